This is an optimization exercise on Yosys and OpenROAD, whose aim is small area and a short achievable clock period, not a production implementation. At most, simulation tests tie the RTL to the original design; equivalence was not proved. Order is by start time. A run may have started before the one above it ended, and the first run may already hold edits. Some runs may be left out. An edit can pass the tests and still lose a function that they never use. No functional check of the RTL was part of runs 4 to 15. Power and IR drop assume default switching activity.

File: flow/constraint.sdc
create_clock -name core_clock -period 8.0 [get_ports {CLOCK_50}]
set_input_delay 1.6000 -clock core_clock [delete_from_list [all_inputs] [get_ports {CLOCK_50}]]
set_output_delay 1.6000 -clock core_clock [all_outputs]
set_load 0.01 [all_outputs]
File: flow/run.sh
#!/bin/bash
# synth_recipe.tcl (not shown) runs the flow's synth.tcl, then flattens the netlist and writes it again
# the make line also repeats each setting of config.mk as NAME=value (left out here)
make -C /OpenROAD-flow-scripts/flow DESIGN_CONFIG=/design/flow/config.mk WORK_HOME=/design/flow/orfs CLKGATE_MAP_FILE= SYNTH_SCRIPT=/design/flow/synth_recipe.tcl finish
File: flow/config.mk
export PLATFORM = sky130hd
export DESIGN_NAME = project3_frame
export DESIGN_NICKNAME = project3_frame
export VERILOG_FILES = /design/flow/design.v
export SDC_FILE = /design/flow/constraint.sdc
export NUM_CORES = 4
export LEC_CHECK = 0
export CAP_MARGIN = 20
export CORE_MARGIN = 2
export CORE_UTILIZATION = 40
export SLEW_MARGIN = 20
File: flow/design.v
module FE_STAGE(
  input clk,
  input reset,
  input [1-1:0] from_DE_to_FE,
  input [(1 + 1 + 1 + 32 + 32 )-1:0] from_AGEX_to_FE,   
  input [4-1:0] from_MEM_to_FE,   
  input [4-1:0] from_WB_to_FE, 
  output [16-2-1:0] imem_addr,
  input  [32-1:0] imem_data,
  output[(32+32+32+4)-1:0] FE_latch_out
);
  reg [(32+32+32+4)-1:0] FE_latch;   
  reg [32-1:0] PC_FE_latch;  
  wire [32-1:0] inst_FE;   
  wire [32-1:0] pcplus_FE;   
  wire stall_pipe;  
  wire [(32+32+32+4)-1:0] FE_latch_contents; 
  wire from_AGEX_is_br;
  wire from_AGEX_is_jmp;
  wire from_AGEX_br_cond;
  wire [32-1:0] from_AGEX_br_target;
  wire [32-1:0] from_AGEX_jmp_target;
  reg after_branch;  
  wire busy_stall;
  assign imem_addr = PC_FE_latch[16-1:2];
  assign inst_FE = imem_data;
  assign FE_latch_out = FE_latch;
  assign pcplus_FE = PC_FE_latch + 32'd4;
  assign FE_latch_contents = { 
                                inst_FE,
                                PC_FE_latch, 
                                pcplus_FE,
                                4'b1111  
                                };
   assign  {
                              from_AGEX_is_br,
                              from_AGEX_is_jmp,
                              from_AGEX_br_cond,
                              from_AGEX_br_target,
                              from_AGEX_jmp_target
                              } = from_AGEX_to_FE; 
   assign {
            busy_stall
            } = from_DE_to_FE;
  assign stall_pipe = after_branch;
  always @ (posedge clk or posedge reset) begin
    if(reset) begin
      PC_FE_latch <= 32'h100;
      after_branch <= 0;
      end
    else if(!stall_pipe) begin
            if (((inst_FE[31:28] == 4'b0010) || (inst_FE[31:28] == 4'b0011)) && !busy_stall)  
                after_branch <= 1;
            if (!busy_stall)
                PC_FE_latch <= pcplus_FE;  
            else
                PC_FE_latch <= PC_FE_latch;  
         end
    else if ((from_AGEX_is_br || from_AGEX_is_jmp)) begin
        if (from_AGEX_is_jmp) begin
            PC_FE_latch <= from_AGEX_jmp_target;
            after_branch <= 0; 
        end   
        else if (from_AGEX_br_cond) begin
            PC_FE_latch <= from_AGEX_br_target;
            after_branch <= 0;  
            end
        else
            PC_FE_latch <= PC_FE_latch;
            if (inst_FE[31:28] == 4'b0010)
                after_branch <= 1;
            else
                after_branch <= 0;  
        end
      else
        PC_FE_latch <= PC_FE_latch;
  end
  always @ (posedge clk or posedge reset) begin
    if(reset) 
        begin 
        FE_latch <= {(32+32+32+4){1'b0}}; 
        end 
     else    
        begin
            if (stall_pipe && !busy_stall && !(inst_FE[31:28] == 4'b0010))
                FE_latch <= {(32+32+32+4){1'b0}};  
            else if (!busy_stall)
                FE_latch <= FE_latch_contents; 
        end  
  end
endmodule
module DE_STAGE(
  input clk,
  input reset,
  input [(32+32+32+4)-1:0] from_FE_latch,
  input [(1 + 1 + 1 + 32 + 32 )-1:0] from_AGEX_to_DE,  
  input [4-1:0] from_MEM_to_DE,     
  input [(1 + 1 + 4 + 32 + 32)-1:0] from_WB_to_DE,  
  output [1-1:0] from_DE_to_FE,   
  output[(32+32+32+6+8+32+32+32 + 1 + 1 + 1 + 1 + 1+ 4 + 8 + 4)-1:0] DE_latch_out
);
  reg [(32+32+32+6+8+32+32+32 + 1 + 1 + 1 + 1 + 1+ 4 + 8 + 4)-1:0] DE_latch;
  reg [32-1:0] regs [(1 << 4)-1:0];
  reg [32-1:0] bb_table;  
  wire [32-1:0] inst_DE; 
  wire [32-1:0] inst_logic;
  wire clear_bubble_reg;
  wire [32-1:0] PC_DE;
  wire [32-1:0] pcplus_DE; 
  wire [6-1:0] op1_DE;
  wire [8-1:0] op2_DE;
  wire [16-1:0] imm_DE;
  wire [4-1:0] rd_DE;
  wire [4-1:0] rs_DE;
  wire [4-1:0] rt_DE;
  wire signed [32-1:0] regval1_DE;
  wire signed [32-1:0] regval2_DE;
  wire signed [32-1:0] sxt_imm_DE;
  wire is_br_DE;
  wire is_jmp_DE;
  wire writes_rt;
  wire rd_mem_DE;
  wire wr_mem_DE;
  wire wr_reg_DE;
  wire [4-1:0] wregno_DE;
  reg [32-1:0] prev_inst;
  reg should_bubble;
  wire busy_stall;
  reg [4-1:0] prev_write;
  reg prev_wr_reg_DE;
  wire[(32+32+32+6+8+32+32+32 + 1 + 1 + 1 + 1 + 1+ 4 + 8 + 4)-1:0] DE_latch_contents; 
  wire[4-1:0] bus_canary_DE; 
  wire from_WB_write;
  wire from_WB_readmem;
  wire [4-1:0] from_WB_regno;
  wire [32-1:0] from_WB_memval;
  wire [32-1:0] from_WB_aluval;
  wire from_AGEX_is_br;
  wire from_AGEX_is_jmp;
  wire from_AGEX_br_cond;
  wire [32-1:0] from_AGEX_br_target;
  wire [32-1:0] from_AGEX_jmp_target;
  assign op1_DE = inst_DE[31:26];   
  assign op2_DE = inst_DE[25:18];
  assign imm_DE = inst_DE[23:8];
  assign rd_DE = inst_DE[11:8];
  assign rs_DE = inst_DE[7:4];
  assign rt_DE = inst_DE[3:0];
  assign regval1_DE = regs[rs_DE];
  assign regval2_DE = regs[rt_DE];
  assign writes_rt = ((op1_DE == 6'b010010) || (inst_DE[31] == 1'b1) || (is_jmp_DE));
  assign is_br_DE = (inst_DE[31:28] == 4'b0010);
  assign is_jmp_DE = (inst_DE[31:28] == 4'b0011);
  assign rd_mem_DE = (op1_DE == 6'b010010);  
  assign wr_reg_DE = (writes_rt || (op1_DE == 6'b000000));
  assign wr_mem_DE = (op1_DE == 6'b011010);  
  assign wregno_DE = (writes_rt) ? rt_DE : rd_DE;
  assign DE_latch_out = DE_latch; 
  SXT mysxt (.IN(imm_DE), .OUT(sxt_imm_DE));
  assign {
            inst_DE,
            PC_DE, 
            pcplus_DE,
            bus_canary_DE 
            }  = from_FE_latch;   
  assign {
    from_WB_write,  
    from_WB_readmem,  
    from_WB_regno,  
    from_WB_memval,  
    from_WB_aluval   
  } = from_WB_to_DE;
  assign {
    from_AGEX_is_br,
    from_AGEX_is_jmp,
    from_AGEX_br_cond,
    from_AGEX_br_target,
    from_AGEX_jmp_target
  } = from_AGEX_to_DE;
  assign from_DE_to_FE = {busy_stall};
  wire busy_rs;
  wire busy_rt;
  assign busy_rs = bb_table[rs_DE];
  assign busy_rt = bb_table[rt_DE];
  assign busy_stall = 0;  
    assign DE_latch_contents = {
                                  inst_DE,                         
                                  PC_DE,
                                  pcplus_DE,
                                  op1_DE,
                                  op2_DE,
                                  regval1_DE,
                                  regval2_DE,
                                  sxt_imm_DE,
                                  is_br_DE,
                                  is_jmp_DE,
                                  rd_mem_DE,
                                  wr_mem_DE,
                                  wr_reg_DE,
                                  wregno_DE,
                                  rs_DE,
                                  rt_DE,
                                   bus_canary_DE 
                                  }; 
  always @ (negedge clk or posedge reset) begin
    if(reset) begin
	  	regs[0] <= {32{1'b0}};
	  	regs[1] <= {32{1'b0}};
	   	regs[2] <= {32{1'b0}};
		  regs[3] <= {32{1'b0}};
	  	regs[4] <= {32{1'b0}};
		  regs[5] <= {32{1'b0}};
		  regs[6] <= {32{1'b0}};
		  regs[7] <= {32{1'b0}};
		  regs[8] <= {32{1'b0}};
		  regs[9] <= {32{1'b0}};
		  regs[10] <= {32{1'b0}};
		  regs[11] <= {32{1'b0}};
		  regs[12] <= {32{1'b0}};
		  regs[13] <= {32{1'b0}};
		  regs[14] <= {32{1'b0}};
		  regs[15] <= {32{1'b0}}; 
		  bb_table <= 0;
     end else begin
        if (from_WB_write) begin
            regs[from_WB_regno] <= (from_WB_readmem) ? from_WB_memval : from_WB_aluval;
            bb_table[from_WB_regno] <= 0;  
        end
        if (prev_wr_reg_DE)
            bb_table[prev_write] <= 1;   
     end
  end
  always @ (posedge clk or posedge reset) begin
    if(reset) begin
      DE_latch <= {(32+32+32+6+8+32+32+32 + 1 + 1 + 1 + 1 + 1+ 4 + 8 + 4){1'b0}};
      should_bubble <= 0;
      prev_write <= 0;
      prev_wr_reg_DE <= 0;
      end
     else begin
     if (busy_stall || should_bubble)
        DE_latch <= {(32+32+32+6+8+32+32+32 + 1 + 1 + 1 + 1 + 1+ 4 + 8 + 4){1'b0}};
     else
        DE_latch <= DE_latch_contents;
      if (!busy_stall) begin
        prev_wr_reg_DE <= wr_reg_DE;
        if (wr_reg_DE)                                        
            prev_write <= wregno_DE;
        end
      else begin
        prev_wr_reg_DE <= 0;
        prev_write <= 0;
        end
      if ((!should_bubble) && (!busy_stall))       
        should_bubble <= (is_br_DE || is_jmp_DE);
      else if ((from_AGEX_is_br || from_AGEX_is_jmp))
        should_bubble <= 0;
     end
  end
endmodule
module SXT(IN, OUT);
  parameter IBITS = 16;
  parameter OBITS = 32;
  input  [IBITS-1:0] IN;
  output [OBITS-1:0] OUT;
  assign OUT = {{(OBITS-IBITS){IN[IBITS-1]}}, IN};
endmodule
module AGEX_STAGE(
  input clk,
  input reset,
  input [4 + 1 + 32-1:0] from_MEM_to_AGEX,    
  input [4 + 1 + 32-1:0] from_WB_to_AGEX,   
  input [(32+32+32+6+8+32+32+32 + 1 + 1 + 1 + 1 + 1+ 4 + 8 + 4)-1:0] from_DE_latch,
  output[(32+32+32 + 32 + 1 + 1 + 1 + 4 + 4)-1:0] AGEX_latch_out,
  output[(1 + 1 + 1 + 32 + 32 )-1:0] from_AGEX_to_FE,
  output[(1 + 1 + 1 + 32 + 32 )-1:0] from_AGEX_to_DE
);
  reg [(32+32+32 + 32 + 1 + 1 + 1 + 4 + 4)-1:0] AGEX_latch; 
  assign AGEX_latch_out = AGEX_latch;
  wire[(32+32+32 + 32 + 1 + 1 + 1 + 4 + 4)-1:0] AGEX_latch_contents; 
  wire [32-1:0]inst_AGEX; 
  wire [32-1:0]PC_AGEX;
  wire [32-1:0]pcplus_AGEX; 
  wire [6-1:0] op1_AGEX;
  wire [8-1:0] op2_AGEX;
  wire [16-1:0] imm_AGEX;
  wire signed [32-1:0] regval1_AGEX;
  wire signed [32-1:0] regval2_AGEX;
  wire signed [32-1:0] sxt_imm_AGEX;
  wire signed [32-1:0] raw1;
  wire signed [32-1:0] raw2;
  wire forward_check1EX;
  wire forward_check2EX;
  wire forward_check1MEM;
  wire forward_check2MEM;
  wire [3:0] ex_dest;
  wire ex_write;
  wire [32-1:0] alu_forward; 
  wire [3:0] memwb_dest;
  wire memwb_write;
  wire [32-1:0] wb_forward;
  wire is_br_AGEX;
  wire is_jmp_AGEX;
  wire rd_mem_AGEX;
  wire wr_mem_AGEX;
  wire wr_reg_AGEX;
  wire [4-1:0] wregno_AGEX;
  reg br_cond_AGEX;
  reg [32-1:0] aluout_AGEX; 
  wire[32-1:0] pctarget_AGEX;
  wire[32-1:0] pctarget_AGEX_JMP; 
  wire[3:0] incoming_reg1;
  wire[3:0] incoming_reg2;
  wire[4-1:0] bus_canary_AGEX; 
  always @ (op1_AGEX or regval1_AGEX or regval2_AGEX) begin
    case (op1_AGEX)
      6'b001000 : br_cond_AGEX = (regval1_AGEX == regval2_AGEX);
      6'b001001 : br_cond_AGEX = (regval1_AGEX < regval2_AGEX);
      6'b001010 : br_cond_AGEX = (regval1_AGEX <= regval2_AGEX);
      6'b001011 : br_cond_AGEX = (regval1_AGEX != regval2_AGEX);
      default : br_cond_AGEX = 1'b0;
    endcase
  end
  always @ (op1_AGEX or op2_AGEX or regval1_AGEX or regval2_AGEX or sxt_imm_AGEX) begin
    if(op1_AGEX == 6'b000000)
      case (op2_AGEX)
			8'b00001000	 : aluout_AGEX = {31'b0, regval1_AGEX == regval2_AGEX};
			8'b00001001	 : aluout_AGEX = {31'b0, regval1_AGEX < regval2_AGEX};
		    8'b00001010  : aluout_AGEX = {31'b0, regval1_AGEX <= regval2_AGEX};
		    8'b00001011  : aluout_AGEX = {31'b0, regval1_AGEX != regval2_AGEX};
		    8'b00100000  : aluout_AGEX = (regval1_AGEX + regval2_AGEX);
		    8'b00100100  : aluout_AGEX = (regval1_AGEX & regval2_AGEX);
		    8'b00100101  : aluout_AGEX = (regval1_AGEX | regval2_AGEX);
		    8'b00100110  : aluout_AGEX = (regval1_AGEX ^ regval2_AGEX);
		    8'b00101000  : aluout_AGEX = (regval1_AGEX - regval2_AGEX);
		    8'b00101100  : aluout_AGEX = (~(regval1_AGEX & regval2_AGEX));
		    8'b00101101  : aluout_AGEX = (~(regval1_AGEX | regval2_AGEX));
		    8'b00101110  : aluout_AGEX = (~(regval1_AGEX ^ regval2_AGEX));
		    8'b00110000  : aluout_AGEX = (regval1_AGEX >> regval2_AGEX);
		    8'b00110001  : aluout_AGEX = (regval1_AGEX << regval2_AGEX);
			default	 : aluout_AGEX = {32{1'b0}};
		endcase
	 else if(op1_AGEX == 6'b010010 || op1_AGEX == 6'b011010 || op1_AGEX == 6'b100000)
		aluout_AGEX = regval1_AGEX + sxt_imm_AGEX;
	 else if(op1_AGEX == 6'b100100)
		aluout_AGEX = regval1_AGEX & sxt_imm_AGEX;
	 else if(op1_AGEX == 6'b100101)
		aluout_AGEX = regval1_AGEX | sxt_imm_AGEX;
	 else if(op1_AGEX == 6'b100110)
		aluout_AGEX = regval1_AGEX ^ sxt_imm_AGEX;
     else if(op1_AGEX == 6'b001100)
        aluout_AGEX = PC_AGEX + 4;  
	 else
		aluout_AGEX = {32{1'b0}};
	 end
    assign pctarget_AGEX = PC_AGEX + 4 + 4 * sxt_imm_AGEX;
    assign pctarget_AGEX_JMP = regval1_AGEX + 4 * sxt_imm_AGEX;
    assign {
      ex_dest,
      ex_write,
      alu_forward
    } = from_MEM_to_AGEX;
    assign {
      memwb_dest,
      memwb_write,
      wb_forward
    } = from_WB_to_AGEX;
    wire[4-1:0] in_destex;
    wire[4-1:0] raw_destex;
    assign in_destex = raw_destex;
    wire forward_checkDESTEX;
    assign forward_check1EX = ((incoming_reg1 == ex_dest) & ex_write);
    assign forward_check2EX = ((incoming_reg2 == ex_dest) & ex_write);
    assign forward_checkDESTEX = (((in_destex == ex_dest) & ex_write) & (op1_AGEX == 6'b010010 || op1_AGEX == 6'b011010 || op1_AGEX == 6'b100000));
    assign forward_check1MEM = (memwb_write & (memwb_dest == incoming_reg1) & (~(ex_dest == incoming_reg1) || (ex_write == 0)));
    assign forward_check2MEM = (memwb_write & (memwb_dest == incoming_reg2) & (~(ex_dest == incoming_reg2) || (ex_write == 0)));
    assign forward_checkDESTMEM = ((memwb_write & (memwb_dest == in_destex) & (~(ex_dest == in_destex) || (ex_write == 0))) & (op1_AGEX == 6'b010010 || op1_AGEX == 6'b011010 || op1_AGEX == 6'b100000));
    assign regval1_AGEX = forward_check1EX ? alu_forward : (forward_check1MEM ? wb_forward : raw1);
    assign regval2_AGEX = forward_check2EX ? alu_forward : (forward_check2MEM ? wb_forward : raw2);
    assign wregno_AGEX = in_destex;
    assign  {
                                  inst_AGEX,
                                  PC_AGEX,
                                  pcplus_AGEX,
                                  op1_AGEX,
                                  op2_AGEX,
                                  raw1,
                                  raw2,
                                  sxt_imm_AGEX,                                
                                  is_br_AGEX,
                                  is_jmp_AGEX,
                                  rd_mem_AGEX,
                                  wr_mem_AGEX,
                                  wr_reg_AGEX,
                                  raw_destex,
                                  incoming_reg1,
                                  incoming_reg2,
                                  bus_canary_AGEX
                                  } = from_DE_latch; 
  assign AGEX_latch_contents = {
                                inst_AGEX,
                                PC_AGEX,
                                aluout_AGEX,
                                regval2_AGEX,
                                rd_mem_AGEX,
                                wr_mem_AGEX,
                                wr_reg_AGEX,
                                wregno_AGEX,
                                bus_canary_AGEX     
                                 }; 
  assign from_AGEX_to_FE = {
                                is_br_AGEX,  
                                is_jmp_AGEX,  
                                br_cond_AGEX,  
                                pctarget_AGEX,  
                                pctarget_AGEX_JMP  
                                 }; 
  assign from_AGEX_to_DE = {
                                is_br_AGEX,  
                                is_jmp_AGEX,  
                                br_cond_AGEX,  
                                pctarget_AGEX,  
                                pctarget_AGEX_JMP  
                                 };
  always @ (posedge clk or posedge reset) begin
    if(reset) begin
      AGEX_latch <= {(32+32+32 + 32 + 1 + 1 + 1 + 4 + 4){1'b0}};
        end 
    else 
        begin
            AGEX_latch <= AGEX_latch_contents ;
        end 
  end
endmodule
module MEM_STAGE(
  input clk,
  input reset,
  input  [3:0] KEY,
  output [16-2-1:0] dmem_addr,
  output [32-1:0] dmem_wdata,
  output dmem_we,
  output dmem_re,
  input  [32-1:0] dmem_rdata,
  input [4-1:0] from_WB_to_MEM,  
  input [(32+32+32 + 32 + 1 + 1 + 1 + 4 + 4)-1:0] from_AGEX_latch, 
  output[(32+32+32 +32 + 32 + 1 + 1 + 4 + 1 + 32 + 32 + 4)-1:0] MEM_latch_out,
  output[4-1:0] from_MEM_to_FE,
  output[4-1:0] from_MEM_to_DE,
  output[4 + 1 + 32-1:0] from_MEM_to_AGEX
);
  reg [(32+32+32 +32 + 32 + 1 + 1 + 4 + 1 + 32 + 32 + 4)-1:0] MEM_latch; 
  wire[(32+32+32 +32 + 32 + 1 + 1 + 4 + 1 + 32 + 32 + 4)-1:0] MEM_latch_contents; 
  wire [32-1:0] rd_val_MEM; 
  wire [32-1:0] memaddr_MEM; 
  wire [32-1:0] inst_MEM; 
  wire [32-1:0] PC_MEM;
  wire [32-1:0] aluout_MEM; 
  wire [32-1:0] regval2_MEM;
  wire rd_mem_MEM;
  wire wr_mem_MEM;
  wire wr_reg_MEM;
  wire [4-1:0] wregno_MEM;
  wire [32-1:0 ] regval_MEM;  
   wire [4-1:0] bus_canary_MEM;
  assign rd_val_MEM = (memaddr_MEM == 32'hFFFFF080) ? {{(32-4){1'b0}}, ~KEY} :
  								dmem_rdata;
  assign dmem_addr = memaddr_MEM[16-1:2];
  assign dmem_wdata = regval2_MEM;
  assign dmem_we = wr_mem_MEM;
  assign dmem_re = rd_mem_MEM;
   assign MEM_latch_out = MEM_latch; 
   assign memaddr_MEM = aluout_MEM;
   assign regval_MEM = 0;
   assign {
                                inst_MEM,
                                PC_MEM,
                                aluout_MEM,
                                regval2_MEM,
                                rd_mem_MEM,
                                wr_mem_MEM,
                                wr_reg_MEM,
                                wregno_MEM,
                                 bus_canary_MEM
                                 } = from_AGEX_latch;  
   assign MEM_latch_contents = {
                                inst_MEM,
                                PC_MEM,
                                memaddr_MEM,
                                regval_MEM,
                                regval2_MEM, 
                                wr_mem_MEM,
                                wr_reg_MEM,
                                wregno_MEM,
                                rd_mem_MEM,  
                                rd_val_MEM,  
                                aluout_MEM,  
                              bus_canary_MEM                   
   };
   assign from_MEM_to_AGEX = {
                                wregno_MEM,
                                wr_reg_MEM,
                                aluout_MEM
   };
  always @ (posedge clk or posedge reset) begin
    if(reset) begin
        MEM_latch <= {(32+32+32 +32 + 32 + 1 + 1 + 4 + 1 + 32 + 32 + 4){1'b0}}; 
    end
    else 
     begin 
        MEM_latch <= MEM_latch_contents;
     end 
  end
endmodule
module WB_STAGE(
  input clk,
  input reset,  
  input [(32+32+32 +32 + 32 + 1 + 1 + 4 + 1 + 32 + 32 + 4)-1:0] from_MEM_latch,
  output[4-1:0] from_WB_to_FE,
  output[(1 + 1 + 4 + 32 + 32)-1:0] from_WB_to_DE,  
  output[4 + 1 + 32-1:0] from_WB_to_AGEX,
  output[4-1:0] from_WB_to_MEM,
  output [6:0] HEX0,
  output [6:0] HEX1, 
  output [9:0] LEDR 
);
  wire [32-1:0]inst_WB; 
  wire [32-1:0]PC_WB;
  wire [32-1:0] memaddr_WB; 
  wire [32-1:0] regval_WB; 
  wire [32-1:0] regval2_WB;
  wire wr_mem_WB;
  wire wr_reg_WB;
  wire [4-1:0] wregno_WB;
  wire [4-1:0] bus_canary_WB;
  reg [23:0] HEX_out; 
  reg [9:0] LEDR_out; 
  wire rd_mem_WB;
  wire [32-1:0] rd_val_WB;
  wire [32-1:0] aluout_WB;
 always @ (posedge clk or posedge reset) begin
    if(reset)
	   HEX_out <= 24'hFEDEAD;
	 else if(wr_mem_WB && (memaddr_WB == 32'hFFFFF000))
      HEX_out <= regval2_WB[24-1:0];
  end
  assign HEX0 = HEX_out[3:0];  
  assign HEX1 = HEX_out[7:4];
   assign {
                                inst_WB,                        
                                PC_WB,
                                memaddr_WB,
                                regval_WB,
                                regval2_WB,
                                wr_mem_WB,
                                wr_reg_WB,
                                wregno_WB,
                                rd_mem_WB,
                                rd_val_WB, 
                                aluout_WB, 
                                 bus_canary_WB 
                                 } = from_MEM_latch; 
   assign from_WB_to_DE = {
                                wr_reg_WB,  
                                rd_mem_WB,  
                                wregno_WB,  
                                rd_val_WB,  
                                aluout_WB   
   };
   assign from_WB_to_AGEX = {
                                wregno_WB,
                                wr_reg_WB,
                                aluout_WB
   };
   always @ (posedge clk or posedge reset) begin
    if(reset)
	   LEDR_out <= 0;
	 else if(wr_mem_WB && (memaddr_WB == 32'hFFFFF020))
      LEDR_out <= regval2_WB[10-1:0];
  end
  assign LEDR = LEDR_out;
endmodule 
module project3_frame(
  input        CLOCK_50,
  input        RESET_N,
  input  [3:0] KEY,
  output [6:0] HEX0,
  output [6:0] HEX1,
  output [9:0] LEDR,
  output [16-2-1:0] imem_addr,
  input  [32-1:0] imem_data,
  output [16-2-1:0] dmem_addr,
  output [32-1:0] dmem_wdata,
  output dmem_we,
  output dmem_re,
  input  [32-1:0] dmem_rdata
);
 wire clk;
 wire reset; 
  assign clk = CLOCK_50;
  assign reset = !RESET_N;
  wire [(32+32+32+4)-1:0] FE_latch_out; 
  wire [(32+32+32+6+8+32+32+32 + 1 + 1 + 1 + 1 + 1+ 4 + 8 + 4)-1:0] DE_latch_out; 
  wire [(32+32+32 + 32 + 1 + 1 + 1 + 4 + 4)-1:0] AGEX_latch_out; 
  wire [(32+32+32 +32 + 32 + 1 + 1 + 4 + 1 + 32 + 32 + 4)-1:0] MEM_latch_out;
  wire [1-1:0] from_DE_to_FE;
  wire [(1 + 1 + 1 + 32 + 32 )-1:0] from_AGEX_to_FE;
  wire [4-1:0] from_MEM_to_FE;
  wire [4-1:0] from_WB_to_FE;
  wire [(1 + 1 + 1 + 32 + 32 )-1:0] from_AGEX_to_DE;
  wire [4-1:0] from_MEM_to_DE;
  wire [(1 + 1 + 4 + 32 + 32)-1:0] from_WB_to_DE;
  wire [4 + 1 + 32-1:0] from_MEM_to_AGEX;
  wire [4 + 1 + 32-1:0] from_WB_to_AGEX;
  wire [4-1:0] from_WB_to_MEM;
FE_STAGE my_FE_stage(
    .clk(clk), 
    .reset(reset), 
    .from_DE_to_FE(from_DE_to_FE),
    .from_AGEX_to_FE(from_AGEX_to_FE),
    .from_MEM_to_FE(from_MEM_to_FE),
    .from_WB_to_FE(from_WB_to_FE),
    .imem_addr(imem_addr),
    .imem_data(imem_data),
    .FE_latch_out(FE_latch_out)); 
DE_STAGE my_DE_stage(
  .clk(clk),
  .reset(reset),
  .from_FE_latch(FE_latch_out),
  .from_AGEX_to_DE(from_AGEX_to_DE),  
  .from_MEM_to_DE(from_MEM_to_DE),     
  .from_WB_to_DE(from_WB_to_DE), 
  .from_DE_to_FE(from_DE_to_FE),   
  .DE_latch_out(DE_latch_out)
);
AGEX_STAGE my_AGEX_stage(
  .clk(clk),
  .reset(reset),
  .from_MEM_to_AGEX(from_MEM_to_AGEX),    
  .from_WB_to_AGEX(from_WB_to_AGEX),   
  .from_DE_latch(DE_latch_out),
  .AGEX_latch_out(AGEX_latch_out),
  .from_AGEX_to_FE(from_AGEX_to_FE),
  .from_AGEX_to_DE(from_AGEX_to_DE)
);
MEM_STAGE my_MEM_stage(
  .clk(clk),
  .reset(reset),
  .KEY(KEY),
  .dmem_addr(dmem_addr),
  .dmem_wdata(dmem_wdata),
  .dmem_we(dmem_we),
  .dmem_re(dmem_re),
  .dmem_rdata(dmem_rdata),
  .from_WB_to_MEM(from_WB_to_MEM),  
  .from_AGEX_latch(AGEX_latch_out), 
  .MEM_latch_out(MEM_latch_out),
  .from_MEM_to_FE(from_MEM_to_FE),
  .from_MEM_to_DE(from_MEM_to_DE),
  .from_MEM_to_AGEX(from_MEM_to_AGEX)
);     
WB_STAGE my_WB_stage(
  .clk(clk),
  .reset(reset),  
  .from_MEM_latch(MEM_latch_out),
  .from_WB_to_FE(from_WB_to_FE),
  .from_WB_to_DE(from_WB_to_DE),  
  .from_WB_to_AGEX(from_WB_to_AGEX),
  .from_WB_to_MEM(from_WB_to_MEM),
  .HEX0(HEX0),
  .HEX1(HEX1), 
  .LEDR(LEDR) 
);
endmodule
==> results of run 1 <==
[per-layer routing]
metal | track usage, % | part of all wire (%) | vias to the layer above
li1 | - | - | 22452
met1 | 45.97 | 39 | 25512
met2 | 48.49 | 41 | 3835
met3 | 11.93 | 14 | 943
met4 | 18.34 | 6.5 | 24
met5 | 0.5832 | 0.10 | -
[worst reg2reg max path, delay by kind of cell, from the launching register on]
kind | cells | cell delay (ns)
DFF | 1 | 0.50
AOI/OAI and AO/OA | 1 | 0.08
and+or+nand+nor | 3 | 1.50
buffers and inverters | 2 | 0.59
[cell usage after synthesis, types with 27 or more instances]
| master | count |
|---|---|
| sky130_fd_sc_hd__nor2_1 | 718 |
| sky130_fd_sc_hd__a21oi_1 | 621 |
| sky130_fd_sc_hd__dfrtn_1 | 512 |
| sky130_fd_sc_hd__nand2_1 | 449 |
| sky130_fd_sc_hd__dfrtp_1 | 399 |
| sky130_fd_sc_hd__clkbuf_1 | 396 |
| sky130_fd_sc_hd__o21ai_0 | 388 |
| sky130_fd_sc_hd__a22oi_1 | 365 |
| sky130_fd_sc_hd__mux2i_1 | 242 |
| sky130_fd_sc_hd__ha_1 | 206 |
| sky130_fd_sc_hd__nor3_1 | 167 |
| sky130_fd_sc_hd__nand4_1 | 159 |
| sky130_fd_sc_hd__xnor2_1 | 149 |
| sky130_fd_sc_hd__inv_1 | 142 |
| sky130_fd_sc_hd__nand3_1 | 118 |
| sky130_fd_sc_hd__and2_1 | 107 |
| sky130_fd_sc_hd__nor2b_1 | 79 |
| sky130_fd_sc_hd__a221oi_1 | 76 |
| sky130_fd_sc_hd__xor2_1 | 74 |
| sky130_fd_sc_hd__buf_4 | 66 |
| sky130_fd_sc_hd__a31oi_1 | 57 |
| sky130_fd_sc_hd__a22o_1 | 56 |
| sky130_fd_sc_hd__a211oi_1 | 53 |
| sky130_fd_sc_hd__o31ai_1 | 49 |
| sky130_fd_sc_hd__a21o_1 | 47 |
| sky130_fd_sc_hd__o21a_1 | 45 |
| sky130_fd_sc_hd__buf_1 | 43 |
| sky130_fd_sc_hd__nand2b_1 | 43 |
| sky130_fd_sc_hd__and3_1 | 35 |
| sky130_fd_sc_hd__buf_2 | 34 |
| sky130_fd_sc_hd__o22ai_1 | 33 |
| sky130_fd_sc_hd__o211ai_1 | 32 |
| sky130_fd_sc_hd__nor4_1 | 28 |
| sky130_fd_sc_hd__o21bai_1 | 27 |
[registers in the layout, indices dropped and copies added (netlist names)]
| name | cells |
|---|---|
| my_WB_stage.LEDR_out | 10 |
| my_FE_stage.PC_FE_latch | 32 |
| my_FE_stage.after_branch | 1 |
| my_DE_stage.should_bubble | 1 |
| my_DE_stage.regs | 512 |
| my_FE_stage.FE_latch | 64 |
| my_DE_stage.DE_latch | 137 |
| my_WB_stage.HEX_out | 8 |
| my_MEM_stage.MEM_latch | 81 |
| my_AGEX_stage.AGEX_latch | 71 |
[area by class of cell]
cell class,instances,share of cell area (%)
inverter,145,0.8751
sequential,917,36.85
clock inverter,53,1.170
clock buffer,141,4.787
antenna,4,0.01606
multi-input combinational,4678,47.76
timing repair buffer,344,4.942
tap,1794,3.601
[layout by cell type, fill, tap and decap left out, types with 21 or more instances in the layout]
master and count:
sky130_fd_sc_hd__clkdlybuf4s50_1 148, sky130_fd_sc_hd__dfrtp_1 393, sky130_fd_sc_hd__dfrtn_1 512, sky130_fd_sc_hd__a211oi_1 53, sky130_fd_sc_hd__nand2b_1 43, sky130_fd_sc_hd__nor3_1 155, sky130_fd_sc_hd__inv_1 141, sky130_fd_sc_hd__nor4_1 24
sky130_fd_sc_hd__xor2_1 73, sky130_fd_sc_hd__a21o_1 47, sky130_fd_sc_hd__a22o_1 56, sky130_fd_sc_hd__o21bai_1 27, sky130_fd_sc_hd__o211ai_1 32, sky130_fd_sc_hd__xnor2_1 148, sky130_fd_sc_hd__nor2_1 689, sky130_fd_sc_hd__ha_1 206
sky130_fd_sc_hd__mux2i_2 24, sky130_fd_sc_hd__o31ai_1 48, sky130_fd_sc_hd__nand4_1 159, sky130_fd_sc_hd__nand2_1 448, sky130_fd_sc_hd__nor2b_1 79, sky130_fd_sc_hd__o22ai_1 33, sky130_fd_sc_hd__clkbuf_16 106, sky130_fd_sc_hd__o21ai_0 388
sky130_fd_sc_hd__a21oi_1 620, sky130_fd_sc_hd__a22oi_1 365, sky130_fd_sc_hd__buf_4 185, sky130_fd_sc_hd__mux2_2 25, sky130_fd_sc_hd__mux2i_1 219, sky130_fd_sc_hd__nor2_4 28, sky130_fd_sc_hd__a31oi_1 54, sky130_fd_sc_hd__a221oi_1 76
sky130_fd_sc_hd__and2_1 107, sky130_fd_sc_hd__nand3_1 116, sky130_fd_sc_hd__o21a_1 45, sky130_fd_sc_hd__and3_1 35, sky130_fd_sc_hd__clkinv_2 21
[per-stage QoR]
stage / hold WS (ns) / utilization [%] / std cells / cell area, sq um / setup WS (ns)
3_5_place_dp: 0.3356 / 42.77 / 7878 / 58590 / 1.189
3_3_place_gp: 0.3339 / 42.70 / 7876 / 58490 / 1.234
5_1_grt: 0.3521 / 45.50 / 8073 / 62330 / 0.9091
2_1_floorplan: 0.3312 / - / 6282 / 55080 / 1.981
6_report: 0.3414 / 45.51 / 8076 / 62330 / 1.069
4_1_cts: 0.3489 / 45.48 / 8072 / 62300 / 1.096
[where the power goes]
part | internal [mW] | switching [mW] | leakage, nW
logic | 5.05 | 10.8 | 13.0
clock network | 3.05 | 2.15 | 1.82
registers | 5.94 | 1.45 | 12.3
total | 14.0 | 14.3 | 27.2
[worst min path at each step]
stage	to	startpoint	cells past startpoint	slack [ns]
after CTS	my_AGEX_stage.AGEX_latch[4]	my_DE_stage.DE_latch[12]	0	0.35
after global routing	my_AGEX_stage.AGEX_latch[8]	my_DE_stage.DE_latch[16]	0	0.35
after detailed placement	my_AGEX_stage.AGEX_latch[4]	my_DE_stage.DE_latch[12]	0	0.34
after global placement	my_AGEX_stage.AGEX_latch[9]	my_DE_stage.DE_latch[17]	0	0.33
final	my_AGEX_stage.AGEX_latch[8]	my_DE_stage.DE_latch[16]	0	0.34
after floorplan	my_AGEX_stage.AGEX_latch[10]	my_DE_stage.DE_latch[18]	0	0.33
[kinds of logic after synthesis]
| kind of cell | Yosys count | synth area share, % |
|---|---|---|
| compound gates | 1996 | 23.04 |
| simple gates | 1972 | 16.59 |
| flops | 917 | 41.69 |
| buf+inv | 687 | 5.254 |
| mux | 270 | 5.017 |
| xor+xnor | 223 | 3.547 |
| fa+ha+maj | 211 | 4.863 |
| other cells | 1 | 0.006811 |
==> results.txt, run 1 <==
CLOCK TREE
---------------------------------------------------------------------------
Clock Tree Root                                                sky130_fd_sc_hd__clkbuf_16
Clock tree from TritonCTS                                               yes
Worst-skew pair later-pin latency                                   0.77 ns
Hold buffers post-CTS                                                     0
Number of levels in the clock H-tree                                      3
Post-CTS Setup Repair Bufs                                                0
Number of buffers created by CTS                                        102
Worst-path clk slew                                                 0.06 ns
Number of gates given a new drive strength after cts                      0
Maximum clock path buffer count                                           3
# clock sinks                                                           917

WORST SETUP PATH
---------------------------------------------------------------------------
CP endpoint kind                                                       flop
Crit-path leading delay family                                 simple AND/OR/NAND/NOR gates
Register-to-register setup slack                                    1.07 ns
Peak fanout along the critical path                                      34
Slowest stage delay, CP                                             0.81 ns
Buf/Inv on CP                                                             2
Worst R2R End                                                  my_DE_stage.regs[8][13]
CP Data Arrival Time                                                3.43 ns
Cell count along the critical path                                        6
Crit path capture                                              my_DE_stage.regs[8][13]
Worst setup path start                                         my_MEM_stage.MEM_latch[72]
Master of the slowest instance on the critical path            sky130_fd_sc_hd__or3_2
CP Cell Sequence                                               inv_1 > or3_1 > or3_2 > buf_4 > nand2_1 > o21ai_0
Required time of the critical path                                  4.50 ns
Critical Path Start Type                                               flop
Cell count of the worst reg-to-reg path                                   6
Launch instance of the worst register-to-register path         my_MEM_stage.MEM_latch[72]
Critical path class                                            flop to flop

LOGIC SYNTHESIS
---------------------------------------------------------------------------
Total of warnings raised by yosys                                         7
Leading cell types by total area after synthesis               sky130_fd_sc_hd__dfrtn_1, sky130_fd_sc_hd__dfrtp_1, sky130_fd_sc_hd__a21oi_1, sky130_fd_sc_hd__a22oi_1, sky130_fd_sc_hd__nor2_1
Dominant synthesized flop cell                                 sky130_fd_sc_hd__dfrtn_1
Post-synthesis area per instance                                8.772 sq um
Share of Yosys cell area claimed by the top area cell type           23.27%
Seq/Total Area, Yosys                                                41.69%
Async SR Flop Fraction                                               100.0%
Post-synth top area cell                                       sky130_fd_sc_hd__dfrtn_1
Unique cell type count in the Yosys netlist                              88
Count of state elements after synthesis                                 917
EDFF count, synth                                                         0
Number of instances in the synthesized netlist                         6277
Post-Syn Area                                                   55060 sq um

FLOORPLANNING
---------------------------------------------------------------------------
Standard-cell rows                                                      136
I/O pins                                                                156
Die W                                                          375.0 microns
Starting density of the core                                         40.20%
Area of the placeable core                                     137000 sq um
Total die area                                                 140600 sq um
Chip Height                                                    375.0 microns

CELLS AND AREA
---------------------------------------------------------------------------
Net count, final                                                       6469
Multi-input gate area in the final layout                       29770 sq um
Register Area                                                   22970 sq um
Synthesis-to-finish area growth                                      13.21%
Fraction of final layout cells sized beyond drive strength 1         8.410%
Fill cell count                                                      13.11k

JOB
---------------------------------------------------------------------------
Number of max-capacitance violations reported                             0

GLOBAL ROUTE
---------------------------------------------------------------------------
Total global-route track usage                                       34.37%
First-pass GRT wire length                                     355800 microns
Antenna violations before repair                                         16
Congestion Overflow GR                                                    0
Via count of the first global-routing pass                           49.72k
Pin count of the biggest net entering global routing                     91

STATUS
---------------------------------------------------------------------------
Status                                                         complete, no violations

TIMING
---------------------------------------------------------------------------
Count of final max-slew check failures                                    0
Hold Violations, Final                                                    0
Unrepaired setup endpoints after global routing                          no
Endpoints failing setup                                                   0
Worst relative slew slack                                            12.30%
Slew at the pin closest to its max-slew limit                      1.309 ns
Setup Total Neg Slack                                                  0 ns
Largest clock skew in the final design                           0.08915 ns

PWR
---------------------------------------------------------------------------
Pwr/cell area                                                  455.5 nW/um^2
Total power of the final layout                                    28.39 mW
Worst IR Drop VDD                                                  301.2 uV
Leakage power total                                                27.21 nW

DETAILED ROUTING
---------------------------------------------------------------------------
Iteration-0 DRC count of the detailed router                           7779
1st-pass router iterations                                                7
Average wire per cell in the routed design                     30.63 microns
Count of unresolved DRC violations after routing                          0
Avg Vias per Cell                                                     6.534
Routed wire length                                             247400 microns
Total vias in the final route                                        52.77k
Post-DRT Antenna Nets                                                     0

PLACEMENT
---------------------------------------------------------------------------
Quantity of I/O buffers inserted on ports                               149
Placed wire-length estimate after detailed placement           169000 microns
Routability Congestion                                                1.077

MIN PATH
---------------------------------------------------------------------------
Classification of the worst-slack hold path                    flop to flop

==> inputs of run 2 (changes only) <==
==> flow/design.v (replaced) <==
module project3_frame(
  input        CLOCK_50,
  input        RESET_N,
  input  [3:0] KEY,
  output [6:0] HEX0,
  output [6:0] HEX1,
  output [9:0] LEDR,
  output [13:0] imem_addr,
  input  [31:0] imem_data,
  output [13:0] dmem_addr,
  output [31:0] dmem_wdata,
  output dmem_we,
  output dmem_re,
  input  [31:0] dmem_rdata
);
  wire clk = CLOCK_50;
  wire reset = !RESET_N;
  reg [31:0] pc;
  reg        ab;           
  reg        fl_v;         
  reg [31:0] fl_inst;
  reg [31:0] fl_pcp;       
  reg        sb;           
  reg        d_isbr, d_isjmp, d_rd, d_wr, d_wreg;
  reg [3:0]  d_wregno;
  reg [31:0] d_r1, d_r2, d_pcp;
  reg [15:0] d_imm;
  reg        d_fwd1, d_fwd2;
  reg        d_useimm, d_sub, d_jal;
  reg [1:0]  d_ct;         
  reg [3:0]  d_cls;
  reg        m_rd, m_wr, m_wreg;
  reg [3:0]  m_wregno;
  reg [31:0] m_alu, m_r2;
  reg        w_hexwe, w_ledwe;
  reg [9:0]  w_data;
  reg [7:0]  hex;
  reg [9:0]  ledr;
  reg [31:0] regs [0:15];
  reg [15:0] rvalid;
  localparam C_ZERO = 4'd0, C_ADD = 4'd1, C_CMP = 4'd2, C_AND = 4'd3,
             C_OR = 4'd4, C_XOR = 4'd5, C_NAND = 4'd6, C_NOR = 4'd7,
             C_NXOR = 4'd8, C_SHR = 4'd9, C_SHL = 4'd10, C_JAL = 4'd11;
  wire [31:0] inst_f = imem_data;
  wire f_isbj = (inst_f[31:29] == 3'b001);
  wire f_isbr = (inst_f[31:28] == 4'b0010);
  wire [31:0] pcplus = pc + 32'd4;
  assign imem_addr = pc[15:2];
  wire        br_cond;
  wire [31:0] jt, bt;
  always @(posedge clk or posedge reset) begin
    if (reset) begin
      pc <= 32'h100;
      ab <= 1'b0;
      fl_v <= 1'b0;
    end else begin
      if (!ab) begin
        pc <= pcplus;
        if (f_isbj) ab <= 1'b1;
      end else if (d_isbr || d_isjmp) begin
        if (d_isjmp) pc <= jt;
        else if (br_cond) pc <= bt;
        ab <= f_isbr;
      end
      fl_v <= !(ab && !f_isbr);
    end
  end
  always @(posedge clk) begin
    fl_inst <= inst_f;
    fl_pcp <= pcplus;
  end
  wire [31:0] inst = fl_inst;
  wire v = fl_v;
  wire [5:0] op1 = inst[31:26];
  wire [7:0] op2 = inst[25:18];
  wire [3:0] rd_f = inst[11:8];
  wire [3:0] rs = inst[7:4];
  wire [3:0] rt = inst[3:0];
  wire is_br_d  = v && (inst[31:28] == 4'b0010);
  wire is_jmp_d = v && (inst[31:28] == 4'b0011);
  wire is_lw_d  = v && (op1 == 6'b010010);
  wire is_sw_d  = v && (op1 == 6'b011010);
  wire alur_d   = !v || (op1 == 6'b000000);
  wire writes_rt = is_lw_d || (v && inst[31]) || is_jmp_d;
  wire wr_reg_d = writes_rt || alur_d;
  wire [3:0] wregno_d = writes_rt ? rt : (v ? rd_f : 4'd0);
  reg [3:0] cls_d;
  reg useimm_d, sub_d;
  always @* begin
    cls_d = C_ZERO;
    useimm_d = 1'b0;
    sub_d = 1'b0;
    if (!v) begin
      cls_d = C_ZERO;
    end else if (op1 == 6'b000000) begin
      case (op2)
        8'b00001000, 8'b00001001, 8'b00001010, 8'b00001011: begin cls_d = C_CMP; sub_d = 1'b1; end
        8'b00100000:  cls_d = C_ADD;
        8'b00101000:  begin cls_d = C_ADD; sub_d = 1'b1; end
        8'b00100100:  cls_d = C_AND;
        8'b00100101:   cls_d = C_OR;
        8'b00100110:  cls_d = C_XOR;
        8'b00101100: cls_d = C_NAND;
        8'b00101101:  cls_d = C_NOR;
        8'b00101110: cls_d = C_NXOR;
        8'b00110000: cls_d = C_SHR;
        8'b00110001: cls_d = C_SHL;
        default:   cls_d = C_ZERO;
      endcase
    end else begin
      case (op1)
        6'b010010, 6'b011010, 6'b100000: begin cls_d = C_ADD; useimm_d = 1'b1; end
        6'b100100: begin cls_d = C_AND; useimm_d = 1'b1; end
        6'b100101:  begin cls_d = C_OR;  useimm_d = 1'b1; end
        6'b100110: begin cls_d = C_XOR; useimm_d = 1'b1; end
        6'b001100:  cls_d = C_JAL;
        default:   cls_d = C_ZERO;
      endcase
      if (inst[31:28] == 4'b0010) sub_d = 1'b1;
    end
  end
  wire [31:0] rf1 = rvalid[rs] ? regs[rs] : 32'd0;
  wire [31:0] rf2 = rvalid[rt] ? regs[rt] : 32'd0;
  wire [31:0] rv1 = (m_wreg && m_wregno == rs) ? m_alu : rf1;
  wire [31:0] rv2 = (m_wreg && m_wregno == rt) ? m_alu : rf2;
  always @(posedge clk or posedge reset) begin
    if (reset) begin
      sb <= 1'b0;
      d_isbr <= 1'b0;
      d_isjmp <= 1'b0;
      d_rd <= 1'b0;
      d_wr <= 1'b0;
      d_wreg <= 1'b0;
    end else begin
      d_isbr <= !sb && is_br_d;
      d_isjmp <= !sb && is_jmp_d;
      d_rd <= !sb && is_lw_d;
      d_wr <= !sb && is_sw_d;
      d_wreg <= !sb && wr_reg_d;
      if (!sb) sb <= is_br_d || is_jmp_d;
      else if (d_isbr || d_isjmp) sb <= 1'b0;
    end
  end
  always @(posedge clk) begin
    d_wregno <= wregno_d;
    d_r1 <= rv1;
    d_r2 <= rv2;
    d_pcp <= fl_pcp;
    d_imm <= inst[23:8];
    d_fwd1 <= d_wreg && (d_wregno == rs);
    d_fwd2 <= d_wreg && (d_wregno == rt);
    d_cls <= cls_d;
    d_useimm <= useimm_d;
    d_sub <= sub_d;
    d_ct <= (inst[31:28] == 4'b0010) ? op1[1:0] : op2[1:0];
  end
  wire [31:0] r1 = d_fwd1 ? m_alu : d_r1;
  wire [31:0] r2 = d_fwd2 ? m_alu : d_r2;
  wire [31:0] simm = {{16{d_imm[15]}}, d_imm};
  wire [31:0] bl = d_useimm ? simm : r2;
  wire [31:0] bx = d_isjmp ? {simm[29:0], 2'b00} : bl;
  wire [31:0] sum = r1 + (d_sub ? ~bx : bx) + {31'd0, d_sub};
  wire [31:0] xr = r1 ^ bl;
  wire eq = (xr == 32'd0);
  wire lt = (r1[31] ^ r2[31]) ? r1[31] : sum[31];
  reg cmp;
  always @* begin
    case (d_ct)
      2'd0: cmp = eq;
      2'd1: cmp = lt;
      2'd2: cmp = lt | eq;
      default: cmp = !eq;
    endcase
  end
  wire big = |r2[31:5];
  wire [31:0] shr = big ? 32'd0 : (r1 >> r2[4:0]);
  wire [31:0] shl = big ? 32'd0 : (r1 << r2[4:0]);
  reg [31:0] aluout;
  always @* begin
    case (d_cls)
      C_ADD:  aluout = sum;
      C_CMP:  aluout = {31'd0, cmp};
      C_AND:  aluout = r1 & bl;
      C_OR:   aluout = r1 | bl;
      C_XOR:  aluout = xr;
      C_NAND: aluout = ~(r1 & bl);
      C_NOR:  aluout = ~(r1 | bl);
      C_NXOR: aluout = ~xr;
      C_SHR:  aluout = shr;
      C_SHL:  aluout = shl;
      C_JAL:  aluout = d_pcp;
      default: aluout = 32'd0;
    endcase
  end
  assign br_cond = cmp;
  assign jt = sum;
  assign bt = d_pcp + {simm[29:0], 2'b00};
  always @(posedge clk or posedge reset) begin
    if (reset) begin
      m_rd <= 1'b0;
      m_wr <= 1'b0;
      m_wreg <= 1'b0;
    end else begin
      m_rd <= d_rd;
      m_wr <= d_wr;
      m_wreg <= d_wreg;
    end
  end
  always @(posedge clk) begin
    m_wregno <= d_wregno;
    m_alu <= aluout;
    m_r2 <= r2;
  end
  assign dmem_addr = m_alu[15:2];
  assign dmem_wdata = m_r2;
  assign dmem_we = m_wr;
  assign dmem_re = m_rd;
  wire io_hi = (m_alu[31:8] == 24'hFFFFF0);
  wire [31:0] rdval = (io_hi && m_alu[7:0] == 8'h80) ? {28'd0, ~KEY} : dmem_rdata;
  wire [31:0] wbval = m_rd ? rdval : m_alu;
  integer k;
  always @(posedge clk) begin
    for (k = 0; k < 16; k = k + 1)
      if (m_wreg && m_wregno == k) regs[k] <= wbval;
  end
  always @(posedge clk or posedge reset) begin
    if (reset) begin
      rvalid <= 16'd0;
      w_hexwe <= 1'b0;
      w_ledwe <= 1'b0;
    end else begin
      if (m_wreg) rvalid[m_wregno] <= 1'b1;
      w_hexwe <= m_wr && io_hi && m_alu[7:0] == 8'h00;
      w_ledwe <= m_wr && io_hi && m_alu[7:0] == 8'h20;
    end
  end
  always @(posedge clk) begin
    w_data <= m_r2[9:0];
  end
  always @(posedge clk or posedge reset) begin
    if (reset) begin
      hex <= 8'hAD;
      ledr <= 10'd0;
    end else begin
      if (w_hexwe) hex <= w_data[7:0];
      if (w_ledwe) ledr <= w_data;
    end
  end
  assign HEX0 = {3'b000, hex[3:0]};
  assign HEX1 = {3'b000, hex[7:4]};
  assign LEDR = ledr;
endmodule
==> results.txt, run 2 <==
PWR
----------------------------------------------------------------------------------------
Worst IR Drop VDD                                                               187.2 uV
Internal power consumption                                                      9.939 mW
Pwr/cell area                                                               320.5 nW/um^2
Sw power                                                                        6.203 mW
Switching power as a share of total power                                         38.43%
Leakage power total                                                             18.48 nW
Comb power frac                                                                    34.0%
Part of the power in the clock network                                             28.5%
Sequential Power Share                                                             37.5%

CELLS AND AREA
----------------------------------------------------------------------------------------
Flip-flop count of the largest register after layout                                 512
Net count, final                                                                    4391
Register ranked first by flip-flop count                                            regs
Top library cells by usage in the layout, fill and taps aside               sky130_fd_sc_hd__edfxtp_1, sky130_fd_sc_hd__nand2_1, sky130_fd_sc_hd__a22oi_1, sky130_fd_sc_hd__dfxtp_1, sky130_fd_sc_hd__o21ai_0
Post-route cell area                                                         50370 sq um
Synthesis-to-finish area growth                                                   14.70%
Fraction of final layout cells sized beyond drive strength 1                      10.03%
Share of the core filled with cells                                               46.27%
Number of inserted diodes                                                              0
Most frequent standard cell in the layout excluding fill and tap cells      sky130_fd_sc_hd__edfxtp_1

CLOCK TREE
----------------------------------------------------------------------------------------
Number of buffers created by CTS                                                      94
Maximum clock path buffer count                                                        3
Clock tree from TritonCTS                                                            yes
Clock Tree Root                                                             sky130_fd_sc_hd__clkbuf_16
Hold buffers post-CTS                                                                  0
# clock sinks                                                                        864
Post-CTS Setup Repair Bufs                                                             0
Number of gates given a new drive strength after cts                                   0
Worst-path clk slew                                                              0.06 ns
Worst-skew pair later-pin latency                                                0.75 ns
Number of levels in the clock H-tree                                                   3

LOGIC SYNTHESIS
----------------------------------------------------------------------------------------
Area share of xor/xnor cells in the synthesized design                            2.553%
Synth cell count leaders                                                    sky130_fd_sc_hd__edfxtp_1, sky130_fd_sc_hd__nand2_1, sky130_fd_sc_hd__a22oi_1, sky130_fd_sc_hd__dfxtp_1, sky130_fd_sc_hd__clkbuf_1
Fraction of the mapped netlist area in simple logic gates                         9.935%
EDFF count, synth                                                                    512
Dominant synthesized flop cell                                              sky130_fd_sc_hd__edfxtp_1
Unique cell type count in the Yosys netlist                                           82
Share of Yosys cell area claimed by the top area cell type                        35.01%
Count of state elements after synthesis                                              864
Post-synthesis adder-cell area fraction                                           3.938%
Post-synth top area cell                                                    sky130_fd_sc_hd__edfxtp_1
Seq/Total Area, Yosys                                                             51.97%
Post-Syn Area                                                                43910 sq um
Leading cell types by total area after synthesis                            sky130_fd_sc_hd__edfxtp_1, sky130_fd_sc_hd__dfxtp_1, sky130_fd_sc_hd__a22oi_1, sky130_fd_sc_hd__dfrtp_1, sky130_fd_sc_hd__mux2i_1
Number of instances in the synthesized netlist                                      4146
Cell with the most instances after synthesis                                sky130_fd_sc_hd__edfxtp_1
Async SR Flop Fraction                                                            9.144%
Total of warnings raised by yosys                                                      2
Post-synthesis compound-gate area fraction                                        21.56%
Largest family of logic cells by synthesized area                           compound AO/OA/AOI/OAI gates
Multiplexer share of the synthesized area                                         5.824%
Post-synthesis area per instance                                             10.59 sq um

FLOORPLANNING
----------------------------------------------------------------------------------------
Standard-cell rows                                                                   121
Area of the placeable core                                                  108900 sq um
Starting density of the core                                                      40.34%
Total die area                                                              112500 sq um
Die W                                                                       335.3 microns
I/O pins                                                                             156
Chip Height                                                                 335.3 microns

WORST SETUP PATH
----------------------------------------------------------------------------------------
Cell count of the worst reg-to-reg path                                               17
Required time of the critical path                                               8.60 ns
Worst R2R End                                                                     pc[12]
CP endpoint kind                                                                    flop
Peak fanout along the critical path                                                   42
Crit path capture                                                                 pc[12]
Critical Path Start Type                                                            flop
Critical path class                                                         flop to flop
CP Data Arrival Time                                                             6.56 ns
Worst setup path start                                                          d_useimm
Register-to-register setup slack                                                 2.03 ns
Launch instance of the worst register-to-register path                          d_useimm

DETAILED ROUTING
----------------------------------------------------------------------------------------
1st-pass router iterations                                                             8
Total vias in the final route                                                     37.92k
Iteration-0 DRC count of the detailed router                                        6422
Routed wire length                                                          194300 microns
Average wire per cell in the routed design                                  34.25 microns
Post-DRT Antenna Nets                                                                  0
Count of unresolved DRC violations after routing                                       0
Avg Vias per Cell                                                                  6.686

GLOBAL ROUTE
----------------------------------------------------------------------------------------
Via count of the first global-routing pass                                        35.88k
Total global-route track usage                                                    33.58%
Congestion Overflow GR                                                                 0
Antenna violations before repair                                                       5
Pin count of the biggest net entering global routing                                  65
First-pass GRT wire length                                                  269200 microns

PLACEMENT
----------------------------------------------------------------------------------------
Placed wire-length estimate after detailed placement                        123400 microns
Post-place instance area                                                     47000 sq um
Quantity of I/O buffers inserted on ports                                            149
Routability Congestion                                                             1.019

TIMING
----------------------------------------------------------------------------------------
Count of final max-slew check failures                                                 0
Post-route minimum period                                                       5.967 ns
Slew at the pin closest to its max-slew limit                                   1.247 ns
Worst relative slew slack                                                         16.86%
Setup Total Neg Slack                                                               0 ns
Portion of the clock cycle consumed by the worst path in the final layout         74.58%
Hold Violations, Final                                                                 0
Endpoints failing setup                                                                0
Unrepaired setup endpoints after global routing                                       no
Largest clock skew in the final design                                         0.1022 ns
Fmax                                                                          0.1676 GHz

JOB
----------------------------------------------------------------------------------------
Number of max-capacitance violations reported                                          0

MIN PATH
----------------------------------------------------------------------------------------
WHS Path Cells                                                                         0
Classification of the worst-slack hold path                                 flop to flop

STATUS
----------------------------------------------------------------------------------------
Status                                                                      complete, no violations

-- run 2: final cells by class --
cell class | instances | area (sq um)
Inverter | 137 | 516.7
Clock inverter | 55 | 749.5
Multi-Input combinational cell | 2835 | 19720
Tap cell | 1414 | 1769
Clock buffer | 114 | 2517
Fill cell | 9989 | 58480
Timing Repair Buffer | 252 | 2262
Sequential cell | 864 | 22830
-- run 2: power by group through the flow --
| stage | Combinational (mW) | Clock, mW | Sequential [mW] |
|---|---|---|---|
| after floorplan | 3.53 | 0 | 5.77 |
| after global placement | 5.32 | 0 | 6.13 |
| after detailed placement | 5.29 | 0 | 6.13 |
| after CTS | 5.32 | 4.64 | 6.04 |
| after global routing | 5.84 | 4.81 | 6.09 |
| final | 5.48 | 4.60 | 6.06 |
-- run 2: worst min-delay path by stage --
| stage | start | end | slack [ns] |
|---|---|---|---|
| finish | fl_inst[8] | d_imm[0] | 0.29 |
| global placement | fl_pcp[1] | d_pcp[1] | 0.31 |
| global route | fl_inst[10] | d_imm[2] | 0.30 |
| CTS | fl_inst[9] | d_imm[1] | 0.30 |
| floorplan | fl_inst[20] | d_imm[12] | 0.31 |
| detailed placement | fl_pcp[28] | d_pcp[28] | 0.31 |
-- run 2: critical path: stages (launching register included) --
cell and delay [ns]:
sky130_fd_sc_hd__dfxtp_1 0.30, sky130_fd_sc_hd__buf_4 0.21, sky130_fd_sc_hd__inv_1 0.71, sky130_fd_sc_hd__mux2i_1 0.48
sky130_fd_sc_hd__o21ai_0 0.16, sky130_fd_sc_hd__xor2_1 0.20, sky130_fd_sc_hd__ha_1 0.42, sky130_fd_sc_hd__o211ai_1 0.12
sky130_fd_sc_hd__a21oi_1 0.33, sky130_fd_sc_hd__o211ai_1 0.16, sky130_fd_sc_hd__a221oi_1 0.61, sky130_fd_sc_hd__a211oi_1 0.18
sky130_fd_sc_hd__nor3_2 0.40, sky130_fd_sc_hd__o31a_1 0.67, sky130_fd_sc_hd__and2_1 0.22, sky130_fd_sc_hd__buf_4 0.36
sky130_fd_sc_hd__nor2_1 0.09, sky130_fd_sc_hd__a22o_1 0.21
-- run 2: layer usage --
metal	vias up	wire, microns	GRT usage [%]	part of all wire (%)
met4	0	15880	23.00	8.2
li1	16008	-	-	-
met3	732	22650	7.808	12
met1	18198	71760	42.46	37
met2	2978	83970	50.99	43
met5	-	0	0	0
-- run 2: kinds of logic after synthesis --
logic type	count (synthesis)
AO/OA/AOI/OAI	1385
AND/OR/NAND/NOR	942
flip-flops	864
buffers and inverters	452
multiplexers	237
adder cells (fa/ha/maj)	137
XOR/XNOR	128
other	1
-- run 2: metrics by stage --
stage	hold WS [ns]	std cells	power, mW	setup slack (ns)
after global routing	0.2951	5671	16.74	1.817
after detailed placement	0.3121	5501	11.42	2.170
after floorplan	0.3096	4151	9.295	3.129
after CTS	0.2959	5670	16.00	2.156
final	0.2932	5671	16.14	2.033
after global placement	0.3108	5501	11.45	2.246
==> inputs of run 3 (changes only) <==
--- a/flow/config.mk
+++ b/flow/config.mk
@@ -8,4 +8,5 @@
 export CAP_MARGIN = 20
 export CORE_MARGIN = 2
 export CORE_UTILIZATION = 40
+export SETUP_SLACK_MARGIN = 4.5
 export SLEW_MARGIN = 20
==> results.txt, run 3 <==
LOGIC SYNTHESIS
----------------------------------------------------------------------------------------
Post-synthesis area per instance                                             10.59 sq um
Count of state elements after synthesis                                              864
Dominant synthesized flop cell                                              sky130_fd_sc_hd__edfxtp_1
Post-Syn Area                                                                43910 sq um
Post-synth top area cell                                                    sky130_fd_sc_hd__edfxtp_1
Async SR Flop Fraction                                                            9.144%
Number of instances in the synthesized netlist                                      4146
Seq/Total Area, Yosys                                                             51.97%
Total of warnings raised by yosys                                                      2
Share of Yosys cell area claimed by the top area cell type                        35.01%
EDFF count, synth                                                                    512
Cell with the most instances after synthesis                                sky130_fd_sc_hd__edfxtp_1
Leading cell types by total area after synthesis                            sky130_fd_sc_hd__edfxtp_1, sky130_fd_sc_hd__dfxtp_1, sky130_fd_sc_hd__a22oi_1, sky130_fd_sc_hd__dfrtp_1, sky130_fd_sc_hd__mux2i_1
Unique cell type count in the Yosys netlist                                           82
Synth cell count leaders                                                    sky130_fd_sc_hd__edfxtp_1, sky130_fd_sc_hd__nand2_1, sky130_fd_sc_hd__a22oi_1, sky130_fd_sc_hd__dfxtp_1, sky130_fd_sc_hd__clkbuf_1

TIMING
----------------------------------------------------------------------------------------
Setup ws final                                                                  3.770 ns
Minimum hold slack                                                             0.3251 ns
Post-route minimum period                                                       4.230 ns
Largest clock skew in the final design                                        0.05163 ns
Hold Violations, Final                                                                 0
Fmax                                                                          0.2364 GHz
Worst relative slew slack                                                         20.58%
Portion of the clock cycle consumed by the worst path in the final layout         52.88%
Unrepaired setup endpoints after global routing                                      yes
Endpoints failing setup                                                                0
Slew at the pin closest to its max-slew limit                                   1.191 ns
Count of final max-slew check failures                                                 0
Setup Total Neg Slack                                                               0 ns

FLOORPLANNING
----------------------------------------------------------------------------------------
Chip Height                                                                 335.3 microns
Area of the placeable core                                                  108900 sq um
I/O pins                                                                             156
Total die area                                                              112500 sq um
Standard-cell rows                                                                   121
Die W                                                                       335.3 microns
Starting density of the core                                                      40.34%

GLOBAL ROUTE
----------------------------------------------------------------------------------------
Antenna violations before repair                                                       3
Global-route layer with the greatest usage                                          met2
Pin count of the biggest net entering global routing                                  65
Congestion Overflow GR                                                                 0
Total global-route track usage                                                    34.17%
Global Route met2 Usage                                                           52.24%
M3 GR Usage                                                                       8.593%
First-pass GRT wire length                                                  274100 microns
Met1 usage                                                                        42.42%
Via count of the first global-routing pass                                        36.94k

DETAILED ROUTING
----------------------------------------------------------------------------------------
Post-DRT Antenna Nets                                                                  0
Total vias in the final route                                                     38.83k
1st-pass router iterations                                                             8
Count of unresolved DRC violations after routing                                       0
Iteration-0 DRC count of the detailed router                                        5864
Avg Vias per Cell                                                                  6.664
Routed wire length                                                          198400 microns
Average wire per cell in the routed design                                  34.05 microns

WORST SETUP PATH
----------------------------------------------------------------------------------------
Register-to-register setup slack                                                 3.77 ns
CP endpoint kind                                                                    flop
CP Data Arrival Time                                                             4.81 ns
Critical path class                                                         flop to flop
Cell count of the worst reg-to-reg path                                               17
Crit path capture                                                                 pc[30]
Critical Path Start Type                                                            flop
Worst setup path start                                                            d_fwd2
Peak fanout along the critical path                                                   11
Required time of the critical path                                               8.58 ns
Worst R2R End                                                                     pc[30]
Launch instance of the worst register-to-register path                            d_fwd2

MIN PATH
----------------------------------------------------------------------------------------
Classification of the worst-slack hold path                                 flop to flop

CLOCK TREE
----------------------------------------------------------------------------------------
Maximum clock path buffer count                                                        3
# clock sinks                                                                        864
Number of buffers created by CTS                                                      93
Number of levels in the clock H-tree                                                   3
Clock tree from TritonCTS                                                            yes
Worst-path clk slew                                                              0.06 ns
Worst-skew pair later-pin latency                                                0.72 ns
Clock Tree Root                                                             sky130_fd_sc_hd__clkbuf_16

CELLS AND AREA
----------------------------------------------------------------------------------------
Share of the core filled with cells                                               48.85%
Net count, final                                                                    4537
Number of non-filler instances in the completed layout                              5827
Most frequent standard cell in the layout excluding fill and tap cells      sky130_fd_sc_hd__edfxtp_1
Register ranked first by flip-flop count                                            regs
Register Area                                                                22880 sq um
Fill cell count                                                                     9749
Synthesis-to-finish area growth                                                   21.09%
Top library cells by usage in the layout, fill and taps aside               sky130_fd_sc_hd__edfxtp_1, sky130_fd_sc_hd__nand2_1, sky130_fd_sc_hd__a22oi_1, sky130_fd_sc_hd__dfxtp_1, sky130_fd_sc_hd__buf_4
Fraction of final layout cells sized beyond drive strength 1                      17.62%
Post-route cell area                                                         53170 sq um
Flip-flop count of the largest register after layout                                 512
Multi-input gate area in the final layout                                    21150 sq um

PLACEMENT
----------------------------------------------------------------------------------------
Pre-CTS setup slack                                                             2.344 ns
Post-place instance area                                                     47170 sq um
Quantity of I/O buffers inserted on ports                                            149
Routability Congestion                                                             1.030
Cell Count Post-Placement                                                           5512
Placed wire-length estimate after detailed placement                        125100 microns

PWR
----------------------------------------------------------------------------------------
Worst IR Drop VDD                                                               165.2 uV
Pwr/cell area                                                               321.5 nW/um^2
Leakage power total                                                             19.58 nW
Total power of the final layout                                                 17.09 mW

JOB
----------------------------------------------------------------------------------------
Number of max-capacitance violations reported                                          0

STATUS
----------------------------------------------------------------------------------------
Status                                                                      complete, no violations

==> run 3: cell counts after synthesis <==
Identical to the previous run, type by type.
==> run 3: worst min-delay path by stage <==
| stage | start | endpoint | cells past startpoint |
|---|---|---|---|
| floorplan | fl_inst[23] | d_imm[15] | 0 |
| global placement | fl_pcp[26] | d_pcp[26] | 0 |
| detailed placement | fl_inst[13] | d_imm[5] | 0 |
| CTS | fl_pcp[30] | d_pcp[30] | 0 |
| global route | fl_pcp[5] | d_pcp[5] | 0 |
| finish | fl_pcp[8] | d_pcp[8] | 0 |
==> run 3: critical path, cell delays in order (launching register included) <==
cell and delay, ns:
sky130_fd_sc_hd__dfxtp_4 0.39, sky130_fd_sc_hd__buf_12 0.15, sky130_fd_sc_hd__mux2_4 0.36, sky130_fd_sc_hd__mux2i_2 0.20, sky130_fd_sc_hd__o21ai_1 0.10, sky130_fd_sc_hd__xor2_1 0.15, sky130_fd_sc_hd__ha_1 0.36, sky130_fd_sc_hd__buf_4 0.16
sky130_fd_sc_hd__a21oi_2 0.48, sky130_fd_sc_hd__and3_1 0.30, sky130_fd_sc_hd__a221oi_4 0.09, sky130_fd_sc_hd__a211oi_2 0.26, sky130_fd_sc_hd__nor3_2 0.08, sky130_fd_sc_hd__o31a_1 0.27, sky130_fd_sc_hd__buf_8 0.16, sky130_fd_sc_hd__a2111oi_2 0.32
sky130_fd_sc_hd__nand3_1 0.12, sky130_fd_sc_hd__nor3b_1 0.15
==> run 3: routing by layer <==
metal / wire length (microns) / up-vias
li1: - / 16352
met1: 72710 / 18771
met2: 86270 / 2937
met3: 22830 / 768
met4: 16610 / 2
met5: 15 / -
==> run 3: report_power, final <==
part	switching [mW]	leakage, nW	internal (mW)	total [mW]
clock	1.92	1.55	2.55	4.46
combinational	4.04	10.1	2.53	6.57
sequential	0.659	7.92	5.40	6.06
==> run 3: layout make-up <==
type	count	share of cell area, %
antenna	2	0.009412
multi-input combinational	2838	39.78
clock buffer	123	4.758
timing repair inverter	2	0.03059
timing repair buffer	394	6.857
clock inverter	53	1.202
sequential	864	43.02
inverter	137	1.019
tap	1414	3.327
==> run 3: kinds of logic after synthesis <==
| logic type | count (synthesis) | synth area share [%] |
|---|---|---|
| AND/OR/NAND/NOR | 942 | 9.935 |
| buffers and inverters | 452 | 4.205 |
| multiplexers | 237 | 5.824 |
| adder cells (fa/ha/maj) | 137 | 3.938 |
| flip-flops | 864 | 51.97 |
| XOR/XNOR | 128 | 2.553 |
| AO/OA/AOI/OAI | 1385 | 21.56 |
| other | 1 | 0.008539 |
==> run 3: timing repair <==
item	in CTS	in global routing
setup buffers	96	31
hold buffers	0	0
setup endpoints to repair	594	142
resized for setup	267	116
gates cloned	7	0
pin swaps	42	48
==> inputs of run 4 (changes only) <==
--- a/flow/design.v
+++ b/flow/design.v
@@ -119,8 +119,18 @@
       if (inst[31:28] == 4'b0010) sub_d = 1'b1;
     end
   end
-  wire [31:0] rf1 = rvalid[rs] ? regs[rs] : 32'd0;
-  wire [31:0] rf2 = rvalid[rt] ? regs[rt] : 32'd0;
+  wire [15:0] sel1 = rvalid & (16'd1 << rs);
+  wire [15:0] sel2 = rvalid & (16'd1 << rt);
+  reg [31:0] rf1, rf2;
+  integer j;
+  always @* begin
+    rf1 = 32'd0;
+    rf2 = 32'd0;
+    for (j = 0; j < 16; j = j + 1) begin
+      rf1 = rf1 | ({32{sel1[j]}} & regs[j]);
+      rf2 = rf2 | ({32{sel2[j]}} & regs[j]);
+    end
+  end
   wire [31:0] rv1 = (m_wreg && m_wregno == rs) ? m_alu : rf1;
   wire [31:0] rv2 = (m_wreg && m_wregno == rt) ? m_alu : rf2;
   always @(posedge clk or posedge reset) begin
==> results.txt, run 4 <==
STATUS
----------------------------------------------------------------------------------------
Status                                                                      complete, no violations

CLOCK TREE
----------------------------------------------------------------------------------------
Clock Tree Root                                                             sky130_fd_sc_hd__clkbuf_16
Worst-path clk slew                                                              0.06 ns
Number of levels in the clock H-tree                                                   3
Clock tree from TritonCTS                                                            yes
# clock sinks                                                                        864
Worst-skew pair later-pin latency                                                0.73 ns
Maximum clock path buffer count                                                        3
Number of buffers created by CTS                                                      94

TIMING
----------------------------------------------------------------------------------------
Portion of the clock cycle consumed by the worst path in the final layout         51.02%
Setup Total Neg Slack                                                               0 ns
Post-route minimum period                                                       4.081 ns
Setup ws final                                                                  3.919 ns
Worst relative slew slack                                                         22.83%
Endpoints failing setup                                                                0
Count of final max-slew check failures                                                 0
Unrepaired setup endpoints after global routing                                      yes
Slew at the pin closest to its max-slew limit                                   1.158 ns
Hold Violations, Final                                                                 0
Largest clock skew in the final design                                        0.08863 ns
Fmax                                                                          0.2450 GHz

LOGIC SYNTHESIS
----------------------------------------------------------------------------------------
Post-synth top area cell                                                    sky130_fd_sc_hd__edfxtp_1
Post-synthesis area per instance                                             10.50 sq um
Number of instances in the synthesized netlist                                      4185
Synth cell count leaders                                                    sky130_fd_sc_hd__edfxtp_1, sky130_fd_sc_hd__nand2_1, sky130_fd_sc_hd__nor2_1, sky130_fd_sc_hd__dfxtp_1, sky130_fd_sc_hd__a22oi_1
Post-Syn Area                                                                43950 sq um
Leading cell types by total area after synthesis                            sky130_fd_sc_hd__edfxtp_1, sky130_fd_sc_hd__dfxtp_1, sky130_fd_sc_hd__a22oi_1, sky130_fd_sc_hd__dfrtp_1, sky130_fd_sc_hd__ha_1
Seq/Total Area, Yosys                                                             51.93%
Cell with the most instances after synthesis                                sky130_fd_sc_hd__edfxtp_1
Share of Yosys cell area claimed by the top area cell type                        34.98%
Dominant synthesized flop cell                                              sky130_fd_sc_hd__edfxtp_1
EDFF count, synth                                                                    512
Total of warnings raised by yosys                                                      2
Unique cell type count in the Yosys netlist                                           82
Async SR Flop Fraction                                                            9.144%
Count of state elements after synthesis                                              864

DETAILED ROUTING
----------------------------------------------------------------------------------------
Count of unresolved DRC violations after routing                                       0
Post-DRT Antenna Nets                                                                  0
Total vias in the final route                                                     38.14k
Avg Vias per Cell                                                                  6.568
1st-pass router iterations                                                             6
Iteration-0 DRC count of the detailed router                                        5488
Routed wire length                                                          195700 microns
Average wire per cell in the routed design                                  33.70 microns

FLOORPLANNING
----------------------------------------------------------------------------------------
Area of the placeable core                                                  108900 sq um
Die W                                                                       335.5 microns
Standard-cell rows                                                                   121
Total die area                                                              112600 sq um
Starting density of the core                                                      40.38%
Chip Height                                                                 335.5 microns
I/O pins                                                                             156

CELLS AND AREA
----------------------------------------------------------------------------------------
Fill cell count                                                                     9827
Top library cells by usage in the layout, fill and taps aside               sky130_fd_sc_hd__edfxtp_1, sky130_fd_sc_hd__nand2_1, sky130_fd_sc_hd__a22oi_1, sky130_fd_sc_hd__nor2_1, sky130_fd_sc_hd__dfxtp_1
Register Area                                                                22870 sq um
Synthesis-to-finish area growth                                                   19.76%
Net count, final                                                                    4517
Most frequent standard cell in the layout excluding fill and tap cells      sky130_fd_sc_hd__edfxtp_1
Multi-input gate area in the final layout                                    20660 sq um
Register ranked first by flip-flop count                                            regs
Fraction of final layout cells sized beyond drive strength 1                      16.51%
Flip-flop count of the largest register after layout                                 512

GLOBAL ROUTE
----------------------------------------------------------------------------------------
Total global-route track usage                                                    33.78%
M3 GR Usage                                                                       8.639%
Global-route layer with the greatest usage                                          met2
First-pass GRT wire length                                                  271500 microns
Met1 usage                                                                        41.44%
Global Route met2 Usage                                                           52.66%
Via count of the first global-routing pass                                        36.90k
Antenna violations before repair                                                       5
Pin count of the biggest net entering global routing                                  65
Congestion Overflow GR                                                                 0

PLACEMENT
----------------------------------------------------------------------------------------
Placed wire-length estimate after detailed placement                        122000 microns
Routability Congestion                                                             1.035
Pre-CTS setup slack                                                             2.756 ns
Quantity of I/O buffers inserted on ports                                            149

WORST SETUP PATH
----------------------------------------------------------------------------------------
Crit path capture                                                                  pc[6]
Critical path class                                                         flop to flop
Cell count of the worst reg-to-reg path                                               17
Peak fanout along the critical path                                                    9
Worst R2R End                                                                      pc[6]
Crit-path leading delay family                                              compound AO/OA/AOI/OAI gates
Slowest stage delay, CP                                                          0.45 ns
Cell count along the critical path                                                    17
Launch instance of the worst register-to-register path                            d_fwd2
CP Cell Sequence                                                            buf_12 > mux2_4 > mux2i_4 > o21ai_0 > xnor2_1 > ha_1 > or2_2 > o31ai_2 > a31oi_4 > o21ai_4 > nor3_2 > o21a_1 > o2111ai_2 > and3_4 > buf_12 > a21oi_1 > o22a_1
Critical path's most frequent cell                                          sky130_fd_sc_hd__buf_12
Master of the slowest instance on the critical path                         sky130_fd_sc_hd__dfxtp_4
CP endpoint kind                                                                    flop
Register-to-register setup slack                                                 3.92 ns
Buf/Inv on CP                                                                          2
Worst setup path start                                                            d_fwd2
Critical Path Start Type                                                            flop
Required time of the critical path                                               8.58 ns
CP Data Arrival Time                                                             4.66 ns

PWR
----------------------------------------------------------------------------------------
Worst IR Drop VDD                                                               195.5 uV
Pwr/cell area                                                               346.3 nW/um^2
Leakage power total                                                             19.88 nW

MIN PATH
----------------------------------------------------------------------------------------
Worst hold start                                                                    d_wr
Classification of the worst-slack hold path                                 flop to flop

JOB
----------------------------------------------------------------------------------------
Number of max-capacitance violations reported                                          0

run 4: cell types whose count changed after synthesis, moves of 19 or more:
cell | before | now
sky130_fd_sc_hd__mux2i_1 | 170 | 149
sky130_fd_sc_hd__nand2_1 | 386 | 324
sky130_fd_sc_hd__a221oi_1 | 88 | 146
sky130_fd_sc_hd__nand3_1 | 106 | 172
sky130_fd_sc_hd__clkbuf_1 | 233 | 252
sky130_fd_sc_hd__and3_1 | 40 | 68
sky130_fd_sc_hd__nor2_1 | 172 | 275
sky130_fd_sc_hd__a22o_1 | 66 | 146
sky130_fd_sc_hd__xor2_1 | 77 | 46
sky130_fd_sc_hd__nand4_1 | 87 | 18
sky130_fd_sc_hd__o31ai_1 | 71 | 12
sky130_fd_sc_hd__xnor2_1 | 51 | 83
sky130_fd_sc_hd__a22oi_1 | 349 | 270
sky130_fd_sc_hd__o22ai_1 | 146 | 61
run 4: repair_timing:
action | 4_1_cts | 5_1_grt
setup buffers | 80 | 4
pin swaps | 75 | 22
hold buffers | 0 | 0
endpoints found under the setup margin | 479 | 194
gates resized for setup | 275 | 58
gates cloned | 17 | 0
run 4: cell families after synthesis:
kind of cell / after synthesis / synth area share [%]
AO/OA/AOI/OAI: 1335 / 21.16
AND/OR/NAND/NOR: 1021 / 10.64
flip-flops: 864 / 51.93
buffers and inverters: 472 / 4.367
multiplexers: 225 / 5.366
adder cells (fa/ha/maj): 138 / 3.957
XOR/XNOR: 129 / 2.571
other: 1 / 0.008532
run 4: through the flow:
step	util [%]	std cells	total power, mW	cell area, sq um	hold WS, ns
2_1_floorplan	-	4190	10.03	44250	0.3095
3_3_place_gp	43.04	5523	12.47	46850	0.3097
3_5_place_dp	43.06	5524	12.45	46870	0.3121
4_1_cts	48.00	5797	17.84	52250	0.3083
5_1_grt	48.35	5804	18.84	52630	0.3146
6_report	48.36	5807	18.23	52640	0.3070
run 4: layout make-up:
cell class,instances,area share [%]
tap,1414,3.361
clock buffer,130,5.015
timing repair inverter,1,0.01426
sequential,864,43.45
timing repair buffer,355,6.834
clock inverter,46,1.036
inverter,139,1.015
multi-input combinational,2855,39.26
antenna,3,0.01426
run 4: worst min-delay path by stage:
| stage | end | slack (ns) | cells after the start |
|---|---|---|---|
| final | m_wr | 0.31 | 0 |
| after global routing | m_wr | 0.31 | 0 |
| after CTS | m_wr | 0.31 | 0 |
| after detailed placement | d_pcp[1] | 0.31 | 0 |
| after global placement | d_imm[14] | 0.31 | 0 |
| after floorplan | d_imm[15] | 0.31 | 0 |
run 4: power breakdown:
| part | internal [mW] | total [mW] | switching, mW |
|---|---|---|---|
| Combinational | 2.99 | 7.70 | 4.71 |
| Clock | 2.55 | 4.46 | 1.91 |
| Sequential | 5.43 | 6.07 | 0.635 |
run 4: routing by layer:
| metal | part of all wire, % | vias to the layer above |
|---|---|---|
| met2 | 44 | 2800 |
| met4 | 7.7 | 4 |
| met1 | 36 | 18476 |
| met3 | 12 | 737 |
| li1 | - | 16124 |
| met5 | 0.014 | - |
==> inputs of run 5 (changes only) <==
--- a/flow/design.v
+++ b/flow/design.v
@@ -23,10 +23,9 @@
   reg        sb;           
   reg        d_isbr, d_isjmp, d_rd, d_wr, d_wreg;
   reg [3:0]  d_wregno;
-  reg [31:0] d_r1, d_r2, d_pcp;
-  reg [15:0] d_imm;
-  reg        d_fwd1, d_fwd2;
-  reg        d_useimm, d_sub, d_jal;
+  reg [31:0] d_r1, d_r2, d_b, d_y;
+  reg        d_fwd1, d_fwd2, d_fwdb;
+  reg        d_sub;
   reg [1:0]  d_ct;         
   reg [3:0]  d_cls;
   reg        m_rd, m_wr, m_wreg;
@@ -151,28 +150,33 @@
       else if (d_isbr || d_isjmp) sb <= 1'b0;
     end
   end
+  wire [31:0] simm_d = {{16{inst[23]}}, inst[23:8]};
+  wire useb_imm = useimm_d || is_jmp_d;
+  wire [31:0] immx_d = is_jmp_d ? {simm_d[29:0], 2'b00} : simm_d;
+  wire [31:0] b_d = useb_imm ? immx_d : (sub_d ? ~rv2 : rv2);
+  wire [31:0] y_d = fl_pcp + ((inst[31:28] == 4'b0010) ? {simm_d[29:0], 2'b00} : 32'd0);
+  wire hit2 = d_wreg && (d_wregno == rt);
   always @(posedge clk) begin
     d_wregno <= wregno_d;
     d_r1 <= rv1;
     d_r2 <= rv2;
-    d_pcp <= fl_pcp;
-    d_imm <= inst[23:8];
+    d_b <= b_d;
+    d_y <= y_d;
     d_fwd1 <= d_wreg && (d_wregno == rs);
-    d_fwd2 <= d_wreg && (d_wregno == rt);
+    d_fwd2 <= hit2;
+    d_fwdb <= hit2 && !useb_imm;
     d_cls <= cls_d;
-    d_useimm <= useimm_d;
     d_sub <= sub_d;
     d_ct <= (inst[31:28] == 4'b0010) ? op1[1:0] : op2[1:0];
   end
   wire [31:0] r1 = d_fwd1 ? m_alu : d_r1;
-  wire [31:0] r2 = d_fwd2 ? m_alu : d_r2;
-  wire [31:0] simm = {{16{d_imm[15]}}, d_imm};
-  wire [31:0] bl = d_useimm ? simm : r2;
-  wire [31:0] bx = d_isjmp ? {simm[29:0], 2'b00} : bl;
-  wire [31:0] sum = r1 + (d_sub ? ~bx : bx) + {31'd0, d_sub};
-  wire [31:0] xr = r1 ^ bl;
-  wire eq = (xr == 32'd0);
-  wire lt = (r1[31] ^ r2[31]) ? r1[31] : sum[31];
+  wire [31:0] r2 = d_fwd2 ? m_alu : d_r2;               
+  wire [31:0] b  = d_fwdb ? (m_alu ^ {32{d_sub}}) : d_b;  
+  wire [32:0] sum_c = {r1, 1'b1} + {b, d_sub};
+  wire [31:0] sum = sum_c[32:1];
+  wire [31:0] xr = r1 ^ b;
+  wire eq = &xr;                                        
+  wire lt = (r1[31] ^ ~b[31]) ? r1[31] : sum[31];
   reg cmp;
   always @* begin
     case (d_ct)
@@ -182,29 +186,29 @@
       default: cmp = !eq;
     endcase
   end
-  wire big = |r2[31:5];
-  wire [31:0] shr = big ? 32'd0 : (r1 >> r2[4:0]);
-  wire [31:0] shl = big ? 32'd0 : (r1 << r2[4:0]);
+  wire big = |b[31:5];
+  wire [31:0] shr = big ? 32'd0 : (r1 >> b[4:0]);
+  wire [31:0] shl = big ? 32'd0 : (r1 << b[4:0]);
   reg [31:0] aluout;
   always @* begin
     case (d_cls)
       C_ADD:  aluout = sum;
       C_CMP:  aluout = {31'd0, cmp};
-      C_AND:  aluout = r1 & bl;
-      C_OR:   aluout = r1 | bl;
+      C_AND:  aluout = r1 & b;
+      C_OR:   aluout = r1 | b;
       C_XOR:  aluout = xr;
-      C_NAND: aluout = ~(r1 & bl);
-      C_NOR:  aluout = ~(r1 | bl);
+      C_NAND: aluout = ~(r1 & b);
+      C_NOR:  aluout = ~(r1 | b);
       C_NXOR: aluout = ~xr;
       C_SHR:  aluout = shr;
       C_SHL:  aluout = shl;
-      C_JAL:  aluout = d_pcp;
+      C_JAL:  aluout = d_y;
       default: aluout = 32'd0;
     endcase
   end
   assign br_cond = cmp;
   assign jt = sum;
-  assign bt = d_pcp + {simm[29:0], 2'b00};
+  assign bt = d_y;
   always @(posedge clk or posedge reset) begin
     if (reset) begin
       m_rd <= 1'b0;
==> results.txt, run 5 <==
STATUS
----------------------------------------------------------------------------------------
Status                                                                      complete, no violations

CLOCK TREE
----------------------------------------------------------------------------------------
Hold buffers post-CTS                                                                  0
Worst-path clk slew                                                              0.06 ns
Maximum clock path buffer count                                                        3
Worst-skew pair later-pin latency                                                0.72 ns
Clock tree from TritonCTS                                                            yes
Number of buffers created by CTS                                                      93
Number of levels in the clock H-tree                                                   3
# clock sinks                                                                        880
Clock Tree Root                                                             sky130_fd_sc_hd__clkbuf_16

WORST SETUP PATH
----------------------------------------------------------------------------------------
Register-to-register setup slack                                                 2.71 ns
CP endpoint kind                                                                    flop
Peak fanout along the critical path                                                    7
Buf/Inv on CP                                                                          3
Crit-path leading delay family                                              compound AO/OA/AOI/OAI gates
Cell count of the worst reg-to-reg path                                               22
Cell count along the critical path                                                    22
Required time of the critical path                                               8.56 ns
Critical Path Start Type                                                            flop
Critical path class                                                         flop to flop
CP Data Arrival Time                                                             5.86 ns
Master of the slowest instance on the critical path                         sky130_fd_sc_hd__fa_2
Launch instance of the worst register-to-register path                            d_fwd1
Worst R2R End                                                                     pc[28]
CP Cell Sequence                                                            mux2_4 > fa_2 > a211oi_4 > nor2_2 > o31ai_4 > a211oi_4 > o41a_1 > a221o_1 > a21o_1 > a221o_1 > a21o_1 > fa_2 > inv_2 > o21ai_2 > a31o_2 > o311ai_4 > nand2_4 > buf_6 > buf_6 > mux2_4 > o22ai_2 > a31oi_1
Slowest stage delay, CP                                                          0.44 ns

PWR
----------------------------------------------------------------------------------------
Pwr/cell area                                                               327.2 nW/um^2
Part of the power in the clock network                                             25.2%
Sequential Power Share                                                             34.2%
Internal power consumption                                                      10.81 mW
Sw power                                                                        7.056 mW
Comb power frac                                                                    40.5%
Worst IR Drop VDD                                                               191.6 uV
Leakage power total                                                             19.91 nW
Switching power as a share of total power                                         39.49%

PLACEMENT
----------------------------------------------------------------------------------------
Routability Congestion                                                             1.100
Quantity of I/O buffers inserted on ports                                            149
Placed wire-length estimate after detailed placement                        124700 microns
Post-place instance area                                                     48290 sq um

CELLS AND AREA
----------------------------------------------------------------------------------------
Top library cells by usage in the layout, fill and taps aside               sky130_fd_sc_hd__edfxtp_1, sky130_fd_sc_hd__nor2_1, sky130_fd_sc_hd__a22oi_1, sky130_fd_sc_hd__dfxtp_1, sky130_fd_sc_hd__nand2_1
Most frequent standard cell in the layout excluding fill and tap cells      sky130_fd_sc_hd__edfxtp_1
Fraction of final layout cells sized beyond drive strength 1                      18.14%
Register ranked first by flip-flop count                                            regs
Share of the core filled with cells                                               48.53%
Net count, final                                                                    4648
Synthesis-to-finish area growth                                                   20.38%
Flip-flop count of the largest register after layout                                 512
Post-route cell area                                                         54600 sq um

MIN PATH
----------------------------------------------------------------------------------------
Hold path endpoint                                                                d_y[0]
Worst hold start                                                               fl_pcp[0]
WHS Path Cells                                                                         0
Classification of the worst-slack hold path                                 flop to flop

GLOBAL ROUTE
----------------------------------------------------------------------------------------
Via count of the first global-routing pass                                        37.47k
Congestion Overflow GR                                                                 0
Total global-route track usage                                                    32.74%
Pin count of the biggest net entering global routing                                  66
Antenna violations before repair                                                      11
First-pass GRT wire length                                                  275500 microns

TIMING
----------------------------------------------------------------------------------------
Fmax                                                                          0.1889 GHz
Slew at the pin closest to its max-slew limit                                   1.253 ns
Portion of the clock cycle consumed by the worst path in the final layout         66.18%
Setup Total Neg Slack                                                               0 ns
Unrepaired setup endpoints after global routing                                      yes
Count of final max-slew check failures                                                 0
Post-route minimum period                                                       5.295 ns
Endpoints failing setup                                                                0
Largest clock skew in the final design                                        0.05499 ns
Worst relative slew slack                                                         16.30%
Hold Violations, Final                                                                 0

DETAILED ROUTING
----------------------------------------------------------------------------------------
Avg Vias per Cell                                                                  6.617
Post-DRT Antenna Nets                                                                  0
Total vias in the final route                                                     40.05k
Average wire per cell in the routed design                                  32.76 microns
1st-pass router iterations                                                             7
Count of unresolved DRC violations after routing                                       0
Iteration-0 DRC count of the detailed router                                        6674
Routed wire length                                                          198300 microns

LOGIC SYNTHESIS
----------------------------------------------------------------------------------------
Total of warnings raised by yosys                                                      2
Cell with the most instances after synthesis                                sky130_fd_sc_hd__edfxtp_1
Count of state elements after synthesis                                              880
Dominant synthesized flop cell                                              sky130_fd_sc_hd__edfxtp_1
Post-synth top area cell                                                    sky130_fd_sc_hd__edfxtp_1
Post-synthesis area per instance                                             10.41 sq um
Leading cell types by total area after synthesis                            sky130_fd_sc_hd__edfxtp_1, sky130_fd_sc_hd__dfxtp_1, sky130_fd_sc_hd__a22oi_1, sky130_fd_sc_hd__dfrtp_1, sky130_fd_sc_hd__mux2i_1
Unique cell type count in the Yosys netlist                                           88
Share of Yosys cell area claimed by the top area cell type                        33.90%
EDFF count, synth                                                                    512
Seq/Total Area, Yosys                                                             51.03%
Synth cell count leaders                                                    sky130_fd_sc_hd__edfxtp_1, sky130_fd_sc_hd__nor2_1, sky130_fd_sc_hd__a22oi_1, sky130_fd_sc_hd__dfxtp_1, sky130_fd_sc_hd__nand2_1
Post-Syn Area                                                                45360 sq um
Number of instances in the synthesized netlist                                      4358
Async SR Flop Fraction                                                            8.977%

FLOORPLANNING
----------------------------------------------------------------------------------------
Total die area                                                              116100 sq um
I/O pins                                                                             156
Starting density of the core                                                      40.32%
Chip Height                                                                 340.7 microns
Standard-cell rows                                                                   123
Area of the placeable core                                                  112500 sq um
Die W                                                                       340.7 microns

JOB
----------------------------------------------------------------------------------------
Number of max-capacitance violations reported                                          0

==> run 5: cell types whose count changed after synthesis, sizes merged, moves of 19 or more <==
cell,delta
nor2,+99
buf,+64
nand2,-56
o21ai,-50
a22oi,+36
a31oi,+31
o22ai,-30
ha,-29
nor3,+22
a221oi,-19
==> run 5: cell families (layout without fill, tap and decap cells) <==
logic type / count (synthesis) / count (layout) / share of synthesized area, %
flops: 880 / 880 / 51.03
buf+inv: 520 / 704 / 4.880
other cells: 1 / 9 / 0.008268
xor+xnor: 161 / 161 / 3.109
mux: 239 / 239 / 5.779
compound gates: 1351 / 1351 / 20.99
fa+ha+maj: 109 / 109 / 3.056
simple gates: 1097 / 1099 / 11.15
==> run 5: per-stage QoR <==
stage	worst slack, ns	std cells	total power [mW]	hold WS, ns
finish	2.705	6052	17.87	0.3207
global placement	1.822	5744	11.97	0.3116
global route	2.652	6050	18.35	0.3292
floorplan	2.705	4363	9.707	0.3096
detailed placement	1.661	5744	11.95	0.3182
CTS	2.805	6002	17.12	0.3202
==> run 5: area by class of cell <==
cell class              count  area [sq um]
clock buffers             125          2603
clock inverters            50         561.8
multi-input cells        2965         22060
well taps                1500          1877
fillers                 10087         57900
flip-flops and latches    880         23190
repair buffers            395          3762
diodes                      3         7.507
inverters                 134         533.0
==> run 5: worst max path at each step <==
| stage | start | endpoint |
|---|---|---|
| finish | d_fwd1 | pc[28] |
| global placement | d_fwd1 | pc[16] |
| global route | d_sub | pc[16] |
| floorplan | d_sub | pc[30] |
| CTS | d_fwd1 | pc[28] |
| detailed placement | d_fwd1 | pc[7] |
==> run 5: per-layer routing <==
metal  up-vias  global-route usage [%]  part of all wire [%]
li1      16682                       -                     -
met5         -                       0                0.0091
met4         4                   19.67                   7.3
met2      3170                   50.79                    44
met1     19413                   40.65                    36
met3       779                   9.152                    13
==> run 5: timing repair <==
action,in CTS,in global routing
buffers inserted,76,42
gates cloned,7,4
endpoints found under the setup margin,609,100
resized for setup,295,168
endpoints found under the hold margin,0,0
pin swaps,45,57
==> run 5: power by group through the flow <==
stage | clock network, mW | logic [mW] | registers (mW)
floorplan | 0 | 3.81 | 5.89
global placement | 0 | 5.81 | 6.16
detailed placement | 0 | 5.79 | 6.16
CTS | 4.55 | 6.49 | 6.08
global route | 4.74 | 7.45 | 6.16
finish | 4.51 | 7.24 | 6.11
==> inputs of run 6 (changes only) <==
==> flow/design.v: back to that of run 4 <==
--- a/flow/config.mk
+++ b/flow/config.mk
@@ -5,6 +5,7 @@
 export SDC_FILE = /design/flow/constraint.sdc
 export NUM_CORES = 4
 export LEC_CHECK = 0
+export ABC_AREA = 1
 export CAP_MARGIN = 20
 export CORE_MARGIN = 2
 export CORE_UTILIZATION = 40
==> results.txt, run 6 <==
CLOCK TREE
----------------------------------------------------------------------------------------
Hold buffers post-CTS                                                                  0
# clock sinks                                                                        864
Maximum clock path buffer count                                                        3
Worst-path clk slew                                                              0.07 ns
Worst-skew pair later-pin latency                                                0.74 ns
Number of buffers created by CTS                                                      94
Clock Tree Root                                                             sky130_fd_sc_hd__clkbuf_16
Clock tree from TritonCTS                                                            yes
Number of levels in the clock H-tree                                                   3

CELLS AND AREA
----------------------------------------------------------------------------------------
Most frequent standard cell in the layout excluding fill and tap cells      sky130_fd_sc_hd__nand2_1
Post-route cell area                                                         55130 sq um
Register ranked first by flip-flop count                                            regs
Flip-flop count of the largest register after layout                                 512
Fraction of final layout cells sized beyond drive strength 1                      17.26%
Top library cells by usage in the layout, fill and taps aside               sky130_fd_sc_hd__nand2_1, sky130_fd_sc_hd__inv_1, sky130_fd_sc_hd__edfxtp_1, sky130_fd_sc_hd__o21ai_0, sky130_fd_sc_hd__buf_4
Net count, final                                                                    5519
Synthesis-to-finish area growth                                                   23.62%
Share of the core filled with cells                                               49.82%

TIMING
----------------------------------------------------------------------------------------
Endpoints failing setup                                                                0
Fmax                                                                          0.2685 GHz
Hold Violations, Final                                                                 0
Unrepaired setup endpoints after global routing                                      yes
Count of final max-slew check failures                                                 0
Largest clock skew in the final design                                        0.07711 ns
Portion of the clock cycle consumed by the worst path in the final layout         46.55%
Setup Total Neg Slack                                                               0 ns
Post-route minimum period                                                       3.724 ns
Worst relative slew slack                                                         22.48%
Minimum hold slack                                                             0.3253 ns
Slew at the pin closest to its max-slew limit                                   1.159 ns

DETAILED ROUTING
----------------------------------------------------------------------------------------
Average wire per cell in the routed design                                  30.88 microns
Iteration-0 DRC count of the detailed router                                        6683
Avg Vias per Cell                                                                  6.262
1st-pass router iterations                                                             7
Routed wire length                                                          212700 microns
Count of unresolved DRC violations after routing                                       0
Post-DRT Antenna Nets                                                                  0
Total vias in the final route                                                     43.14k

GLOBAL ROUTE
----------------------------------------------------------------------------------------
First-pass GRT wire length                                                  293600 microns
Pin count of the biggest net entering global routing                                  64
Total global-route track usage                                                    36.28%
Via count of the first global-routing pass                                        40.11k
Antenna violations before repair                                                       9
Congestion Overflow GR                                                                 0

PWR
----------------------------------------------------------------------------------------
Worst IR Drop VDD                                                               232.1 uV
Leakage power total                                                             22.30 nW
Pwr/cell area                                                               345.0 nW/um^2
Total power of the final layout                                                 19.02 mW

FLOORPLANNING
----------------------------------------------------------------------------------------
Standard-cell rows                                                                   122
Die W                                                                       337.9 microns
Chip Height                                                                 337.9 microns
I/O pins                                                                             156
Area of the placeable core                                                  110700 sq um
Starting density of the core                                                      40.30%
Total die area                                                              114200 sq um

WORST SETUP PATH
----------------------------------------------------------------------------------------
Worst R2R End                                                                   d_r2[17]
Cell count of the worst reg-to-reg path                                                8
Launch instance of the worst register-to-register path                        fl_inst[0]
CP endpoint kind                                                                    flop
Critical path class                                                         flop to flop
CP Data Arrival Time                                                             4.22 ns
Required time of the critical path                                               8.50 ns
Peak fanout along the critical path                                                   27
Critical Path Start Type                                                            flop
Register-to-register setup slack                                                 4.28 ns

LOGIC SYNTHESIS
----------------------------------------------------------------------------------------
Post-synth top area cell                                                    sky130_fd_sc_hd__edfxtp_1
EDFF count, synth                                                                    512
Cell with the most instances after synthesis                                sky130_fd_sc_hd__nand2_1
Total of warnings raised by yosys                                                      2
Unique cell type count in the Yosys netlist                                           68
Async SR Flop Fraction                                                            9.144%
Dominant synthesized flop cell                                              sky130_fd_sc_hd__edfxtp_1
Leading cell types by total area after synthesis                            sky130_fd_sc_hd__edfxtp_1, sky130_fd_sc_hd__dfxtp_1, sky130_fd_sc_hd__nand2_1, sky130_fd_sc_hd__inv_1, sky130_fd_sc_hd__o21ai_0
Post-Syn Area                                                                44600 sq um
Synth cell count leaders                                                    sky130_fd_sc_hd__nand2_1, sky130_fd_sc_hd__inv_1, sky130_fd_sc_hd__edfxtp_1, sky130_fd_sc_hd__o21ai_0, sky130_fd_sc_hd__dfxtp_1
Share of Yosys cell area claimed by the top area cell type                        34.47%
Count of state elements after synthesis                                              864
Seq/Total Area, Yosys                                                             51.18%
Number of instances in the synthesized netlist                                      4988
Post-synthesis area per instance                                             8.941 sq um

PLACEMENT
----------------------------------------------------------------------------------------
Placed wire-length estimate after detailed placement                        138400 microns
Routability Congestion                                                             1.034
Quantity of I/O buffers inserted on ports                                            149
Post-place instance area                                                     48120 sq um

JOB
----------------------------------------------------------------------------------------
Number of max-capacitance violations reported                                          0

MIN PATH
----------------------------------------------------------------------------------------
Hold path endpoint                                                              d_pcp[9]
WHS Path Cells                                                                         0
Worst hold start                                                               fl_pcp[9]
Classification of the worst-slack hold path                                 flop to flop

STATUS
----------------------------------------------------------------------------------------
Status                                                                      complete, no violations

-- run 6: where the power goes --
part           total, mW  internal, mW  switching, mW  leakage, nW
Clock               4.55          2.63           1.92         1.55
Combinational       8.45          2.99           5.46         12.7
Sequential          6.02          5.44          0.580         8.01
Total               19.0          11.1           7.97         22.3
-- run 6: per-stage QoR --
stage / setup slack (ns) / std cells
3_5_place_dp: 2.860 / 6513
2_1_floorplan: 4.507 / 4993
4_1_cts: 4.472 / 6815
3_3_place_gp: 2.947 / 6513
6_report: 4.276 / 6889
5_1_grt: 4.204 / 6882
-- run 6: worst max-delay path: stages, from the launching register on --
cell                       delay, ns
sky130_fd_sc_hd__dfxtp_1        0.45
sky130_fd_sc_hd__inv_1          0.19
sky130_fd_sc_hd__nor3_1         0.38
sky130_fd_sc_hd__nand3_1        0.76
sky130_fd_sc_hd__inv_6          0.69
sky130_fd_sc_hd__a221oi_1       0.16
sky130_fd_sc_hd__nand3_1        0.14
sky130_fd_sc_hd__nor4_1         0.06
sky130_fd_sc_hd__a21oi_1        0.70
-- run 6: how the worst max path moves through the flow --
stage / startpoint / to / slack [ns]
floorplan: d_fwd2 / pc[10] / 4.51
global placement: d_fwd2 / m_alu[30] / 2.95
detailed placement: d_fwd2 / pc[25] / 2.86
CTS: fl_inst[3] / d_r2[11] / 4.47
global route: d_useimm / pc[30] / 4.20
finish: fl_inst[0] / d_r2[17] / 4.28
-- run 6: logic make-up after synthesis --
group / share of synthesized area, %
buffers and inverters: 7.852
adders and majority gates: 3.877
DFF: 51.18
and+or+nand+nor: 16.47
xor gates and xnor gates: 1.807
other: 0.008408
AOI/OAI and AO/OA: 18.03
muxes: 0.7715
-- run 6: what timing repair did --
| item | CTS | global route |
|---|---|---|
| setup endpoints to repair | 125 | 117 |
| pin swaps | 76 | 67 |
| gates cloned | 18 | 2 |
| setup buffers | 107 | 64 |
| gates resized for setup | 338 | 192 |
-- run 6: cell type report --
| cell class | count | area (sq um) |
|---|---|---|
| well taps | 1488 | 1862 |
| fillers | 10363 | 55540 |
| clock buffers | 127 | 2599 |
| inverters | 615 | 2429 |
| flip-flops and latches | 864 | 22860 |
| clock inverters | 50 | 614.3 |
| multi-input cells | 3262 | 20220 |
| diodes | 8 | 20.02 |
| repair buffers | 475 | 4526 |
-- run 6: routing by layer --
layer	vias up	part of all wire [%]	global-route usage [%]
met1	20561	36	45.88
met2	3362	42	54.65
met5	-	0.011	0
met3	904	13	9.896
met4	4	8.3	23.50
li1	18311	-	-
==> inputs of run 7 (changes only) <==
==> flow/design.v: back to that of run 5 <==
==> results.txt, run 7 <==
CLOCK TREE
----------------------------------------------------------------------------------------
Hold buffers post-CTS                                                                  0
Worst-skew pair later-pin latency                                                0.74 ns
# clock sinks                                                                        880
Number of levels in the clock H-tree                                                   3
Worst-path clk slew                                                              0.06 ns
Clock Tree Root                                                             sky130_fd_sc_hd__clkbuf_16
Clock tree from TritonCTS                                                            yes
Maximum clock path buffer count                                                        3
Number of buffers created by CTS                                                      97

WORST SETUP PATH
----------------------------------------------------------------------------------------
CP endpoint kind                                                                    flop
Critical Path Start Type                                                            flop
Critical path class                                                         flop to flop
Required time of the critical path                                               8.59 ns
CP Data Arrival Time                                                             4.35 ns
Peak fanout along the critical path                                                    8

LOGIC SYNTHESIS
----------------------------------------------------------------------------------------
Async SR Flop Fraction                                                            8.977%
Post-synth top area cell                                                    sky130_fd_sc_hd__edfxtp_1
Synth cell count leaders                                                    sky130_fd_sc_hd__nand2_1, sky130_fd_sc_hd__inv_1, sky130_fd_sc_hd__nand3_1, sky130_fd_sc_hd__edfxtp_1, sky130_fd_sc_hd__nor2_1
Total of warnings raised by yosys                                                      2
Post-Syn Area                                                                46720 sq um
Share of Yosys cell area claimed by the top area cell type                        32.91%
Fraction of the mapped netlist area in simple logic gates                         21.33%
Leading cell types by total area after synthesis                            sky130_fd_sc_hd__edfxtp_1, sky130_fd_sc_hd__dfxtp_1, sky130_fd_sc_hd__nand2_1, sky130_fd_sc_hd__nand3_1, sky130_fd_sc_hd__inv_1
Dominant synthesized flop cell                                              sky130_fd_sc_hd__edfxtp_1
Unique cell type count in the Yosys netlist                                           77
Post-synthesis compound-gate area fraction                                        14.57%
Count of state elements after synthesis                                              880
Area share of xor/xnor cells in the synthesized design                            1.875%
Post-synthesis area per instance                                             8.435 sq um
Post-synthesis adder-cell area fraction                                           2.967%
EDFF count, synth                                                                    512
Seq/Total Area, Yosys                                                             49.54%
Cell with the most instances after synthesis                                sky130_fd_sc_hd__nand2_1
Number of instances in the synthesized netlist                                      5539
Largest family of logic cells by synthesized area                           simple AND/OR/NAND/NOR gates
Multiplexer share of the synthesized area                                        0.4338%

PWR
----------------------------------------------------------------------------------------
Sequential Power Share                                                             34.9%
Internal power consumption                                                      10.21 mW
Leakage power total                                                             23.68 nW
Comb power frac                                                                    39.7%
Part of the power in the clock network                                             25.4%
Sw power                                                                        7.102 mW
Switching power as a share of total power                                         41.03%
Pwr/cell area                                                               304.8 nW/um^2
Worst IR Drop VDD                                                               189.1 uV

TIMING
----------------------------------------------------------------------------------------
Count of final max-slew check failures                                                 0
Portion of the clock cycle consumed by the worst path in the final layout         47.05%
Slew at the pin closest to its max-slew limit                                   1.222 ns
Minimum hold slack                                                             0.3311 ns
Largest clock skew in the final design                                        0.06958 ns
Unrepaired setup endpoints after global routing                                      yes
Endpoints failing setup                                                                0
Setup Total Neg Slack                                                               0 ns
Hold Violations, Final                                                                 0
Worst relative slew slack                                                         18.00%
Fmax                                                                          0.2657 GHz
Post-route minimum period                                                       3.764 ns

PLACEMENT
----------------------------------------------------------------------------------------
Quantity of I/O buffers inserted on ports                                            149
Routability Congestion                                                             1.014
Placed wire-length estimate after detailed placement                        151000 microns

DETAILED ROUTING
----------------------------------------------------------------------------------------
Total vias in the final route                                                     45.89k
Count of unresolved DRC violations after routing                                       0
1st-pass router iterations                                                             7
Avg Vias per Cell                                                                  6.178
Average wire per cell in the routed design                                  30.87 microns
Routed wire length                                                          229300 microns
Post-DRT Antenna Nets                                                                  0
Iteration-0 DRC count of the detailed router                                        7683

STATUS
----------------------------------------------------------------------------------------
Status                                                                      complete, no violations

FLOORPLANNING
----------------------------------------------------------------------------------------
Total die area                                                              119600 sq um
I/O pins                                                                             156
Die W                                                                       345.8 microns
Standard-cell rows                                                                   125
Starting density of the core                                                      40.26%
Area of the placeable core                                                  116000 sq um
Chip Height                                                                 345.8 microns

MIN PATH
----------------------------------------------------------------------------------------
Classification of the worst-slack hold path                                 flop to flop

GLOBAL ROUTE
----------------------------------------------------------------------------------------
Congestion Overflow GR                                                                 0
Pin count of the biggest net entering global routing                                  69
First-pass GRT wire length                                                  315200 microns
Total global-route track usage                                                    36.82%
Via count of the first global-routing pass                                        42.18k
Antenna violations before repair                                                      12

CELLS AND AREA
----------------------------------------------------------------------------------------
Register ranked first by flip-flop count                                            regs
Flip-flop count of the largest register after layout                                 512
Top library cells by usage in the layout, fill and taps aside               sky130_fd_sc_hd__nand2_1, sky130_fd_sc_hd__inv_1, sky130_fd_sc_hd__nand3_1, sky130_fd_sc_hd__edfxtp_1, sky130_fd_sc_hd__nor2_1
Synthesis-to-finish area growth                                                   21.56%
Most frequent standard cell in the layout excluding fill and tap cells      sky130_fd_sc_hd__nand2_1
Fraction of final layout cells sized beyond drive strength 1                      14.77%
Net count, final                                                                    5997

JOB
----------------------------------------------------------------------------------------
Number of max-capacitance violations reported                                          0

run 7: path summary, 6_finish.rpt:
check / start / end / slack, ns / cells past startpoint
worst max-delay path: d_sub / pc[7] / 4.24 / 21
worst min-delay path: fl_pcp[1] / d_y[1] / 0.33 / 0
worst max register to register: d_sub / pc[7] / 4.24 / 21
worst min register to register: fl_pcp[1] / d_y[1] / 0.33 / 0
max in group asynchronous: RESET_N / m_rd / 5.92 / 2
min in group asynchronous: RESET_N / ledr[7] / 0.92 / 1
run 7: area by class of cell:
type                       instances  area (sq um)
antenna                            7         17.52
sequential                       880         23180
inverter                         754          2895
timing repair buffer             452          4549
fill                           11061         59260
clock buffer                     120          2584
timing repair inverter             2         36.28
multi-input combinational       3631         21090
clock inverter                    59         535.5
tap                             1524          1907
run 7: what timing repair did:
action,CTS,global route
setup endpoints to repair,114,103
gates resized for setup,281,200
cloned,17,5
setup buffers,85,69
pin swaps,55,73
run 7: cell families after synthesis:
family | count (synthesis)
xor gates and xnor gates | 100
DFF | 880
other | 1
adders and majority gates | 109
and+or+nand+nor | 2301
muxes | 18
buffers and inverters | 1035
AOI/OAI and AO/OA | 1095
run 7: metrics by stage:
stage | std cells | worst slack [ns] | area [sq um] | utilization [%] | total power, mW
6_report | 7429 | 4.236 | 56790 | 48.94 | 17.31
5_1_grt | 7422 | 4.146 | 56770 | 48.92 | 17.91
4_1_cts | 7348 | 4.289 | 55420 | 47.76 | 16.61
3_5_place_dp | 7067 | 2.284 | 49940 | 43.03 | 11.57
3_3_place_gp | 7067 | 2.345 | 49940 | 43.03 | 11.59
2_1_floorplan | 5544 | 4.523 | 46870 | - | 9.307
run 7: power by group through the flow:
| stage | Sequential, mW | Combinational, mW | Clock [mW] |
|---|---|---|---|
| floorplan | 5.86 | 3.44 | 0 |
| global placement | 6.06 | 5.52 | 0 |
| detailed placement | 6.07 | 5.50 | 0 |
| CTS | 6.01 | 6.17 | 4.43 |
| global route | 6.09 | 7.20 | 4.62 |
| finish | 6.04 | 6.87 | 4.40 |
run 7: routing by layer:
metal / wire [microns] / up-vias / part of all wire (%) / GRT usage, %
met5: 110 / - / 0.048 / 0
met4: 19730 / 10 / 8.6 / 25.73
met3: 28860 / 910 / 13 / 10.10
met2: 96720 / 3655 / 42 / 55.00
met1: 83920 / 21725 / 37 / 46.13
li1: - / 19594 / - / -
run 7: worst max-delay path, cell delays in order (launching register included):
cell	delay, ns
sky130_fd_sc_hd__dfxtp_4	0.44
sky130_fd_sc_hd__buf_12	0.13
sky130_fd_sc_hd__buf_16	0.13
sky130_fd_sc_hd__buf_4	0.16
sky130_fd_sc_hd__xnor2_1	0.12
sky130_fd_sc_hd__nand2_1	0.06
sky130_fd_sc_hd__o21ai_0	0.08
sky130_fd_sc_hd__buf_4	0.20
sky130_fd_sc_hd__inv_1	0.05
sky130_fd_sc_hd__ha_1	0.39
sky130_fd_sc_hd__inv_1	0.16
sky130_fd_sc_hd__o21ai_0	0.14
sky130_fd_sc_hd__a41o_1	0.27
sky130_fd_sc_hd__fa_2	0.35
sky130_fd_sc_hd__o21ai_2	0.13
sky130_fd_sc_hd__nand2_2	0.08
sky130_fd_sc_hd__nand3_2	0.08
sky130_fd_sc_hd__nand2_4	0.08
sky130_fd_sc_hd__buf_12	0.17
sky130_fd_sc_hd__buf_12	0.15
sky130_fd_sc_hd__a211oi_2	0.15
sky130_fd_sc_hd__a22oi_1	0.09
==> inputs of run 8 (changes only) <==
--- a/flow/design.v
+++ b/flow/design.v
@@ -23,11 +23,13 @@
   reg        sb;           
   reg        d_isbr, d_isjmp, d_rd, d_wr, d_wreg;
   reg [3:0]  d_wregno;
-  reg [31:0] d_r1, d_r2, d_b, d_y;
-  reg        d_fwd1, d_fwd2, d_fwdb;
-  reg        d_sub;
+  reg [31:0] d_r1, d_r2, d_pcp;
+  reg [15:0] d_imm;
+  reg        d_fwd1, d_fwd2;
+  reg        d_useimm, d_sub, d_jal;
   reg [1:0]  d_ct;         
-  reg [3:0]  d_cls;
+  reg [3:0]  d_tt;         
+  reg        d_ssum, d_scmp, d_sshr, d_sshl, d_sy;
   reg        m_rd, m_wr, m_wreg;
   reg [3:0]  m_wregno;
   reg [31:0] m_alu, m_r2;
@@ -150,33 +152,45 @@
       else if (d_isbr || d_isjmp) sb <= 1'b0;
     end
   end
-  wire [31:0] simm_d = {{16{inst[23]}}, inst[23:8]};
-  wire useb_imm = useimm_d || is_jmp_d;
-  wire [31:0] immx_d = is_jmp_d ? {simm_d[29:0], 2'b00} : simm_d;
-  wire [31:0] b_d = useb_imm ? immx_d : (sub_d ? ~rv2 : rv2);
-  wire [31:0] y_d = fl_pcp + ((inst[31:28] == 4'b0010) ? {simm_d[29:0], 2'b00} : 32'd0);
-  wire hit2 = d_wreg && (d_wregno == rt);
+  wire [31:0] rv1_rev;
+  genvar gr;
+  generate
+    for (gr = 0; gr < 32; gr = gr + 1) begin : g_rev1
+      assign rv1_rev[gr] = rv1[31 - gr];
+    end
+  endgenerate
   always @(posedge clk) begin
     d_wregno <= wregno_d;
-    d_r1 <= rv1;
+    d_r1 <= (cls_d == C_SHL) ? rv1_rev : rv1;    
     d_r2 <= rv2;
-    d_b <= b_d;
-    d_y <= y_d;
+    d_pcp <= fl_pcp;
+    d_imm <= inst[23:8];
     d_fwd1 <= d_wreg && (d_wregno == rs);
-    d_fwd2 <= hit2;
-    d_fwdb <= hit2 && !useb_imm;
-    d_cls <= cls_d;
+    d_fwd2 <= d_wreg && (d_wregno == rt);
+    d_tt <= (cls_d == C_AND)  ? 4'b1000 :
+            (cls_d == C_OR)   ? 4'b1110 :
+            (cls_d == C_XOR)  ? 4'b0110 :
+            (cls_d == C_NAND) ? 4'b0111 :
+            (cls_d == C_NOR)  ? 4'b0001 :
+            (cls_d == C_NXOR) ? 4'b1001 : 4'b0000;
+    d_ssum <= (cls_d == C_ADD);
+    d_scmp <= (cls_d == C_CMP);
+    d_sshr <= (cls_d == C_SHR);
+    d_sshl <= (cls_d == C_SHL);
+    d_sy <= (cls_d == C_JAL);
+    d_useimm <= useimm_d;
     d_sub <= sub_d;
     d_ct <= (inst[31:28] == 4'b0010) ? op1[1:0] : op2[1:0];
   end
   wire [31:0] r1 = d_fwd1 ? m_alu : d_r1;
-  wire [31:0] r2 = d_fwd2 ? m_alu : d_r2;               
-  wire [31:0] b  = d_fwdb ? (m_alu ^ {32{d_sub}}) : d_b;  
-  wire [32:0] sum_c = {r1, 1'b1} + {b, d_sub};
-  wire [31:0] sum = sum_c[32:1];
-  wire [31:0] xr = r1 ^ b;
-  wire eq = &xr;                                        
-  wire lt = (r1[31] ^ ~b[31]) ? r1[31] : sum[31];
+  wire [31:0] r2 = d_fwd2 ? m_alu : d_r2;
+  wire [31:0] simm = {{16{d_imm[15]}}, d_imm};
+  wire [31:0] bl = d_useimm ? simm : r2;
+  wire [31:0] bx = d_isjmp ? {simm[29:0], 2'b00} : bl;
+  wire [31:0] sum = r1 + (d_sub ? ~bx : bx) + {31'd0, d_sub};
+  wire [31:0] xr = r1 ^ bl;
+  wire eq = (xr == 32'd0);
+  wire lt = (r1[31] ^ r2[31]) ? r1[31] : sum[31];
   reg cmp;
   always @* begin
     case (d_ct)
@@ -186,29 +200,32 @@
       default: cmp = !eq;
     endcase
   end
-  wire big = |b[31:5];
-  wire [31:0] shr = big ? 32'd0 : (r1 >> b[4:0]);
-  wire [31:0] shl = big ? 32'd0 : (r1 << b[4:0]);
-  reg [31:0] aluout;
-  always @* begin
-    case (d_cls)
-      C_ADD:  aluout = sum;
-      C_CMP:  aluout = {31'd0, cmp};
-      C_AND:  aluout = r1 & b;
-      C_OR:   aluout = r1 | b;
-      C_XOR:  aluout = xr;
-      C_NAND: aluout = ~(r1 & b);
-      C_NOR:  aluout = ~(r1 | b);
-      C_NXOR: aluout = ~xr;
-      C_SHR:  aluout = shr;
-      C_SHL:  aluout = shl;
-      C_JAL:  aluout = d_y;
-      default: aluout = 32'd0;
-    endcase
-  end
+  wire big = |r2[31:5];
+  wire [31:0] m_alu_rev, shres_rev;
+  wire [31:0] sh_in = d_fwd1 ? (d_sshl ? m_alu_rev : m_alu) : d_r1;
+  wire [31:0] shres = sh_in >> r2[4:0];
+  genvar gs;
+  generate
+    for (gs = 0; gs < 32; gs = gs + 1) begin : g_rev2
+      assign m_alu_rev[gs] = m_alu[31 - gs];
+      assign shres_rev[gs] = shres[31 - gs];
+    end
+  endgenerate
+  wire [31:0] shr = big ? 32'd0 : shres;
+  wire [31:0] shl = big ? 32'd0 : shres_rev;
+  wire [31:0] lut;
+  genvar gi;
+  generate
+    for (gi = 0; gi < 32; gi = gi + 1) begin : g_lut
+      assign lut[gi] = d_tt[{r1[gi], bl[gi]}];
+    end
+  endgenerate
+  wire [31:0] aluout = ({32{d_ssum}} & sum) | lut |
+                       ({32{d_sshr}} & shr) | ({32{d_sshl}} & shl) |
+                       ({32{d_sy}} & d_pcp) | {31'd0, d_scmp & cmp};
   assign br_cond = cmp;
   assign jt = sum;
-  assign bt = d_y;
+  assign bt = d_pcp + {simm[29:0], 2'b00};
   always @(posedge clk or posedge reset) begin
     if (reset) begin
       m_rd <= 1'b0;
--- a/flow/config.mk
+++ b/flow/config.mk
@@ -9,5 +9,7 @@
 export CAP_MARGIN = 20
 export CORE_MARGIN = 2
 export CORE_UTILIZATION = 40
+export CTS_BUF_LIST = sky130_fd_sc_hd__clkbuf_4 sky130_fd_sc_hd__clkbuf_8
+export CTS_CLUSTER_SIZE = 20
 export SETUP_SLACK_MARGIN = 4.5
 export SLEW_MARGIN = 20
==> results.txt, run 8 <==
FLOORPLANNING
----------------------------------------------------------------------------------------
Starting density of the core                                                      40.44%
Chip Height                                                                 333.7 microns
I/O pins                                                                             156
Area of the placeable core                                                  107500 sq um
Total die area                                                              111300 sq um
Die W                                                                       333.7 microns
Standard-cell rows                                                                   120

CLOCK TREE
----------------------------------------------------------------------------------------
Clock tree from TritonCTS                                                            yes
Hold buffers post-CTS                                                                  0
Number of buffers created by CTS                                                     151
Worst-skew pair later-pin latency                                                0.93 ns
Clock Tree Root                                                             sky130_fd_sc_hd__clkbuf_8
Worst-path clk slew                                                              0.06 ns
Number of levels in the clock H-tree                                                   4
Maximum clock path buffer count                                                        3
# clock sinks                                                                        868

LOGIC SYNTHESIS
----------------------------------------------------------------------------------------
Cell with the most instances after synthesis                                sky130_fd_sc_hd__nand2_1
Post-synth top area cell                                                    sky130_fd_sc_hd__edfxtp_1
Unique cell type count in the Yosys netlist                                           71
Async SR Flop Fraction                                                            9.101%
Dominant synthesized flop cell                                              sky130_fd_sc_hd__edfxtp_1
Synth cell count leaders                                                    sky130_fd_sc_hd__nand2_1, sky130_fd_sc_hd__inv_1, sky130_fd_sc_hd__edfxtp_1, sky130_fd_sc_hd__o21ai_0, sky130_fd_sc_hd__nor2_1
EDFF count, synth                                                                    512
Count of state elements after synthesis                                              868
Post-synthesis area per instance                                             8.923 sq um
Total of warnings raised by yosys                                                      2
Post-Syn Area                                                                43470 sq um
Share of Yosys cell area claimed by the top area cell type                        35.37%
Number of instances in the synthesized netlist                                      4872
Leading cell types by total area after synthesis                            sky130_fd_sc_hd__edfxtp_1, sky130_fd_sc_hd__dfxtp_1, sky130_fd_sc_hd__nand2_1, sky130_fd_sc_hd__o21ai_0, sky130_fd_sc_hd__inv_1
Seq/Total Area, Yosys                                                             52.69%

CELLS AND AREA
----------------------------------------------------------------------------------------
Register Area                                                                23000 sq um
Register ranked first by flip-flop count                                            regs
Flip-flop count of the largest register after layout                                 512
Most frequent standard cell in the layout excluding fill and tap cells      sky130_fd_sc_hd__nand2_1
Net count, final                                                                    5437
Top library cells by usage in the layout, fill and taps aside               sky130_fd_sc_hd__nand2_1, sky130_fd_sc_hd__edfxtp_1, sky130_fd_sc_hd__inv_1, sky130_fd_sc_hd__o21ai_0, sky130_fd_sc_hd__buf_4
Fraction of final layout cells sized beyond drive strength 1                      20.10%
Synthesis-to-finish area growth                                                   24.40%
Fill cell count                                                                     9990
Multi-input gate area in the final layout                                    19240 sq um

PWR
----------------------------------------------------------------------------------------
Leakage power total                                                             21.64 nW
Sequential Power Share                                                             32.8%
Comb power frac                                                                    46.2%
Sw power                                                                        9.032 mW
Internal power consumption                                                      11.43 mW
Switching power as a share of total power                                         44.13%
Part of the power in the clock network                                             21.0%
Worst IR Drop VDD                                                               174.5 uV
Total power of the final layout                                                 20.47 mW
Pwr/cell area                                                               378.4 nW/um^2

WORST SETUP PATH
----------------------------------------------------------------------------------------
CP endpoint kind                                                                    flop
Worst R2R End                                                                     pc[11]
Launch instance of the worst register-to-register path                            d_fwd1
Critical Path Start Type                                                            flop
CP Data Arrival Time                                                             4.47 ns
Cell count of the worst reg-to-reg path                                               16
Peak fanout along the critical path                                                   48
Required time of the critical path                                               8.76 ns
Register-to-register setup slack                                                 4.29 ns
Critical path class                                                         flop to flop

DETAILED ROUTING
----------------------------------------------------------------------------------------
Routed wire length on met3                                                  29950 microns
1st-pass router iterations                                                             8
Top Metal Used                                                                      met5
Routed wire length                                                          214600 microns
Total vias in the final route                                                     42.81k
Iteration-0 DRC count of the detailed router                                        7301
Average wire per cell in the routed design                                  31.42 microns
Count of unresolved DRC violations after routing                                       0
Metal-1 WL                                                                  75130 microns
Avg Vias per Cell                                                                  6.267
Met2 routed WL                                                              90660 microns
Post-DRT Antenna Nets                                                                  0

PLACEMENT
----------------------------------------------------------------------------------------
Routability Congestion                                                             1.050
Quantity of I/O buffers inserted on ports                                            149
Placed wire-length estimate after detailed placement                        139800 microns
Pre-CTS setup slack                                                             2.559 ns

GLOBAL ROUTE
----------------------------------------------------------------------------------------
Antenna violations before repair                                                      25
First-pass GRT wire length                                                  293800 microns
Total global-route track usage                                                    37.30%
Congestion Overflow GR                                                                 0
Via count of the first global-routing pass                                        39.70k
Pin count of the biggest net entering global routing                                  57

TIMING
----------------------------------------------------------------------------------------
Portion of the clock cycle consumed by the worst path in the final layout         46.37%
Unrepaired setup endpoints after global routing                                      yes
Fmax                                                                          0.2696 GHz
Post-route minimum period                                                       3.709 ns
Count of final max-slew check failures                                                 0
Worst relative slew slack                                                         15.74%
Largest clock skew in the final design                                        0.05900 ns
Minimum hold slack                                                             0.3081 ns
Hold Violations, Final                                                                 0
Slew at the pin closest to its max-slew limit                                   1.258 ns
Setup Total Neg Slack                                                               0 ns
Endpoints failing setup                                                                0
Setup ws final                                                                  4.291 ns

JOB
----------------------------------------------------------------------------------------
Number of max-capacitance violations reported                                          0

MIN PATH
----------------------------------------------------------------------------------------
Hold path endpoint                                                             d_pcp[29]
Classification of the worst-slack hold path                                 flop to flop
Worst hold start                                                              fl_pcp[29]
WHS Path Cells                                                                         0

STATUS
----------------------------------------------------------------------------------------
Status                                                                      complete, no violations

## run 8: cell count changes after synthesis, sizes merged, moves of 19 or more
cell,delta
xnor2,-20
a211oi,-26
inv,-203
nand2,-114
clkbuf,+69
o22ai,-79
nand3,-335
a22oi,-19
nor2,-96
a221oi,+56
ha,-38
xor2,+44
o21ai,+125
buf,-93
## run 8: what timing repair did
item                       4_1_cts  5_1_grt
gates resized for setup        436      199
setup buffers                  134       73
pin swaps                       95      105
cloned                          22        1
setup endpoints to repair      603      112
## run 8: worst max path at each step
stage	start	endpoint	slack (ns)	depth (start not counted)
6_report	d_fwd1	pc[11]	4.29	16
5_1_grt	d_fwd2	pc[25]	4.21	21
4_1_cts	d_fwd2	pc[11]	4.28	25
3_5_place_dp	d_imm[15]	pc[30]	2.56	19
3_3_place_gp	d_imm[15]	pc[18]	2.60	19
2_1_floorplan	d_sub	m_alu[20]	4.51	20
## run 8: worst max-delay path: stages (launching register included)
cell                       delay, ns
sky130_fd_sc_hd__dfxtp_1        0.34
sky130_fd_sc_hd__buf_8          0.33
sky130_fd_sc_hd__inv_16         0.14
sky130_fd_sc_hd__nand2_1        0.12
sky130_fd_sc_hd__nand2_1        0.46
sky130_fd_sc_hd__xnor2_1        0.42
sky130_fd_sc_hd__o211ai_1       0.12
sky130_fd_sc_hd__nor2_1         0.12
sky130_fd_sc_hd__nand2_1        0.06
sky130_fd_sc_hd__nor2_1         0.33
sky130_fd_sc_hd__nand3_1        0.15
sky130_fd_sc_hd__nand2_2        0.27
sky130_fd_sc_hd__nand3_4        0.20
sky130_fd_sc_hd__buf_12         0.21
sky130_fd_sc_hd__buf_6          0.11
sky130_fd_sc_hd__o211ai_1       0.07
sky130_fd_sc_hd__nand2_1        0.08
## run 8: layout make-up
cell class / count / share of cell area [%]
Tap cell: 1403 / 3.246
Clock buffer: 211 / 4.884
Antenna cell: 5 / 0.02314
Inverter: 552 / 4.120
Timing Repair Buffer: 507 / 8.558
Timing Repair inverter: 7 / 0.1272
Clock inverter: 68 / 0.9486
Multi-Input combinational cell: 3210 / 35.57
Sequential cell: 868 / 42.52
## run 8: cells by family (layout without fill, tap and decap cells)
kind of cell	count (synthesis)	in the layout	share of synthesized area (%)
AOI/OAI and AO/OA	1215	1215	17.61
xor gates and xnor gates	124	124	2.498
adders and majority gates	70	70	2.049
buffers and inverters	809	1345	7.478
DFF	868	868	52.69
muxes	25	25	0.6274
other	1	11	0.008626
and+or+nand+nor	1760	1770	17.04
## run 8: power by group through the flow
stage,combinational (mW),sequential (mW),clock [mW]
after floorplan,4.21,6.34,0
after global placement,7.10,6.72,0
after detailed placement,7.08,6.71,0
after CTS,8.44,6.67,4.32
after global routing,9.88,6.73,4.51
final,9.46,6.71,4.30
## run 8: metal layers
layer | track usage [%] | vias to the layer above
met5 | 0 | -
met4 | 26.88 | 24
met3 | 12.80 | 1001
met2 | 55.56 | 3469
met1 | 44.93 | 20279
li1 | - | 18035
## run 8: stage by stage
| step | cells | util, % | instance area, sq um |
|---|---|---|---|
| after floorplan | 4877 | - | 43490 |
| after detailed placement | 6316 | 43.55 | 46810 |
| after global placement | 6316 | 43.54 | 46810 |
| after global routing | 6827 | 50.30 | 54070 |
| after CTS | 6751 | 49.07 | 52760 |
| final | 6831 | 50.31 | 54080 |
==> inputs of run 9 (changes only) <==
--- a/flow/config.mk
+++ b/flow/config.mk
@@ -9,7 +9,5 @@
 export CAP_MARGIN = 20
 export CORE_MARGIN = 2
 export CORE_UTILIZATION = 40
-export CTS_BUF_LIST = sky130_fd_sc_hd__clkbuf_4 sky130_fd_sc_hd__clkbuf_8
-export CTS_CLUSTER_SIZE = 20
 export SETUP_SLACK_MARGIN = 4.5
 export SLEW_MARGIN = 20
==> results.txt, run 9 <==
PWR
----------------------------------------------------------------------------------------
Internal power consumption                                                      11.61 mW
Sequential Power Share                                                             32.8%
Pwr/cell area                                                               381.2 nW/um^2
Comb power frac                                                                    45.3%
Worst IR Drop VDD                                                               226.0 uV
Sw power                                                                        8.935 mW
Part of the power in the clock network                                             21.9%
Total power of the final layout                                                 20.55 mW
Leakage power total                                                             21.34 nW
Switching power as a share of total power                                         43.49%

FLOORPLANNING
----------------------------------------------------------------------------------------
Chip Height                                                                 333.7 microns
Die W                                                                       333.7 microns
Total die area                                                              111300 sq um
I/O pins                                                                             156
Standard-cell rows                                                                   120
Area of the placeable core                                                  107500 sq um
Starting density of the core                                                      40.44%

GLOBAL ROUTE
----------------------------------------------------------------------------------------
Via count of the first global-routing pass                                        39.03k
M3 GR Usage                                                                       12.29%
Global Route met2 Usage                                                           55.49%
Total global-route track usage                                                    37.00%
Pin count of the biggest net entering global routing                                  57
Global-route layer with the greatest usage                                          met2
Congestion Overflow GR                                                                 0
First-pass GRT wire length                                                  291900 microns
Antenna violations before repair                                                      15
Met1 usage                                                                        44.86%

LOGIC SYNTHESIS
----------------------------------------------------------------------------------------
Synth cell count leaders                                                    sky130_fd_sc_hd__nand2_1, sky130_fd_sc_hd__inv_1, sky130_fd_sc_hd__edfxtp_1, sky130_fd_sc_hd__o21ai_0, sky130_fd_sc_hd__nor2_1
EDFF count, synth                                                                    512
Post-synth top area cell                                                    sky130_fd_sc_hd__edfxtp_1
Leading cell types by total area after synthesis                            sky130_fd_sc_hd__edfxtp_1, sky130_fd_sc_hd__dfxtp_1, sky130_fd_sc_hd__nand2_1, sky130_fd_sc_hd__o21ai_0, sky130_fd_sc_hd__inv_1
Total of warnings raised by yosys                                                      2
Largest family of logic cells by synthesized area                           compound AO/OA/AOI/OAI gates
Count of state elements after synthesis                                              868
Async SR Flop Fraction                                                            9.101%
Dominant synthesized flop cell                                              sky130_fd_sc_hd__edfxtp_1
Fraction of the mapped netlist area in simple logic gates                         17.04%
Area share of xor/xnor cells in the synthesized design                            2.498%
Post-synthesis compound-gate area fraction                                        17.61%
Seq/Total Area, Yosys                                                             52.69%
Multiplexer share of the synthesized area                                        0.6274%
Number of instances in the synthesized netlist                                      4872
Post-synthesis area per instance                                             8.923 sq um
Post-Syn Area                                                                43470 sq um
Unique cell type count in the Yosys netlist                                           71
Share of Yosys cell area claimed by the top area cell type                        35.37%
Post-synthesis adder-cell area fraction                                           2.049%
Cell with the most instances after synthesis                                sky130_fd_sc_hd__nand2_1

CELLS AND AREA
----------------------------------------------------------------------------------------
Share of the core filled with cells                                               50.14%
Fraction of final layout cells sized beyond drive strength 1                      17.80%
Register ranked first by flip-flop count                                            regs
Top library cells by usage in the layout, fill and taps aside               sky130_fd_sc_hd__nand2_1, sky130_fd_sc_hd__edfxtp_1, sky130_fd_sc_hd__inv_1, sky130_fd_sc_hd__o21ai_0, sky130_fd_sc_hd__buf_4
Most frequent standard cell in the layout excluding fill and tap cells      sky130_fd_sc_hd__nand2_1
Synthesis-to-finish area growth                                                   23.99%
Number of non-filler instances in the completed layout                              6715
Flip-flop count of the largest register after layout                                 512
Net count, final                                                                    5360

CLOCK TREE
----------------------------------------------------------------------------------------
Maximum clock path buffer count                                                        3
Clock Tree Root                                                             sky130_fd_sc_hd__clkbuf_16
Worst-skew pair later-pin latency                                                0.73 ns
Number of levels in the clock H-tree                                                   3
# clock sinks                                                                        868
Number of buffers created by CTS                                                      96
Worst-path clk slew                                                              0.07 ns
Clock tree from TritonCTS                                                            yes

PLACEMENT
----------------------------------------------------------------------------------------
Quantity of I/O buffers inserted on ports                                            149
Placed wire-length estimate after detailed placement                        139800 microns
Cell Count Post-Placement                                                           6316
Routability Congestion                                                             1.050

DETAILED ROUTING
----------------------------------------------------------------------------------------
Iteration-0 DRC count of the detailed router                                        7030
1st-pass router iterations                                                             9
Routed wire length                                                          212800 microns
Count of unresolved DRC violations after routing                                       0
Post-DRT Antenna Nets                                                                  0
Total vias in the final route                                                     42.22k
Average wire per cell in the routed design                                  31.69 microns
Avg Vias per Cell                                                                  6.287

STATUS
----------------------------------------------------------------------------------------
Status                                                                      complete, no violations

TIMING
----------------------------------------------------------------------------------------
Worst relative slew slack                                                         15.59%
Setup Total Neg Slack                                                               0 ns
Post-route minimum period                                                       3.832 ns
Count of final max-slew check failures                                                 0
Portion of the clock cycle consumed by the worst path in the final layout         47.90%
Endpoints failing setup                                                                0
Hold Violations, Final                                                                 0
Largest clock skew in the final design                                        0.05893 ns
Unrepaired setup endpoints after global routing                                      yes
Fmax                                                                          0.2609 GHz
Minimum hold slack                                                             0.3183 ns
Slew at the pin closest to its max-slew limit                                   1.260 ns

WORST SETUP PATH
----------------------------------------------------------------------------------------
Master of the slowest instance on the critical path                         sky130_fd_sc_hd__dfxtp_1
Critical path's most frequent cell                                          sky130_fd_sc_hd__nand2_1
Required time of the critical path                                               8.56 ns
Launch instance of the worst register-to-register path                         m_alu[23]
Critical Path Start Type                                                            flop
Slowest stage delay, CP                                                          0.61 ns
Cell count of the worst reg-to-reg path                                               15
CP endpoint kind                                                                    flop
CP Data Arrival Time                                                             4.39 ns
CP Cell Sequence                                                            inv_1 > o21ai_4 > or2_2 > nand4_1 > nor3_1 > nand2_1 > nor2_2 > nand2_1 > nand2_1 > nand2_1 > nand3_4 > buf_12 > nand2_8 > nand2_2 > nand2_2
Register-to-register setup slack                                                 4.17 ns
Peak fanout along the critical path                                                    8
Worst R2R End                                                                     pc[11]
Critical path class                                                         flop to flop

JOB
----------------------------------------------------------------------------------------
Number of max-capacitance violations reported                                          0

MIN PATH
----------------------------------------------------------------------------------------
WHS Path Cells                                                                         0
Hold path endpoint                                                             d_pcp[10]
Classification of the worst-slack hold path                                 flop to flop
Worst hold start                                                              fl_pcp[10]

-- run 9: repair_timing --
action,4_1_cts,5_1_grt
buffers inserted,115,68
hold buffers,0,0
setup endpoints to repair,572,160
gates resized for setup,362,189
cloned,26,0
pin swaps,65,92
endpoints found under the hold margin,0,0
-- run 9: layer usage --
layer / vias up / part of all wire, %
met5: - / 0.096
met3: 966 / 14
met4: 14 / 8.6
met2: 3407 / 42
met1: 19980 / 35
li1: 17850 / -
-- run 9: metrics by stage --
| stage | instance area (sq um) | setup slack [ns] |
|---|---|---|
| floorplan | 43490 | 4.507 |
| global placement | 46810 | 2.601 |
| detailed placement | 46810 | 2.559 |
| CTS | 52630 | 4.238 |
| global route | 53880 | 4.149 |
| finish | 53900 | 4.168 |
-- run 9: worst max-delay path, delay by kind of cell, from the launching register on --
| family | cells | cell delay, ns |
|---|---|---|
| AO/OA/AOI/OAI | 1 | 0.35 |
| flip-flops | 1 | 0.61 |
| buffers and inverters | 2 | 0.67 |
| AND/OR/NAND/NOR | 12 | 2.04 |
-- run 9: worst max path at each step --
stage              start         to  slack [ns]  cells past startpoint
2_1_floorplan      d_sub  m_alu[20]        4.51                     20
3_3_place_gp   d_imm[15]     pc[18]        2.60                     19
3_5_place_dp   d_imm[15]     pc[30]        2.56                     19
4_1_cts           d_fwd1     pc[24]        4.24                     16
5_1_grt           d_fwd2     pc[25]        4.15                     29
6_report       m_alu[23]     pc[11]        4.17                     15
-- run 9: final cells by class --
type                       count  area (sq um)
timing repair buffer         485          4496
tap                         1403          1755
antenna                        9         22.52
inverter                     552          2216
timing repair inverter         7         60.06
fill                        9992         53600
sequential                   868         22970
clock inverter                55         548.0
multi-input combinational   3210         19190
clock buffer                 126          2646
-- run 9: cell families after synthesis --
| logic type | count (synthesis) |
|---|---|
| flops | 868 |
| compound gates | 1215 |
| simple gates | 1760 |
| other cells | 1 |
| fa+ha+maj | 70 |
| buf+inv | 809 |
| xor+xnor | 124 |
| mux | 25 |
-- run 9: power by group through the flow --
stage / Sequential, mW / Clock, mW / Combinational (mW)
floorplan: 6.34 / 0 / 4.21
global placement: 6.72 / 0 / 7.10
detailed placement: 6.71 / 0 / 7.08
CTS: 6.68 / 4.53 / 8.32
global route: 6.75 / 4.70 / 9.74
finish: 6.73 / 4.50 / 9.31
==> inputs of run 10 (changes only) <==
==> flow/design.v (replaced) <==
module project3_frame(
  input        CLOCK_50,
  input        RESET_N,
  input  [3:0] KEY,
  output [6:0] HEX0,
  output [6:0] HEX1,
  output [9:0] LEDR,
  output [13:0] imem_addr,
  input  [31:0] imem_data,
  output [13:0] dmem_addr,
  output [31:0] dmem_wdata,
  output dmem_we,
  output dmem_re,
  input  [31:0] dmem_rdata
);
  wire clk = CLOCK_50;
  wire reset = !RESET_N;
  reg [31:0] pc;
  reg        take;         
  reg [31:0] tgt;
  reg        ab;           
  reg        fl_v;         
  reg [31:0] fl_inst;
  reg [31:0] fl_pcp;       
  reg [15:0] fl_oh1, fl_oh2;  
  reg        sb;           
  reg        d_isbr, d_isjmp, d_rd, d_wr, d_wreg;
  reg [3:0]  d_wregno;
  reg [31:0] d_r1;         
  reg [31:0] d_r2;         
  reg [31:0] d_b;          
  reg [31:0] d_y;          
  reg        d_fwd1, d_fwd2, d_fwdb;
  reg        d_sub;
  reg [1:0]  d_ct;         
  reg [3:0]  d_tt;         
  reg        d_ssum, d_scmp, d_sshr, d_sshl, d_sy;
  reg        m_rd, m_wr, m_wreg;
  reg [3:0]  m_wregno;
  reg [31:0] m_alu, m_r2;
  reg        w_hexwe, w_ledwe;
  reg [9:0]  w_data;
  reg [7:0]  hex;
  reg [9:0]  ledr;
  reg [31:0] regs [0:15];
  reg [15:0] rvalid;
  wire [31:0] inst_f = imem_data;
  wire f_isbj = (inst_f[31:29] == 3'b001);
  wire f_isbr = (inst_f[31:28] == 4'b0010);
  wire [31:0] pc_f = take ? tgt : pc;
  wire [31:0] pcplus = pc_f + 32'd4;
  assign imem_addr = pc_f[15:2];
  wire        br_cond;
  wire [31:0] jt;
  always @(posedge clk or posedge reset) begin
    if (reset) begin
      pc <= 32'h100;
      take <= 1'b0;
      ab <= 1'b0;
      fl_v <= 1'b0;
    end else begin
      if (!ab) pc <= pcplus;
      else if (d_isjmp) pc <= jt;
      else pc <= pc_f;
      take <= ab && d_isbr && br_cond;
      if (!ab) begin
        if (f_isbj) ab <= 1'b1;
      end else if (d_isbr || d_isjmp) begin
        ab <= f_isbr;
      end
      fl_v <= !(ab && !f_isbr);
    end
  end
  always @(posedge clk) begin
    tgt <= d_y;
    fl_inst <= inst_f;
    fl_pcp <= pcplus;
    fl_oh1 <= 16'd1 << inst_f[7:4];
    fl_oh2 <= 16'd1 << inst_f[3:0];
  end
  wire [31:0] inst = fl_inst;
  wire v = fl_v;
  wire [5:0] op1 = inst[31:26];
  wire [7:0] op2 = inst[25:18];
  wire [3:0] rd_f = inst[11:8];
  wire [3:0] rs = inst[7:4];
  wire [3:0] rt = inst[3:0];
  wire is_br_d  = v && (inst[31:28] == 4'b0010);
  wire is_jmp_d = v && (inst[31:28] == 4'b0011);
  wire is_lw_d  = v && (op1 == 6'b010010);
  wire is_sw_d  = v && (op1 == 6'b011010);
  wire alur_d   = !v || (op1 == 6'b000000);
  wire writes_rt = is_lw_d || (v && inst[31]) || is_jmp_d;
  wire wr_reg_d = writes_rt || alur_d;
  wire [3:0] wregno_d = writes_rt ? rt : (v ? rd_f : 4'd0);
  reg useimm_d, sub_d, ssum_d, scmp_d, sshr_d, sshl_d;
  reg [3:0] tt_d;
  always @* begin
    useimm_d = 1'b0;
    sub_d = 1'b0;
    ssum_d = 1'b0;
    scmp_d = 1'b0;
    sshr_d = 1'b0;
    sshl_d = 1'b0;
    tt_d = 4'b0000;
    if (v && op1 == 6'b000000) begin
      case (op2)
        8'b00001000, 8'b00001001, 8'b00001010, 8'b00001011: begin scmp_d = 1'b1; sub_d = 1'b1; end
        8'b00100000:  ssum_d = 1'b1;
        8'b00101000:  begin ssum_d = 1'b1; sub_d = 1'b1; end
        8'b00100100:  tt_d = 4'b1000;
        8'b00100101:   tt_d = 4'b1110;
        8'b00100110:  tt_d = 4'b0110;
        8'b00101100: tt_d = 4'b0111;
        8'b00101101:  tt_d = 4'b0001;
        8'b00101110: tt_d = 4'b1001;
        8'b00110000: sshr_d = 1'b1;
        8'b00110001: sshl_d = 1'b1;
        default: ;
      endcase
    end else if (v) begin
      case (op1)
        6'b010010, 6'b011010, 6'b100000: begin ssum_d = 1'b1; useimm_d = 1'b1; end
        6'b100100: begin tt_d = 4'b1000; useimm_d = 1'b1; end
        6'b100101:  begin tt_d = 4'b1110; useimm_d = 1'b1; end
        6'b100110: begin tt_d = 4'b0110; useimm_d = 1'b1; end
        default: ;
      endcase
      if (inst[31:28] == 4'b0010) sub_d = 1'b1;
    end
  end
  wire sy_d = v && (op1 == 6'b001100);
  wire hitk1 = m_wreg && (m_wregno == rs);
  wire hitk2 = m_wreg && (m_wregno == rt);
  wire [15:0] sel1 = rvalid & fl_oh1 & {16{!hitk1}};
  wire [15:0] sel2 = rvalid & fl_oh2 & {16{!hitk2}};
  reg [31:0] rv1, rv2;
  integer j;
  always @* begin
    rv1 = {32{hitk1}} & m_alu;
    rv2 = {32{hitk2}} & m_alu;
    for (j = 0; j < 16; j = j + 1) begin
      rv1 = rv1 | ({32{sel1[j]}} & regs[j]);
      rv2 = rv2 | ({32{sel2[j]}} & regs[j]);
    end
  end
  wire [31:0] simm_d = {{16{inst[23]}}, inst[23:8]};
  wire useb_imm = useimm_d || is_jmp_d;
  wire [31:0] immx_d = is_jmp_d ? {simm_d[29:0], 2'b00} : simm_d;
  wire [31:0] b_d = useb_imm ? immx_d : (sub_d ? ~rv2 : rv2);
  wire [31:0] y_d = fl_pcp + ((inst[31:28] == 4'b0010) ? {simm_d[29:0], 2'b00} : 32'd0);
  wire hitj1 = d_wreg && (d_wregno == rs);
  wire hitj2 = d_wreg && (d_wregno == rt);
  wire [31:0] rv1_rev;
  genvar gr;
  generate
    for (gr = 0; gr < 32; gr = gr + 1) begin : g_rev1
      assign rv1_rev[gr] = rv1[31 - gr];
    end
  endgenerate
  always @(posedge clk or posedge reset) begin
    if (reset) begin
      sb <= 1'b0;
      d_isbr <= 1'b0;
      d_isjmp <= 1'b0;
      d_rd <= 1'b0;
      d_wr <= 1'b0;
      d_wreg <= 1'b0;
    end else begin
      d_isbr <= !sb && is_br_d;
      d_isjmp <= !sb && is_jmp_d;
      d_rd <= !sb && is_lw_d;
      d_wr <= !sb && is_sw_d;
      d_wreg <= !sb && wr_reg_d;
      if (!sb) sb <= is_br_d || is_jmp_d;
      else if (d_isbr || d_isjmp) sb <= 1'b0;
    end
  end
  always @(posedge clk) begin
    d_wregno <= wregno_d;
    d_r1 <= sshl_d ? rv1_rev : rv1;
    d_r2 <= rv2;
    d_b <= b_d;
    d_y <= y_d;
    d_fwd1 <= hitj1;
    d_fwd2 <= hitj2;
    d_fwdb <= hitj2 && !useb_imm;
    d_sub <= sub_d;
    d_ct <= (inst[31:28] == 4'b0010) ? op1[1:0] : op2[1:0];
    d_tt <= tt_d;
    d_ssum <= ssum_d;
    d_scmp <= scmp_d;
    d_sshr <= sshr_d;
    d_sshl <= sshl_d;
    d_sy <= sy_d;
  end
  wire [31:0] r1 = d_fwd1 ? m_alu : d_r1;
  wire [31:0] r2 = d_fwd2 ? m_alu : d_r2;                 
  wire [31:0] b  = d_fwdb ? (m_alu ^ {32{d_sub}}) : d_b;   
  wire [32:0] sum_c = {r1, 1'b1} + {b, d_sub};
  wire [31:0] sum = sum_c[32:1];
  wire [31:0] xr = r1 ^ b;
  wire eq = &xr;                                           
  wire lt = $signed(r1) < $signed(~b);
  reg cmp;
  always @* begin
    case (d_ct)
      2'd0: cmp = eq;
      2'd1: cmp = lt;
      2'd2: cmp = lt | eq;
      default: cmp = !eq;
    endcase
  end
  wire big = |b[31:5];
  wire [31:0] m_alu_rev, shres_rev;
  wire [31:0] sh_in = d_fwd1 ? (d_sshl ? m_alu_rev : m_alu) : d_r1;
  wire [31:0] shres = sh_in >> b[4:0];
  genvar gs;
  generate
    for (gs = 0; gs < 32; gs = gs + 1) begin : g_rev2
      assign m_alu_rev[gs] = m_alu[31 - gs];
      assign shres_rev[gs] = shres[31 - gs];
    end
  endgenerate
  wire [31:0] shr = big ? 32'd0 : shres;
  wire [31:0] shl = big ? 32'd0 : shres_rev;
  wire [31:0] lut;
  genvar gi;
  generate
    for (gi = 0; gi < 32; gi = gi + 1) begin : g_lut
      assign lut[gi] = d_tt[{r1[gi], b[gi]}];
    end
  endgenerate
  wire [31:0] aluout = ({32{d_ssum}} & sum) | lut |
                       ({32{d_sshr}} & shr) | ({32{d_sshl}} & shl) |
                       ({32{d_sy}} & d_y) | {31'd0, d_scmp & cmp};
  assign br_cond = cmp;
  assign jt = sum;
  always @(posedge clk or posedge reset) begin
    if (reset) begin
      m_rd <= 1'b0;
      m_wr <= 1'b0;
      m_wreg <= 1'b0;
    end else begin
      m_rd <= d_rd;
      m_wr <= d_wr;
      m_wreg <= d_wreg;
    end
  end
  always @(posedge clk) begin
    m_wregno <= d_wregno;
    m_alu <= aluout;
    m_r2 <= r2;
  end
  assign dmem_addr = m_alu[15:2];
  assign dmem_wdata = m_r2;
  assign dmem_we = m_wr;
  assign dmem_re = m_rd;
  wire io_hi = (m_alu[31:8] == 24'hFFFFF0);
  wire [31:0] rdval = (io_hi && m_alu[7:0] == 8'h80) ? {28'd0, ~KEY} : dmem_rdata;
  wire [31:0] wbval = m_rd ? rdval : m_alu;
  integer k;
  always @(posedge clk) begin
    for (k = 0; k < 16; k = k + 1)
      if (m_wreg && m_wregno == k) regs[k] <= wbval;
  end
  always @(posedge clk or posedge reset) begin
    if (reset) begin
      rvalid <= 16'd0;
      w_hexwe <= 1'b0;
      w_ledwe <= 1'b0;
    end else begin
      if (m_wreg) rvalid[m_wregno] <= 1'b1;
      w_hexwe <= m_wr && io_hi && m_alu[7:0] == 8'h00;
      w_ledwe <= m_wr && io_hi && m_alu[7:0] == 8'h20;
    end
  end
  always @(posedge clk) begin
    w_data <= m_r2[9:0];
  end
  always @(posedge clk or posedge reset) begin
    if (reset) begin
      hex <= 8'hAD;
      ledr <= 10'd0;
    end else begin
      if (w_hexwe) hex <= w_data[7:0];
      if (w_ledwe) ledr <= w_data;
    end
  end
  assign HEX0 = {3'b000, hex[3:0]};
  assign HEX1 = {3'b000, hex[7:4]};
  assign LEDR = ledr;
endmodule
--- a/flow/config.mk
+++ b/flow/config.mk
@@ -8,6 +8,6 @@
 export ABC_AREA = 1
 export CAP_MARGIN = 20
 export CORE_MARGIN = 2
-export CORE_UTILIZATION = 40
+export CORE_UTILIZATION = 50
 export SETUP_SLACK_MARGIN = 4.5
 export SLEW_MARGIN = 20
==> results.txt, run 10 <==
LOGIC SYNTHESIS
----------------------------------------------------------------------------------------
Total of warnings raised by yosys                                                      2
Seq/Total Area, Yosys                                                             50.97%
Async SR Flop Fraction                                                            8.403%
Post-Syn Area                                                                48240 sq um
Dominant synthesized flop cell                                              sky130_fd_sc_hd__edfxtp_1
Post-synthesis area per instance                                             7.852 sq um
Number of instances in the synthesized netlist                                      6144
Post-synth top area cell                                                    sky130_fd_sc_hd__edfxtp_1
Synth cell count leaders                                                    sky130_fd_sc_hd__nand2_1, sky130_fd_sc_hd__nand3_1, sky130_fd_sc_hd__nor2_1, sky130_fd_sc_hd__edfxtp_1, sky130_fd_sc_hd__inv_1
Unique cell type count in the Yosys netlist                                           63
Share of Yosys cell area claimed by the top area cell type                        31.87%
Cell with the most instances after synthesis                                sky130_fd_sc_hd__nand2_1
EDFF count, synth                                                                    512
Leading cell types by total area after synthesis                            sky130_fd_sc_hd__edfxtp_1, sky130_fd_sc_hd__nand2_1, sky130_fd_sc_hd__dfxtp_1, sky130_fd_sc_hd__nand3_1, sky130_fd_sc_hd__nor2_1
Count of state elements after synthesis                                              952

GLOBAL ROUTE
----------------------------------------------------------------------------------------
First-pass GRT wire length                                                  291200 microns
Antenna violations before repair                                                      12
Via count of the first global-routing pass                                        40.44k
Pin count of the biggest net entering global routing                                  64
Congestion Overflow GR                                                                 0
Total global-route track usage                                                    41.45%

DETAILED ROUTING
----------------------------------------------------------------------------------------
Average wire per cell in the routed design                                  27.51 microns
Post-DRT Antenna Nets                                                                  0
Count of unresolved DRC violations after routing                                       0
Iteration-0 DRC count of the detailed router                                        6187
Routed wire length                                                          209900 microns
Avg Vias per Cell                                                                  5.895
Total vias in the final route                                                     44.98k
1st-pass router iterations                                                             9

TIMING
----------------------------------------------------------------------------------------
Post-route minimum period                                                       3.494 ns
Worst relative slew slack                                                         18.74%
Setup ws final                                                                  4.506 ns
Count of final max-slew check failures                                                 0
Largest clock skew in the final design                                        0.04205 ns
Endpoints failing setup                                                                0
Hold Violations, Final                                                                 0
Setup Total Neg Slack                                                               0 ns
Unrepaired setup endpoints after global routing                                      yes
Portion of the clock cycle consumed by the worst path in the final layout         43.68%
Slew at the pin closest to its max-slew limit                                   1.206 ns
Fmax                                                                          0.2862 GHz

WORST SETUP PATH
----------------------------------------------------------------------------------------
Peak fanout along the critical path                                                   11
Critical path's most frequent cell                                          sky130_fd_sc_hd__nand2_1
CP Cell Sequence                                                            inv_1 > nand2_1 > o21ai_0 > inv_2 > nand3_4 > buf_4 > inv_1 > nand2_1 > nand3_1 > nor2_1 > nand3_1 > nand2_1 > nand3_1 > nand2_1
Slowest stage delay, CP                                                          0.54 ns
Cell count of the worst reg-to-reg path                                               14
Critical path class                                                         flop to flop
Master of the slowest instance on the critical path                         sky130_fd_sc_hd__inv_1
Worst R2R End                                                                     d_b[1]
Launch instance of the worst register-to-register path                       m_wregno[1]
CP Data Arrival Time                                                             4.02 ns
Required time of the critical path                                               8.53 ns
CP endpoint kind                                                                    flop
Critical Path Start Type                                                            flop
Register-to-register setup slack                                                 4.51 ns

JOB
----------------------------------------------------------------------------------------
Number of max-capacitance violations reported                                          0

CLOCK TREE
----------------------------------------------------------------------------------------
Maximum clock path buffer count                                                        3
# clock sinks                                                                        952
Clock tree from TritonCTS                                                            yes
Hold buffers post-CTS                                                                  0
Clock Tree Root                                                             sky130_fd_sc_hd__clkbuf_16
Worst-skew pair later-pin latency                                                0.72 ns
Number of levels in the clock H-tree                                                   3
Worst-path clk slew                                                              0.06 ns
Number of buffers created by CTS                                                     102

CELLS AND AREA
----------------------------------------------------------------------------------------
Fraction of final layout cells sized beyond drive strength 1                      8.648%
Most frequent standard cell in the layout excluding fill and tap cells      sky130_fd_sc_hd__nand2_1
Flip-flop count of the largest register after layout                                 512
Top library cells by usage in the layout, fill and taps aside               sky130_fd_sc_hd__nand2_1, sky130_fd_sc_hd__nand3_1, sky130_fd_sc_hd__nor2_1, sky130_fd_sc_hd__edfxtp_1, sky130_fd_sc_hd__inv_1
Synthesis-to-finish area growth                                                   14.17%
Register ranked first by flip-flop count                                            regs
Net count, final                                                                    6415

STATUS
----------------------------------------------------------------------------------------
Status                                                                      complete, no violations

MIN PATH
----------------------------------------------------------------------------------------
Worst hold start                                                               fl_pcp[0]
WHS Path Cells                                                                         0
Classification of the worst-slack hold path                                 flop to flop
Hold path endpoint                                                                d_y[0]

FLOORPLANNING
----------------------------------------------------------------------------------------
Die W                                                                       314.6 microns
Starting density of the core                                                      50.63%
Chip Height                                                                 314.6 microns
I/O pins                                                                             156
Standard-cell rows                                                                   113
Area of the placeable core                                                   95290 sq um
Total die area                                                               98990 sq um

PLACEMENT
----------------------------------------------------------------------------------------
Quantity of I/O buffers inserted on ports                                            149
Routability Congestion                                                             1.078
Pre-CTS setup slack                                                             3.816 ns
Placed wire-length estimate after detailed placement                        145900 microns

PWR
----------------------------------------------------------------------------------------
Leakage power total                                                             24.04 nW
Pwr/cell area                                                               321.0 nW/um^2
Worst IR Drop VDD                                                               225.1 uV

run 10: cell types whose count changed in the layout (fill, tap and decap cells not counted), moves of 31 or more:
cell | before | now
sky130_fd_sc_hd__a221oi_1 | 119 | 5
sky130_fd_sc_hd__buf_4 | 300 | 130
sky130_fd_sc_hd__dfxtp_1 | 248 | 342
sky130_fd_sc_hd__inv_1 | 489 | 410
sky130_fd_sc_hd__nand2_1 | 920 | 2206
sky130_fd_sc_hd__nand2_2 | 79 | 16
sky130_fd_sc_hd__nand3_1 | 217 | 640
sky130_fd_sc_hd__nand4_1 | 66 | 100
sky130_fd_sc_hd__nor2_1 | 269 | 577
sky130_fd_sc_hd__o2111ai_1 | 43 | 2
sky130_fd_sc_hd__o21ai_0 | 355 | 236
sky130_fd_sc_hd__o221ai_1 | 31 | 0
sky130_fd_sc_hd__o22ai_1 | 123 | 23
sky130_fd_sc_hd__xor2_1 | 88 | 48
run 10: metal layers:
layer | vias up | track usage [%] | part of all wire [%]
met5 | - | 0 | 0.0048
met3 | 668 | 9.071 | 10
li1 | 20397 | - | -
met4 | 2 | 28.73 | 8.1
met2 | 2798 | 63.92 | 44
met1 | 21112 | 52.00 | 37
run 10: area by class of cell:
type	instances	area [sq um]
Timing Repair Buffer	301	2825
Clock buffer	157	2955
Multi-Input combinational cell	4460	20900
Tap cell	1265	1583
Clock inverter	35	345.3
Fill cell	8858	40210
Sequential cell	952	24620
Timing Repair inverter	3	30.03
Antenna cell	5	12.51
Inverter	452	1799
run 10: stage by stage:
step           cell area, sq um  hold WS (ns)  total power [mW]  utilization [%]  std cells
6_report                  55080        0.3316             17.68            57.80       7630
5_1_grt                   55070        0.3385             18.29            57.79       7625
4_1_cts                   54490        0.3348             17.31            57.18       7593
3_5_place_dp              50670        0.3208             12.57            53.17       7374
3_3_place_gp              50650        0.3185             12.58            53.16       7373
2_1_floorplan             48260        0.3096             10.01                -       6149
run 10: how the worst max path moves through the flow:
stage / start / endpoint / slack (ns) / cells after the start
2_1_floorplan: fl_inst[31] / d_y[30] / 5.10 / 16
3_3_place_gp: d_sub / m_alu[29] / 3.83 / 19
3_5_place_dp: d_sub / m_alu[27] / 3.82 / 18
4_1_cts: take / imem_addr[0] / 4.32 / 6
5_1_grt: d_fwd1 / m_alu[0] / 4.41 / 15
6_report: m_wregno[1] / d_b[1] / 4.51 / 14
run 10: critical path, delay by kind of cell, from the launching register on:
family | cells | cell delay (ns)
simple gates | 9 | 1.56
flops | 1 | 0.49
compound gates | 1 | 0.10
buf+inv | 4 | 1.15
run 10: report_power, final:
part,internal (mW),switching [mW],leakage (nW)
Clock,2.65,2.04,1.61
Sequential,6.36,0.712,8.72
Combinational,1.67,4.25,13.7
run 10: cells by family (layout without fill, tap and decap cells):
kind of cell | after synthesis | after routing | synth area share [%]
AO/OA/AOI/OAI | 574 | 574 | 6.556
multiplexers | 20 | 20 | 0.4668
adder cells (fa/ha/maj) | 73 | 73 | 1.924
flip-flops | 952 | 952 | 50.97
XOR/XNOR | 81 | 81 | 1.471
other | 1 | 11 | 0.007773
AND/OR/NAND/NOR | 3703 | 3706 | 31.80
buffers and inverters | 740 | 948 | 6.800
run 10: repair_timing:
action	4_1_cts	5_1_grt
hold endpoints to repair	0	0
resized for setup	134	100
buffers inserted	21	29
cloned	6	2
pin swaps	6	5
setup endpoints to repair	216	301
==> inputs of run 11 (changes only) <==
--- a/flow/config.mk
+++ b/flow/config.mk
@@ -5,7 +5,6 @@
 export SDC_FILE = /design/flow/constraint.sdc
 export NUM_CORES = 4
 export LEC_CHECK = 0
-export ABC_AREA = 1
 export CAP_MARGIN = 20
 export CORE_MARGIN = 2
 export CORE_UTILIZATION = 50
==> results.txt, run 11 <==
DETAILED ROUTING
----------------------------------------------------------------------------------------
Routed wire length                                                          184200 microns
1st-pass router iterations                                                            10
Total vias in the final route                                                     37.39k
Post-DRT Antenna Nets                                                                  0
Average wire per cell in the routed design                                  33.95 microns
Avg Vias per Cell                                                                  6.892
Count of unresolved DRC violations after routing                                       0
Iteration-0 DRC count of the detailed router                                        6061

LOGIC SYNTHESIS
----------------------------------------------------------------------------------------
Cell with the most instances after synthesis                                sky130_fd_sc_hd__edfxtp_1
Post-synth top area cell                                                    sky130_fd_sc_hd__edfxtp_1
Count of state elements after synthesis                                              952
Post-synthesis area per instance                                             11.29 sq um
Total of warnings raised by yosys                                                      2
Unique cell type count in the Yosys netlist                                           99
Synth cell count leaders                                                    sky130_fd_sc_hd__edfxtp_1, sky130_fd_sc_hd__dfxtp_1, sky130_fd_sc_hd__a22oi_1, sky130_fd_sc_hd__nand2_1, sky130_fd_sc_hd__nor2_1
Dominant synthesized flop cell                                              sky130_fd_sc_hd__edfxtp_1
Post-Syn Area                                                                45020 sq um
EDFF count, synth                                                                    512
Share of Yosys cell area claimed by the top area cell type                        34.15%
Async SR Flop Fraction                                                            8.403%
Leading cell types by total area after synthesis                            sky130_fd_sc_hd__edfxtp_1, sky130_fd_sc_hd__dfxtp_1, sky130_fd_sc_hd__a22oi_1, sky130_fd_sc_hd__dfrtp_1, sky130_fd_sc_hd__mux2_2
Seq/Total Area, Yosys                                                             54.63%
Number of instances in the synthesized netlist                                      3987

PLACEMENT
----------------------------------------------------------------------------------------
Placed wire-length estimate after detailed placement                        111600 microns
Quantity of I/O buffers inserted on ports                                            149
Routability Congestion                                                            0.9899
Post-place instance area                                                     47540 sq um
Cell Count Post-Placement                                                           5102

GLOBAL ROUTE
----------------------------------------------------------------------------------------
Antenna violations before repair                                                       4
First-pass GRT wire length                                                  257300 microns
Total global-route track usage                                                    38.39%
Congestion Overflow GR                                                                 0
Pin count of the biggest net entering global routing                                  63
Via count of the first global-routing pass                                        35.59k

TIMING
----------------------------------------------------------------------------------------
Worst relative slew slack                                                         23.54%
Fmax                                                                          0.2778 GHz
Setup Total Neg Slack                                                               0 ns
Portion of the clock cycle consumed by the worst path in the final layout         45.00%
Unrepaired setup endpoints after global routing                                      yes
Slew at the pin closest to its max-slew limit                                   1.147 ns
Endpoints failing setup                                                                0
Post-route minimum period                                                       3.600 ns
Count of final max-slew check failures                                                 0
Hold Violations, Final                                                                 0
Largest clock skew in the final design                                        0.02573 ns

CLOCK TREE
----------------------------------------------------------------------------------------
Clock Tree Root                                                             sky130_fd_sc_hd__clkbuf_16
Worst-path clk slew                                                              0.07 ns
Number of buffers created by CTS                                                     102
Clock tree from TritonCTS                                                            yes
Maximum clock path buffer count                                                        3
Number of levels in the clock H-tree                                                   3
Worst-skew pair later-pin latency                                                0.70 ns
# clock sinks                                                                        952

JOB
----------------------------------------------------------------------------------------
Number of max-capacitance violations reported                                          0

WORST SETUP PATH
----------------------------------------------------------------------------------------
Launch instance of the worst register-to-register path                             d_sub
Buf/Inv on CP                                                                          3
Worst setup path start                                                             d_sub
CP Data Arrival Time                                                             4.19 ns
Critical Path Start Type                                                            flop
Master of the slowest instance on the critical path                         sky130_fd_sc_hd__a2bb2oi_1
Register-to-register setup slack                                                 4.40 ns
CP Cell Sequence                                                            buf_12 > xor2_2 > mux2i_4 > buf_4 > clkbuf_16 > mux2_2 > o21ai_0 > a2bb2oi_1 > o221ai_1 > a21o_1
Critical path class                                                         flop to flop
CP endpoint kind                                                                    flop
Crit-path leading delay family                                              compound AO/OA/AOI/OAI gates
Peak fanout along the critical path                                                   12
Required time of the critical path                                               8.59 ns
Slowest stage delay, CP                                                          0.85 ns

CELLS AND AREA
----------------------------------------------------------------------------------------
Flip-flop count of the largest register after layout                                 512
Fill cell count                                                                     7346
Most frequent standard cell in the layout excluding fill and tap cells      sky130_fd_sc_hd__edfxtp_1
Number of non-filler instances in the completed layout                              5425
Register ranked first by flip-flop count                                            regs
Fraction of final layout cells sized beyond drive strength 1                      20.37%
Post-route cell area                                                         53470 sq um
Share of the core filled with cells                                               59.68%
Net count, final                                                                    4299
Top library cells by usage in the layout, fill and taps aside               sky130_fd_sc_hd__edfxtp_1, sky130_fd_sc_hd__dfxtp_1, sky130_fd_sc_hd__a22oi_1, sky130_fd_sc_hd__nand2_1, sky130_fd_sc_hd__nor2_1
Synthesis-to-finish area growth                                                   18.78%

FLOORPLANNING
----------------------------------------------------------------------------------------
Total die area                                                               92450 sq um
Standard-cell rows                                                                   110
Die W                                                                       304.1 microns
Area of the placeable core                                                   89600 sq um
Starting density of the core                                                      50.24%
I/O pins                                                                             156
Chip Height                                                                 304.1 microns

PWR
----------------------------------------------------------------------------------------
Leakage power total                                                             19.63 nW
Total power of the final layout                                                 17.66 mW
Pwr/cell area                                                               330.3 nW/um^2
Worst IR Drop VDD                                                               186.7 uV

MIN PATH
----------------------------------------------------------------------------------------
Classification of the worst-slack hold path                                 flop to flop
Worst hold start                                                               fl_pcp[0]

STATUS
----------------------------------------------------------------------------------------
Status                                                                      complete, no violations

[run 11: cell types whose count changed in the layout (fill, tap and decap cells not counted), sizes merged, moves of 145 or more]
cell / before / now
nor2: 607 / 236
a22oi: 3 / 262
nand3: 645 / 128
inv: 441 / 100
nand2: 2239 / 241
a221oi: 5 / 150
[run 11: per-layer routing]
layer  GRT usage (%)  part of all wire [%]  wire length [microns]
met5          0.7752                 0.015                     27
met4           21.95                   6.7                  12290
met3           9.012                    12                  22690
met2           58.48                    44                  80370
met1           50.31                    37                  68800
[run 11: report_power, final]
group	internal [mW]	total [mW]	switching, mW
logic	2.33	6.17	3.84
registers	6.06	6.72	0.660
clock network	2.74	4.77	2.04
total	11.1	17.7	6.54
[run 11: cell families after synthesis]
logic type               after synthesis  share of synthesized area [%]
XOR/XNOR                             167                          3.249
AND/OR/NAND/NOR                      933                          10.26
flip-flops                           952                          54.63
adder cells (fa/ha/maj)               73                          2.062
AO/OA/AOI/OAI                       1164                          18.93
buffers and inverters                430                          4.466
other                                  1                       0.008330
multiplexers                         267                          6.398
[run 11: path summary, 6_finish.rpt]
| path | end | depth (start not counted) |
|---|---|---|
| setup / recovery | m_alu[27] | 10 |
| hold / removal | d_y[0] | 0 |
| setup reg to reg | m_alu[27] | 10 |
| hold reg to reg | d_y[0] | 0 |
| max in group asynchronous | take | 2 |
| min in group asynchronous | rvalid[0] | 1 |
[run 11: layout make-up]
class | count | area [sq um] | share of cell area [%]
Sequential cell | 952 | 24660 | 46.13
Multi-Input combinational cell | 2611 | 19790 | 37.01
Timing Repair Buffer | 390 | 3756 | 7.025
Clock buffer | 144 | 2939 | 5.497
Tap cell | 1176 | 1471 | 2.752
Clock inverter | 50 | 447.9 | 0.8377
Inverter | 98 | 391.6 | 0.7324
Antenna cell | 3 | 7.507 | 0.01404
Timing Repair inverter | 1 | 5.005 | 0.009360
[run 11: repair_timing]
action / 4_1_cts / 5_1_grt
gates cloned: 8 / 5
pin swaps: 23 / 47
gates resized for setup: 250 / 136
setup endpoints to repair: 319 / 106
hold buffers: 0 / 0
setup buffers: 59 / 54
[run 11: per-stage QoR]
| stage | setup WS (ns) | hold WS (ns) |
|---|---|---|
| final | 4.400 | 0.3268 |
| after global routing | 4.378 | 0.3392 |
| after CTS | 4.397 | 0.3274 |
| after detailed placement | 2.624 | 0.3143 |
| after global placement | 2.674 | 0.3108 |
| after floorplan | 4.506 | 0.3096 |
==> inputs of run 12 (changes only) <==
--- a/flow/design.v
+++ b/flow/design.v
@@ -30,7 +30,6 @@
   reg [31:0] d_r2;         
   reg [31:0] d_b;          
   reg [31:0] d_y;          
-  reg        d_fwd1, d_fwd2, d_fwdb;
   reg        d_sub;
   reg [1:0]  d_ct;         
   reg [3:0]  d_tt;         
@@ -48,10 +47,13 @@
   wire f_isbj = (inst_f[31:29] == 3'b001);
   wire f_isbr = (inst_f[31:28] == 4'b0010);
   wire [31:0] pc_f = take ? tgt : pc;
-  wire [31:0] pcplus = pc_f + 32'd4;
+  wire [31:0] pc4 = pc + 32'd4;
+  wire [31:0] tgt4 = tgt + 32'd4;
+  wire [31:0] pcplus = take ? tgt4 : pc4;
   assign imem_addr = pc_f[15:2];
   wire        br_cond;
   wire [31:0] jt;
+  wire [31:0] aluout;
   always @(posedge clk or posedge reset) begin
     if (reset) begin
       pc <= 32'h100;
@@ -151,13 +153,17 @@
   wire [31:0] y_d = fl_pcp + ((inst[31:28] == 4'b0010) ? {simm_d[29:0], 2'b00} : 32'd0);
   wire hitj1 = d_wreg && (d_wregno == rs);
   wire hitj2 = d_wreg && (d_wregno == rt);
-  wire [31:0] rv1_rev;
+  wire [31:0] rv1_rev, alu_rev;
   genvar gr;
   generate
     for (gr = 0; gr < 32; gr = gr + 1) begin : g_rev1
       assign rv1_rev[gr] = rv1[31 - gr];
+      assign alu_rev[gr] = aluout[31 - gr];
     end
   endgenerate
+  wire [31:0] r1_d = hitj1 ? (sshl_d ? alu_rev : aluout) : (sshl_d ? rv1_rev : rv1);
+  wire [31:0] r2_d = hitj2 ? aluout : rv2;
+  wire [31:0] bb_d = (hitj2 && !useb_imm) ? (aluout ^ {32{sub_d}}) : b_d;
   always @(posedge clk or posedge reset) begin
     if (reset) begin
       sb <= 1'b0;
@@ -178,13 +184,10 @@
   end
   always @(posedge clk) begin
     d_wregno <= wregno_d;
-    d_r1 <= sshl_d ? rv1_rev : rv1;
-    d_r2 <= rv2;
-    d_b <= b_d;
+    d_r1 <= r1_d;
+    d_r2 <= r2_d;
+    d_b <= bb_d;
     d_y <= y_d;
-    d_fwd1 <= hitj1;
-    d_fwd2 <= hitj2;
-    d_fwdb <= hitj2 && !useb_imm;
     d_sub <= sub_d;
     d_ct <= (inst[31:28] == 4'b0010) ? op1[1:0] : op2[1:0];
     d_tt <= tt_d;
@@ -194,9 +197,9 @@
     d_sshl <= sshl_d;
     d_sy <= sy_d;
   end
-  wire [31:0] r1 = d_fwd1 ? m_alu : d_r1;
-  wire [31:0] r2 = d_fwd2 ? m_alu : d_r2;                 
-  wire [31:0] b  = d_fwdb ? (m_alu ^ {32{d_sub}}) : d_b;   
+  wire [31:0] r1 = d_r1;
+  wire [31:0] r2 = d_r2;                                   
+  wire [31:0] b  = d_b;                                    
   wire [32:0] sum_c = {r1, 1'b1} + {b, d_sub};
   wire [31:0] sum = sum_c[32:1];
   wire [31:0] xr = r1 ^ b;
@@ -212,13 +215,11 @@
     endcase
   end
   wire big = |b[31:5];
-  wire [31:0] m_alu_rev, shres_rev;
-  wire [31:0] sh_in = d_fwd1 ? (d_sshl ? m_alu_rev : m_alu) : d_r1;
-  wire [31:0] shres = sh_in >> b[4:0];
+  wire [31:0] shres_rev;
+  wire [31:0] shres = r1 >> b[4:0];
   genvar gs;
   generate
     for (gs = 0; gs < 32; gs = gs + 1) begin : g_rev2
-      assign m_alu_rev[gs] = m_alu[31 - gs];
       assign shres_rev[gs] = shres[31 - gs];
     end
   endgenerate
@@ -231,7 +232,7 @@
       assign lut[gi] = d_tt[{r1[gi], b[gi]}];
     end
   endgenerate
-  wire [31:0] aluout = ({32{d_ssum}} & sum) | lut |
+  assign aluout = ({32{d_ssum}} & sum) | lut |
                        ({32{d_sshr}} & shr) | ({32{d_sshl}} & shl) |
                        ({32{d_sy}} & d_y) | {31'd0, d_scmp & cmp};
   assign br_cond = cmp;
--- a/flow/config.mk
+++ b/flow/config.mk
@@ -5,6 +5,7 @@
 export SDC_FILE = /design/flow/constraint.sdc
 export NUM_CORES = 4
 export LEC_CHECK = 0
+export ABC_AREA = 1
 export CAP_MARGIN = 20
 export CORE_MARGIN = 2
 export CORE_UTILIZATION = 50
==> results.txt, run 12 <==
DETAILED ROUTING
----------------------------------------------------------------------------------------
1st-pass router iterations                                                             7
Average wire per cell in the routed design                                  29.18 microns
Count of unresolved DRC violations after routing                                       0
Routed wire length                                                          217300 microns
Avg Vias per Cell                                                                  6.148
Iteration-0 DRC count of the detailed router                                        7396
Total vias in the final route                                                     45.78k
Post-DRT Antenna Nets                                                                  0

PLACEMENT
----------------------------------------------------------------------------------------
Quantity of I/O buffers inserted on ports                                            149
Routability Congestion                                                             1.038
Placed wire-length estimate after detailed placement                        152200 microns

STATUS
----------------------------------------------------------------------------------------
Status                                                                      complete, no violations

LOGIC SYNTHESIS
----------------------------------------------------------------------------------------
Post-synth top area cell                                                    sky130_fd_sc_hd__edfxtp_1
EDFF count, synth                                                                    512
Seq/Total Area, Yosys                                                             51.60%
Post-synthesis area per instance                                             8.001 sq um
Post-Syn Area                                                                47540 sq um
Cell with the most instances after synthesis                                sky130_fd_sc_hd__nand2_1
Leading cell types by total area after synthesis                            sky130_fd_sc_hd__edfxtp_1, sky130_fd_sc_hd__nand2_1, sky130_fd_sc_hd__dfxtp_1, sky130_fd_sc_hd__nand3_1, sky130_fd_sc_hd__nor2_1
Count of state elements after synthesis                                              949
Share of Yosys cell area claimed by the top area cell type                        32.34%
Total of warnings raised by yosys                                                      2
Synth cell count leaders                                                    sky130_fd_sc_hd__nand2_1, sky130_fd_sc_hd__nand3_1, sky130_fd_sc_hd__nor2_1, sky130_fd_sc_hd__edfxtp_1, sky130_fd_sc_hd__inv_1
Async SR Flop Fraction                                                            8.430%
Number of instances in the synthesized netlist                                      5942
Dominant synthesized flop cell                                              sky130_fd_sc_hd__edfxtp_1
Unique cell type count in the Yosys netlist                                           62

FLOORPLANNING
----------------------------------------------------------------------------------------
Standard-cell rows                                                                   113
Chip Height                                                                 312.4 microns
Total die area                                                               97570 sq um
Area of the placeable core                                                   94590 sq um
Starting density of the core                                                      50.26%
I/O pins                                                                             156
Die W                                                                       312.4 microns

CLOCK TREE
----------------------------------------------------------------------------------------
Worst-skew pair later-pin latency                                                0.73 ns
Hold buffers post-CTS                                                                  0
Clock tree from TritonCTS                                                            yes
Number of levels in the clock H-tree                                                   3
Maximum clock path buffer count                                                        3
Clock Tree Root                                                             sky130_fd_sc_hd__clkbuf_16
# clock sinks                                                                        949
Worst-path clk slew                                                              0.07 ns
Number of buffers created by CTS                                                     101

WORST SETUP PATH
----------------------------------------------------------------------------------------
Peak fanout along the critical path                                                    5
Required time of the critical path                                               8.48 ns
Register-to-register setup slack                                                 4.48 ns
CP Data Arrival Time                                                             4.01 ns
CP endpoint kind                                                                    flop
Launch instance of the worst register-to-register path                          d_r1[19]
Critical path class                                                         flop to flop
Critical Path Start Type                                                            flop
Worst setup path start                                                          d_r1[19]

CELLS AND AREA
----------------------------------------------------------------------------------------
Most frequent standard cell in the layout excluding fill and tap cells      sky130_fd_sc_hd__nand2_1
Top library cells by usage in the layout, fill and taps aside               sky130_fd_sc_hd__nand2_1, sky130_fd_sc_hd__nand3_1, sky130_fd_sc_hd__nor2_1, sky130_fd_sc_hd__edfxtp_1, sky130_fd_sc_hd__inv_1
Flip-flop count of the largest register after layout                                 512
Net count, final                                                                    6232
Synthesis-to-finish area growth                                                   15.31%
Fraction of final layout cells sized beyond drive strength 1                      8.323%
Fill cell count                                                                     8597
Register ranked first by flip-flop count                                            regs

PWR
----------------------------------------------------------------------------------------
Sw power                                                                        6.942 mW
Internal power consumption                                                      10.66 mW
Pwr/cell area                                                               321.2 nW/um^2
Sequential Power Share                                                             41.2%
Leakage power total                                                             23.11 nW
Total power of the final layout                                                 17.61 mW
Worst IR Drop VDD                                                               248.4 uV
Switching power as a share of total power                                         39.43%
Part of the power in the clock network                                             28.0%
Comb power frac                                                                    30.7%

MIN PATH
----------------------------------------------------------------------------------------
Classification of the worst-slack hold path                                 flop to flop
Worst hold start                                                                d_r2[24]

TIMING
----------------------------------------------------------------------------------------
Fmax                                                                          0.2838 GHz
Setup Total Neg Slack                                                               0 ns
Count of final max-slew check failures                                                 0
Endpoints failing setup                                                                0
Slew at the pin closest to its max-slew limit                                   1.155 ns
Portion of the clock cycle consumed by the worst path in the final layout         44.05%
Largest clock skew in the final design                                        0.05831 ns
Worst relative slew slack                                                         22.92%
Hold Violations, Final                                                                 0
Unrepaired setup endpoints after global routing                                      yes
Post-route minimum period                                                       3.524 ns

GLOBAL ROUTE
----------------------------------------------------------------------------------------
First-pass GRT wire length                                                  300500 microns
Via count of the first global-routing pass                                        41.81k
Antenna violations before repair                                                      12
Pin count of the biggest net entering global routing                                  85
Total global-route track usage                                                    43.26%
Congestion Overflow GR                                                                 0

JOB
----------------------------------------------------------------------------------------
Number of max-capacitance violations reported                                          0

[run 12: cell count changes after synthesis, sizes merged, moves of 134 or more]
cell and change:
nand2 +1697, nand3 +592, inv +362, nor2 +346
a22oi -248, a221oi -140, o21ai +134
[run 12: path summary, 6_finish.rpt]
path,depth (start not counted),endpoint
setup / recovery,12,d_r1[1]
hold / removal,0,m_r2[24]
setup reg to reg,12,d_r1[1]
hold reg to reg,0,m_r2[24]
max in group asynchronous,2,m_wr
min in group asynchronous,1,ledr[7]
[run 12: worst max-delay path, stage by stage, from the launching register on]
cell and delay, ns:
sky130_fd_sc_hd__dfxtp_1 0.60, sky130_fd_sc_hd__ha_1 0.44, sky130_fd_sc_hd__a21oi_1 0.48, sky130_fd_sc_hd__o21ai_0 0.23
sky130_fd_sc_hd__a21o_1 0.22, sky130_fd_sc_hd__a21oi_1 0.18, sky130_fd_sc_hd__nand3_1 0.12, sky130_fd_sc_hd__nand3_1 0.31
sky130_fd_sc_hd__nand2_1 0.25, sky130_fd_sc_hd__nand2_1 0.11, sky130_fd_sc_hd__o21ai_0 0.08, sky130_fd_sc_hd__nand2_1 0.07
sky130_fd_sc_hd__nand2_1 0.22
[run 12: routing by layer]
layer,vias to the layer above,wire length (microns),track usage [%]
li1,20153,-,-
met5,-,41,0
met1,21425,78320,54.38
met2,3395,93020,65.25
met3,801,26740,11.21
met4,6,19160,30.23
[run 12: area by class of cell]
cell class / count / area, sq um / area share (%)
antenna: 5 / 12.51 / 0.02282
inverter: 468 / 1873 / 3.417
tap: 1265 / 1583 / 2.887
clock buffer: 137 / 2763 / 5.039
multi-input combinational: 4273 / 20530 / 37.45
timing repair buffer: 294 / 2791 / 5.092
clock inverter: 53 / 693.2 / 1.264
timing repair inverter: 2 / 23.77 / 0.04336
sequential: 949 / 24550 / 44.79
[run 12: repair_timing]
item,CTS,global route
pin swaps,10,7
cloned,7,1
gates resized for setup,138,85
setup endpoints to repair,146,118
setup buffers,23,17
[run 12: metrics by stage]
| stage | instances | utilization [%] | hold WS [ns] | setup slack [ns] | area, sq um |
|---|---|---|---|---|---|
| final | 7446 | 57.96 | 0.3264 | 4.476 | 54820 |
| after global routing | 7441 | 57.95 | 0.3298 | 4.464 | 54810 |
| after CTS | 7423 | 57.54 | 0.3256 | 4.274 | 54430 |
| after detailed placement | 7203 | 53.22 | 0.3121 | 3.646 | 50340 |
| after global placement | 7203 | 53.21 | 0.3101 | 3.583 | 50330 |
| after floorplan | 5947 | - | 0.3096 | 4.914 | 47560 |
[run 12: logic make-up (layout without fill, tap and decap cells)]
group	Yosys count	count (layout)	synth area share (%)
flip-flops	949	949	51.60
AND/OR/NAND/NOR	3467	3470	30.60
AO/OA/AOI/OAI	633	633	7.735
adder cells (fa/ha/maj)	73	73	1.953
XOR/XNOR	72	72	1.326
multiplexers	19	19	0.4474
other	1	11	0.007888
buffers and inverters	728	954	6.329
[run 12: power groups by stage]
stage               logic [mW]  clock network [mW]  registers (mW)
floorplan                 2.92                   0            6.74
global placement          5.06                   0            7.28
detailed placement        5.05                   0            7.27
CTS                       5.14                4.93            7.19
global route              5.71                5.11            7.26
finish                    5.41                4.94            7.26
==> inputs of run 13 (changes only) <==
--- a/flow/config.mk
+++ b/flow/config.mk
@@ -5,7 +5,6 @@
 export SDC_FILE = /design/flow/constraint.sdc
 export NUM_CORES = 4
 export LEC_CHECK = 0
-export ABC_AREA = 1
 export CAP_MARGIN = 20
 export CORE_MARGIN = 2
 export CORE_UTILIZATION = 50
==> results.txt, run 13 <==
STATUS
----------------------------------------------------------------------------------------
Status                                                                      complete, no violations

GLOBAL ROUTE
----------------------------------------------------------------------------------------
Global Route met2 Usage                                                           65.43%
M3 GR Usage                                                                       12.68%
Global-route layer with the greatest usage                                          met2
Antenna violations before repair                                                      13
First-pass GRT wire length                                                  273300 microns
Total global-route track usage                                                    42.86%
Pin count of the biggest net entering global routing                                  57
Met1 usage                                                                        52.07%
Congestion Overflow GR                                                                 0
Via count of the first global-routing pass                                        37.06k

CLOCK TREE
----------------------------------------------------------------------------------------
Clock tree from TritonCTS                                                            yes
Number of levels in the clock H-tree                                                   3
Worst-path clk slew                                                              0.06 ns
# clock sinks                                                                        949
Number of buffers created by CTS                                                     101
Worst-skew pair later-pin latency                                                0.72 ns
Clock Tree Root                                                             sky130_fd_sc_hd__clkbuf_16
Maximum clock path buffer count                                                        3

LOGIC SYNTHESIS
----------------------------------------------------------------------------------------
Number of instances in the synthesized netlist                                      3750
Leading cell types by total area after synthesis                            sky130_fd_sc_hd__edfxtp_1, sky130_fd_sc_hd__dfxtp_1, sky130_fd_sc_hd__a22oi_1, sky130_fd_sc_hd__dfrtp_1, sky130_fd_sc_hd__a221oi_1
Seq/Total Area, Yosys                                                             56.32%
Share of Yosys cell area claimed by the top area cell type                        35.30%
Total of warnings raised by yosys                                                      2
Synth cell count leaders                                                    sky130_fd_sc_hd__edfxtp_1, sky130_fd_sc_hd__dfxtp_1, sky130_fd_sc_hd__a22oi_1, sky130_fd_sc_hd__nand2_1, sky130_fd_sc_hd__nor2_1
Area share of xor/xnor cells in the synthesized design                            2.714%
Count of state elements after synthesis                                              949
Async SR Flop Fraction                                                            8.430%
Post-synthesis compound-gate area fraction                                        19.98%
Dominant synthesized flop cell                                              sky130_fd_sc_hd__edfxtp_1
Cell with the most instances after synthesis                                sky130_fd_sc_hd__edfxtp_1
Largest family of logic cells by synthesized area                           compound AO/OA/AOI/OAI gates
Multiplexer share of the synthesized area                                         5.288%
Fraction of the mapped netlist area in simple logic gates                         9.709%
Post-synth top area cell                                                    sky130_fd_sc_hd__edfxtp_1
Post-synthesis adder-cell area fraction                                           2.154%
EDFF count, synth                                                                    512
Post-Syn Area                                                                43560 sq um
Unique cell type count in the Yosys netlist                                          102
Post-synthesis area per instance                                             11.62 sq um

PWR
----------------------------------------------------------------------------------------
Part of the power in the clock network                                             26.8%
Leakage power total                                                             19.21 nW
Switching power as a share of total power                                         38.74%
Sequential Power Share                                                             37.2%
Comb power frac                                                                    36.0%
Worst IR Drop VDD                                                               200.1 uV
Sw power                                                                        7.346 mW
Internal power consumption                                                      11.62 mW
Pwr/cell area                                                               354.6 nW/um^2

CELLS AND AREA
----------------------------------------------------------------------------------------
Register ranked first by flip-flop count                                            regs
Most frequent standard cell in the layout excluding fill and tap cells      sky130_fd_sc_hd__edfxtp_1
Number of non-filler instances in the completed layout                              5217
Top library cells by usage in the layout, fill and taps aside               sky130_fd_sc_hd__edfxtp_1, sky130_fd_sc_hd__dfxtp_1, sky130_fd_sc_hd__a22oi_1, sky130_fd_sc_hd__nand2_1, sky130_fd_sc_hd__nor2_1
Net count, final                                                                    4115
Synthesis-to-finish area growth                                                   22.77%
Fill cell count                                                                     6746
Flip-flop count of the largest register after layout                                 512
Fraction of final layout cells sized beyond drive strength 1                      21.72%

WORST SETUP PATH
----------------------------------------------------------------------------------------
Buf/Inv on CP                                                                          6
Master of the slowest instance on the critical path                         sky130_fd_sc_hd__dfrtp_2
CP endpoint kind                                                            primary output
Crit-path leading delay family                                              buffers and inverters
Critical path's most frequent cell                                          sky130_fd_sc_hd__buf_12
Critical Path Start Type                                                            flop
Cell count along the critical path                                                     7
Required time of the critical path                                               6.40 ns
Peak fanout along the critical path                                                    5
Critical path class                                                         flop to primary output
CP Cell Sequence                                                            buf_12 > buf_16 > buf_4 > buf_12 > mux2i_4 > inv_1 > buf_2
CP Data Arrival Time                                                             2.03 ns
Cell count of the worst reg-to-reg path                                               10
Slowest stage delay, CP                                                          0.46 ns

TIMING
----------------------------------------------------------------------------------------
Setup Total Neg Slack                                                               0 ns
Count of final max-slew check failures                                                 0
Slew at the pin closest to its max-slew limit                                   1.285 ns
Worst relative slew slack                                                         13.01%
Largest clock skew in the final design                                        0.05892 ns
Hold Violations, Final                                                                 0
Endpoints failing setup                                                                0
Post-route minimum period                                                       3.633 ns
Fmax                                                                          0.2752 GHz
Portion of the clock cycle consumed by the worst path in the final layout         45.41%
Unrepaired setup endpoints after global routing                                      yes

DETAILED ROUTING
----------------------------------------------------------------------------------------
Iteration-0 DRC count of the detailed router                                        7040
1st-pass router iterations                                                            10
Total vias in the final route                                                     37.93k
Post-DRT Antenna Nets                                                                  0
Routed wire length                                                          197400 microns
Count of unresolved DRC violations after routing                                       0
Avg Vias per Cell                                                                  7.271
Average wire per cell in the routed design                                  37.84 microns

FLOORPLANNING
----------------------------------------------------------------------------------------
Die W                                                                       299.2 microns
Starting density of the core                                                      50.29%
I/O pins                                                                             156
Area of the placeable core                                                   86620 sq um
Standard-cell rows                                                                   108
Chip Height                                                                 299.2 microns
Total die area                                                               89500 sq um

MIN PATH
----------------------------------------------------------------------------------------
Classification of the worst-slack hold path                                 flop to flop
WHS Path Cells                                                                         0

JOB
----------------------------------------------------------------------------------------
Number of max-capacitance violations reported                                          0

PLACEMENT
----------------------------------------------------------------------------------------
Quantity of I/O buffers inserted on ports                                            149
Cell Count Post-Placement                                                           4895
Placed wire-length estimate after detailed placement                        123600 microns
Routability Congestion                                                             1.058

run 13: changes by cell type after synthesis, moves of 56 or more:
cell	change
sky130_fd_sc_hd__o211ai_1	-56
sky130_fd_sc_hd__nand4_1	-72
sky130_fd_sc_hd__nand2_1	-1705
sky130_fd_sc_hd__nor2_1	-367
sky130_fd_sc_hd__o21ai_0	-177
sky130_fd_sc_hd__nand3_1	-588
sky130_fd_sc_hd__a22o_1	+66
sky130_fd_sc_hd__mux2i_1	+93
sky130_fd_sc_hd__a222oi_1	+65
sky130_fd_sc_hd__a221oi_1	+131
sky130_fd_sc_hd__a22oi_1	+270
sky130_fd_sc_hd__inv_1	-303
run 13: power by group through the flow:
stage	Combinational (mW)	Sequential (mW)	Clock (mW)
global route	7.03	7.09	5.29
finish	6.83	7.05	5.08
floorplan	3.29	6.59	0
global placement	5.53	6.99	0
detailed placement	5.52	7.01	0
CTS	6.10	6.96	5.09
run 13: worst paths after layout:
check | startpoint | endpoint | slack, ns
setup / recovery | take | imem_addr[5] | 4.37
hold / removal | d_r2[20] | m_r2[20] | 0.32
setup reg to reg | d_b[19] | d_b[6] | 4.39
hold reg to reg | d_r2[20] | m_r2[20] | 0.32
max in group asynchronous | RESET_N | take | 5.92
min in group asynchronous | RESET_N | pc[30] | 0.89
run 13: final cells by class:
| class | instances | area, sq um | share of cell area (%) |
|---|---|---|---|
| Antenna cell | 1 | 2.502 | 0.004679 |
| Clock buffer | 142 | 3039 | 5.683 |
| Clock inverter | 50 | 643.1 | 1.203 |
| Inverter | 133 | 508.0 | 0.9499 |
| Multi-Input combinational cell | 2411 | 19600 | 36.64 |
| Sequential cell | 949 | 24590 | 45.99 |
| Tap cell | 1155 | 1445 | 2.702 |
| Timing Repair Buffer | 376 | 3651 | 6.827 |
run 13: kinds of logic after synthesis:
kind of cell	after synthesis
adder cells (fa/ha/maj)	74
flip-flops	949
XOR/XNOR	135
other	1
multiplexers	174
buffers and inverters	395
AND/OR/NAND/NOR	866
AO/OA/AOI/OAI	1156
run 13: routing by layer:
layer  wire (microns)  vias up
li1                 -    15125
met1            67490    18362
met2            86340     3405
met3            25630     1024
met4            17820       16
met5              124        -
run 13: through the flow:
stage	hold WS (ns)	utilization [%]	setup slack [ns]	total power [mW]	instance area, sq um
finish	0.3237	61.74	4.367	18.96	53480
global route	0.3379	61.74	4.330	19.41	53470
CTS	0.3285	60.23	4.324	18.15	52170
detailed placement	0.3138	53.77	2.862	12.52	46570
global placement	0.3145	53.75	2.809	12.52	46550
floorplan	0.3096	-	4.524	9.880	43590
run 13: what timing repair did:
action / in CTS / in global routing
pin swaps: 44 / 47
resized for setup: 294 / 205
endpoints found under the setup margin: 189 / 160
gates cloned: 5 / 3
hold buffers: 0 / 0
buffers inserted: 82 / 36
==> inputs of run 14 (changes only) <==
--- a/flow/design.v
+++ b/flow/design.v
@@ -23,6 +23,8 @@
   reg [31:0] fl_inst;
   reg [31:0] fl_pcp;       
   reg [15:0] fl_oh1, fl_oh2;  
+  reg        fl_hitj1, fl_hitj2;  
+  reg        fl_hitk1, fl_hitk2;  
   reg        sb;           
   reg        d_isbr, d_isjmp, d_rd, d_wr, d_wreg;
   reg [3:0]  d_wregno;
@@ -79,6 +81,10 @@
     fl_pcp <= pcplus;
     fl_oh1 <= 16'd1 << inst_f[7:4];
     fl_oh2 <= 16'd1 << inst_f[3:0];
+    fl_hitj1 <= wreg_next && (wregno_d == inst_f[7:4]);
+    fl_hitj2 <= wreg_next && (wregno_d == inst_f[3:0]);
+    fl_hitk1 <= d_wreg && (d_wregno == inst_f[7:4]);
+    fl_hitk2 <= d_wreg && (d_wregno == inst_f[3:0]);
   end
   wire [31:0] inst = fl_inst;
   wire v = fl_v;
@@ -132,8 +138,9 @@
     end
   end
   wire sy_d = v && (op1 == 6'b001100);
-  wire hitk1 = m_wreg && (m_wregno == rs);
-  wire hitk2 = m_wreg && (m_wregno == rt);
+  wire hitk1 = fl_hitk1;    
+  wire hitk2 = fl_hitk2;    
+  wire wreg_next = !sb && wr_reg_d;    
   wire [15:0] sel1 = rvalid & fl_oh1 & {16{!hitk1}};
   wire [15:0] sel2 = rvalid & fl_oh2 & {16{!hitk2}};
   reg [31:0] rv1, rv2;
@@ -150,9 +157,10 @@
   wire useb_imm = useimm_d || is_jmp_d;
   wire [31:0] immx_d = is_jmp_d ? {simm_d[29:0], 2'b00} : simm_d;
   wire [31:0] b_d = useb_imm ? immx_d : (sub_d ? ~rv2 : rv2);
-  wire [31:0] y_d = fl_pcp + ((inst[31:28] == 4'b0010) ? {simm_d[29:0], 2'b00} : 32'd0);
-  wire hitj1 = d_wreg && (d_wregno == rs);
-  wire hitj2 = d_wreg && (d_wregno == rt);
+  wire [31:0] bt_d = fl_pcp + {simm_d[29:0], 2'b00};
+  wire [31:0] y_d = (inst[31:28] == 4'b0010) ? bt_d : fl_pcp;
+  wire hitj1 = fl_hitj1;    
+  wire hitj2 = fl_hitj2;    
   wire [31:0] rv1_rev, alu_rev;
   genvar gr;
   generate
@@ -177,7 +185,7 @@
       d_isjmp <= !sb && is_jmp_d;
       d_rd <= !sb && is_lw_d;
       d_wr <= !sb && is_sw_d;
-      d_wreg <= !sb && wr_reg_d;
+      d_wreg <= wreg_next;
       if (!sb) sb <= is_br_d || is_jmp_d;
       else if (d_isbr || d_isjmp) sb <= 1'b0;
     end
==> results.txt, run 14 <==
TIMING
----------------------------------------------------------------------------------------
Count of final max-slew check failures                                                 0
Portion of the clock cycle consumed by the worst path in the final layout         44.74%
Setup ws final                                                                  4.421 ns
Setup Total Neg Slack                                                               0 ns
Endpoints failing setup                                                                0
Unrepaired setup endpoints after global routing                                      yes
Worst relative slew slack                                                         20.41%
Post-route minimum period                                                       3.579 ns
Slew at the pin closest to its max-slew limit                                   1.194 ns
Largest clock skew in the final design                                        0.06185 ns
Hold Violations, Final                                                                 0
Fmax                                                                          0.2794 GHz

GLOBAL ROUTE
----------------------------------------------------------------------------------------
Via count of the first global-routing pass                                        36.29k
First-pass GRT wire length                                                  273200 microns
Pin count of the biggest net entering global routing                                  59
Total global-route track usage                                                    42.66%
Antenna violations before repair                                                       7
Congestion Overflow GR                                                                 0

WORST SETUP PATH
----------------------------------------------------------------------------------------
Crit-path leading delay family                                              compound AO/OA/AOI/OAI gates
CP endpoint kind                                                                    flop
Slowest stage delay, CP                                                          0.78 ns
Critical Path Start Type                                                            flop
Critical path's most frequent cell                                          sky130_fd_sc_hd__a21oi_1
Critical path class                                                         flop to flop
Crit path capture                                                                d_b[15]
Cell count along the critical path                                                     9
CP Cell Sequence                                                            nor4_1 > and4_1 > nand2_1 > a21oi_1 > a21oi_1 > o31ai_4 > o22a_2 > xnor2_1 > a21oi_1
Cell count of the worst reg-to-reg path                                                9
Peak fanout along the critical path                                                    7
Required time of the critical path                                               8.55 ns
Worst R2R End                                                                    d_b[15]
Master of the slowest instance on the critical path                         sky130_fd_sc_hd__a21oi_1
Register-to-register setup slack                                                 4.42 ns
Launch instance of the worst register-to-register path                           d_b[30]
Buf/Inv on CP                                                                          0
Worst setup path start                                                           d_b[30]
CP Data Arrival Time                                                             4.13 ns

LOGIC SYNTHESIS
----------------------------------------------------------------------------------------
Post-Syn Area                                                                44280 sq um
Share of Yosys cell area claimed by the top area cell type                        34.72%
Async SR Flop Fraction                                                            8.430%
Post-synth top area cell                                                    sky130_fd_sc_hd__edfxtp_1
Unique cell type count in the Yosys netlist                                           91
Seq/Total Area, Yosys                                                             55.40%
Leading cell types by total area after synthesis                            sky130_fd_sc_hd__edfxtp_1, sky130_fd_sc_hd__dfxtp_1, sky130_fd_sc_hd__a22oi_1, sky130_fd_sc_hd__dfrtp_1, sky130_fd_sc_hd__a221oi_1
Cell with the most instances after synthesis                                sky130_fd_sc_hd__edfxtp_1
Total of warnings raised by yosys                                                      2
Dominant synthesized flop cell                                              sky130_fd_sc_hd__edfxtp_1
Count of state elements after synthesis                                              949
Number of instances in the synthesized netlist                                      3859
Post-synthesis area per instance                                             11.48 sq um
Synth cell count leaders                                                    sky130_fd_sc_hd__edfxtp_1, sky130_fd_sc_hd__dfxtp_1, sky130_fd_sc_hd__nand2_1, sky130_fd_sc_hd__a22oi_1, sky130_fd_sc_hd__clkbuf_1
EDFF count, synth                                                                    512

STATUS
----------------------------------------------------------------------------------------
Status                                                                      complete, no violations

FLOORPLANNING
----------------------------------------------------------------------------------------
I/O pins                                                                             156
Die W                                                                       301.6 microns
Chip Height                                                                 301.6 microns
Total die area                                                               90960 sq um
Standard-cell rows                                                                   109
Starting density of the core                                                      50.26%
Area of the placeable core                                                   88100 sq um

CELLS AND AREA
----------------------------------------------------------------------------------------
Net count, final                                                                    4109
Post-route cell area                                                         51430 sq um
Top library cells by usage in the layout, fill and taps aside               sky130_fd_sc_hd__edfxtp_1, sky130_fd_sc_hd__dfxtp_1, sky130_fd_sc_hd__nand2_1, sky130_fd_sc_hd__a22oi_1, sky130_fd_sc_hd__nor2_1
Register ranked first by flip-flop count                                            regs
Most frequent standard cell in the layout excluding fill and tap cells      sky130_fd_sc_hd__edfxtp_1
Synthesis-to-finish area growth                                                   16.14%
Fraction of final layout cells sized beyond drive strength 1                      15.77%
Flip-flop count of the largest register after layout                                 512

CLOCK TREE
----------------------------------------------------------------------------------------
Maximum clock path buffer count                                                        3
# clock sinks                                                                        949
Worst-path clk slew                                                              0.06 ns
Number of buffers created by CTS                                                     100
Clock Tree Root                                                             sky130_fd_sc_hd__clkbuf_16
Worst-skew pair later-pin latency                                                0.71 ns
Clock tree from TritonCTS                                                            yes
Number of levels in the clock H-tree                                                   3

DETAILED ROUTING
----------------------------------------------------------------------------------------
Count of unresolved DRC violations after routing                                       0
Average wire per cell in the routed design                                  38.11 microns
Top Metal Used                                                                      met5
Routed wire length on met3                                                  26290 microns
Avg Vias per Cell                                                                  7.246
Iteration-0 DRC count of the detailed router                                        7042
Total vias in the final route                                                     37.87k
Met2 routed WL                                                              86620 microns
Post-DRT Antenna Nets                                                                  0
Metal-1 WL                                                                  69250 microns
1st-pass router iterations                                                            11
Routed wire length                                                          199200 microns

PLACEMENT
----------------------------------------------------------------------------------------
Placed wire-length estimate after detailed placement                        124500 microns
Routability Congestion                                                             1.040
Quantity of I/O buffers inserted on ports                                            149
Pre-CTS setup slack                                                             3.612 ns
Post-place instance area                                                     46810 sq um

PWR
----------------------------------------------------------------------------------------
Worst IR Drop VDD                                                               277.3 uV
Leakage power total                                                             18.59 nW
Pwr/cell area                                                               365.2 nW/um^2

JOB
----------------------------------------------------------------------------------------
Number of max-capacitance violations reported                                          0

MIN PATH
----------------------------------------------------------------------------------------
Classification of the worst-slack hold path                                 flop to flop

## run 14: worst min-delay path by stage
stage	start	endpoint	slack, ns	cells after the start
floorplan	fl_pcp[0]	d_y[0]	0.31	0
global placement	d_r2[15]	m_r2[15]	0.31	0
detailed placement	d_r2[15]	m_r2[15]	0.31	0
CTS	d_r2[15]	m_r2[15]	0.33	0
global route	d_r2[27]	m_r2[27]	0.34	0
finish	d_r2[15]	m_r2[15]	0.32	0
## run 14: per-layer routing
metal,up-vias,GRT usage [%]
met1,18427,52.69
met2,3241,64.19
met3,833,12.72
li1,15362,-
met5,-,0
met4,4,29.86
## run 14: repair_timing
action                                 CTS  global route
setup buffers                           18            28
pin swaps                                9            12
hold buffers                             0             0
gates resized for setup                126           142
endpoints found under the hold margin    0             0
gates cloned                             3             4
setup endpoints to repair              209           129
## run 14: power by group
part	internal (mW)	switching [mW]	leakage, nW
clock	2.59	1.99	1.60
sequential	6.26	1.23	8.64
combinational	2.47	4.24	8.35
## run 14: layout make-up
class                      instances  area, sq um
antenna                            9        22.52
inverter                         100        381.6
sequential                       949        24630
clock buffer                     146         2858
timing repair buffer             297         2823
tap                             1165         1458
clock inverter                    42        391.6
fill                            7297        36670
multi-input combinational       2518        18870
## run 14: per-stage QoR
stage / cells / total power, mW / hold WS (ns) / utilization, %
finish: 5226 / 18.78 / 0.3242 / 58.38
global route: 5222 / 19.31 / 0.3353 / 58.36
CTS: 5181 / 18.20 / 0.3261 / 57.51
detailed placement: 4972 / 13.45 / 0.3136 / 53.13
global placement: 4971 / 13.40 / 0.3117 / 53.10
floorplan: 3864 / 10.68 / 0.3096 / -
## run 14: kinds of logic (layout without fill, tap and decap cells)
group | count (synthesis) | count (layout) | synth area share, %
buf+inv | 397 | 585 | 3.871
xor+xnor | 134 | 134 | 2.650
flops | 949 | 949 | 55.40
compound gates | 1171 | 1171 | 19.89
fa+ha+maj | 73 | 73 | 2.097
other cells | 1 | 15 | 0.008468
mux | 162 | 162 | 5.487
simple gates | 972 | 972 | 10.60
==> inputs of run 15 (changes only) <==
--- a/flow/config.mk
+++ b/flow/config.mk
@@ -5,6 +5,7 @@
 export SDC_FILE = /design/flow/constraint.sdc
 export NUM_CORES = 4
 export LEC_CHECK = 0
+export ABC_AREA = 1
 export CAP_MARGIN = 20
 export CORE_MARGIN = 2
 export CORE_UTILIZATION = 50
==> results.txt, run 15 <==
JOB
----------------------------------------------------------------------------------------
Number of max-capacitance violations reported                                          0

TIMING
----------------------------------------------------------------------------------------
Worst relative slew slack                                                         11.67%
Slew at the pin closest to its max-slew limit                                   1.291 ns
Unrepaired setup endpoints after global routing                                       no
Endpoints failing setup                                                                0
Minimum hold slack                                                             0.3238 ns
Post-route minimum period                                                       3.563 ns
Setup Total Neg Slack                                                               0 ns
Hold Violations, Final                                                                 0
Fmax                                                                          0.2806 GHz
Portion of the clock cycle consumed by the worst path in the final layout         44.54%
Count of final max-slew check failures                                                 0
Largest clock skew in the final design                                        0.02902 ns

CLOCK TREE
----------------------------------------------------------------------------------------
Number of levels in the clock H-tree                                                   3
Clock Tree Root                                                             sky130_fd_sc_hd__clkbuf_16
Worst-skew pair later-pin latency                                                0.71 ns
Clock tree from TritonCTS                                                            yes
# clock sinks                                                                        949
Worst-path clk slew                                                              0.06 ns
Number of buffers created by CTS                                                     100
Maximum clock path buffer count                                                        3

DETAILED ROUTING
----------------------------------------------------------------------------------------
Post-DRT Antenna Nets                                                                  0
Total vias in the final route                                                     42.59k
Count of unresolved DRC violations after routing                                       0
Iteration-0 DRC count of the detailed router                                        5478
Routed wire length                                                          204800 microns
Average wire per cell in the routed design                                  29.59 microns
1st-pass router iterations                                                             7
Avg Vias per Cell                                                                  6.155

WORST SETUP PATH
----------------------------------------------------------------------------------------
Master of the slowest instance on the critical path                         sky130_fd_sc_hd__inv_2
Launch instance of the worst register-to-register path                          fl_hitk2
Slowest stage delay, CP                                                          0.87 ns
Required time of the critical path                                               8.54 ns
Worst setup path start                                                          fl_hitk2
CP Cell Sequence                                                            inv_4 > nand3_2 > inv_2 > nand2_1 > o2111ai_1 > nor2_1 > nand2_1 > nor2_1 > a31oi_1
Critical Path Start Type                                                            flop
CP Data Arrival Time                                                             4.11 ns
Critical path class                                                         flop to flop
CP endpoint kind                                                                    flop
Peak fanout along the critical path                                                   19

MIN PATH
----------------------------------------------------------------------------------------
Classification of the worst-slack hold path                                 flop to flop
Worst hold start                                                                d_r2[16]

LOGIC SYNTHESIS
----------------------------------------------------------------------------------------
Seq/Total Area, Yosys                                                             52.64%
Post-synthesis area per instance                                             8.574 sq um
EDFF count, synth                                                                    512
Async SR Flop Fraction                                                            8.430%
Count of state elements after synthesis                                              949
Synth cell count leaders                                                    sky130_fd_sc_hd__nand2_1, sky130_fd_sc_hd__edfxtp_1, sky130_fd_sc_hd__inv_1, sky130_fd_sc_hd__nand3_1, sky130_fd_sc_hd__dfxtp_1
Post-synth top area cell                                                    sky130_fd_sc_hd__edfxtp_1
Leading cell types by total area after synthesis                            sky130_fd_sc_hd__edfxtp_1, sky130_fd_sc_hd__dfxtp_1, sky130_fd_sc_hd__nand2_1, sky130_fd_sc_hd__nand3_1, sky130_fd_sc_hd__dfrtp_1
Total of warnings raised by yosys                                                      2
Unique cell type count in the Yosys netlist                                           76
Number of instances in the synthesized netlist                                      5435
Post-Syn Area                                                                46600 sq um
Share of Yosys cell area claimed by the top area cell type                        32.99%
Cell with the most instances after synthesis                                sky130_fd_sc_hd__nand2_1
Dominant synthesized flop cell                                              sky130_fd_sc_hd__edfxtp_1

PLACEMENT
----------------------------------------------------------------------------------------
Placed wire-length estimate after detailed placement                        141800 microns
Routability Congestion                                                             1.042
Quantity of I/O buffers inserted on ports                                            149

PWR
----------------------------------------------------------------------------------------
Leakage power total                                                             21.98 nW
Pwr/cell area                                                               336.7 nW/um^2
Worst IR Drop VDD                                                               258.2 uV

STATUS
----------------------------------------------------------------------------------------
Status                                                                      complete, no violations

FLOORPLANNING
----------------------------------------------------------------------------------------
Starting density of the core                                                      50.61%
Standard-cell rows                                                                   111
Total die area                                                               95660 sq um
I/O pins                                                                             156
Die W                                                                       309.3 microns
Area of the placeable core                                                   92080 sq um
Chip Height                                                                 309.3 microns

CELLS AND AREA
----------------------------------------------------------------------------------------
Most frequent standard cell in the layout excluding fill and tap cells      sky130_fd_sc_hd__nand2_1
Register ranked first by flip-flop count                                            regs
Fraction of final layout cells sized beyond drive strength 1                      9.452%
Flip-flop count of the largest register after layout                                 512
Net count, final                                                                    5728
Top library cells by usage in the layout, fill and taps aside               sky130_fd_sc_hd__nand2_1, sky130_fd_sc_hd__edfxtp_1, sky130_fd_sc_hd__inv_1, sky130_fd_sc_hd__nand3_1, sky130_fd_sc_hd__dfxtp_1
Share of the core filled with cells                                               58.32%
Synthesis-to-finish area growth                                                   15.25%

GLOBAL ROUTE
----------------------------------------------------------------------------------------
Congestion Overflow GR                                                                 0
First-pass GRT wire length                                                  286200 microns
Via count of the first global-routing pass                                        39.70k
Total global-route track usage                                                    42.33%
Antenna violations before repair                                                       5
Pin count of the biggest net entering global routing                                  66

[run 15: cell types whose count changed in the layout (fill, tap and decap cells not counted), sizes merged, moves of 56 or more]
cell	previous run	this run
nor2	216	342
o21ai	124	371
a221oi	146	32
nand3	137	468
a21oi	127	198
nand2	303	1533
o22ai	35	97
a22oi	258	20
mux4	56	0
a211oi	23	89
inv	103	486
mux2i	68	2
a222oi	65	0
xnor2	79	23
[run 15: stage by stage]
stage	worst slack, ns	instance area (sq um)	cells	power, mW
4_1_cts	4.407	53430	6901	17.80
6_report	4.437	53710	6920	18.08
5_1_grt	4.500	53690	6915	18.69
3_3_place_gp	3.567	49510	6698	12.79
2_1_floorplan	5.423	46620	5440	10.09
3_5_place_dp	3.422	49510	6698	12.78
[run 15: cell type report]
cell class,count,area (sq um)
fill,8295,38370
sequential,949,24550
multi-input combinational,3743,19480
clock buffer,135,2851
timing repair buffer,292,2601
inverter,498,1937
tap,1243,1555
clock inverter,53,704.4
antenna,6,15.01
timing repair inverter,1,7.507
[run 15: layer usage]
metal,track usage (%),part of all wire [%]
met1,52.76,37
met2,64.61,44
met3,8.819,10
met4,32.67,9.1
met5,0,0.0063
[run 15: power breakdown]
group | leakage [nW] | switching, mW | total, mW | internal [mW]
clock network | 1.73 | 2.06 | 5.03 | 2.97
registers | 8.68 | 0.962 | 7.27 | 6.31
logic | 11.6 | 4.08 | 5.78 | 1.70
[run 15: final timing paths]
path / endpoint / slack [ns] / cells past startpoint
max: d_r2[12] / 4.44 / 9
min: m_r2[16] / 0.32 / 0
max reg2reg: d_r2[12] / 4.44 / 9
min reg2reg: m_r2[16] / 0.32 / 0
max in group asynchronous: m_rd / 5.92 / 2
min in group asynchronous: ledr[3] / 0.93 / 1
[run 15: logic make-up after synthesis]
kind of cell	Yosys count	share of synthesized area, %
XOR/XNOR	81	1.555
multiplexers	21	0.5021
AND/OR/NAND/NOR	2531	23.12
other	1	0.008047
buffers and inverters	748	6.551
flip-flops	949	52.64
adder cells (fa/ha/maj)	73	1.992
AO/OA/AOI/OAI	1031	13.63
[run 15: timing repair]
item,in CTS,in global routing
buffers inserted,12,13
endpoints found under the setup margin,122,87
pin swaps,3,2
gates cloned,3,0
hold buffers,0,0
resized for setup,89,63
[run 15: worst max-delay path, delay by kind of cell (launching register included)]
kind | cells | cell delay, ns
simple gates | 5 | 1.29
compound gates | 2 | 0.55
buf+inv | 2 | 1.12
flops | 1 | 0.40
==> inputs of run 16 (changes only) <==
--- a/flow/design.v
+++ b/flow/design.v
@@ -21,7 +21,7 @@
   reg        ab;           
   reg        fl_v;         
   reg [31:0] fl_inst;
-  reg [31:0] fl_pcp;       
+  reg        fl_ab;        
   reg [15:0] fl_oh1, fl_oh2;  
   reg        fl_hitj1, fl_hitj2;  
   reg        fl_hitk1, fl_hitk2;  
@@ -29,7 +29,6 @@
   reg        d_isbr, d_isjmp, d_rd, d_wr, d_wreg;
   reg [3:0]  d_wregno;
   reg [31:0] d_r1;         
-  reg [31:0] d_r2;         
   reg [31:0] d_b;          
   reg [31:0] d_y;          
   reg        d_sub;
@@ -49,8 +48,22 @@
   wire f_isbj = (inst_f[31:29] == 3'b001);
   wire f_isbr = (inst_f[31:28] == 4'b0010);
   wire [31:0] pc_f = take ? tgt : pc;
-  wire [31:0] pc4 = pc + 32'd4;
-  wire [31:0] tgt4 = tgt + 32'd4;
+  wire [31:0] pc4, tgt4;
+  genvar gp;
+  generate
+    for (gp = 0; gp < 32; gp = gp + 1) begin : g_inc
+      if (gp < 2) begin : g_lo
+        assign pc4[gp] = pc[gp];
+        assign tgt4[gp] = tgt[gp];
+      end else if (gp == 2) begin : g_b2
+        assign pc4[gp] = !pc[gp];
+        assign tgt4[gp] = !tgt[gp];
+      end else begin : g_hi
+        assign pc4[gp] = pc[gp] ^ (&pc[gp-1:2]);
+        assign tgt4[gp] = tgt[gp] ^ (&tgt[gp-1:2]);
+      end
+    end
+  endgenerate
   wire [31:0] pcplus = take ? tgt4 : pc4;
   assign imem_addr = pc_f[15:2];
   wire        br_cond;
@@ -64,9 +77,8 @@
       fl_v <= 1'b0;
     end else begin
       if (!ab) pc <= pcplus;
-      else if (d_isjmp) pc <= jt;
       else pc <= pc_f;
-      take <= ab && d_isbr && br_cond;
+      take <= ab && (d_isjmp || (d_isbr && br_cond));
       if (!ab) begin
         if (f_isbj) ab <= 1'b1;
       end else if (d_isbr || d_isjmp) begin
@@ -76,9 +88,9 @@
     end
   end
   always @(posedge clk) begin
-    tgt <= d_y;
+    tgt <= d_isjmp ? jt : d_y;
     fl_inst <= inst_f;
-    fl_pcp <= pcplus;
+    fl_ab <= ab;
     fl_oh1 <= 16'd1 << inst_f[7:4];
     fl_oh2 <= 16'd1 << inst_f[3:0];
     fl_hitj1 <= wreg_next && (wregno_d == inst_f[7:4]);
@@ -157,8 +169,9 @@
   wire useb_imm = useimm_d || is_jmp_d;
   wire [31:0] immx_d = is_jmp_d ? {simm_d[29:0], 2'b00} : simm_d;
   wire [31:0] b_d = useb_imm ? immx_d : (sub_d ? ~rv2 : rv2);
-  wire [31:0] bt_d = fl_pcp + {simm_d[29:0], 2'b00};
-  wire [31:0] y_d = (inst[31:28] == 4'b0010) ? bt_d : fl_pcp;
+  wire [31:0] pcp_d = fl_ab ? pc4 : pc;
+  wire [31:0] bt_d = pcp_d + {simm_d[29:0], 2'b00};
+  wire [31:0] y_d = (inst[31:28] == 4'b0010) ? bt_d : pcp_d;
   wire hitj1 = fl_hitj1;    
   wire hitj2 = fl_hitj2;    
   wire [31:0] rv1_rev, alu_rev;
@@ -193,9 +206,8 @@
   always @(posedge clk) begin
     d_wregno <= wregno_d;
     d_r1 <= r1_d;
-    d_r2 <= r2_d;
     d_b <= bb_d;
-    d_y <= y_d;
+    d_y <= is_sw_d ? r2_d : y_d;
     d_sub <= sub_d;
     d_ct <= (inst[31:28] == 4'b0010) ? op1[1:0] : op2[1:0];
     d_tt <= tt_d;
@@ -206,13 +218,13 @@
     d_sy <= sy_d;
   end
   wire [31:0] r1 = d_r1;
-  wire [31:0] r2 = d_r2;                                   
+  wire [31:0] r2 = d_y;                                    
   wire [31:0] b  = d_b;                                    
   wire [32:0] sum_c = {r1, 1'b1} + {b, d_sub};
   wire [31:0] sum = sum_c[32:1];
   wire [31:0] xr = r1 ^ b;
   wire eq = &xr;                                           
-  wire lt = $signed(r1) < $signed(~b);
+  wire lt = {~r1[31], r1[30:0]} < {b[31], ~b[30:0]};    
   reg cmp;
   always @* begin
     case (d_ct)
==> results.txt, run 16 <==
WORST SETUP PATH
----------------------------------------------------------------------------------------
Peak fanout along the critical path                                                    5
Launch instance of the worst register-to-register path                          fl_hitk2
Critical path class                                                         flop to primary output
Required time of the critical path                                               6.40 ns
Worst setup path start                                                              take
CP Data Arrival Time                                                             2.03 ns
CP endpoint kind                                                            primary output
Critical Path Start Type                                                            flop

PWR
----------------------------------------------------------------------------------------
Switching power as a share of total power                                         42.99%
Internal power consumption                                                      10.65 mW
Leakage power total                                                             22.42 nW
Part of the power in the clock network                                             24.5%
Sw power                                                                        8.027 mW
Comb power frac                                                                    37.8%
Sequential Power Share                                                             37.6%
Pwr/cell area                                                               339.2 nW/um^2
Worst IR Drop VDD                                                               206.1 uV

FLOORPLANNING
----------------------------------------------------------------------------------------
Chip Height                                                                 312.2 microns
Die W                                                                       312.2 microns
Standard-cell rows                                                                   113
Starting density of the core                                                      50.20%
I/O pins                                                                             156
Total die area                                                               97440 sq um
Area of the placeable core                                                   94590 sq um

TIMING
----------------------------------------------------------------------------------------
Count of final max-slew check failures                                                 0
Worst relative slew slack                                                         4.765%
Setup Total Neg Slack                                                               0 ns
Largest clock skew in the final design                                        0.04855 ns
Endpoints failing setup                                                                0
Minimum hold slack                                                             0.3477 ns
Slew at the pin closest to its max-slew limit                                   1.427 ns
Hold Violations, Final                                                                 0
Post-route minimum period                                                       3.629 ns
Fmax                                                                          0.2755 GHz
Portion of the clock cycle consumed by the worst path in the final layout         45.36%
Unrepaired setup endpoints after global routing                                      yes

CELLS AND AREA
----------------------------------------------------------------------------------------
Flip-flop count of the largest register after layout                                 512
Register ranked first by flip-flop count                                            regs
Fill cell count                                                                     8552
Fraction of final layout cells sized beyond drive strength 1                      11.98%
Most frequent standard cell in the layout excluding fill and tap cells      sky130_fd_sc_hd__nand2_1
Top library cells by usage in the layout, fill and taps aside               sky130_fd_sc_hd__nand2_1, sky130_fd_sc_hd__nand3_1, sky130_fd_sc_hd__edfxtp_1, sky130_fd_sc_hd__inv_1, sky130_fd_sc_hd__o21ai_0
Share of the core filled with cells                                               58.21%
Post-route cell area                                                         55060 sq um
Net count, final                                                                    6118
Synthesis-to-finish area growth                                                   15.96%

LOGIC SYNTHESIS
----------------------------------------------------------------------------------------
Post-synth top area cell                                                    sky130_fd_sc_hd__edfxtp_1
Async SR Flop Fraction                                                            9.029%
Share of Yosys cell area claimed by the top area cell type                        32.38%
Seq/Total Area, Yosys                                                             49.01%
Cell with the most instances after synthesis                                sky130_fd_sc_hd__nand2_1
Total of warnings raised by yosys                                                      2
Post-Syn Area                                                                47480 sq um
Synth cell count leaders                                                    sky130_fd_sc_hd__nand2_1, sky130_fd_sc_hd__nand3_1, sky130_fd_sc_hd__edfxtp_1, sky130_fd_sc_hd__inv_1, sky130_fd_sc_hd__o21ai_0
Post-synthesis area per instance                                             8.134 sq um
Number of instances in the synthesized netlist                                      5837
Count of state elements after synthesis                                              886
EDFF count, synth                                                                    512
Unique cell type count in the Yosys netlist                                           74
Leading cell types by total area after synthesis                            sky130_fd_sc_hd__edfxtp_1, sky130_fd_sc_hd__nand2_1, sky130_fd_sc_hd__dfxtp_1, sky130_fd_sc_hd__nand3_1, sky130_fd_sc_hd__dfrtp_1
Dominant synthesized flop cell                                              sky130_fd_sc_hd__edfxtp_1

JOB
----------------------------------------------------------------------------------------
Number of max-capacitance violations reported                                          0

GLOBAL ROUTE
----------------------------------------------------------------------------------------
First-pass GRT wire length                                                  306300 microns
Antenna violations before repair                                                       3
Congestion Overflow GR                                                                 0
Global Route met2 Usage                                                           65.91%
Global-route layer with the greatest usage                                          met2
Total global-route track usage                                                    44.05%
M3 GR Usage                                                                       9.847%
Via count of the first global-routing pass                                        42.09k
Met1 usage                                                                        55.30%
Pin count of the biggest net entering global routing                                  66

CLOCK TREE
----------------------------------------------------------------------------------------
Clock tree from TritonCTS                                                            yes
Worst-skew pair later-pin latency                                                0.72 ns
Worst-path clk slew                                                              0.06 ns
Clock Tree Root                                                             sky130_fd_sc_hd__clkbuf_16
Number of buffers created by CTS                                                      96
Maximum clock path buffer count                                                        3
# clock sinks                                                                        886
Hold buffers post-CTS                                                                  0
Number of levels in the clock H-tree                                                   3

PLACEMENT
----------------------------------------------------------------------------------------
Post-place instance area                                                     50110 sq um
Quantity of I/O buffers inserted on ports                                            149
Placed wire-length estimate after detailed placement                        149400 microns
Routability Congestion                                                             1.072

DETAILED ROUTING
----------------------------------------------------------------------------------------
Routed wire length                                                          221100 microns
Total vias in the final route                                                     46.32k
Count of unresolved DRC violations after routing                                       0
Avg Vias per Cell                                                                  6.333
Iteration-0 DRC count of the detailed router                                        6719
1st-pass router iterations                                                             6
Average wire per cell in the routed design                                  30.23 microns
Post-DRT Antenna Nets                                                                  0

STATUS
----------------------------------------------------------------------------------------
Status                                                                      complete, no violations

MIN PATH
----------------------------------------------------------------------------------------
Worst hold start                                                                    d_rd
Classification of the worst-slack hold path                                 flop to flop

-- run 16: changes by cell type in the layout (fill, tap and decap cells not counted), sizes merged, moves of 39 or more --
cell / change
dfxtp: -63
buf: +39
o21ai: +52
nand4: +72
nand2: +228
nand3: +137
-- run 16: logic make-up after synthesis --
kind of cell / Yosys count / synth area share (%)
simple gates: 2969 / 27.12
mux: 20 / 0.4691
other cells: 1 / 0.007898
compound gates: 1011 / 12.82
flops: 886 / 49.01
xor+xnor: 60 / 1.107
buf+inv: 808 / 7.271
fa+ha+maj: 82 / 2.193
-- run 16: repair_timing --
action | 4_1_cts | 5_1_grt
buffers inserted | 31 | 27
cloned | 5 | 1
pin swaps | 27 | 53
gates resized for setup | 167 | 206
endpoints found under the setup margin | 104 | 79
-- run 16: final timing paths --
| path | end | slack, ns | depth (start not counted) |
|---|---|---|---|
| setup reg to reg | d_y[19] | 4.41 | 13 |
| hold / removal | m_rd | 0.35 | 0 |
| min in group asynchronous | ledr[8] | 0.86 | 1 |
| setup / recovery | imem_addr[9] | 4.37 | 8 |
| hold reg to reg | m_rd | 0.35 | 0 |
| max in group asynchronous | m_rd | 5.82 | 2 |
-- run 16: critical path, cell delays in order (launching register included) --
cell and delay [ns]:
sky130_fd_sc_hd__dfrtp_2 0.39, sky130_fd_sc_hd__buf_12 0.13, sky130_fd_sc_hd__clkinvlp_4 0.09, sky130_fd_sc_hd__buf_4 0.14, sky130_fd_sc_hd__buf_6 0.11, sky130_fd_sc_hd__or2_4 0.22, sky130_fd_sc_hd__o21ai_2 0.06, sky130_fd_sc_hd__inv_1 0.06
sky130_fd_sc_hd__buf_2 0.13
-- run 16: area by class of cell --
| cell class | instances | area (sq um) | share of cell area [%] |
|---|---|---|---|
| clock buffer | 129 | 2664 | 4.838 |
| timing repair buffer | 325 | 2944 | 5.347 |
| antenna | 3 | 7.507 | 0.01364 |
| tap | 1265 | 1583 | 2.875 |
| multi-input combinational | 4150 | 22060 | 40.08 |
| clock inverter | 48 | 555.5 | 1.009 |
| inverter | 506 | 1942 | 3.527 |
| timing repair inverter | 1 | 7.507 | 0.01364 |
| sequential | 886 | 23290 | 42.30 |
-- run 16: stage by stage --
step                setup slack [ns]  instances  power [mW]
finish                         4.371       7313       18.67
global route                   4.303       7310       19.26
CTS                            4.289       7282       17.90
detailed placement             3.417       7069       13.23
global placement               3.404       7069       13.23
floorplan                      4.754       5842       10.25
-- run 16: per-layer routing --
layer	share of wire (%)	up-vias	wire length, microns
met4	9.6	4	21260
li1	-	20178	-
met5	0.047	-	104
met3	12	886	27100
met2	43	3479	94100
met1	36	21769	78520
-- run 16: power by group through the flow --
| stage | combinational [mW] | sequential, mW | clock [mW] |
|---|---|---|---|
| 3_3_place_gp | 6.23 | 7.00 | 0 |
| 6_report | 7.06 | 7.03 | 4.58 |
| 5_1_grt | 7.50 | 7.01 | 4.75 |
| 3_5_place_dp | 6.24 | 6.98 | 0 |
| 4_1_cts | 6.41 | 6.91 | 4.58 |
| 2_1_floorplan | 3.84 | 6.41 | 0 |
==> inputs of run 17 (changes only) <==
--- a/flow/config.mk
+++ b/flow/config.mk
@@ -5,9 +5,10 @@
 export SDC_FILE = /design/flow/constraint.sdc
 export NUM_CORES = 4
 export LEC_CHECK = 0
-export ABC_AREA = 1
 export CAP_MARGIN = 20
 export CORE_MARGIN = 2
 export CORE_UTILIZATION = 50
+export CTS_CLUSTER_DIAMETER = 100
+export CTS_CLUSTER_SIZE = 22
 export SETUP_SLACK_MARGIN = 4.5
 export SLEW_MARGIN = 20
==> results.txt, run 17 <==
PWR
----------------------------------------------------------------------------------------
Worst IR Drop VDD                                                               234.8 uV
Pwr/cell area                                                               334.4 nW/um^2
Leakage power total                                                             17.87 nW

TIMING
----------------------------------------------------------------------------------------
Worst relative slew slack                                                         18.18%
Setup Total Neg Slack                                                               0 ns
Endpoints failing setup                                                                0
Setup ws final                                                                  3.985 ns
Portion of the clock cycle consumed by the worst path in the final layout         50.19%
Hold Violations, Final                                                                 0
Unrepaired setup endpoints after global routing                                      yes
Slew at the pin closest to its max-slew limit                                   1.223 ns
Fmax                                                                          0.2490 GHz
Post-route minimum period                                                       4.015 ns
Largest clock skew in the final design                                        0.05539 ns
Count of final max-slew check failures                                                 0

LOGIC SYNTHESIS
----------------------------------------------------------------------------------------
Post-synthesis area per instance                                             11.01 sq um
Count of state elements after synthesis                                              886
Seq/Total Area, Yosys                                                             52.93%
Dominant synthesized flop cell                                              sky130_fd_sc_hd__edfxtp_1
EDFF count, synth                                                                    512
Unique cell type count in the Yosys netlist                                           97
Share of Yosys cell area claimed by the top area cell type                        34.97%
Number of instances in the synthesized netlist                                      3994
Post-synth top area cell                                                    sky130_fd_sc_hd__edfxtp_1
Leading cell types by total area after synthesis                            sky130_fd_sc_hd__edfxtp_1, sky130_fd_sc_hd__dfxtp_1, sky130_fd_sc_hd__a22oi_1, sky130_fd_sc_hd__dfrtp_1, sky130_fd_sc_hd__nand2_1
Async SR Flop Fraction                                                            9.029%
Post-Syn Area                                                                43960 sq um
Total of warnings raised by yosys                                                      2
Cell with the most instances after synthesis                                sky130_fd_sc_hd__edfxtp_1
Synth cell count leaders                                                    sky130_fd_sc_hd__edfxtp_1, sky130_fd_sc_hd__nand2_1, sky130_fd_sc_hd__dfxtp_1, sky130_fd_sc_hd__a22oi_1, sky130_fd_sc_hd__clkbuf_1

CLOCK TREE
----------------------------------------------------------------------------------------
Number of buffers created by CTS                                                      47
# clock sinks                                                                        886
Hold buffers post-CTS                                                                  0
Maximum clock path buffer count                                                        3
Clock tree from TritonCTS                                                            yes
Number of levels in the clock H-tree                                                   2
Worst-skew pair later-pin latency                                                0.67 ns
Worst-path clk slew                                                              0.10 ns
Clock Tree Root                                                             sky130_fd_sc_hd__clkbuf_16

DETAILED ROUTING
----------------------------------------------------------------------------------------
Routed wire length                                                          192800 microns
Metal-1 WL                                                                  68050 microns
Avg Vias per Cell                                                                  7.178
Post-DRT Antenna Nets                                                                  0
Top Metal Used                                                                      met5
Count of unresolved DRC violations after routing                                       0
1st-pass router iterations                                                            14
Iteration-0 DRC count of the detailed router                                        6561
Routed wire length on met3                                                  25400 microns
Average wire per cell in the routed design                                  36.79 microns
Met2 routed WL                                                              83260 microns
Total vias in the final route                                                     37.62k

JOB
----------------------------------------------------------------------------------------
Number of max-capacitance violations reported                                          0

GLOBAL ROUTE
----------------------------------------------------------------------------------------
Pin count of the biggest net entering global routing                                  49
Antenna violations before repair                                                       3
Congestion Overflow GR                                                                 0
Total global-route track usage                                                    41.49%
First-pass GRT wire length                                                  265300 microns
Via count of the first global-routing pass                                        35.09k

WORST SETUP PATH
----------------------------------------------------------------------------------------
Master of the slowest instance on the critical path                         sky130_fd_sc_hd__or4_4
CP Data Arrival Time                                                             4.50 ns
Critical Path Start Type                                                            flop
Critical path class                                                         flop to flop
Required time of the critical path                                               8.48 ns
Peak fanout along the critical path                                                    4
Slowest stage delay, CP                                                          0.55 ns
CP Cell Sequence                                                            ha_2 > and3_4 > nand4_1 > buf_4 > nor2_4 > nand2_2 > nor2_2 > ha_1 > nand2_1 > xnor2_2 > ha_1 > and4_4 > nand3_2 > or4_4 > nand2_4 > o41ai_4 > o21ai_1 > xnor2_1 > o221ai_1
Worst setup path start                                                             pc[2]
Critical path's most frequent cell                                          sky130_fd_sc_hd__ha_1
Launch instance of the worst register-to-register path                             pc[2]
CP endpoint kind                                                                    flop

FLOORPLANNING
----------------------------------------------------------------------------------------
Die W                                                                       300.5 microns
Standard-cell rows                                                                   108
I/O pins                                                                             156
Area of the placeable core                                                   86890 sq um
Chip Height                                                                 300.5 microns
Total die area                                                               90310 sq um
Starting density of the core                                                      50.60%

STATUS
----------------------------------------------------------------------------------------
Status                                                                      complete, no violations

MIN PATH
----------------------------------------------------------------------------------------
Classification of the worst-slack hold path                                 flop to flop
Worst hold start                                                                 m_r2[9]

PLACEMENT
----------------------------------------------------------------------------------------
Quantity of I/O buffers inserted on ports                                            149
Pre-CTS setup slack                                                             3.661 ns
Routability Congestion                                                             1.068
Cell Count Post-Placement                                                           5069
Placed wire-length estimate after detailed placement                        124000 microns

CELLS AND AREA
----------------------------------------------------------------------------------------
Register ranked first by flip-flop count                                            regs
Synthesis-to-finish area growth                                                   12.85%
Net count, final                                                                    4199
Top library cells by usage in the layout, fill and taps aside               sky130_fd_sc_hd__edfxtp_1, sky130_fd_sc_hd__nand2_1, sky130_fd_sc_hd__a22oi_1, sky130_fd_sc_hd__dfxtp_1, sky130_fd_sc_hd__nor2_1
Fraction of final layout cells sized beyond drive strength 1                      15.52%
Number of non-filler instances in the completed layout                              5241
Most frequent standard cell in the layout excluding fill and tap cells      sky130_fd_sc_hd__edfxtp_1
Flip-flop count of the largest register after layout                                 512

-- run 17: kinds of logic after synthesis --
family	after synthesis	synth area share (%)
flip-flops	886	52.93
multiplexers	168	5.356
buffers and inverters	421	4.061
AND/OR/NAND/NOR	1105	12.21
AO/OA/AOI/OAI	1147	19.40
XOR/XNOR	184	3.666
other	1	0.008530
adder cells (fa/ha/maj)	82	2.368
-- run 17: metal layers --
metal / vias up / global-route usage, %
li1: 15511 / -
met4: 2 / 27.92
met1: 18194 / 52.48
met2: 3107 / 62.80
met5: - / 0
met3: 804 / 10.68
-- run 17: power breakdown --
group	internal [mW]	switching, mW	total (mW)	leakage, nW
combinational	2.64	4.29	6.93	9.04
clock	1.18	1.56	2.74	0.682
sequential	5.79	1.14	6.93	8.15
-- run 17: final timing paths --
check | end | slack [ns] | cells past startpoint
worst max register to register | d_y[29] | 3.98 | 19
worst max-delay path | d_y[29] | 3.98 | 19
max in group asynchronous | m_rd | 5.81 | 2
min in group asynchronous | rvalid[10] | 0.89 | 1
worst min register to register | w_data[9] | 0.36 | 0
worst min-delay path | w_data[9] | 0.36 | 0
-- run 17: what timing repair did --
action                                 in CTS  in global routing
setup buffers                              42                 35
setup endpoints to repair                 186                134
gates cloned                                3                  0
resized for setup                         184                112
pin swaps                                  28                 43
endpoints found under the hold margin       0                  0
-- run 17: critical path: cells and delay by family (launching register included) --
kind / cells / cell delay (ns)
buf+inv: 1 / 0.22
xor+xnor: 2 / 0.32
fa+ha+maj: 3 / 0.74
flops: 1 / 0.39
simple gates: 10 / 1.82
compound gates: 3 / 0.36
-- run 17: final cells by class --
cell class	count	area, sq um
fill	7316	37280
sequential	886	23320
multi-input combinational	2692	20010
timing repair buffer	323	3023
tap	1155	1445
clock buffer	80	1324
inverter	97	384.1
clock inverter	7	102.6
antenna	1	2.502
-- run 17: through the flow --
stage	utilization, %	cell area, sq um	hold slack (ns)	power, mW
final	57.10	49610	0.3586	16.59
after CTS	56.18	48810	0.3628	15.97
after global routing	57.09	49610	0.3699	17.07
after floorplan	-	44030	0.3312	10.38
after global placement	53.31	46320	0.3365	13.02
after detailed placement	53.31	46320	0.3356	13.00
==> inputs of run 18 (changes only) <==
--- a/flow/design.v
+++ b/flow/design.v
@@ -18,6 +18,7 @@
   reg [31:0] pc;
   reg        take;         
   reg [31:0] tgt;
+  reg [13:0] ia;           
   reg        ab;           
   reg        fl_v;         
   reg [31:0] fl_inst;
@@ -65,20 +66,24 @@
     end
   endgenerate
   wire [31:0] pcplus = take ? tgt4 : pc4;
-  assign imem_addr = pc_f[15:2];
+  assign imem_addr = ia;
   wire        br_cond;
   wire [31:0] jt;
   wire [31:0] aluout;
+  wire        take_next = ab && (d_isjmp || (d_isbr && br_cond));
+  wire [31:0] tgt_next = d_isjmp ? jt : d_y;
+  wire [31:0] pc_next = ab ? pc_f : pcplus;
   always @(posedge clk or posedge reset) begin
     if (reset) begin
       pc <= 32'h100;
       take <= 1'b0;
+      ia <= 32'h100 >> 2;
       ab <= 1'b0;
       fl_v <= 1'b0;
     end else begin
-      if (!ab) pc <= pcplus;
-      else pc <= pc_f;
-      take <= ab && (d_isjmp || (d_isbr && br_cond));
+      pc <= pc_next;
+      take <= take_next;
+      ia <= take_next ? tgt_next[15:2] : pc_next[15:2];
       if (!ab) begin
         if (f_isbj) ab <= 1'b1;
       end else if (d_isbr || d_isjmp) begin
@@ -88,7 +93,7 @@
     end
   end
   always @(posedge clk) begin
-    tgt <= d_isjmp ? jt : d_y;
+    tgt <= tgt_next;
     fl_inst <= inst_f;
     fl_ab <= ab;
     fl_oh1 <= 16'd1 << inst_f[7:4];
==> results.txt, run 18 <==
PWR
----------------------------------------------------------------------------------------
Sw power                                                                        6.836 mW
Pwr/cell area                                                               325.0 nW/um^2
Total power of the final layout                                                 16.35 mW
Sequential Power Share                                                             42.4%
Leakage power total                                                             18.04 nW
Part of the power in the clock network                                             16.9%
Internal power consumption                                                      9.514 mW
Comb power frac                                                                    40.7%
Switching power as a share of total power                                         41.81%
Worst IR Drop VDD                                                               202.1 uV

TIMING
----------------------------------------------------------------------------------------
Largest clock skew in the final design                                        0.04683 ns
Fmax                                                                          0.2508 GHz
Setup ws final                                                                  4.013 ns
Worst relative slew slack                                                         20.37%
Portion of the clock cycle consumed by the worst path in the final layout         49.83%
Setup Total Neg Slack                                                               0 ns
Hold Violations, Final                                                                 0
Endpoints failing setup                                                                0
Slew at the pin closest to its max-slew limit                                   1.184 ns
Post-route minimum period                                                       3.987 ns
Count of final max-slew check failures                                                 0
Unrepaired setup endpoints after global routing                                      yes
Minimum hold slack                                                             0.3445 ns

PLACEMENT
----------------------------------------------------------------------------------------
Routability Congestion                                                             1.091
Post-place instance area                                                     46920 sq um
Pre-CTS setup slack                                                             3.507 ns
Placed wire-length estimate after detailed placement                        122600 microns
Quantity of I/O buffers inserted on ports                                            149

WORST SETUP PATH
----------------------------------------------------------------------------------------
Required time of the critical path                                               8.54 ns
CP Data Arrival Time                                                             4.53 ns
CP endpoint kind                                                                    flop
Master of the slowest instance on the critical path                         sky130_fd_sc_hd__dfrtp_1
Buf/Inv on CP                                                                         17
Critical path's most frequent cell                                          sky130_fd_sc_hd__buf_6
Critical Path Start Type                                                            flop
Slowest stage delay, CP                                                          0.37 ns
Critical path class                                                         flop to flop
Crit-path leading delay family                                              buffers and inverters
Peak fanout along the critical path                                                    4

DETAILED ROUTING
----------------------------------------------------------------------------------------
Avg Vias per Cell                                                                  7.235
Iteration-0 DRC count of the detailed router                                        6495
1st-pass router iterations                                                            10
Total vias in the final route                                                     38.03k
Average wire per cell in the routed design                                  37.29 microns
Routed wire length                                                          196000 microns
Post-DRT Antenna Nets                                                                  0
Count of unresolved DRC violations after routing                                       0

FLOORPLANNING
----------------------------------------------------------------------------------------
Area of the placeable core                                                   88240 sq um
Starting density of the core                                                      50.36%
Standard-cell rows                                                                   109
Total die area                                                               91260 sq um
I/O pins                                                                             156
Chip Height                                                                 302.1 microns
Die W                                                                       302.1 microns

CLOCK TREE
----------------------------------------------------------------------------------------
Number of levels in the clock H-tree                                                   2
Hold buffers post-CTS                                                                  0
Worst-path clk slew                                                              0.09 ns
Clock tree from TritonCTS                                                            yes
# clock sinks                                                                        900
Worst-skew pair later-pin latency                                                0.67 ns
Clock Tree Root                                                             sky130_fd_sc_hd__clkbuf_16
Maximum clock path buffer count                                                        3
Number of buffers created by CTS                                                      47

LOGIC SYNTHESIS
----------------------------------------------------------------------------------------
Count of state elements after synthesis                                              900
Post-Syn Area                                                                44430 sq um
Number of instances in the synthesized netlist                                      4009
Leading cell types by total area after synthesis                            sky130_fd_sc_hd__edfxtp_1, sky130_fd_sc_hd__dfxtp_1, sky130_fd_sc_hd__a22oi_1, sky130_fd_sc_hd__dfrtp_1, sky130_fd_sc_hd__nand2_1
Dominant synthesized flop cell                                              sky130_fd_sc_hd__edfxtp_1
Seq/Total Area, Yosys                                                             53.16%
Unique cell type count in the Yosys netlist                                           95
Cell with the most instances after synthesis                                sky130_fd_sc_hd__edfxtp_1
Synth cell count leaders                                                    sky130_fd_sc_hd__edfxtp_1, sky130_fd_sc_hd__nand2_1, sky130_fd_sc_hd__a22oi_1, sky130_fd_sc_hd__dfxtp_1, sky130_fd_sc_hd__clkbuf_1
Post-synthesis area per instance                                             11.08 sq um
Share of Yosys cell area claimed by the top area cell type                        34.60%
EDFF count, synth                                                                    512
Total of warnings raised by yosys                                                      2
Post-synth top area cell                                                    sky130_fd_sc_hd__edfxtp_1
Async SR Flop Fraction                                                            10.44%

GLOBAL ROUTE
----------------------------------------------------------------------------------------
Total global-route track usage                                                    41.81%
Via count of the first global-routing pass                                        35.34k
Pin count of the biggest net entering global routing                                  56
Congestion Overflow GR                                                                 0
First-pass GRT wire length                                                  269600 microns
Antenna violations before repair                                                       5

MIN PATH
----------------------------------------------------------------------------------------
Classification of the worst-slack hold path                                 flop to flop

CELLS AND AREA
----------------------------------------------------------------------------------------
Fraction of final layout cells sized beyond drive strength 1                      15.64%
Net count, final                                                                    4205
Register ranked first by flip-flop count                                            regs
Top library cells by usage in the layout, fill and taps aside               sky130_fd_sc_hd__edfxtp_1, sky130_fd_sc_hd__nand2_1, sky130_fd_sc_hd__a22oi_1, sky130_fd_sc_hd__dfxtp_1, sky130_fd_sc_hd__nor2_1
Synthesis-to-finish area growth                                                   13.22%
Post-route cell area                                                         50310 sq um
Flip-flop count of the largest register after layout                                 512
Most frequent standard cell in the layout excluding fill and tap cells      sky130_fd_sc_hd__edfxtp_1
Number of inserted diodes                                                              0

JOB
----------------------------------------------------------------------------------------
Number of max-capacitance violations reported                                          0

STATUS
----------------------------------------------------------------------------------------
Status                                                                      complete, no violations

[run 18: cell count changes in the layout (fill, tap and decap cells not counted), moves of 10 or more]
cell | previous run | this run
sky130_fd_sc_hd__o21ai_0 | 102 | 79
sky130_fd_sc_hd__nand2_1 | 333 | 314
sky130_fd_sc_hd__a22oi_1 | 277 | 295
sky130_fd_sc_hd__xnor2_1 | 108 | 90
sky130_fd_sc_hd__buf_4 | 147 | 130
sky130_fd_sc_hd__nand3_1 | 127 | 142
sky130_fd_sc_hd__nor2_1 | 223 | 238
sky130_fd_sc_hd__clkdlybuf4s50_1 | 134 | 148
sky130_fd_sc_hd__dfrtp_1 | 72 | 84
sky130_fd_sc_hd__nand2b_1 | 30 | 19
sky130_fd_sc_hd__a21o_1 | 40 | 50
sky130_fd_sc_hd__a221o_1 | 23 | 13
[run 18: final timing paths]
check / from / endpoint / slack [ns] / cells after the start
worst min-delay path: d_rd / m_rd / 0.34 / 0
worst min register to register: d_rd / m_rd / 0.34 / 0
min in group asynchronous: RESET_N / rvalid[3] / 0.98 / 1
max in group asynchronous: RESET_N / m_rd / 5.75 / 2
worst max register to register: pc[3] / ia[13] / 4.01 / 27
worst max-delay path: pc[3] / ia[13] / 4.01 / 27
[run 18: repair_timing]
action                                  CTS  global route
resized for setup                       149           124
cloned                                    2             2
pin swaps                                29            56
buffers inserted                         40            29
endpoints found under the setup margin  194           154
[run 18: cell type report]
type,instances,area [sq um]
timing repair buffer,312,2939
timing repair inverter,1,5.005
clock buffer,82,1329
multi-input combinational,2698,20430
clock inverter,5,105.1
inverter,93,364.1
fill,7496,37930
sequential,900,23680
tap,1165,1458
[run 18: cells by family (layout without fill, tap and decap cells)]
logic type,count (synthesis),in the layout,share of synthesized area (%)
XOR/XNOR,182,182,3.588
buffers and inverters,416,493,3.771
adder cells (fa/ha/maj),82,82,2.343
other,1,6,0.008440
flip-flops,900,900,53.16
AND/OR/NAND/NOR,1101,1101,12.00
multiplexers,184,184,5.989
AO/OA/AOI/OAI,1143,1143,19.14
[run 18: through the flow]
| step | instances | utilization [%] |
|---|---|---|
| 2_1_floorplan | 4014 | - |
| 3_3_place_gp | 5095 | 53.17 |
| 3_5_place_dp | 5095 | 53.17 |
| 4_1_cts | 5224 | 55.95 |
| 5_1_grt | 5256 | 57.01 |
| 6_report | 5256 | 57.01 |
[run 18: worst reg2reg max path, delay by kind of cell (launching register included)]
family,cells,cell delay (ns)
multiplexers,2,0.40
buffers and inverters,17,1.84
adder cells (fa/ha/maj),1,0.18
AND/OR/NAND/NOR,6,0.91
XOR/XNOR,1,0.14
flip-flops,1,0.37
[run 18: power by group through the flow]
stage / Combinational, mW / Sequential [mW] / Clock (mW)
2_1_floorplan: 3.84 / 6.35 / 0
3_5_place_dp: 5.87 / 6.91 / 0
5_1_grt: 6.93 / 6.94 / 2.93
4_1_cts: 6.15 / 6.82 / 2.78
6_report: 6.66 / 6.93 / 2.77
3_3_place_gp: 5.90 / 6.91 / 0
[run 18: metal layers]
| metal | global-route usage [%] | up-vias | wire, microns |
|---|---|---|---|
| met1 | 53.96 | 18584 | 69610 |
| met2 | 62.38 | 3090 | 84490 |
| li1 | - | 15587 | - |
| met4 | 26.99 | 6 | 15670 |
| met3 | 11.06 | 760 | 26180 |
| met5 | 0.4658 | - | 38 |
==> inputs of run 19 (changes only) <==
--- a/flow/design.v
+++ b/flow/design.v
@@ -18,12 +18,10 @@
   reg [31:0] pc;
   reg        take;         
   reg [31:0] tgt;
-  reg [13:0] ia;           
   reg        ab;           
   reg        fl_v;         
   reg [31:0] fl_inst;
   reg        fl_ab;        
-  reg [15:0] fl_oh1, fl_oh2;  
   reg        fl_hitj1, fl_hitj2;  
   reg        fl_hitk1, fl_hitk2;  
   reg        sb;           
@@ -66,7 +64,7 @@
     end
   endgenerate
   wire [31:0] pcplus = take ? tgt4 : pc4;
-  assign imem_addr = ia;
+  assign imem_addr = pc_f[15:2];
   wire        br_cond;
   wire [31:0] jt;
   wire [31:0] aluout;
@@ -77,13 +75,11 @@
     if (reset) begin
       pc <= 32'h100;
       take <= 1'b0;
-      ia <= 32'h100 >> 2;
       ab <= 1'b0;
       fl_v <= 1'b0;
     end else begin
       pc <= pc_next;
       take <= take_next;
-      ia <= take_next ? tgt_next[15:2] : pc_next[15:2];
       if (!ab) begin
         if (f_isbj) ab <= 1'b1;
       end else if (d_isbr || d_isjmp) begin
@@ -96,8 +92,6 @@
     tgt <= tgt_next;
     fl_inst <= inst_f;
     fl_ab <= ab;
-    fl_oh1 <= 16'd1 << inst_f[7:4];
-    fl_oh2 <= 16'd1 << inst_f[3:0];
     fl_hitj1 <= wreg_next && (wregno_d == inst_f[7:4]);
     fl_hitj2 <= wreg_next && (wregno_d == inst_f[3:0]);
     fl_hitk1 <= d_wreg && (d_wregno == inst_f[7:4]);
@@ -158,8 +152,8 @@
   wire hitk1 = fl_hitk1;    
   wire hitk2 = fl_hitk2;    
   wire wreg_next = !sb && wr_reg_d;    
-  wire [15:0] sel1 = rvalid & fl_oh1 & {16{!hitk1}};
-  wire [15:0] sel2 = rvalid & fl_oh2 & {16{!hitk2}};
+  wire [15:0] sel1 = rvalid & (16'd1 << rs) & {16{!hitk1}};
+  wire [15:0] sel2 = rvalid & (16'd1 << rt) & {16{!hitk2}};
   reg [31:0] rv1, rv2;
   integer j;
   always @* begin
@@ -175,7 +169,8 @@
   wire [31:0] immx_d = is_jmp_d ? {simm_d[29:0], 2'b00} : simm_d;
   wire [31:0] b_d = useb_imm ? immx_d : (sub_d ? ~rv2 : rv2);
   wire [31:0] pcp_d = fl_ab ? pc4 : pc;
-  wire [31:0] bt_d = pcp_d + {simm_d[29:0], 2'b00};
+  wire [30:0] bt_sum = {pc[31:2], 1'b1} + {simm_d[29:0], fl_ab};
+  wire [31:0] bt_d = {bt_sum[30:1], pc[1:0]};
   wire [31:0] y_d = (inst[31:28] == 4'b0010) ? bt_d : pcp_d;
   wire hitj1 = fl_hitj1;    
   wire hitj2 = fl_hitj2;    
==> results.txt, run 19 <==
STATUS
----------------------------------------------------------------------------------------
Status                                                                      complete, no violations

JOB
----------------------------------------------------------------------------------------
Number of max-capacitance violations reported                                          0

FLOORPLANNING
----------------------------------------------------------------------------------------
Total die area                                                               87310 sq um
Die W                                                                       295.5 microns
Starting density of the core                                                      50.60%
Chip Height                                                                 295.5 microns
I/O pins                                                                             156
Area of the placeable core                                                   83950 sq um
Standard-cell rows                                                                   106

TIMING
----------------------------------------------------------------------------------------
Endpoints failing setup                                                                0
Count of final max-slew check failures                                                 0
Largest clock skew in the final design                                        0.04664 ns
Worst relative slew slack                                                         18.20%
Portion of the clock cycle consumed by the worst path in the final layout         44.91%
Hold Violations, Final                                                                 0
Setup Total Neg Slack                                                               0 ns
Post-route minimum period                                                       3.593 ns
Unrepaired setup endpoints after global routing                                      yes
Slew at the pin closest to its max-slew limit                                   1.227 ns
Fmax                                                                          0.2783 GHz

LOGIC SYNTHESIS
----------------------------------------------------------------------------------------
Post-synthesis area per instance                                             11.18 sq um
EDFF count, synth                                                                    512
Leading cell types by total area after synthesis                            sky130_fd_sc_hd__edfxtp_1, sky130_fd_sc_hd__dfxtp_1, sky130_fd_sc_hd__a22oi_1, sky130_fd_sc_hd__dfrtp_1, sky130_fd_sc_hd__a221oi_1
Share of Yosys cell area claimed by the top area cell type                        36.19%
Async SR Flop Fraction                                                            9.324%
Unique cell type count in the Yosys netlist                                           90
Synth cell count leaders                                                    sky130_fd_sc_hd__edfxtp_1, sky130_fd_sc_hd__nand2_1, sky130_fd_sc_hd__dfxtp_1, sky130_fd_sc_hd__a22oi_1, sky130_fd_sc_hd__clkbuf_1
Seq/Total Area, Yosys                                                             53.46%
Post-synth top area cell                                                    sky130_fd_sc_hd__edfxtp_1
Cell with the most instances after synthesis                                sky130_fd_sc_hd__edfxtp_1
Post-Syn Area                                                                42480 sq um
Dominant synthesized flop cell                                              sky130_fd_sc_hd__edfxtp_1
Number of instances in the synthesized netlist                                      3799
Count of state elements after synthesis                                              858
Total of warnings raised by yosys                                                      2

CELLS AND AREA
----------------------------------------------------------------------------------------
Fill cell count                                                                     7003
Post-route cell area                                                         47980 sq um
Most frequent standard cell in the layout excluding fill and tap cells      sky130_fd_sc_hd__edfxtp_1
Register ranked first by flip-flop count                                            regs
Fraction of final layout cells sized beyond drive strength 1                      13.45%
Multi-input gate area in the final layout                                    19010 sq um
Net count, final                                                                    4010
Register Area                                                                22750 sq um
Share of the core filled with cells                                               57.15%
Synthesis-to-finish area growth                                                   12.94%
Top library cells by usage in the layout, fill and taps aside               sky130_fd_sc_hd__edfxtp_1, sky130_fd_sc_hd__nand2_1, sky130_fd_sc_hd__a22oi_1, sky130_fd_sc_hd__dfxtp_1, sky130_fd_sc_hd__nor2_1
Flip-flop count of the largest register after layout                                 512
Number of non-filler instances in the completed layout                              5038

CLOCK TREE
----------------------------------------------------------------------------------------
Clock tree from TritonCTS                                                            yes
# clock sinks                                                                        858
Worst-path clk slew                                                              0.09 ns
Clock Tree Root                                                             sky130_fd_sc_hd__clkbuf_16
Worst-skew pair later-pin latency                                                0.67 ns
Maximum clock path buffer count                                                        3
Number of buffers created by CTS                                                      47
Hold buffers post-CTS                                                                  0
Number of levels in the clock H-tree                                                   2

WORST SETUP PATH
----------------------------------------------------------------------------------------
CP endpoint kind                                                                    flop
Critical path class                                                         flop to flop
Cell count of the worst reg-to-reg path                                               11
Worst setup path start                                                        fl_inst[8]
Required time of the critical path                                               8.50 ns
CP Data Arrival Time                                                             4.09 ns
Peak fanout along the critical path                                                    5
Launch instance of the worst register-to-register path                        fl_inst[8]
Critical Path Start Type                                                            flop

DETAILED ROUTING
----------------------------------------------------------------------------------------
1st-pass router iterations                                                            10
Total vias in the final route                                                     36.94k
Post-DRT Antenna Nets                                                                  0
Average wire per cell in the routed design                                  38.22 microns
Count of unresolved DRC violations after routing                                       0
Routed wire length                                                          192600 microns
Avg Vias per Cell                                                                  7.332
Iteration-0 DRC count of the detailed router                                        6630

PLACEMENT
----------------------------------------------------------------------------------------
Post-place instance area                                                     44970 sq um
Quantity of I/O buffers inserted on ports                                            149
Cell Count Post-Placement                                                           4885
Placed wire-length estimate after detailed placement                        122200 microns
Routability Congestion                                                             1.070

PWR
----------------------------------------------------------------------------------------
Pwr/cell area                                                               328.4 nW/um^2
Worst IR Drop VDD                                                               221.5 uV
Total power of the final layout                                                 15.76 mW
Leakage power total                                                             17.10 nW

MIN PATH
----------------------------------------------------------------------------------------
Classification of the worst-slack hold path                                 flop to flop
Worst hold start                                                                    d_wr
WHS Path Cells                                                                         0

GLOBAL ROUTE
----------------------------------------------------------------------------------------
M3 GR Usage                                                                       13.58%
Congestion Overflow GR                                                                 0
Met1 usage                                                                        51.86%
Antenna violations before repair                                                      13
Pin count of the biggest net entering global routing                                  50
Total global-route track usage                                                    43.23%
Global Route met2 Usage                                                           65.16%
Global-route layer with the greatest usage                                          met2
First-pass GRT wire length                                                  265500 microns
Via count of the first global-routing pass                                        35.10k

-- run 19: cell count changes after synthesis, sizes merged, moves of 14 or more --
cell,before,now
nor3,78,52
dfxtp,294,266
o311ai,7,21
clkbuf,255,223
a22oi,298,260
and3,67,88
a31oi,31,15
a22o,57,71
a221oi,132,160
xnor2,106,123
and3b,33,2
nor2,249,206
and2,34,14
-- run 19: metal layers --
| layer | vias to the layer above | wire length [microns] |
|---|---|---|
| met5 | - | 93 |
| met4 | 12 | 17880 |
| met1 | 17924 | 65770 |
| met3 | 891 | 25650 |
| met2 | 3198 | 83170 |
| li1 | 14913 | - |
-- run 19: final timing paths --
path                             endpoint  slack (ns)
max in group asynchronous            take        5.90
worst min register to register       m_wr        0.33
worst max register to register    d_y[30]        4.41
min in group asynchronous       rvalid[9]        0.90
worst min-delay path                 m_wr        0.33
worst max-delay path              d_y[30]        4.41
-- run 19: cells by family after synthesis --
kind of cell,after synthesis,share of synthesized area [%]
compound gates,1124,19.79
xor+xnor,187,3.855
fa+ha+maj,82,2.450
buf+inv,399,3.950
flops,858,53.46
mux,166,5.516
other cells,1,0.008827
simple gates,982,10.97
-- run 19: stage by stage --
stage                     hold WS (ns)  setup slack [ns]
after floorplan                 0.3312             4.638
after global placement          0.3368             2.324
after detailed placement        0.3395             2.774
after CTS                       0.3395             4.449
after global routing            0.3520             4.351
final                           0.3274             4.407
-- run 19: area by class of cell --
class	instances	share of cell area [%]
sequential	858	47.42
clock buffer	78	2.759
antenna	7	0.03651
tap	1134	2.957
inverter	100	0.8110
clock inverter	10	0.2790
multi-input combinational	2547	39.63
timing repair buffer	304	6.102
-- run 19: what timing repair did --
action	CTS	global route
setup endpoints to repair	200	117
pin swaps	21	19
buffers inserted	25	29
cloned	2	1
gates resized for setup	155	87
-- run 19: worst max-delay path: stages (launching register included) --
cell and delay (ns):
sky130_fd_sc_hd__dfxtp_2 0.58, sky130_fd_sc_hd__ha_1 0.31, sky130_fd_sc_hd__a21o_1 0.18, sky130_fd_sc_hd__a21oi_1 0.28, sky130_fd_sc_hd__o21a_1 0.22, sky130_fd_sc_hd__o211a_1 0.21
sky130_fd_sc_hd__nor2_1 0.14, sky130_fd_sc_hd__a2111oi_1 0.60, sky130_fd_sc_hd__o2bb2ai_1 0.15, sky130_fd_sc_hd__mux2_2 0.31, sky130_fd_sc_hd__a311oi_2 0.34, sky130_fd_sc_hd__o21ai_0 0.14
-- run 19: where the power goes --
| group | internal (mW) | leakage [nW] | switching [mW] | total (mW) |
|---|---|---|---|---|
| sequential | 5.59 | 7.87 | 1.08 | 6.67 |
| combinational | 2.41 | 8.54 | 3.97 | 6.37 |
| clock | 1.17 | 0.695 | 1.54 | 2.71 |
| total | 9.17 | 17.1 | 6.59 | 15.8 |
==> inputs of run 20 (changes only) <==
--- a/flow/config.mk
+++ b/flow/config.mk
@@ -10,5 +10,5 @@
 export CORE_UTILIZATION = 50
 export CTS_CLUSTER_DIAMETER = 100
 export CTS_CLUSTER_SIZE = 22
-export SETUP_SLACK_MARGIN = 4.5
+export SETUP_SLACK_MARGIN = 5.0
 export SLEW_MARGIN = 20
==> results.txt, run 20 <==
CELLS AND AREA
----------------------------------------------------------------------------------------
Flip-flop count of the largest register after layout                                 512
Post-route cell area                                                         51450 sq um
Synthesis-to-finish area growth                                                   21.12%
Most frequent standard cell in the layout excluding fill and tap cells      sky130_fd_sc_hd__edfxtp_1
Fill cell count                                                                     6701
Top library cells by usage in the layout, fill and taps aside               sky130_fd_sc_hd__edfxtp_1, sky130_fd_sc_hd__nand2_1, sky130_fd_sc_hd__a22oi_1, sky130_fd_sc_hd__dfxtp_1, sky130_fd_sc_hd__nor2_1
Net count, final                                                                    4146
Register ranked first by flip-flop count                                            regs
Fraction of final layout cells sized beyond drive strength 1                      23.61%
Share of the core filled with cells                                               61.29%

CLOCK TREE
----------------------------------------------------------------------------------------
# clock sinks                                                                        858
Clock tree from TritonCTS                                                            yes
Clock Tree Root                                                             sky130_fd_sc_hd__clkbuf_16
Maximum clock path buffer count                                                        3
Number of levels in the clock H-tree                                                   2
Worst-skew pair later-pin latency                                                0.68 ns
Number of buffers created by CTS                                                      48
Worst-path clk slew                                                              0.09 ns

GLOBAL ROUTE
----------------------------------------------------------------------------------------
First-pass GRT wire length                                                  272600 microns
Antenna violations before repair                                                      16
Pin count of the biggest net entering global routing                                  49
Total global-route track usage                                                    44.53%
Congestion Overflow GR                                                                 0
Via count of the first global-routing pass                                        36.31k

DETAILED ROUTING
----------------------------------------------------------------------------------------
1st-pass router iterations                                                             8
Total vias in the final route                                                     38.10k
Count of unresolved DRC violations after routing                                       0
Average wire per cell in the routed design                                  38.51 microns
Avg Vias per Cell                                                                  7.368
Post-DRT Antenna Nets                                                                  0
Routed wire length                                                          199200 microns
Iteration-0 DRC count of the detailed router                                        6535

LOGIC SYNTHESIS
----------------------------------------------------------------------------------------
Post-synthesis area per instance                                             11.18 sq um
Post-Syn Area                                                                42480 sq um
Post-synthesis adder-cell area fraction                                           2.450%
Largest family of logic cells by synthesized area                           compound AO/OA/AOI/OAI gates
Cell with the most instances after synthesis                                sky130_fd_sc_hd__edfxtp_1
Seq/Total Area, Yosys                                                             53.46%
Share of Yosys cell area claimed by the top area cell type                        36.19%
Count of state elements after synthesis                                              858
Synth cell count leaders                                                    sky130_fd_sc_hd__edfxtp_1, sky130_fd_sc_hd__nand2_1, sky130_fd_sc_hd__dfxtp_1, sky130_fd_sc_hd__a22oi_1, sky130_fd_sc_hd__clkbuf_1
Unique cell type count in the Yosys netlist                                           90
Fraction of the mapped netlist area in simple logic gates                         10.97%
Total of warnings raised by yosys                                                      2
Async SR Flop Fraction                                                            9.324%
Number of instances in the synthesized netlist                                      3799
Leading cell types by total area after synthesis                            sky130_fd_sc_hd__edfxtp_1, sky130_fd_sc_hd__dfxtp_1, sky130_fd_sc_hd__a22oi_1, sky130_fd_sc_hd__dfrtp_1, sky130_fd_sc_hd__a221oi_1
Multiplexer share of the synthesized area                                         5.516%
Post-synthesis compound-gate area fraction                                        19.79%
EDFF count, synth                                                                    512
Dominant synthesized flop cell                                              sky130_fd_sc_hd__edfxtp_1
Post-synth top area cell                                                    sky130_fd_sc_hd__edfxtp_1
Area share of xor/xnor cells in the synthesized design                            3.855%

FLOORPLANNING
----------------------------------------------------------------------------------------
Die W                                                                       295.5 microns
I/O pins                                                                             156
Area of the placeable core                                                   83950 sq um
Starting density of the core                                                      50.60%
Total die area                                                               87310 sq um
Chip Height                                                                 295.5 microns
Standard-cell rows                                                                   106

PLACEMENT
----------------------------------------------------------------------------------------
Quantity of I/O buffers inserted on ports                                            149
Post-place instance area                                                     45020 sq um
Routability Congestion                                                             1.035
Placed wire-length estimate after detailed placement                        125700 microns

WORST SETUP PATH
----------------------------------------------------------------------------------------
Critical path class                                                         flop to flop
CP Data Arrival Time                                                             3.99 ns
CP endpoint kind                                                                    flop
Critical Path Start Type                                                            flop
Peak fanout along the critical path                                                    7
Required time of the critical path                                               8.50 ns

PWR
----------------------------------------------------------------------------------------
Leakage power total                                                             18.63 nW
Worst IR Drop VDD                                                               228.4 uV
Pwr/cell area                                                               336.4 nW/um^2

TIMING
----------------------------------------------------------------------------------------
Fmax                                                                          0.2862 GHz
Slew at the pin closest to its max-slew limit                                   1.325 ns
Endpoints failing setup                                                                0
Portion of the clock cycle consumed by the worst path in the final layout         43.68%
Largest clock skew in the final design                                        0.05067 ns
Worst relative slew slack                                                         11.67%
Hold Violations, Final                                                                 0
Setup Total Neg Slack                                                               0 ns
Post-route minimum period                                                       3.494 ns
Count of final max-slew check failures                                                 0
Unrepaired setup endpoints after global routing                                      yes

JOB
----------------------------------------------------------------------------------------
Number of max-capacitance violations reported                                          0

MIN PATH
----------------------------------------------------------------------------------------
Classification of the worst-slack hold path                                 flop to flop

STATUS
----------------------------------------------------------------------------------------
Status                                                                      complete, no violations

==> run 20: cell counts after synthesis <==
Identical to the previous run, type by type.
==> run 20: power by group <==
part	total (mW)	switching, mW	internal [mW]	leakage, nW
clock network	2.73	1.56	1.17	0.699
registers	6.71	1.10	5.61	7.88
logic	7.87	4.61	3.27	10.0
==> run 20: through the flow <==
step                cells  hold slack (ns)  power [mW]  setup slack, ns
floorplan            3804           0.3312       9.792            4.857
global placement     4883           0.3380       12.36            2.552
detailed placement   4884           0.3419       12.38            2.967
CTS                  5111           0.3558       16.38            4.550
global route         5167           0.3650       17.74            4.511
finish               5171           0.3517       17.31            4.506
==> run 20: routing by layer <==
layer	global-route usage (%)	part of all wire (%)	up-vias	routed length, microns
met4	33.54	9.5	18	18940
met2	67.65	43	3503	85810
met3	14.98	14	1041	27670
met5	0.4989	0.054	-	107
li1	-	-	15166	-
met1	52.36	33	18374	66630
==> run 20: cells by family (layout without fill, tap and decap cells) <==
kind of cell    after synthesis  in the layout
mux                         166            166
compound gates             1124           1124
simple gates                982            982
xor+xnor                    187            187
fa+ha+maj                    82             82
other cells                   1             10
buf+inv                     399            628
flops                       858            858
==> run 20: layout make-up <==
| class | count | area (sq um) | area share, % |
|---|---|---|---|
| flip-flops and latches | 858 | 22860 | 44.42 |
| multi-input cells | 2547 | 20870 | 40.57 |
| repair buffers | 439 | 4418 | 8.586 |
| well taps | 1134 | 1419 | 2.758 |
| clock buffers | 77 | 1310 | 2.546 |
| inverters | 100 | 407.9 | 0.7927 |
| clock inverters | 12 | 158.9 | 0.3088 |
| diodes | 4 | 10.01 | 0.01945 |
==> run 20: timing repair <==
item	in CTS	in global routing
gates cloned	11	1
setup endpoints to repair	752	561
pin swaps	139	98
hold buffers	0	0
gates resized for setup	721	190
buffers inserted	127	55
==> run 20: worst paths after layout <==
path,end,start,cells past startpoint,slack (ns)
max,d_y[24],d_b[0],11,4.51
min,w_data[7],m_r2[7],0,0.35
max reg2reg,d_y[24],d_b[0],11,4.51
min reg2reg,w_data[7],m_r2[7],0,0.35
max in group asynchronous,m_rd,RESET_N,2,5.94
min in group asynchronous,rvalid[7],RESET_N,1,0.94
==> run 20: critical path: stages (launching register included) <==
cell                       delay [ns]
sky130_fd_sc_hd__dfxtp_4         0.41
sky130_fd_sc_hd__buf_6           0.12
sky130_fd_sc_hd__buf_16          0.12
sky130_fd_sc_hd__mux4_2          0.53
sky130_fd_sc_hd__mux2_4          0.30
sky130_fd_sc_hd__nand2_2         0.07
sky130_fd_sc_hd__o21ai_2         0.05
sky130_fd_sc_hd__a22o_4          0.29
sky130_fd_sc_hd__a221oi_4        0.41
sky130_fd_sc_hd__o311ai_4        0.18
sky130_fd_sc_hd__o211ai_1        0.66
sky130_fd_sc_hd__o211ai_1        0.20
==> inputs of run 21 (changes only) <==
--- a/flow/config.mk
+++ b/flow/config.mk
@@ -10,5 +10,5 @@
 export CORE_UTILIZATION = 50
 export CTS_CLUSTER_DIAMETER = 100
 export CTS_CLUSTER_SIZE = 22
-export SETUP_SLACK_MARGIN = 5.0
+export SETUP_SLACK_MARGIN = 4.0
 export SLEW_MARGIN = 20
==> results.txt, run 21 <==
TIMING
----------------------------------------------------------------------------------------
Largest clock skew in the final design                                        0.03890 ns
Post-route minimum period                                                       4.101 ns
Portion of the clock cycle consumed by the worst path in the final layout         51.27%
Count of final max-slew check failures                                                 0
Setup Total Neg Slack                                                               0 ns
Slew at the pin closest to its max-slew limit                                   1.196 ns
Worst relative slew slack                                                         20.30%
Fmax                                                                          0.2438 GHz
Endpoints failing setup                                                                0
Hold Violations, Final                                                                 0
Minimum hold slack                                                             0.3359 ns
Unrepaired setup endpoints after global routing                                      yes

LOGIC SYNTHESIS
----------------------------------------------------------------------------------------
Area share of xor/xnor cells in the synthesized design                            3.855%
Share of Yosys cell area claimed by the top area cell type                        36.19%
Post-synthesis compound-gate area fraction                                        19.79%
Post-synthesis area per instance                                             11.18 sq um
Post-synthesis adder-cell area fraction                                           2.450%
Largest family of logic cells by synthesized area                           compound AO/OA/AOI/OAI gates
Post-synth top area cell                                                    sky130_fd_sc_hd__edfxtp_1
Leading cell types by total area after synthesis                            sky130_fd_sc_hd__edfxtp_1, sky130_fd_sc_hd__dfxtp_1, sky130_fd_sc_hd__a22oi_1, sky130_fd_sc_hd__dfrtp_1, sky130_fd_sc_hd__a221oi_1
Count of state elements after synthesis                                              858
Total of warnings raised by yosys                                                      2
Fraction of the mapped netlist area in simple logic gates                         10.97%
Cell with the most instances after synthesis                                sky130_fd_sc_hd__edfxtp_1
Synth cell count leaders                                                    sky130_fd_sc_hd__edfxtp_1, sky130_fd_sc_hd__nand2_1, sky130_fd_sc_hd__dfxtp_1, sky130_fd_sc_hd__a22oi_1, sky130_fd_sc_hd__clkbuf_1
Post-Syn Area                                                                42480 sq um
Dominant synthesized flop cell                                              sky130_fd_sc_hd__edfxtp_1
Multiplexer share of the synthesized area                                         5.516%
EDFF count, synth                                                                    512
Number of instances in the synthesized netlist                                      3799
Seq/Total Area, Yosys                                                             53.46%
Unique cell type count in the Yosys netlist                                           90
Async SR Flop Fraction                                                            9.324%

CELLS AND AREA
----------------------------------------------------------------------------------------
Top library cells by usage in the layout, fill and taps aside               sky130_fd_sc_hd__edfxtp_1, sky130_fd_sc_hd__nand2_1, sky130_fd_sc_hd__a22oi_1, sky130_fd_sc_hd__dfxtp_1, sky130_fd_sc_hd__nor2_1
Net count, final                                                                    3961
Fraction of final layout cells sized beyond drive strength 1                      9.823%
Synthesis-to-finish area growth                                                   9.816%
Register ranked first by flip-flop count                                            regs
Post-route cell area                                                         46650 sq um
Most frequent standard cell in the layout excluding fill and tap cells      sky130_fd_sc_hd__edfxtp_1
Flip-flop count of the largest register after layout                                 512

WORST SETUP PATH
----------------------------------------------------------------------------------------
Critical Path Start Type                                                            flop
Critical path class                                                         flop to flop
CP endpoint kind                                                                    flop
Critical path's most frequent cell                                          sky130_fd_sc_hd__buf_4
Slowest stage delay, CP                                                          0.72 ns
Required time of the critical path                                               8.47 ns
Buf/Inv on CP                                                                          2
Peak fanout along the critical path                                                   36
Crit-path leading delay family                                              simple AND/OR/NAND/NOR gates
CP Cell Sequence                                                            buf_4 > nor3b_1 > and3_2 > buf_4 > a222oi_1 > nand4_1 > o22ai_1 > o21ai_0
CP Data Arrival Time                                                             4.57 ns
Master of the slowest instance on the critical path                         sky130_fd_sc_hd__and3_2

CLOCK TREE
----------------------------------------------------------------------------------------
Worst-skew pair later-pin latency                                                0.69 ns
# clock sinks                                                                        858
Number of buffers created by CTS                                                      47
Clock tree from TritonCTS                                                            yes
Maximum clock path buffer count                                                        3
Clock Tree Root                                                             sky130_fd_sc_hd__clkbuf_16
Number of levels in the clock H-tree                                                   2
Worst-path clk slew                                                              0.09 ns
Hold buffers post-CTS                                                                  0

FLOORPLANNING
----------------------------------------------------------------------------------------
I/O pins                                                                             156
Starting density of the core                                                      50.60%
Die W                                                                       295.5 microns
Area of the placeable core                                                   83950 sq um
Chip Height                                                                 295.5 microns
Standard-cell rows                                                                   106
Total die area                                                               87310 sq um

STATUS
----------------------------------------------------------------------------------------
Status                                                                      complete, no violations

PWR
----------------------------------------------------------------------------------------
Pwr/cell area                                                               328.8 nW/um^2
Total power of the final layout                                                 15.34 mW
Worst IR Drop VDD                                                               235.8 uV
Leakage power total                                                             16.61 nW

DETAILED ROUTING
----------------------------------------------------------------------------------------
Total vias in the final route                                                     36.56k
Average wire per cell in the routed design                                  38.45 microns
Iteration-0 DRC count of the detailed router                                        6487
Routed wire length                                                          191700 microns
Count of unresolved DRC violations after routing                                       0
Avg Vias per Cell                                                                  7.333
Post-DRT Antenna Nets                                                                  0
1st-pass router iterations                                                             7

GLOBAL ROUTE
----------------------------------------------------------------------------------------
Antenna violations before repair                                                      18
Pin count of the biggest net entering global routing                                  76
Total global-route track usage                                                    42.95%
First-pass GRT wire length                                                  263200 microns
Congestion Overflow GR                                                                 0
Via count of the first global-routing pass                                        34.69k

PLACEMENT
----------------------------------------------------------------------------------------
Routability Congestion                                                             1.093
Quantity of I/O buffers inserted on ports                                            149
Placed wire-length estimate after detailed placement                        123200 microns
Post-place instance area                                                     44910 sq um

MIN PATH
----------------------------------------------------------------------------------------
Classification of the worst-slack hold path                                 flop to flop

JOB
----------------------------------------------------------------------------------------
Number of max-capacitance violations reported                                          0

## run 21: cell count changes in the layout (fill, tap and decap cells not counted), sizes merged
cell	previous run	this run
buf	303	107
clkdlybuf4s50	68	148
dlygate4sd2	58	0
bufbuf	5	0
clkinv	8	4
clkdlybuf4s15	2	0
clkinvlp	3	1
inv	101	103
## run 21: final cells by class
class	instances	area [sq um]
timing repair buffer	255	2325
antenna	4	10.01
sequential	858	22730
fill	7118	37300
inverter	100	379.1
clock inverter	8	126.4
clock buffer	80	1331
tap	1134	1419
multi-input combinational	2547	18330
## run 21: path summary, 6_finish.rpt
path	startpoint	to	cells past startpoint	slack (ns)
setup / recovery	fl_hitk2	d_y[3]	8	3.90
hold / removal	d_rd	m_rd	0	0.34
setup reg to reg	fl_hitk2	d_y[3]	8	3.90
hold reg to reg	d_rd	m_rd	0	0.34
max in group asynchronous	RESET_N	take	2	5.95
min in group asynchronous	RESET_N	rvalid[4]	1	0.89
## run 21: metal layers
layer	wire (microns)	part of all wire [%]	track usage, %
met5	166	0.087	0
met4	16120	8.4	30.68
met3	26670	14	13.79
met2	83390	43	65.08
met1	65360	34	51.77
## run 21: logic make-up (layout without fill, tap and decap cells)
group           Yosys count  in the layout
compound gates         1124           1124
buf+inv                 399            443
other cells               1             10
xor+xnor                187            187
mux                     166            166
fa+ha+maj                82             82
simple gates            982            982
flops                   858            858
## run 21: report_power, final
part,switching [mW],leakage [nW],internal [mW]
Combinational,3.73,8.04,2.15
Sequential,1.13,7.87,5.59
Clock,1.57,0.694,1.17
Total,6.43,16.6,8.91
## run 21: what timing repair did
| action | in CTS | in global routing |
|---|---|---|
| setup buffers | 2 | 9 |
| pin swaps | 1 | 3 |
| resized for setup | 22 | 16 |
| endpoints found under the setup margin | 98 | 59 |
## run 21: metrics by stage
stage,setup slack (ns),util (%),std cells
global placement,3.119,53.49,4881
detailed placement,3.098,53.49,4881
finish,3.899,55.57,4986
CTS,3.982,55.36,4971
floorplan,4.180,-,3804
global route,3.952,55.56,4982
==> inputs of run 22 (changes only) <==
--- a/flow/config.mk
+++ b/flow/config.mk
@@ -10,5 +10,5 @@
 export CORE_UTILIZATION = 50
 export CTS_CLUSTER_DIAMETER = 100
 export CTS_CLUSTER_SIZE = 22
-export SETUP_SLACK_MARGIN = 4.0
+export SETUP_SLACK_MARGIN = 3.5
 export SLEW_MARGIN = 20
==> results.txt, run 22 <==
LOGIC SYNTHESIS
----------------------------------------------------------------------------------------
Synth cell count leaders                                                    sky130_fd_sc_hd__edfxtp_1, sky130_fd_sc_hd__nand2_1, sky130_fd_sc_hd__dfxtp_1, sky130_fd_sc_hd__a22oi_1, sky130_fd_sc_hd__clkbuf_1
Post-synthesis area per instance                                             11.18 sq um
Async SR Flop Fraction                                                            9.324%
Unique cell type count in the Yosys netlist                                           90
EDFF count, synth                                                                    512
Number of instances in the synthesized netlist                                      3799
Leading cell types by total area after synthesis                            sky130_fd_sc_hd__edfxtp_1, sky130_fd_sc_hd__dfxtp_1, sky130_fd_sc_hd__a22oi_1, sky130_fd_sc_hd__dfrtp_1, sky130_fd_sc_hd__a221oi_1
Dominant synthesized flop cell                                              sky130_fd_sc_hd__edfxtp_1
Cell with the most instances after synthesis                                sky130_fd_sc_hd__edfxtp_1
Share of Yosys cell area claimed by the top area cell type                        36.19%
Total of warnings raised by yosys                                                      2
Post-synth top area cell                                                    sky130_fd_sc_hd__edfxtp_1
Count of state elements after synthesis                                              858
Post-Syn Area                                                                42480 sq um
Seq/Total Area, Yosys                                                             53.46%

TIMING
----------------------------------------------------------------------------------------
Endpoints failing setup                                                                0
Portion of the clock cycle consumed by the worst path in the final layout         55.82%
Count of final max-slew check failures                                                 0
Post-route minimum period                                                       4.466 ns
Largest clock skew in the final design                                        0.03874 ns
Setup Total Neg Slack                                                               0 ns
Slew at the pin closest to its max-slew limit                                   1.208 ns
Worst relative slew slack                                                         19.50%
Hold Violations, Final                                                                 0
Unrepaired setup endpoints after global routing                                       no
Fmax                                                                          0.2239 GHz

GLOBAL ROUTE
----------------------------------------------------------------------------------------
M3 GR Usage                                                                       12.74%
First-pass GRT wire length                                                  262900 microns
Global Route met2 Usage                                                           65.35%
Antenna violations before repair                                                      16
Global-route layer with the greatest usage                                          met2
Met1 usage                                                                        52.54%
Total global-route track usage                                                    42.97%
Via count of the first global-routing pass                                        34.67k
Pin count of the biggest net entering global routing                                  76
Congestion Overflow GR                                                                 0

CLOCK TREE
----------------------------------------------------------------------------------------
Clock tree from TritonCTS                                                            yes
Hold buffers post-CTS                                                                  0
Worst-path clk slew                                                              0.10 ns
Maximum clock path buffer count                                                        3
Worst-skew pair later-pin latency                                                0.68 ns
Clock Tree Root                                                             sky130_fd_sc_hd__clkbuf_16
Number of levels in the clock H-tree                                                   2
# clock sinks                                                                        858
Number of buffers created by CTS                                                      47

PLACEMENT
----------------------------------------------------------------------------------------
Routability Congestion                                                             1.093
Placed wire-length estimate after detailed placement                        123200 microns
Quantity of I/O buffers inserted on ports                                            149

CELLS AND AREA
----------------------------------------------------------------------------------------
Register ranked first by flip-flop count                                            regs
Fill cell count                                                                     7134
Net count, final                                                                    3951
Register Area                                                                22720 sq um
Top library cells by usage in the layout, fill and taps aside               sky130_fd_sc_hd__edfxtp_1, sky130_fd_sc_hd__nand2_1, sky130_fd_sc_hd__a22oi_1, sky130_fd_sc_hd__dfxtp_1, sky130_fd_sc_hd__nor2_1
Fraction of final layout cells sized beyond drive strength 1                      9.067%
Flip-flop count of the largest register after layout                                 512
Share of the core filled with cells                                               55.35%
Synthesis-to-finish area growth                                                   9.375%
Multi-input gate area in the final layout                                    18250 sq um
Most frequent standard cell in the layout excluding fill and tap cells      sky130_fd_sc_hd__edfxtp_1

PWR
----------------------------------------------------------------------------------------
Pwr/cell area                                                               329.2 nW/um^2
Part of the power in the clock network                                             17.9%
Sequential Power Share                                                             44.0%
Sw power                                                                        6.422 mW
Worst IR Drop VDD                                                               235.6 uV
Internal power consumption                                                      8.876 mW
Comb power frac                                                                    38.0%
Switching power as a share of total power                                         41.98%
Leakage power total                                                             16.49 nW

FLOORPLANNING
----------------------------------------------------------------------------------------
Standard-cell rows                                                                   106
Chip Height                                                                 295.5 microns
Starting density of the core                                                      50.60%
Total die area                                                               87310 sq um
Die W                                                                       295.5 microns
Area of the placeable core                                                   83950 sq um
I/O pins                                                                             156

WORST SETUP PATH
----------------------------------------------------------------------------------------
Worst R2R End                                                                    d_y[19]
Required time of the critical path                                               8.56 ns
CP Data Arrival Time                                                             5.03 ns
Critical Path Start Type                                                            flop
Launch instance of the worst register-to-register path                           d_r1[8]
Critical path class                                                         flop to flop
CP endpoint kind                                                                    flop
Peak fanout along the critical path                                                    8
Register-to-register setup slack                                                 3.53 ns
Cell count of the worst reg-to-reg path                                               11

DETAILED ROUTING
----------------------------------------------------------------------------------------
Avg Vias per Cell                                                                  7.385
Routed wire length                                                          192100 microns
1st-pass router iterations                                                             7
Total vias in the final route                                                     36.78k
Average wire per cell in the routed design                                  38.57 microns
Post-DRT Antenna Nets                                                                  0
Count of unresolved DRC violations after routing                                       0
Iteration-0 DRC count of the detailed router                                        6776

MIN PATH
----------------------------------------------------------------------------------------
Classification of the worst-slack hold path                                 flop to flop
Hold path endpoint                                                                  m_rd
Worst hold start                                                                    d_rd
WHS Path Cells                                                                         0

STATUS
----------------------------------------------------------------------------------------
Status                                                                      complete, no violations

JOB
----------------------------------------------------------------------------------------
Number of max-capacitance violations reported                                          0

run 22: cell count changes in the layout (fill, tap and decap cells not counted), moves of 4 or more:
cell / before / now
sky130_fd_sc_hd__a221oi_1: 153 / 157
sky130_fd_sc_hd__diode_2: 4 / 8
sky130_fd_sc_hd__a221oi_2: 6 / 2
sky130_fd_sc_hd__dfxtp_1: 252 / 258
sky130_fd_sc_hd__buf_4: 103 / 96
sky130_fd_sc_hd__dfxtp_2: 13 / 7
run 22: cells by family after synthesis:
family | synth area share, %
xor gates and xnor gates | 3.855
AOI/OAI and AO/OA | 19.79
buffers and inverters | 3.950
muxes | 5.516
other | 0.008827
DFF | 53.46
adders and majority gates | 2.450
and+or+nand+nor | 10.97
run 22: power groups by stage:
| stage | clock network [mW] | registers (mW) | logic [mW] |
|---|---|---|---|
| 3_3_place_gp | 0 | 6.77 | 5.49 |
| 2_1_floorplan | 0 | 6.19 | 3.58 |
| 6_report | 2.74 | 6.74 | 5.82 |
| 4_1_cts | 2.75 | 6.68 | 5.55 |
| 5_1_grt | 2.89 | 6.76 | 6.08 |
| 3_5_place_dp | 0 | 6.78 | 5.52 |
run 22: worst max-delay path by stage:
stage	start	to	slack, ns	cells after the start
final	d_r1[8]	d_y[19]	3.53	11
after detailed placement	d_b[0]	d_b[8]	3.10	11
after CTS	d_b[0]	d_b[8]	3.51	11
after global placement	d_b[0]	d_b[8]	3.12	11
after global routing	d_r1[8]	d_y[19]	3.52	11
after floorplan	m_wregno[0]	regs[4][0]	4.18	5
run 22: per-stage QoR:
step / setup slack (ns) / instance area (sq um) / hold slack, ns / cells / power, mW
finish: 3.534 / 46460 / 0.3406 / 4980 / 15.30
global route: 3.521 / 46440 / 0.3633 / 4972 / 15.73
CTS: 3.508 / 46370 / 0.3425 / 4969 / 14.97
detailed placement: 3.098 / 44910 / 0.3354 / 4881 / 12.29
global placement: 3.119 / 44910 / 0.3385 / 4881 / 12.26
floorplan: 4.180 / 42500 / 0.3312 / 3804 / 9.774
run 22: critical path, stage by stage, from the launching register on:
cell	delay, ns
sky130_fd_sc_hd__dfxtp_1	0.80
sky130_fd_sc_hd__ha_1	0.43
sky130_fd_sc_hd__a21o_1	0.20
sky130_fd_sc_hd__a21oi_1	0.21
sky130_fd_sc_hd__o21ai_0	0.22
sky130_fd_sc_hd__a211oi_1	0.38
sky130_fd_sc_hd__o21ai_0	0.28
sky130_fd_sc_hd__a31oi_1	0.27
sky130_fd_sc_hd__xnor2_1	0.17
sky130_fd_sc_hd__a221oi_1	0.99
sky130_fd_sc_hd__nand2_1	0.14
sky130_fd_sc_hd__a31o_2	0.27
run 22: final cells by class:
| cell class | instances | share of cell area, % |
|---|---|---|
| Inverter | 100 | 0.8078 |
| Timing Repair Buffer | 245 | 4.782 |
| Sequential cell | 858 | 48.91 |
| Tap cell | 1134 | 3.054 |
| Antenna cell | 8 | 0.04308 |
| Multi-Input combinational cell | 2547 | 39.27 |
| Clock buffer | 80 | 2.865 |
| Clock inverter | 8 | 0.2720 |
run 22: layer usage:
metal / vias to the layer above / share of wire (%) / routed length [microns]
li1: 14782 / - / -
met1: 17815 / 34 / 66020
met2: 3298 / 44 / 83750
met3: 865 / 14 / 26270
met4: 18 / 8.3 / 15950
met5: - / 0.060 / 116
run 22: what timing repair did:
item                       in CTS  in global routing
resized for setup               1                  7
setup buffers                   0                  1
pin swaps                       0                  0
setup endpoints to repair      14                 16
==> inputs of run 23 (changes only) <==
--- a/flow/config.mk
+++ b/flow/config.mk
@@ -7,8 +7,8 @@
 export LEC_CHECK = 0
 export CAP_MARGIN = 20
 export CORE_MARGIN = 2
-export CORE_UTILIZATION = 50
+export CORE_UTILIZATION = 58
 export CTS_CLUSTER_DIAMETER = 100
 export CTS_CLUSTER_SIZE = 22
-export SETUP_SLACK_MARGIN = 3.5
+export SETUP_SLACK_MARGIN = 4.5
 export SLEW_MARGIN = 20
==> results.txt, run 23 <==
CELLS AND AREA
----------------------------------------------------------------------------------------
Multi-input gate area in the final layout                                    18890 sq um
Net count, final                                                                    4002
Share of the core filled with cells                                               65.36%
Most frequent standard cell in the layout excluding fill and tap cells      sky130_fd_sc_hd__edfxtp_1
Fraction of final layout cells sized beyond drive strength 1                      13.45%
Number of non-filler instances in the completed layout                              4852
Register Area                                                                22780 sq um
Fill cell count                                                                     5440
Register ranked first by flip-flop count                                            regs
Top library cells by usage in the layout, fill and taps aside               sky130_fd_sc_hd__edfxtp_1, sky130_fd_sc_hd__nand2_1, sky130_fd_sc_hd__a22oi_1, sky130_fd_sc_hd__dfxtp_1, sky130_fd_sc_hd__nor2_1
Flip-flop count of the largest register after layout                                 512
Synthesis-to-finish area growth                                                   11.86%

LOGIC SYNTHESIS
----------------------------------------------------------------------------------------
Number of instances in the synthesized netlist                                      3799
Post-synthesis compound-gate area fraction                                        19.79%
Seq/Total Area, Yosys                                                             53.46%
Largest family of logic cells by synthesized area                           compound AO/OA/AOI/OAI gates
Post-synthesis adder-cell area fraction                                           2.450%
Dominant synthesized flop cell                                              sky130_fd_sc_hd__edfxtp_1
Total of warnings raised by yosys                                                      2
Cell with the most instances after synthesis                                sky130_fd_sc_hd__edfxtp_1
EDFF count, synth                                                                    512
Unique cell type count in the Yosys netlist                                           90
Fraction of the mapped netlist area in simple logic gates                         10.97%
Post-synth top area cell                                                    sky130_fd_sc_hd__edfxtp_1
Share of Yosys cell area claimed by the top area cell type                        36.19%
Async SR Flop Fraction                                                            9.324%
Synth cell count leaders                                                    sky130_fd_sc_hd__edfxtp_1, sky130_fd_sc_hd__nand2_1, sky130_fd_sc_hd__dfxtp_1, sky130_fd_sc_hd__a22oi_1, sky130_fd_sc_hd__clkbuf_1
Area share of xor/xnor cells in the synthesized design                            3.855%
Post-Syn Area                                                                42480 sq um
Leading cell types by total area after synthesis                            sky130_fd_sc_hd__edfxtp_1, sky130_fd_sc_hd__dfxtp_1, sky130_fd_sc_hd__a22oi_1, sky130_fd_sc_hd__dfrtp_1, sky130_fd_sc_hd__a221oi_1
Multiplexer share of the synthesized area                                         5.516%
Post-synthesis area per instance                                             11.18 sq um
Count of state elements after synthesis                                              858

FLOORPLANNING
----------------------------------------------------------------------------------------
I/O pins                                                                             156
Standard-cell rows                                                                    99
Total die area                                                               75420 sq um
Area of the placeable core                                                   72710 sq um
Chip Height                                                                 274.6 microns
Starting density of the core                                                      58.43%
Die W                                                                       274.6 microns

DETAILED ROUTING
----------------------------------------------------------------------------------------
Total vias in the final route                                                     37.59k
Avg Vias per Cell                                                                  7.746
Iteration-0 DRC count of the detailed router                                        8004
Post-DRT Antenna Nets                                                                  0
Routed wire length                                                          186700 microns
1st-pass router iterations                                                            11
Average wire per cell in the routed design                                  38.49 microns
Count of unresolved DRC violations after routing                                       0

PLACEMENT
----------------------------------------------------------------------------------------
Placed wire-length estimate after detailed placement                        118600 microns
Cell Count Post-Placement                                                           4706
Quantity of I/O buffers inserted on ports                                            149
Routability Congestion                                                             1.046

TIMING
----------------------------------------------------------------------------------------
Post-route minimum period                                                       3.595 ns
Fmax                                                                          0.2782 GHz
Hold Violations, Final                                                                 0
Slew at the pin closest to its max-slew limit                                   1.225 ns
Minimum hold slack                                                             0.3576 ns
Endpoints failing setup                                                                0
Unrepaired setup endpoints after global routing                                      yes
Setup Total Neg Slack                                                               0 ns
Count of final max-slew check failures                                                 0
Worst relative slew slack                                                         17.26%
Largest clock skew in the final design                                        0.04256 ns
Portion of the clock cycle consumed by the worst path in the final layout         44.94%

JOB
----------------------------------------------------------------------------------------
Number of max-capacitance violations reported                                          0

GLOBAL ROUTE
----------------------------------------------------------------------------------------
Congestion Overflow GR                                                                 0
Pin count of the biggest net entering global routing                                  65
Antenna violations before repair                                                      11
Total global-route track usage                                                    48.25%
First-pass GRT wire length                                                  257300 microns
Via count of the first global-routing pass                                        35.62k

WORST SETUP PATH
----------------------------------------------------------------------------------------
Critical path class                                                         flop to primary output
CP Cell Sequence                                                            buf_12 > buf_12 > buf_6 > mux2_4 > buf_6
Required time of the critical path                                               6.40 ns
CP Data Arrival Time                                                             2.00 ns
Master of the slowest instance on the critical path                         sky130_fd_sc_hd__dfrtp_4
Slowest stage delay, CP                                                          0.52 ns
Peak fanout along the critical path                                                    5
Critical Path Start Type                                                            flop
CP endpoint kind                                                            primary output

CLOCK TREE
----------------------------------------------------------------------------------------
Number of buffers created by CTS                                                      47
# clock sinks                                                                        858
Number of levels in the clock H-tree                                                   2
Worst-skew pair later-pin latency                                                0.67 ns
Maximum clock path buffer count                                                        3
Clock tree from TritonCTS                                                            yes
Clock Tree Root                                                             sky130_fd_sc_hd__clkbuf_16
Worst-path clk slew                                                              0.10 ns

PWR
----------------------------------------------------------------------------------------
Internal power consumption                                                      9.150 mW
Comb power frac                                                                    39.8%
Switching power as a share of total power                                         41.68%
Leakage power total                                                             17.00 nW
Part of the power in the clock network                                             17.3%
Sw power                                                                        6.539 mW
Sequential Power Share                                                             43.0%
Pwr/cell area                                                               330.2 nW/um^2
Worst IR Drop VDD                                                               276.8 uV

STATUS
----------------------------------------------------------------------------------------
Status                                                                      complete, no violations

MIN PATH
----------------------------------------------------------------------------------------
Classification of the worst-slack hold path                                 flop to flop

## run 23: cell counts after synthesis
No cell type changed its count.
## run 23: per-stage QoR
step | instance area, sq um | total power [mW] | setup WS [ns]
after floorplan | 42510 | 9.774 | 4.638
after global placement | 44710 | 12.16 | 2.571
after detailed placement | 44710 | 12.22 | 2.513
after CTS | 46860 | 15.05 | 4.354
after global routing | 47510 | 16.07 | 4.382
final | 47520 | 15.69 | 4.405
## run 23: final cells by class
| class | count | area share, % |
|---|---|---|
| diodes | 5 | 0.02633 |
| clock buffers | 79 | 2.728 |
| clock inverters | 8 | 0.3291 |
| inverters | 100 | 0.8057 |
| multi-input cells | 2547 | 39.74 |
| flip-flops and latches | 858 | 47.93 |
| well taps | 959 | 2.525 |
| repair buffers | 296 | 5.908 |
## run 23: cells by family (layout without fill, tap and decap cells)
| logic type | count (synthesis) | after routing |
|---|---|---|
| xor gates and xnor gates | 187 | 187 |
| AOI/OAI and AO/OA | 1124 | 1124 |
| other | 1 | 11 |
| muxes | 166 | 166 |
| adders and majority gates | 82 | 82 |
| and+or+nand+nor | 982 | 982 |
| DFF | 858 | 858 |
| buffers and inverters | 399 | 483 |
## run 23: path summary, 6_finish.rpt
path	end	cells after the start	slack, ns	start
max in group asynchronous	take	2	5.89	RESET_N
worst min-delay path	w_data[4]	0	0.36	m_r2[4]
worst min register to register	w_data[4]	0	0.36	m_r2[4]
worst max-delay path	imem_addr[4]	5	4.40	take
min in group asynchronous	rvalid[3]	1	0.91	RESET_N
worst max register to register	d_r1[1]	9	4.42	fl_hitk1
## run 23: critical path: cells and delay by family, from the launching register on
| family | cells | cell delay [ns] |
|---|---|---|
| buf+inv | 4 | 0.51 |
| flops | 1 | 0.52 |
| mux | 1 | 0.31 |
## run 23: power by group through the flow
stage          registers [mW]  logic, mW  clock network [mW]
6_report                 6.74       6.24                2.71
5_1_grt                  6.76       6.49                2.82
4_1_cts                  6.64       5.74                2.67
3_5_place_dp             6.75       5.47                   0
3_3_place_gp             6.72       5.43                   0
2_1_floorplan            6.19       3.59                   0
## run 23: routing by layer
layer	GRT usage (%)	share of wire, %	wire length (microns)	up-vias
met1	57.33	32	60250	17792
met5	0	0.031	58	-
met2	71.62	42	78650	3766
met4	36.66	10	18800	8
met3	17.67	16	28980	1153
li1	-	-	-	14866
## run 23: timing repair
item,4_1_cts,5_1_grt
endpoints found under the setup margin,171,160
buffers inserted,32,19
hold buffers,0,0
cloned,2,1
resized for setup,135,124
pin swaps,17,22
==> inputs of run 24 (changes only) <==
--- a/flow/config.mk
+++ b/flow/config.mk
@@ -7,8 +7,8 @@
 export LEC_CHECK = 0
 export CAP_MARGIN = 20
 export CORE_MARGIN = 2
-export CORE_UTILIZATION = 58
+export CORE_UTILIZATION = 50
 export CTS_CLUSTER_DIAMETER = 100
 export CTS_CLUSTER_SIZE = 22
-export SETUP_SLACK_MARGIN = 4.5
+export SETUP_SLACK_MARGIN = 4.7
 export SLEW_MARGIN = 20
==> results.txt, run 24 <==
LOGIC SYNTHESIS
----------------------------------------------------------------------------------------
Share of Yosys cell area claimed by the top area cell type                        36.19%
Post-synthesis area per instance                                             11.18 sq um
Post-Syn Area                                                                42480 sq um
Number of instances in the synthesized netlist                                      3799
Seq/Total Area, Yosys                                                             53.46%
Count of state elements after synthesis                                              858
Total of warnings raised by yosys                                                      2
Cell with the most instances after synthesis                                sky130_fd_sc_hd__edfxtp_1
Synth cell count leaders                                                    sky130_fd_sc_hd__edfxtp_1, sky130_fd_sc_hd__nand2_1, sky130_fd_sc_hd__dfxtp_1, sky130_fd_sc_hd__a22oi_1, sky130_fd_sc_hd__clkbuf_1
Leading cell types by total area after synthesis                            sky130_fd_sc_hd__edfxtp_1, sky130_fd_sc_hd__dfxtp_1, sky130_fd_sc_hd__a22oi_1, sky130_fd_sc_hd__dfrtp_1, sky130_fd_sc_hd__a221oi_1
Dominant synthesized flop cell                                              sky130_fd_sc_hd__edfxtp_1
Unique cell type count in the Yosys netlist                                           90
EDFF count, synth                                                                    512
Post-synth top area cell                                                    sky130_fd_sc_hd__edfxtp_1
Async SR Flop Fraction                                                            9.324%

CELLS AND AREA
----------------------------------------------------------------------------------------
Top library cells by usage in the layout, fill and taps aside               sky130_fd_sc_hd__edfxtp_1, sky130_fd_sc_hd__nand2_1, sky130_fd_sc_hd__a22oi_1, sky130_fd_sc_hd__dfxtp_1, sky130_fd_sc_hd__nor2_1
Multi-input gate area in the final layout                                    19500 sq um
Register Area                                                                22830 sq um
Synthesis-to-finish area growth                                                   15.18%
Fill cell count                                                                     7054
Net count, final                                                                    4057
Number of non-filler instances in the completed layout                              5079
Register ranked first by flip-flop count                                            regs
Fraction of final layout cells sized beyond drive strength 1                      17.50%
Share of the core filled with cells                                               58.28%
Flip-flop count of the largest register after layout                                 512
Most frequent standard cell in the layout excluding fill and tap cells      sky130_fd_sc_hd__edfxtp_1

PWR
----------------------------------------------------------------------------------------
Sw power                                                                        6.763 mW
Leakage power total                                                             17.48 nW
Worst IR Drop VDD                                                               288.5 uV
Pwr/cell area                                                               331.3 nW/um^2
Comb power frac                                                                    42.3%
Internal power consumption                                                      9.445 mW
Sequential Power Share                                                             41.4%
Total power of the final layout                                                 16.21 mW
Switching power as a share of total power                                         41.73%
Part of the power in the clock network                                             16.3%

MIN PATH
----------------------------------------------------------------------------------------
Classification of the worst-slack hold path                                 flop to flop
Worst hold start                                                                 m_r2[9]

FLOORPLANNING
----------------------------------------------------------------------------------------
Starting density of the core                                                      50.60%
I/O pins                                                                             156
Die W                                                                       295.5 microns
Total die area                                                               87310 sq um
Area of the placeable core                                                   83950 sq um
Standard-cell rows                                                                   106
Chip Height                                                                 295.5 microns

CLOCK TREE
----------------------------------------------------------------------------------------
Clock Tree Root                                                             sky130_fd_sc_hd__clkbuf_16
Hold buffers post-CTS                                                                  0
# clock sinks                                                                        858
Number of buffers created by CTS                                                      46
Worst-skew pair later-pin latency                                                0.66 ns
Clock tree from TritonCTS                                                            yes
Maximum clock path buffer count                                                        3
Worst-path clk slew                                                              0.10 ns
Number of levels in the clock H-tree                                                   2

WORST SETUP PATH
----------------------------------------------------------------------------------------
Required time of the critical path                                               6.40 ns
Peak fanout along the critical path                                                    8
Buf/Inv on CP                                                                          3
Crit-path leading delay family                                                flip-flops
CP Data Arrival Time                                                             1.87 ns
Master of the slowest instance on the critical path                         sky130_fd_sc_hd__dfrtp_4
Critical Path Start Type                                                            flop
CP Cell Sequence                                                            buf_6 > buf_12 > mux2_2 > buf_6
Launch instance of the worst register-to-register path                           d_b[19]
CP endpoint kind                                                            primary output
Critical path class                                                         flop to primary output
Critical path's most frequent cell                                          sky130_fd_sc_hd__buf_6
Worst setup path start                                                              take
Slowest stage delay, CP                                                          0.56 ns

TIMING
----------------------------------------------------------------------------------------
Largest clock skew in the final design                                        0.04026 ns
Fmax                                                                          0.2883 GHz
Portion of the clock cycle consumed by the worst path in the final layout         43.36%
Endpoints failing setup                                                                0
Setup Total Neg Slack                                                               0 ns
Unrepaired setup endpoints after global routing                                      yes
Hold Violations, Final                                                                 0
Post-route minimum period                                                       3.469 ns
Worst relative slew slack                                                         20.82%
Slew at the pin closest to its max-slew limit                                   1.188 ns
Count of final max-slew check failures                                                 0

DETAILED ROUTING
----------------------------------------------------------------------------------------
Count of unresolved DRC violations after routing                                       0
Total vias in the final route                                                     37.23k
Iteration-0 DRC count of the detailed router                                        6918
1st-pass router iterations                                                             9
Routed wire length                                                          193800 microns
Post-DRT Antenna Nets                                                                  0
Average wire per cell in the routed design                                  38.15 microns
Avg Vias per Cell                                                                  7.330

GLOBAL ROUTE
----------------------------------------------------------------------------------------
Congestion Overflow GR                                                                 0
Pin count of the biggest net entering global routing                                  49
Via count of the first global-routing pass                                        35.27k
Antenna violations before repair                                                      12
First-pass GRT wire length                                                  264400 microns
Total global-route track usage                                                    43.04%

STATUS
----------------------------------------------------------------------------------------
Status                                                                      complete, no violations

PLACEMENT
----------------------------------------------------------------------------------------
Placed wire-length estimate after detailed placement                        121600 microns
Quantity of I/O buffers inserted on ports                                            149
Routability Congestion                                                             1.031
Cell Count Post-Placement                                                           4883

JOB
----------------------------------------------------------------------------------------
Number of max-capacitance violations reported                                          0

[run 24: changes by cell type in the layout (fill, tap and decap cells not counted), sizes merged]
cell           change
buf               +62
bufbuf             -1
bufinv             -1
clkbuf             -4
clkdlybuf4s15      -2
clkdlybuf4s50      -6
clkinv             +2
clkinvlp           +1
diode              -2
dlygate4sd2        +5
inv                -2
[run 24: routing by layer]
| layer | vias up | wire, microns | GRT usage (%) | part of all wire [%] |
|---|---|---|---|---|
| li1 | 14994 | - | - | - |
| met1 | 18122 | 65960 | 51.92 | 34 |
| met2 | 3187 | 83600 | 65.44 | 43 |
| met3 | 906 | 27000 | 13.81 | 14 |
| met4 | 18 | 17070 | 30.15 | 8.8 |
| met5 | - | 137 | 0 | 0.071 |
[run 24: repair_timing]
action                     4_1_cts  5_1_grt
hold endpoints to repair         0        0
buffers inserted                57       43
cloned                           4        2
gates resized for setup        313      158
pin swaps                       41       55
setup endpoints to repair      246      147
[run 24: worst register-to-register path: cells and delay by family (launching register included)]
| kind | cells | cell delay, ns |
|---|---|---|
| flip-flops | 1 | 0.44 |
| buffers and inverters | 3 | 0.67 |
| AND/OR/NAND/NOR | 4 | 1.23 |
| XOR/XNOR | 1 | 0.13 |
| AO/OA/AOI/OAI | 5 | 0.86 |
[run 24: cells by family (layout without fill, tap and decap cells)]
family	Yosys count	after routing	synth area share, %
xor+xnor	187	187	3.855
simple gates	982	982	10.97
fa+ha+maj	82	82	2.450
buf+inv	399	537	3.950
mux	166	166	5.516
flops	858	858	53.46
other cells	1	9	0.008827
compound gates	1124	1124	19.79
[run 24: final timing paths]
check / endpoint / slack [ns] / cells after the start
worst max-delay path: imem_addr[3] / 4.53 / 4
worst min-delay path: w_data[9] / 0.36 / 0
worst max register to register: d_b[14] / 4.56 / 13
worst min register to register: w_data[9] / 0.36 / 0
max in group asynchronous: m_rd / 5.88 / 2
min in group asynchronous: ledr[0] / 0.92 / 1
[run 24: power groups by stage]
stage / Clock [mW] / Combinational, mW / Sequential (mW)
6_report: 2.64 / 6.85 / 6.71
5_1_grt: 2.77 / 7.14 / 6.74
4_1_cts: 2.64 / 6.13 / 6.65
3_5_place_dp: 0 / 5.55 / 6.72
3_3_place_gp: 0 / 5.53 / 6.71
2_1_floorplan: 0 / 3.59 / 6.19
[run 24: final cells by class]
cell class	instances	share of cell area [%]
sequential	858	46.67
multi-input combinational	2547	39.86
timing repair buffer	352	6.981
tap	1134	2.900
clock buffer	77	2.590
inverter	100	0.7953
clock inverter	8	0.1918
antenna	3	0.01534
[run 24: per-stage QoR]
step	hold WS, ns	worst slack (ns)	instance area (sq um)
after floorplan	0.3312	4.638	42510
after global placement	0.3341	2.771	44930
after detailed placement	0.3382	2.771	44940
after CTS	0.3600	4.488	47800
after global routing	0.3658	4.498	48930
final	0.3559	4.531	48930
==> inputs of run 25 (changes only) <==
--- a/flow/config.mk
+++ b/flow/config.mk
@@ -12,3 +12,4 @@
 export CTS_CLUSTER_SIZE = 22
 export SETUP_SLACK_MARGIN = 4.7
 export SLEW_MARGIN = 20
+export TNS_END_PERCENT = 10
==> results.txt, run 25 <==
STATUS
----------------------------------------------------------------------------------------
Status                                                                      complete, no violations

FLOORPLANNING
----------------------------------------------------------------------------------------
Area of the placeable core                                                   83950 sq um
Standard-cell rows                                                                   106
Starting density of the core                                                      50.60%
I/O pins                                                                             156
Total die area                                                               87310 sq um
Die W                                                                       295.5 microns
Chip Height                                                                 295.5 microns

LOGIC SYNTHESIS
----------------------------------------------------------------------------------------
Share of Yosys cell area claimed by the top area cell type                        36.19%
Post-synth top area cell                                                    sky130_fd_sc_hd__edfxtp_1
Seq/Total Area, Yosys                                                             53.46%
Count of state elements after synthesis                                              858
Unique cell type count in the Yosys netlist                                           90
EDFF count, synth                                                                    512
Post-Syn Area                                                                42480 sq um
Dominant synthesized flop cell                                              sky130_fd_sc_hd__edfxtp_1
Number of instances in the synthesized netlist                                      3799
Post-synthesis area per instance                                             11.18 sq um
Synth cell count leaders                                                    sky130_fd_sc_hd__edfxtp_1, sky130_fd_sc_hd__nand2_1, sky130_fd_sc_hd__dfxtp_1, sky130_fd_sc_hd__a22oi_1, sky130_fd_sc_hd__clkbuf_1
Leading cell types by total area after synthesis                            sky130_fd_sc_hd__edfxtp_1, sky130_fd_sc_hd__dfxtp_1, sky130_fd_sc_hd__a22oi_1, sky130_fd_sc_hd__dfrtp_1, sky130_fd_sc_hd__a221oi_1
Async SR Flop Fraction                                                            9.324%
Total of warnings raised by yosys                                                      2
Cell with the most instances after synthesis                                sky130_fd_sc_hd__edfxtp_1

CELLS AND AREA
----------------------------------------------------------------------------------------
Most frequent standard cell in the layout excluding fill and tap cells      sky130_fd_sc_hd__edfxtp_1
Synthesis-to-finish area growth                                                   14.49%
Fraction of final layout cells sized beyond drive strength 1                      16.65%
Fill cell count                                                                     6953
Top library cells by usage in the layout, fill and taps aside               sky130_fd_sc_hd__edfxtp_1, sky130_fd_sc_hd__nand2_1, sky130_fd_sc_hd__a22oi_1, sky130_fd_sc_hd__dfxtp_1, sky130_fd_sc_hd__nor2_1
Share of the core filled with cells                                               57.93%
Net count, final                                                                    4048
Flip-flop count of the largest register after layout                                 512
Register ranked first by flip-flop count                                            regs

TIMING
----------------------------------------------------------------------------------------
Endpoints failing setup                                                                0
Post-route minimum period                                                       3.509 ns
Fmax                                                                          0.2850 GHz
Largest clock skew in the final design                                        0.04889 ns
Portion of the clock cycle consumed by the worst path in the final layout         43.86%
Worst relative slew slack                                                         18.89%
Count of final max-slew check failures                                                 0
Unrepaired setup endpoints after global routing                                      yes
Slew at the pin closest to its max-slew limit                                   1.217 ns
Hold Violations, Final                                                                 0
Setup Total Neg Slack                                                               0 ns

CLOCK TREE
----------------------------------------------------------------------------------------
Worst-path clk slew                                                              0.10 ns
Number of buffers created by CTS                                                      47
Worst-skew pair later-pin latency                                                0.67 ns
Clock tree from TritonCTS                                                            yes
Clock Tree Root                                                             sky130_fd_sc_hd__clkbuf_16
# clock sinks                                                                        858
Number of levels in the clock H-tree                                                   2
Maximum clock path buffer count                                                        3

MIN PATH
----------------------------------------------------------------------------------------
Worst hold start                                                                 m_r2[3]
Classification of the worst-slack hold path                                 flop to flop
Hold path endpoint                                                             w_data[3]
WHS Path Cells                                                                         0

JOB
----------------------------------------------------------------------------------------
Number of max-capacitance violations reported                                          0

DETAILED ROUTING
----------------------------------------------------------------------------------------
Average wire per cell in the routed design                                  38.34 microns
Routed wire length                                                          194400 microns
Iteration-0 DRC count of the detailed router                                        6358
Post-DRT Antenna Nets                                                                  0
Avg Vias per Cell                                                                  7.299
Total vias in the final route                                                     37.01k
Count of unresolved DRC violations after routing                                       0
1st-pass router iterations                                                             7

WORST SETUP PATH
----------------------------------------------------------------------------------------
Slowest stage delay, CP                                                          0.55 ns
Crit-path leading delay family                                              compound AO/OA/AOI/OAI gates
Critical Path Start Type                                                            flop
CP Cell Sequence                                                            buf_12 > mux2i_1 > mux2i_1 > mux2_2 > nor2_1 > o32ai_2 > a221o_2 > o22ai_4 > xnor2_1 > nor2_1 > a31oi_2
Peak fanout along the critical path                                                   20
Register-to-register setup slack                                                 4.49 ns
Worst setup path start                                                            d_b[1]
Buf/Inv on CP                                                                          1
Cell count of the worst reg-to-reg path                                               11
Required time of the critical path                                               8.54 ns
CP endpoint kind                                                                    flop
Critical path class                                                         flop to flop
CP Data Arrival Time                                                             4.05 ns
Worst R2R End                                                                     d_b[8]
Master of the slowest instance on the critical path                         sky130_fd_sc_hd__a221o_2
Launch instance of the worst register-to-register path                            d_b[1]

GLOBAL ROUTE
----------------------------------------------------------------------------------------
Pin count of the biggest net entering global routing                                  65
Via count of the first global-routing pass                                        35.40k
Total global-route track usage                                                    43.49%
Congestion Overflow GR                                                                 0
First-pass GRT wire length                                                  267500 microns
Antenna violations before repair                                                       7

PLACEMENT
----------------------------------------------------------------------------------------
Routability Congestion                                                             1.027
Quantity of I/O buffers inserted on ports                                            149
Placed wire-length estimate after detailed placement                        125800 microns

PWR
----------------------------------------------------------------------------------------
Leakage power total                                                             17.38 nW
Total power of the final layout                                                 16.06 mW
Pwr/cell area                                                               330.3 nW/um^2
Worst IR Drop VDD                                                               263.8 uV

run 25: cell counts after synthesis:
Identical to the previous run, type by type.
run 25: what timing repair did:
action / in CTS / in global routing
pin swaps: 28 / 43
setup buffers: 43 / 40
hold buffers: 0 / 0
gates resized for setup: 187 / 192
gates cloned: 3 / 4
setup endpoints to repair: 247 / 508
run 25: area by class of cell:
type                       count  area (sq um)  share of cell area [%]
antenna                        4         10.01                 0.02058
clock buffer                  77          1310                   2.693
clock inverter                 9         147.6                  0.3036
inverter                     100         395.4                  0.8129
multi-input combinational   2547         19320                   39.73
sequential                   858         22800                   46.88
tap                         1134          1419                   2.917
timing repair buffer         342          3231                   6.642
run 25: worst max path at each step:
| stage | cells past startpoint | end | slack, ns |
|---|---|---|---|
| 2_1_floorplan | 5 | regs[0][0] | 4.32 |
| 3_3_place_gp | 11 | d_b[8] | 2.79 |
| 3_5_place_dp | 11 | d_b[8] | 2.85 |
| 4_1_cts | 13 | d_b[23] | 4.42 |
| 5_1_grt | 10 | d_y[30] | 4.49 |
| 6_report | 11 | d_b[8] | 4.49 |
run 25: routing by layer:
layer	global-route usage [%]	wire length, microns
met1	52.15	65960
met2	66.82	85390
met3	12.16	25170
met4	32.72	17860
met5	0	13
run 25: cell families (layout without fill, tap and decap cells):
group | count (synthesis) | after routing | synth area share (%)
flip-flops | 858 | 858 | 53.46
buffers and inverters | 399 | 528 | 3.950
other | 1 | 10 | 0.008827
multiplexers | 166 | 166 | 5.516
AND/OR/NAND/NOR | 982 | 982 | 10.97
XOR/XNOR | 187 | 187 | 3.855
AO/OA/AOI/OAI | 1124 | 1124 | 19.79
adder cells (fa/ha/maj) | 82 | 82 | 2.450
run 25: report_power, final:
| group | internal [mW] | switching, mW |
|---|---|---|
| Combinational | 2.55 | 4.03 |
| Sequential | 5.61 | 1.14 |
| Clock | 1.19 | 1.54 |
| Total | 9.35 | 6.71 |
run 25: through the flow:
step	instance area, sq um	hold WS (ns)	std cells	setup WS [ns]
final	48640	0.3614	5071	4.491
after global routing	48630	0.3694	5067	4.490
after CTS	47480	0.3645	5019	4.422
after detailed placement	44950	0.3394	4887	2.848
after global placement	44950	0.3366	4887	2.786
after floorplan	42510	0.3312	3804	4.317
==> inputs of run 26 (changes only) <==
--- a/flow/config.mk
+++ b/flow/config.mk
@@ -8,8 +8,7 @@
 export CAP_MARGIN = 20
 export CORE_MARGIN = 2
 export CORE_UTILIZATION = 50
-export CTS_CLUSTER_DIAMETER = 100
-export CTS_CLUSTER_SIZE = 22
+export CTS_CLUSTER_DIAMETER = 110
+export CTS_CLUSTER_SIZE = 26
 export SETUP_SLACK_MARGIN = 4.7
 export SLEW_MARGIN = 20
-export TNS_END_PERCENT = 10
==> results.txt, run 26 <==
STATUS
----------------------------------------------------------------------------------------
Status                                                                      complete, no violations

LOGIC SYNTHESIS
----------------------------------------------------------------------------------------
Async SR Flop Fraction                                                            9.324%
Total of warnings raised by yosys                                                      2
Post-synth top area cell                                                    sky130_fd_sc_hd__edfxtp_1
Number of instances in the synthesized netlist                                      3799
Cell with the most instances after synthesis                                sky130_fd_sc_hd__edfxtp_1
Share of Yosys cell area claimed by the top area cell type                        36.19%
Post-Syn Area                                                                42480 sq um
Seq/Total Area, Yosys                                                             53.46%
Post-synthesis area per instance                                             11.18 sq um
Synth cell count leaders                                                    sky130_fd_sc_hd__edfxtp_1, sky130_fd_sc_hd__nand2_1, sky130_fd_sc_hd__dfxtp_1, sky130_fd_sc_hd__a22oi_1, sky130_fd_sc_hd__clkbuf_1
Leading cell types by total area after synthesis                            sky130_fd_sc_hd__edfxtp_1, sky130_fd_sc_hd__dfxtp_1, sky130_fd_sc_hd__a22oi_1, sky130_fd_sc_hd__dfrtp_1, sky130_fd_sc_hd__a221oi_1
EDFF count, synth                                                                    512
Unique cell type count in the Yosys netlist                                           90
Count of state elements after synthesis                                              858
Dominant synthesized flop cell                                              sky130_fd_sc_hd__edfxtp_1

WORST SETUP PATH
----------------------------------------------------------------------------------------
Slowest stage delay, CP                                                          0.56 ns
Crit-path leading delay family                                                flip-flops
Critical Path Start Type                                                            flop
Master of the slowest instance on the critical path                         sky130_fd_sc_hd__dfrtp_4
Required time of the critical path                                               6.40 ns
Buf/Inv on CP                                                                          3
Critical path's most frequent cell                                          sky130_fd_sc_hd__buf_6
Peak fanout along the critical path                                                    8
Critical path class                                                         flop to primary output
CP Cell Sequence                                                            buf_6 > buf_12 > mux2_2 > buf_6
CP endpoint kind                                                            primary output
CP Data Arrival Time                                                             1.86 ns

CLOCK TREE
----------------------------------------------------------------------------------------
Clock tree from TritonCTS                                                            yes
# clock sinks                                                                        858
Number of buffers created by CTS                                                      41
Hold buffers post-CTS                                                                  0
Number of levels in the clock H-tree                                                   2
Clock Tree Root                                                             sky130_fd_sc_hd__clkbuf_16
Worst-skew pair later-pin latency                                                0.66 ns
Maximum clock path buffer count                                                        3
Worst-path clk slew                                                              0.11 ns

PLACEMENT
----------------------------------------------------------------------------------------
Routability Congestion                                                             1.031
Cell Count Post-Placement                                                           4883
Placed wire-length estimate after detailed placement                        121600 microns
Quantity of I/O buffers inserted on ports                                            149

GLOBAL ROUTE
----------------------------------------------------------------------------------------
Pin count of the biggest net entering global routing                                  49
Total global-route track usage                                                    43.03%
Congestion Overflow GR                                                                 0
First-pass GRT wire length                                                  264300 microns
Antenna violations before repair                                                       8
Via count of the first global-routing pass                                        35.34k

TIMING
----------------------------------------------------------------------------------------
Post-route minimum period                                                       3.463 ns
Worst relative slew slack                                                         17.92%
Unrepaired setup endpoints after global routing                                      yes
Endpoints failing setup                                                                0
Count of final max-slew check failures                                                 0
Portion of the clock cycle consumed by the worst path in the final layout         43.28%
Slew at the pin closest to its max-slew limit                                   1.231 ns
Setup Total Neg Slack                                                               0 ns
Fmax                                                                          0.2888 GHz
Hold Violations, Final                                                                 0
Largest clock skew in the final design                                        0.05013 ns

DETAILED ROUTING
----------------------------------------------------------------------------------------
Count of unresolved DRC violations after routing                                       0
Post-DRT Antenna Nets                                                                  0
1st-pass router iterations                                                            10
Avg Vias per Cell                                                                  7.347
Iteration-0 DRC count of the detailed router                                        6416
Routed wire length                                                          192600 microns
Average wire per cell in the routed design                                  38.03 microns
Total vias in the final route                                                     37.21k

FLOORPLANNING
----------------------------------------------------------------------------------------
Die W                                                                       295.5 microns
I/O pins                                                                             156
Starting density of the core                                                      50.60%
Chip Height                                                                 295.5 microns
Standard-cell rows                                                                   106
Area of the placeable core                                                   83950 sq um
Total die area                                                               87310 sq um

CELLS AND AREA
----------------------------------------------------------------------------------------
Fraction of final layout cells sized beyond drive strength 1                      17.49%
Flip-flop count of the largest register after layout                                 512
Synthesis-to-finish area growth                                                   15.11%
Most frequent standard cell in the layout excluding fill and tap cells      sky130_fd_sc_hd__edfxtp_1
Number of non-filler instances in the completed layout                              5064
Top library cells by usage in the layout, fill and taps aside               sky130_fd_sc_hd__edfxtp_1, sky130_fd_sc_hd__nand2_1, sky130_fd_sc_hd__a22oi_1, sky130_fd_sc_hd__dfxtp_1, sky130_fd_sc_hd__nor2_1
Register ranked first by flip-flop count                                            regs
Net count, final                                                                    4048
Share of the core filled with cells                                               58.25%

PWR
----------------------------------------------------------------------------------------
Leakage power total                                                             17.42 nW
Pwr/cell area                                                               329.4 nW/um^2
Worst IR Drop VDD                                                               247.6 uV

JOB
----------------------------------------------------------------------------------------
Number of max-capacitance violations reported                                          0

MIN PATH
----------------------------------------------------------------------------------------
Classification of the worst-slack hold path                                 flop to flop

run 26: path summary, 6_finish.rpt:
| kind | startpoint | endpoint | slack, ns | cells after the start |
|---|---|---|---|---|
| setup / recovery | take | imem_addr[3] | 4.54 | 4 |
| hold / removal | m_r2[9] | w_data[9] | 0.36 | 0 |
| setup reg to reg | d_b[0] | d_r1[30] | 4.61 | 11 |
| hold reg to reg | m_r2[9] | w_data[9] | 0.36 | 0 |
| max in group asynchronous | RESET_N | take | 5.91 | 2 |
| min in group asynchronous | RESET_N | rvalid[7] | 0.92 | 1 |
run 26: timing repair:
action                                  in CTS  in global routing
gates resized for setup                    318                166
hold endpoints to repair                     0                  0
buffers inserted                            60                 37
pin swaps                                   36                 57
cloned                                       4                  1
endpoints found under the setup margin     246                138
run 26: metrics by stage:
step	setup slack [ns]	hold WS (ns)	instance area (sq um)	total power, mW
floorplan	4.638	0.3312	42510	9.774
global placement	2.771	0.3341	44930	12.24
detailed placement	2.771	0.3382	44940	12.27
CTS	4.487	0.3616	47760	15.33
global route	4.506	0.3656	48890	16.57
finish	4.537	0.3587	48900	16.11
run 26: area by class of cell:
| cell class | count | area (sq um) |
|---|---|---|
| fillers | 7002 | 35050 |
| flip-flops and latches | 858 | 22840 |
| multi-input cells | 2547 | 19580 |
| repair buffers | 348 | 3385 |
| well taps | 1134 | 1419 |
| clock buffers | 65 | 1157 |
| inverters | 100 | 386.6 |
| clock inverters | 9 | 131.4 |
| diodes | 3 | 7.507 |
run 26: kinds of logic (layout without fill, tap and decap cells):
| group | count (synthesis) | in the layout | share of synthesized area, % |
|---|---|---|---|
| fa+ha+maj | 82 | 82 | 2.450 |
| buf+inv | 399 | 522 | 3.950 |
| compound gates | 1124 | 1124 | 19.79 |
| flops | 858 | 858 | 53.46 |
| other cells | 1 | 9 | 0.008827 |
| mux | 166 | 166 | 5.516 |
| simple gates | 982 | 982 | 10.97 |
| xor+xnor | 187 | 187 | 3.855 |
run 26: per-layer routing:
| metal | track usage (%) | part of all wire [%] | vias to the layer above |
|---|---|---|---|
| met5 | 0 | 0.030 | - |
| met4 | 31.30 | 8.9 | 8 |
| met3 | 13.68 | 13 | 950 |
| met2 | 65.13 | 43 | 3248 |
| met1 | 51.77 | 34 | 18040 |
| li1 | - | - | 14960 |
run 26: power breakdown:
group          total, mW  internal, mW  switching, mW
combinational       6.83          2.72           4.11
clock               2.55          1.04           1.51
sequential          6.73          5.61           1.11
==> inputs of run 27 (changes only) <==
==> flow/flow/run.sh (new file) <==
#!/bin/bash
set -euo pipefail
export BUFFER_PORTS_ARGS="-buffer_cell sky130_fd_sc_hd__buf_2"
bash standard.sh finish > flow_make.log 2>&1
==> flow/standard.sh (new file) <==
#!/bin/bash
# synth_recipe.tcl (not shown) runs the flow's synth.tcl, then flattens the netlist and writes it again
# the make line also repeats each setting of config.mk as NAME=value (left out here)
make -C /OpenROAD-flow-scripts/flow DESIGN_CONFIG=/design/flow/config.mk WORK_HOME=/design/flow/orfs CLKGATE_MAP_FILE= SYNTH_SCRIPT=/design/flow/synth_recipe.tcl "${@:-finish}"
--- a/flow/config.mk
+++ b/flow/config.mk
@@ -8,7 +8,7 @@
 export CAP_MARGIN = 20
 export CORE_MARGIN = 2
 export CORE_UTILIZATION = 50
-export CTS_CLUSTER_DIAMETER = 110
-export CTS_CLUSTER_SIZE = 26
+export CTS_CLUSTER_DIAMETER = 100
+export CTS_CLUSTER_SIZE = 22
 export SETUP_SLACK_MARGIN = 4.7
 export SLEW_MARGIN = 20
removed: flow/run.sh
==> results.txt, run 27 <==
WORST SETUP PATH
----------------------------------------------------------------------------------------
CP Cell Sequence                                                            buf_12 > buf_12 > mux4_2 > nand2_1 > o21ai_1 > mux2_2 > a22o_1 > a221o_1 > o22ai_2 > xnor2_1 > o21ai_0
Master of the slowest instance on the critical path                         sky130_fd_sc_hd__a221o_1
CP endpoint kind                                                                    flop
Peak fanout along the critical path                                                    5
Launch instance of the worst register-to-register path                            d_b[0]
CP Data Arrival Time                                                             3.88 ns
Critical Path Start Type                                                            flop
Required time of the critical path                                               8.51 ns
Critical path's most frequent cell                                          sky130_fd_sc_hd__buf_12
Buf/Inv on CP                                                                          2
Critical path class                                                         flop to flop
Slowest stage delay, CP                                                          0.51 ns
Crit-path leading delay family                                              compound AO/OA/AOI/OAI gates
Worst setup path start                                                            d_b[0]

CELLS AND AREA
----------------------------------------------------------------------------------------
Net count, final                                                                    4044
Flip-flop count of the largest register after layout                                 512
Register ranked first by flip-flop count                                            regs
Top library cells by usage in the layout, fill and taps aside               sky130_fd_sc_hd__edfxtp_1, sky130_fd_sc_hd__nand2_1, sky130_fd_sc_hd__a22oi_1, sky130_fd_sc_hd__dfxtp_1, sky130_fd_sc_hd__nor2_1
Most frequent standard cell in the layout excluding fill and tap cells      sky130_fd_sc_hd__edfxtp_1
Synthesis-to-finish area growth                                                   13.20%
Fraction of final layout cells sized beyond drive strength 1                      20.03%
Share of the core filled with cells                                               57.28%
Fill cell count                                                                     7016
Post-route cell area                                                         48090 sq um

JOB
----------------------------------------------------------------------------------------
Number of max-capacitance violations reported                                          0

FLOORPLANNING
----------------------------------------------------------------------------------------
I/O pins                                                                             156
Chip Height                                                                 295.5 microns
Total die area                                                               87310 sq um
Starting density of the core                                                      50.60%
Die W                                                                       295.5 microns
Standard-cell rows                                                                   106
Area of the placeable core                                                   83950 sq um

TIMING
----------------------------------------------------------------------------------------
Largest clock skew in the final design                                        0.03805 ns
Worst relative slew slack                                                         20.61%
Portion of the clock cycle consumed by the worst path in the final layout         42.12%
Hold Violations, Final                                                                 0
Fmax                                                                          0.2968 GHz
Unrepaired setup endpoints after global routing                                      yes
Slew at the pin closest to its max-slew limit                                   1.191 ns
Endpoints failing setup                                                                0
Count of final max-slew check failures                                                 0
Setup Total Neg Slack                                                               0 ns
Post-route minimum period                                                       3.370 ns

LOGIC SYNTHESIS
----------------------------------------------------------------------------------------
Post-synth top area cell                                                    sky130_fd_sc_hd__edfxtp_1
Dominant synthesized flop cell                                              sky130_fd_sc_hd__edfxtp_1
EDFF count, synth                                                                    512
Synth cell count leaders                                                    sky130_fd_sc_hd__edfxtp_1, sky130_fd_sc_hd__nand2_1, sky130_fd_sc_hd__dfxtp_1, sky130_fd_sc_hd__a22oi_1, sky130_fd_sc_hd__clkbuf_1
Seq/Total Area, Yosys                                                             53.46%
Leading cell types by total area after synthesis                            sky130_fd_sc_hd__edfxtp_1, sky130_fd_sc_hd__dfxtp_1, sky130_fd_sc_hd__a22oi_1, sky130_fd_sc_hd__dfrtp_1, sky130_fd_sc_hd__a221oi_1
Count of state elements after synthesis                                              858
Unique cell type count in the Yosys netlist                                           90
Post-synthesis area per instance                                             11.18 sq um
Cell with the most instances after synthesis                                sky130_fd_sc_hd__edfxtp_1
Total of warnings raised by yosys                                                      2
Post-Syn Area                                                                42480 sq um
Share of Yosys cell area claimed by the top area cell type                        36.19%
Number of instances in the synthesized netlist                                      3799
Async SR Flop Fraction                                                            9.324%

MIN PATH
----------------------------------------------------------------------------------------
Worst hold start                                                                 m_r2[1]
Classification of the worst-slack hold path                                 flop to flop

PLACEMENT
----------------------------------------------------------------------------------------
Quantity of I/O buffers inserted on ports                                            149
Placed wire-length estimate after detailed placement                        120200 microns
Routability Congestion                                                             1.056
Post-place instance area                                                     44200 sq um

CLOCK TREE
----------------------------------------------------------------------------------------
Clock Tree Root                                                             sky130_fd_sc_hd__clkbuf_16
Worst-path clk slew                                                              0.09 ns
Number of buffers created by CTS                                                      46
Clock tree from TritonCTS                                                            yes
Maximum clock path buffer count                                                        3
# clock sinks                                                                        858
Number of levels in the clock H-tree                                                   2
Worst-skew pair later-pin latency                                                0.67 ns
Hold buffers post-CTS                                                                  0

DETAILED ROUTING
----------------------------------------------------------------------------------------
1st-pass router iterations                                                            10
Avg Vias per Cell                                                                  7.287
Post-DRT Antenna Nets                                                                  0
Routed wire length                                                          190800 microns
Total vias in the final route                                                     36.92k
Count of unresolved DRC violations after routing                                       0
Average wire per cell in the routed design                                  37.66 microns
Iteration-0 DRC count of the detailed router                                        6373

GLOBAL ROUTE
----------------------------------------------------------------------------------------
First-pass GRT wire length                                                  262100 microns
Antenna violations before repair                                                       9
Via count of the first global-routing pass                                        34.90k
Total global-route track usage                                                    42.52%
Pin count of the biggest net entering global routing                                  49
Congestion Overflow GR                                                                 0

PWR
----------------------------------------------------------------------------------------
Leakage power total                                                             17.42 nW
Worst IR Drop VDD                                                               212.7 uV
Pwr/cell area                                                               330.7 nW/um^2
Total power of the final layout                                                 15.90 mW

STATUS
----------------------------------------------------------------------------------------
Status                                                                      complete, no violations

run 27: cell counts after synthesis:
Identical to the previous run, type by type.
run 27: routing by layer:
metal,vias to the layer above,track usage [%],wire length (microns)
li1,14970,-,-
met1,17804,52.62,65480
met2,3264,64.88,82580
met3,876,11.76,25950
met4,8,29.02,16760
met5,-,0,51
run 27: stage by stage:
step / hold slack, ns / cells / setup slack [ns]
5_1_grt: 0.3533 / 5063 / 4.595
4_1_cts: 0.3577 / 5020 / 4.618
3_3_place_gp: 0.3315 / 4881 / 2.472
2_1_floorplan: 0.3312 / 3804 / 4.638
3_5_place_dp: 0.3394 / 4882 / 3.248
6_report: 0.3539 / 5067 / 4.630
run 27: area by class of cell:
cell class              instances  area (sq um)  area share, %
repair buffers                339          2650          5.510
clock inverters                 9         96.34         0.2003
flip-flops and latches        858         22800          47.41
inverters                     100         387.9         0.8065
well taps                    1134          1419          2.950
diodes                          4         10.01        0.02081
multi-input cells            2547         19460          40.47
clock buffers                  76          1264          2.628
run 27: cells by family (layout without fill, tap and decap cells):
family                     count (synthesis)  count (layout)  synth area share, %
other                                      1              10             0.008827
adders and majority gates                 82              82                2.450
AOI/OAI and AO/OA                       1124            1124                19.79
DFF                                      858             858                53.46
xor gates and xnor gates                 187             187                3.855
and+or+nand+nor                          982             982                10.97
buffers and inverters                    399             524                3.950
muxes                                    166             166                5.516
run 27: worst paths after layout:
path,to,slack (ns),cells after the start
setup / recovery,d_b[6],4.63,11
hold reg to reg,w_data[1],0.35,0
setup reg to reg,d_b[6],4.63,11
min in group asynchronous,w_ledwe,0.93,1
max in group asynchronous,m_rd,5.91,2
hold / removal,w_data[1],0.35,0
run 27: what timing repair did:
| action | CTS | global route |
|---|---|---|
| gates resized for setup | 220 | 147 |
| endpoints found under the setup margin | 214 | 162 |
| pin swaps | 41 | 46 |
| buffers inserted | 49 | 37 |
| gates cloned | 4 | 5 |
| hold endpoints to repair | 0 | 0 |
run 27: where the power goes:
| part | internal [mW] | total [mW] | leakage, nW | switching (mW) |
|---|---|---|---|---|
| logic | 2.52 | 6.54 | 8.89 | 4.02 |
| clock network | 1.11 | 2.63 | 0.647 | 1.52 |
| registers | 5.61 | 6.74 | 7.88 | 1.13 |
| total | 9.24 | 15.9 | 17.4 | 6.67 |
run 27: worst register-to-register path, stage by stage (launching register included):
cell,delay (ns)
sky130_fd_sc_hd__dfxtp_4,0.43
sky130_fd_sc_hd__buf_12,0.14
sky130_fd_sc_hd__buf_12,0.11
sky130_fd_sc_hd__mux4_2,0.50
sky130_fd_sc_hd__nand2_1,0.10
sky130_fd_sc_hd__o21ai_1,0.10
sky130_fd_sc_hd__mux2_2,0.36
sky130_fd_sc_hd__a22o_1,0.27
sky130_fd_sc_hd__a221o_1,0.51
sky130_fd_sc_hd__o22ai_2,0.48
sky130_fd_sc_hd__xnor2_1,0.17
sky130_fd_sc_hd__o21ai_0,0.08
==> inputs of run 28 (changes only) <==
==> flow/flow/run.sh (replaced) <==
#!/bin/bash
set -euo pipefail
export BUFFER_PORTS_ARGS="-buffer_cell sky130_fd_sc_hd__buf_1"
bash standard.sh finish > flow_make.log 2>&1
==> results.txt, run 28 <==
GLOBAL ROUTE
----------------------------------------------------------------------------------------
Congestion Overflow GR                                                                 0
First-pass GRT wire length                                                  265700 microns
Via count of the first global-routing pass                                        35.34k
Pin count of the biggest net entering global routing                                  65
Total global-route track usage                                                    43.26%
Antenna violations before repair                                                      10

WORST SETUP PATH
----------------------------------------------------------------------------------------
Launch instance of the worst register-to-register path                            d_b[0]
Slowest stage delay, CP                                                          0.60 ns
CP Data Arrival Time                                                             3.92 ns
CP Cell Sequence                                                            buf_12 > buf_4 > buf_4 > buf_4 > mux2i_1 > nor3_1 > a22oi_1 > nor2_1 > a31oi_2 > o211ai_1 > buf_4 > o22ai_4 > xnor2_1 > o21ai_1
Peak fanout along the critical path                                                    7
Crit-path leading delay family                                              compound AO/OA/AOI/OAI gates
CP endpoint kind                                                                    flop
Master of the slowest instance on the critical path                         sky130_fd_sc_hd__nor3_1
Buf/Inv on CP                                                                          5
Critical path's most frequent cell                                          sky130_fd_sc_hd__buf_4
Worst R2R End                                                                    d_b[14]
Critical Path Start Type                                                            flop
Required time of the critical path                                               8.55 ns
Register-to-register setup slack                                                 4.63 ns
Cell count of the worst reg-to-reg path                                               14
Critical path class                                                         flop to flop

LOGIC SYNTHESIS
----------------------------------------------------------------------------------------
Leading cell types by total area after synthesis                            sky130_fd_sc_hd__edfxtp_1, sky130_fd_sc_hd__dfxtp_1, sky130_fd_sc_hd__a22oi_1, sky130_fd_sc_hd__dfrtp_1, sky130_fd_sc_hd__a221oi_1
Dominant synthesized flop cell                                              sky130_fd_sc_hd__edfxtp_1
Share of Yosys cell area claimed by the top area cell type                        36.19%
Total of warnings raised by yosys                                                      2
Async SR Flop Fraction                                                            9.324%
Seq/Total Area, Yosys                                                             53.46%
Number of instances in the synthesized netlist                                      3799
EDFF count, synth                                                                    512
Unique cell type count in the Yosys netlist                                           90
Synth cell count leaders                                                    sky130_fd_sc_hd__edfxtp_1, sky130_fd_sc_hd__nand2_1, sky130_fd_sc_hd__dfxtp_1, sky130_fd_sc_hd__a22oi_1, sky130_fd_sc_hd__clkbuf_1
Post-Syn Area                                                                42480 sq um
Cell with the most instances after synthesis                                sky130_fd_sc_hd__edfxtp_1
Post-synthesis area per instance                                             11.18 sq um
Post-synth top area cell                                                    sky130_fd_sc_hd__edfxtp_1
Count of state elements after synthesis                                              858

FLOORPLANNING
----------------------------------------------------------------------------------------
Standard-cell rows                                                                   106
Total die area                                                               87310 sq um
I/O pins                                                                             156
Area of the placeable core                                                   83950 sq um
Die W                                                                       295.5 microns
Chip Height                                                                 295.5 microns
Starting density of the core                                                      50.60%

MIN PATH
----------------------------------------------------------------------------------------
Worst hold start                                                                 m_r2[4]
Hold path endpoint                                                             w_data[4]
Classification of the worst-slack hold path                                 flop to flop
WHS Path Cells                                                                         0

TIMING
----------------------------------------------------------------------------------------
Endpoints failing setup                                                                0
Count of final max-slew check failures                                                 0
Largest clock skew in the final design                                        0.04002 ns
Fmax                                                                          0.2964 GHz
Post-route minimum period                                                       3.374 ns
Unrepaired setup endpoints after global routing                                      yes
Worst relative slew slack                                                         14.76%
Setup Total Neg Slack                                                               0 ns
Hold Violations, Final                                                                 0
Portion of the clock cycle consumed by the worst path in the final layout         42.17%
Slew at the pin closest to its max-slew limit                                   1.262 ns

CELLS AND AREA
----------------------------------------------------------------------------------------
Most frequent standard cell in the layout excluding fill and tap cells      sky130_fd_sc_hd__edfxtp_1
Top library cells by usage in the layout, fill and taps aside               sky130_fd_sc_hd__edfxtp_1, sky130_fd_sc_hd__nand2_1, sky130_fd_sc_hd__a22oi_1, sky130_fd_sc_hd__dfxtp_1, sky130_fd_sc_hd__nor2_1
Register ranked first by flip-flop count                                            regs
Synthesis-to-finish area growth                                                   12.60%
Post-route cell area                                                         47830 sq um
Fraction of final layout cells sized beyond drive strength 1                      16.24%
Net count, final                                                                    4037
Number of non-filler instances in the completed layout                              5061
Flip-flop count of the largest register after layout                                 512

DETAILED ROUTING
----------------------------------------------------------------------------------------
Count of unresolved DRC violations after routing                                       0
Total vias in the final route                                                     37.06k
Iteration-0 DRC count of the detailed router                                        6134
1st-pass router iterations                                                            10
Avg Vias per Cell                                                                  7.322
Average wire per cell in the routed design                                  38.49 microns
Routed wire length                                                          194800 microns
Post-DRT Antenna Nets                                                                  0

CLOCK TREE
----------------------------------------------------------------------------------------
Number of levels in the clock H-tree                                                   2
Number of buffers created by CTS                                                      46
Hold buffers post-CTS                                                                  0
Worst-path clk slew                                                              0.10 ns
Maximum clock path buffer count                                                        3
# clock sinks                                                                        858
Clock Tree Root                                                             sky130_fd_sc_hd__clkbuf_16
Worst-skew pair later-pin latency                                                0.67 ns
Clock tree from TritonCTS                                                            yes

PLACEMENT
----------------------------------------------------------------------------------------
Cell Count Post-Placement                                                           4882
Routability Congestion                                                             1.082
Placed wire-length estimate after detailed placement                        122800 microns
Quantity of I/O buffers inserted on ports                                            149
Post-place instance area                                                     44010 sq um

PWR
----------------------------------------------------------------------------------------
Leakage power total                                                             16.89 nW
Worst IR Drop VDD                                                               239.3 uV
Pwr/cell area                                                               334.5 nW/um^2

STATUS
----------------------------------------------------------------------------------------
Status                                                                      complete, no violations

JOB
----------------------------------------------------------------------------------------
Number of max-capacitance violations reported                                          0

-- run 28: cell counts after synthesis --
No cell type changed its count.
-- run 28: final cells by class --
class	instances	area, sq um
Fill cell	7044	36120
Sequential cell	858	22800
Multi-Input combinational cell	2547	19430
Timing Repair Buffer	332	2389
Tap cell	1134	1419
Clock buffer	78	1313
Inverter	100	389.1
Clock inverter	7	81.33
Antenna cell	5	12.51
-- run 28: worst max-delay path by stage --
stage,from,slack (ns),depth (start not counted),end
2_1_floorplan,d_b[0],4.64,13,d_r1[20]
3_3_place_gp,d_b[0],2.77,11,d_b[23]
3_5_place_dp,d_b[0],2.96,11,d_b[8]
4_1_cts,d_b[0],4.57,9,d_r1[30]
5_1_grt,d_b[0],4.55,14,d_b[14]
6_report,d_b[0],4.63,14,d_b[14]
-- run 28: cell families after synthesis --
| family | Yosys count | share of synthesized area (%) |
|---|---|---|
| compound gates | 1124 | 19.79 |
| xor+xnor | 187 | 3.855 |
| fa+ha+maj | 82 | 2.450 |
| buf+inv | 399 | 3.950 |
| flops | 858 | 53.46 |
| mux | 166 | 5.516 |
| other cells | 1 | 0.008827 |
| simple gates | 982 | 10.97 |
-- run 28: per-layer routing --
layer / routed length [microns] / vias to the layer above / part of all wire [%] / global-route usage [%]
met3: 26220 / 848 / 13 / 12.28
li1: - / 14956 / - / -
met2: 84160 / 3248 / 43 / 65.96
met4: 17230 / 14 / 8.8 / 30.18
met1: 67010 / 17991 / 34 / 53.05
met5: 197 / - / 0.10 / 0.9978
-- run 28: stage by stage --
step                power [mW]  utilization [%]  setup WS, ns  hold WS (ns)
CTS                      15.25            55.62         4.573        0.3506
floorplan                9.774                -         4.638        0.3312
global route             16.46            56.96         4.548        0.3648
global placement         12.11            52.41         2.771        0.3371
finish                   16.00            56.98         4.626        0.3499
detailed placement       12.14            52.43         2.962        0.3396
-- run 28: what timing repair did --
action                                  in CTS  in global routing
endpoints found under the setup margin     241                254
resized for setup                          201                162
cloned                                       4                  6
pin swaps                                   32                 48
buffers inserted                            47                 30
-- run 28: where the power goes --
part	leakage (nW)	internal, mW	switching [mW]
Combinational	8.34	2.50	4.09
Clock	0.670	1.15	1.52
Sequential	7.88	5.61	1.13
==> inputs of run 29 (changes only) <==
--- a/flow/config.mk
+++ b/flow/config.mk
@@ -10,5 +10,5 @@
 export CORE_UTILIZATION = 50
 export CTS_CLUSTER_DIAMETER = 100
 export CTS_CLUSTER_SIZE = 22
-export SETUP_SLACK_MARGIN = 4.7
+export SETUP_SLACK_MARGIN = 4.8
 export SLEW_MARGIN = 20
==> results.txt, run 29 <==
LOGIC SYNTHESIS
----------------------------------------------------------------------------------------
Post-synth top area cell                                                    sky130_fd_sc_hd__edfxtp_1
Leading cell types by total area after synthesis                            sky130_fd_sc_hd__edfxtp_1, sky130_fd_sc_hd__dfxtp_1, sky130_fd_sc_hd__a22oi_1, sky130_fd_sc_hd__dfrtp_1, sky130_fd_sc_hd__a221oi_1
Post-Syn Area                                                                42480 sq um
Async SR Flop Fraction                                                            9.324%
Post-synthesis area per instance                                             11.18 sq um
Number of instances in the synthesized netlist                                      3799
Dominant synthesized flop cell                                              sky130_fd_sc_hd__edfxtp_1
Count of state elements after synthesis                                              858
Total of warnings raised by yosys                                                      2
Unique cell type count in the Yosys netlist                                           90
Seq/Total Area, Yosys                                                             53.46%
EDFF count, synth                                                                    512
Share of Yosys cell area claimed by the top area cell type                        36.19%
Synth cell count leaders                                                    sky130_fd_sc_hd__edfxtp_1, sky130_fd_sc_hd__nand2_1, sky130_fd_sc_hd__dfxtp_1, sky130_fd_sc_hd__a22oi_1, sky130_fd_sc_hd__clkbuf_1
Cell with the most instances after synthesis                                sky130_fd_sc_hd__edfxtp_1

CELLS AND AREA
----------------------------------------------------------------------------------------
Register ranked first by flip-flop count                                            regs
Multi-input gate area in the final layout                                    19920 sq um
Net count, final                                                                    4089
Most frequent standard cell in the layout excluding fill and tap cells      sky130_fd_sc_hd__edfxtp_1
Fill cell count                                                                     6881
Fraction of final layout cells sized beyond drive strength 1                      18.84%
Flip-flop count of the largest register after layout                                 512
Synthesis-to-finish area growth                                                   14.97%
Post-route cell area                                                         48840 sq um
Top library cells by usage in the layout, fill and taps aside               sky130_fd_sc_hd__edfxtp_1, sky130_fd_sc_hd__nand2_1, sky130_fd_sc_hd__a22oi_1, sky130_fd_sc_hd__dfxtp_1, sky130_fd_sc_hd__nor2_1
Register Area                                                                22790 sq um
Number of non-filler instances in the completed layout                              5114

GLOBAL ROUTE
----------------------------------------------------------------------------------------
Total global-route track usage                                                    42.87%
Via count of the first global-routing pass                                        35.70k
Pin count of the biggest net entering global routing                                  65
Congestion Overflow GR                                                                 0
Antenna violations before repair                                                      11
First-pass GRT wire length                                                  265100 microns

DETAILED ROUTING
----------------------------------------------------------------------------------------
Post-DRT Antenna Nets                                                                  0
1st-pass router iterations                                                            10
Total vias in the final route                                                     37.32k
Iteration-0 DRC count of the detailed router                                        6322
Count of unresolved DRC violations after routing                                       0
Routed wire length                                                          191900 microns
Avg Vias per Cell                                                                  7.298
Average wire per cell in the routed design                                  37.53 microns

FLOORPLANNING
----------------------------------------------------------------------------------------
Area of the placeable core                                                   83950 sq um
I/O pins                                                                             156
Standard-cell rows                                                                   106
Total die area                                                               87310 sq um
Starting density of the core                                                      50.60%
Chip Height                                                                 295.5 microns
Die W                                                                       295.5 microns

WORST SETUP PATH
----------------------------------------------------------------------------------------
CP endpoint kind                                                                    flop
Required time of the critical path                                               8.51 ns
Critical path class                                                         flop to flop
Critical Path Start Type                                                            flop
CP Data Arrival Time                                                             3.93 ns
Peak fanout along the critical path                                                    3

TIMING
----------------------------------------------------------------------------------------
Unrepaired setup endpoints after global routing                                      yes
Worst relative slew slack                                                         21.59%
Minimum hold slack                                                             0.3331 ns
Slew at the pin closest to its max-slew limit                                   1.176 ns
Fmax                                                                          0.2922 GHz
Largest clock skew in the final design                                        0.07084 ns
Endpoints failing setup                                                                0
Post-route minimum period                                                       3.423 ns
Hold Violations, Final                                                                 0
Portion of the clock cycle consumed by the worst path in the final layout         42.78%
Setup Total Neg Slack                                                               0 ns
Count of final max-slew check failures                                                 0

JOB
----------------------------------------------------------------------------------------
Number of max-capacitance violations reported                                          0

CLOCK TREE
----------------------------------------------------------------------------------------
Worst-path clk slew                                                              0.10 ns
Maximum clock path buffer count                                                        3
Number of levels in the clock H-tree                                                   2
Clock tree from TritonCTS                                                            yes
Worst-skew pair later-pin latency                                                0.68 ns
Hold buffers post-CTS                                                                  0
# clock sinks                                                                        858
Number of buffers created by CTS                                                      47
Clock Tree Root                                                             sky130_fd_sc_hd__clkbuf_16

PWR
----------------------------------------------------------------------------------------
Worst IR Drop VDD                                                               186.6 uV
Total power of the final layout                                                 16.39 mW
Leakage power total                                                             17.37 nW
Pwr/cell area                                                               335.5 nW/um^2

MIN PATH
----------------------------------------------------------------------------------------
Classification of the worst-slack hold path                                 flop to flop

STATUS
----------------------------------------------------------------------------------------
Status                                                                      complete, no violations

PLACEMENT
----------------------------------------------------------------------------------------
Placed wire-length estimate after detailed placement                        120400 microns
Post-place instance area                                                     44040 sq um
Cell Count Post-Placement                                                           4881
Quantity of I/O buffers inserted on ports                                            149
Routability Congestion                                                             1.098

==> run 29: layout make-up <==
| class | instances | area share [%] |
|---|---|---|
| flip-flops and latches | 858 | 46.66 |
| inverters | 100 | 0.7890 |
| multi-input cells | 2547 | 40.79 |
| well taps | 1134 | 2.905 |
| clock buffers | 77 | 2.703 |
| repair buffers | 383 | 5.879 |
| diodes | 4 | 0.02049 |
| clock inverters | 11 | 0.2613 |
==> run 29: power by group <==
part           switching [mW]  internal (mW)  total (mW)
sequential               1.11           5.61        6.72
clock                    1.55           1.17        2.72
combinational            4.20           2.76        6.95
total                    6.86           9.53        16.4
==> run 29: path summary, 6_finish.rpt <==
path / start / to / slack, ns / cells past startpoint
setup / recovery: d_b[0] / d_y[15] / 4.58 / 13
hold / removal: d_rd / m_rd / 0.33 / 0
setup reg to reg: d_b[0] / d_y[15] / 4.58 / 13
hold reg to reg: d_rd / m_rd / 0.33 / 0
max in group asynchronous: RESET_N / fl_v / 5.86 / 2
min in group asynchronous: RESET_N / rvalid[7] / 0.90 / 1
==> run 29: critical path, stage by stage, from the launching register on <==
cell	delay [ns]
sky130_fd_sc_hd__dfxtp_4	0.39
sky130_fd_sc_hd__buf_12	0.12
sky130_fd_sc_hd__buf_8	0.10
sky130_fd_sc_hd__buf_6	0.11
sky130_fd_sc_hd__mux4_2	0.50
sky130_fd_sc_hd__mux2_4	0.30
sky130_fd_sc_hd__a221oi_2	0.25
sky130_fd_sc_hd__a21o_2	0.24
sky130_fd_sc_hd__o21ai_2	0.11
sky130_fd_sc_hd__or3b_4	0.48
sky130_fd_sc_hd__o22a_4	0.32
sky130_fd_sc_hd__buf_4	0.16
sky130_fd_sc_hd__a21oi_2	0.12
sky130_fd_sc_hd__o21ai_2	0.08
==> run 29: stage by stage <==
| stage | util (%) | setup slack [ns] |
|---|---|---|
| finish | 58.18 | 4.577 |
| global route | 58.17 | 4.520 |
| CTS | 56.42 | 4.646 |
| detailed placement | 52.46 | 3.191 |
| global placement | 52.44 | 2.737 |
| floorplan | - | 4.758 |
==> run 29: cell families (layout without fill, tap and decap cells) <==
kind of cell             count (synthesis)  in the layout  share of synthesized area (%)
other                                    1             10                       0.008827
buffers and inverters                  399            571                          3.950
AND/OR/NAND/NOR                        982            982                          10.97
multiplexers                           166            166                          5.516
flip-flops                             858            858                          53.46
AO/OA/AOI/OAI                         1124           1124                          19.79
adder cells (fa/ha/maj)                 82             82                          2.450
XOR/XNOR                               187            187                          3.855
==> run 29: routing by layer <==
| metal | wire, microns | vias to the layer above | track usage (%) |
|---|---|---|---|
| li1 | - | 15038 | - |
| met1 | 66590 | 18214 | 52.60 |
| met2 | 83440 | 3204 | 65.53 |
| met3 | 25670 | 854 | 12.64 |
| met4 | 16150 | 10 | 28.87 |
| met5 | 81 | - | 0 |
==> run 29: what timing repair did <==
item,in CTS,in global routing
pin swaps,63,81
buffers inserted,74,59
gates resized for setup,272,197
endpoints found under the setup margin,234,133
gates cloned,4,1
endpoints found under the hold margin,0,0
==> inputs of run 30 (changes only) <==
==> flow/config.mk (replaced) <==
export PLATFORM = sky130hd
export DESIGN_NAME = project3_frame
export DESIGN_NICKNAME = project3_frame
export VERILOG_FILES = /design/flow/design.v
export SDC_FILE = /design/flow/constraint.sdc
export NUM_CORES = 4
export LEC_CHECK = 0
export CAP_MARGIN = 10
export CORE_MARGIN = 2
export CORE_UTILIZATION = 50
export CTS_CLUSTER_DIAMETER = 100
export CTS_CLUSTER_SIZE = 22
export SETUP_SLACK_MARGIN = 4.7
export SLEW_MARGIN = 10
==> results.txt, run 30 <==
MIN PATH
----------------------------------------------------------------------------------------
WHS Path Cells                                                                         0
Worst hold start                                                                 m_r2[1]
Classification of the worst-slack hold path                                 flop to flop

PWR
----------------------------------------------------------------------------------------
Worst IR Drop VDD                                                               220.2 uV
Leakage power total                                                             17.10 nW
Pwr/cell area                                                               335.8 nW/um^2
Total power of the final layout                                                 16.17 mW

LOGIC SYNTHESIS
----------------------------------------------------------------------------------------
Dominant synthesized flop cell                                              sky130_fd_sc_hd__edfxtp_1
Count of state elements after synthesis                                              858
Post-Syn Area                                                                42480 sq um
Unique cell type count in the Yosys netlist                                           90
Seq/Total Area, Yosys                                                             53.46%
Post-synth top area cell                                                    sky130_fd_sc_hd__edfxtp_1
EDFF count, synth                                                                    512
Post-synthesis area per instance                                             11.18 sq um
Number of instances in the synthesized netlist                                      3799
Leading cell types by total area after synthesis                            sky130_fd_sc_hd__edfxtp_1, sky130_fd_sc_hd__dfxtp_1, sky130_fd_sc_hd__a22oi_1, sky130_fd_sc_hd__dfrtp_1, sky130_fd_sc_hd__a221oi_1
Async SR Flop Fraction                                                            9.324%
Total of warnings raised by yosys                                                      2
Cell with the most instances after synthesis                                sky130_fd_sc_hd__edfxtp_1
Synth cell count leaders                                                    sky130_fd_sc_hd__edfxtp_1, sky130_fd_sc_hd__nand2_1, sky130_fd_sc_hd__dfxtp_1, sky130_fd_sc_hd__a22oi_1, sky130_fd_sc_hd__clkbuf_1
Share of Yosys cell area claimed by the top area cell type                        36.19%

PLACEMENT
----------------------------------------------------------------------------------------
Quantity of I/O buffers inserted on ports                                            149
Placed wire-length estimate after detailed placement                        122900 microns
Post-place instance area                                                     44010 sq um
Routability Congestion                                                             1.082
Cell Count Post-Placement                                                           4883
Pre-CTS setup slack                                                             2.982 ns

GLOBAL ROUTE
----------------------------------------------------------------------------------------
Congestion Overflow GR                                                                 0
Total global-route track usage                                                    43.37%
Via count of the first global-routing pass                                        35.37k
Pin count of the biggest net entering global routing                                  65
Antenna violations before repair                                                       8
First-pass GRT wire length                                                  266200 microns

CELLS AND AREA
----------------------------------------------------------------------------------------
Flip-flop count of the largest register after layout                                 512
Post-route cell area                                                         48150 sq um
Number of non-filler instances in the completed layout                              5080
Share of the core filled with cells                                               57.36%
Most frequent standard cell in the layout excluding fill and tap cells      sky130_fd_sc_hd__edfxtp_1
Fraction of final layout cells sized beyond drive strength 1                      16.65%
Synthesis-to-finish area growth                                                   13.35%
Fill cell count                                                                     7062
Register ranked first by flip-flop count                                            regs
Net count, final                                                                    4054
Top library cells by usage in the layout, fill and taps aside               sky130_fd_sc_hd__edfxtp_1, sky130_fd_sc_hd__nand2_1, sky130_fd_sc_hd__a22oi_1, sky130_fd_sc_hd__dfxtp_1, sky130_fd_sc_hd__nor2_1

WORST SETUP PATH
----------------------------------------------------------------------------------------
Cell count of the worst reg-to-reg path                                               12
Required time of the critical path                                               6.40 ns
CP endpoint kind                                                            primary output
Master of the slowest instance on the critical path                         sky130_fd_sc_hd__dfrtp_2
Slowest stage delay, CP                                                          0.49 ns
CP Cell Sequence                                                            clkbuf_16 > mux2_2 > buf_1
Launch instance of the worst register-to-register path                            d_b[0]
Critical Path Start Type                                                            flop
CP Data Arrival Time                                                             1.82 ns
Peak fanout along the critical path                                                    5
Worst setup path start                                                              take
Critical path class                                                         flop to primary output

TIMING
----------------------------------------------------------------------------------------
Fmax                                                                          0.2922 GHz
Hold Violations, Final                                                                 0
Largest clock skew in the final design                                        0.02249 ns
Endpoints failing setup                                                                0
Post-route minimum period                                                       3.422 ns
Setup ws final                                                                  4.578 ns
Portion of the clock cycle consumed by the worst path in the final layout         42.78%
Unrepaired setup endpoints after global routing                                      yes
Slew at the pin closest to its max-slew limit                                   1.227 ns
Minimum hold slack                                                             0.3580 ns
Worst relative slew slack                                                         18.18%
Setup Total Neg Slack                                                               0 ns
Count of final max-slew check failures                                                 0

FLOORPLANNING
----------------------------------------------------------------------------------------
Die W                                                                       295.5 microns
Total die area                                                               87310 sq um
I/O pins                                                                             156
Area of the placeable core                                                   83950 sq um
Chip Height                                                                 295.5 microns
Standard-cell rows                                                                   106
Starting density of the core                                                      50.60%

CLOCK TREE
----------------------------------------------------------------------------------------
Number of buffers created by CTS                                                      47
Worst-skew pair later-pin latency                                                0.66 ns
Hold buffers post-CTS                                                                  0
Clock Tree Root                                                             sky130_fd_sc_hd__clkbuf_16
# clock sinks                                                                        858
Number of levels in the clock H-tree                                                   2
Clock tree from TritonCTS                                                            yes
Maximum clock path buffer count                                                        3
Worst-path clk slew                                                              0.09 ns

STATUS
----------------------------------------------------------------------------------------
Status                                                                      complete, no violations

DETAILED ROUTING
----------------------------------------------------------------------------------------
Total vias in the final route                                                     37.09k
1st-pass router iterations                                                             9
Post-DRT Antenna Nets                                                                  0
Iteration-0 DRC count of the detailed router                                        6752
Average wire per cell in the routed design                                  38.49 microns
Routed wire length                                                          195500 microns
Avg Vias per Cell                                                                  7.301
Count of unresolved DRC violations after routing                                       0

JOB
----------------------------------------------------------------------------------------
Number of max-capacitance violations reported                                          0

==> run 30: cell counts after synthesis <==
Identical to the previous run, type by type.
==> run 30: layout make-up <==
| cell class | count | area, sq um | area share (%) |
|---|---|---|---|
| clock buffers | 78 | 1344 | 2.791 |
| repair buffers | 348 | 2603 | 5.404 |
| diodes | 5 | 12.51 | 0.02598 |
| well taps | 1134 | 1419 | 2.946 |
| multi-input cells | 2547 | 19430 | 40.36 |
| clock inverters | 10 | 153.9 | 0.3196 |
| flip-flops and latches | 858 | 22790 | 47.34 |
| inverters | 100 | 395.4 | 0.8211 |
==> run 30: path summary, 6_finish.rpt <==
| path | end | slack [ns] |
|---|---|---|
| max | imem_addr[2] | 4.58 |
| min | w_data[1] | 0.36 |
| max reg2reg | d_b[7] | 4.64 |
| min reg2reg | w_data[1] | 0.36 |
| max in group asynchronous | fl_v | 5.88 |
| min in group asynchronous | ledr[5] | 0.91 |
==> run 30: report_power, final <==
group          total [mW]  switching (mW)  internal (mW)  leakage [nW]
sequential           6.75            1.14           5.61          7.88
combinational        6.65            4.08           2.57          8.51
clock                2.77            1.55           1.22         0.719
==> run 30: critical path: cells and delay by family, from the launching register on <==
family	cells	cell delay, ns
muxes	1	0.35
DFF	1	0.49
buffers and inverters	2	0.33
==> run 30: timing repair <==
action | 4_1_cts | 5_1_grt
setup endpoints to repair | 256 | 354
resized for setup | 202 | 184
pin swaps | 35 | 42
setup buffers | 55 | 36
gates cloned | 5 | 8
==> run 30: routing by layer <==
layer	global-route usage, %	vias up	wire [microns]
met3	13.31	817	26180
met1	52.67	18073	67040
met5	0	-	51
met4	30.00	8	16500
met2	66.20	3195	85750
li1	-	14996	-
==> run 30: logic make-up after synthesis <==
kind of cell | share of synthesized area, %
AO/OA/AOI/OAI | 19.79
XOR/XNOR | 3.855
adder cells (fa/ha/maj) | 2.450
buffers and inverters | 3.950
flip-flops | 53.46
multiplexers | 5.516
other | 0.008827
AND/OR/NAND/NOR | 10.97

-- port drivers added, routing unchanged --
The results above use ideal ports. As a check the final layouts listed here were re-extracted and re-timed, cells and wires unchanged.
Step 1: set_driving_cell puts a clkbuf_16 on CLOCK_50 and a buf_2 on each other input, an assumption about the parent block.
Step 2 also shifts input and output timing later by t, the mid clock arrival at the registers, as if the neighbouring blocks saw the same clock.
Slacks: ideal / step 1 / step 2; pairs: ideal / step 1.
run	t, ns	setup slack, ns	hold WS [ns]	clock arrival spread, ns	pins driven straight from the clock port
run 2	0.776	2.033 / 2.033 / 2.033	0.293 / 0.293 / 0.293	0.114 / 0.113	1
run 3	0.776	3.770 / 3.770 / 3.770	0.325 / 0.325 / 0.325	0.051 / 0.051	1
run 4	0.758	3.919 / 3.919 / 3.919	0.307 / 0.307 / 0.307	0.091 / 0.091	1
run 5	0.770	2.705 / 2.705 / 2.705	0.321 / 0.321 / 0.321	0.055 / 0.055	1
run 6	0.774	4.276 / 4.276 / 4.276	0.325 / 0.325 / 0.325	0.077 / 0.077	1
run 7	0.773	4.236 / 4.236 / 4.236	0.331 / 0.331 / 0.331	0.081 / 0.081	1
run 8	0.965	4.291 / 4.291 / 4.291	0.308 / 0.308 / 0.308	0.068 / 0.068	1
run 9	0.770	4.168 / 4.168 / 4.168	0.318 / 0.318 / 0.318	0.062 / 0.063	1
run 10	0.776	4.506 / 4.447 / 4.506	0.332 / 0.332 / 0.332	0.043 / 0.043	1
run 11	0.756	4.400 / 4.344 / 4.400	0.327 / 0.327 / 0.327	0.026 / 0.027	1
run 12	0.772	4.476 / 4.431 / 4.476	0.326 / 0.326 / 0.326	0.062 / 0.063	1
run 13	0.767	4.367 / 4.293 / 4.389	0.324 / 0.324 / 0.324	0.060 / 0.060	1
run 14	0.760	4.421 / 4.351 / 4.421	0.324 / 0.324 / 0.324	0.067 / 0.067	1
run 15	0.774	4.437 / 4.437 / 4.080	0.324 / 0.324 / 0.324	0.031 / 0.031	1
run 16	0.772	4.371 / 4.295 / 4.414	0.348 / 0.348 / 0.348	0.050 / 0.049	1
run 17	0.720	3.985 / 3.985 / 3.985	0.359 / 0.359 / 0.359	0.058 / 0.058	1
run 18	0.715	4.013 / 4.013 / 4.013	0.345 / 0.345 / 0.345	0.050 / 0.050	1
run 19	0.716	4.407 / 4.407 / 4.407	0.327 / 0.327 / 0.327	0.049 / 0.049	1
run 20	0.728	4.506 / 4.475 / 4.297	0.352 / 0.352 / 0.352	0.056 / 0.057	1
run 21	0.728	3.899 / 3.899 / 3.899	0.336 / 0.336 / 0.336	0.054 / 0.054	1
run 22	0.727	3.534 / 3.534 / 3.534	0.341 / 0.341 / 0.341	0.053 / 0.052	1
run 23	0.714	4.405 / 4.339 / 4.424	0.358 / 0.358 / 0.358	0.043 / 0.044	1
run 24	0.709	4.531 / 4.458 / 4.460	0.356 / 0.356 / 0.356	0.042 / 0.042	1
run 25	0.722	4.491 / 4.465 / 4.456	0.361 / 0.361 / 0.361	0.050 / 0.050	1
run 26	0.706	4.537 / 4.463 / 4.438	0.359 / 0.359 / 0.359	0.051 / 0.051	1
run 27	0.718	4.630 / 4.572 / 4.630	0.354 / 0.354 / 0.354	0.039 / 0.039	1
run 28	0.714	4.626 / 4.613 / 4.626	0.350 / 0.350 / 0.350	0.042 / 0.041	1
run 29	0.716	4.577 / 4.577 / 4.577	0.333 / 0.333 / 0.333	0.072 / 0.072	1
run 30	0.728	4.578 / 4.504 / 4.643	0.358 / 0.358 / 0.358	0.025 / 0.026	1
After both steps every run listed still meets setup and hold. For run 15, which loses most, drivers alone change the setup slack by 0.000 ns; drivers and shift together by -0.357 ns.
